This is an optimization exercise on Yosys and OpenROAD, whose aim is small area and a short achievable clock period, not a production implementation. RTL that was checked went through simulation tests only; none was proved equivalent to the original. Order is by start time. A run may have started before the one above it ended, and the first run may already hold edits. Not every run is shown, and edits may drop behaviour that the tests do not exercise. Function not checked in runs 6, 20, 21, 23 and 24: the RTL went through the layout flow alone. The clock cells of runs 15 to 26 come from the design's own scripts or RTL, not from TritonCTS. The clock port is modelled as an ideal driver, which makes a skipped or thinned clock tree look cheaper than it is; a real chip needs a root buffer or a tree. Power and IR drop assume default switching activity.

### flow/constraint.sdc
create_clock -name core_clock -period 9.0 [get_ports {i_clk}]
set_input_delay 1.8000 -clock core_clock [delete_from_list [all_inputs] [get_ports {i_clk}]]
set_output_delay 1.8000 -clock core_clock [all_outputs]
set_load 0.01 [all_outputs]
### flow/config.mk
export PLATFORM = sky130hd
export DESIGN_NAME = TEN_GIG_MAC_RX_PATH
export DESIGN_NICKNAME = TEN_GIG_MAC_RX_PATH
export VERILOG_FILES = /design/flow/design.v
export SDC_FILE = /design/flow/constraint.sdc
export NUM_CORES = 4
export LEC_CHECK = 0
export CAP_MARGIN = 20
export CORE_MARGIN = 2
export CORE_UTILIZATION = 40
export SLEW_MARGIN = 20
### flow/run.sh
#!/bin/bash
# synth_recipe.tcl (not shown) runs the flow's synth.tcl, then flattens the netlist and writes it again
# the make line also repeats each setting of config.mk as NAME=value (left out here)
make -C /OpenROAD-flow-scripts/flow DESIGN_CONFIG=/design/flow/config.mk WORK_HOME=/design/flow/orfs CLKGATE_MAP_FILE= SYNTH_SCRIPT=/design/flow/synth_recipe.tcl finish
### flow/design.v
module CRC32_64bKEEP(
  input             i_clk       ,
  input             i_rst       ,
  input             i_en        ,
  input  [7 :0]     i_data      ,
  input  [7 :0]     i_data_1    ,
  input  [7 :0]     i_data_2    ,
  input  [7 :0]     i_data_3    ,
  input  [7 :0]     i_data_4    ,
  input  [7 :0]     i_data_5    ,
  input  [7 :0]     i_data_6    ,
  input  [7 :0]     i_data_7    ,
  output [31:0]     o_crc_8     , 
  output [31:0]     o_crc_1     , 
  output [31:0]     o_crc_2     , 
  output [31:0]     o_crc_3     , 
  output [31:0]     o_crc_4     , 
  output [31:0]     o_crc_5     , 
  output [31:0]     o_crc_6     , 
  output [31:0]     o_crc_7       
);
    reg  [31:0] crc;
    wire [7 :0] d[0:7];
    wire [31:0] c[0:7];
    wire [31:0] newcrc[0:7];
    reg  [31:0] ro_crc[0:7];
    assign o_crc_8 = ro_crc[7];
    assign o_crc_1 = ro_crc[0];
    assign o_crc_2 = ro_crc[1];
    assign o_crc_3 = ro_crc[2];
    assign o_crc_4 = ro_crc[3];
    assign o_crc_5 = ro_crc[4];
    assign o_crc_6 = ro_crc[5];
    assign o_crc_7 = ro_crc[6];
    assign d[0] = {i_data[0],i_data[1],i_data[2],i_data[3],i_data[4],i_data[5],i_data[6],i_data[7]}; 
    assign d[1] = {i_data_1[0],i_data_1[1],i_data_1[2],i_data_1[3],i_data_1[4],i_data_1[5],i_data_1[6],i_data_1[7]};
    assign d[2] = {i_data_2[0],i_data_2[1],i_data_2[2],i_data_2[3],i_data_2[4],i_data_2[5],i_data_2[6],i_data_2[7]};
    assign d[3] = {i_data_3[0],i_data_3[1],i_data_3[2],i_data_3[3],i_data_3[4],i_data_3[5],i_data_3[6],i_data_3[7]};
    assign d[4] = {i_data_4[0],i_data_4[1],i_data_4[2],i_data_4[3],i_data_4[4],i_data_4[5],i_data_4[6],i_data_4[7]};
    assign d[5] = {i_data_5[0],i_data_5[1],i_data_5[2],i_data_5[3],i_data_5[4],i_data_5[5],i_data_5[6],i_data_5[7]};
    assign d[6] = {i_data_6[0],i_data_6[1],i_data_6[2],i_data_6[3],i_data_6[4],i_data_6[5],i_data_6[6],i_data_6[7]};
    assign d[7] = {i_data_7[0],i_data_7[1],i_data_7[2],i_data_7[3],i_data_7[4],i_data_7[5],i_data_7[6],i_data_7[7]};
    assign c[0]  = crc;
genvar i ;
generate for(i = 0 ; i < 8 ; i = i + 1)
begin
    assign newcrc[i][0]  = i_en ? d[i][6] ^ d[i][0] ^ c[i][24] ^ c[i][30] : 'd0;
    assign newcrc[i][1]  = i_en ? d[i][7] ^ d[i][6] ^ d[i][1] ^ d[i][0] ^ c[i][24] ^ c[i][25] ^ c[i][30] ^ c[i][31]: 'd0;
    assign newcrc[i][2]  = i_en ? d[i][7] ^ d[i][6] ^ d[i][2] ^ d[i][1] ^ d[i][0] ^ c[i][24] ^ c[i][25] ^ c[i][26] ^ c[i][30] ^ c[i][31]: 'd0;
    assign newcrc[i][3]  = i_en ? d[i][7] ^ d[i][3] ^ d[i][2] ^ d[i][1] ^ c[i][25] ^ c[i][26] ^ c[i][27] ^ c[i][31]: 'd0;
    assign newcrc[i][4]  = i_en ? d[i][6] ^ d[i][4] ^ d[i][3] ^ d[i][2] ^ d[i][0] ^ c[i][24] ^ c[i][26] ^ c[i][27] ^ c[i][28] ^ c[i][30]: 'd0;
    assign newcrc[i][5]  = i_en ? d[i][7] ^ d[i][6] ^ d[i][5] ^ d[i][4] ^ d[i][3] ^ d[i][1] ^ d[i][0] ^ c[i][24] ^ c[i][25] ^ c[i][27] ^ c[i][28] ^ c[i][29] ^ c[i][30] ^ c[i][31]: 'd0;
    assign newcrc[i][6]  = i_en ? d[i][7] ^ d[i][6] ^ d[i][5] ^ d[i][4] ^ d[i][2] ^ d[i][1] ^ c[i][25] ^ c[i][26] ^ c[i][28] ^ c[i][29] ^ c[i][30] ^ c[i][31]: 'd0;
    assign newcrc[i][7]  = i_en ? d[i][7] ^ d[i][5] ^ d[i][3] ^ d[i][2] ^ d[i][0] ^ c[i][24] ^ c[i][26] ^ c[i][27] ^ c[i][29] ^ c[i][31]: 'd0;
    assign newcrc[i][8]  = i_en ? d[i][4] ^ d[i][3] ^ d[i][1] ^ d[i][0] ^ c[i][0] ^ c[i][24] ^ c[i][25] ^ c[i][27] ^ c[i][28]: 'd0;
    assign newcrc[i][9]  = i_en ? d[i][5] ^ d[i][4] ^ d[i][2] ^ d[i][1] ^ c[i][1] ^ c[i][25] ^ c[i][26] ^ c[i][28] ^ c[i][29]: 'd0;
    assign newcrc[i][10] = i_en ? d[i][5] ^ d[i][3] ^ d[i][2] ^ d[i][0] ^ c[i][2] ^ c[i][24] ^ c[i][26] ^ c[i][27] ^ c[i][29]: 'd0;
    assign newcrc[i][11] = i_en ? d[i][4] ^ d[i][3] ^ d[i][1] ^ d[i][0] ^ c[i][3] ^ c[i][24] ^ c[i][25] ^ c[i][27] ^ c[i][28]: 'd0;
    assign newcrc[i][12] = i_en ? d[i][6] ^ d[i][5] ^ d[i][4] ^ d[i][2] ^ d[i][1] ^ d[i][0] ^ c[i][4] ^ c[i][24] ^ c[i][25] ^ c[i][26] ^ c[i][28] ^ c[i][29] ^ c[i][30]: 'd0;
    assign newcrc[i][13] = i_en ? d[i][7] ^ d[i][6] ^ d[i][5] ^ d[i][3] ^ d[i][2] ^ d[i][1] ^ c[i][5] ^ c[i][25] ^ c[i][26] ^ c[i][27] ^ c[i][29] ^ c[i][30] ^ c[i][31]: 'd0;
    assign newcrc[i][14] = i_en ? d[i][7] ^ d[i][6] ^ d[i][4] ^ d[i][3] ^ d[i][2] ^ c[i][6] ^ c[i][26] ^ c[i][27] ^ c[i][28] ^ c[i][30] ^ c[i][31]: 'd0;
    assign newcrc[i][15] = i_en ? d[i][7] ^ d[i][5] ^ d[i][4] ^ d[i][3] ^ c[i][7] ^ c[i][27] ^ c[i][28] ^ c[i][29] ^ c[i][31]: 'd0;
    assign newcrc[i][16] = i_en ? d[i][5] ^ d[i][4] ^ d[i][0] ^ c[i][8] ^ c[i][24] ^ c[i][28] ^ c[i][29]: 'd0;
    assign newcrc[i][17] = i_en ? d[i][6] ^ d[i][5] ^ d[i][1] ^ c[i][9] ^ c[i][25] ^ c[i][29] ^ c[i][30]: 'd0;
    assign newcrc[i][18] = i_en ? d[i][7] ^ d[i][6] ^ d[i][2] ^ c[i][10] ^ c[i][26] ^ c[i][30] ^ c[i][31]: 'd0;
    assign newcrc[i][19] = i_en ? d[i][7] ^ d[i][3] ^ c[i][11] ^ c[i][27] ^ c[i][31]: 'd0;
    assign newcrc[i][20] = i_en ? d[i][4] ^ c[i][12] ^ c[i][28]: 'd0;
    assign newcrc[i][21] = i_en ? d[i][5] ^ c[i][13] ^ c[i][29]: 'd0;
    assign newcrc[i][22] = i_en ? d[i][0] ^ c[i][14] ^ c[i][24]: 'd0;
    assign newcrc[i][23] = i_en ? d[i][6] ^ d[i][1] ^ d[i][0] ^ c[i][15] ^ c[i][24] ^ c[i][25] ^ c[i][30]: 'd0;
    assign newcrc[i][24] = i_en ? d[i][7] ^ d[i][2] ^ d[i][1] ^ c[i][16] ^ c[i][25] ^ c[i][26] ^ c[i][31]: 'd0;
    assign newcrc[i][25] = i_en ? d[i][3] ^ d[i][2] ^ c[i][17] ^ c[i][26] ^ c[i][27]: 'd0;
    assign newcrc[i][26] = i_en ? d[i][6] ^ d[i][4] ^ d[i][3] ^ d[i][0] ^ c[i][18] ^ c[i][24] ^ c[i][27] ^ c[i][28] ^ c[i][30]: 'd0;
    assign newcrc[i][27] = i_en ? d[i][7] ^ d[i][5] ^ d[i][4] ^ d[i][1] ^ c[i][19] ^ c[i][25] ^ c[i][28] ^ c[i][29] ^ c[i][31]: 'd0;
    assign newcrc[i][28] = i_en ? d[i][6] ^ d[i][5] ^ d[i][2] ^ c[i][20] ^ c[i][26] ^ c[i][29] ^ c[i][30]: 'd0;
    assign newcrc[i][29] = i_en ? d[i][7] ^ d[i][6] ^ d[i][3] ^ c[i][21] ^ c[i][27] ^ c[i][30] ^ c[i][31]: 'd0;
    assign newcrc[i][30] = i_en ? d[i][7] ^ d[i][4] ^ c[i][22] ^ c[i][28] ^ c[i][31]: 'd0;
    assign newcrc[i][31] = i_en ? d[i][5] ^ c[i][23] ^ c[i][29]: 'd0;
    if(i > 0) begin
        assign c[i] = newcrc[i - 1];
    end
always@(posedge i_clk,posedge i_rst)
begin
  if(i_rst)
    ro_crc[i] <= 'd0;
  else 
    ro_crc[i] <= ~{
                  newcrc[i][0],newcrc[i][1],newcrc[i][2],newcrc[i][3],newcrc[i][4],newcrc[i][5],newcrc[i][6],newcrc[i][7],
                  newcrc[i][8],newcrc[i][9],newcrc[i][10],newcrc[i][11],newcrc[i][12],newcrc[i][13],newcrc[i][14],newcrc[i][15],
                  newcrc[i][16],newcrc[i][17],newcrc[i][18],newcrc[i][19],newcrc[i][20],newcrc[i][21],newcrc[i][22],newcrc[i][23],
                  newcrc[i][24],newcrc[i][25],newcrc[i][26],newcrc[i][27],newcrc[i][28],newcrc[i][29],newcrc[i][30],newcrc[i][31]
                  };
end
end
endgenerate
always@(posedge i_clk,posedge i_rst)
begin
  if(i_rst)
    crc <= 32'hffffffff;
  else if(!i_en)
    crc <= 32'hffffffff;
  else if(i_en)
    crc <= newcrc[7];
  else 
    crc <= crc;
end
endmodule
`timescale 1ns / 1ps
module MAC_RX_header(
    input           i_clk               ,
    input           i_rst               ,
    input  [63:0]   i_xgmii_rxd         ,
    input  [7 :0]   i_xgmii_rxc         ,
    output [63:0]   o_xgmii_rxd         ,
    output [7 :0]   o_xgmii_rxc         
);
reg  [63:0]         ri_xgmii_rxd        ;
reg  [7 :0]         ri_xgmii_rxc        ;
reg  [7 :0]         ri_xgmii_rxc_1d     ;
reg  [63:0]         ri_xgmii_rxd_1d     ;
reg  [63:0]         ro_xgmii_rxd        ;
reg  [7 :0]         ro_xgmii_rxc        ;
wire                w_sof               ;
wire                w_sof_local         ;
wire                w_eof               ;
assign o_xgmii_rxd = ro_xgmii_rxd       ;
assign o_xgmii_rxc = ro_xgmii_rxc       ;
assign w_sof = (ri_xgmii_rxc[7] && ri_xgmii_rxd[63:56] == 8'hFB) || 
               (ri_xgmii_rxc[3] && ri_xgmii_rxd[31:24] == 8'hFB) ;
assign w_sof_local = (ri_xgmii_rxc[7] && ri_xgmii_rxd[63:56] == 8'hFB) ? 0 : 1;
always@(posedge i_clk,posedge i_rst)
begin
    if(i_rst) begin
        ri_xgmii_rxd <= 'd0;
        ri_xgmii_rxc <= 'd0;
        ri_xgmii_rxc_1d <= 'd0;
        ri_xgmii_rxd_1d <= 'd0;
    end else begin
        ri_xgmii_rxd <= i_xgmii_rxd;
        ri_xgmii_rxc <= i_xgmii_rxc;
        ri_xgmii_rxc_1d <= ri_xgmii_rxc;
        ri_xgmii_rxd_1d <= ri_xgmii_rxd;
    end  
end
always@(posedge i_clk,posedge i_rst)
begin
    if(i_rst)   
        ro_xgmii_rxd <= 'd0;
    else if(w_sof && w_sof_local == 0)
        ro_xgmii_rxd <= {ri_xgmii_rxd[63:56],8'h55,ri_xgmii_rxd[55:8]};
    else if(w_sof && w_sof_local == 1)
        ro_xgmii_rxd <= {ri_xgmii_rxd[63:32],ri_xgmii_rxd[31:24],8'h55,ri_xgmii_rxd[23:8]};
    else 
        ro_xgmii_rxd <= {ri_xgmii_rxd_1d[7 :0],ri_xgmii_rxd[63:8]};
end
always@(posedge i_clk,posedge i_rst)
begin
    if(i_rst)   
        ro_xgmii_rxc <= 'd0;
    else if(w_sof && w_sof_local == 0)
        ro_xgmii_rxc <= ri_xgmii_rxc;
    else if(w_sof && w_sof_local == 1)
        ro_xgmii_rxc <= ri_xgmii_rxc;
    else 
        ro_xgmii_rxc <= {ri_xgmii_rxc_1d[0],ri_xgmii_rxc[7:1]};
end
endmodule
`timescale 1ns / 1ps
module TEN_GIG_MAC_RX#(
    parameter       P_SRC_MAC  = 48'h00_00_00_00_00_00   ,
    parameter       P_DST_MAC  = 48'h00_00_00_00_00_00   
)(
    input           i_clk               ,
    input           i_rst               ,
    input  [63:0]   i_xgmii_rxd         ,
    input  [7 :0]   i_xgmii_rxc         ,
    input  [47:0]   i_dynamic_src_mac   ,
    input           i_dynamic_src_valid ,
    input  [47:0]   i_dynamic_dst_mac   ,
    input           i_dynamic_dst_valid ,
    output [63:0]   m_axis_rdata        ,
    output [79:0]   m_axis_ruser        , 
    output [7 :0]   m_axis_rkeep        ,
    output          m_axis_rlast        ,
    output          m_axis_rvalid       ,
    output          o_crc_error         ,
    output          o_crc_valid         
);
localparam      P_FRAME_IDLE    = 8'h07 ,
                P_FRAME_START   = 8'hFB ,
                P_FRAME_END     = 8'hFD ,
                P_FRAME_EEROR   = 8'hFE ;
reg  [47:0]     ri_dynamic_src_mac      ;
reg  [47:0]     ri_dynamic_dst_mac      ;
reg  [63:0]     ri_xgmii_rxd        ;
reg  [7 :0]     ri_xgmii_rxc        ;
reg  [63:0]     ri_xgmii_rxd_1d     ;
reg  [7 :0]     ri_xgmii_rxc_1d     ;
reg  [63:0]     ri_xgmii_rxd_2d     ;
reg  [7 :0]     ri_xgmii_rxc_2d     ;
reg  [63:0]     rm_axis_rdata       ;
reg  [63:0]     rm_axis_rdata_1d    ;
reg  [79:0]     rm_axis_ruser       ;
reg  [7 :0]     rm_axis_rkeep       ;
reg  [7 :0]     rm_axis_rkeep_1d    ;
reg             rm_axis_rlast       ;
reg             rm_axis_rlast_1d    ;
reg             rm_axis_rvalid      ;
reg             rm_axis_rvalid_1d   ;
reg  [15:0]     r_data_len          ;
reg  [15:0]     r_recv_cnt          ;
reg             r_comma             ;
reg  [47:0]     r_dst_mac           ;
reg  [47:0]     r_src_mac           ;
reg  [15:0]     r_type              ;
reg             r_data_run          ; 
reg             r_data_run_1d       ;
reg             r_data_run_2d       ;
reg             r_data_run_3d       ;
reg             r_mac_check         ;
reg             r_sof               ;
reg             r_eof               ;
reg             r_eof_1d            ;
reg  [2 :0]     r_sof_location      ;
reg  [2 :0]     r_eof_location      ;
reg             r_crc_run           ; 
reg             r_crc_run_1d        ;
reg             r_crc_run_2d        ;
reg  [63:0]     r_crc_data          ;
reg  [7 :0]     r_crc_keep          ;
reg  [7 :0]     r_crc_keep_1d       ;
reg             r_crc_end           ;
reg             r_crc_en            ;
reg             r_crc_en_1d         ;
reg  [31:0]     r_crc_result        ;
reg             ro_crc_valid        ;
reg  [31:0]     r_crc_recv          ;
reg             ro_crc_error        ;
reg             r_crc_check         ;
reg             r_crc_out           ;
wire            w_sof               ;
wire            w_eof               ;
wire [2 :0]     w_sof_location      ;
wire [2 :0]     w_eof_location      ;
wire [31:0]     w_crc_8             ;
wire [31:0]     w_crc_1             ;
wire [31:0]     w_crc_2             ;
wire [31:0]     w_crc_3             ;
wire [31:0]     w_crc_4             ;
wire [31:0]     w_crc_5             ;
wire [31:0]     w_crc_6             ;
wire [31:0]     w_crc_7             ;
wire [31:0]     w_crc_recv          ;
CRC32_64bKEEP CRC32_64bKEEP_u0(
  .i_clk        (i_clk              ),
  .i_rst        (i_rst              ),
  .i_en         (r_crc_en           ),
  .i_data       (r_crc_data[63:56]  ),
  .i_data_1     (r_crc_data[55:48]  ),
  .i_data_2     (r_crc_data[47:40]  ),
  .i_data_3     (r_crc_data[39:32]  ),
  .i_data_4     (r_crc_data[31:24]  ),
  .i_data_5     (r_crc_data[23:16]  ),
  .i_data_6     (r_crc_data[15: 8]  ),
  .i_data_7     (r_crc_data[7 : 0]  ),
  .o_crc_8      (w_crc_8            ),
  .o_crc_1      (w_crc_1            ),
  .o_crc_2      (w_crc_2            ),
  .o_crc_3      (w_crc_3            ),
  .o_crc_4      (w_crc_4            ),
  .o_crc_5      (w_crc_5            ),
  .o_crc_6      (w_crc_6            ),
  .o_crc_7      (w_crc_7            ) 
);
assign m_axis_rdata  = rm_axis_rdata_1d ;
assign m_axis_ruser  = rm_axis_ruser    ;
assign m_axis_rkeep  = rm_axis_rkeep_1d ;
assign m_axis_rlast  = rm_axis_rlast_1d ;
assign m_axis_rvalid = rm_axis_rvalid_1d;
assign o_crc_valid   = ro_crc_valid     ;
assign o_crc_error   = ro_crc_error     ;
assign w_crc_recv = {r_crc_recv[7:0],r_crc_recv[15:8],r_crc_recv[23:16],r_crc_recv[31:24]};
assign w_sof =  ((ri_xgmii_rxd[63:56] == P_FRAME_START) && (ri_xgmii_rxc[7] == 1)) || 
                ((ri_xgmii_rxd[31:24] == P_FRAME_START) && (ri_xgmii_rxc[3] == 1));
assign w_sof_location = ((ri_xgmii_rxd[63:56] == P_FRAME_START) && (ri_xgmii_rxc[7] == 1)) ? 7 : 
                        ((ri_xgmii_rxd[31:24] == P_FRAME_START) && (ri_xgmii_rxc[3] == 1)) ? 3 :0;
assign w_eof =  ((ri_xgmii_rxd[63:56] == P_FRAME_END) && (ri_xgmii_rxc[7] == 1)) || 
                ((ri_xgmii_rxd[55:48] == P_FRAME_END) && (ri_xgmii_rxc[6] == 1)) ||
                ((ri_xgmii_rxd[47:40] == P_FRAME_END) && (ri_xgmii_rxc[5] == 1)) ||
                ((ri_xgmii_rxd[39:32] == P_FRAME_END) && (ri_xgmii_rxc[4] == 1)) ||
                ((ri_xgmii_rxd[31:24] == P_FRAME_END) && (ri_xgmii_rxc[3] == 1)) ||
                ((ri_xgmii_rxd[23:16] == P_FRAME_END) && (ri_xgmii_rxc[2] == 1)) ||
                ((ri_xgmii_rxd[15: 8] == P_FRAME_END) && (ri_xgmii_rxc[1] == 1)) ||
                ((ri_xgmii_rxd[7 : 0] == P_FRAME_END) && (ri_xgmii_rxc[0] == 1));
assign w_eof_location = ((ri_xgmii_rxd[63:56] == P_FRAME_END) && (ri_xgmii_rxc[7] == 1)) ? 7 : 
                        ((ri_xgmii_rxd[55:48] == P_FRAME_END) && (ri_xgmii_rxc[6] == 1)) ? 6 :
                        ((ri_xgmii_rxd[47:40] == P_FRAME_END) && (ri_xgmii_rxc[5] == 1)) ? 5 :
                        ((ri_xgmii_rxd[39:32] == P_FRAME_END) && (ri_xgmii_rxc[4] == 1)) ? 4 :
                        ((ri_xgmii_rxd[31:24] == P_FRAME_END) && (ri_xgmii_rxc[3] == 1)) ? 3 :
                        ((ri_xgmii_rxd[23:16] == P_FRAME_END) && (ri_xgmii_rxc[2] == 1)) ? 2 :
                        ((ri_xgmii_rxd[15: 8] == P_FRAME_END) && (ri_xgmii_rxc[1] == 1)) ? 1 :
                        ((ri_xgmii_rxd[7 : 0] == P_FRAME_END) && (ri_xgmii_rxc[0] == 1)) ? 0 : 0;
always @(posedge i_clk or posedge i_rst)begin
    if(i_rst)
        ri_dynamic_src_mac <= P_SRC_MAC;
    else if(i_dynamic_src_valid)
        ri_dynamic_src_mac <= i_dynamic_src_mac;
    else
        ri_dynamic_src_mac <= ri_dynamic_src_mac;
end
always @(posedge i_clk or posedge i_rst)begin
    if(i_rst)
        ri_dynamic_dst_mac <= P_DST_MAC;
    else if(i_dynamic_dst_valid)
        ri_dynamic_dst_mac <= i_dynamic_dst_mac;
    else
        ri_dynamic_dst_mac <= ri_dynamic_dst_mac;
end
always @(posedge i_clk or posedge i_rst)begin
    if(i_rst)begin
        ri_xgmii_rxd    <= 'd0;
        ri_xgmii_rxc    <= 'd0;
        ri_xgmii_rxd_1d <= 'd0;
        ri_xgmii_rxc_1d <= 'd0;
        ri_xgmii_rxd_2d <= 'd0;
        ri_xgmii_rxc_2d <= 'd0;
        r_eof_1d <= 'd0;
    end
    else begin
        ri_xgmii_rxd    <= i_xgmii_rxd      ;
        ri_xgmii_rxc    <= i_xgmii_rxc      ;
        ri_xgmii_rxd_1d <= ri_xgmii_rxd     ;
        ri_xgmii_rxc_1d <= ri_xgmii_rxc     ;
        ri_xgmii_rxd_2d <= ri_xgmii_rxd_1d;
        ri_xgmii_rxc_2d <= ri_xgmii_rxc_1d;
        r_eof_1d <= r_eof;
    end
end
always @(posedge i_clk or posedge i_rst)begin
    if(i_rst)begin
        r_sof           <= 'd0;
        r_sof_location  <= 'd0;
    end
    else if(w_sof)begin
        r_sof           <= w_sof            ;
        r_sof_location  <= w_sof_location   ;
    end
    else begin
        r_sof           <= 'd0            ;
        r_sof_location  <= r_sof_location   ;
    end
end
always @(posedge i_clk or posedge i_rst)begin
    if(i_rst)begin
        r_eof           <= 'd0;
        r_eof_location  <= 'd0;
    end
    else if(w_eof)begin
        r_eof           <= w_eof            ;
        r_eof_location  <= w_eof_location   ;
    end
    else begin
        r_eof           <= 'd0            ;
        r_eof_location  <= r_eof_location   ;    
    end
end 
always @(posedge i_clk or posedge i_rst)begin
    if(i_rst)
        r_comma <= 'd0;
    else if(r_eof)
        r_comma <= 'd0;
    else if((r_sof_location == 7) && (ri_xgmii_rxd_1d[55:0] == 56'h55_5555_5555_5555) && (ri_xgmii_rxd[63:56] == 8'hd5))
        r_comma <= 'd1;
    else if((r_sof_location == 3) && (ri_xgmii_rxd_1d[23:0] == 24'h55_5555) && (ri_xgmii_rxd[63:24] == 40'h55_5555_55d5))
        r_comma <= 'd1;
    else
        r_comma <= r_comma;
end
always @(posedge i_clk or posedge i_rst)begin
    if(i_rst)
        r_recv_cnt <= 'd0;
    else if(r_eof)
        r_recv_cnt <= 'd0;
    else if(r_sof | r_recv_cnt)
        r_recv_cnt <= r_recv_cnt + 'd1;
    else
        r_recv_cnt <= r_recv_cnt;
end
always @(posedge i_clk or posedge i_rst)begin
    if(i_rst)
        r_dst_mac <= 'd0;
    else if(r_sof_location == 7 && r_recv_cnt == 1)
        r_dst_mac <= ri_xgmii_rxd_1d[55:8];
    else if(r_sof_location == 3 && r_recv_cnt == 1)
        r_dst_mac <= {ri_xgmii_rxd_1d[23:0],ri_xgmii_rxd[63:40]};
    else
        r_dst_mac <= r_dst_mac;
end
always @(posedge i_clk or posedge i_rst)begin
    if(i_rst)
        r_src_mac <= 'd0;
    else if(r_sof_location == 7 && r_recv_cnt == 1)
        r_src_mac <= {ri_xgmii_rxd_1d[7:0],ri_xgmii_rxd[63:24]};
    else if(r_sof_location == 3 && r_recv_cnt == 2)
        r_src_mac <= {ri_xgmii_rxd_1d[39:0],ri_xgmii_rxd[63:56]};
    else
        r_src_mac <= r_src_mac;
end
always @(posedge i_clk or posedge i_rst)begin
    if(i_rst)
        r_type <= 'd0;
    else if(r_sof_location == 7 && r_recv_cnt == 2)
        r_type <= ri_xgmii_rxd_1d[23:8];
    else if(r_sof_location == 3 && r_recv_cnt == 3)
        r_type <= ri_xgmii_rxd_1d[55:40];
    else
        r_type <= r_type;
end
always @(posedge i_clk or posedge i_rst)begin
    if(i_rst)
        r_mac_check <= 'd0;
    else if(r_dst_mac == 48'hff_ff_ff_ff_ff_ff && r_recv_cnt == 2)
        r_mac_check <= 'd1;
    else if(r_dst_mac == ri_dynamic_src_mac && r_recv_cnt == 2)
        r_mac_check <= 'd1;
    else if(r_dst_mac != ri_dynamic_src_mac && r_recv_cnt == 2)
        r_mac_check <= 'd0;
    else
        r_mac_check <= r_mac_check;
end
always @(posedge i_clk or posedge i_rst)begin
    if(i_rst)
        r_crc_run <= 'd0;
    else if(r_sof_location == 7 && w_eof && w_eof_location >= 2)
        r_crc_run <= 'd0;
    else if(r_sof_location == 7 && r_eof && r_eof_location < 2)
        r_crc_run <= 'd0;
    else if(r_sof_location == 3 && w_eof && w_eof_location >= 6)
        r_crc_run <= 'd0;
    else if(r_sof_location == 3 && r_eof && r_eof_location < 6)
        r_crc_run <= 'd0;
    else if(r_sof && (r_sof_location == 7 || r_sof_location == 3))
        r_crc_run <= 'd1;
    else
        r_crc_run <= r_crc_run;
end
always @(posedge i_clk or posedge i_rst)begin
    if(i_rst)begin
        r_crc_run_1d <= 'd0;
        r_crc_run_2d <= 'd0;
    end
    else begin
        r_crc_run_1d <= r_crc_run   ;
        r_crc_run_2d <= r_crc_run_1d;
    end
end
always @(posedge i_clk or posedge i_rst)begin
    if(i_rst)
        r_crc_data <= 'd0;
    else if(r_sof_location == 7 && r_crc_run)
        r_crc_data <= {ri_xgmii_rxd_1d[55:0],ri_xgmii_rxd[63:56]};
    else if(r_sof_location == 3 && r_crc_run_1d)
        r_crc_data <= {ri_xgmii_rxd_2d[23:0],ri_xgmii_rxd_1d[63:24]};
    else
        r_crc_data <= 'd0;
end
always @(posedge i_clk or posedge i_rst)begin
    if(i_rst)
        r_crc_keep <= 8'b1111_1111;
    else if(r_sof_location == 7 && w_eof && w_eof_location >= 2)
        case (w_eof_location)
            7       : r_crc_keep <= 8'b1110_0000;
            6       : r_crc_keep <= 8'b1111_0000;
            5       : r_crc_keep <= 8'b1111_1000;
            4       : r_crc_keep <= 8'b1111_1100;
            3       : r_crc_keep <= 8'b1111_1110;
            2       : r_crc_keep <= 8'b1111_1111;
            default : r_crc_keep <= 8'b1111_1111;
        endcase
    else if(r_sof_location == 7 && r_eof && r_eof_location < 2)
        case (r_eof_location)
            1       : r_crc_keep <= 8'b1000_0000;
            0       : r_crc_keep <= 8'b1100_0000;
            default : r_crc_keep <= 8'b1111_1111;
    endcase
    else if(r_sof_location == 3 && w_eof && w_eof_location >= 6)
        case (w_eof_location)
            7       : r_crc_keep <= 8'b1111_1110; 
            6       : r_crc_keep <= 8'b1111_1111; 
            default : r_crc_keep <= 8'b1111_1111;
        endcase
    else if(r_sof_location == 3 && r_eof && r_eof_location < 6)
        case (r_eof_location)
            5       : r_crc_keep <= 8'b1000_0000;
            4       : r_crc_keep <= 8'b1100_0000;
            3       : r_crc_keep <= 8'b1110_0000;
            2       : r_crc_keep <= 8'b1111_0000;
            1       : r_crc_keep <= 8'b1111_1000;
            0       : r_crc_keep <= 8'b1111_1100;
            default : r_crc_keep <= 8'b1111_1111;
        endcase
    else
        r_crc_keep <= 8'b1111_1111;
end
always @(posedge i_clk or posedge i_rst)begin
    if(i_rst)
        r_crc_end <= 'd0;
    else if(r_sof_location == 7 && w_eof && w_eof_location >= 2)
        r_crc_end <= 'd1;
    else if(r_sof_location == 7 && r_eof && r_eof_location < 2)
        r_crc_end <= 'd1;
    else if(r_sof_location == 3 && w_eof && w_eof_location >= 6)
        r_crc_end <= 'd1;
    else if(r_sof_location == 3 && r_eof && r_eof_location < 6)
        r_crc_end <= 'd1;
    else
        r_crc_end <= 'd0;
end
always @(posedge i_clk or posedge i_rst)begin
    if(i_rst)
        r_crc_recv <= 'd0;
    else if(ro_crc_valid)
        r_crc_recv <= 'd0;
    else if(r_eof)
        case (r_eof_location)
            7       : r_crc_recv <= ri_xgmii_rxd_2d[31:0];
            6       : r_crc_recv <= {ri_xgmii_rxd_2d[23:0],ri_xgmii_rxd_1d[63:56]};
            5       : r_crc_recv <= {ri_xgmii_rxd_2d[15:0],ri_xgmii_rxd_1d[63:48]};
            4       : r_crc_recv <= {ri_xgmii_rxd_2d[7 :0],ri_xgmii_rxd_1d[63:40]};
            3       : r_crc_recv <= {ri_xgmii_rxd_1d[63:32]};
            2       : r_crc_recv <= {ri_xgmii_rxd_1d[55:24]};
            1       : r_crc_recv <= {ri_xgmii_rxd_1d[47:16]};
            0       : r_crc_recv <= {ri_xgmii_rxd_1d[39: 8]};
            default : r_crc_recv <= r_crc_recv;
        endcase
    else
        r_crc_recv <= r_crc_recv;
end
always @(posedge i_clk or posedge i_rst)begin
    if(i_rst)
        r_crc_en <= 'd0;
    else if(r_crc_end)
        r_crc_en <= 'd0;
    else if(r_sof_location == 7 && r_crc_run && !r_crc_run_1d)
        r_crc_en <= 'd1;
    else if(r_sof_location == 3 && r_crc_run_1d && !r_crc_run_2d)
        r_crc_en <= 'd1;
    else
        r_crc_en <= r_crc_en;
end
always @(posedge i_clk or posedge i_rst)begin
    if(i_rst)
        r_crc_en_1d <= 'd0;
    else
        r_crc_en_1d <= r_crc_en;
end
always @(posedge i_clk or posedge i_rst)begin
    if(i_rst)
        r_crc_keep_1d <= 'd0;
    else
        r_crc_keep_1d <= r_crc_keep;
end
always @(posedge i_clk or posedge i_rst)begin
    if(i_rst)
        r_crc_result <= 'd0;
    else if(!r_crc_en && r_crc_en_1d)
        case (r_crc_keep_1d)
            8'b1000_0000    : r_crc_result <= w_crc_1;
            8'b1100_0000    : r_crc_result <= w_crc_2;
            8'b1110_0000    : r_crc_result <= w_crc_3;
            8'b1111_0000    : r_crc_result <= w_crc_4;
            8'b1111_1000    : r_crc_result <= w_crc_5; 
            8'b1111_1100    : r_crc_result <= w_crc_6; 
            8'b1111_1110    : r_crc_result <= w_crc_7; 
            8'b1111_1111    : r_crc_result <= w_crc_8; 
            default         : r_crc_result <= 'd0; 
        endcase
    else
        r_crc_result <= 'd0;
end
always @(posedge i_clk or posedge i_rst)begin
    if(i_rst)
        r_crc_check <= 'd0;
    else if(!r_crc_en && r_crc_en_1d)
        r_crc_check <= 'd1;
    else
        r_crc_check <= 'd0;
end
always @(posedge i_clk or posedge i_rst)begin
    if(i_rst)
        ro_crc_error <= 'd0;
    else if(r_crc_check)
        ro_crc_error <= (r_crc_result == w_crc_recv) ? 'd0 : 'd1;
    else
        ro_crc_error <= 'd0;
end
always@(posedge i_clk,posedge i_rst)
begin
    if(i_rst)
        r_crc_out <= 'd0;
    else if(r_crc_check)
        r_crc_out <= 'd0;
    else if(rm_axis_rvalid)       
        r_crc_out <= 'd1;
    else    
        r_crc_out <= r_crc_out;
end
always @(posedge i_clk or posedge i_rst)begin
    if(i_rst)
        ro_crc_valid <= 'd0;
    else if(r_crc_check && r_crc_out)
        ro_crc_valid <= 'd1;
    else
        ro_crc_valid <= 'd0;
end
always @(posedge i_clk or posedge i_rst)begin
    if(i_rst)
        r_data_run <= 'd0;
    else if(r_eof_1d)
        r_data_run <= 'd0;
    else if(r_sof_location == 7 && r_recv_cnt == 1)
        r_data_run <= 'd1;
    else if(r_sof_location == 3 && r_recv_cnt == 2)
        r_data_run <= 'd1;
    else
        r_data_run <= r_data_run;
end
always @(posedge i_clk or posedge i_rst)begin
    if(i_rst)begin
        r_data_run_1d <= 'd0;
        r_data_run_2d <= 'd0;
        r_data_run_3d <= 'd0;
    end
    else begin
        r_data_run_1d <= r_data_run;
        r_data_run_2d <= r_data_run_1d;
        r_data_run_3d <= r_data_run_2d;
    end
end
always @(posedge i_clk or posedge i_rst)begin
    if(i_rst)
        rm_axis_rkeep <= 8'b1111_1111;
    else if(r_sof_location == 7 && w_eof && w_eof_location >= 4)
        case (w_eof_location)
            7       : rm_axis_rkeep <= 8'b1111_1000; 
            6       : rm_axis_rkeep <= 8'b1111_1100; 
            5       : rm_axis_rkeep <= 8'b1111_1110; 
            4       : rm_axis_rkeep <= 8'b1111_1111; 
            default : rm_axis_rkeep <= 8'b1111_1111;
        endcase
    else if(r_sof_location == 7 && r_eof && r_eof_location < 4)
        case (r_eof_location)
            3       : rm_axis_rkeep <= 8'b1000_0000;
            2       : rm_axis_rkeep <= 8'b1100_0000;
            1       : rm_axis_rkeep <= 8'b1110_0000;
            0       : rm_axis_rkeep <= 8'b1111_0000;
            default : rm_axis_rkeep <= 8'b1111_1111;
    endcase
    else if(r_sof_location == 3 && r_eof)
        case (r_eof_location)
            7       : rm_axis_rkeep <= 8'b1000_0000;
            6       : rm_axis_rkeep <= 8'b1100_0000;
            5       : rm_axis_rkeep <= 8'b1110_0000;
            4       : rm_axis_rkeep <= 8'b1111_0000;
            3       : rm_axis_rkeep <= 8'b1111_1000;
            2       : rm_axis_rkeep <= 8'b1111_1100;
            1       : rm_axis_rkeep <= 8'b1111_1110;
            0       : rm_axis_rkeep <= 8'b1111_1111;
            default : rm_axis_rkeep <= 8'b1111_1111;
        endcase
    else
        rm_axis_rkeep <= 8'b1111_1111;
end
always @(posedge i_clk or posedge i_rst)begin
    if(i_rst)
        rm_axis_rdata <= 'd0;
    else if(r_sof_location == 7 && r_data_run_1d)
        rm_axis_rdata <= {ri_xgmii_rxd_2d[7:0],ri_xgmii_rxd_1d[63:8]};
    else if(r_sof_location == 3 && r_data_run_1d)
        rm_axis_rdata <= {ri_xgmii_rxd_2d[39:0],ri_xgmii_rxd_1d[63:40]};
    else
        rm_axis_rdata <= 'd0;
end
always @(posedge i_clk or posedge i_rst)begin
    if(i_rst)
        rm_axis_rlast <= 'd0;
    else if(r_sof_location == 7 && w_eof && w_eof_location >= 4 && rm_axis_rvalid)
        rm_axis_rlast <= 'd1;
    else if(r_sof_location == 7 && r_eof && r_eof_location < 4 && rm_axis_rvalid)
        rm_axis_rlast <= 'd1;
    else if(r_sof_location == 3 && r_eof && rm_axis_rvalid)
        rm_axis_rlast <= 'd1;
    else
        rm_axis_rlast <= 'd0;
end
always @(posedge i_clk or posedge i_rst)begin
    if(i_rst)
        rm_axis_rlast_1d <= 'd0;
    else
        rm_axis_rlast_1d <= rm_axis_rlast; 
end
always @(posedge i_clk or posedge i_rst)begin
    if(i_rst)
        rm_axis_rvalid <= 'd0;
    else if(rm_axis_rlast)
        rm_axis_rvalid <= 'd0; 
    else if(r_data_run_1d && !r_data_run_2d && r_mac_check && r_comma)
        rm_axis_rvalid <= 'd1; 
    else
        rm_axis_rvalid <= rm_axis_rvalid;
end
always @(posedge i_clk or posedge i_rst)begin
    if(i_rst)
        rm_axis_rvalid_1d <= 'd0;
    else
        rm_axis_rvalid_1d <= rm_axis_rvalid; 
end
always @(posedge i_clk or posedge i_rst)begin
    if(i_rst)
        rm_axis_rdata_1d <= 'd0;
    else
        rm_axis_rdata_1d <= rm_axis_rdata;
end
always @(posedge i_clk or posedge i_rst)begin
    if(i_rst)
        rm_axis_rkeep_1d <= 'd0;
    else
        rm_axis_rkeep_1d <= rm_axis_rkeep;
end
always @(posedge i_clk or posedge i_rst)begin
    if(i_rst)
        rm_axis_ruser <= 'd0;
    else
        rm_axis_ruser <= {r_data_len + 16'd1,r_src_mac,r_type};
end
always @(posedge i_clk or posedge i_rst)begin
    if(i_rst)
        r_data_len <= 'd0;
    else if(rm_axis_rlast_1d)
        r_data_len <= 'd0;
    else if((r_data_run_2d && !r_data_run_3d) || r_data_len)
        r_data_len <= r_data_len + 1;
    else
        r_data_len <= r_data_len;
end
endmodule
`timescale 1ns / 1ps
module TEN_GIG_MAC_RX_PATH #(
    parameter       P_SRC_MAC  = 48'h01_02_03_04_05_06
)(
    input           i_clk               ,
    input           i_rst               ,
    input  [63:0]   i_xgmii_rxd         ,
    input  [7 :0]   i_xgmii_rxc         ,
    input  [47:0]   i_dynamic_src_mac   ,
    input           i_dynamic_src_valid ,
    output [63:0]   m_axis_rdata        ,
    output [79:0]   m_axis_ruser        ,
    output [7 :0]   m_axis_rkeep        ,
    output          m_axis_rlast        ,
    output          m_axis_rvalid       ,
    output          o_crc_error         ,
    output          o_crc_valid
);
wire [63:0]     w_xgmii_rxd         ;
wire [7 :0]     w_xgmii_rxc         ;
wire [63:0]     w_xgmii_rxd_7h55    ;
wire [7 :0]     w_xgmii_rxc_7h55    ;
assign w_xgmii_rxd   = {i_xgmii_rxd[7 :0],i_xgmii_rxd[15:8],i_xgmii_rxd[23:16],i_xgmii_rxd[31:24],
                        i_xgmii_rxd[39:32],i_xgmii_rxd[47:40],i_xgmii_rxd[55:48],i_xgmii_rxd[63:56]};
assign w_xgmii_rxc   = {i_xgmii_rxc[0],i_xgmii_rxc[1],i_xgmii_rxc[2],i_xgmii_rxc[3],
                        i_xgmii_rxc[4],i_xgmii_rxc[5],i_xgmii_rxc[6],i_xgmii_rxc[7]};
MAC_RX_header MAC_RX_header_u0(
    .i_clk                  (i_clk                  ),
    .i_rst                  (i_rst                  ),
    .i_xgmii_rxd            (w_xgmii_rxd            ),
    .i_xgmii_rxc            (w_xgmii_rxc            ),
    .o_xgmii_rxd            (w_xgmii_rxd_7h55       ),
    .o_xgmii_rxc            (w_xgmii_rxc_7h55       )
);
TEN_GIG_MAC_RX#(
    .P_SRC_MAC              (P_SRC_MAC          ),
    .P_DST_MAC              (48'h00_00_00_00_00_00)
) TEN_GIG_MAC_RX_u0(
    .i_clk                  (i_clk              ),
    .i_rst                  (i_rst              ),
    .i_dynamic_src_mac      (i_dynamic_src_mac  ),
    .i_dynamic_src_valid    (i_dynamic_src_valid),
    .i_dynamic_dst_mac      (48'd0              ),
    .i_dynamic_dst_valid    (1'b0               ),
    .i_xgmii_rxd            (w_xgmii_rxd_7h55   ),
    .i_xgmii_rxc            (w_xgmii_rxc_7h55   ),
    .m_axis_rdata           (m_axis_rdata       ),
    .m_axis_ruser           (m_axis_ruser       ),
    .m_axis_rkeep           (m_axis_rkeep       ),
    .m_axis_rlast           (m_axis_rlast       ),
    .m_axis_rvalid          (m_axis_rvalid      ),
    .o_crc_error            (o_crc_error        ),
    .o_crc_valid            (o_crc_valid        )
);
endmodule
==> results of run 1 <==
worst max-delay path by stage:
stage / end / cells past startpoint
global route: TEN_GIG_MAC_RX_u0.CRC32_64bKEEP_u0.ro_crc[7][18] / 23
finish: TEN_GIG_MAC_RX_u0.CRC32_64bKEEP_u0.ro_crc[7][18] / 23
detailed placement: TEN_GIG_MAC_RX_u0.CRC32_64bKEEP_u0.ro_crc[7][18] / 23
CTS: TEN_GIG_MAC_RX_u0.CRC32_64bKEEP_u0.ro_crc[7][18] / 23
floorplan: MAC_RX_header_u0.ri_xgmii_rxc[0] / 1
global placement: TEN_GIG_MAC_RX_u0.CRC32_64bKEEP_u0.ro_crc[7][18] / 23
logic make-up after synthesis:
logic type,share of synthesized area
AND/OR/NAND/NOR,0.0859
XOR/XNOR,0.208
other,0.0000683
AO/OA/AOI/OAI,0.0759
buffers and inverters,0.0212
adder cells (fa/ha/maj),0.00228
flip-flops,0.549
multiplexers,0.0584
cells in the mapped netlist, types with 9 or more instances:
cell type | count | area, um2
xnor2_1 | 464 | 4060
a222oi_1 | 64 | 641
xnor3_1 | 114 | 2570
or2_2 | 25 | 156
mux2_2 | 88 | 991
o21ai_0 | 105 | 526
nor4_1 | 44 | 275
nand4_1 | 47 | 294
inv_1 | 34 | 128
mux2i_1 | 216 | 2160
and3_1 | 17 | 106
a31oi_1 | 9 | 56.3
or3_1 | 9 | 56.3
nor2b_1 | 19 | 119
nor4bb_1 | 9 | 90.1
xnor2_2 | 31 | 504
xnor3_2 | 11 | 262
xor3_1 | 38 | 903
nand2_1 | 431 | 1620
xnor2_4 | 15 | 413
nand3_1 | 34 | 170
dfstp_2 | 55 | 1450
ha_1 | 10 | 125
nand2b_1 | 58 | 363
and2_1 | 21 | 131
nor2_1 | 234 | 878
clkbuf_1 | 213 | 800
a22o_1 | 128 | 1120
buf_1 | 44 | 165
dfrtp_1 | 1147 | 28700
nor3_1 | 27 | 135
xor2_2 | 13 | 211
a22oi_1 | 33 | 248
a21oi_1 | 188 | 941
a221oi_1 | 26 | 228
xor2_1 | 244 | 2140
flip-flops by register name, indices dropped and copies added, names as in the netlist, 16 cells and up:
signal,flops
TEN_GIG_MAC_RX_u0.rm_axis_ruser,80
TEN_GIG_MAC_RX_u0.r_src_mac,48
TEN_GIG_MAC_RX_u0.ri_xgmii_rxd_1d,64
TEN_GIG_MAC_RX_u0.r_data_len,16
TEN_GIG_MAC_RX_u0.r_crc_result,32
MAC_RX_header_u0.ro_xgmii_rxd,64
TEN_GIG_MAC_RX_u0.rm_axis_rdata_1d,64
TEN_GIG_MAC_RX_u0.ri_xgmii_rxd_2d,40
TEN_GIG_MAC_RX_u0.r_dst_mac,48
TEN_GIG_MAC_RX_u0.r_crc_recv,32
TEN_GIG_MAC_RX_u0.rm_axis_rdata,64
TEN_GIG_MAC_RX_u0.r_recv_cnt,16
TEN_GIG_MAC_RX_u0.CRC32_64bKEEP_u0.ro_crc,256
TEN_GIG_MAC_RX_u0.CRC32_64bKEEP_u0.crc,32
TEN_GIG_MAC_RX_u0.ri_xgmii_rxd,64
TEN_GIG_MAC_RX_u0.ri_dynamic_src_mac,48
MAC_RX_header_u0.ri_xgmii_rxd,64
TEN_GIG_MAC_RX_u0.r_crc_data,64
TEN_GIG_MAC_RX_u0.r_type,16
critical path: cells and delay by family (launching register included):
kind,cells,cell delay [ps]
muxes,2,690
and+or+nand+nor,4,970
xor gates and xnor gates,17,6630
DFF,1,460
metal layers:
metal	track usage	up-vias	wire [um]	part of all wire
met5	0	-	27	0.00014
met4	0.110	4	8110	0.042
met3	0.0590	331	16200	0.083
met2	0.407	1822	85500	0.44
met1	0.395	18400	84600	0.43
li1	-	15500	-	-
cell type report:
class,count,area [um2],share of cell area
Antenna cell,9,22.5,0.000348
Inverter,37,143,0.00221
Clock buffer,184,3780,0.0585
Tap cell,1781,2230,0.0345
Timing Repair Buffer,394,3770,0.0583
Sequential cell,1202,30200,0.466
Clock inverter,55,838,0.0130
Multi-Input combinational cell,2875,23700,0.367
through the flow:
step	hold WS (ps)	utilization	cells	power, mW
after floorplan	331	-	4382	10.1
after global placement	332	0.442	6288	11.9
after detailed placement	335	0.442	6288	11.9
after CTS	336	0.476	6527	17.7
after global routing	351	0.476	6528	18.3
final	336	0.476	6537	17.7
power breakdown:
group          leakage, nW  total (mW)  internal [mW]  switching (mW)
sequential            14.3        6.00           5.69           0.311
combinational         11.9        5.91           2.67            3.24
clock                 2.25        5.79           3.41            2.38
==> flow_metrics.env, run 1 <==
export IMPL_period_share=0.984
export IMPL_tightestPinTransition_ps=1260
export IMPL_antenna_left=0
export IMPL_final_common_cell="dfrtp_1"
export IMPL_ys_flop_type="dfrtp_1"
export IMPL_start_kind="register"
export IMPL_hold_violations=0
export IMPL_syn_nets=4515
export IMPL_setup_tns_ps=0
export IMPL_drc_errors=0
export IMPL_period_needed_ps=8860
export IMPL_cts_htree_levels=4
export IMPL_synthArstFlopShare=1.00
export IMPL_vias=36100
export IMPL_ios=279
export IMPL_hold_start="MAC_RX_header_u0.ri_xgmii_rxd[4]"
export IMPL_peakVddDrop_v=0.000189
export IMPL_start_util=0.405
export IMPL_core_area_um2=136000
export IMPL_cp_max_fo=9
export IMPL_setup_viol=0
export IMPL_netlist_instances=4382
export IMPL_fp_dieH_um=375
export IMPL_critPathMaxStageDelay_ps=540
export IMPL_cts_buffers=134
export IMPL_grt_max_degree=166
export IMPL_slew_violations=0
export IMPL_crit_chain="xnor2_4 > xnor3_2 > xnor3_1 > xnor2_1 > mux2_4 > xnor2_2 > xnor2_1 > nand2_1 > xnor2_1 > xor3_1 > xnor2_1 > xnor3_1 > nand2b_4 > xor3_2 > xnor2_4 > mux2i_1 > xnor2_1 > xnor2_1 > nand2b_4 > xor3_2 > xor2_2 > xnor3_1 > or2_1"
export IMPL_fp_dieArea_um2=140000
export IMPL_status="timing/DRC/antenna clean"
export IMPL_synth_seq_cells=1202
export IMPL_grt_overflow=0
export IMPL_fin_worst_skew_ps=42.9
export IMPL_final_cell_mix="dfrtp_1, xnor2_1, nand2_1"
export IMPL_rsz0062_at_grt="false"
export IMPL_placed_cell_area_um2=60000
export IMPL_synth_cell_types=85
export IMPL_clock_sinks=1202
export IMPL_grt_pass1_wl_mm=273
export IMPL_n_fill_cell=12200
export IMPL_grt_use_total=0.275
export IMPL_gp_congestion=0.941
export IMPL_max_freq_mhz=113
export IMPL_pre_cts_ws_ps=310
export IMPL_drt_iter0_markers=4248
export IMPL_yosys_warnings=4
export IMPL_hold_buffers=0
export IMPL_grt_antenna_before_repair=13
export IMPL_worstPathArrival_ps=9530
export IMPL_cts_resized=0
export IMPL_maxCapViolCount=0
export IMPL_drive_above_1_share=0.134
export IMPL_max_slew_margin_rel=0.151
export IMPL_crit_start="TEN_GIG_MAC_RX_u0.r_crc_data[57]"
export IMPL_clock_latency_ps=800
export IMPL_cts_tree="done"
export IMPL_r2r_start="TEN_GIG_MAC_RX_u0.r_crc_data[57]"
export IMPL_power_per_cell_area_nw_per_um2=274
export IMPL_hold_depth=0
export IMPL_worst_r2r_path_depth=23
export IMPL_clkSlewWorstSetupHoldPaths_ps=60
export IMPL_syn_mean_instance_area_um2=12.5
export IMPL_synth_area_um2=54900
export IMPL_area_delta_synth_final_pct=17.7
export IMPL_holdCritPathClass="reg -> reg"
export IMPL_final_nets=4777
export IMPL_crit_top_cell="xnor2_1"
export IMPL_wl_per_cell_um=29.7
export IMPL_drtPass1Iterations=11
export IMPL_crit_type="reg -> reg"
export IMPL_r2r_slack_ps=140
export IMPL_port_buffers=278
export IMPL_reg2reg_to="TEN_GIG_MAC_RX_u0.CRC32_64bKEEP_u0.ro_crc[7][18]"
export IMPL_crit_path_top_delay_cell="xnor3_2"
export IMPL_via_per_inst=5.52
export IMPL_ys_seq_area_frac=0.549
export IMPL_die_x_um=375
export IMPL_p_leak_nw=28.5
export IMPL_cts_buffer_depth=3
export IMPL_postCtsSetupRepairBufs=0
export IMPL_endpoint_kind="register"
export IMPL_synth_edff_count=0
export IMPL_worstPathRequired_ps=9680
export IMPL_num_rows=135
export IMPL_cts_root_buffer="clkbuf_16"
export IMPL_first_global_vias=35800
export IMPL_routed_wl_mm=194
export IMPL_design_area_um2=64700
export IMPL_setup_slack_ps=141
export IMPL_holdPathEnd="MAC_RX_header_u0.ri_xgmii_rxd_1d[4]"
export IMPL_place_hpwl_mm=143
==> inputs of run 2 (changes only) <==
==> flow/design.v (replaced) <==
module CRC32_64bKEEP(
    input  [31:0] c,
    input  [63:0] d,
    output [31:0] n
);
assign n[0] = c[1] ^ c[3] ^ c[4] ^ c[6] ^ c[9] ^ c[10] ^ c[11] ^ c[14] ^ c[16] ^ c[17] ^ c[19] ^ c[20] ^ c[27] ^ c[30] ^ d[1] ^ d[3] ^ d[4] ^ d[6] ^ d[9] ^ d[10] ^ d[11] ^ d[14] ^ d[16] ^ d[17] ^ d[19] ^ d[20] ^ d[27] ^ d[30] ^ d[32] ^ d[33] ^ d[34] ^ d[35] ^ d[36] ^ d[38] ^ d[39] ^ d[40] ^ d[48] ^ d[52] ^ d[54] ^ d[55] ^ d[58];
assign n[1] = c[0] ^ c[2] ^ c[4] ^ c[5] ^ c[7] ^ c[10] ^ c[11] ^ c[12] ^ c[15] ^ c[17] ^ c[18] ^ c[20] ^ c[21] ^ c[28] ^ c[31] ^ d[0] ^ d[2] ^ d[4] ^ d[5] ^ d[7] ^ d[10] ^ d[11] ^ d[12] ^ d[15] ^ d[17] ^ d[18] ^ d[20] ^ d[21] ^ d[28] ^ d[31] ^ d[33] ^ d[34] ^ d[35] ^ d[36] ^ d[37] ^ d[39] ^ d[40] ^ d[41] ^ d[49] ^ d[53] ^ d[55] ^ d[56] ^ d[59];
assign n[2] = c[0] ^ c[1] ^ c[3] ^ c[5] ^ c[6] ^ c[8] ^ c[11] ^ c[12] ^ c[13] ^ c[16] ^ c[18] ^ c[19] ^ c[21] ^ c[22] ^ c[29] ^ d[0] ^ d[1] ^ d[3] ^ d[5] ^ d[6] ^ d[8] ^ d[11] ^ d[12] ^ d[13] ^ d[16] ^ d[18] ^ d[19] ^ d[21] ^ d[22] ^ d[29] ^ d[32] ^ d[34] ^ d[35] ^ d[36] ^ d[37] ^ d[38] ^ d[40] ^ d[41] ^ d[42] ^ d[50] ^ d[54] ^ d[56] ^ d[57] ^ d[60];
assign n[3] = c[0] ^ c[1] ^ c[2] ^ c[4] ^ c[6] ^ c[7] ^ c[9] ^ c[12] ^ c[13] ^ c[14] ^ c[17] ^ c[19] ^ c[20] ^ c[22] ^ c[23] ^ c[30] ^ d[0] ^ d[1] ^ d[2] ^ d[4] ^ d[6] ^ d[7] ^ d[9] ^ d[12] ^ d[13] ^ d[14] ^ d[17] ^ d[19] ^ d[20] ^ d[22] ^ d[23] ^ d[30] ^ d[33] ^ d[35] ^ d[36] ^ d[37] ^ d[38] ^ d[39] ^ d[41] ^ d[42] ^ d[43] ^ d[51] ^ d[55] ^ d[57] ^ d[58] ^ d[61];
assign n[4] = c[0] ^ c[1] ^ c[2] ^ c[3] ^ c[5] ^ c[7] ^ c[8] ^ c[10] ^ c[13] ^ c[14] ^ c[15] ^ c[18] ^ c[20] ^ c[21] ^ c[23] ^ c[24] ^ c[31] ^ d[0] ^ d[1] ^ d[2] ^ d[3] ^ d[5] ^ d[7] ^ d[8] ^ d[10] ^ d[13] ^ d[14] ^ d[15] ^ d[18] ^ d[20] ^ d[21] ^ d[23] ^ d[24] ^ d[31] ^ d[34] ^ d[36] ^ d[37] ^ d[38] ^ d[39] ^ d[40] ^ d[42] ^ d[43] ^ d[44] ^ d[52] ^ d[56] ^ d[58] ^ d[59] ^ d[62];
assign n[5] = c[1] ^ c[2] ^ c[3] ^ c[4] ^ c[6] ^ c[8] ^ c[9] ^ c[11] ^ c[14] ^ c[15] ^ c[16] ^ c[19] ^ c[21] ^ c[22] ^ c[24] ^ c[25] ^ d[1] ^ d[2] ^ d[3] ^ d[4] ^ d[6] ^ d[8] ^ d[9] ^ d[11] ^ d[14] ^ d[15] ^ d[16] ^ d[19] ^ d[21] ^ d[22] ^ d[24] ^ d[25] ^ d[32] ^ d[35] ^ d[37] ^ d[38] ^ d[39] ^ d[40] ^ d[41] ^ d[43] ^ d[44] ^ d[45] ^ d[53] ^ d[57] ^ d[59] ^ d[60] ^ d[63];
assign n[6] = c[1] ^ c[2] ^ c[5] ^ c[6] ^ c[7] ^ c[11] ^ c[12] ^ c[14] ^ c[15] ^ c[19] ^ c[22] ^ c[23] ^ c[25] ^ c[26] ^ c[27] ^ c[30] ^ d[1] ^ d[2] ^ d[5] ^ d[6] ^ d[7] ^ d[11] ^ d[12] ^ d[14] ^ d[15] ^ d[19] ^ d[22] ^ d[23] ^ d[25] ^ d[26] ^ d[27] ^ d[30] ^ d[32] ^ d[34] ^ d[35] ^ d[41] ^ d[42] ^ d[44] ^ d[45] ^ d[46] ^ d[48] ^ d[52] ^ d[55] ^ d[60] ^ d[61];
assign n[7] = c[0] ^ c[2] ^ c[3] ^ c[6] ^ c[7] ^ c[8] ^ c[12] ^ c[13] ^ c[15] ^ c[16] ^ c[20] ^ c[23] ^ c[24] ^ c[26] ^ c[27] ^ c[28] ^ c[31] ^ d[0] ^ d[2] ^ d[3] ^ d[6] ^ d[7] ^ d[8] ^ d[12] ^ d[13] ^ d[15] ^ d[16] ^ d[20] ^ d[23] ^ d[24] ^ d[26] ^ d[27] ^ d[28] ^ d[31] ^ d[33] ^ d[35] ^ d[36] ^ d[42] ^ d[43] ^ d[45] ^ d[46] ^ d[47] ^ d[49] ^ d[53] ^ d[56] ^ d[61] ^ d[62];
assign n[8] = c[1] ^ c[3] ^ c[4] ^ c[7] ^ c[8] ^ c[9] ^ c[13] ^ c[14] ^ c[16] ^ c[17] ^ c[21] ^ c[24] ^ c[25] ^ c[27] ^ c[28] ^ c[29] ^ d[1] ^ d[3] ^ d[4] ^ d[7] ^ d[8] ^ d[9] ^ d[13] ^ d[14] ^ d[16] ^ d[17] ^ d[21] ^ d[24] ^ d[25] ^ d[27] ^ d[28] ^ d[29] ^ d[32] ^ d[34] ^ d[36] ^ d[37] ^ d[43] ^ d[44] ^ d[46] ^ d[47] ^ d[48] ^ d[50] ^ d[54] ^ d[57] ^ d[62] ^ d[63];
assign n[9] = c[1] ^ c[2] ^ c[3] ^ c[5] ^ c[6] ^ c[8] ^ c[11] ^ c[15] ^ c[16] ^ c[18] ^ c[19] ^ c[20] ^ c[22] ^ c[25] ^ c[26] ^ c[27] ^ c[28] ^ c[29] ^ d[1] ^ d[2] ^ d[3] ^ d[5] ^ d[6] ^ d[8] ^ d[11] ^ d[15] ^ d[16] ^ d[18] ^ d[19] ^ d[20] ^ d[22] ^ d[25] ^ d[26] ^ d[27] ^ d[28] ^ d[29] ^ d[32] ^ d[34] ^ d[36] ^ d[37] ^ d[39] ^ d[40] ^ d[44] ^ d[45] ^ d[47] ^ d[49] ^ d[51] ^ d[52] ^ d[54] ^ d[63];
assign n[10] = c[1] ^ c[2] ^ c[7] ^ c[10] ^ c[11] ^ c[12] ^ c[14] ^ c[21] ^ c[23] ^ c[26] ^ c[28] ^ c[29] ^ d[1] ^ d[2] ^ d[7] ^ d[10] ^ d[11] ^ d[12] ^ d[14] ^ d[21] ^ d[23] ^ d[26] ^ d[28] ^ d[29] ^ d[32] ^ d[34] ^ d[36] ^ d[37] ^ d[39] ^ d[41] ^ d[45] ^ d[46] ^ d[50] ^ d[53] ^ d[54] ^ d[58];
assign n[11] = c[2] ^ c[3] ^ c[8] ^ c[11] ^ c[12] ^ c[13] ^ c[15] ^ c[22] ^ c[24] ^ c[27] ^ c[29] ^ c[30] ^ d[2] ^ d[3] ^ d[8] ^ d[11] ^ d[12] ^ d[13] ^ d[15] ^ d[22] ^ d[24] ^ d[27] ^ d[29] ^ d[30] ^ d[33] ^ d[35] ^ d[37] ^ d[38] ^ d[40] ^ d[42] ^ d[46] ^ d[47] ^ d[51] ^ d[54] ^ d[55] ^ d[59];
assign n[12] = c[3] ^ c[4] ^ c[9] ^ c[12] ^ c[13] ^ c[14] ^ c[16] ^ c[23] ^ c[25] ^ c[28] ^ c[30] ^ c[31] ^ d[3] ^ d[4] ^ d[9] ^ d[12] ^ d[13] ^ d[14] ^ d[16] ^ d[23] ^ d[25] ^ d[28] ^ d[30] ^ d[31] ^ d[34] ^ d[36] ^ d[38] ^ d[39] ^ d[41] ^ d[43] ^ d[47] ^ d[48] ^ d[52] ^ d[55] ^ d[56] ^ d[60];
assign n[13] = c[4] ^ c[5] ^ c[10] ^ c[13] ^ c[14] ^ c[15] ^ c[17] ^ c[24] ^ c[26] ^ c[29] ^ c[31] ^ d[4] ^ d[5] ^ d[10] ^ d[13] ^ d[14] ^ d[15] ^ d[17] ^ d[24] ^ d[26] ^ d[29] ^ d[31] ^ d[32] ^ d[35] ^ d[37] ^ d[39] ^ d[40] ^ d[42] ^ d[44] ^ d[48] ^ d[49] ^ d[53] ^ d[56] ^ d[57] ^ d[61];
assign n[14] = c[5] ^ c[6] ^ c[11] ^ c[14] ^ c[15] ^ c[16] ^ c[18] ^ c[25] ^ c[27] ^ c[30] ^ d[5] ^ d[6] ^ d[11] ^ d[14] ^ d[15] ^ d[16] ^ d[18] ^ d[25] ^ d[27] ^ d[30] ^ d[32] ^ d[33] ^ d[36] ^ d[38] ^ d[40] ^ d[41] ^ d[43] ^ d[45] ^ d[49] ^ d[50] ^ d[54] ^ d[57] ^ d[58] ^ d[62];
assign n[15] = c[6] ^ c[7] ^ c[12] ^ c[15] ^ c[16] ^ c[17] ^ c[19] ^ c[26] ^ c[28] ^ c[31] ^ d[6] ^ d[7] ^ d[12] ^ d[15] ^ d[16] ^ d[17] ^ d[19] ^ d[26] ^ d[28] ^ d[31] ^ d[33] ^ d[34] ^ d[37] ^ d[39] ^ d[41] ^ d[42] ^ d[44] ^ d[46] ^ d[50] ^ d[51] ^ d[55] ^ d[58] ^ d[59] ^ d[63];
assign n[16] = c[1] ^ c[3] ^ c[4] ^ c[6] ^ c[7] ^ c[8] ^ c[9] ^ c[10] ^ c[11] ^ c[13] ^ c[14] ^ c[18] ^ c[19] ^ c[29] ^ c[30] ^ d[1] ^ d[3] ^ d[4] ^ d[6] ^ d[7] ^ d[8] ^ d[9] ^ d[10] ^ d[11] ^ d[13] ^ d[14] ^ d[18] ^ d[19] ^ d[29] ^ d[30] ^ d[33] ^ d[36] ^ d[39] ^ d[42] ^ d[43] ^ d[45] ^ d[47] ^ d[48] ^ d[51] ^ d[54] ^ d[55] ^ d[56] ^ d[58] ^ d[59] ^ d[60];
assign n[17] = c[0] ^ c[2] ^ c[4] ^ c[5] ^ c[7] ^ c[8] ^ c[9] ^ c[10] ^ c[11] ^ c[12] ^ c[14] ^ c[15] ^ c[19] ^ c[20] ^ c[30] ^ c[31] ^ d[0] ^ d[2] ^ d[4] ^ d[5] ^ d[7] ^ d[8] ^ d[9] ^ d[10] ^ d[11] ^ d[12] ^ d[14] ^ d[15] ^ d[19] ^ d[20] ^ d[30] ^ d[31] ^ d[34] ^ d[37] ^ d[40] ^ d[43] ^ d[44] ^ d[46] ^ d[48] ^ d[49] ^ d[52] ^ d[55] ^ d[56] ^ d[57] ^ d[59] ^ d[60] ^ d[61];
assign n[18] = c[1] ^ c[3] ^ c[5] ^ c[6] ^ c[8] ^ c[9] ^ c[10] ^ c[11] ^ c[12] ^ c[13] ^ c[15] ^ c[16] ^ c[20] ^ c[21] ^ c[31] ^ d[1] ^ d[3] ^ d[5] ^ d[6] ^ d[8] ^ d[9] ^ d[10] ^ d[11] ^ d[12] ^ d[13] ^ d[15] ^ d[16] ^ d[20] ^ d[21] ^ d[31] ^ d[32] ^ d[35] ^ d[38] ^ d[41] ^ d[44] ^ d[45] ^ d[47] ^ d[49] ^ d[50] ^ d[53] ^ d[56] ^ d[57] ^ d[58] ^ d[60] ^ d[61] ^ d[62];
assign n[19] = c[0] ^ c[2] ^ c[4] ^ c[6] ^ c[7] ^ c[9] ^ c[10] ^ c[11] ^ c[12] ^ c[13] ^ c[14] ^ c[16] ^ c[17] ^ c[21] ^ c[22] ^ d[0] ^ d[2] ^ d[4] ^ d[6] ^ d[7] ^ d[9] ^ d[10] ^ d[11] ^ d[12] ^ d[13] ^ d[14] ^ d[16] ^ d[17] ^ d[21] ^ d[22] ^ d[32] ^ d[33] ^ d[36] ^ d[39] ^ d[42] ^ d[45] ^ d[46] ^ d[48] ^ d[50] ^ d[51] ^ d[54] ^ d[57] ^ d[58] ^ d[59] ^ d[61] ^ d[62] ^ d[63];
assign n[20] = c[4] ^ c[5] ^ c[6] ^ c[7] ^ c[8] ^ c[9] ^ c[12] ^ c[13] ^ c[15] ^ c[16] ^ c[18] ^ c[19] ^ c[20] ^ c[22] ^ c[23] ^ c[27] ^ c[30] ^ d[4] ^ d[5] ^ d[6] ^ d[7] ^ d[8] ^ d[9] ^ d[12] ^ d[13] ^ d[15] ^ d[16] ^ d[18] ^ d[19] ^ d[20] ^ d[22] ^ d[23] ^ d[27] ^ d[30] ^ d[32] ^ d[35] ^ d[36] ^ d[37] ^ d[38] ^ d[39] ^ d[43] ^ d[46] ^ d[47] ^ d[48] ^ d[49] ^ d[51] ^ d[54] ^ d[59] ^ d[60] ^ d[62] ^ d[63];
assign n[21] = c[0] ^ c[1] ^ c[3] ^ c[4] ^ c[5] ^ c[7] ^ c[8] ^ c[11] ^ c[13] ^ c[21] ^ c[23] ^ c[24] ^ c[27] ^ c[28] ^ c[30] ^ c[31] ^ d[0] ^ d[1] ^ d[3] ^ d[4] ^ d[5] ^ d[7] ^ d[8] ^ d[11] ^ d[13] ^ d[21] ^ d[23] ^ d[24] ^ d[27] ^ d[28] ^ d[30] ^ d[31] ^ d[32] ^ d[34] ^ d[35] ^ d[37] ^ d[44] ^ d[47] ^ d[49] ^ d[50] ^ d[54] ^ d[58] ^ d[60] ^ d[61] ^ d[63];
assign n[22] = c[2] ^ c[3] ^ c[5] ^ c[8] ^ c[10] ^ c[11] ^ c[12] ^ c[16] ^ c[17] ^ c[19] ^ c[20] ^ c[22] ^ c[24] ^ c[25] ^ c[27] ^ c[28] ^ c[29] ^ c[30] ^ c[31] ^ d[2] ^ d[3] ^ d[5] ^ d[8] ^ d[10] ^ d[11] ^ d[12] ^ d[16] ^ d[17] ^ d[19] ^ d[20] ^ d[22] ^ d[24] ^ d[25] ^ d[27] ^ d[28] ^ d[29] ^ d[30] ^ d[31] ^ d[34] ^ d[39] ^ d[40] ^ d[45] ^ d[50] ^ d[51] ^ d[52] ^ d[54] ^ d[58] ^ d[59] ^ d[61] ^ d[62];
assign n[23] = c[0] ^ c[3] ^ c[4] ^ c[6] ^ c[9] ^ c[11] ^ c[12] ^ c[13] ^ c[17] ^ c[18] ^ c[20] ^ c[21] ^ c[23] ^ c[25] ^ c[26] ^ c[28] ^ c[29] ^ c[30] ^ c[31] ^ d[0] ^ d[3] ^ d[4] ^ d[6] ^ d[9] ^ d[11] ^ d[12] ^ d[13] ^ d[17] ^ d[18] ^ d[20] ^ d[21] ^ d[23] ^ d[25] ^ d[26] ^ d[28] ^ d[29] ^ d[30] ^ d[31] ^ d[32] ^ d[35] ^ d[40] ^ d[41] ^ d[46] ^ d[51] ^ d[52] ^ d[53] ^ d[55] ^ d[59] ^ d[60] ^ d[62] ^ d[63];
assign n[24] = c[3] ^ c[5] ^ c[6] ^ c[7] ^ c[9] ^ c[11] ^ c[12] ^ c[13] ^ c[16] ^ c[17] ^ c[18] ^ c[20] ^ c[21] ^ c[22] ^ c[24] ^ c[26] ^ c[29] ^ c[31] ^ d[3] ^ d[5] ^ d[6] ^ d[7] ^ d[9] ^ d[11] ^ d[12] ^ d[13] ^ d[16] ^ d[17] ^ d[18] ^ d[20] ^ d[21] ^ d[22] ^ d[24] ^ d[26] ^ d[29] ^ d[31] ^ d[34] ^ d[35] ^ d[38] ^ d[39] ^ d[40] ^ d[41] ^ d[42] ^ d[47] ^ d[48] ^ d[53] ^ d[55] ^ d[56] ^ d[58] ^ d[60] ^ d[61] ^ d[63];
assign n[25] = c[1] ^ c[3] ^ c[7] ^ c[8] ^ c[9] ^ c[11] ^ c[12] ^ c[13] ^ c[16] ^ c[18] ^ c[20] ^ c[21] ^ c[22] ^ c[23] ^ c[25] ^ d[1] ^ d[3] ^ d[7] ^ d[8] ^ d[9] ^ d[11] ^ d[12] ^ d[13] ^ d[16] ^ d[18] ^ d[20] ^ d[21] ^ d[22] ^ d[23] ^ d[25] ^ d[33] ^ d[34] ^ d[38] ^ d[41] ^ d[42] ^ d[43] ^ d[49] ^ d[52] ^ d[55] ^ d[56] ^ d[57] ^ d[58] ^ d[59] ^ d[61] ^ d[62];
assign n[26] = c[0] ^ c[2] ^ c[4] ^ c[8] ^ c[9] ^ c[10] ^ c[12] ^ c[13] ^ c[14] ^ c[17] ^ c[19] ^ c[21] ^ c[22] ^ c[23] ^ c[24] ^ c[26] ^ d[0] ^ d[2] ^ d[4] ^ d[8] ^ d[9] ^ d[10] ^ d[12] ^ d[13] ^ d[14] ^ d[17] ^ d[19] ^ d[21] ^ d[22] ^ d[23] ^ d[24] ^ d[26] ^ d[34] ^ d[35] ^ d[39] ^ d[42] ^ d[43] ^ d[44] ^ d[50] ^ d[53] ^ d[56] ^ d[57] ^ d[58] ^ d[59] ^ d[60] ^ d[62] ^ d[63];
assign n[27] = c[0] ^ c[4] ^ c[5] ^ c[6] ^ c[13] ^ c[15] ^ c[16] ^ c[17] ^ c[18] ^ c[19] ^ c[22] ^ c[23] ^ c[24] ^ c[25] ^ c[30] ^ d[0] ^ d[4] ^ d[5] ^ d[6] ^ d[13] ^ d[15] ^ d[16] ^ d[17] ^ d[18] ^ d[19] ^ d[22] ^ d[23] ^ d[24] ^ d[25] ^ d[30] ^ d[32] ^ d[33] ^ d[34] ^ d[38] ^ d[39] ^ d[43] ^ d[44] ^ d[45] ^ d[48] ^ d[51] ^ d[52] ^ d[55] ^ d[57] ^ d[59] ^ d[60] ^ d[61] ^ d[63];
assign n[28] = c[3] ^ c[4] ^ c[5] ^ c[7] ^ c[9] ^ c[10] ^ c[11] ^ c[18] ^ c[23] ^ c[24] ^ c[25] ^ c[26] ^ c[27] ^ c[30] ^ c[31] ^ d[3] ^ d[4] ^ d[5] ^ d[7] ^ d[9] ^ d[10] ^ d[11] ^ d[18] ^ d[23] ^ d[24] ^ d[25] ^ d[26] ^ d[27] ^ d[30] ^ d[31] ^ d[32] ^ d[36] ^ d[38] ^ d[44] ^ d[45] ^ d[46] ^ d[48] ^ d[49] ^ d[53] ^ d[54] ^ d[55] ^ d[56] ^ d[60] ^ d[61] ^ d[62];
assign n[29] = c[4] ^ c[5] ^ c[6] ^ c[8] ^ c[10] ^ c[11] ^ c[12] ^ c[19] ^ c[24] ^ c[25] ^ c[26] ^ c[27] ^ c[28] ^ c[31] ^ d[4] ^ d[5] ^ d[6] ^ d[8] ^ d[10] ^ d[11] ^ d[12] ^ d[19] ^ d[24] ^ d[25] ^ d[26] ^ d[27] ^ d[28] ^ d[31] ^ d[32] ^ d[33] ^ d[37] ^ d[39] ^ d[45] ^ d[46] ^ d[47] ^ d[49] ^ d[50] ^ d[54] ^ d[55] ^ d[56] ^ d[57] ^ d[61] ^ d[62] ^ d[63];
assign n[30] = c[0] ^ c[1] ^ c[3] ^ c[4] ^ c[5] ^ c[7] ^ c[10] ^ c[12] ^ c[13] ^ c[14] ^ c[16] ^ c[17] ^ c[19] ^ c[25] ^ c[26] ^ c[28] ^ c[29] ^ c[30] ^ d[0] ^ d[1] ^ d[3] ^ d[4] ^ d[5] ^ d[7] ^ d[10] ^ d[12] ^ d[13] ^ d[14] ^ d[16] ^ d[17] ^ d[19] ^ d[25] ^ d[26] ^ d[28] ^ d[29] ^ d[30] ^ d[35] ^ d[36] ^ d[39] ^ d[46] ^ d[47] ^ d[50] ^ d[51] ^ d[52] ^ d[54] ^ d[56] ^ d[57] ^ d[62] ^ d[63];
assign n[31] = c[0] ^ c[2] ^ c[3] ^ c[5] ^ c[8] ^ c[9] ^ c[10] ^ c[13] ^ c[15] ^ c[16] ^ c[18] ^ c[19] ^ c[26] ^ c[29] ^ c[31] ^ d[0] ^ d[2] ^ d[3] ^ d[5] ^ d[8] ^ d[9] ^ d[10] ^ d[13] ^ d[15] ^ d[16] ^ d[18] ^ d[19] ^ d[26] ^ d[29] ^ d[31] ^ d[32] ^ d[33] ^ d[34] ^ d[35] ^ d[37] ^ d[38] ^ d[39] ^ d[47] ^ d[51] ^ d[53] ^ d[54] ^ d[57] ^ d[63];
endmodule
`timescale 1ns / 1ps
module TEN_GIG_MAC_RX_PATH #(
    parameter       P_SRC_MAC  = 48'h01_02_03_04_05_06
)(
    input           i_clk               ,
    input           i_rst               ,
    input  [63:0]   i_xgmii_rxd         ,
    input  [7 :0]   i_xgmii_rxc         ,
    input  [47:0]   i_dynamic_src_mac   ,
    input           i_dynamic_src_valid ,
    output [63:0]   m_axis_rdata        ,
    output [79:0]   m_axis_ruser        ,
    output [7 :0]   m_axis_rkeep        ,
    output          m_axis_rlast        ,
    output          m_axis_rvalid       ,
    output          o_crc_error         ,
    output          o_crc_valid
);
reg  [63:0] d1;              
reg  [7 :0] c1;
reg  [31:0] r2;              
always @(posedge i_clk) begin
    d1 <= i_xgmii_rxd;
    c1 <= i_xgmii_rxc;
    r2 <= d1[63:32];
end
wire        fb0 = c1[0] && d1[7 :0 ] == 8'hFB;      
wire        fb4 = c1[4] && d1[39:32] == 8'hFB;      
wire [7:0]  fd;                                     
genvar gi;
generate for (gi = 0; gi < 8; gi = gi + 1) begin : g_fd
    assign fd[gi] = c1[gi] && d1[8*gi+7 -: 8] == 8'hFD;
end endgenerate
reg         loc3;            
reg         sof4d;
reg  [3:0]  fdr;             
always @(posedge i_clk or posedge i_rst) begin
    if (i_rst) begin
        loc3  <= 1'b0;
        sof4d <= 1'b0;
        fdr   <= 4'd0;
    end else begin
        if (fb0)
            loc3 <= 1'b0;
        else if (fb4)
            loc3 <= 1'b1;
        sof4d <= fb4 && !fb0;
        fdr   <= fd[7:4];
    end
end
wire [63:0] acur  = loc3 ? {d1[31:0], r2} : d1;
wire [7 :0] fda   = loc3 ? {fd[3:0], fdr} : fd;
wire        sofa  = fb0 || sof4d;
wire        eofa  = |fda;
wire [2 :0] phia  = {fda[4] | fda[5] | fda[6] | fda[7],
                     fda[2] | fda[3] | fda[6] | fda[7],
                     fda[1] | fda[3] | fda[5] | fda[7]};
reg  [63:0] a2, a3, a4, a5, a6;
reg  [15:0] a7;              
always @(posedge i_clk) begin
    a2 <= acur;
    a3 <= a2;
    a4 <= a3;
    a5 <= a4;
    a6 <= a5;
    a7 <= a6[63:48];
end
assign m_axis_rdata = {a7[7:0], a7[15:8], a6[7:0], a6[15:8], a6[23:16],
                       a6[31:24], a6[39:32], a6[47:40]};
reg         s2, s3, s4;      
reg         e2, e3, e4, e5;  
reg  [2:0]  phi;
reg         busy, cnt1, cnt2, vs, vs2, p6, p7, p8, p9;
reg         rv_int, rlast_int, rlast_out, rvalid_out, rl2;
reg  [7:0]  rkeep_out;
reg         k1, k2, chk, crc_out, crc_valid;
reg  [15:0] ulen;
reg  [47:0] local_mac;
wire        r_eof  = (e4 && phi != 3'd7) || (e5 && phi == 3'd7);
wire        kc     = (e3 && phi <= 3'd2) || (e4 && phi >= 3'd3);
wire        clr    = (e3 && phi <= 3'd4) || (e4 && phi >= 3'd5);
wire [47:0] dst    = {a4[7:0], a4[15:8], a4[23:16], a4[31:24], a4[39:32], a4[47:40]};
wire [47:0] mac_c  = (i_dynamic_src_valid && !loc3) ? i_dynamic_src_mac : local_mac;
wire        mac_ok = (&dst) || (dst == mac_c);
reg  [7:0]  kv;
always @(*) begin
    case (phi)
        3'd0: kv = 8'b1111_1100;
        3'd1: kv = 8'b1111_1110;
        3'd2: kv = 8'b1111_1111;
        3'd3: kv = 8'b1000_0000;
        3'd4: kv = 8'b1100_0000;
        3'd5: kv = 8'b1110_0000;
        3'd6: kv = 8'b1111_0000;
        default: kv = 8'b1111_1000;
    endcase
end
always @(posedge i_clk or posedge i_rst) begin
    if (i_rst) begin
        s2 <= 1'b0; s3 <= 1'b0; s4 <= 1'b0;
        e2 <= 1'b0; e3 <= 1'b0; e4 <= 1'b0; e5 <= 1'b0;
        phi <= 3'd0;
        busy <= 1'b0; cnt1 <= 1'b0; cnt2 <= 1'b0; vs <= 1'b0; vs2 <= 1'b0;
        p6 <= 1'b0; p7 <= 1'b0; p8 <= 1'b0; p9 <= 1'b0;
        rv_int <= 1'b0; rlast_int <= 1'b0; rlast_out <= 1'b0;
        rvalid_out <= 1'b0; rl2 <= 1'b0;
        k1 <= 1'b0; k2 <= 1'b0; chk <= 1'b0;
        crc_out <= 1'b0; crc_valid <= 1'b0;
        ulen <= 16'd1;
        local_mac <= P_SRC_MAC;
    end else begin
        s2 <= sofa; s3 <= s2; s4 <= s3;
        e2 <= eofa; e3 <= e2; e4 <= e3; e5 <= e4;
        if (eofa)
            phi <= phia;
        busy <= !r_eof && (s3 || busy);
        cnt1 <= !r_eof && s3 && !busy;
        cnt2 <= !r_eof && cnt1;
        vs   <= cnt2 && mac_ok;
        vs2  <= vs;
        p6 <= cnt2; p7 <= p6; p8 <= p7; p9 <= p8;
        if (rlast_int)
            rv_int <= 1'b0;
        else if (vs2)
            rv_int <= 1'b1;
        rlast_int  <= rv_int && kc;
        rlast_out  <= rlast_int;
        rvalid_out <= rv_int;
        rl2        <= rlast_out;
        k1 <= clr; k2 <= k1; chk <= k2;
        if (chk)
            crc_out <= 1'b0;
        else if (rv_int)
            crc_out <= 1'b1;
        crc_valid <= chk && crc_out;
        if (rl2)
            ulen <= 16'd1;
        else if (p9 || ulen != 16'd1)
            ulen <= ulen + 16'd1;
        if (i_dynamic_src_valid)
            local_mac <= i_dynamic_src_mac;
    end
end
reg  [63:0] st;
always @(posedge i_clk) begin
    rkeep_out <= rlast_int ? kv : 8'hFF;
    if (p8)
        st <= m_axis_rdata;
end
reg  [31:0] crc;
reg         crc_err;
wire [31:0] crc_nxt;
reg  [31:0] kres;
always @(*) begin
    case (phi)
        3'd0: kres = 32'hc37bc775;
        3'd1: kres = 32'h7749d4fa;
        3'd2: kres = 32'h4ee46c06;
        3'd3: kres = 32'he0ef52e5;
        3'd4: kres = 32'h3abbfb0d;
        3'd5: kres = 32'h0eaac366;
        3'd6: kres = 32'h714b540f;
        default: kres = 32'hfad18643;
    endcase
end
CRC32_64bKEEP u_crc (.c(crc), .d(a4), .n(crc_nxt));
always @(posedge i_clk) begin
    crc <= s4 ? 32'hFFFF_FFFF : crc_nxt;
    if (e5)
        crc_err <= crc != kres;
end
assign m_axis_rvalid = rvalid_out;
assign m_axis_rlast  = rlast_out;
assign m_axis_rkeep  = rkeep_out;
assign m_axis_ruser  = {ulen, st};
assign o_crc_valid   = crc_valid;
assign o_crc_error   = crc_err;
endmodule
==> run 2 against run 1 <==
Sequential share of layout area shrank 1.2 points. Via count down 58%. Synthesized area decreased by 54%. Final area fell by 52%. Highest routed layer unchanged. Final cell count is 52% lower. Non-clock buffer count is 88 lower. Clock-buffer cell count fell by 92.
==> flow_metrics.env, run 2 <==
export IMPL_port_buffers=277
export IMPL_synth_cell_types=69
export IMPL_yosys_warnings=1
export IMPL_synthAdderAreaFrac=0.00246
export IMPL_setup_tns_ps=0
export IMPL_synth_xor_xnor_area_share=0.266
export IMPL_vias=15000
export IMPL_period_needed_ps=4250
export IMPL_synth_largest_area_cell="dfxtp_1"
export IMPL_synth_edff_count=65
export IMPL_ys_top_cells_by_area="dfxtp_1, xnor2_1, dfrtp_1"
export IMPL_crit_top_cell="buf_4"
export IMPL_num_rows=92
export IMPL_post_synth_top_area_fraction=0.377
export IMPL_cts_tree="done"
export IMPL_ys_seq_area_frac=0.552
export IMPL_hold_violations=0
export IMPL_slew_violations=0
export IMPL_final_nets=2355
export IMPL_cts_buffer_depth=3
export IMPL_synth_area_um2=25400
export IMPL_grt_use_total=0.234
export IMPL_path_buf_inv=3
export IMPL_drtPass1Iterations=5
export IMPL_crit_path_top_delay_cell="buf_4"
export IMPL_worstPathRequired_ps=9530
export IMPL_final_cell_mix="xnor2_1, dfxtp_1, clkdlybuf4s50_1"
export IMPL_critPathMaxStageDelay_ps=510
export IMPL_postCtsSetupRepairBufs=0
export IMPL_fp_dieArea_um2=65600
export IMPL_synth_top_family_by_area="XOR/XNOR gates"
export IMPL_synth_compound_area_frac=0.0238
export IMPL_start_util=0.404
export IMPL_cts_buffers=67
export IMPL_drc_errors=0
export IMPL_syn_nets=2147
export IMPL_synth_mux_area_frac=0.0734
export IMPL_yosysMostFrequentCell="xnor2_1"
export IMPL_grt_pass1_wl_mm=111
export IMPL_maxCapViolCount=0
export IMPL_via_per_inst=4.80
export IMPL_antenna_left=0
export IMPL_cts_htree_levels=3
export IMPL_area_delta_synth_final_pct=21.6
export IMPL_worstPathArrival_ps=4780
export IMPL_grt_max_degree=67
export IMPL_rsz0062_at_grt="false"
export IMPL_clock_sinks=643
export IMPL_endpoint_kind="register"
export IMPL_die_x_um=256
export IMPL_num_antenna_cells=0
export IMPL_cp_max_fo=49
export IMPL_gp_congestion=0.955
export IMPL_crit_family="simple AND/OR/NAND/NOR gates"
export IMPL_drive_above_1_share=0.127
export IMPL_period_share=0.472
export IMPL_grt_overflow=0
export IMPL_syn_mean_instance_area_um2=12.6
export IMPL_cts_resized=0
export IMPL_core_area_um2=63000
export IMPL_ys_flop_type="dfxtp_1"
export IMPL_start_kind="input port"
export IMPL_synthArstFlopShare=0.154
export IMPL_netlist_instances=2019
export IMPL_clkSlewWorstSetupHoldPaths_ps=60
export IMPL_crit_type="in -> reg"
export IMPL_hold_buffers=0
export IMPL_clock_latency_ps=610
export IMPL_fp_dieH_um=256
export IMPL_setup_viol=0
export IMPL_status="timing/DRC/antenna clean"
export IMPL_routed_wl_mm=77.3
export IMPL_fin_worst_skew_ps=36.4
export IMPL_place_hpwl_mm=58.3
export IMPL_wl_per_cell_um=24.7
export IMPL_synth_seq_cells=643
export IMPL_cts_root_buffer="clkbuf_16"
export IMPL_n_fill_cell=5561
export IMPL_first_global_vias=15700
export IMPL_grt_antenna_before_repair=3
export IMPL_holdCritPathClass="reg -> reg"
export IMPL_tightestPinTransition_ps=1020
export IMPL_crit_chain="buf_2 > buf_4 > nand2b_2 > buf_4 > mux2i_1 > xor2_1 > nand4_1 > nor4_1 > nand3_1 > a21boi_0"
export IMPL_max_freq_mhz=235
export IMPL_synth_simple_area_share=0.0451
export IMPL_drt_iter0_markers=1031
export IMPL_final_common_cell="xnor2_1"
export IMPL_max_slew_margin_rel=0.318
export IMPL_ios=279
export IMPL_synth_commonest_cells="xnor2_1, dfxtp_1, xor2_1, mux2_2, dfrtp_1"
==> run 2: stage by stage <==
step | worst slack (ps) | hold WS [ps] | cell area, um2 | util | std cells
after floorplan | 4630 | 310 | 25400 | - | 2019
after global placement | 4270 | 310 | 28600 | 0.454 | 3003
after CTS | 4780 | 315 | 30900 | 0.491 | 3126
after detailed placement | 4170 | 312 | 28600 | 0.454 | 3004
final | 4750 | 317 | 30900 | 0.491 | 3126
after global routing | 4580 | 320 | 30900 | 0.491 | 3126
==> run 2: routing by layer <==
layer  share of wire  global-route usage  wire (um)  up-vias
met5         0.00017                   0         13        -
met4           0.034              0.0854       2630        2
met3           0.054              0.0433       4170      127
met2            0.47               0.384      36200      494
met1            0.44               0.308      34300     7419
li1                -                   -          -     6977
==> run 2: worst paths after layout <==
path | cells after the start | endpoint | startpoint | slack [ps]
max | 10 | vs | i_dynamic_src_valid | 4750
max in group asynchronous | 3 | loc3 | i_rst | 6180
min reg2reg | 0 | a4[27] | a3[27] | 320
min | 0 | a4[27] | a3[27] | 320
min in group asynchronous | 2 | ulen[5] | i_rst | 1550
max reg2reg | 9 | crc_err | phi[2] | 5430
==> run 2: worst reg2reg max path: cells and delay by family, from the launching register on <==
family	cells	cell delay [ps]
AO/OA/AOI/OAI	3	1010
XOR/XNOR	1	160
adder cells (fa/ha/maj)	1	420
buffers and inverters	2	700
flip-flops	1	330
AND/OR/NAND/NOR	2	680
==> run 2: cell families (layout without fill, tap and decap cells) <==
kind of cell / Yosys count / count (layout)
XOR/XNOR: 712 / 712
flip-flops: 643 / 643
AND/OR/NAND/NOR: 206 / 206
buffers and inverters: 183 / 444
multiplexers: 172 / 172
AO/OA/AOI/OAI: 97 / 97
adder cells (fa/ha/maj): 5 / 5
other: 1 / 1
==> run 2: layout make-up <==
| type | count | area (um2) | area share |
|---|---|---|---|
| sequential | 643 | 14000 | 0.454 |
| multi-input combinational | 1193 | 10400 | 0.338 |
| timing repair buffer | 306 | 3010 | 0.0972 |
| clock buffer | 92 | 1920 | 0.0622 |
| tap | 846 | 1060 | 0.0342 |
| clock inverter | 30 | 383 | 0.0124 |
| inverter | 16 | 62.6 | 0.00202 |
Power of run 2 is not shown: the default activity estimate is doubtful for this run.
==> inputs of run 3 (changes only) <==
==> flow/design.v (replaced) <==
module CRC32_64bKEEP(
    input  [31:0] c,
    input  [63:0] d,
    output [31:0] n
);
wire [31:0] x = c ^ d[31:0];
wire t64 = x[3] ^ x[13];
wire t65 = x[4] ^ d[39];
wire t66 = x[11] ^ d[32];
wire t67 = x[6] ^ x[16];
wire t68 = x[7] ^ x[12];
wire t69 = d[36] ^ d[54];
wire t70 = x[5] ^ x[15];
wire t71 = x[8] ^ d[37];
wire t72 = x[9] ^ d[38];
wire t73 = x[19] ^ d[34];
wire t74 = x[30] ^ d[55];
wire t75 = x[10] ^ d[56];
wire t76 = d[47] ^ t64;
wire t77 = d[35] ^ d[53];
wire t78 = x[1] ^ x[14];
wire t79 = x[31] ^ d[61];
wire t80 = d[45] ^ t66;
wire t81 = d[50] ^ d[57];
wire t82 = d[42] ^ d[58];
wire t83 = d[43] ^ d[59];
wire t84 = d[44] ^ d[60];
wire t85 = d[46] ^ d[62];
wire t86 = d[51] ^ d[63];
wire t87 = x[20] ^ d[40];
wire t88 = x[0] ^ x[2];
wire t89 = x[21] ^ d[41];
wire t90 = x[25] ^ d[52];
wire t91 = x[17] ^ t65;
wire t92 = x[24] ^ x[27];
wire t93 = x[26] ^ x[28];
wire t94 = d[48] ^ t74;
wire t95 = x[18] ^ t70;
wire t96 = x[22] ^ t67;
wire t97 = d[49] ^ t79;
wire t98 = x[29] ^ t69;
wire t99 = d[33] ^ t68;
wire t100 = x[23] ^ d[34];
wire t101 = t77 ^ t89;
wire t102 = x[13] ^ t91;
wire t103 = t75 ^ t97;
wire t104 = x[12] ^ t81;
wire t105 = x[18] ^ d[60];
wire t106 = x[24] ^ t83;
wire t107 = x[23] ^ t84;
wire t108 = x[8] ^ d[62];
wire t109 = t85 ^ t86;
wire t110 = d[35] ^ t78;
wire t111 = t73 ^ t87;
wire t112 = d[36] ^ t88;
wire t113 = d[35] ^ t71;
wire t114 = x[20] ^ t72;
wire t115 = x[19] ^ t65;
wire t116 = t85 ^ t92;
wire t117 = x[16] ^ t90;
wire t118 = d[49] ^ t95;
wire t119 = t82 ^ t99;
wire t120 = x[2] ^ t80;
wire t121 = d[38] ^ d[40];
wire t122 = d[41] ^ d[43];
wire t123 = d[57] ^ d[61];
wire t124 = d[39] ^ d[44];
wire t125 = d[32] ^ d[48];
wire t126 = d[50] ^ d[58];
wire t127 = d[33] ^ d[54];
wire t128 = x[27] ^ t69;
wire t129 = x[11] ^ d[55];
wire t130 = x[31] ^ d[59];
wire t131 = x[0] ^ x[5];
wire t132 = x[22] ^ d[51];
wire t133 = x[7] ^ x[21];
wire t134 = x[25] ^ d[63];
wire t135 = x[4] ^ x[9];
wire t136 = x[10] ^ d[39];
wire t137 = x[12] ^ x[29];
wire t138 = x[26] ^ x[29];
wire t139 = x[3] ^ t72;
wire t140 = d[58] ^ t67;
wire t141 = t71 ^ t78;
wire t142 = t75 ^ t82;
wire t143 = x[26] ^ t107;
wire t144 = d[46] ^ t68;
wire t145 = t93 ^ t98;
wire t146 = t73 ^ t86;
wire t147 = x[14] ^ t88;
wire t148 = d[33] ^ t94;
wire t149 = t87 ^ t101;
wire t150 = d[56] ^ t76;
wire t151 = t70 ^ t103;
wire t152 = d[40] ^ d[57];
wire t153 = x[28] ^ d[34];
wire t154 = x[1] ^ d[56];
wire t155 = d[42] ^ t121;
wire t156 = x[6] ^ x[23];
wire t157 = x[8] ^ d[45];
wire t158 = d[42] ^ t77;
wire t159 = d[44] ^ t125;
wire t160 = x[2] ^ x[11];
wire t161 = x[15] ^ d[46];
wire t162 = x[14] ^ t122;
wire t163 = x[30] ^ t81;
wire t164 = x[11] ^ t83;
wire t165 = x[1] ^ t84;
wire t166 = x[9] ^ x[21];
wire t167 = x[28] ^ x[30];
wire t168 = d[54] ^ t126;
wire t169 = x[5] ^ x[17];
wire t170 = d[37] ^ t130;
wire t171 = t64 ^ t66;
wire t172 = t73 ^ t104;
wire t173 = t89 ^ t154;
wire t174 = t98 ^ t105;
wire t175 = t74 ^ t132;
wire t176 = x[31] ^ t100;
wire t177 = d[38] ^ t106;
wire t178 = x[27] ^ t90;
wire t179 = t67 ^ t93;
wire t180 = x[17] ^ t135;
wire t181 = d[47] ^ t71;
wire t182 = d[59] ^ t92;
wire t183 = t137 ^ t160;
wire t184 = x[24] ^ t138;
wire t185 = d[57] ^ t71;
wire t186 = t68 ^ t109;
wire t187 = t167 ^ t168;
wire t188 = t79 ^ t169;
wire t189 = x[0] ^ t90;
wire t190 = x[22] ^ t108;
wire t191 = d[52] ^ t111;
wire t192 = t91 ^ t110;
wire t193 = t128 ^ t140;
wire t194 = t99 ^ t112;
wire t195 = t96 ^ t113;
wire t196 = t114 ^ t123;
wire t197 = t95 ^ t177;
wire t198 = t133 ^ t141;
wire t199 = t115 ^ t134;
wire t200 = t94 ^ t143;
wire t201 = d[43] ^ t116;
wire t202 = x[16] ^ t76;
wire t203 = x[3] ^ t111;
wire t204 = t76 ^ t113;
wire t205 = t182 ^ t183;
wire t206 = x[25] ^ t80;
wire t207 = t80 ^ t104;
wire t208 = d[48] ^ t96;
wire t209 = t147 ^ t166;
wire t210 = d[32] ^ t146;
wire t211 = x[5] ^ t116;
wire t212 = t129 ^ t149;
wire t213 = d[37] ^ t102;
wire t214 = t119 ^ t196;
wire t215 = t96 ^ t120;
wire t216 = t120 ^ t144;
wire t217 = t72 ^ t150;
wire t218 = t102 ^ t209;
wire t219 = t103 ^ t211;
assign n[0] = ((t191 ^ t192) ^ (t193 ^ (((x[10] ^ t66) ^ t139) ^ t148)));
assign n[1] = (t212 ^ ((t118 ^ t194) ^ (t91 ^ ((t153 ^ t75) ^ t170))));
assign n[2] = (((t172 ^ t173) ^ t195) ^ (t174 ^ ((t131 ^ t155) ^ t171)));
assign n[3] = (t214 ^ (((((t122 ^ x[19]) ^ t156) ^ t110) ^ (t112 ^ t175)) ^ t213));
assign n[4] = ((t176 ^ (t112 ^ t142)) ^ (t198 ^ ((t87 ^ (((d[52] ^ d[62]) ^ t124) ^ t64)) ^ t197)));
assign n[5] = (t215 ^ (((t106 ^ (x[15] ^ (t152 ^ t84))) ^ t199) ^ (t141 ^ (t101 ^ t139))));
assign n[6] = (t216 ^ (t200 ^ ((((d[61] ^ (d[41] ^ d[42])) ^ (x[22] ^ x[6])) ^ (t70 ^ t73)) ^ (t110 ^ t178))));
assign n[7] = ((t150 ^ t194) ^ (t201 ^ (((t157 ^ t158) ^ (x[23] ^ (x[15] ^ x[20]))) ^ (t179 ^ t97))));
assign n[8] = ((t198 ^ t201) ^ (t202 ^ (((t81 ^ t134) ^ t180) ^ (t98 ^ (t153 ^ t159)))));
assign n[9] = (t215 ^ ((((x[1] ^ (t124 ^ t86)) ^ t145) ^ (t178 ^ t181)) ^ (t118 ^ t203)));
assign n[10] = ((((t136 ^ t78) ^ t145) ^ (t89 ^ (((d[37] ^ d[53]) ^ t126) ^ t100))) ^ t216);
assign n[11] = ((t175 ^ (t161 ^ (t127 ^ t155))) ^ (t204 ^ t205));
assign n[12] = (t217 ^ ((t117 ^ t176) ^ (t94 ^ ((t162 ^ t65) ^ (x[28] ^ ((d[36] ^ d[60]) ^ x[12]))))));
assign n[13] = (t213 ^ ((t184 ^ (t159 ^ ((t152 ^ x[14]) ^ t158))) ^ t151));
assign n[14] = (((t163 ^ (((d[33] ^ d[62]) ^ t121) ^ t162)) ^ t118) ^ (t193 ^ t206));
assign n[15] = (((t161 ^ ((d[55] ^ (d[41] ^ d[50])) ^ (t124 ^ x[17]))) ^ t119) ^ (t179 ^ (t146 ^ t170)));
assign n[16] = ((t76 ^ ((t157 ^ t164) ^ t115)) ^ (t148 ^ ((t142 ^ t174) ^ (t78 ^ ((d[51] ^ x[6]) ^ (x[7] ^ x[9]))))));
assign n[17] = (t151 ^ (((t144 ^ t147) ^ (t164 ^ (t84 ^ t135))) ^ ((t185 ^ t94) ^ t191)));
assign n[18] = (t151 ^ (((t114 ^ t140) ^ t207) ^ (t76 ^ ((t108 ^ t165) ^ t101))));
assign n[19] = (t218 ^ ((t119 ^ t208) ^ (t80 ^ (t109 ^ (((d[59] ^ d[61]) ^ t69) ^ (t81 ^ x[10]))))));
assign n[20] = ((t186 ^ ((((d[47] ^ d[60]) ^ t125) ^ (t83 ^ x[13])) ^ ((x[23] ^ x[30]) ^ t128))) ^ (t195 ^ ((t114 ^ t115) ^ t118)));
assign n[21] = ((((t131 ^ t133) ^ (t165 ^ t66)) ^ (t187 ^ t97)) ^ ((t92 ^ ((d[63] ^ x[4]) ^ t100)) ^ t204));
assign n[22] = ((t188 ^ ((d[45] ^ t108) ^ (t132 ^ t136))) ^ (t205 ^ ((t117 ^ t187) ^ t203)));
assign n[23] = ((t189 ^ ((t130 ^ t137) ^ (t156 ^ t74))) ^ (t149 ^ ((t171 ^ t180) ^ (t93 ^ (t105 ^ t109)))));
assign n[24] = ((t208 ^ (((t105 ^ t68) ^ (t82 ^ (d[63] ^ (d[34] ^ d[39])))) ^ (t184 ^ t188))) ^ (t212 ^ t217));
assign n[25] = (t214 ^ ((t64 ^ (t100 ^ t129)) ^ (((x[18] ^ (d[49] ^ t83)) ^ t117) ^ (t173 ^ t190))));
assign n[26] = (t218 ^ ((t143 ^ t172) ^ (t190 ^ (((d[63] ^ t77) ^ t106) ^ t142))));
assign n[27] = ((t96 ^ (((d[45] ^ t123) ^ t107) ^ t189)) ^ ((t102 ^ t148) ^ (t197 ^ t210)));
assign n[28] = (t219 ^ ((t139 ^ ((x[18] ^ x[4]) ^ (x[7] ^ (d[53] ^ t69)))) ^ (t200 ^ t206)));
assign n[29] = (t219 ^ ((t181 ^ (t93 ^ (x[6] ^ (d[55] ^ t127)))) ^ (t199 ^ t207)));
assign n[30] = ((((t163 ^ t75) ^ (x[19] ^ t131)) ^ (t117 ^ t145)) ^ ((t186 ^ t76) ^ t192));
assign n[31] = ((t95 ^ ((t136 ^ t138) ^ (t72 ^ t88))) ^ (t210 ^ (((x[31] ^ (t127 ^ t77)) ^ t185) ^ t202)));
endmodule
`timescale 1ns / 1ps
module TEN_GIG_MAC_RX_PATH #(
    parameter       P_SRC_MAC  = 48'h01_02_03_04_05_06
)(
    input           i_clk               ,
    input           i_rst               ,
    input  [63:0]   i_xgmii_rxd         ,
    input  [7 :0]   i_xgmii_rxc         ,
    input  [47:0]   i_dynamic_src_mac   ,
    input           i_dynamic_src_valid ,
    output [63:0]   m_axis_rdata        ,
    output [79:0]   m_axis_ruser        ,
    output [7 :0]   m_axis_rkeep        ,
    output          m_axis_rlast        ,
    output          m_axis_rvalid       ,
    output          o_crc_error         ,
    output          o_crc_valid
);
reg  [63:0] d1;              
reg  [7 :0] c1;
reg  [31:0] r2;              
always @(posedge i_clk) begin
    d1 <= i_xgmii_rxd;
    c1 <= i_xgmii_rxc;
    r2 <= d1[63:32];
end
wire        fb0 = c1[0] && d1[7 :0 ] == 8'hFB;      
wire        fb4 = c1[4] && d1[39:32] == 8'hFB;      
wire [7:0]  fd;                                     
genvar gi;
generate for (gi = 0; gi < 8; gi = gi + 1) begin : g_fd
    assign fd[gi] = c1[gi] && d1[8*gi+7 -: 8] == 8'hFD;
end endgenerate
reg         loc3;            
reg         sof4d;
reg  [3:0]  fdr;             
always @(posedge i_clk or posedge i_rst) begin
    if (i_rst) begin
        loc3  <= 1'b0;
        sof4d <= 1'b0;
        fdr   <= 4'd0;
    end else begin
        if (fb0)
            loc3 <= 1'b0;
        else if (fb4)
            loc3 <= 1'b1;
        sof4d <= fb4 && !fb0;
        fdr   <= fd[7:4];
    end
end
wire [63:0] acur  = loc3 ? {d1[31:0], r2} : d1;
wire [7 :0] fda   = loc3 ? {fd[3:0], fdr} : fd;
wire        sofa  = fb0 || sof4d;
wire        eofa  = |fda;
wire [2 :0] phia  = {fda[4] | fda[5] | fda[6] | fda[7],
                     fda[2] | fda[3] | fda[6] | fda[7],
                     fda[1] | fda[3] | fda[5] | fda[7]};
reg  [63:0] a2, a3, a4, a5, a6;
reg  [15:0] a7;              
always @(posedge i_clk) begin
    a2 <= acur;
    a3 <= a2;
    a4 <= a3;
    a5 <= a4;
    a6 <= a5;
    a7 <= a6[63:48];
end
assign m_axis_rdata = {a7[7:0], a7[15:8], a6[7:0], a6[15:8], a6[23:16],
                       a6[31:24], a6[39:32], a6[47:40]};
reg         s2, s3, s4;      
reg         e2, e3, e4, e5, e6;  
reg  [2:0]  phi;
reg         busy, cnt1, cnt2, mok, p6, p7, p8, p9;
reg         rv_int, rlast_int, rlast_out, rvalid_out, rl2;
reg  [7:0]  rkeep_out;
reg         k1, k2, chk, crc_out, crc_valid;
reg  [15:0] ulen;
reg  [47:0] local_mac;
wire        r_eof  = (e4 && phi != 3'd7) || (e5 && phi == 3'd7);
wire        kc     = (e3 && phi <= 3'd2) || (e4 && phi >= 3'd3);
wire        clr    = (e3 && phi <= 3'd4) || (e4 && phi >= 3'd5);
wire [47:0] da4    = {a4[7:0], a4[15:8], a4[23:16], a4[31:24], a4[39:32], a4[47:40]};
wire [47:0] da5    = {a5[7:0], a5[15:8], a5[23:16], a5[31:24], a5[39:32], a5[47:40]};
wire [47:0] dst    = loc3 ? da4 : da5;
wire        mac_ok = (&dst) || (dst == local_mac);
wire        mac_at = loc3 ? cnt2 : p6;
reg  [7:0]  kv;
always @(*) begin
    case (phi)
        3'd0: kv = 8'b1111_1100;
        3'd1: kv = 8'b1111_1110;
        3'd2: kv = 8'b1111_1111;
        3'd3: kv = 8'b1000_0000;
        3'd4: kv = 8'b1100_0000;
        3'd5: kv = 8'b1110_0000;
        3'd6: kv = 8'b1111_0000;
        default: kv = 8'b1111_1000;
    endcase
end
always @(posedge i_clk or posedge i_rst) begin
    if (i_rst) begin
        s2 <= 1'b0; s3 <= 1'b0; s4 <= 1'b0;
        e2 <= 1'b0; e3 <= 1'b0; e4 <= 1'b0; e5 <= 1'b0; e6 <= 1'b0;
        phi <= 3'd0;
        busy <= 1'b0; cnt1 <= 1'b0; cnt2 <= 1'b0; mok <= 1'b0;
        p6 <= 1'b0; p7 <= 1'b0; p8 <= 1'b0; p9 <= 1'b0;
        rv_int <= 1'b0; rlast_int <= 1'b0; rlast_out <= 1'b0;
        rvalid_out <= 1'b0; rl2 <= 1'b0;
        k1 <= 1'b0; k2 <= 1'b0; chk <= 1'b0;
        crc_out <= 1'b0; crc_valid <= 1'b0;
        ulen <= 16'd1;
        local_mac <= P_SRC_MAC;
    end else begin
        s2 <= sofa; s3 <= s2; s4 <= s3;
        e2 <= eofa; e3 <= e2; e4 <= e3; e5 <= e4; e6 <= e5;
        if (eofa)
            phi <= phia;
        busy <= !r_eof && (s3 || busy);
        cnt1 <= !r_eof && s3 && !busy;
        cnt2 <= !r_eof && cnt1;
        if (mac_at)
            mok <= mac_ok;
        p6 <= cnt2; p7 <= p6; p8 <= p7; p9 <= p8;
        if (rlast_int)
            rv_int <= 1'b0;
        else if (p7 && mok)
            rv_int <= 1'b1;
        rlast_int  <= rv_int && kc;
        rlast_out  <= rlast_int;
        rvalid_out <= rv_int;
        rl2        <= rlast_out;
        k1 <= clr; k2 <= k1; chk <= k2;
        if (chk)
            crc_out <= 1'b0;
        else if (rv_int)
            crc_out <= 1'b1;
        crc_valid <= chk && crc_out;
        if (rl2)
            ulen <= 16'd1;
        else if (p9 || ulen != 16'd1)
            ulen <= ulen + 16'd1;
        if (i_dynamic_src_valid)
            local_mac <= i_dynamic_src_mac;
    end
end
reg  [63:0] st;
always @(posedge i_clk) begin
    rkeep_out <= rlast_int ? kv : 8'hFF;
    if (p8)
        st <= m_axis_rdata;
end
reg  [31:0] crc;
reg         crc_err;
wire [31:0] crc_nxt;
reg  [31:0] kres;
always @(*) begin
    case (phi)
        3'd0: kres = 32'hc37bc775;
        3'd1: kres = 32'h7749d4fa;
        3'd2: kres = 32'h4ee46c06;
        3'd3: kres = 32'he0ef52e5;
        3'd4: kres = 32'h3abbfb0d;
        3'd5: kres = 32'h0eaac366;
        3'd6: kres = 32'h714b540f;
        default: kres = 32'hfad18643;
    endcase
end
CRC32_64bKEEP u_crc (.c(crc), .d(a4), .n(crc_nxt));
wire [31:0] crc_x = crc ^ kres;
reg  [3:0]  crc_m;
always @(posedge i_clk) begin
    crc <= s4 ? 32'hFFFF_FFFF : crc_nxt;
    crc_m <= {~|crc_x[31:24], ~|crc_x[23:16], ~|crc_x[15:8], ~|crc_x[7:0]};
    if (e6)
        crc_err <= !(&crc_m);
end
assign m_axis_rvalid = rvalid_out;
assign m_axis_rlast  = rlast_out;
assign m_axis_rkeep  = rkeep_out;
assign m_axis_ruser  = {ulen, st};
assign o_crc_valid   = crc_valid;
assign o_crc_error   = crc_err;
endmodule
--- a/flow/config.mk
+++ b/flow/config.mk
@@ -7,5 +7,6 @@
 export LEC_CHECK = 0
 export CAP_MARGIN = 20
 export CORE_MARGIN = 2
-export CORE_UTILIZATION = 40
+export CORE_UTILIZATION = 60
+export SETUP_SLACK_MARGIN = 5
 export SLEW_MARGIN = 20
==> run 3 against run 2 <==
Still clean on timing, DRC and antenna. Worst hold slack improved by 3.3 ps. Global-route usage is 7.8 points higher. Sequential share of layout area increased by 3.3 points. Worst setup slack improved by 670 ps. Clock-buffer cell count down 6. Via count shrank 5.9%. Synthesized cell count is 14% lower. Wire length is 17% lower. Clock skew decreased by 13 ps. Fmax up 19%. Final cell count fell by 18%.
==> flow_metrics.env, run 3 <==
export IMPL_maxCapViolCount=0
export IMPL_final_common_cell="dfxtp_1"
export IMPL_ios=279
export IMPL_final_cell_mix="dfxtp_1, clkdlybuf4s50_1, xnor2_1"
export IMPL_cp_max_fo=6
export IMPL_tightestPinTransition_ps=1040
export IMPL_clock_latency_ps=620
export IMPL_max_slew_margin_rel=0.306
export IMPL_die_x_um=204
export IMPL_crit_path_top_delay_cell="dfstp_2"
export IMPL_synth_commonest_cells="dfxtp_1, xnor2_1, xor2_1, mux2_2, dfrtp_1"
export IMPL_drt_iter0_markers=1259
export IMPL_cts_resized=0
export IMPL_grt_use_total=0.312
export IMPL_path_buf_inv=1
export IMPL_drc_errors=0
export IMPL_clock_sinks=647
export IMPL_synth_cell_types=66
export IMPL_fp_dieH_um=204
export IMPL_clkSlewWorstSetupHoldPaths_ps=70
export IMPL_hold_buffers=0
export IMPL_start_util=0.606
export IMPL_antenna_left=0
export IMPL_num_antenna_cells=0
export IMPL_period_needed_ps=3580
export IMPL_fin_worst_skew_ps=23.5
export IMPL_placed_cell_area_um2=26900
export IMPL_synth_largest_area_cell="dfxtp_1"
export IMPL_fp_dieArea_um2=41600
export IMPL_crit_family="flip-flops"
export IMPL_slew_violations=0
export IMPL_endpoint_kind="output port"
export IMPL_drtPass1Iterations=7
export IMPL_period_share=0.397
export IMPL_rsz0062_at_grt="false"
export IMPL_port_buffers=277
export IMPL_crit_start="ulen[0]"
export IMPL_synth_seq_cells=647
export IMPL_hold_start="a2[32]"
export IMPL_area_delta_synth_final_pct=20.6
export IMPL_place_hpwl_mm=47.5
export IMPL_vias=14100
export IMPL_grt_overflow=0
export IMPL_postCtsSetupRepairBufs=0
export IMPL_syn_mean_instance_area_um2=13.8
export IMPL_yosysMostFrequentCell="dfxtp_1"
export IMPL_grt_antenna_before_repair=0
export IMPL_synth_area_um2=24000
export IMPL_syn_nets=1863
export IMPL_synthArstFlopShare=0.153
export IMPL_worstPathArrival_ps=1780
export IMPL_worstPathRequired_ps=7200
export IMPL_wl_per_cell_um=25.2
export IMPL_r2r_start="loc3"
export IMPL_crit_chain="clkdlybuf4s50_1"
export IMPL_post_synth_top_area_fraction=0.403
export IMPL_ys_seq_area_frac=0.588
export IMPL_design_area_um2=29000
export IMPL_synth_edff_count=65
export IMPL_crit_type="reg -> out"
export IMPL_ys_top_cells_by_area="dfxtp_1, dfrtp_1, edfxtp_1"
export IMPL_gp_congestion=0.997
export IMPL_grt_max_degree=77
export IMPL_status="timing/DRC/antenna clean"
export IMPL_routed_wl_mm=64.3
export IMPL_whs_ps=320
export IMPL_netlist_instances=1735
export IMPL_cts_buffer_depth=3
export IMPL_final_cells=2553
export IMPL_setup_tns_ps=0
export IMPL_via_per_inst=5.54
export IMPL_setup_viol=0
export IMPL_core_area_um2=39600
export IMPL_holdCritPathClass="reg -> reg"
export IMPL_ys_flop_type="dfxtp_1"
export IMPL_cts_htree_levels=2
export IMPL_cts_buffers=60
export IMPL_yosys_warnings=1
export IMPL_max_freq_mhz=280
export IMPL_drive_above_1_share=0.134
export IMPL_cts_root_buffer="clkbuf_16"
export IMPL_first_global_vias=14000
export IMPL_cts_tree="done"
export IMPL_dp_cells=2439
export IMPL_hold_violations=0
export IMPL_num_rows=73
export IMPL_start_kind="register"
export IMPL_final_nets=2105
export IMPL_critPathMaxStageDelay_ps=590
export IMPL_grt_pass1_wl_mm=93.1
[run 3: routing by layer]
metal  GRT usage  part of all wire  vias to the layer above
met5           0                 0                        -
met2       0.496              0.46                      670
met3      0.0552             0.076                      106
li1            -                 -                     6338
met4       0.101             0.029                        0
met1       0.438              0.43                     7022
[run 3: metrics by stage]
step	setup slack, ps	utilization
2_1_floorplan	6030	-
3_3_place_gp	5240	0.679
3_5_place_dp	5200	0.679
4_1_cts	5400	0.730
5_1_grt	5380	0.731
6_report	5420	0.731
[run 3: cell type report]
class / count / area [um2]
multi-input combinational: 967 / 9240
clock inverter: 27 / 275
clock buffer: 86 / 1740
timing repair buffer: 289 / 2870
sequential: 647 / 14100
inverter: 12 / 48.8
fill: 2606 / 10700
tap: 525 / 657
[run 3: cell families (layout without fill, tap and decap cells)]
logic type | Yosys count | after routing | synth area share
flip-flops | 647 | 647 | 0.588
XOR/XNOR | 442 | 442 | 0.223
AND/OR/NAND/NOR | 257 | 257 | 0.0567
multiplexers | 178 | 178 | 0.0801
buffers and inverters | 121 | 414 | 0.0271
AO/OA/AOI/OAI | 84 | 84 | 0.0222
adder cells (fa/ha/maj) | 5 | 5 | 0.00261
other | 1 | 1 | 0.000156
[run 3: path summary, 6_finish.rpt]
| path | slack, ps | cells after the start | to |
|---|---|---|---|
| setup / recovery | 5420 | 1 | m_axis_ruser[64] |
| hold / removal | 320 | 0 | a3[32] |
| setup reg to reg | 5620 | 7 | mok |
| hold reg to reg | 320 | 0 | a3[32] |
| max in group asynchronous | 6180 | 4 | p8 |
| min in group asynchronous | 1470 | 2 | ulen[1] |
Power of run 3 is not shown: the default activity estimate is doubtful for this run.
==> inputs of run 4 (changes only) <==
--- a/flow/config.mk
+++ b/flow/config.mk
@@ -7,6 +7,5 @@
 export LEC_CHECK = 0
 export CAP_MARGIN = 20
 export CORE_MARGIN = 2
-export CORE_UTILIZATION = 60
-export SETUP_SLACK_MARGIN = 5
+export CORE_UTILIZATION = 40
 export SLEW_MARGIN = 20
==> run 4 against run 3 <==
Worst hold slack worse by 4.5 ps. Die area grew 49%. Final cell count increased by 10%. Wire length increased by 4.0%. Synthesized cell count unchanged. Final area grew 2.1%. Worst setup slack got worse by 1.1 ps. Clock-buffer cell count grew 1. Core utilization shrank 23 points. Critical endpoint is now m_axis_ruser[45]. Highest routed layer is now met5.
==> flow_metrics.env, run 4 <==
export IMPL_post_synth_top_area_fraction=0.403
export IMPL_cts_resized=0
export IMPL_drive_above_1_share=0.140
export IMPL_num_rows=89
export IMPL_fin_worst_skew_ps=36.7
export IMPL_via_per_inst=4.89
export IMPL_final_nets=2111
export IMPL_grt_overflow=0
export IMPL_synth_seq_cells=647
export IMPL_cts_root_buffer="clkbuf_16"
export IMPL_crit_end="m_axis_ruser[45]"
export IMPL_max_slew_margin_rel=0.315
export IMPL_r2r_start="loc3"
export IMPL_reg2reg_to="phi[0]"
export IMPL_hold_start="a2[16]"
export IMPL_yosys_warnings=1
export IMPL_n_fill_cell=5018
export IMPL_status="timing/DRC/antenna clean"
export IMPL_setup_viol=0
export IMPL_fp_dieH_um=249
export IMPL_antenna_left=0
export IMPL_period_share=0.398
export IMPL_grt_antenna_before_repair=2
export IMPL_synth_largest_area_cell="dfxtp_1"
export IMPL_path_buf_inv=1
export IMPL_design_area_um2=29600
export IMPL_crit_family="buffers and inverters"
export IMPL_syn_mean_instance_area_um2=13.8
export IMPL_fp_dieArea_um2=62000
export IMPL_ys_top_cells_by_area="dfxtp_1, dfrtp_1, edfxtp_1"
export IMPL_crit_chain="clkdlybuf4s50_1"
export IMPL_cts_buffers=69
export IMPL_ios=279
export IMPL_crit_type="reg -> out"
export IMPL_worst_r2r_path_depth=5
export IMPL_clock_sinks=647
export IMPL_netlist_instances=1735
export IMPL_cts_buffer_depth=3
export IMPL_drt_iter0_markers=944
export IMPL_slew_violations=0
export IMPL_cts_tree="done"
export IMPL_drtPass1Iterations=5
export IMPL_period_needed_ps=3580
export IMPL_cp_depth=1
export IMPL_start_util=0.406
export IMPL_synthArstFlopShare=0.153
export IMPL_setup_tns_ps=0
export IMPL_clkSlewWorstSetupHoldPaths_ps=70
export IMPL_worstPathArrival_ps=1780
export IMPL_endpoint_kind="output port"
export IMPL_tightestPinTransition_ps=1030
export IMPL_place_hpwl_mm=50.7
export IMPL_synth_cell_types=66
export IMPL_hold_buffers=0
export IMPL_drc_errors=0
export IMPL_wl_per_cell_um=23.8
export IMPL_cts_htree_levels=3
export IMPL_vias=13800
export IMPL_critPathMaxStageDelay_ps=620
export IMPL_first_global_vias=14000
export IMPL_synth_edff_count=65
export IMPL_crit_start="st[45]"
export IMPL_final_cell_mix="dfxtp_1, clkdlybuf4s50_1, xnor2_1"
export IMPL_final_common_cell="dfxtp_1"
export IMPL_gp_congestion=0.959
export IMPL_maxCapViolCount=0
export IMPL_rsz0062_at_grt="false"
export IMPL_start_kind="register"
export IMPL_placed_cell_area_um2=27200
export IMPL_routed_wl_mm=66.8
export IMPL_postCtsSetupRepairBufs=0
export IMPL_die_x_um=249
export IMPL_core_area_um2=59100
export IMPL_grt_use_total=0.214
export IMPL_worstPathRequired_ps=7200
export IMPL_syn_nets=1863
export IMPL_synth_commonest_cells="dfxtp_1, xnor2_1, xor2_1, mux2_2, dfrtp_1"
export IMPL_port_buffers=277
export IMPL_area_delta_synth_final_pct=23.2
export IMPL_max_freq_mhz=279
export IMPL_crit_path_top_delay_cell="clkdlybuf4s50_1"
export IMPL_r2r_slack_ps=5740
export IMPL_ys_seq_area_frac=0.588
export IMPL_holdCritPathClass="reg -> reg"
export IMPL_grt_max_degree=75
export IMPL_grt_pass1_wl_mm=96.5
export IMPL_synth_area_um2=24000
export IMPL_hold_violations=0
export IMPL_ys_flop_type="dfxtp_1"
export IMPL_cp_max_fo=1
export IMPL_clock_latency_ps=640
export IMPL_yosysMostFrequentCell="dfxtp_1"
## run 4: cell counts after synthesis
Identical to the previous run, type by type.
## run 4: final cells by class
cell class	instances	area, um2	area share
diodes	2	5.00	0.000169
clock buffers	87	1900	0.0641
clock inverters	37	458	0.0155
inverters	12	47.5	0.00161
multi-input cells	967	9240	0.313
flip-flops and latches	647	14100	0.477
well taps	773	967	0.0327
repair buffers	286	2840	0.0960
## run 4: worst min-delay path by stage
stage | endpoint | slack, ps | depth (start not counted)
floorplan | a3[0] | 310 | 0
finish | a3[16] | 320 | 0
global route | a4[16] | 320 | 0
global placement | a4[59] | 310 | 0
detailed placement | a3[1] | 310 | 0
CTS | a4[46] | 310 | 0
## run 4: through the flow
step                      utilization  setup WS (ps)  instances  hold WS (ps)
after floorplan                     -           4630       1735           310
after global placement          0.460           5450       2685           310
after detailed placement        0.460           5440       2685           312
after CTS                       0.500           5380       2809           308
after global routing            0.500           5370       2810           317
final                           0.500           5420       2811           316
## run 4: worst register-to-register path: cells and delay by family, from the launching register on
family	cells	cell delay, ps
AOI/OAI and AO/OA	1	660
and+or+nand+nor	2	450
muxes	1	210
DFF	1	1030
buffers and inverters	1	820
## run 4: kinds of logic after synthesis
| kind of cell | Yosys count | synth area share |
|---|---|---|
| compound gates | 84 | 0.0222 |
| xor+xnor | 442 | 0.223 |
| fa+ha+maj | 5 | 0.00261 |
| buf+inv | 121 | 0.0271 |
| flops | 647 | 0.588 |
| mux | 178 | 0.0801 |
| other cells | 1 | 0.000156 |
| simple gates | 257 | 0.0567 |
## run 4: layer usage
layer | global-route usage | wire (um) | vias up
met1 | 0.291 | 29800 | 6806
met5 | 0 | 13 | -
met4 | 0.0823 | 2150 | 2
met2 | 0.343 | 31100 | 477
li1 | - | - | 6368
met3 | 0.0356 | 3720 | 103
Power of run 4 is not shown: the default activity estimate is doubtful for this run.
==> inputs of run 5 (changes only) <==
==> flow/flow/run.sh (new file) <==
#!/bin/bash
# Own layout flow: the standard ORFS flow (standard.sh), with
#  - port buffers chosen here (buf_1 on inputs, buf_2 on outputs) instead of
#    the resizer's default cell, one buffer per port as the standard flow does;
#  - timing repair asked to leave more setup slack than the default, so the
#    layout reaches a shorter clock period (the SDC and clock are the standard flow's).
set -euo pipefail
W=$(pwd)
export DONT_BUFFER_PORTS=1
export PRE_GLOBAL_PLACE_TCL=$W/flow/ports.tcl
export SETUP_SLACK_MARGIN=${RUN_SETUP_MARGIN:-6.0}
export CTS_BUF_LIST="sky130_fd_sc_hd__clkbuf_4 sky130_fd_sc_hd__clkbuf_8"
bash standard.sh > $W/standard_flow.log 2>&1
==> flow/flow/ports.tcl (new file) <==
# one buffer on every input and output port (the clock port is left to CTS)
buffer_ports -inputs -buffer_cell sky130_fd_sc_hd__buf_1
buffer_ports -outputs -buffer_cell sky130_fd_sc_hd__buf_2
==> flow/standard.sh (new file) <==
#!/bin/bash
# synth_recipe.tcl (not shown) runs the flow's synth.tcl, then flattens the netlist and writes it again
# the make line also repeats each setting of config.mk as NAME=value (left out here)
make -C /OpenROAD-flow-scripts/flow DESIGN_CONFIG=/design/flow/config.mk WORK_HOME=/design/flow/orfs CLKGATE_MAP_FILE= SYNTH_SCRIPT=/design/flow/synth_recipe.tcl "${@:-finish}"
removed: flow/run.sh
==> run 5 against run 4 <==
Still clean. Core utilization shrank 4.4 points. Via count fell by 5.2%. Final cell count decreased by 7.4%. Highest routed layer unchanged.
==> flow_metrics.env, run 5 <==
export IMPL_use_met2=0.337
export IMPL_synth_seq_cells=647
export IMPL_cts_buffer_depth=3
export IMPL_slew_violations=0
export IMPL_place_hpwl_mm=50.5
export IMPL_grt_overflow=0
export IMPL_max_freq_mhz=319
export IMPL_grt_antenna_before_repair=4
export IMPL_worstPathArrival_ps=1340
export IMPL_vias=13000
export IMPL_synthAdderAreaFrac=0.00261
export IMPL_cts_tree="done"
export IMPL_core_area_um2=59100
export IMPL_ys_top_cells_by_area="dfxtp_1, dfrtp_1, edfxtp_1"
export IMPL_synth_top_family_by_area="XOR/XNOR gates"
export IMPL_tightestPinTransition_ps=1010
export IMPL_synth_commonest_cells="dfxtp_1, xnor2_1, xor2_1, mux2_2, dfrtp_1"
export IMPL_start_kind="register"
export IMPL_synth_xor_xnor_area_share=0.223
export IMPL_cts_buffers=104
export IMPL_busiest_layer="met2"
export IMPL_cts_htree_levels=3
export IMPL_ys_flop_type="dfxtp_1"
export IMPL_clkSlewWorstSetupHoldPaths_ps=60
export IMPL_num_rows=89
export IMPL_first_global_vias=13500
export IMPL_final_common_cell="dfxtp_1"
export IMPL_clock_sinks=647
export IMPL_gr_usage_met1=0.288
export IMPL_final_cell_mix="dfxtp_1, xnor2_1, clkbuf_8"
export IMPL_status="timing/DRC/antenna clean"
export IMPL_grt_max_degree=75
export IMPL_port_buffers=276
export IMPL_synthArstFlopShare=0.153
export IMPL_yosys_warnings=1
export IMPL_crit_type="reg -> out"
export IMPL_drtPass1Iterations=5
export IMPL_fp_dieArea_um2=62000
export IMPL_setup_tns_ps=0
export IMPL_routed_wl_mm=67.3
export IMPL_hold_violations=0
export IMPL_maxCapViolCount=0
export IMPL_yosysMostFrequentCell="dfxtp_1"
export IMPL_synth_mux_area_frac=0.0801
export IMPL_synth_cell_types=66
export IMPL_synth_edff_count=65
export IMPL_drt_iter0_markers=919
export IMPL_netlist_instances=1735
export IMPL_die_x_um=249
export IMPL_endpoint_kind="output port"
export IMPL_synth_area_um2=24000
export IMPL_cts_root_buffer="clkbuf_8"
export IMPL_grt_use_total=0.216
export IMPL_start_util=0.406
export IMPL_drc_errors=0
export IMPL_wl_per_cell_um=25.8
export IMPL_syn_mean_instance_area_um2=13.8
export IMPL_period_share=0.349
export IMPL_post_synth_top_area_fraction=0.403
export IMPL_worstPathRequired_ps=7200
export IMPL_hold_buffers=0
export IMPL_fin_worst_skew_ps=60.1
export IMPL_grt_pass1_wl_mm=96.6
export IMPL_rsz0062_at_grt="true"
export IMPL_synth_compound_area_frac=0.0222
export IMPL_synth_largest_area_cell="dfxtp_1"
export IMPL_antenna_left=0
export IMPL_cp_max_fo=6
export IMPL_holdCritPathClass="reg -> reg"
export IMPL_ios=279
export IMPL_syn_nets=1863
export IMPL_ys_seq_area_frac=0.588
export IMPL_via_per_inst=5.01
export IMPL_drive_above_1_share=0.214
export IMPL_max_slew_margin_rel=0.325
export IMPL_setup_viol=0
export IMPL_clock_latency_ps=730
export IMPL_fp_dieH_um=249
export IMPL_synth_simple_area_share=0.0567
export IMPL_period_needed_ps=3140
export IMPL_area_delta_synth_final_pct=12.3
export IMPL_gp_congestion=1.02
export IMPL_final_nets=1873
export IMPL_grt_met3_usage=0.0521
run 5: cell families (layout without fill, tap and decap cells):
group | after synthesis | count (layout)
xor gates and xnor gates | 442 | 442
DFF | 647 | 647
adders and majority gates | 5 | 5
and+or+nand+nor | 257 | 257
muxes | 178 | 178
AOI/OAI and AO/OA | 84 | 84
other | 1 | 4
buffers and inverters | 121 | 214
run 5: cell type report:
| cell class | count | area, um2 |
|---|---|---|
| Antenna cell | 3 | 7.51 |
| Clock inverter | 29 | 373 |
| Timing Repair Buffer | 13 | 134 |
| Tap cell | 773 | 967 |
| Clock buffer | 160 | 2020 |
| Fill cell | 5265 | 32200 |
| Multi-Input combinational cell | 967 | 9270 |
| Sequential cell | 647 | 14100 |
| Inverter | 12 | 48.8 |
run 5: timing repair:
action	in CTS	in global routing
gates resized for setup	22	5
setup buffers	1	0
cloned	0	0
endpoints found under the hold margin	0	0
setup endpoints to repair	38	23
run 5: metrics by stage:
step | hold WS [ps] | setup WS [ps] | utilization | cell area, um2 | std cells
5_1_grt | 313 | 5810 | 0.456 | 27000 | 2602
6_report | 282 | 5860 | 0.456 | 27000 | 2604
3_5_place_dp | 312 | 5680 | 0.414 | 24500 | 2410
4_1_cts | 298 | 5790 | 0.455 | 26900 | 2600
2_1_floorplan | 310 | 6030 | - | 24000 | 1735
3_3_place_gp | 310 | 5740 | 0.414 | 24500 | 2410
run 5: worst register-to-register path: stages (launching register included):
cell	delay, ps
dfxtp_1	700
xor2_1	490
xor2_2	420
xnor3_1	540
xnor3_1	410
xnor2_1	190
nand2b_1	70
run 5: metal layers:
metal	share of wire	vias up	wire, um
li1	-	5903	-
met1	0.44	6494	29700
met2	0.45	514	30400
met3	0.069	128	4660
met4	0.036	4	2420
met5	0.00077	-	52
run 5: final timing paths:
| path | from | slack (ps) | end | cells after the start |
|---|---|---|---|---|
| hold / removal | a2[2] | 280 | a3[2] | 0 |
| max in group asynchronous | i_rst | 6840 | loc3 | 2 |
| setup / recovery | ulen[0] | 5860 | m_axis_ruser[64] | 0 |
| min in group asynchronous | i_rst | 1020 | ulen[8] | 1 |
| setup reg to reg | a4[10] | 6070 | crc[31] | 6 |
| hold reg to reg | a2[2] | 280 | a3[2] | 0 |
Power of run 5 is not shown: the default activity estimate is doubtful for this run.
==> inputs of run 6 (changes only) <==
==> flow/design.v (replaced) <==
module CRC32_64bKEEP(
    input  [31:0] c,
    input  [63:0] d,
    output [31:0] n
);
wire [31:0] x;
CRC_XOR2 u0 (.a(c[0]), .b(d[0]), .y(x[0]));
CRC_XOR2 u1 (.a(c[1]), .b(d[1]), .y(x[1]));
CRC_XOR2 u2 (.a(c[2]), .b(d[2]), .y(x[2]));
CRC_XOR2 u3 (.a(c[3]), .b(d[3]), .y(x[3]));
CRC_XOR2 u4 (.a(c[4]), .b(d[4]), .y(x[4]));
CRC_XOR2 u5 (.a(c[5]), .b(d[5]), .y(x[5]));
CRC_XOR2 u6 (.a(c[6]), .b(d[6]), .y(x[6]));
CRC_XOR2 u7 (.a(c[7]), .b(d[7]), .y(x[7]));
CRC_XOR2 u8 (.a(c[8]), .b(d[8]), .y(x[8]));
CRC_XOR2 u9 (.a(c[9]), .b(d[9]), .y(x[9]));
CRC_XOR2 u10 (.a(c[10]), .b(d[10]), .y(x[10]));
CRC_XOR2 u11 (.a(c[11]), .b(d[11]), .y(x[11]));
CRC_XOR2 u12 (.a(c[12]), .b(d[12]), .y(x[12]));
CRC_XOR2 u13 (.a(c[13]), .b(d[13]), .y(x[13]));
CRC_XOR2 u14 (.a(c[14]), .b(d[14]), .y(x[14]));
CRC_XOR2 u15 (.a(c[15]), .b(d[15]), .y(x[15]));
CRC_XOR2 u16 (.a(c[16]), .b(d[16]), .y(x[16]));
CRC_XOR2 u17 (.a(c[17]), .b(d[17]), .y(x[17]));
CRC_XOR2 u18 (.a(c[18]), .b(d[18]), .y(x[18]));
CRC_XOR2 u19 (.a(c[19]), .b(d[19]), .y(x[19]));
CRC_XOR2 u20 (.a(c[20]), .b(d[20]), .y(x[20]));
CRC_XOR2 u21 (.a(c[21]), .b(d[21]), .y(x[21]));
CRC_XOR2 u22 (.a(c[22]), .b(d[22]), .y(x[22]));
CRC_XOR2 u23 (.a(c[23]), .b(d[23]), .y(x[23]));
CRC_XOR2 u24 (.a(c[24]), .b(d[24]), .y(x[24]));
CRC_XOR2 u25 (.a(c[25]), .b(d[25]), .y(x[25]));
CRC_XOR2 u26 (.a(c[26]), .b(d[26]), .y(x[26]));
CRC_XOR2 u27 (.a(c[27]), .b(d[27]), .y(x[27]));
CRC_XOR2 u28 (.a(c[28]), .b(d[28]), .y(x[28]));
CRC_XOR2 u29 (.a(c[29]), .b(d[29]), .y(x[29]));
CRC_XOR2 u30 (.a(c[30]), .b(d[30]), .y(x[30]));
CRC_XOR2 u31 (.a(c[31]), .b(d[31]), .y(x[31]));
wire t64;
CRC_XOR2 u32 (.a(x[3]), .b(x[13]), .y(t64));
wire t65;
CRC_XOR2 u33 (.a(x[4]), .b(d[39]), .y(t65));
wire t66;
CRC_XOR2 u34 (.a(x[11]), .b(d[32]), .y(t66));
wire t67;
CRC_XOR2 u35 (.a(x[6]), .b(x[16]), .y(t67));
wire t68;
CRC_XOR2 u36 (.a(x[7]), .b(x[12]), .y(t68));
wire t69;
CRC_XOR2 u37 (.a(d[36]), .b(d[54]), .y(t69));
wire t70;
CRC_XOR2 u38 (.a(x[5]), .b(x[15]), .y(t70));
wire t71;
CRC_XOR2 u39 (.a(x[8]), .b(d[37]), .y(t71));
wire t72;
CRC_XOR2 u40 (.a(x[9]), .b(d[38]), .y(t72));
wire t73;
CRC_XOR2 u41 (.a(x[19]), .b(d[34]), .y(t73));
wire t74;
CRC_XOR2 u42 (.a(x[30]), .b(d[55]), .y(t74));
wire t75;
CRC_XOR2 u43 (.a(x[10]), .b(d[56]), .y(t75));
wire t76;
CRC_XOR2 u44 (.a(d[47]), .b(t64), .y(t76));
wire t77;
CRC_XOR2 u45 (.a(d[35]), .b(d[53]), .y(t77));
wire t78;
CRC_XOR2 u46 (.a(x[1]), .b(x[14]), .y(t78));
wire t79;
CRC_XOR2 u47 (.a(x[31]), .b(d[61]), .y(t79));
wire t80;
CRC_XOR2 u48 (.a(d[45]), .b(t66), .y(t80));
wire t81;
CRC_XOR2 u49 (.a(d[50]), .b(d[57]), .y(t81));
wire t82;
CRC_XOR2 u50 (.a(d[42]), .b(d[58]), .y(t82));
wire t83;
CRC_XOR2 u51 (.a(d[43]), .b(d[59]), .y(t83));
wire t84;
CRC_XOR2 u52 (.a(d[44]), .b(d[60]), .y(t84));
wire t85;
CRC_XOR2 u53 (.a(d[46]), .b(d[62]), .y(t85));
wire t86;
CRC_XOR2 u54 (.a(d[51]), .b(d[63]), .y(t86));
wire t87;
CRC_XOR2 u55 (.a(x[20]), .b(d[40]), .y(t87));
wire t88;
CRC_XOR2 u56 (.a(x[0]), .b(x[2]), .y(t88));
wire t89;
CRC_XOR2 u57 (.a(x[21]), .b(d[41]), .y(t89));
wire t90;
CRC_XOR2 u58 (.a(x[25]), .b(d[52]), .y(t90));
wire t91;
CRC_XOR2 u59 (.a(x[17]), .b(t65), .y(t91));
wire t92;
CRC_XOR2 u60 (.a(x[24]), .b(x[27]), .y(t92));
wire t93;
CRC_XOR2 u61 (.a(x[26]), .b(x[28]), .y(t93));
wire t94;
CRC_XOR2 u62 (.a(d[48]), .b(t74), .y(t94));
wire t95;
CRC_XOR2 u63 (.a(x[18]), .b(t70), .y(t95));
wire t96;
CRC_XOR2 u64 (.a(x[22]), .b(t67), .y(t96));
wire t97;
CRC_XOR2 u65 (.a(d[49]), .b(t79), .y(t97));
wire t98;
CRC_XOR2 u66 (.a(x[29]), .b(t69), .y(t98));
wire t99;
CRC_XOR2 u67 (.a(d[33]), .b(t68), .y(t99));
wire t100;
CRC_XOR2 u68 (.a(x[23]), .b(d[34]), .y(t100));
wire t101;
CRC_XOR2 u69 (.a(t77), .b(t89), .y(t101));
wire t102;
CRC_XOR2 u70 (.a(x[13]), .b(t91), .y(t102));
wire t103;
CRC_XOR2 u71 (.a(t75), .b(t97), .y(t103));
wire t104;
CRC_XOR2 u72 (.a(x[12]), .b(t81), .y(t104));
wire t105;
CRC_XOR2 u73 (.a(x[18]), .b(d[60]), .y(t105));
wire t106;
CRC_XOR2 u74 (.a(x[24]), .b(t83), .y(t106));
wire t107;
CRC_XOR2 u75 (.a(x[23]), .b(t84), .y(t107));
wire t108;
CRC_XOR2 u76 (.a(x[8]), .b(d[62]), .y(t108));
wire t109;
CRC_XOR2 u77 (.a(t85), .b(t86), .y(t109));
wire t110;
CRC_XOR2 u78 (.a(d[35]), .b(t78), .y(t110));
wire t111;
CRC_XOR2 u79 (.a(t73), .b(t87), .y(t111));
wire t112;
CRC_XOR2 u80 (.a(d[36]), .b(t88), .y(t112));
wire t113;
CRC_XOR2 u81 (.a(d[35]), .b(t71), .y(t113));
wire t114;
CRC_XOR2 u82 (.a(x[20]), .b(t72), .y(t114));
wire t115;
CRC_XOR2 u83 (.a(x[19]), .b(t65), .y(t115));
wire t116;
CRC_XOR2 u84 (.a(t85), .b(t92), .y(t116));
wire t117;
CRC_XOR2 u85 (.a(x[16]), .b(t90), .y(t117));
wire t118;
CRC_XOR2 u86 (.a(d[49]), .b(t95), .y(t118));
wire t119;
CRC_XOR2 u87 (.a(t82), .b(t99), .y(t119));
wire t120;
CRC_XOR2 u88 (.a(x[2]), .b(t80), .y(t120));
wire t121;
CRC_XOR2 u89 (.a(d[38]), .b(d[40]), .y(t121));
wire t122;
CRC_XOR2 u90 (.a(d[41]), .b(d[43]), .y(t122));
wire t123;
CRC_XOR2 u91 (.a(d[57]), .b(d[61]), .y(t123));
wire t124;
CRC_XOR2 u92 (.a(d[39]), .b(d[44]), .y(t124));
wire t125;
CRC_XOR2 u93 (.a(d[32]), .b(d[48]), .y(t125));
wire t126;
CRC_XOR2 u94 (.a(d[50]), .b(d[58]), .y(t126));
wire t127;
CRC_XOR2 u95 (.a(d[33]), .b(d[54]), .y(t127));
wire t128;
CRC_XOR2 u96 (.a(x[27]), .b(t69), .y(t128));
wire t129;
CRC_XOR2 u97 (.a(x[11]), .b(d[55]), .y(t129));
wire t130;
CRC_XOR2 u98 (.a(x[31]), .b(d[59]), .y(t130));
wire t131;
CRC_XOR2 u99 (.a(x[0]), .b(x[5]), .y(t131));
wire t132;
CRC_XOR2 u100 (.a(x[22]), .b(d[51]), .y(t132));
wire t133;
CRC_XOR2 u101 (.a(x[7]), .b(x[21]), .y(t133));
wire t134;
CRC_XOR2 u102 (.a(x[25]), .b(d[63]), .y(t134));
wire t135;
CRC_XOR2 u103 (.a(x[4]), .b(x[9]), .y(t135));
wire t136;
CRC_XOR2 u104 (.a(x[10]), .b(d[39]), .y(t136));
wire t137;
CRC_XOR2 u105 (.a(x[12]), .b(x[29]), .y(t137));
wire t138;
CRC_XOR2 u106 (.a(x[26]), .b(x[29]), .y(t138));
wire t139;
CRC_XOR2 u107 (.a(x[3]), .b(t72), .y(t139));
wire t140;
CRC_XOR2 u108 (.a(d[58]), .b(t67), .y(t140));
wire t141;
CRC_XOR2 u109 (.a(t71), .b(t78), .y(t141));
wire t142;
CRC_XOR2 u110 (.a(t75), .b(t82), .y(t142));
wire t143;
CRC_XOR2 u111 (.a(x[26]), .b(t107), .y(t143));
wire t144;
CRC_XOR2 u112 (.a(d[46]), .b(t68), .y(t144));
wire t145;
CRC_XOR2 u113 (.a(t93), .b(t98), .y(t145));
wire t146;
CRC_XOR2 u114 (.a(t73), .b(t86), .y(t146));
wire t147;
CRC_XOR2 u115 (.a(x[14]), .b(t88), .y(t147));
wire t148;
CRC_XOR2 u116 (.a(d[33]), .b(t94), .y(t148));
wire t149;
CRC_XOR2 u117 (.a(t87), .b(t101), .y(t149));
wire t150;
CRC_XOR2 u118 (.a(d[56]), .b(t76), .y(t150));
wire t151;
CRC_XOR2 u119 (.a(t70), .b(t103), .y(t151));
wire t152;
CRC_XOR2 u120 (.a(d[40]), .b(d[57]), .y(t152));
wire t153;
CRC_XOR2 u121 (.a(x[28]), .b(d[34]), .y(t153));
wire t154;
CRC_XOR2 u122 (.a(x[1]), .b(d[56]), .y(t154));
wire t155;
CRC_XOR2 u123 (.a(d[42]), .b(t121), .y(t155));
wire t156;
CRC_XOR2 u124 (.a(x[6]), .b(x[23]), .y(t156));
wire t157;
CRC_XOR2 u125 (.a(x[8]), .b(d[45]), .y(t157));
wire t158;
CRC_XOR2 u126 (.a(d[42]), .b(t77), .y(t158));
wire t159;
CRC_XOR2 u127 (.a(d[44]), .b(t125), .y(t159));
wire t160;
CRC_XOR2 u128 (.a(x[2]), .b(x[11]), .y(t160));
wire t161;
CRC_XOR2 u129 (.a(x[15]), .b(d[46]), .y(t161));
wire t162;
CRC_XOR2 u130 (.a(x[14]), .b(t122), .y(t162));
wire t163;
CRC_XOR2 u131 (.a(x[30]), .b(t81), .y(t163));
wire t164;
CRC_XOR2 u132 (.a(x[11]), .b(t83), .y(t164));
wire t165;
CRC_XOR2 u133 (.a(x[1]), .b(t84), .y(t165));
wire t166;
CRC_XOR2 u134 (.a(x[9]), .b(x[21]), .y(t166));
wire t167;
CRC_XOR2 u135 (.a(x[28]), .b(x[30]), .y(t167));
wire t168;
CRC_XOR2 u136 (.a(d[54]), .b(t126), .y(t168));
wire t169;
CRC_XOR2 u137 (.a(x[5]), .b(x[17]), .y(t169));
wire t170;
CRC_XOR2 u138 (.a(d[37]), .b(t130), .y(t170));
wire t171;
CRC_XOR2 u139 (.a(t64), .b(t66), .y(t171));
wire t172;
CRC_XOR2 u140 (.a(t73), .b(t104), .y(t172));
wire t173;
CRC_XOR2 u141 (.a(t89), .b(t154), .y(t173));
wire t174;
CRC_XOR2 u142 (.a(t98), .b(t105), .y(t174));
wire t175;
CRC_XOR2 u143 (.a(t74), .b(t132), .y(t175));
wire t176;
CRC_XOR2 u144 (.a(x[31]), .b(t100), .y(t176));
wire t177;
CRC_XOR2 u145 (.a(d[38]), .b(t106), .y(t177));
wire t178;
CRC_XOR2 u146 (.a(x[27]), .b(t90), .y(t178));
wire t179;
CRC_XOR2 u147 (.a(t67), .b(t93), .y(t179));
wire t180;
CRC_XOR2 u148 (.a(x[17]), .b(t135), .y(t180));
wire t181;
CRC_XOR2 u149 (.a(d[47]), .b(t71), .y(t181));
wire t182;
CRC_XOR2 u150 (.a(d[59]), .b(t92), .y(t182));
wire t183;
CRC_XOR2 u151 (.a(t137), .b(t160), .y(t183));
wire t184;
CRC_XOR2 u152 (.a(x[24]), .b(t138), .y(t184));
wire t185;
CRC_XOR2 u153 (.a(d[57]), .b(t71), .y(t185));
wire t186;
CRC_XOR2 u154 (.a(t68), .b(t109), .y(t186));
wire t187;
CRC_XOR2 u155 (.a(t167), .b(t168), .y(t187));
wire t188;
CRC_XOR2 u156 (.a(t79), .b(t169), .y(t188));
wire t189;
CRC_XOR2 u157 (.a(x[0]), .b(t90), .y(t189));
wire t190;
CRC_XOR2 u158 (.a(x[22]), .b(t108), .y(t190));
wire t191;
CRC_XOR2 u159 (.a(d[52]), .b(t111), .y(t191));
wire t192;
CRC_XOR2 u160 (.a(t91), .b(t110), .y(t192));
wire t193;
CRC_XOR2 u161 (.a(t128), .b(t140), .y(t193));
wire t194;
CRC_XOR2 u162 (.a(t99), .b(t112), .y(t194));
wire t195;
CRC_XOR2 u163 (.a(t96), .b(t113), .y(t195));
wire t196;
CRC_XOR2 u164 (.a(t114), .b(t123), .y(t196));
wire t197;
CRC_XOR2 u165 (.a(t95), .b(t177), .y(t197));
wire t198;
CRC_XOR2 u166 (.a(t133), .b(t141), .y(t198));
wire t199;
CRC_XOR2 u167 (.a(t115), .b(t134), .y(t199));
wire t200;
CRC_XOR2 u168 (.a(t94), .b(t143), .y(t200));
wire t201;
CRC_XOR2 u169 (.a(d[43]), .b(t116), .y(t201));
wire t202;
CRC_XOR2 u170 (.a(x[16]), .b(t76), .y(t202));
wire t203;
CRC_XOR2 u171 (.a(x[3]), .b(t111), .y(t203));
wire t204;
CRC_XOR2 u172 (.a(t76), .b(t113), .y(t204));
wire t205;
CRC_XOR2 u173 (.a(t182), .b(t183), .y(t205));
wire t206;
CRC_XOR2 u174 (.a(x[25]), .b(t80), .y(t206));
wire t207;
CRC_XOR2 u175 (.a(t80), .b(t104), .y(t207));
wire t208;
CRC_XOR2 u176 (.a(d[48]), .b(t96), .y(t208));
wire t209;
CRC_XOR2 u177 (.a(t147), .b(t166), .y(t209));
wire t210;
CRC_XOR2 u178 (.a(d[32]), .b(t146), .y(t210));
wire t211;
CRC_XOR2 u179 (.a(x[5]), .b(t116), .y(t211));
wire t212;
CRC_XOR2 u180 (.a(t129), .b(t149), .y(t212));
wire t213;
CRC_XOR2 u181 (.a(d[37]), .b(t102), .y(t213));
wire t214;
CRC_XOR2 u182 (.a(t119), .b(t196), .y(t214));
wire t215;
CRC_XOR2 u183 (.a(t96), .b(t120), .y(t215));
wire t216;
CRC_XOR2 u184 (.a(t120), .b(t144), .y(t216));
wire t217;
CRC_XOR2 u185 (.a(t72), .b(t150), .y(t217));
wire t218;
CRC_XOR2 u186 (.a(t102), .b(t209), .y(t218));
wire t219;
CRC_XOR2 u187 (.a(t103), .b(t211), .y(t219));
wire w0;
CRC_XOR2 u188 (.a(t191), .b(t192), .y(w0));
wire w1;
CRC_XOR2 u189 (.a(x[10]), .b(t66), .y(w1));
wire w2;
CRC_XOR2 u190 (.a(w1), .b(t139), .y(w2));
wire w3;
CRC_XOR2 u191 (.a(w2), .b(t148), .y(w3));
wire w4;
CRC_XOR2 u192 (.a(t193), .b(w3), .y(w4));
wire w5;
CRC_XOR2 u193 (.a(w0), .b(w4), .y(w5));
assign n[0] = w5;
wire w6;
CRC_XOR2 u194 (.a(t118), .b(t194), .y(w6));
wire w7;
CRC_XOR2 u195 (.a(t153), .b(t75), .y(w7));
wire w8;
CRC_XOR2 u196 (.a(w7), .b(t170), .y(w8));
wire w9;
CRC_XOR2 u197 (.a(t91), .b(w8), .y(w9));
wire w10;
CRC_XOR2 u198 (.a(w6), .b(w9), .y(w10));
wire w11;
CRC_XOR2 u199 (.a(t212), .b(w10), .y(w11));
assign n[1] = w11;
wire w12;
CRC_XOR2 u200 (.a(t172), .b(t173), .y(w12));
wire w13;
CRC_XOR2 u201 (.a(w12), .b(t195), .y(w13));
wire w14;
CRC_XOR2 u202 (.a(t131), .b(t155), .y(w14));
wire w15;
CRC_XOR2 u203 (.a(w14), .b(t171), .y(w15));
wire w16;
CRC_XOR2 u204 (.a(t174), .b(w15), .y(w16));
wire w17;
CRC_XOR2 u205 (.a(w13), .b(w16), .y(w17));
assign n[2] = w17;
wire w18;
CRC_XOR2 u206 (.a(t122), .b(x[19]), .y(w18));
wire w19;
CRC_XOR2 u207 (.a(w18), .b(t156), .y(w19));
wire w20;
CRC_XOR2 u208 (.a(w19), .b(t110), .y(w20));
wire w21;
CRC_XOR2 u209 (.a(t112), .b(t175), .y(w21));
wire w22;
CRC_XOR2 u210 (.a(w20), .b(w21), .y(w22));
wire w23;
CRC_XOR2 u211 (.a(w22), .b(t213), .y(w23));
wire w24;
CRC_XOR2 u212 (.a(t214), .b(w23), .y(w24));
assign n[3] = w24;
wire w25;
CRC_XOR2 u213 (.a(t112), .b(t142), .y(w25));
wire w26;
CRC_XOR2 u214 (.a(t176), .b(w25), .y(w26));
wire w27;
CRC_XOR2 u215 (.a(d[52]), .b(d[62]), .y(w27));
wire w28;
CRC_XOR2 u216 (.a(w27), .b(t124), .y(w28));
wire w29;
CRC_XOR2 u217 (.a(w28), .b(t64), .y(w29));
wire w30;
CRC_XOR2 u218 (.a(t87), .b(w29), .y(w30));
wire w31;
CRC_XOR2 u219 (.a(w30), .b(t197), .y(w31));
wire w32;
CRC_XOR2 u220 (.a(t198), .b(w31), .y(w32));
wire w33;
CRC_XOR2 u221 (.a(w26), .b(w32), .y(w33));
assign n[4] = w33;
wire w34;
CRC_XOR2 u222 (.a(t152), .b(t84), .y(w34));
wire w35;
CRC_XOR2 u223 (.a(x[15]), .b(w34), .y(w35));
wire w36;
CRC_XOR2 u224 (.a(t106), .b(w35), .y(w36));
wire w37;
CRC_XOR2 u225 (.a(w36), .b(t199), .y(w37));
wire w38;
CRC_XOR2 u226 (.a(t101), .b(t139), .y(w38));
wire w39;
CRC_XOR2 u227 (.a(t141), .b(w38), .y(w39));
wire w40;
CRC_XOR2 u228 (.a(w37), .b(w39), .y(w40));
wire w41;
CRC_XOR2 u229 (.a(t215), .b(w40), .y(w41));
assign n[5] = w41;
wire w42;
CRC_XOR2 u230 (.a(d[41]), .b(d[42]), .y(w42));
wire w43;
CRC_XOR2 u231 (.a(d[61]), .b(w42), .y(w43));
wire w44;
CRC_XOR2 u232 (.a(x[22]), .b(x[6]), .y(w44));
wire w45;
CRC_XOR2 u233 (.a(w43), .b(w44), .y(w45));
wire w46;
CRC_XOR2 u234 (.a(t70), .b(t73), .y(w46));
wire w47;
CRC_XOR2 u235 (.a(w45), .b(w46), .y(w47));
wire w48;
CRC_XOR2 u236 (.a(t110), .b(t178), .y(w48));
wire w49;
CRC_XOR2 u237 (.a(w47), .b(w48), .y(w49));
wire w50;
CRC_XOR2 u238 (.a(t200), .b(w49), .y(w50));
wire w51;
CRC_XOR2 u239 (.a(t216), .b(w50), .y(w51));
assign n[6] = w51;
wire w52;
CRC_XOR2 u240 (.a(t150), .b(t194), .y(w52));
wire w53;
CRC_XOR2 u241 (.a(t157), .b(t158), .y(w53));
wire w54;
CRC_XOR2 u242 (.a(x[15]), .b(x[20]), .y(w54));
wire w55;
CRC_XOR2 u243 (.a(x[23]), .b(w54), .y(w55));
wire w56;
CRC_XOR2 u244 (.a(w53), .b(w55), .y(w56));
wire w57;
CRC_XOR2 u245 (.a(t179), .b(t97), .y(w57));
wire w58;
CRC_XOR2 u246 (.a(w56), .b(w57), .y(w58));
wire w59;
CRC_XOR2 u247 (.a(t201), .b(w58), .y(w59));
wire w60;
CRC_XOR2 u248 (.a(w52), .b(w59), .y(w60));
assign n[7] = w60;
wire w61;
CRC_XOR2 u249 (.a(t198), .b(t201), .y(w61));
wire w62;
CRC_XOR2 u250 (.a(t81), .b(t134), .y(w62));
wire w63;
CRC_XOR2 u251 (.a(w62), .b(t180), .y(w63));
wire w64;
CRC_XOR2 u252 (.a(t153), .b(t159), .y(w64));
wire w65;
CRC_XOR2 u253 (.a(t98), .b(w64), .y(w65));
wire w66;
CRC_XOR2 u254 (.a(w63), .b(w65), .y(w66));
wire w67;
CRC_XOR2 u255 (.a(t202), .b(w66), .y(w67));
wire w68;
CRC_XOR2 u256 (.a(w61), .b(w67), .y(w68));
assign n[8] = w68;
wire w69;
CRC_XOR2 u257 (.a(t124), .b(t86), .y(w69));
wire w70;
CRC_XOR2 u258 (.a(x[1]), .b(w69), .y(w70));
wire w71;
CRC_XOR2 u259 (.a(w70), .b(t145), .y(w71));
wire w72;
CRC_XOR2 u260 (.a(t178), .b(t181), .y(w72));
wire w73;
CRC_XOR2 u261 (.a(w71), .b(w72), .y(w73));
wire w74;
CRC_XOR2 u262 (.a(t118), .b(t203), .y(w74));
wire w75;
CRC_XOR2 u263 (.a(w73), .b(w74), .y(w75));
wire w76;
CRC_XOR2 u264 (.a(t215), .b(w75), .y(w76));
assign n[9] = w76;
wire w77;
CRC_XOR2 u265 (.a(t136), .b(t78), .y(w77));
wire w78;
CRC_XOR2 u266 (.a(w77), .b(t145), .y(w78));
wire w79;
CRC_XOR2 u267 (.a(d[37]), .b(d[53]), .y(w79));
wire w80;
CRC_XOR2 u268 (.a(w79), .b(t126), .y(w80));
wire w81;
CRC_XOR2 u269 (.a(w80), .b(t100), .y(w81));
wire w82;
CRC_XOR2 u270 (.a(t89), .b(w81), .y(w82));
wire w83;
CRC_XOR2 u271 (.a(w78), .b(w82), .y(w83));
wire w84;
CRC_XOR2 u272 (.a(w83), .b(t216), .y(w84));
assign n[10] = w84;
wire w85;
CRC_XOR2 u273 (.a(t127), .b(t155), .y(w85));
wire w86;
CRC_XOR2 u274 (.a(t161), .b(w85), .y(w86));
wire w87;
CRC_XOR2 u275 (.a(t175), .b(w86), .y(w87));
wire w88;
CRC_XOR2 u276 (.a(t204), .b(t205), .y(w88));
wire w89;
CRC_XOR2 u277 (.a(w87), .b(w88), .y(w89));
assign n[11] = w89;
wire w90;
CRC_XOR2 u278 (.a(t117), .b(t176), .y(w90));
wire w91;
CRC_XOR2 u279 (.a(t162), .b(t65), .y(w91));
wire w92;
CRC_XOR2 u280 (.a(d[36]), .b(d[60]), .y(w92));
wire w93;
CRC_XOR2 u281 (.a(w92), .b(x[12]), .y(w93));
wire w94;
CRC_XOR2 u282 (.a(x[28]), .b(w93), .y(w94));
wire w95;
CRC_XOR2 u283 (.a(w91), .b(w94), .y(w95));
wire w96;
CRC_XOR2 u284 (.a(t94), .b(w95), .y(w96));
wire w97;
CRC_XOR2 u285 (.a(w90), .b(w96), .y(w97));
wire w98;
CRC_XOR2 u286 (.a(t217), .b(w97), .y(w98));
assign n[12] = w98;
wire w99;
CRC_XOR2 u287 (.a(t152), .b(x[14]), .y(w99));
wire w100;
CRC_XOR2 u288 (.a(w99), .b(t158), .y(w100));
wire w101;
CRC_XOR2 u289 (.a(t159), .b(w100), .y(w101));
wire w102;
CRC_XOR2 u290 (.a(t184), .b(w101), .y(w102));
wire w103;
CRC_XOR2 u291 (.a(w102), .b(t151), .y(w103));
wire w104;
CRC_XOR2 u292 (.a(t213), .b(w103), .y(w104));
assign n[13] = w104;
wire w105;
CRC_XOR2 u293 (.a(d[33]), .b(d[62]), .y(w105));
wire w106;
CRC_XOR2 u294 (.a(w105), .b(t121), .y(w106));
wire w107;
CRC_XOR2 u295 (.a(w106), .b(t162), .y(w107));
wire w108;
CRC_XOR2 u296 (.a(t163), .b(w107), .y(w108));
wire w109;
CRC_XOR2 u297 (.a(w108), .b(t118), .y(w109));
wire w110;
CRC_XOR2 u298 (.a(t193), .b(t206), .y(w110));
wire w111;
CRC_XOR2 u299 (.a(w109), .b(w110), .y(w111));
assign n[14] = w111;
wire w112;
CRC_XOR2 u300 (.a(d[41]), .b(d[50]), .y(w112));
wire w113;
CRC_XOR2 u301 (.a(d[55]), .b(w112), .y(w113));
wire w114;
CRC_XOR2 u302 (.a(t124), .b(x[17]), .y(w114));
wire w115;
CRC_XOR2 u303 (.a(w113), .b(w114), .y(w115));
wire w116;
CRC_XOR2 u304 (.a(t161), .b(w115), .y(w116));
wire w117;
CRC_XOR2 u305 (.a(w116), .b(t119), .y(w117));
wire w118;
CRC_XOR2 u306 (.a(t146), .b(t170), .y(w118));
wire w119;
CRC_XOR2 u307 (.a(t179), .b(w118), .y(w119));
wire w120;
CRC_XOR2 u308 (.a(w117), .b(w119), .y(w120));
assign n[15] = w120;
wire w121;
CRC_XOR2 u309 (.a(t157), .b(t164), .y(w121));
wire w122;
CRC_XOR2 u310 (.a(w121), .b(t115), .y(w122));
wire w123;
CRC_XOR2 u311 (.a(t76), .b(w122), .y(w123));
wire w124;
CRC_XOR2 u312 (.a(t142), .b(t174), .y(w124));
wire w125;
CRC_XOR2 u313 (.a(d[51]), .b(x[6]), .y(w125));
wire w126;
CRC_XOR2 u314 (.a(x[7]), .b(x[9]), .y(w126));
wire w127;
CRC_XOR2 u315 (.a(w125), .b(w126), .y(w127));
wire w128;
CRC_XOR2 u316 (.a(t78), .b(w127), .y(w128));
wire w129;
CRC_XOR2 u317 (.a(w124), .b(w128), .y(w129));
wire w130;
CRC_XOR2 u318 (.a(t148), .b(w129), .y(w130));
wire w131;
CRC_XOR2 u319 (.a(w123), .b(w130), .y(w131));
assign n[16] = w131;
wire w132;
CRC_XOR2 u320 (.a(t144), .b(t147), .y(w132));
wire w133;
CRC_XOR2 u321 (.a(t84), .b(t135), .y(w133));
wire w134;
CRC_XOR2 u322 (.a(t164), .b(w133), .y(w134));
wire w135;
CRC_XOR2 u323 (.a(w132), .b(w134), .y(w135));
wire w136;
CRC_XOR2 u324 (.a(t185), .b(t94), .y(w136));
wire w137;
CRC_XOR2 u325 (.a(w136), .b(t191), .y(w137));
wire w138;
CRC_XOR2 u326 (.a(w135), .b(w137), .y(w138));
wire w139;
CRC_XOR2 u327 (.a(t151), .b(w138), .y(w139));
assign n[17] = w139;
wire w140;
CRC_XOR2 u328 (.a(t114), .b(t140), .y(w140));
wire w141;
CRC_XOR2 u329 (.a(w140), .b(t207), .y(w141));
wire w142;
CRC_XOR2 u330 (.a(t108), .b(t165), .y(w142));
wire w143;
CRC_XOR2 u331 (.a(w142), .b(t101), .y(w143));
wire w144;
CRC_XOR2 u332 (.a(t76), .b(w143), .y(w144));
wire w145;
CRC_XOR2 u333 (.a(w141), .b(w144), .y(w145));
wire w146;
CRC_XOR2 u334 (.a(t151), .b(w145), .y(w146));
assign n[18] = w146;
wire w147;
CRC_XOR2 u335 (.a(t119), .b(t208), .y(w147));
wire w148;
CRC_XOR2 u336 (.a(d[59]), .b(d[61]), .y(w148));
wire w149;
CRC_XOR2 u337 (.a(w148), .b(t69), .y(w149));
wire w150;
CRC_XOR2 u338 (.a(t81), .b(x[10]), .y(w150));
wire w151;
CRC_XOR2 u339 (.a(w149), .b(w150), .y(w151));
wire w152;
CRC_XOR2 u340 (.a(t109), .b(w151), .y(w152));
wire w153;
CRC_XOR2 u341 (.a(t80), .b(w152), .y(w153));
wire w154;
CRC_XOR2 u342 (.a(w147), .b(w153), .y(w154));
wire w155;
CRC_XOR2 u343 (.a(t218), .b(w154), .y(w155));
assign n[19] = w155;
wire w156;
CRC_XOR2 u344 (.a(d[47]), .b(d[60]), .y(w156));
wire w157;
CRC_XOR2 u345 (.a(w156), .b(t125), .y(w157));
wire w158;
CRC_XOR2 u346 (.a(t83), .b(x[13]), .y(w158));
wire w159;
CRC_XOR2 u347 (.a(w157), .b(w158), .y(w159));
wire w160;
CRC_XOR2 u348 (.a(x[23]), .b(x[30]), .y(w160));
wire w161;
CRC_XOR2 u349 (.a(w160), .b(t128), .y(w161));
wire w162;
CRC_XOR2 u350 (.a(w159), .b(w161), .y(w162));
wire w163;
CRC_XOR2 u351 (.a(t186), .b(w162), .y(w163));
wire w164;
CRC_XOR2 u352 (.a(t114), .b(t115), .y(w164));
wire w165;
CRC_XOR2 u353 (.a(w164), .b(t118), .y(w165));
wire w166;
CRC_XOR2 u354 (.a(t195), .b(w165), .y(w166));
wire w167;
CRC_XOR2 u355 (.a(w163), .b(w166), .y(w167));
assign n[20] = w167;
wire w168;
CRC_XOR2 u356 (.a(t131), .b(t133), .y(w168));
wire w169;
CRC_XOR2 u357 (.a(t165), .b(t66), .y(w169));
wire w170;
CRC_XOR2 u358 (.a(w168), .b(w169), .y(w170));
wire w171;
CRC_XOR2 u359 (.a(t187), .b(t97), .y(w171));
wire w172;
CRC_XOR2 u360 (.a(w170), .b(w171), .y(w172));
wire w173;
CRC_XOR2 u361 (.a(d[63]), .b(x[4]), .y(w173));
wire w174;
CRC_XOR2 u362 (.a(w173), .b(t100), .y(w174));
wire w175;
CRC_XOR2 u363 (.a(t92), .b(w174), .y(w175));
wire w176;
CRC_XOR2 u364 (.a(w175), .b(t204), .y(w176));
wire w177;
CRC_XOR2 u365 (.a(w172), .b(w176), .y(w177));
assign n[21] = w177;
wire w178;
CRC_XOR2 u366 (.a(d[45]), .b(t108), .y(w178));
wire w179;
CRC_XOR2 u367 (.a(t132), .b(t136), .y(w179));
wire w180;
CRC_XOR2 u368 (.a(w178), .b(w179), .y(w180));
wire w181;
CRC_XOR2 u369 (.a(t188), .b(w180), .y(w181));
wire w182;
CRC_XOR2 u370 (.a(t117), .b(t187), .y(w182));
wire w183;
CRC_XOR2 u371 (.a(w182), .b(t203), .y(w183));
wire w184;
CRC_XOR2 u372 (.a(t205), .b(w183), .y(w184));
wire w185;
CRC_XOR2 u373 (.a(w181), .b(w184), .y(w185));
assign n[22] = w185;
wire w186;
CRC_XOR2 u374 (.a(t130), .b(t137), .y(w186));
wire w187;
CRC_XOR2 u375 (.a(t156), .b(t74), .y(w187));
wire w188;
CRC_XOR2 u376 (.a(w186), .b(w187), .y(w188));
wire w189;
CRC_XOR2 u377 (.a(t189), .b(w188), .y(w189));
wire w190;
CRC_XOR2 u378 (.a(t171), .b(t180), .y(w190));
wire w191;
CRC_XOR2 u379 (.a(t105), .b(t109), .y(w191));
wire w192;
CRC_XOR2 u380 (.a(t93), .b(w191), .y(w192));
wire w193;
CRC_XOR2 u381 (.a(w190), .b(w192), .y(w193));
wire w194;
CRC_XOR2 u382 (.a(t149), .b(w193), .y(w194));
wire w195;
CRC_XOR2 u383 (.a(w189), .b(w194), .y(w195));
assign n[23] = w195;
wire w196;
CRC_XOR2 u384 (.a(t105), .b(t68), .y(w196));
wire w197;
CRC_XOR2 u385 (.a(d[34]), .b(d[39]), .y(w197));
wire w198;
CRC_XOR2 u386 (.a(d[63]), .b(w197), .y(w198));
wire w199;
CRC_XOR2 u387 (.a(t82), .b(w198), .y(w199));
wire w200;
CRC_XOR2 u388 (.a(w196), .b(w199), .y(w200));
wire w201;
CRC_XOR2 u389 (.a(t184), .b(t188), .y(w201));
wire w202;
CRC_XOR2 u390 (.a(w200), .b(w201), .y(w202));
wire w203;
CRC_XOR2 u391 (.a(t208), .b(w202), .y(w203));
wire w204;
CRC_XOR2 u392 (.a(t212), .b(t217), .y(w204));
wire w205;
CRC_XOR2 u393 (.a(w203), .b(w204), .y(w205));
assign n[24] = w205;
wire w206;
CRC_XOR2 u394 (.a(t100), .b(t129), .y(w206));
wire w207;
CRC_XOR2 u395 (.a(t64), .b(w206), .y(w207));
wire w208;
CRC_XOR2 u396 (.a(d[49]), .b(t83), .y(w208));
wire w209;
CRC_XOR2 u397 (.a(x[18]), .b(w208), .y(w209));
wire w210;
CRC_XOR2 u398 (.a(w209), .b(t117), .y(w210));
wire w211;
CRC_XOR2 u399 (.a(t173), .b(t190), .y(w211));
wire w212;
CRC_XOR2 u400 (.a(w210), .b(w211), .y(w212));
wire w213;
CRC_XOR2 u401 (.a(w207), .b(w212), .y(w213));
wire w214;
CRC_XOR2 u402 (.a(t214), .b(w213), .y(w214));
assign n[25] = w214;
wire w215;
CRC_XOR2 u403 (.a(t143), .b(t172), .y(w215));
wire w216;
CRC_XOR2 u404 (.a(d[63]), .b(t77), .y(w216));
wire w217;
CRC_XOR2 u405 (.a(w216), .b(t106), .y(w217));
wire w218;
CRC_XOR2 u406 (.a(w217), .b(t142), .y(w218));
wire w219;
CRC_XOR2 u407 (.a(t190), .b(w218), .y(w219));
wire w220;
CRC_XOR2 u408 (.a(w215), .b(w219), .y(w220));
wire w221;
CRC_XOR2 u409 (.a(t218), .b(w220), .y(w221));
assign n[26] = w221;
wire w222;
CRC_XOR2 u410 (.a(d[45]), .b(t123), .y(w222));
wire w223;
CRC_XOR2 u411 (.a(w222), .b(t107), .y(w223));
wire w224;
CRC_XOR2 u412 (.a(w223), .b(t189), .y(w224));
wire w225;
CRC_XOR2 u413 (.a(t96), .b(w224), .y(w225));
wire w226;
CRC_XOR2 u414 (.a(t102), .b(t148), .y(w226));
wire w227;
CRC_XOR2 u415 (.a(t197), .b(t210), .y(w227));
wire w228;
CRC_XOR2 u416 (.a(w226), .b(w227), .y(w228));
wire w229;
CRC_XOR2 u417 (.a(w225), .b(w228), .y(w229));
assign n[27] = w229;
wire w230;
CRC_XOR2 u418 (.a(x[18]), .b(x[4]), .y(w230));
wire w231;
CRC_XOR2 u419 (.a(d[53]), .b(t69), .y(w231));
wire w232;
CRC_XOR2 u420 (.a(x[7]), .b(w231), .y(w232));
wire w233;
CRC_XOR2 u421 (.a(w230), .b(w232), .y(w233));
wire w234;
CRC_XOR2 u422 (.a(t139), .b(w233), .y(w234));
wire w235;
CRC_XOR2 u423 (.a(t200), .b(t206), .y(w235));
wire w236;
CRC_XOR2 u424 (.a(w234), .b(w235), .y(w236));
wire w237;
CRC_XOR2 u425 (.a(t219), .b(w236), .y(w237));
assign n[28] = w237;
wire w238;
CRC_XOR2 u426 (.a(d[55]), .b(t127), .y(w238));
wire w239;
CRC_XOR2 u427 (.a(x[6]), .b(w238), .y(w239));
wire w240;
CRC_XOR2 u428 (.a(t93), .b(w239), .y(w240));
wire w241;
CRC_XOR2 u429 (.a(t181), .b(w240), .y(w241));
wire w242;
CRC_XOR2 u430 (.a(t199), .b(t207), .y(w242));
wire w243;
CRC_XOR2 u431 (.a(w241), .b(w242), .y(w243));
wire w244;
CRC_XOR2 u432 (.a(t219), .b(w243), .y(w244));
assign n[29] = w244;
wire w245;
CRC_XOR2 u433 (.a(t163), .b(t75), .y(w245));
wire w246;
CRC_XOR2 u434 (.a(x[19]), .b(t131), .y(w246));
wire w247;
CRC_XOR2 u435 (.a(w245), .b(w246), .y(w247));
wire w248;
CRC_XOR2 u436 (.a(t117), .b(t145), .y(w248));
wire w249;
CRC_XOR2 u437 (.a(w247), .b(w248), .y(w249));
wire w250;
CRC_XOR2 u438 (.a(t186), .b(t76), .y(w250));
wire w251;
CRC_XOR2 u439 (.a(w250), .b(t192), .y(w251));
wire w252;
CRC_XOR2 u440 (.a(w249), .b(w251), .y(w252));
assign n[30] = w252;
wire w253;
CRC_XOR2 u441 (.a(t136), .b(t138), .y(w253));
wire w254;
CRC_XOR2 u442 (.a(t72), .b(t88), .y(w254));
wire w255;
CRC_XOR2 u443 (.a(w253), .b(w254), .y(w255));
wire w256;
CRC_XOR2 u444 (.a(t95), .b(w255), .y(w256));
wire w257;
CRC_XOR2 u445 (.a(t127), .b(t77), .y(w257));
wire w258;
CRC_XOR2 u446 (.a(x[31]), .b(w257), .y(w258));
wire w259;
CRC_XOR2 u447 (.a(w258), .b(t185), .y(w259));
wire w260;
CRC_XOR2 u448 (.a(w259), .b(t202), .y(w260));
wire w261;
CRC_XOR2 u449 (.a(t210), .b(w260), .y(w261));
wire w262;
CRC_XOR2 u450 (.a(w256), .b(w261), .y(w262));
assign n[31] = w262;
endmodule
module CRC_XOR2(input a, input b, output y);
assign y = a ^ b;
endmodule
`timescale 1ns / 1ps
module TEN_GIG_MAC_RX_PATH #(
    parameter       P_SRC_MAC  = 48'h01_02_03_04_05_06
)(
    input           i_clk               ,
    input           i_rst               ,
    input  [63:0]   i_xgmii_rxd         ,
    input  [7 :0]   i_xgmii_rxc         ,
    input  [47:0]   i_dynamic_src_mac   ,
    input           i_dynamic_src_valid ,
    output [63:0]   m_axis_rdata        ,
    output [79:0]   m_axis_ruser        ,
    output [7 :0]   m_axis_rkeep        ,
    output          m_axis_rlast        ,
    output          m_axis_rvalid       ,
    output          o_crc_error         ,
    output          o_crc_valid
);
reg  [63:0] d1;              
reg  [7 :0] c1;
reg  [31:0] r2;              
always @(posedge i_clk) begin
    d1 <= i_xgmii_rxd;
    c1 <= i_xgmii_rxc;
    r2 <= d1[63:32];
end
wire        fb0 = c1[0] && d1[7 :0 ] == 8'hFB;      
wire        fb4 = c1[4] && d1[39:32] == 8'hFB;      
wire [7:0]  fd;                                     
genvar gi;
generate for (gi = 0; gi < 8; gi = gi + 1) begin : g_fd
    assign fd[gi] = c1[gi] && d1[8*gi+7 -: 8] == 8'hFD;
end endgenerate
reg         loc3;            
reg         sof4d;
reg  [3:0]  fdr;             
always @(posedge i_clk or posedge i_rst) begin
    if (i_rst) begin
        loc3  <= 1'b0;
        sof4d <= 1'b0;
        fdr   <= 4'd0;
    end else begin
        if (fb0)
            loc3 <= 1'b0;
        else if (fb4)
            loc3 <= 1'b1;
        sof4d <= fb4 && !fb0;
        fdr   <= fd[7:4];
    end
end
wire [63:0] acur  = loc3 ? {d1[31:0], r2} : d1;
wire [7 :0] fda   = loc3 ? {fd[3:0], fdr} : fd;
wire        sofa  = fb0 || sof4d;
wire        eofa  = |fda;
wire [2 :0] phia  = {fda[4] | fda[5] | fda[6] | fda[7],
                     fda[2] | fda[3] | fda[6] | fda[7],
                     fda[1] | fda[3] | fda[5] | fda[7]};
reg  [63:0] a2, a3, a4, a5, a6;
reg  [15:0] a7;              
always @(posedge i_clk) begin
    a2 <= acur;
    a3 <= a2;
    a4 <= a3;
    a5 <= a4;
    a6 <= a5;
    a7 <= a6[63:48];
end
assign m_axis_rdata = {a7[7:0], a7[15:8], a6[7:0], a6[15:8], a6[23:16],
                       a6[31:24], a6[39:32], a6[47:40]};
reg         s2, s3, s4;      
reg         e2, e3, e4, e5, e6;  
reg  [2:0]  phi;
reg         busy, cnt1, cnt2, mok, p6, p7, p8, p9;
reg         rv_int, rlast_int, rlast_out, rvalid_out, rl2;
reg  [7:0]  rkeep_out;
reg         k1, k2, chk, crc_out, crc_valid;
reg  [15:0] ulen;
reg  [47:0] local_mac;
wire        r_eof  = (e4 && phi != 3'd7) || (e5 && phi == 3'd7);
wire        kc     = (e3 && phi <= 3'd2) || (e4 && phi >= 3'd3);
wire        clr    = (e3 && phi <= 3'd4) || (e4 && phi >= 3'd5);
wire [47:0] da4    = {a4[7:0], a4[15:8], a4[23:16], a4[31:24], a4[39:32], a4[47:40]};
wire [47:0] da5    = {a5[7:0], a5[15:8], a5[23:16], a5[31:24], a5[39:32], a5[47:40]};
wire [47:0] dst    = loc3 ? da4 : da5;
wire        mac_ok = (&dst) || (dst == local_mac);
wire        mac_at = loc3 ? cnt2 : p6;
reg  [7:0]  kv;
always @(*) begin
    case (phi)
        3'd0: kv = 8'b1111_1100;
        3'd1: kv = 8'b1111_1110;
        3'd2: kv = 8'b1111_1111;
        3'd3: kv = 8'b1000_0000;
        3'd4: kv = 8'b1100_0000;
        3'd5: kv = 8'b1110_0000;
        3'd6: kv = 8'b1111_0000;
        default: kv = 8'b1111_1000;
    endcase
end
always @(posedge i_clk or posedge i_rst) begin
    if (i_rst) begin
        s2 <= 1'b0; s3 <= 1'b0; s4 <= 1'b0;
        e2 <= 1'b0; e3 <= 1'b0; e4 <= 1'b0; e5 <= 1'b0; e6 <= 1'b0;
        phi <= 3'd0;
        busy <= 1'b0; cnt1 <= 1'b0; cnt2 <= 1'b0; mok <= 1'b0;
        p6 <= 1'b0; p7 <= 1'b0; p8 <= 1'b0; p9 <= 1'b0;
        rv_int <= 1'b0; rlast_int <= 1'b0; rlast_out <= 1'b0;
        rvalid_out <= 1'b0; rl2 <= 1'b0;
        k1 <= 1'b0; k2 <= 1'b0; chk <= 1'b0;
        crc_out <= 1'b0; crc_valid <= 1'b0;
        ulen <= 16'd0;
        local_mac <= P_SRC_MAC;
    end else begin
        s2 <= sofa; s3 <= s2; s4 <= s3;
        e2 <= eofa; e3 <= e2; e4 <= e3; e5 <= e4; e6 <= e5;
        if (eofa)
            phi <= phia;
        busy <= !r_eof && (s3 || busy);
        cnt1 <= !r_eof && s3 && !busy;
        cnt2 <= !r_eof && cnt1;
        if (mac_at)
            mok <= mac_ok;
        p6 <= cnt2; p7 <= p6; p8 <= p7; p9 <= p8;
        if (rlast_int)
            rv_int <= 1'b0;
        else if (p7 && mok)
            rv_int <= 1'b1;
        rlast_int  <= rv_int && kc;
        rlast_out  <= rlast_int;
        rvalid_out <= rv_int;
        rl2        <= rlast_out;
        k1 <= clr; k2 <= k1; chk <= k2;
        if (chk)
            crc_out <= 1'b0;
        else if (rv_int)
            crc_out <= 1'b1;
        crc_valid <= chk && crc_out;
        if (rl2)
            ulen <= 16'd1;
        else if (p9 || ulen != 16'd1)
            ulen <= ulen + 16'd1;
        if (i_dynamic_src_valid)
            local_mac <= i_dynamic_src_mac;
    end
end
reg  [63:0] st;
always @(posedge i_clk) begin
    rkeep_out <= rlast_int ? kv : 8'hFF;
    if (p8)
        st <= m_axis_rdata;
end
reg  [31:0] crc;
reg         crc_err;
wire [31:0] crc_nxt;
reg  [31:0] kres;
always @(*) begin
    case (phi)
        3'd0: kres = 32'hc37bc775;
        3'd1: kres = 32'h7749d4fa;
        3'd2: kres = 32'h4ee46c06;
        3'd3: kres = 32'he0ef52e5;
        3'd4: kres = 32'h3abbfb0d;
        3'd5: kres = 32'h0eaac366;
        3'd6: kres = 32'h714b540f;
        default: kres = 32'hfad18643;
    endcase
end
CRC32_64bKEEP u_crc (.c(crc), .d(a4), .n(crc_nxt));
wire [31:0] crc_x = crc ^ kres;
reg  [3:0]  crc_m;
always @(posedge i_clk) begin
    crc <= s4 ? 32'hFFFF_FFFF : crc_nxt;
    crc_m <= {~|crc_x[31:24], ~|crc_x[23:16], ~|crc_x[15:8], ~|crc_x[7:0]};
    if (e6)
        crc_err <= !(&crc_m);
end
assign m_axis_rvalid = rvalid_out;
assign m_axis_rlast  = rlast_out;
assign m_axis_rkeep  = rkeep_out;
assign m_axis_ruser  = {ulen, st};
assign o_crc_valid   = crc_valid;
assign o_crc_error   = crc_err;
endmodule
==> flow/flow/run.sh (replaced) <==
#!/bin/bash
set -euo pipefail
W=$(pwd)
MARGIN=6.2
CLUSTER=12
DIAM=60
export BUFFER_PORTS_ARGS="-buffer_cell sky130_fd_sc_hd__buf_2"
export CTS_ARGS="-sink_clustering_enable -repair_clock_nets -dont_use_dummy_load -buf_list {sky130_fd_sc_hd__clkbuf_4 sky130_fd_sc_hd__clkbuf_8} -sink_clustering_size $CLUSTER -sink_clustering_max_diameter $DIAM"
if [[ $MARGIN != 0 ]]; then export SETUP_SLACK_MARGIN=$MARGIN; fi
bash standard.sh > $W/standard_flow.log 2>&1
--- a/flow/config.mk
+++ b/flow/config.mk
@@ -9,3 +9,5 @@
 export CORE_MARGIN = 2
 export CORE_UTILIZATION = 40
 export SLEW_MARGIN = 20
+export SYNTH_HIERARCHICAL = 1
+export SYNTH_MINIMUM_KEEP_SIZE = 0
removed: flow/flow/ports.tcl
==> run 6 against run 5 <==
Synthesized area shrank 3.0%. Sequential share of layout area shrank 2.5 points. Synthesized cell count grew 4.5%. Final area rose by 6.0%. Still clean on timing, DRC and antenna. Largest cell class unchanged. Critical endpoint is now m_axis_ruser[68]. Register-to-register slack got worse by 20 ps. Critical path type unchanged. Worst hold slack gained 35 ps.
==> flow_metrics.env, run 6 <==
export IMPL_period_needed_ps=3000
export IMPL_holdPathEnd="a4[18]"
export IMPL_via_per_inst=4.78
export IMPL_die_x_um=245
export IMPL_area_delta_synth_final_pct=22.8
export IMPL_fp_dieH_um=245
export IMPL_num_rows=88
export IMPL_fin_worst_skew_ps=58.6
export IMPL_syn_nets=1941
export IMPL_worstPathArrival_ps=1200
export IMPL_hold_violations=0
export IMPL_routed_wl_mm=67.3
export IMPL_antenna_left=0
export IMPL_r2r_slack_ps=6050
export IMPL_setup_tns_ps=0
export IMPL_endpoint_kind="output port"
export IMPL_worstPathRequired_ps=7200
export IMPL_ys_seq_area_frac=0.606
export IMPL_drtPass1Iterations=12
export IMPL_setup_viol=0
export IMPL_syn_mean_instance_area_um2=12.8
export IMPL_crit_family="flip-flops"
export IMPL_grt_met3_usage=0.0442
export IMPL_reg2reg_to="mok"
export IMPL_place_hpwl_mm=51.3
export IMPL_synth_area_um2=23300
export IMPL_crit_type="reg -> out"
export IMPL_synth_edff_count=65
export IMPL_use_met2=0.362
export IMPL_yosys_warnings=7
export IMPL_core_area_um2=57600
export IMPL_synth_largest_area_cell="dfxtp_1"
export IMPL_hold_depth=0
export IMPL_r2r_start="loc3"
export IMPL_clock_latency_ps=670
export IMPL_ios=279
export IMPL_start_util=0.404
export IMPL_tightestPinTransition_ps=1000
export IMPL_cts_buffers=69
export IMPL_gp_congestion=1.02
export IMPL_grt_pass1_wl_mm=96.5
export IMPL_cts_htree_levels=3
export IMPL_path_buf_inv=1
export IMPL_cts_root_buffer="clkbuf_8"
export IMPL_grt_use_total=0.225
export IMPL_synth_commonest_cells="dfxtp_1, xor2_1, mux2_2, dfrtp_1, buf_4"
export IMPL_wl_per_cell_um=23.4
export IMPL_drive_above_1_share=0.388
export IMPL_synth_seq_cells=647
export IMPL_gr_usage_met1=0.299
export IMPL_worst_r2r_path_depth=7
export IMPL_slew_violations=0
export IMPL_post_synth_top_area_fraction=0.415
export IMPL_vias=13800
export IMPL_fp_dieArea_um2=60100
export IMPL_start_kind="register"
export IMPL_clock_sinks=647
export IMPL_clkSlewWorstSetupHoldPaths_ps=80
export IMPL_synth_cell_types=63
export IMPL_cts_buffer_depth=3
export IMPL_crit_path_top_delay_cell="dfrtp_1"
export IMPL_drc_errors=0
export IMPL_grt_antenna_before_repair=4
export IMPL_holdCritPathClass="reg -> reg"
export IMPL_first_global_vias=14200
export IMPL_whs_ps=317
export IMPL_grt_overflow=0
export IMPL_ys_top_cells_by_area="dfxtp_1, xor2_1, dfrtp_1"
export IMPL_final_common_cell="xor2_1"
export IMPL_max_freq_mhz=333
export IMPL_max_slew_margin_rel=0.331
export IMPL_drt_iter0_markers=1168
export IMPL_hold_start="a3[18]"
export IMPL_maxCapViolCount=0
export IMPL_crit_chain="buf_2"
export IMPL_port_buffers=277
export IMPL_final_cell_mix="xor2_1, dfxtp_1, buf_2"
export IMPL_rsz0062_at_grt="true"
export IMPL_cts_tree="done"
export IMPL_period_share=0.333
export IMPL_grt_max_degree=71
export IMPL_hold_buffers=0
export IMPL_n_fill_cell=5070
export IMPL_cp_max_fo=2
export IMPL_synthArstFlopShare=0.153
export IMPL_netlist_instances=1813
export IMPL_ys_flop_type="dfxtp_1"
export IMPL_busiest_layer="met2"
export IMPL_critPathMaxStageDelay_ps=410
export IMPL_final_nets=2243
export IMPL_status="timing/DRC/antenna clean"
==> run 6: changes by cell type in the layout (fill, tap and decap cells not counted), moves of 62 or more <==
cell	before	now
buf_2	0	201
buf_6	1	76
clkbuf_8	131	69
dfxtp_1	476	359
dfxtp_2	6	120
xnor2_1	194	44
xnor3_1	72	0
xor2_1	127	370
xor2_4	1	63
==> run 6: logic make-up (layout without fill, tap and decap cells) <==
group                    count (synthesis)  count (layout)  share of synthesized area
multiplexers                           156             156                     0.0730
adder cells (fa/ha/maj)                  6               6                    0.00312
flip-flops                             647             647                      0.606
other                                    1               2                   0.000161
AO/OA/AOI/OAI                           94              94                     0.0252
AND/OR/NAND/NOR                        252             252                     0.0578
XOR/XNOR                               527             527                      0.198
buffers and inverters                  130             430                     0.0363
==> run 6: final cells by class <==
class                      count  area, um2  share of cell area
sequential                   647      14300               0.500
inverter                      10       41.3             0.00144
clock buffer                  69        950              0.0332
multi-input combinational   1036       9890               0.346
timing repair buffer         351       2470              0.0864
antenna                        1       2.50           0.0000875
tap                          765        957              0.0335
==> run 6: worst max path at each step <==
stage	start	endpoint	slack, ps	depth (start not counted)
2_1_floorplan	i_rst	busy	6030	1
3_3_place_gp	a4[43]	crc[4]	5300	8
3_5_place_dp	loc3	mok	5280	7
4_1_cts	ulen[4]	m_axis_ruser[68]	5930	1
5_1_grt	st[39]	m_axis_ruser[39]	5930	1
6_report	ulen[4]	m_axis_ruser[68]	6000	1
==> run 6: per-stage QoR <==
step	util	setup WS (ps)	cell area, um2	cells
floorplan	-	6030	23300	1813
global placement	0.433	5300	24900	2750
detailed placement	0.433	5280	24900	2750
CTS	0.482	5930	27800	2850
global route	0.497	5930	28600	2879
finish	0.497	6000	28600	2879
==> run 6: what timing repair did <==
| item | 4_1_cts | 5_1_grt |
|---|---|---|
| endpoints found under the setup margin | 188 | 188 |
| buffers inserted | 31 | 28 |
| pin swaps | 13 | 20 |
| resized for setup | 293 | 93 |
==> run 6: Yosys stat by module (local to each module, per instance) <==
| module | flops+latches | copies in the design | cells |
|---|---|---|---|
| TEN_GIG_MAC_RX_PATH | 647 | 1 | 1330 |
| CRC32_64bKEEP | 0 | 1 | 32 |
| CRC_XOR2 | 0 | 451 | 1 |
==> run 6: per-layer routing <==
layer  wire, um  part of all wire
met5          0                 0
met4       2280             0.034
met3       3650             0.054
met2      31800              0.47
met1      29600              0.44
Power of run 6 is not shown: the default activity estimate is doubtful for this run.
==> inputs of run 7 (changes only) <==
==> flow/design.v (replaced) <==
module CRC32_64bKEEP(
    input  [31:0] c,
    input  [63:0] d,
    output [31:0] n
);
wire [31:0] x = c ^ d[31:0];
wire t64 = x[3] ^ x[13];
wire t65 = x[4] ^ d[39];
wire t66 = x[11] ^ d[32];
wire t67 = x[6] ^ x[16];
wire t68 = x[7] ^ x[12];
wire t69 = d[36] ^ d[54];
wire t70 = x[5] ^ x[15];
wire t71 = x[8] ^ d[37];
wire t72 = x[9] ^ d[38];
wire t73 = x[19] ^ d[34];
wire t74 = x[30] ^ d[55];
wire t75 = x[10] ^ d[56];
wire t76 = d[47] ^ t64;
wire t77 = d[35] ^ d[53];
wire t78 = x[1] ^ x[14];
wire t79 = x[31] ^ d[61];
wire t80 = d[45] ^ t66;
wire t81 = d[50] ^ d[57];
wire t82 = d[42] ^ d[58];
wire t83 = d[43] ^ d[59];
wire t84 = d[44] ^ d[60];
wire t85 = d[46] ^ d[62];
wire t86 = d[51] ^ d[63];
wire t87 = x[20] ^ d[40];
wire t88 = x[0] ^ x[2];
wire t89 = x[21] ^ d[41];
wire t90 = x[25] ^ d[52];
wire t91 = x[17] ^ t65;
wire t92 = x[24] ^ x[27];
wire t93 = x[26] ^ x[28];
wire t94 = d[48] ^ t74;
wire t95 = x[18] ^ t70;
wire t96 = x[22] ^ t67;
wire t97 = d[49] ^ t79;
wire t98 = x[29] ^ t69;
wire t99 = d[33] ^ t68;
wire t100 = x[23] ^ d[34];
wire t101 = t77 ^ t89;
wire t102 = x[13] ^ t91;
wire t103 = t75 ^ t97;
wire t104 = x[12] ^ t81;
wire t105 = x[18] ^ d[60];
wire t106 = x[24] ^ t83;
wire t107 = x[23] ^ t84;
wire t108 = x[8] ^ d[62];
wire t109 = t85 ^ t86;
wire t110 = d[35] ^ t78;
wire t111 = t73 ^ t87;
wire t112 = d[36] ^ t88;
wire t113 = d[35] ^ t71;
wire t114 = x[20] ^ t72;
wire t115 = x[19] ^ t65;
wire t116 = t85 ^ t92;
wire t117 = x[16] ^ t90;
wire t118 = d[49] ^ t95;
wire t119 = t82 ^ t99;
wire t120 = x[2] ^ t80;
wire t121 = d[38] ^ d[40];
wire t122 = d[41] ^ d[43];
wire t123 = d[57] ^ d[61];
wire t124 = d[39] ^ d[44];
wire t125 = d[32] ^ d[48];
wire t126 = d[50] ^ d[58];
wire t127 = d[33] ^ d[54];
wire t128 = x[27] ^ t69;
wire t129 = x[11] ^ d[55];
wire t130 = x[31] ^ d[59];
wire t131 = x[0] ^ x[5];
wire t132 = x[22] ^ d[51];
wire t133 = x[7] ^ x[21];
wire t134 = x[25] ^ d[63];
wire t135 = x[4] ^ x[9];
wire t136 = x[10] ^ d[39];
wire t137 = x[12] ^ x[29];
wire t138 = x[26] ^ x[29];
wire t139 = x[3] ^ t72;
wire t140 = d[58] ^ t67;
wire t141 = t71 ^ t78;
wire t142 = t75 ^ t82;
wire t143 = x[26] ^ t107;
wire t144 = d[46] ^ t68;
wire t145 = t93 ^ t98;
wire t146 = t73 ^ t86;
wire t147 = x[14] ^ t88;
wire t148 = d[33] ^ t94;
wire t149 = t87 ^ t101;
wire t150 = d[56] ^ t76;
wire t151 = t70 ^ t103;
wire t152 = d[40] ^ d[57];
wire t153 = x[28] ^ d[34];
wire t154 = x[1] ^ d[56];
wire t155 = d[42] ^ t121;
wire t156 = x[6] ^ x[23];
wire t157 = x[8] ^ d[45];
wire t158 = d[42] ^ t77;
wire t159 = d[44] ^ t125;
wire t160 = x[2] ^ x[11];
wire t161 = x[15] ^ d[46];
wire t162 = x[14] ^ t122;
wire t163 = x[30] ^ t81;
wire t164 = x[11] ^ t83;
wire t165 = x[1] ^ t84;
wire t166 = x[9] ^ x[21];
wire t167 = x[28] ^ x[30];
wire t168 = d[54] ^ t126;
wire t169 = x[5] ^ x[17];
wire t170 = d[37] ^ t130;
wire t171 = t64 ^ t66;
wire t172 = t73 ^ t104;
wire t173 = t89 ^ t154;
wire t174 = t98 ^ t105;
wire t175 = t74 ^ t132;
wire t176 = x[31] ^ t100;
wire t177 = d[38] ^ t106;
wire t178 = x[27] ^ t90;
wire t179 = t67 ^ t93;
wire t180 = x[17] ^ t135;
wire t181 = d[47] ^ t71;
wire t182 = d[59] ^ t92;
wire t183 = t137 ^ t160;
wire t184 = x[24] ^ t138;
wire t185 = d[57] ^ t71;
wire t186 = t68 ^ t109;
wire t187 = t167 ^ t168;
wire t188 = t79 ^ t169;
wire t189 = x[0] ^ t90;
wire t190 = x[22] ^ t108;
wire t191 = d[52] ^ t111;
wire t192 = t91 ^ t110;
wire t193 = t128 ^ t140;
wire t194 = t99 ^ t112;
wire t195 = t96 ^ t113;
wire t196 = t114 ^ t123;
wire t197 = t95 ^ t177;
wire t198 = t133 ^ t141;
wire t199 = t115 ^ t134;
wire t200 = t94 ^ t143;
wire t201 = d[43] ^ t116;
wire t202 = x[16] ^ t76;
wire t203 = x[3] ^ t111;
wire t204 = t76 ^ t113;
wire t205 = t182 ^ t183;
wire t206 = x[25] ^ t80;
wire t207 = t80 ^ t104;
wire t208 = d[48] ^ t96;
wire t209 = t147 ^ t166;
wire t210 = d[32] ^ t146;
wire t211 = x[5] ^ t116;
wire t212 = t129 ^ t149;
wire t213 = d[37] ^ t102;
wire t214 = t119 ^ t196;
wire t215 = t96 ^ t120;
wire t216 = t120 ^ t144;
wire t217 = t72 ^ t150;
wire t218 = t102 ^ t209;
wire t219 = t103 ^ t211;
assign n[0] = ((t191 ^ t192) ^ (t193 ^ (((x[10] ^ t66) ^ t139) ^ t148)));
assign n[1] = (t212 ^ ((t118 ^ t194) ^ (t91 ^ ((t153 ^ t75) ^ t170))));
assign n[2] = (((t172 ^ t173) ^ t195) ^ (t174 ^ ((t131 ^ t155) ^ t171)));
assign n[3] = (t214 ^ (((((t122 ^ x[19]) ^ t156) ^ t110) ^ (t112 ^ t175)) ^ t213));
assign n[4] = ((t176 ^ (t112 ^ t142)) ^ (t198 ^ ((t87 ^ (((d[52] ^ d[62]) ^ t124) ^ t64)) ^ t197)));
assign n[5] = (t215 ^ (((t106 ^ (x[15] ^ (t152 ^ t84))) ^ t199) ^ (t141 ^ (t101 ^ t139))));
assign n[6] = (t216 ^ (t200 ^ ((((d[61] ^ (d[41] ^ d[42])) ^ (x[22] ^ x[6])) ^ (t70 ^ t73)) ^ (t110 ^ t178))));
assign n[7] = ((t150 ^ t194) ^ (t201 ^ (((t157 ^ t158) ^ (x[23] ^ (x[15] ^ x[20]))) ^ (t179 ^ t97))));
assign n[8] = ((t198 ^ t201) ^ (t202 ^ (((t81 ^ t134) ^ t180) ^ (t98 ^ (t153 ^ t159)))));
assign n[9] = (t215 ^ ((((x[1] ^ (t124 ^ t86)) ^ t145) ^ (t178 ^ t181)) ^ (t118 ^ t203)));
assign n[10] = ((((t136 ^ t78) ^ t145) ^ (t89 ^ (((d[37] ^ d[53]) ^ t126) ^ t100))) ^ t216);
assign n[11] = ((t175 ^ (t161 ^ (t127 ^ t155))) ^ (t204 ^ t205));
assign n[12] = (t217 ^ ((t117 ^ t176) ^ (t94 ^ ((t162 ^ t65) ^ (x[28] ^ ((d[36] ^ d[60]) ^ x[12]))))));
assign n[13] = (t213 ^ ((t184 ^ (t159 ^ ((t152 ^ x[14]) ^ t158))) ^ t151));
assign n[14] = (((t163 ^ (((d[33] ^ d[62]) ^ t121) ^ t162)) ^ t118) ^ (t193 ^ t206));
assign n[15] = (((t161 ^ ((d[55] ^ (d[41] ^ d[50])) ^ (t124 ^ x[17]))) ^ t119) ^ (t179 ^ (t146 ^ t170)));
assign n[16] = ((t76 ^ ((t157 ^ t164) ^ t115)) ^ (t148 ^ ((t142 ^ t174) ^ (t78 ^ ((d[51] ^ x[6]) ^ (x[7] ^ x[9]))))));
assign n[17] = (t151 ^ (((t144 ^ t147) ^ (t164 ^ (t84 ^ t135))) ^ ((t185 ^ t94) ^ t191)));
assign n[18] = (t151 ^ (((t114 ^ t140) ^ t207) ^ (t76 ^ ((t108 ^ t165) ^ t101))));
assign n[19] = (t218 ^ ((t119 ^ t208) ^ (t80 ^ (t109 ^ (((d[59] ^ d[61]) ^ t69) ^ (t81 ^ x[10]))))));
assign n[20] = ((t186 ^ ((((d[47] ^ d[60]) ^ t125) ^ (t83 ^ x[13])) ^ ((x[23] ^ x[30]) ^ t128))) ^ (t195 ^ ((t114 ^ t115) ^ t118)));
assign n[21] = ((((t131 ^ t133) ^ (t165 ^ t66)) ^ (t187 ^ t97)) ^ ((t92 ^ ((d[63] ^ x[4]) ^ t100)) ^ t204));
assign n[22] = ((t188 ^ ((d[45] ^ t108) ^ (t132 ^ t136))) ^ (t205 ^ ((t117 ^ t187) ^ t203)));
assign n[23] = ((t189 ^ ((t130 ^ t137) ^ (t156 ^ t74))) ^ (t149 ^ ((t171 ^ t180) ^ (t93 ^ (t105 ^ t109)))));
assign n[24] = ((t208 ^ (((t105 ^ t68) ^ (t82 ^ (d[63] ^ (d[34] ^ d[39])))) ^ (t184 ^ t188))) ^ (t212 ^ t217));
assign n[25] = (t214 ^ ((t64 ^ (t100 ^ t129)) ^ (((x[18] ^ (d[49] ^ t83)) ^ t117) ^ (t173 ^ t190))));
assign n[26] = (t218 ^ ((t143 ^ t172) ^ (t190 ^ (((d[63] ^ t77) ^ t106) ^ t142))));
assign n[27] = ((t96 ^ (((d[45] ^ t123) ^ t107) ^ t189)) ^ ((t102 ^ t148) ^ (t197 ^ t210)));
assign n[28] = (t219 ^ ((t139 ^ ((x[18] ^ x[4]) ^ (x[7] ^ (d[53] ^ t69)))) ^ (t200 ^ t206)));
assign n[29] = (t219 ^ ((t181 ^ (t93 ^ (x[6] ^ (d[55] ^ t127)))) ^ (t199 ^ t207)));
assign n[30] = ((((t163 ^ t75) ^ (x[19] ^ t131)) ^ (t117 ^ t145)) ^ ((t186 ^ t76) ^ t192));
assign n[31] = ((t95 ^ ((t136 ^ t138) ^ (t72 ^ t88))) ^ (t210 ^ (((x[31] ^ (t127 ^ t77)) ^ t185) ^ t202)));
endmodule
`timescale 1ns / 1ps
module TEN_GIG_MAC_RX_PATH #(
    parameter       P_SRC_MAC  = 48'h01_02_03_04_05_06
)(
    input           i_clk               ,
    input           i_rst               ,
    input  [63:0]   i_xgmii_rxd         ,
    input  [7 :0]   i_xgmii_rxc         ,
    input  [47:0]   i_dynamic_src_mac   ,
    input           i_dynamic_src_valid ,
    output [63:0]   m_axis_rdata        ,
    output [79:0]   m_axis_ruser        ,
    output [7 :0]   m_axis_rkeep        ,
    output          m_axis_rlast        ,
    output          m_axis_rvalid       ,
    output          o_crc_error         ,
    output          o_crc_valid
);
reg  [63:0] d1;              
reg  [7 :0] c1;
reg  [31:0] r2;              
always @(posedge i_clk) begin
    d1 <= i_xgmii_rxd;
    c1 <= i_xgmii_rxc;
    r2 <= d1[63:32];
end
wire        fb0 = c1[0] && d1[7 :0 ] == 8'hFB;      
wire        fb4 = c1[4] && d1[39:32] == 8'hFB;      
wire [7:0]  fd;                                     
genvar gi;
generate for (gi = 0; gi < 8; gi = gi + 1) begin : g_fd
    assign fd[gi] = c1[gi] && d1[8*gi+7 -: 8] == 8'hFD;
end endgenerate
reg         loc3;            
reg         sof4d;
reg  [3:0]  fdr;             
always @(posedge i_clk or posedge i_rst) begin
    if (i_rst) begin
        loc3  <= 1'b0;
        sof4d <= 1'b0;
        fdr   <= 4'd0;
    end else begin
        if (fb0)
            loc3 <= 1'b0;
        else if (fb4)
            loc3 <= 1'b1;
        sof4d <= fb4 && !fb0;
        fdr   <= fd[7:4];
    end
end
wire [63:0] acur  = loc3 ? {d1[31:0], r2} : d1;
wire [7 :0] fda   = loc3 ? {fd[3:0], fdr} : fd;
wire        sofa  = fb0 || sof4d;
wire        eofa  = |fda;
wire [2 :0] phia  = {fda[4] | fda[5] | fda[6] | fda[7],
                     fda[2] | fda[3] | fda[6] | fda[7],
                     fda[1] | fda[3] | fda[5] | fda[7]};
reg  [63:0] a2, a3, a4, a5, a6;
reg  [15:0] a7;              
always @(posedge i_clk) begin
    a2 <= acur;
    a3 <= a2;
    a4 <= a3;
    a5 <= a4;
    a6 <= a5;
    a7 <= a6[63:48];
end
assign m_axis_rdata = {a7[7:0], a7[15:8], a6[7:0], a6[15:8], a6[23:16],
                       a6[31:24], a6[39:32], a6[47:40]};
reg         s2, s3, s4;      
reg         e2, e3, e4, e5, e6;  
reg  [2:0]  phi;
reg         busy, cnt1, cnt2, mok, p6, p7, p8, p9;
reg         rv_int, rlast_int, rlast_out, rvalid_out, rl2;
reg  [7:0]  rkeep_out;
reg         k1, k2, chk, crc_out, crc_valid;
reg  [15:0] ulen;
reg  [47:0] local_mac;
wire        r_eof  = (e4 && phi != 3'd7) || (e5 && phi == 3'd7);
wire        kc     = (e3 && phi <= 3'd2) || (e4 && phi >= 3'd3);
wire        clr    = (e3 && phi <= 3'd4) || (e4 && phi >= 3'd5);
wire [47:0] da4    = {a4[7:0], a4[15:8], a4[23:16], a4[31:24], a4[39:32], a4[47:40]};
wire [47:0] da5    = {a5[7:0], a5[15:8], a5[23:16], a5[31:24], a5[39:32], a5[47:40]};
wire [47:0] dst    = loc3 ? da4 : da5;
wire        mac_ok = (&dst) || (dst == local_mac);
wire        mac_at = loc3 ? cnt2 : p6;
reg  [7:0]  kv;
always @(*) begin
    case (phi)
        3'd0: kv = 8'b1111_1100;
        3'd1: kv = 8'b1111_1110;
        3'd2: kv = 8'b1111_1111;
        3'd3: kv = 8'b1000_0000;
        3'd4: kv = 8'b1100_0000;
        3'd5: kv = 8'b1110_0000;
        3'd6: kv = 8'b1111_0000;
        default: kv = 8'b1111_1000;
    endcase
end
always @(posedge i_clk or posedge i_rst) begin
    if (i_rst) begin
        s2 <= 1'b0; s3 <= 1'b0; s4 <= 1'b0;
        e2 <= 1'b0; e3 <= 1'b0; e4 <= 1'b0; e5 <= 1'b0; e6 <= 1'b0;
        phi <= 3'd0;
        busy <= 1'b0; cnt1 <= 1'b0; cnt2 <= 1'b0; mok <= 1'b0;
        p6 <= 1'b0; p7 <= 1'b0; p8 <= 1'b0; p9 <= 1'b0;
        rv_int <= 1'b0; rlast_int <= 1'b0; rlast_out <= 1'b0;
        rvalid_out <= 1'b0; rl2 <= 1'b0;
        k1 <= 1'b0; k2 <= 1'b0; chk <= 1'b0;
        crc_out <= 1'b0; crc_valid <= 1'b0;
        ulen <= 16'd0;
        local_mac <= P_SRC_MAC;
    end else begin
        s2 <= sofa; s3 <= s2; s4 <= s3;
        e2 <= eofa; e3 <= e2; e4 <= e3; e5 <= e4; e6 <= e5;
        if (eofa)
            phi <= phia;
        busy <= !r_eof && (s3 || busy);
        cnt1 <= !r_eof && s3 && !busy;
        cnt2 <= !r_eof && cnt1;
        if (mac_at)
            mok <= mac_ok;
        p6 <= cnt2; p7 <= p6; p8 <= p7; p9 <= p8;
        if (rlast_int)
            rv_int <= 1'b0;
        else if (p7 && mok)
            rv_int <= 1'b1;
        rlast_int  <= rv_int && kc;
        rlast_out  <= rlast_int;
        rvalid_out <= rv_int;
        rl2        <= rlast_out;
        k1 <= clr; k2 <= k1; chk <= k2;
        if (chk)
            crc_out <= 1'b0;
        else if (rv_int)
            crc_out <= 1'b1;
        crc_valid <= chk && crc_out;
        if (rl2)
            ulen <= 16'd1;
        else if (p9 || ulen != 16'd1)
            ulen <= ulen + 16'd1;
        if (i_dynamic_src_valid)
            local_mac <= i_dynamic_src_mac;
    end
end
reg  [63:0] st;
always @(posedge i_clk) begin
    rkeep_out <= rlast_int ? kv : 8'hFF;
    if (p8)
        st <= m_axis_rdata;
end
reg  [31:0] crc;
reg         crc_err;
wire [31:0] crc_nxt;
reg  [31:0] kres;
always @(*) begin
    case (phi)
        3'd0: kres = 32'hc37bc775;
        3'd1: kres = 32'h7749d4fa;
        3'd2: kres = 32'h4ee46c06;
        3'd3: kres = 32'he0ef52e5;
        3'd4: kres = 32'h3abbfb0d;
        3'd5: kres = 32'h0eaac366;
        3'd6: kres = 32'h714b540f;
        default: kres = 32'hfad18643;
    endcase
end
CRC32_64bKEEP u_crc (.c(crc), .d(a4), .n(crc_nxt));
wire [31:0] crc_x = crc ^ kres;
reg  [3:0]  crc_m;
always @(posedge i_clk) begin
    crc <= s4 ? 32'hFFFF_FFFF : crc_nxt;
    crc_m <= {~|crc_x[31:24], ~|crc_x[23:16], ~|crc_x[15:8], ~|crc_x[7:0]};
    if (e6)
        crc_err <= !(&crc_m);
end
assign m_axis_rvalid = rvalid_out;
assign m_axis_rlast  = rlast_out;
assign m_axis_rkeep  = rkeep_out;
assign m_axis_ruser  = {ulen, st};
assign o_crc_valid   = crc_valid;
assign o_crc_error   = crc_err;
endmodule
--- a/flow/config.mk
+++ b/flow/config.mk
@@ -9,5 +9,3 @@
 export CORE_MARGIN = 2
 export CORE_UTILIZATION = 40
 export SLEW_MARGIN = 20
-export SYNTH_HIERARCHICAL = 1
-export SYNTH_MINIMUM_KEEP_SIZE = 0
==> run 7 against run 6 <==
Fmax shrank 1.2%. Critical path depth is the same. Core utilization decreased by 2.5 points. Non-clock buffer count is 37 lower. Worst setup slack lost 37 ps. Largest cell class unchanged.
==> flow_metrics.env, run 7 <==
export IMPL_synth_commonest_cells="dfxtp_1, xnor2_1, xor2_1, mux2_2, dfrtp_1"
export IMPL_setup_viol=0
export IMPL_hold_buffers=0
export IMPL_use_met2=0.338
export IMPL_post_synth_top_area_fraction=0.403
export IMPL_gp_congestion=0.939
export IMPL_crit_family="flip-flops"
export IMPL_vias=13700
export IMPL_final_common_cell="dfxtp_1"
export IMPL_crit_path_top_delay_cell="dfrtp_1"
export IMPL_start_kind="register"
export IMPL_setup_slack_ps=5960
export IMPL_grt_met3_usage=0.0350
export IMPL_ys_seq_area_frac=0.588
export IMPL_clock_sinks=647
export IMPL_cts_root_buffer="clkbuf_8"
export IMPL_fp_dieArea_um2=62000
export IMPL_design_area_um2=27900
export IMPL_fp_dieH_um=249
export IMPL_syn_nets=1863
export IMPL_synthArstFlopShare=0.153
export IMPL_placed_cell_area_um2=25900
export IMPL_worstPathRequired_ps=7200
export IMPL_port_buffers=277
export IMPL_area_delta_synth_final_pct=16.1
export IMPL_rsz0062_at_grt="true"
export IMPL_synth_largest_area_cell="dfxtp_1"
export IMPL_final_cell_mix="dfxtp_1, buf_2, xnor2_1"
export IMPL_ys_flop_type="dfxtp_1"
export IMPL_yosys_warnings=1
export IMPL_via_per_inst=4.93
export IMPL_period_share=0.337
export IMPL_drt_iter0_markers=974
export IMPL_fin_worst_skew_ps=95.7
export IMPL_synth_area_um2=24000
export IMPL_drive_above_1_share=0.324
export IMPL_slew_violations=0
export IMPL_worstPathArrival_ps=1240
export IMPL_drtPass1Iterations=5
export IMPL_syn_mean_instance_area_um2=13.8
export IMPL_grt_max_degree=75
export IMPL_synth_edff_count=65
export IMPL_core_area_um2=59100
export IMPL_pre_cts_ws_ps=5800
export IMPL_die_x_um=249
export IMPL_clock_latency_ps=670
export IMPL_critPathMaxStageDelay_ps=420
export IMPL_netlist_instances=1735
export IMPL_maxCapViolCount=0
export IMPL_cts_buffers=69
export IMPL_cts_buffer_depth=3
export IMPL_start_util=0.406
export IMPL_endpoint_kind="output port"
export IMPL_max_freq_mhz=329
export IMPL_final_nets=2139
export IMPL_cp_max_fo=5
export IMPL_holdCritPathClass="reg -> reg"
export IMPL_synth_seq_cells=647
export IMPL_grt_antenna_before_repair=3
export IMPL_period_needed_ps=3040
export IMPL_cts_tree="done"
export IMPL_path_buf_inv=1
export IMPL_yosysMostFrequentCell="dfxtp_1"
export IMPL_n_fill_cell=5220
export IMPL_busiest_layer="met2"
export IMPL_num_rows=89
export IMPL_seq_area_um2=14200
export IMPL_grt_use_total=0.212
export IMPL_utilization=0.471
export IMPL_setup_tns_ps=0
export IMPL_multi_input_area_um2=9520
export IMPL_drc_errors=0
export IMPL_status="timing/DRC/antenna clean"
export IMPL_crit_type="reg -> out"
export IMPL_grt_pass1_wl_mm=95.6
export IMPL_grt_overflow=0
export IMPL_clkSlewWorstSetupHoldPaths_ps=70
export IMPL_ios=279
export IMPL_synth_cell_types=66
export IMPL_first_global_vias=14000
export IMPL_gr_usage_met1=0.285
export IMPL_routed_wl_mm=66.3
export IMPL_place_hpwl_mm=50.5
export IMPL_antenna_left=0
export IMPL_cts_htree_levels=3
export IMPL_tightestPinTransition_ps=1130
export IMPL_hold_violations=0
export IMPL_wl_per_cell_um=23.8
export IMPL_crit_chain="buf_2"
export IMPL_ys_top_cells_by_area="dfxtp_1, dfrtp_1, edfxtp_1"
export IMPL_max_slew_margin_rel=0.246
[run 7: metal layers]
| layer | vias up | wire (um) |
|---|---|---|
| li1 | 6342 | - |
| met1 | 6799 | 29000 |
| met2 | 487 | 30700 |
| met3 | 107 | 4090 |
| met4 | 0 | 2400 |
| met5 | - | 0 |
[run 7: layout make-up]
class,count,share of cell area
sequential,647,0.510
multi-input combinational,967,0.341
timing repair buffer,314,0.0775
tap,773,0.0347
clock buffer,69,0.0341
inverter,12,0.00180
antenna,2,0.000180
[run 7: worst paths after layout]
check / start / to / slack, ps / depth (start not counted)
max: ulen[8] / m_axis_ruser[72] / 5960 / 1
max reg2reg: crc[31] / crc[17] / 6200 / 6
min: a2[40] / a3[40] / 300 / 0
min in group asynchronous: i_rst / local_mac[38] / 1250 / 2
min reg2reg: a2[40] / a3[40] / 300 / 0
max in group asynchronous: i_rst / ulen[0] / 6560 / 3
[run 7: through the flow]
stage	hold slack, ps	cells
global route	301	2783
floorplan	310	1735
CTS	299	2775
global placement	310	2686
detailed placement	312	2687
finish	301	2784
[run 7: what timing repair did]
action | in CTS | in global routing
setup endpoints to repair | 175 | 175
pin swaps | 1 | 0
gates resized for setup | 165 | 28
setup buffers | 19 | 7
[run 7: cell families after synthesis]
group	share of synthesized area
adders and majority gates	0.00261
AOI/OAI and AO/OA	0.0222
DFF	0.588
other	0.000156
and+or+nand+nor	0.0567
buffers and inverters	0.0271
xor gates and xnor gates	0.223
muxes	0.0801
Power of run 7 is not shown: the default activity estimate is doubtful for this run.
==> inputs of run 8 (changes only) <==
==> flow/flow/run.sh (replaced) <==
#!/bin/bash
set -euo pipefail
W=$(pwd)
MARGIN=6.0
CLUSTER=16
DIAM=60
export BUFFER_PORTS_ARGS="-buffer_cell sky130_fd_sc_hd__buf_2"
export CTS_ARGS="-sink_clustering_enable -repair_clock_nets -dont_use_dummy_load -buf_list {sky130_fd_sc_hd__clkbuf_8 sky130_fd_sc_hd__clkbuf_16} -root_buf sky130_fd_sc_hd__clkbuf_16 -sink_clustering_size $CLUSTER -sink_clustering_max_diameter $DIAM"
if [[ $MARGIN != 0 ]]; then export SETUP_SLACK_MARGIN=$MARGIN; fi
bash standard.sh > $W/standard_flow.log 2>&1
==> run 8 against run 7 <==
Critical path depth did not move. Largest cell class unchanged. Clock-buffer cell count fell by 17. Global-route usage rose by 0.32 points. Still clean. Wire length rose by 2.0%. Synthesized area did not move. Worst hold slack improved by 8.1 ps. Non-clock buffer count fell by 9. Final cell count fell by 0.97%. Register-to-register slack got worse by 150 ps. Clock skew fell by 12 ps. Core utilization fell by 0.79 points. Sequential share of layout area rose by 0.52 points.
==> flow_metrics.env, run 8 <==
export IMPL_max_freq_mhz=338
export IMPL_crit_chain="buf_2"
export IMPL_period_needed_ps=2960
export IMPL_syn_mean_instance_area_um2=13.8
export IMPL_setup_tns_ps=0
export IMPL_yosysMostFrequentCell="dfxtp_1"
export IMPL_synth_cell_types=66
export IMPL_period_share=0.329
export IMPL_yosys_warnings=1
export IMPL_hold_violations=0
export IMPL_place_hpwl_mm=51.9
export IMPL_synth_seq_cells=647
export IMPL_ios=279
export IMPL_grt_use_total=0.215
export IMPL_start_kind="register"
export IMPL_crit_path_top_delay_cell="dfrtp_2"
export IMPL_netlist_instances=1735
export IMPL_num_rows=89
export IMPL_drc_errors=0
export IMPL_drt_iter0_markers=1067
export IMPL_path_buf_inv=1
export IMPL_start_util=0.406
export IMPL_vias=13800
export IMPL_cts_tree="done"
export IMPL_die_x_um=249
export IMPL_setup_viol=0
export IMPL_crit_family="flip-flops"
export IMPL_area_delta_synth_final_pct=14.2
export IMPL_first_global_vias=13900
export IMPL_ys_seq_area_frac=0.588
export IMPL_synth_edff_count=65
export IMPL_ys_top_cells_by_area="dfxtp_1, dfrtp_1, edfxtp_1"
export IMPL_post_synth_top_area_fraction=0.403
export IMPL_clock_latency_ps=620
export IMPL_slew_violations=0
export IMPL_cp_max_fo=2
export IMPL_syn_nets=1863
export IMPL_utilization=0.463
export IMPL_final_common_cell="dfxtp_1"
export IMPL_cts_buffer_depth=3
export IMPL_via_per_inst=5.01
export IMPL_cts_buffers=52
export IMPL_r2r_slack_ps=6050
export IMPL_maxCapViolCount=0
export IMPL_critPathMaxStageDelay_ps=410
export IMPL_endpoint_kind="output port"
export IMPL_max_slew_margin_rel=0.281
export IMPL_rsz0062_at_grt="true"
export IMPL_tightestPinTransition_ps=1080
export IMPL_worstPathRequired_ps=7200
export IMPL_gp_congestion=1.01
export IMPL_use_met2=0.341
export IMPL_setup_slack_ps=6040
export IMPL_busiest_layer="met2"
export IMPL_synth_area_um2=24000
export IMPL_grt_max_degree=84
export IMPL_ys_flop_type="dfxtp_1"
export IMPL_hold_buffers=0
export IMPL_grt_antenna_before_repair=3
export IMPL_cts_root_buffer="clkbuf_16"
export IMPL_synth_commonest_cells="dfxtp_1, xnor2_1, xor2_1, mux2_2, dfrtp_1"
export IMPL_clock_sinks=647
export IMPL_fp_dieH_um=249
export IMPL_grt_overflow=0
export IMPL_pre_cts_ws_ps=5470
export IMPL_drtPass1Iterations=5
export IMPL_synth_largest_area_cell="dfxtp_1"
export IMPL_antenna_left=0
export IMPL_wl_per_cell_um=24.5
export IMPL_final_cell_mix="dfxtp_1, buf_2, xnor2_1"
export IMPL_fin_worst_skew_ps=83.4
export IMPL_core_area_um2=59100
export IMPL_fp_dieArea_um2=62000
export IMPL_holdCritPathClass="reg -> reg"
export IMPL_grt_met3_usage=0.0413
export IMPL_gr_usage_met1=0.290
export IMPL_routed_wl_mm=67.6
export IMPL_final_nets=2113
export IMPL_cts_htree_levels=2
export IMPL_clkSlewWorstSetupHoldPaths_ps=70
export IMPL_crit_type="reg -> out"
export IMPL_port_buffers=277
export IMPL_drive_above_1_share=0.269
export IMPL_synthArstFlopShare=0.153
export IMPL_status="timing/DRC/antenna clean"
export IMPL_worstPathArrival_ps=1160
export IMPL_grt_pass1_wl_mm=96.6
## run 8: kinds of logic (layout without fill, tap and decap cells)
| group | Yosys count | in the layout | synth area share |
|---|---|---|---|
| buffers and inverters | 121 | 369 | 0.0271 |
| multiplexers | 178 | 178 | 0.0801 |
| other | 1 | 2 | 0.000156 |
| flip-flops | 647 | 647 | 0.588 |
| adder cells (fa/ha/maj) | 5 | 5 | 0.00261 |
| AND/OR/NAND/NOR | 257 | 257 | 0.0567 |
| AO/OA/AOI/OAI | 84 | 84 | 0.0222 |
| XOR/XNOR | 442 | 442 | 0.223 |
## run 8: final timing paths
kind,startpoint,endpoint,cells past startpoint
max in group asynchronous,i_rst,loc3,4
worst max-delay path,ulen[6],m_axis_ruser[70],1
worst max register to register,a4[9],crc[5],6
worst min register to register,a2[2],a3[2],0
min in group asynchronous,i_rst,ulen[10],3
worst min-delay path,a2[2],a3[2],0
## run 8: layout make-up
| type | count | area [um2] |
|---|---|---|
| Fill cell | 5308 | 31700 |
| Timing Repair Buffer | 305 | 1630 |
| Antenna cell | 1 | 2.50 |
| Inverter | 12 | 52.6 |
| Sequential cell | 647 | 14100 |
| Multi-Input combinational cell | 967 | 9330 |
| Tap cell | 773 | 967 |
| Clock buffer | 52 | 1300 |
## run 8: per-stage QoR
step	hold WS, ps	area [um2]	instances
floorplan	310	24000	1735
global placement	310	25800	2687
detailed placement	312	25800	2687
CTS	316	27300	2756
global route	310	27400	2756
finish	309	27400	2757
## run 8: routing by layer
layer  part of all wire  up-vias
met2               0.46      530
li1                   -     6309
met3              0.069      119
met5            0.00038        -
met1               0.43     6862
met4              0.035        4
## run 8: repair_timing
action / 4_1_cts / 5_1_grt
gates cloned: 0 / 0
buffers inserted: 17 / 0
pin swaps: 0 / 0
setup endpoints to repair: 24 / 16
gates resized for setup: 9 / 14
Power of run 8 is not shown: the default activity estimate is doubtful for this run.
==> inputs of run 9 (changes only) <==
--- a/flow/config.mk
+++ b/flow/config.mk
@@ -7,5 +7,5 @@
 export LEC_CHECK = 0
 export CAP_MARGIN = 20
 export CORE_MARGIN = 2
-export CORE_UTILIZATION = 40
+export CORE_UTILIZATION = 60
 export SLEW_MARGIN = 20
==> run 9 against run 8 <==
Still clean on timing, DRC and antenna. Worst hold slack lost 2.7 ps. Die area shrank 33%. Core utilization grew 22 points. Clock skew grew 5.1 ps. Highest routed layer is now met4.
==> flow_metrics.env, run 9 <==
export IMPL_die_x_um=204
export IMPL_hold_violations=0
export IMPL_final_cell_mix="dfxtp_1, buf_2, xnor2_1"
export IMPL_core_area_um2=39600
export IMPL_synth_xor_xnor_area_share=0.223
export IMPL_antenna_left=0
export IMPL_wl_per_cell_um=25.0
export IMPL_crit_family="XOR/XNOR gates"
export IMPL_cp_max_fo=5
export IMPL_status="timing/DRC/antenna clean"
export IMPL_yosys_warnings=1
export IMPL_start_kind="register"
export IMPL_num_rows=73
export IMPL_crit_chain="xnor2_1 > xnor2_2 > xnor3_1 > xnor3_1 > xnor2_1 > nand2b_1"
export IMPL_synth_seq_cells=647
export IMPL_drt_iter0_markers=1285
export IMPL_port_buffers=277
export IMPL_slew_violations=0
export IMPL_first_global_vias=13500
export IMPL_post_synth_top_area_fraction=0.403
export IMPL_holdCritPathClass="reg -> reg"
export IMPL_drc_errors=0
export IMPL_synth_top_family_by_area="XOR/XNOR gates"
export IMPL_start_util=0.606
export IMPL_max_freq_mhz=337
export IMPL_yosysMostFrequentCell="dfxtp_1"
export IMPL_worstPathRequired_ps=9430
export IMPL_final_nets=2116
export IMPL_clkSlewWorstSetupHoldPaths_ps=70
export IMPL_crit_path_top_delay_cell="xnor2_1"
export IMPL_area_delta_synth_final_pct=12.7
export IMPL_grt_pass1_wl_mm=90.1
export IMPL_synth_cell_types=66
export IMPL_synth_compound_area_frac=0.0222
export IMPL_period_needed_ps=2970
export IMPL_final_common_cell="dfxtp_1"
export IMPL_drive_above_1_share=0.271
export IMPL_synth_edff_count=65
export IMPL_path_buf_inv=0
export IMPL_synth_simple_area_share=0.0567
export IMPL_place_hpwl_mm=47.9
export IMPL_vias=13800
export IMPL_routed_wl_mm=62.8
export IMPL_setup_viol=0
export IMPL_grt_antenna_before_repair=1
export IMPL_synth_mux_area_frac=0.0801
export IMPL_fp_dieArea_um2=41600
export IMPL_max_slew_margin_rel=0.338
export IMPL_netlist_instances=1735
export IMPL_ys_flop_type="dfxtp_1"
export IMPL_setup_tns_ps=0
export IMPL_cts_buffers=51
export IMPL_synth_commonest_cells="dfxtp_1, xnor2_1, xor2_1, mux2_2, dfrtp_1"
export IMPL_ys_seq_area_frac=0.588
export IMPL_cts_buffer_depth=3
export IMPL_synthArstFlopShare=0.153
export IMPL_grt_use_total=0.304
export IMPL_syn_mean_instance_area_um2=13.8
export IMPL_critPathMaxStageDelay_ps=810
export IMPL_drtPass1Iterations=5
export IMPL_grt_overflow=0
export IMPL_endpoint_kind="register"
export IMPL_clock_sinks=647
export IMPL_via_per_inst=5.49
export IMPL_cts_root_buffer="clkbuf_16"
export IMPL_fin_worst_skew_ps=88.5
export IMPL_period_share=0.329
export IMPL_maxCapViolCount=0
export IMPL_synth_area_um2=24000
export IMPL_syn_nets=1863
export IMPL_cts_htree_levels=2
export IMPL_tightestPinTransition_ps=994
export IMPL_worstPathArrival_ps=3400
export IMPL_crit_type="reg -> reg"
export IMPL_grt_max_degree=75
export IMPL_clock_latency_ps=610
export IMPL_n_fill_cell=2858
export IMPL_fp_dieH_um=204
export IMPL_ys_top_cells_by_area="dfxtp_1, dfrtp_1, edfxtp_1"
export IMPL_ios=279
export IMPL_synth_largest_area_cell="dfxtp_1"
export IMPL_gp_congestion=1.03
export IMPL_cts_tree="done"
export IMPL_synthAdderAreaFrac=0.00261
export IMPL_rsz0062_at_grt="true"
## run 9: repair_timing
item | CTS | global route
hold buffers | 0 | 0
endpoints found under the setup margin | 18 | 10
resized for setup | 10 | 6
setup buffers | 10 | 9
## run 9: path summary, 6_finish.rpt
kind                                  to  slack [ps]   start  depth (start not counted)
max                              crc[16]        6030  a4[11]                          6
min                                a4[2]         310   a3[2]                          0
max reg2reg                      crc[16]        6030  a4[11]                          6
min reg2reg                        a4[2]         310   a3[2]                          0
max in group asynchronous             p8        6500   i_rst                          4
min in group asynchronous  local_mac[16]        1450   i_rst                          3
## run 9: stage by stage
| stage | area, um2 | setup slack [ps] | utilization | std cells | hold WS [ps] |
|---|---|---|---|---|---|
| floorplan | 24000 | 6030 | - | 1735 | 310 |
| finish | 27000 | 6030 | 0.682 | 2513 | 307 |
| global route | 27000 | 5990 | 0.682 | 2511 | 318 |
| global placement | 25600 | 5800 | 0.645 | 2441 | 311 |
| detailed placement | 25600 | 5720 | 0.645 | 2441 | 312 |
| CTS | 26900 | 6000 | 0.680 | 2502 | 303 |
## run 9: layer usage
layer	GRT usage	wire length, um	vias up
li1	-	-	6320
met1	0.432	27200	6747
met2	0.462	28100	628
met3	0.0781	5780	97
met4	0.0914	1820	0
met5	0	0	-
## run 9: cell families after synthesis
group           Yosys count
xor+xnor                442
mux                     178
buf+inv                 121
fa+ha+maj                 5
compound gates           84
other cells               1
flops                   647
simple gates            257
## run 9: layout make-up
class	instances	area, um2	share of cell area
sequential	647	14100	0.522
multi-input combinational	967	9300	0.344
timing repair buffer	309	1630	0.0604
antenna	2	5.00	0.000185
inverter	12	52.6	0.00194
clock buffer	51	1280	0.0472
tap	525	657	0.0243
Power of run 9 is not shown: the default activity estimate is doubtful for this run.
==> inputs of run 10 (changes only) <==
==> flow/flow/run.sh (replaced) <==
#!/bin/bash
set -euo pipefail
W=$(pwd)
MARGIN=6.3
CLUSTER=30
DIAM=80
export BUFFER_PORTS_ARGS="-buffer_cell sky130_fd_sc_hd__buf_2"
export CTS_ARGS="-sink_clustering_enable -repair_clock_nets -dont_use_dummy_load -buf_list {sky130_fd_sc_hd__clkbuf_8 sky130_fd_sc_hd__clkbuf_16} -root_buf sky130_fd_sc_hd__clkbuf_16 -sink_clustering_size $CLUSTER -sink_clustering_max_diameter $DIAM"
if [[ $MARGIN != 0 ]]; then export SETUP_SLACK_MARGIN=$MARGIN; fi
bash standard.sh > $W/standard_flow.log 2>&1
==> run 10 against run 9 <==
Critical endpoint is now m_axis_ruser[26]. Largest cell class unchanged. Still clean on timing, DRC and antenna. Synthesized cell count stayed put. Worst setup slack worse by 17 ps. Die area stayed put. Global-route usage is 0.33 points lower. Sequential cell count stayed put. Sequential share of layout area is 0.89 points lower. Highest routed layer unchanged. Via count is 0.24% higher. Final cell count is 0.12% higher. Core utilization is 1.9 points higher. Register-to-register slack better by 260 ps. Worst hold slack worse by 54 ps.
==> flow_metrics.env, run 10 <==
export IMPL_status="timing/DRC/antenna clean"
export IMPL_ys_top_cells_by_area="dfxtp_1, dfrtp_1, edfxtp_1"
export IMPL_synth_cell_types=66
export IMPL_ios=279
export IMPL_utilization=0.701
export IMPL_worst_r2r_path_depth=8
export IMPL_yosysMostFrequentCell="dfxtp_1"
export IMPL_grt_max_degree=75
export IMPL_grt_pass1_wl_mm=89.7
export IMPL_synth_area_um2=24000
export IMPL_holdCritPathClass="reg -> reg"
export IMPL_start_util=0.606
export IMPL_cts_tree="done"
export IMPL_clkSlewWorstSetupHoldPaths_ps=100
export IMPL_slew_violations=0
export IMPL_design_area_um2=27800
export IMPL_clock_sinks=647
export IMPL_cts_root_buffer="clkbuf_16"
export IMPL_synth_edff_count=65
export IMPL_syn_mean_instance_area_um2=13.8
export IMPL_cts_buffer_depth=3
export IMPL_place_hpwl_mm=47.3
export IMPL_crit_path_top_delay_cell="edfxtp_1"
export IMPL_fp_dieH_um=204
export IMPL_post_synth_top_area_fraction=0.403
export IMPL_cp_max_fo=1
export IMPL_first_global_vias=13600
export IMPL_vias=13800
export IMPL_syn_nets=1863
export IMPL_num_rows=73
export IMPL_num_antenna_cells=0
export IMPL_setup_tns_ps=0
export IMPL_wl_met1_mm=27.6
export IMPL_drtPass1Iterations=5
export IMPL_clock_latency_ps=640
export IMPL_grt_overflow=0
export IMPL_rsz0062_at_grt="true"
export IMPL_placed_cell_area_um2=25500
export IMPL_synth_largest_area_cell="dfxtp_1"
export IMPL_wl_per_cell_um=24.9
export IMPL_met2_length_mm=28.5
export IMPL_path_buf_inv=1
export IMPL_cts_buffers=30
export IMPL_whs_ps=252
export IMPL_via_per_inst=5.49
export IMPL_period_needed_ps=2980
export IMPL_drt_iter0_markers=1160
export IMPL_wl_met3_mm=4.77
export IMPL_synth_seq_cells=647
export IMPL_antenna_left=0
export IMPL_ys_seq_area_frac=0.588
export IMPL_final_common_cell="dfxtp_1"
export IMPL_endpoint_kind="output port"
export IMPL_tightestPinTransition_ps=1010
export IMPL_drive_above_1_share=0.339
export IMPL_period_share=0.331
export IMPL_top_layer="met4"
export IMPL_final_cell_mix="dfxtp_1, buf_2, xnor2_1"
export IMPL_gp_congestion=1.00
export IMPL_drc_errors=0
export IMPL_start_kind="register"
export IMPL_synth_commonest_cells="dfxtp_1, xnor2_1, xor2_1, mux2_2, dfrtp_1"
export IMPL_crit_family="flip-flops"
export IMPL_worstPathArrival_ps=1180
export IMPL_setup_viol=0
export IMPL_grt_use_total=0.301
export IMPL_ys_flop_type="dfxtp_1"
export IMPL_final_nets=2121
export IMPL_yosys_warnings=1
export IMPL_crit_type="reg -> out"
export IMPL_netlist_instances=1735
export IMPL_fp_dieArea_um2=41600
export IMPL_worstPathRequired_ps=7200
export IMPL_port_buffers=277
export IMPL_cts_htree_levels=1
export IMPL_cp_depth=1
export IMPL_fin_worst_skew_ps=104
export IMPL_critPathMaxStageDelay_ps=390
export IMPL_synthArstFlopShare=0.153
export IMPL_hold_violations=0
export IMPL_area_delta_synth_final_pct=15.8
export IMPL_max_slew_margin_rel=0.324
export IMPL_routed_wl_mm=62.7
export IMPL_grt_antenna_before_repair=1
export IMPL_maxCapViolCount=0
export IMPL_hold_depth=0
export IMPL_crit_chain="buf_2"
export IMPL_core_area_um2=39600
export IMPL_die_x_um=204
export IMPL_max_freq_mhz=335
export IMPL_n_fill_cell=2854
[run 10: through the flow]
step / cells / setup slack (ps)
6_report: 2516 / 6020
4_1_cts: 2490 / 5990
3_3_place_gp: 2432 / 5700
5_1_grt: 2516 / 5970
3_5_place_dp: 2432 / 5560
2_1_floorplan: 1735 / 6030
[run 10: layout make-up]
cell class	instances	area, um2	area share
sequential	647	14300	0.514
timing repair buffer	335	2320	0.0837
inverter	12	50.0	0.00180
tap	525	657	0.0236
clock buffer	30	751	0.0270
multi-input combinational	967	9740	0.350
[run 10: final timing paths]
kind | startpoint | to | slack [ps]
worst max-delay path | st[26] | m_axis_ruser[26] | 6020
worst max register to register | phi[2] | crc_m[2] | 6290
worst min-delay path | a3[42] | a4[42] | 250
worst min register to register | a3[42] | a4[42] | 250
min in group asynchronous | i_rst | s3 | 1340
max in group asynchronous | i_rst | ulen[11] | 6570
[run 10: logic make-up (layout without fill, tap and decap cells)]
kind of cell | after synthesis | in the layout | share of synthesized area
muxes | 178 | 178 | 0.0801
other | 1 | 1 | 0.000156
DFF | 647 | 647 | 0.588
xor gates and xnor gates | 442 | 442 | 0.223
and+or+nand+nor | 257 | 257 | 0.0567
adders and majority gates | 5 | 5 | 0.00261
buffers and inverters | 121 | 377 | 0.0271
AOI/OAI and AO/OA | 84 | 84 | 0.0222
[run 10: worst reg2reg max path, cell delays in order (launching register included)]
cell and delay (ps):
dfrtp_2 790, clkinv_2 440, ha_1 420, nor3b_1 180
a21oi_1 140, o21ai_0 90, o31a_1 130, a221oi_1 280
nor4_1 90
[run 10: per-layer routing]
metal  GRT usage  vias up
met2       0.470      581
met3      0.0556      105
li1            -     6306
met1       0.435     6833
met5     0.00238        -
met4      0.0802        0
[run 10: repair_timing]
item | in CTS | in global routing
hold buffers | 0 | 0
hold endpoints to repair | 0 | 0
setup endpoints to repair | 228 | 182
resized for setup | 205 | 45
pin swaps | 3 | 7
setup buffers | 28 | 26
gates cloned | 0 | 0
Power of run 10 is not shown: the default activity estimate is doubtful for this run.
==> inputs of run 11 (changes only) <==
--- a/flow/flow/run.sh
+++ b/flow/flow/run.sh
@@ -1,7 +1,7 @@
 #!/bin/bash
 set -euo pipefail
 W=$(pwd)
-MARGIN=6.3
+MARGIN=6.6
 CLUSTER=30
 DIAM=80
 export BUFFER_PORTS_ARGS="-buffer_cell sky130_fd_sc_hd__buf_2"
==> run 11 against run 10 <==
Final cell count is 2.1% higher. Critical path depth stayed put. Critical endpoint is now m_axis_ruser[55]. Still clean on timing, DRC and antenna. Sequential cell count did not move. Critical path type unchanged.
==> flow_metrics.env, run 11 <==
export IMPL_status="timing/DRC/antenna clean"
export IMPL_wl_per_cell_um=25.2
export IMPL_drive_above_1_share=0.405
export IMPL_die_x_um=204
export IMPL_fp_dieArea_um2=41600
export IMPL_path_buf_inv=1
export IMPL_slew_violations=0
export IMPL_routed_wl_mm=64.7
export IMPL_synth_largest_area_cell="dfxtp_1"
export IMPL_crit_path_top_delay_cell="edfxtp_1"
export IMPL_cts_buffer_depth=3
export IMPL_final_common_cell="dfxtp_1"
export IMPL_place_hpwl_mm=47.2
export IMPL_syn_mean_instance_area_um2=13.8
export IMPL_post_synth_top_area_fraction=0.403
export IMPL_tightestPinTransition_ps=981
export IMPL_reg2reg_to="crc[24]"
export IMPL_area_delta_synth_final_pct=21.2
export IMPL_yosysMostFrequentCell="dfxtp_1"
export IMPL_r2r_slack_ps=6570
export IMPL_hold_depth=0
export IMPL_grt_max_degree=75
export IMPL_vias=14200
export IMPL_ys_seq_area_frac=0.588
export IMPL_maxCapViolCount=0
export IMPL_start_util=0.606
export IMPL_grt_pass1_wl_mm=91.8
export IMPL_clkSlewWorstSetupHoldPaths_ps=110
export IMPL_period_needed_ps=2970
export IMPL_grt_overflow=0
export IMPL_worst_r2r_path_depth=7
export IMPL_utilization=0.734
export IMPL_hold_violations=0
export IMPL_crit_family="flip-flops"
export IMPL_hold_start="a6[63]"
export IMPL_synth_seq_cells=647
export IMPL_clock_sinks=647
export IMPL_r2r_start="a4[11]"
export IMPL_synthArstFlopShare=0.153
export IMPL_synth_edff_count=65
export IMPL_via_per_inst=5.54
export IMPL_setup_tns_ps=0
export IMPL_setup_viol=0
export IMPL_synth_mux_area_frac=0.0801
export IMPL_holdPathEnd="a7[15]"
export IMPL_max_freq_mhz=337
export IMPL_ys_flop_type="dfxtp_1"
export IMPL_synth_commonest_cells="dfxtp_1, xnor2_1, xor2_1, mux2_2, dfrtp_1"
export IMPL_synth_compound_area_frac=0.0222
export IMPL_cp_max_fo=1
export IMPL_gp_congestion=1.02
export IMPL_critPathMaxStageDelay_ps=400
export IMPL_synth_xor_xnor_area_share=0.223
export IMPL_crit_chain="buf_2"
export IMPL_cts_root_buffer="clkbuf_16"
export IMPL_endpoint_kind="output port"
export IMPL_num_antenna_cells=0
export IMPL_clock_latency_ps=630
export IMPL_first_global_vias=13700
export IMPL_grt_use_total=0.307
export IMPL_n_fill_cell=2638
export IMPL_grt_antenna_before_repair=2
export IMPL_cts_htree_levels=1
export IMPL_crit_type="reg -> out"
export IMPL_hold_buffers=0
export IMPL_cp_depth=1
export IMPL_drtPass1Iterations=6
export IMPL_core_area_um2=39600
export IMPL_fin_worst_skew_ps=78.7
export IMPL_worstPathArrival_ps=1170
export IMPL_synthAdderAreaFrac=0.00261
export IMPL_cts_tree="done"
export IMPL_netlist_instances=1735
export IMPL_yosys_warnings=1
export IMPL_synth_simple_area_share=0.0567
export IMPL_antenna_left=0
export IMPL_ys_top_cells_by_area="dfxtp_1, dfrtp_1, edfxtp_1"
export IMPL_synth_cell_types=66
export IMPL_final_nets=2174
export IMPL_synth_top_family_by_area="XOR/XNOR gates"
export IMPL_final_cell_mix="dfxtp_1, buf_2, xnor2_1"
export IMPL_fp_dieH_um=204
export IMPL_holdCritPathClass="reg -> reg"
export IMPL_ios=279
export IMPL_cts_buffers=29
export IMPL_period_share=0.330
export IMPL_synth_area_um2=24000
export IMPL_num_rows=73
export IMPL_drt_iter0_markers=1270
export IMPL_start_kind="register"
export IMPL_syn_nets=1863
export IMPL_max_slew_margin_rel=0.346
export IMPL_worstPathRequired_ps=7200
export IMPL_drc_errors=0
export IMPL_rsz0062_at_grt="true"
export IMPL_port_buffers=277
## run 11: worst max-delay path by stage
stage	startpoint	to
final	st[55]	m_axis_ruser[55]
after global routing	st[6]	m_axis_ruser[6]
after CTS	st[6]	m_axis_ruser[6]
after detailed placement	i_rst	p9
after global placement	i_rst	ulen[14]
after floorplan	i_rst	busy
## run 11: routing by layer
metal | up-vias | wire length, um | track usage
met3 | 148 | 5430 | 0.0482
li1 | 6424 | - | -
met4 | 0 | 2830 | 0.107
met5 | - | 0 | 0
met1 | 6987 | 27200 | 0.437
met2 | 686 | 29300 | 0.483
## run 11: through the flow
| stage | area (um2) | cells | setup WS (ps) | hold WS, ps |
|---|---|---|---|---|
| 6_report | 29100 | 2569 | 6030 | 268 |
| 5_1_grt | 29100 | 2569 | 5970 | 279 |
| 4_1_cts | 28300 | 2528 | 6000 | 279 |
| 3_5_place_dp | 25600 | 2437 | 5770 | 312 |
| 3_3_place_gp | 25600 | 2437 | 5810 | 310 |
| 2_1_floorplan | 24200 | 1735 | 6030 | 310 |
## run 11: repair_timing
action / CTS / global route
setup endpoints to repair: 310 / 188
resized for setup: 316 / 95
pin swaps: 36 / 36
buffers inserted: 62 / 41
## run 11: layout make-up
class / count / area (um2) / area share
clock buffer: 29 / 726 / 0.0249
tap: 525 / 657 / 0.0226
multi-input combinational: 967 / 10500 / 0.359
inverter: 12 / 56.3 / 0.00194
sequential: 647 / 14400 / 0.495
timing repair buffer: 389 / 2810 / 0.0964
## run 11: logic make-up after synthesis
| family | Yosys count |
|---|---|
| buf+inv | 121 |
| simple gates | 257 |
| other cells | 1 |
| xor+xnor | 442 |
| mux | 178 |
| flops | 647 |
| compound gates | 84 |
| fa+ha+maj | 5 |
Power of run 11 is not shown: the default activity estimate is doubtful for this run.
==> inputs of run 12 (changes only) <==
--- a/flow/flow/run.sh
+++ b/flow/flow/run.sh
@@ -1,7 +1,7 @@
 #!/bin/bash
 set -euo pipefail
 W=$(pwd)
-MARGIN=6.6
+MARGIN=6.0
 CLUSTER=30
 DIAM=80
 export BUFFER_PORTS_ARGS="-buffer_cell sky130_fd_sc_hd__buf_2"
--- a/flow/config.mk
+++ b/flow/config.mk
@@ -7,5 +7,5 @@
 export LEC_CHECK = 0
 export CAP_MARGIN = 20
 export CORE_MARGIN = 2
-export CORE_UTILIZATION = 60
+export CORE_UTILIZATION = 70
 export SLEW_MARGIN = 20
==> run 12 against run 11 <==
Critical endpoint is now m_axis_ruser[26]. Sequential cell count unchanged. Critical path depth is the same. Largest cell class unchanged. Highest routed layer unchanged. Final cell count down 6.9%. Via count down 0.37%. First-iteration DRC count is 24% higher. Core utilization up 4.5 points. Register-to-register slack worse by 550 ps. Clock skew rose by 15 ps. Synthesized area did not move.
==> flow_metrics.env, run 12 <==
export IMPL_status="timing/DRC/antenna clean"
export IMPL_drc_errors=0
export IMPL_synthArstFlopShare=0.153
export IMPL_crit_chain="buf_2"
export IMPL_cp_max_fo=1
export IMPL_fp_dieH_um=189
export IMPL_post_synth_top_area_fraction=0.403
export IMPL_grt_max_degree=66
export IMPL_grt_antenna_before_repair=0
export IMPL_cts_tree="done"
export IMPL_clock_latency_ps=610
export IMPL_wl_per_cell_um=26.0
export IMPL_final_cell_mix="dfxtp_1, buf_2, xnor2_1"
export IMPL_hold_start="a5[52]"
export IMPL_synth_cell_types=66
export IMPL_final_nets=2072
export IMPL_rsz0062_at_grt="true"
export IMPL_area_delta_synth_final_pct=9.12
export IMPL_holdCritPathClass="reg -> reg"
export IMPL_crit_start="st[26]"
export IMPL_syn_mean_instance_area_um2=13.8
export IMPL_cts_htree_levels=1
export IMPL_port_buffers=277
export IMPL_yosysMostFrequentCell="dfxtp_1"
export IMPL_critPathMaxStageDelay_ps=450
export IMPL_holdPathEnd="a6[52]"
export IMPL_ios=279
export IMPL_synth_largest_area_cell="dfxtp_1"
export IMPL_synth_edff_count=65
export IMPL_max_slew_margin_rel=0.185
export IMPL_path_buf_inv=1
export IMPL_fp_dieArea_um2=35800
export IMPL_num_rows=67
export IMPL_ys_top_cells_by_area="dfxtp_1, dfrtp_1, edfxtp_1"
export IMPL_start_kind="register"
export IMPL_grt_overflow=0
export IMPL_worst_r2r_path_depth=6
export IMPL_via_per_inst=5.94
export IMPL_cts_root_buffer="clkbuf_16"
export IMPL_reg2reg_to="crc[19]"
export IMPL_first_global_vias=13900
export IMPL_whs_ps=314
export IMPL_start_util=0.714
export IMPL_synth_seq_cells=647
export IMPL_core_area_um2=33600
export IMPL_cts_buffers=26
export IMPL_vias=14200
export IMPL_tightestPinTransition_ps=1210
export IMPL_cts_buffer_depth=3
export IMPL_syn_nets=1863
export IMPL_worstPathRequired_ps=7200
export IMPL_drtPass1Iterations=6
export IMPL_crit_family="flip-flops"
export IMPL_ys_flop_type="dfxtp_1"
export IMPL_slew_violations=0
export IMPL_period_share=0.336
export IMPL_die_x_um=189
export IMPL_max_freq_mhz=330
export IMPL_crit_type="reg -> out"
export IMPL_place_hpwl_mm=46.4
export IMPL_setup_tns_ps=0
export IMPL_hold_violations=0
export IMPL_setup_viol=0
export IMPL_synth_area_um2=24000
export IMPL_clock_sinks=647
export IMPL_r2r_slack_ps=6020
export IMPL_ys_seq_area_frac=0.588
export IMPL_final_common_cell="dfxtp_1"
export IMPL_drt_iter0_markers=1581
export IMPL_worstPathArrival_ps=1230
export IMPL_grt_pass1_wl_mm=90.2
export IMPL_period_needed_ps=3030
export IMPL_maxCapViolCount=0
export IMPL_clkSlewWorstSetupHoldPaths_ps=110
export IMPL_fin_worst_skew_ps=93.2
export IMPL_drive_above_1_share=0.255
export IMPL_netlist_instances=1735
export IMPL_grt_use_total=0.346
export IMPL_gp_congestion=0.990
export IMPL_hold_buffers=0
export IMPL_crit_path_top_delay_cell="edfxtp_1"
export IMPL_synth_commonest_cells="dfxtp_1, xnor2_1, xor2_1, mux2_2, dfrtp_1"
export IMPL_routed_wl_mm=62.2
export IMPL_yosys_warnings=1
export IMPL_r2r_start="a4[12]"
export IMPL_antenna_left=0
export IMPL_hold_depth=0
export IMPL_endpoint_kind="output port"
[run 12: worst max path at each step]
stage	end	slack, ps	cells past startpoint
4_1_cts	m_axis_ruser[26]	5960	1
3_5_place_dp	mok	5670	7
2_1_floorplan	busy	6030	1
3_3_place_gp	loc3	5820	4
5_1_grt	m_axis_ruser[26]	5950	1
6_report	m_axis_ruser[26]	5970	1
[run 12: repair_timing]
item                                    4_1_cts  5_1_grt
buffers inserted                              1        3
endpoints found under the setup margin        8       17
resized for setup                             7       12
[run 12: cell type report]
cell class                 instances  area, um2
antenna                            1       2.50
clock buffer                      26        651
fill                            1996       7420
inverter                          12       48.8
multi-input combinational        967       9290
sequential                       647      14100
tap                              448        561
timing repair buffer             290       1510
[run 12: layer usage]
layer	vias up	routed length, um	global-route usage
met3	134	6490	0.0584
met5	-	0	0
met1	6995	24800	0.493
met2	843	28600	0.548
met4	0	2300	0.110
li1	6220	-	-
[run 12: cells by family (layout without fill, tap and decap cells)]
| group | Yosys count | count (layout) | share of synthesized area |
|---|---|---|---|
| buf+inv | 121 | 328 | 0.0271 |
| other cells | 1 | 2 | 0.000156 |
| mux | 178 | 178 | 0.0801 |
| fa+ha+maj | 5 | 5 | 0.00261 |
| simple gates | 257 | 257 | 0.0567 |
| flops | 647 | 647 | 0.588 |
| compound gates | 84 | 84 | 0.0222 |
| xor+xnor | 442 | 442 | 0.223 |
[run 12: through the flow]
step | utilization | cell area, um2 | setup slack, ps | cells
after detailed placement | 0.756 | 25400 | 5670 | 2360
after CTS | 0.777 | 26100 | 5960 | 2387
after global routing | 0.779 | 26200 | 5950 | 2390
after floorplan | - | 24000 | 6030 | 1735
after global placement | 0.756 | 25400 | 5820 | 2360
final | 0.779 | 26200 | 5970 | 2391
Power of run 12 is not shown: the default activity estimate is doubtful for this run.
==> inputs of run 13 (changes only) <==
--- a/flow/config.mk
+++ b/flow/config.mk
@@ -7,5 +7,5 @@
 export LEC_CHECK = 0
 export CAP_MARGIN = 20
 export CORE_MARGIN = 2
-export CORE_UTILIZATION = 70
+export CORE_UTILIZATION = 60
 export SLEW_MARGIN = 20
==> run 13 against run 12 <==
Largest cell class unchanged. Final cell count rose by 4.1%. Core utilization fell by 11 points. Worst hold slack got worse by 20 ps. Sequential share of layout area fell by 0.60 points. Still clean. Sequential cell count did not move. Highest routed layer unchanged. Clock skew fell by 8.9 ps. Global-route usage fell by 4.7 points. Worst setup slack improved by 43 ps. Final area rose by 1.2%. Via count fell by 3.7%. Critical path type unchanged.
==> flow_metrics.env, run 13 <==
export IMPL_worst_r2r_path_depth=6
export IMPL_cts_htree_levels=1
export IMPL_die_x_um=204
export IMPL_rsz0062_at_grt="true"
export IMPL_hold_violations=0
export IMPL_n_fill_cell=2901
export IMPL_setup_viol=0
export IMPL_grt_max_degree=75
export IMPL_grt_use_total=0.299
export IMPL_ys_top_cells_by_area="dfxtp_1, dfrtp_1, edfxtp_1"
export IMPL_syn_nets=1863
export IMPL_max_slew_margin_rel=0.339
export IMPL_ys_seq_area_frac=0.588
export IMPL_whs_ps=294
export IMPL_final_common_cell="dfxtp_1"
export IMPL_placed_cell_area_um2=25600
export IMPL_routed_wl_mm=62.0
export IMPL_worstPathArrival_ps=1180
export IMPL_drc_errors=0
export IMPL_worstPathRequired_ps=7200
export IMPL_ys_flop_type="dfxtp_1"
export IMPL_fin_worst_skew_ps=84.3
export IMPL_clkSlewWorstSetupHoldPaths_ps=100
export IMPL_endpoint_kind="output port"
export IMPL_crit_path_top_delay_cell="edfxtp_1"
export IMPL_gp_congestion=1.03
export IMPL_grt_pass1_wl_mm=88.7
export IMPL_maxCapViolCount=0
export IMPL_design_area_um2=26500
export IMPL_grt_antenna_before_repair=2
export IMPL_cp_depth=1
export IMPL_tightestPinTransition_ps=992
export IMPL_final_nets=2094
export IMPL_vias=13700
export IMPL_critPathMaxStageDelay_ps=410
export IMPL_drive_above_1_share=0.264
export IMPL_synth_area_um2=24000
export IMPL_crit_type="reg -> out"
export IMPL_crit_chain="buf_2"
export IMPL_start_kind="register"
export IMPL_area_delta_synth_final_pct=10.4
export IMPL_status="timing/DRC/antenna clean"
export IMPL_first_global_vias=13200
export IMPL_hold_depth=0
export IMPL_synth_commonest_cells="dfxtp_1, xnor2_1, xor2_1, mux2_2, dfrtp_1"
export IMPL_final_cell_mix="dfxtp_1, buf_2, xnor2_1"
export IMPL_slew_violations=0
export IMPL_clock_latency_ps=620
export IMPL_yosysMostFrequentCell="dfxtp_1"
export IMPL_cts_buffers=29
export IMPL_path_buf_inv=1
export IMPL_drt_iter0_markers=1144
export IMPL_synthArstFlopShare=0.153
export IMPL_cts_tree="done"
export IMPL_period_needed_ps=2980
export IMPL_drtPass1Iterations=6
export IMPL_fp_dieH_um=204
export IMPL_holdCritPathClass="reg -> reg"
export IMPL_num_rows=73
export IMPL_synth_largest_area_cell="dfxtp_1"
export IMPL_grt_overflow=0
export IMPL_yosys_warnings=1
export IMPL_setup_tns_ps=0
export IMPL_start_util=0.606
export IMPL_fp_dieArea_um2=41600
export IMPL_clock_sinks=647
export IMPL_core_area_um2=39600
export IMPL_via_per_inst=5.49
export IMPL_synth_seq_cells=647
export IMPL_netlist_instances=1735
export IMPL_place_hpwl_mm=47.9
export IMPL_synth_cell_types=66
export IMPL_cts_root_buffer="clkbuf_16"
export IMPL_port_buffers=277
export IMPL_cts_buffer_depth=3
export IMPL_synth_edff_count=65
export IMPL_period_share=0.332
export IMPL_syn_mean_instance_area_um2=13.8
export IMPL_cp_max_fo=1
export IMPL_antenna_left=0
export IMPL_wl_per_cell_um=24.9
export IMPL_post_synth_top_area_fraction=0.403
export IMPL_max_freq_mhz=335
export IMPL_crit_family="flip-flops"
export IMPL_ios=279
==> run 13: timing repair <==
| action | 4_1_cts | 5_1_grt |
|---|---|---|
| hold endpoints to repair | 0 | 0 |
| hold buffers | 0 | 0 |
| buffers inserted | 12 | 7 |
| endpoints found under the setup margin | 22 | 30 |
| resized for setup | 11 | 11 |
==> run 13: cell families (layout without fill, tap and decap cells) <==
group,Yosys count,after routing,synth area share
fa+ha+maj,5,5,0.00261
simple gates,257,257,0.0567
xor+xnor,442,442,0.223
compound gates,84,84,0.0222
mux,178,178,0.0801
other cells,1,2,0.000156
buf+inv,121,350,0.0271
flops,647,647,0.588
==> run 13: worst paths after layout <==
kind                             start               end  slack, ps
worst max-delay path            st[49]  m_axis_ruser[49]       6020
worst min-delay path            a5[61]            a6[61]        290
worst max register to register   a4[8]           crc[16]       6070
worst min register to register  a5[61]            a6[61]        290
max in group asynchronous        i_rst                s4       6490
min in group asynchronous        i_rst           ulen[2]       1430
==> run 13: per-stage QoR <==
stage	cells	util	worst slack, ps
4_1_cts	2482	0.666	5970
2_1_floorplan	1735	-	6030
3_3_place_gp	2441	0.645	5800
5_1_grt	2489	0.669	5950
6_report	2490	0.669	6020
3_5_place_dp	2441	0.645	5720
==> run 13: routing by layer <==
layer | global-route usage | vias up | routed length [um]
li1 | - | 6274 | -
met1 | 0.430 | 6668 | 26800
met2 | 0.453 | 624 | 27400
met3 | 0.0689 | 104 | 5750
met4 | 0.0880 | 0 | 2030
met5 | 0 | - | 0
==> run 13: final cells by class <==
class | instances | area (um2) | share of cell area
multi-input cells | 967 | 9300 | 0.351
inverters | 12 | 52.6 | 0.00198
diodes | 1 | 2.50 | 0.0000944
clock buffers | 29 | 726 | 0.0274
repair buffers | 309 | 1630 | 0.0616
flip-flops and latches | 647 | 14100 | 0.533
well taps | 525 | 657 | 0.0248
Power of run 13 is not shown: the default activity estimate is doubtful for this run.
==> inputs of run 14 (changes only) <==
==> flow/flow/run.sh (replaced) <==
#!/bin/bash
set -euo pipefail
W=$(pwd)
MARGIN=6.0
CLUSTER=30
DIAM=80
export DONT_BUFFER_PORTS=1
export PRE_GLOBAL_PLACE_TCL=$W/flow/ports.tcl
export CTS_ARGS="-sink_clustering_enable -repair_clock_nets -dont_use_dummy_load -buf_list {sky130_fd_sc_hd__clkbuf_8 sky130_fd_sc_hd__clkbuf_16} -root_buf sky130_fd_sc_hd__clkbuf_16 -sink_clustering_size $CLUSTER -sink_clustering_max_diameter $DIAM"
if [[ $MARGIN != 0 ]]; then export SETUP_SLACK_MARGIN=$MARGIN; fi
bash standard.sh > $W/standard_flow.log 2>&1
==> flow/flow/ports.tcl (new file) <==
# Sourced before global placement (PRE_GLOBAL_PLACE_TCL). The standard step
# removes the synthesis buffers and then buffers every port; here the port
# buffering (DONT_BUFFER_PORTS=1 skips the standard one) follows
# remove_buffers directly, with buf_1 on inputs and buf_2 on outputs.
rename remove_buffers my_std_remove_buffers
proc remove_buffers {args} {
  my_std_remove_buffers {*}$args
  buffer_ports -inputs -buffer_cell sky130_fd_sc_hd__buf_1
  buffer_ports -outputs -buffer_cell sky130_fd_sc_hd__buf_2
}
==> run 14 against run 13 <==
Wire length is 1.3% higher. First-iteration DRC count is 5.0% higher. Final area down 0.55%. Worst hold slack improved by 30 ps. Global-route usage up 0.10 points. Non-clock buffer count decreased by 3. Sequential share of layout area grew 0.29 points. Critical path type unchanged. Critical endpoint is now m_axis_ruser[62]. Largest cell class unchanged.
==> flow_metrics.env, run 14 <==
export IMPL_status="timing/DRC/antenna clean"
export IMPL_start_kind="register"
export IMPL_port_buffers=277
export IMPL_synth_commonest_cells="dfxtp_1, xnor2_1, xor2_1, mux2_2, dfrtp_1"
export IMPL_cts_tree="done"
export IMPL_synthArstFlopShare=0.153
export IMPL_worst_r2r_path_depth=6
export IMPL_reg2reg_to="crc[7]"
export IMPL_first_global_vias=13300
export IMPL_die_x_um=204
export IMPL_vias=13800
export IMPL_synth_edff_count=65
export IMPL_ys_seq_area_frac=0.588
export IMPL_cts_buffers=29
export IMPL_crit_type="reg -> out"
export IMPL_synth_area_um2=24000
export IMPL_synth_cell_types=66
export IMPL_setup_tns_ps=0
export IMPL_hold_buffers=0
export IMPL_maxCapViolCount=0
export IMPL_drive_above_1_share=0.203
export IMPL_fp_dieArea_um2=41600
export IMPL_period_needed_ps=2970
export IMPL_drc_errors=0
export IMPL_setup_viol=0
export IMPL_grt_pass1_wl_mm=89.5
export IMPL_clkSlewWorstSetupHoldPaths_ps=110
export IMPL_path_buf_inv=1
export IMPL_grt_use_total=0.300
export IMPL_hold_violations=0
export IMPL_grt_antenna_before_repair=0
export IMPL_yosys_warnings=1
export IMPL_worstPathArrival_ps=1170
export IMPL_crit_path_top_delay_cell="edfxtp_1"
export IMPL_antenna_left=0
export IMPL_max_freq_mhz=337
export IMPL_final_nets=2091
export IMPL_num_antenna_cells=0
export IMPL_crit_chain="buf_2"
export IMPL_period_share=0.330
export IMPL_setup_slack_ps=6030
export IMPL_grt_overflow=0
export IMPL_holdCritPathClass="reg -> reg"
export IMPL_netlist_instances=1735
export IMPL_post_synth_top_area_fraction=0.403
export IMPL_yosysMostFrequentCell="dfxtp_1"
export IMPL_tightestPinTransition_ps=1010
export IMPL_critPathMaxStageDelay_ps=390
export IMPL_crit_family="flip-flops"
export IMPL_holdPathEnd="a4[24]"
export IMPL_cp_max_fo=1
export IMPL_ys_flop_type="dfxtp_1"
export IMPL_final_common_cell="dfxtp_1"
export IMPL_cts_root_buffer="clkbuf_16"
export IMPL_r2r_slack_ps=6040
export IMPL_clock_latency_ps=630
export IMPL_r2r_start="crc[13]"
export IMPL_area_delta_synth_final_pct=9.83
export IMPL_ys_top_cells_by_area="dfxtp_1, dfrtp_1, edfxtp_1"
export IMPL_core_area_um2=39600
export IMPL_place_hpwl_mm=48.3
export IMPL_final_cell_mix="dfxtp_1, xnor2_1, buf_2"
export IMPL_design_area_um2=26400
export IMPL_max_slew_margin_rel=0.324
export IMPL_syn_nets=1863
export IMPL_routed_wl_mm=62.8
export IMPL_placed_cell_area_um2=25400
export IMPL_fin_worst_skew_ps=92.3
export IMPL_endpoint_kind="output port"
export IMPL_syn_mean_instance_area_um2=13.8
export IMPL_clock_sinks=647
export IMPL_synth_largest_area_cell="dfxtp_1"
export IMPL_whs_ps=324
export IMPL_hold_depth=0
export IMPL_synth_seq_cells=647
export IMPL_grt_max_degree=76
export IMPL_pre_cts_ws_ps=5650
export IMPL_drtPass1Iterations=5
export IMPL_worstPathRequired_ps=7200
export IMPL_hold_start="a3[24]"
export IMPL_n_fill_cell=2954
export IMPL_drt_iter0_markers=1201
export IMPL_cts_buffer_depth=3
export IMPL_start_util=0.606
export IMPL_gp_congestion=1.07
export IMPL_via_per_inst=5.55
export IMPL_fp_dieH_um=204
export IMPL_num_rows=73
export IMPL_wl_per_cell_um=25.3
export IMPL_slew_violations=0
export IMPL_cts_htree_levels=1
export IMPL_rsz0062_at_grt="true"
export IMPL_ios=279
run 14: metrics by stage:
step / util / instances
2_1_floorplan: - / 1735
3_3_place_gp: 0.641 / 2442
3_5_place_dp: 0.641 / 2442
4_1_cts: 0.662 / 2483
5_1_grt: 0.665 / 2486
6_report: 0.665 / 2486
run 14: area by class of cell:
class                   count  area (um2)  share of cell area
multi-input cells         967        9320               0.354
flip-flops and latches    647       14100               0.536
clock buffers              29         726              0.0275
repair buffers            306        1470              0.0557
inverters                  12        50.0             0.00190
well taps                 525         657              0.0249
run 14: cells by family (layout without fill, tap and decap cells):
| group | count (synthesis) | after routing | synth area share |
|---|---|---|---|
| adder cells (fa/ha/maj) | 5 | 5 | 0.00261 |
| AO/OA/AOI/OAI | 84 | 84 | 0.0222 |
| XOR/XNOR | 442 | 442 | 0.223 |
| multiplexers | 178 | 178 | 0.0801 |
| other | 1 | 1 | 0.000156 |
| AND/OR/NAND/NOR | 257 | 257 | 0.0567 |
| buffers and inverters | 121 | 347 | 0.0271 |
| flip-flops | 647 | 647 | 0.588 |
run 14: metal layers:
metal  wire (um)  GRT usage  vias to the layer above  share of wire
met5           0          0                        -              0
met4        1690     0.0761                        0          0.027
met3        4730     0.0364                       88          0.075
met2       28400      0.468                      599           0.45
met1       28000      0.447                     6850           0.45
li1            -          -                     6250              -
run 14: worst max-delay path by stage:
stage                             to  slack [ps]   start  cells past startpoint
floorplan                       busy        6030   i_rst                      1
global placement       local_mac[16]        5690   i_rst                      3
detailed placement      local_mac[4]        5650   i_rst                      3
CTS                 m_axis_ruser[62]        6000  st[62]                      1
global route        m_axis_ruser[42]        5980  st[42]                      1
finish              m_axis_ruser[62]        6030  st[62]                      1
run 14: timing repair:
action / CTS / global route
resized for setup: 14 / 13
pin swaps: 0 / 0
buffers inserted: 12 / 3
setup endpoints to repair: 22 / 23
endpoints found under the hold margin: 0 / 0
Power of run 14 is not shown: the default activity estimate is doubtful for this run.
==> inputs of run 15 (changes only) <==
--- a/flow/design.v
+++ b/flow/design.v
@@ -338,11 +338,13 @@
             local_mac <= i_dynamic_src_mac;
     end
 end
+wire [63:0] nxt_rdata = {a6[55:48], a6[63:56], a5[7:0], a5[15:8], a5[23:16],
+                         a5[31:24], a5[39:32], a5[47:40]};
 reg  [63:0] st;
 always @(posedge i_clk) begin
     rkeep_out <= rlast_int ? kv : 8'hFF;
-    if (p8)
-        st <= m_axis_rdata;
+    if (p7)
+        st <= nxt_rdata;
 end
 reg  [31:0] crc;
 reg         crc_err;
==> flow/flow/run.sh (replaced) <==
#!/bin/bash
set -euo pipefail
W=$(pwd)
MARGIN=6.25
CLUSTER=30
DIAM=80
export DONT_BUFFER_PORTS=1
export PRE_GLOBAL_PLACE_TCL=$W/flow/ports.tcl
export CTS_ARGS="-sink_clustering_enable -repair_clock_nets -dont_use_dummy_load -buf_list {sky130_fd_sc_hd__clkbuf_8 sky130_fd_sc_hd__clkbuf_16} -root_buf sky130_fd_sc_hd__clkbuf_16 -sink_clustering_size $CLUSTER -sink_clustering_max_diameter $DIAM"
NLEAF=26
if [[ $NLEAF != 0 ]]; then export PRE_CTS_TCL=$W/flow/cts.tcl; fi
if [[ $MARGIN != 0 ]]; then export SETUP_SLACK_MARGIN=$MARGIN; fi
bash standard.sh > $W/standard_flow.log 2>&1
==> flow/flow/cts.tcl (new file) <==
# Sourced at the start of the CTS step (PRE_CTS_TCL): builds the clock tree
# here instead of TritonCTS, whose H-tree always puts three buffers between the
# clock port and the registers.  This tree has two levels: one root buffer
# driving one leaf buffer per cluster of registers (k-means on the placed
# register locations, at most a fixed number per cluster), every register one root and one leaf buffer from the
# port, so clock arrival is balanced.  The rest of the CTS step (placement
# legalisation, timing repair) runs as usual.
proc my_two_level_cts {nleaf leafcell rootcell} {
  set block [ord::get_db_block]
  set db [ord::get_db]
  set clknet [$block findNet i_clk]
  set sinks {}
  foreach it [$clknet getITerms] {
    set inst [$it getInst]
    set loc [$inst getLocation]
    lappend sinks [list $it [lindex $loc 0] [lindex $loc 1]]
  }
  set n [llength $sinks]
  set sorted [lsort -real -index 1 $sinks]
  set cents {}
  for {set k 0} {$k < $nleaf} {incr k} {
    set s [lindex $sorted [expr {int(($k + 0.5) * $n / $nleaf)}]]
    lappend cents [list [lindex $s 1] [lindex $s 2]]
  }
  # k-means with at most cap registers per cluster: registers are assigned
  # in order of their distance to the nearest centre, each to the nearest
  # centre that still has room
  set cap [expr {int(ceil(1.12 * $n / $nleaf))}]
  for {set iter 0} {$iter < 30} {incr iter} {
    set order {}
    set i 0
    foreach s $sinks {
      set ds {}
      for {set k 0} {$k < $nleaf} {incr k} {
        set c [lindex $cents $k]
        lappend ds [list $k [expr {abs([lindex $s 1] - [lindex $c 0]) + abs([lindex $s 2] - [lindex $c 1])}]]
      }
      set ds [lsort -real -index 1 $ds]
      lappend order [list $i [lindex $ds 0 1] $ds]
      incr i
    }
    set sumx [lrepeat $nleaf 0.0]; set sumy [lrepeat $nleaf 0.0]; set cnt [lrepeat $nleaf 0]
    set assign [lrepeat $n 0]
    foreach o [lsort -real -index 1 $order] {
      set i [lindex $o 0]
      foreach kd [lindex $o 2] {
        set k [lindex $kd 0]
        if {[lindex $cnt $k] < $cap} { break }
      }
      set s [lindex $sinks $i]
      lset assign $i $k
      lset sumx $k [expr {[lindex $sumx $k] + [lindex $s 1]}]
      lset sumy $k [expr {[lindex $sumy $k] + [lindex $s 2]}]
      lset cnt $k [expr {[lindex $cnt $k] + 1}]
    }
    for {set k 0} {$k < $nleaf} {incr k} {
      if {[lindex $cnt $k] > 0} {
        lset cents $k [list [expr {[lindex $sumx $k] / [lindex $cnt $k]}] [expr {[lindex $sumy $k] / [lindex $cnt $k]}]]
      }
    }
  }
  puts "two-level clock tree: $n registers, cluster sizes [lsort -integer $cnt]"
  set rootm [$db findMaster $rootcell]
  set leafm [$db findMaster $leafcell]
  set root [odb::dbInst_create $block $rootm clktree_root]
  set rootnet [odb::dbNet_create $block clktree_root_net]
  $rootnet setSigType CLOCK
  [$root findITerm A] connect $clknet
  [$root findITerm X] connect $rootnet
  set rx 0.0; set ry 0.0; set used 0
  for {set k 0} {$k < $nleaf} {incr k} {
    if {[lindex $cnt $k] == 0} { continue }
    set leaf [odb::dbInst_create $block $leafm clktree_leaf_$k]
    set lnet [odb::dbNet_create $block clktree_leaf_net_$k]
    $lnet setSigType CLOCK
    [$leaf findITerm A] connect $rootnet
    [$leaf findITerm X] connect $lnet
    set c [lindex $cents $k]
    $leaf setLocation [expr {int([lindex $c 0])}] [expr {int([lindex $c 1])}]
    $leaf setPlacementStatus PLACED
    set rx [expr {$rx + [lindex $c 0]}]; set ry [expr {$ry + [lindex $c 1]}]
    incr used
    set leaves($k) $lnet
  }
  $root setLocation [expr {int($rx / $used)}] [expr {int($ry / $used)}]
  $root setPlacementStatus PLACED
  set i 0
  foreach s $sinks {
    set it [lindex $s 0]
    $it disconnect
    $it connect $leaves([lindex $assign $i])
    incr i
  }
}

my_two_level_cts 26 sky130_fd_sc_hd__clkbuf_16 sky130_fd_sc_hd__clkbuf_16

# the tree is built: the step's clock_tree_synthesis call only sets the
# clock propagated, as TritonCTS leaves it
rename clock_tree_synthesis my_unused_clock_tree_synthesis
proc clock_tree_synthesis {args} {
  puts "clock tree built by flow/cts.tcl; TritonCTS not run"
  set_propagated_clock [all_clocks]
}
==> run 15 against run 14 <==
Fmax fell by 1.9%. Worst setup slack got worse by 57 ps. First-iteration DRC count shrank 11%. Wire length is 0.80% lower. Synthesized cell count did not move. Global-route usage decreased by 0.35 points. Sequential share of layout area down 0.85 points. Critical path depth unchanged. Still clean on timing, DRC and antenna.
==> flow_metrics.env, run 15 <==
export IMPL_yosys_warnings=1
export IMPL_busiest_layer="met2"
export IMPL_tightestPinTransition_ps=1020
export IMPL_use_met2=0.467
export IMPL_crit_family="flip-flops"
export IMPL_synth_commonest_cells="dfxtp_1, xnor2_1, xor2_1, mux2_2, dfrtp_1"
export IMPL_placed_cell_area_um2=25400
export IMPL_hold_violations=0
export IMPL_ys_flop_type="dfxtp_1"
export IMPL_synthArstFlopShare=0.153
export IMPL_antenna_left=0
export IMPL_vias=13600
export IMPL_via_per_inst=5.45
export IMPL_rsz0062_at_grt="true"
export IMPL_critPathMaxStageDelay_ps=440
export IMPL_design_area_um2=26900
export IMPL_start_util=0.606
export IMPL_drtPass1Iterations=8
export IMPL_grt_antenna_before_repair=0
export IMPL_fp_dieArea_um2=41600
export IMPL_yosysMostFrequentCell="dfxtp_1"
export IMPL_wl_per_cell_um=24.9
export IMPL_reg2reg_to="crc[7]"
export IMPL_gp_congestion=0.998
export IMPL_drive_above_1_share=0.232
export IMPL_cp_max_fo=5
export IMPL_syn_mean_instance_area_um2=13.8
export IMPL_drc_errors=0
export IMPL_ys_seq_area_frac=0.588
export IMPL_num_rows=73
export IMPL_final_nets=2102
export IMPL_grt_pass1_wl_mm=89.6
export IMPL_endpoint_kind="output port"
export IMPL_worst_r2r_path_depth=6
export IMPL_fp_dieH_um=204
export IMPL_ys_top_cells_by_area="dfxtp_1, dfrtp_1, edfxtp_1"
export IMPL_setup_tns_ps=0
export IMPL_path_buf_inv=1
export IMPL_post_synth_top_area_fraction=0.403
export IMPL_synth_cell_types=66
export IMPL_r2r_start="a4[13]"
export IMPL_place_hpwl_mm=47.8
export IMPL_worstPathRequired_ps=7200
export IMPL_period_needed_ps=3020
export IMPL_crit_type="reg -> out"
export IMPL_setup_viol=0
export IMPL_syn_nets=1863
export IMPL_crit_chain="buf_2"
export IMPL_max_freq_mhz=331
export IMPL_area_delta_synth_final_pct=11.9
export IMPL_clkSlewWorstSetupHoldPaths_ps=100
export IMPL_first_global_vias=13400
export IMPL_synth_edff_count=65
export IMPL_core_area_um2=39600
export IMPL_grt_met3_usage=0.0391
export IMPL_hold_start="a3[0]"
export IMPL_die_x_um=204
export IMPL_final_common_cell="dfxtp_1"
export IMPL_synth_area_um2=24000
export IMPL_grt_use_total=0.296
export IMPL_holdPathEnd="a4[0]"
export IMPL_utilization=0.678
export IMPL_worstPathArrival_ps=1220
export IMPL_crit_path_top_delay_cell="dfrtp_1"
export IMPL_routed_wl_mm=62.3
export IMPL_ios=279
export IMPL_port_buffers=277
export IMPL_fin_worst_skew_ps=34.1
export IMPL_max_slew_margin_rel=0.319
export IMPL_r2r_slack_ps=6240
export IMPL_gr_usage_met1=0.437
export IMPL_n_fill_cell=2900
export IMPL_synth_seq_cells=647
export IMPL_drt_iter0_markers=1064
export IMPL_netlist_instances=1735
export IMPL_slew_violations=0
export IMPL_grt_overflow=0
export IMPL_clock_latency_ps=620
export IMPL_grt_max_degree=76
export IMPL_synth_largest_area_cell="dfxtp_1"
export IMPL_status="timing/DRC/antenna clean"
export IMPL_hold_depth=0
export IMPL_maxCapViolCount=0
export IMPL_holdCritPathClass="reg -> reg"
export IMPL_hold_buffers=0
export IMPL_start_kind="register"
export IMPL_period_share=0.336
export IMPL_final_cell_mix="dfxtp_1, xnor2_1, buf_1"
[run 15: logic make-up (layout without fill, tap and decap cells)]
kind of cell	Yosys count	count (layout)	synth area share
flops	647	647	0.588
xor+xnor	442	442	0.223
simple gates	257	257	0.0567
mux	178	178	0.0801
buf+inv	121	358	0.0271
compound gates	84	84	0.0222
fa+ha+maj	5	5	0.00261
other cells	1	3	0.000156
[run 15: layout make-up]
type | count | area [um2] | share of cell area
multi-input combinational | 967 | 9470 | 0.353
inverter | 12 | 50.0 | 0.00186
timing repair buffer | 319 | 1820 | 0.0678
antenna | 2 | 5.00 | 0.000186
buffer | 27 | 676 | 0.0252
tap | 525 | 657 | 0.0245
sequential | 647 | 14200 | 0.528
[run 15: worst max path at each step]
stage / from / to / depth (start not counted)
finish: ulen[8] / m_axis_ruser[72] / 1
global route: ulen[8] / m_axis_ruser[72] / 1
CTS: ulen[9] / m_axis_ruser[73] / 1
detailed placement: i_rst / ulen[15] / 3
global placement: i_rst / ulen[14] / 3
floorplan: i_rst / busy / 1
[run 15: layer usage]
metal  vias up  part of all wire
li1       6270                 -
met1      6651              0.43
met2       602              0.45
met3       101             0.083
met4         0             0.031
met5         -                 0
[run 15: repair_timing]
action / CTS / global route
endpoints found under the setup margin: 174 / 228
pin swaps: 1 / 3
setup buffers: 15 / 10
resized for setup: 70 / 49
gates cloned: 0 / 0
[run 15: per-stage QoR]
| step | instances | hold slack [ps] | worst slack, ps |
|---|---|---|---|
| finish | 2499 | 314 | 5980 |
| global route | 2497 | 321 | 5920 |
| CTS | 2487 | 322 | 5910 |
| detailed placement | 2445 | 312 | 5660 |
| global placement | 2445 | 310 | 5700 |
| floorplan | 1735 | 310 | 6030 |
Power of run 15 is not shown: the default activity estimate is doubtful for this run.
==> inputs of run 16 (changes only) <==
==> flow/flow/run.sh (replaced) <==
#!/bin/bash
set -euo pipefail
W=$(pwd)
MARGIN=6.15
CLUSTER=30
DIAM=80
export DONT_BUFFER_PORTS=1
export PRE_GLOBAL_PLACE_TCL=$W/flow/ports.tcl
export CTS_ARGS="-sink_clustering_enable -repair_clock_nets -dont_use_dummy_load -buf_list {sky130_fd_sc_hd__clkbuf_8 sky130_fd_sc_hd__clkbuf_16} -root_buf sky130_fd_sc_hd__clkbuf_16 -sink_clustering_size $CLUSTER -sink_clustering_max_diameter $DIAM"
NLEAF=24
if [[ $NLEAF != 0 ]]; then export PRE_CTS_TCL=$W/flow/cts.tcl; fi
if [[ $MARGIN != 0 ]]; then export SETUP_SLACK_MARGIN=$MARGIN; fi
bash standard.sh > $W/standard_flow.log 2>&1
--- a/flow/flow/cts.tcl
+++ b/flow/flow/cts.tcl
@@ -93,7 +93,7 @@
   }
 }
 
-my_two_level_cts 26 sky130_fd_sc_hd__clkbuf_16 sky130_fd_sc_hd__clkbuf_16
+my_two_level_cts 24 sky130_fd_sc_hd__clkbuf_16 sky130_fd_sc_hd__clkbuf_16
 
 # the tree is built: the step's clock_tree_synthesis call only sets the
 # clock propagated, as TritonCTS leaves it
==> run 16 against run 15 <==
Register-to-register slack got worse by 80 ps. Highest routed layer unchanged. Critical path depth unchanged. Final area fell by 0.66%. Fmax shrank 0.37%. Core utilization is 0.45 points lower. Final cell count down 0.44%. Sequential share of layout area is 0.32 points higher.
==> flow_metrics.env, run 16 <==
export IMPL_hold_start="a2[51]"
export IMPL_vias=13700
export IMPL_port_buffers=277
export IMPL_syn_nets=1863
export IMPL_drc_errors=0
export IMPL_drive_above_1_share=0.224
export IMPL_setup_slack_ps=5970
export IMPL_syn_mean_instance_area_um2=13.8
export IMPL_endpoint_kind="output port"
export IMPL_path_buf_inv=1
export IMPL_crit_start="st[8]"
export IMPL_grt_overflow=0
export IMPL_place_hpwl_mm=47.3
export IMPL_crit_path_top_delay_cell="edfxtp_1"
export IMPL_routed_wl_mm=62.4
export IMPL_fp_dieH_um=204
export IMPL_yosys_warnings=1
export IMPL_setup_tns_ps=0
export IMPL_pre_cts_ws_ps=5780
export IMPL_crit_chain="buf_2"
export IMPL_grt_use_total=0.297
export IMPL_setup_viol=0
export IMPL_period_needed_ps=3030
export IMPL_rsz0062_at_grt="true"
export IMPL_hold_violations=0
export IMPL_status="timing/DRC/antenna clean"
export IMPL_hold_buffers=0
export IMPL_synth_cell_types=66
export IMPL_crit_family="flip-flops"
export IMPL_synthArstFlopShare=0.153
export IMPL_grt_max_degree=76
export IMPL_final_common_cell="dfxtp_1"
export IMPL_max_slew_margin_rel=0.279
export IMPL_fin_worst_skew_ps=48.9
export IMPL_slew_violations=0
export IMPL_netlist_instances=1735
export IMPL_ios=279
export IMPL_core_area_um2=39600
export IMPL_fp_dieArea_um2=41600
export IMPL_crit_type="reg -> out"
export IMPL_maxCapViolCount=0
export IMPL_start_util=0.606
export IMPL_synth_largest_area_cell="dfxtp_1"
export IMPL_num_antenna_cells=0
export IMPL_synth_edff_count=65
export IMPL_max_freq_mhz=330
export IMPL_grt_pass1_wl_mm=89.9
export IMPL_post_synth_top_area_fraction=0.403
export IMPL_holdCritPathClass="reg -> reg"
export IMPL_cp_max_fo=1
export IMPL_final_nets=2093
export IMPL_area_delta_synth_final_pct=11.2
export IMPL_via_per_inst=5.51
export IMPL_ys_flop_type="dfxtp_1"
export IMPL_tightestPinTransition_ps=1080
export IMPL_first_global_vias=13300
export IMPL_period_share=0.337
export IMPL_ys_seq_area_frac=0.588
export IMPL_yosysMostFrequentCell="dfxtp_1"
export IMPL_drt_iter0_markers=1262
export IMPL_synth_commonest_cells="dfxtp_1, xnor2_1, xor2_1, mux2_2, dfrtp_1"
export IMPL_synth_seq_cells=647
export IMPL_die_x_um=204
export IMPL_grt_antenna_before_repair=1
export IMPL_synth_area_um2=24000
export IMPL_start_kind="register"
export IMPL_worstPathArrival_ps=1230
export IMPL_worstPathRequired_ps=7200
export IMPL_antenna_left=0
export IMPL_num_rows=73
export IMPL_drtPass1Iterations=6
export IMPL_critPathMaxStageDelay_ps=440
export IMPL_r2r_start="a4[0]"
export IMPL_wl_per_cell_um=25.1
export IMPL_final_cell_mix="dfxtp_1, xnor2_1, xor2_1"
export IMPL_clock_latency_ps=630
export IMPL_ys_top_cells_by_area="dfxtp_1, dfrtp_1, edfxtp_1"
export IMPL_clkSlewWorstSetupHoldPaths_ps=120
export IMPL_gp_congestion=0.985
run 16: metrics by stage:
step	instances	utilization	hold slack (ps)	cell area (um2)
global route	2488	0.673	315	26700
global placement	2443	0.641	310	25400
detailed placement	2443	0.641	312	25400
CTS	2485	0.667	309	26500
finish	2488	0.673	308	26700
floorplan	1735	-	310	24000
run 16: path summary, 6_finish.rpt:
path                                    to  slack, ps  cells past startpoint
setup / recovery           m_axis_ruser[8]       5970                      1
hold / removal                      a3[51]        310                      0
min in group asynchronous          ulen[5]       1390                      3
setup reg to reg                    crc[3]       6160                      6
hold reg to reg                     a3[51]        310                      0
max in group asynchronous             loc3       6480                      4
run 16: what timing repair did:
item | CTS | global route
setup buffers | 17 | 3
cloned | 0 | 0
resized for setup | 58 | 47
endpoints found under the setup margin | 168 | 169
run 16: metal layers:
| metal | GRT usage | share of wire | vias up |
|---|---|---|---|
| met2 | 0.470 | 0.45 | 615 |
| met5 | 0 | 0 | - |
| li1 | - | - | 6261 |
| met1 | 0.438 | 0.44 | 6728 |
| met4 | 0.0787 | 0.031 | 0 |
| met3 | 0.0354 | 0.080 | 102 |
run 16: cell families after synthesis:
group / share of synthesized area
other cells: 0.000156
flops: 0.588
xor+xnor: 0.223
mux: 0.0801
buf+inv: 0.0271
compound gates: 0.0222
fa+ha+maj: 0.00261
simple gates: 0.0567
run 16: area by class of cell:
cell class / instances / area, um2
plain buffers: 25 / 626
fillers: 2943 / 13000
inverters: 12 / 52.6
multi-input cells: 967 / 9420
flip-flops and latches: 647 / 14200
well taps: 525 / 657
repair buffers: 312 / 1750
Power of run 16 is not shown: the default activity estimate is doubtful for this run.
==> inputs of run 17 (changes only) <==
==> flow/flow/run.sh (replaced) <==
#!/bin/bash
set -euo pipefail
W=$(pwd)
MARGIN=6.35
CLUSTER=30
DIAM=80
export DONT_BUFFER_PORTS=1
export PRE_GLOBAL_PLACE_TCL=$W/flow/ports.tcl
export CTS_ARGS="-sink_clustering_enable -repair_clock_nets -dont_use_dummy_load -buf_list {sky130_fd_sc_hd__clkbuf_8 sky130_fd_sc_hd__clkbuf_16} -root_buf sky130_fd_sc_hd__clkbuf_16 -sink_clustering_size $CLUSTER -sink_clustering_max_diameter $DIAM"
NLEAF=26
if [[ $NLEAF != 0 ]]; then export PRE_CTS_TCL=$W/flow/cts.tcl; fi
if [[ $MARGIN != 0 ]]; then export SETUP_SLACK_MARGIN=$MARGIN; fi
bash standard.sh > $W/standard_flow.log 2>&1
--- a/flow/flow/cts.tcl
+++ b/flow/flow/cts.tcl
@@ -1,11 +1,4 @@
-# Sourced at the start of the CTS step (PRE_CTS_TCL): builds the clock tree
-# here instead of TritonCTS, whose H-tree always puts three buffers between the
-# clock port and the registers.  This tree has two levels: one root buffer
-# driving one leaf buffer per cluster of registers (k-means on the placed
-# register locations, at most a fixed number per cluster), every register one root and one leaf buffer from the
-# port, so clock arrival is balanced.  The rest of the CTS step (placement
-# legalisation, timing repair) runs as usual.
-proc my_two_level_cts {nleaf leafcell rootcell} {
+proc my_two_level_cts {nroot nleaf leafcell rootcell} {
   set block [ord::get_db_block]
   set db [ord::get_db]
   set clknet [$block findNet i_clk]
@@ -59,31 +52,75 @@
       }
     }
   }
-  puts "two-level clock tree: $n registers, cluster sizes [lsort -integer $cnt]"
+  puts "clock tree: $n registers, $nleaf leaf clusters, sizes [lsort -integer $cnt]"
+  # group the leaf clusters into nroot groups (k-means on their centres)
+  set lc {}
+  for {set k 0} {$k < $nleaf} {incr k} {
+    if {[lindex $cnt $k] > 0} { lappend lc [list $k {*}[lindex $cents $k]] }
+  }
+  set nl [llength $lc]
+  set sortedl [lsort -real -index 1 $lc]
+  set rc {}
+  for {set r 0} {$r < $nroot} {incr r} {
+    set s [lindex $sortedl [expr {int(($r + 0.5) * $nl / $nroot)}]]
+    lappend rc [list [lindex $s 1] [lindex $s 2]]
+  }
+  set rcap [expr {int(ceil(1.0 * $nl / $nroot))}]
+  for {set iter 0} {$iter < 30} {incr iter} {
+    set order {}
+    foreach l $lc {
+      set ds {}
+      for {set r 0} {$r < $nroot} {incr r} {
+        set c [lindex $rc $r]
+        lappend ds [list $r [expr {abs([lindex $l 1] - [lindex $c 0]) + abs([lindex $l 2] - [lindex $c 1])}]]
+      }
+      set ds [lsort -real -index 1 $ds]
+      lappend order [list $l [lindex $ds 0 1] $ds]
+    }
+    set rsx [lrepeat $nroot 0.0]; set rsy [lrepeat $nroot 0.0]; set rcnt [lrepeat $nroot 0]
+    array unset rof
+    foreach o [lsort -real -index 1 $order] {
+      set l [lindex $o 0]
+      foreach kd [lindex $o 2] {
+        set r [lindex $kd 0]
+        if {[lindex $rcnt $r] < $rcap} { break }
+      }
+      set rof([lindex $l 0]) $r
+      lset rsx $r [expr {[lindex $rsx $r] + [lindex $l 1]}]
+      lset rsy $r [expr {[lindex $rsy $r] + [lindex $l 2]}]
+      lset rcnt $r [expr {[lindex $rcnt $r] + 1}]
+    }
+    for {set r 0} {$r < $nroot} {incr r} {
+      if {[lindex $rcnt $r] > 0} {
+        lset rc $r [list [expr {[lindex $rsx $r] / [lindex $rcnt $r]}] [expr {[lindex $rsy $r] / [lindex $rcnt $r]}]]
+      }
+    }
+  }
+  puts "clock tree: $nroot root buffers driving [lsort -integer $rcnt] leaf buffers"
   set rootm [$db findMaster $rootcell]
   set leafm [$db findMaster $leafcell]
-  set root [odb::dbInst_create $block $rootm clktree_root]
-  set rootnet [odb::dbNet_create $block clktree_root_net]
-  $rootnet setSigType CLOCK
-  [$root findITerm A] connect $clknet
-  [$root findITerm X] connect $rootnet
-  set rx 0.0; set ry 0.0; set used 0
-  for {set k 0} {$k < $nleaf} {incr k} {
-    if {[lindex $cnt $k] == 0} { continue }
+  for {set r 0} {$r < $nroot} {incr r} {
+    if {[lindex $rcnt $r] == 0} { continue }
+    set root [odb::dbInst_create $block $rootm clktree_root_$r]
+    set rnet($r) [odb::dbNet_create $block clktree_root_net_$r]
+    $rnet($r) setSigType CLOCK
+    [$root findITerm A] connect $clknet
+    [$root findITerm X] connect $rnet($r)
+    set c [lindex $rc $r]
+    $root setLocation [expr {int([lindex $c 0])}] [expr {int([lindex $c 1])}]
+    $root setPlacementStatus PLACED
+  }
+  foreach l $lc {
+    set k [lindex $l 0]
     set leaf [odb::dbInst_create $block $leafm clktree_leaf_$k]
     set lnet [odb::dbNet_create $block clktree_leaf_net_$k]
     $lnet setSigType CLOCK
-    [$leaf findITerm A] connect $rootnet
+    [$leaf findITerm A] connect $rnet($rof($k))
     [$leaf findITerm X] connect $lnet
-    set c [lindex $cents $k]
-    $leaf setLocation [expr {int([lindex $c 0])}] [expr {int([lindex $c 1])}]
+    $leaf setLocation [expr {int([lindex $l 1])}] [expr {int([lindex $l 2])}]
     $leaf setPlacementStatus PLACED
-    set rx [expr {$rx + [lindex $c 0]}]; set ry [expr {$ry + [lindex $c 1]}]
-    incr used
     set leaves($k) $lnet
   }
-  $root setLocation [expr {int($rx / $used)}] [expr {int($ry / $used)}]
-  $root setPlacementStatus PLACED
   set i 0
   foreach s $sinks {
     set it [lindex $s 0]
@@ -93,7 +130,7 @@
   }
 }
 
-my_two_level_cts 24 sky130_fd_sc_hd__clkbuf_16 sky130_fd_sc_hd__clkbuf_16
+my_two_level_cts 4 26 sky130_fd_sc_hd__clkbuf_16 sky130_fd_sc_hd__clkbuf_16
 
 # the tree is built: the step's clock_tree_synthesis call only sets the
 # clock propagated, as TritonCTS leaves it
==> run 17 against run 16 <==
Register-to-register slack improved by 150 ps. Synthesized cell count did not move. First-iteration DRC count fell by 1.2%. Final cell count is 0.76% higher. Clock skew up 4.7 ps. Sequential cell count did not move. Worst hold slack worse by 12 ps. Die area unchanged. Largest cell class unchanged.
==> flow_metrics.env, run 17 <==
export IMPL_die_x_um=204
export IMPL_synth_area_um2=24000
export IMPL_worstPathArrival_ps=940
export IMPL_yosys_warnings=1
export IMPL_ys_top_cells_by_area="dfxtp_1, dfrtp_1, edfxtp_1"
export IMPL_tightestPinTransition_ps=1040
export IMPL_final_common_cell="dfxtp_1"
export IMPL_post_synth_top_area_fraction=0.403
export IMPL_crit_family="flip-flops"
export IMPL_drtPass1Iterations=5
export IMPL_grt_max_degree=76
export IMPL_ys_flop_type="dfxtp_1"
export IMPL_first_global_vias=13200
export IMPL_drt_iter0_markers=1247
export IMPL_crit_type="reg -> out"
export IMPL_synth_largest_area_cell="dfxtp_1"
export IMPL_period_share=0.304
export IMPL_synth_xor_xnor_area_share=0.223
export IMPL_critPathMaxStageDelay_ps=440
export IMPL_synth_commonest_cells="dfxtp_1, xnor2_1, xor2_1, mux2_2, dfrtp_1"
export IMPL_slew_violations=0
export IMPL_clock_latency_ps=380
export IMPL_port_buffers=277
export IMPL_core_area_um2=39600
export IMPL_netlist_instances=1735
export IMPL_cp_max_fo=2
export IMPL_placed_cell_area_um2=25400
export IMPL_maxCapViolCount=0
export IMPL_num_antenna_cells=0
export IMPL_start_kind="register"
export IMPL_final_cell_mix="dfxtp_1, xnor2_1, buf_2"
export IMPL_syn_nets=1863
export IMPL_seq_area_um2=14200
export IMPL_syn_mean_instance_area_um2=13.8
export IMPL_gp_congestion=1.03
export IMPL_fp_dieH_um=204
export IMPL_place_hpwl_mm=47.7
export IMPL_fp_dieArea_um2=41600
export IMPL_wl_per_cell_um=24.9
export IMPL_synth_top_family_by_area="XOR/XNOR gates"
export IMPL_area_delta_synth_final_pct=12.2
export IMPL_drive_above_1_share=0.239
export IMPL_max_freq_mhz=365
export IMPL_synthArstFlopShare=0.153
export IMPL_num_rows=73
export IMPL_via_per_inst=5.47
export IMPL_grt_pass1_wl_mm=88.9
export IMPL_routed_wl_mm=62.3
export IMPL_worstPathRequired_ps=7200
export IMPL_ys_seq_area_frac=0.588
export IMPL_hold_violations=0
export IMPL_crit_chain="buf_6"
export IMPL_holdCritPathClass="reg -> reg"
export IMPL_synth_cell_types=66
export IMPL_max_slew_margin_rel=0.309
export IMPL_fin_worst_skew_ps=53.6
export IMPL_multi_input_area_um2=9560
export IMPL_drc_errors=0
export IMPL_period_needed_ps=2740
export IMPL_synthAdderAreaFrac=0.00261
export IMPL_final_nets=2112
export IMPL_rsz0062_at_grt="true"
export IMPL_endpoint_kind="output port"
export IMPL_n_fill_cell=2954
export IMPL_setup_tns_ps=0
export IMPL_utilization=0.680
export IMPL_ios=279
export IMPL_crit_path_top_delay_cell="dfrtp_2"
export IMPL_grt_antenna_before_repair=4
export IMPL_status="timing/DRC/antenna clean"
export IMPL_hold_buffers=0
export IMPL_clkSlewWorstSetupHoldPaths_ps=100
export IMPL_synth_edff_count=65
export IMPL_setup_viol=0
export IMPL_synth_seq_cells=647
export IMPL_antenna_left=0
export IMPL_whs_ps=296
export IMPL_synth_mux_area_frac=0.0801
export IMPL_vias=13700
export IMPL_path_buf_inv=1
export IMPL_synth_simple_area_share=0.0567
export IMPL_design_area_um2=26900
export IMPL_grt_use_total=0.295
export IMPL_synth_compound_area_frac=0.0222
export IMPL_yosysMostFrequentCell="dfxtp_1"
export IMPL_grt_overflow=0
export IMPL_start_util=0.606
-- run 17: cell count changes in the layout (fill, tap and decap cells not counted), moves of 4 or more --
cell,delta
buf_2,+21
buf_6,-20
buf_4,+12
clkbuf_16,+5
xnor2_1,-5
dfxtp_1,-4
xnor3_1,-4
xnor3_2,+4
xor2_1,-4
-- run 17: stage by stage --
step / cells / worst slack [ps]
4_1_cts: 2496 / 6260
3_3_place_gp: 2445 / 5780
6_report: 2507 / 6260
3_5_place_dp: 2445 / 5790
2_1_floorplan: 1735 / 6030
5_1_grt: 2507 / 6240
-- run 17: final cells by class --
class / count / share of cell area
inverters: 12 / 0.00209
flip-flops and latches: 647 / 0.526
repair buffers: 326 / 0.0645
well taps: 525 / 0.0244
plain buffers: 30 / 0.0279
multi-input cells: 967 / 0.355
-- run 17: path summary, 6_finish.rpt --
check	slack (ps)	from	end	cells past startpoint
min in group asynchronous	1550	i_rst	p8	3
max in group asynchronous	6620	i_rst	local_mac[25]	4
setup reg to reg	6310	crc[30]	crc[23]	5
hold reg to reg	300	a5[51]	a6[51]	0
setup / recovery	6260	ulen[11]	m_axis_ruser[75]	1
hold / removal	300	a5[51]	a6[51]	0
-- run 17: routing by layer --
layer,routed length (um),global-route usage,vias to the layer above
li1,-,-,6298
met1,26600,0.426,6690
met2,28600,0.470,620
met3,5230,0.0470,112
met4,1900,0.0758,2
met5,18,0,-
-- run 17: cell families (layout without fill, tap and decap cells) --
logic type               after synthesis  after routing
multiplexers                         178            178
adder cells (fa/ha/maj)                5              5
AO/OA/AOI/OAI                         84             84
other                                  1              1
flip-flops                           647            647
AND/OR/NAND/NOR                      257            257
buffers and inverters                121            368
XOR/XNOR                             442            442
-- run 17: timing repair --
| item | in CTS | in global routing |
|---|---|---|
| setup buffers | 21 | 11 |
| cloned | 0 | 0 |
| pin swaps | 3 | 4 |
| endpoints found under the setup margin | 163 | 170 |
| hold endpoints to repair | 0 | 0 |
| gates resized for setup | 47 | 65 |
Power of run 17 is not shown: the default activity estimate is doubtful for this run.
==> inputs of run 18 (changes only) <==
--- a/flow/flow/run.sh
+++ b/flow/flow/run.sh
@@ -1,7 +1,7 @@
 #!/bin/bash
 set -euo pipefail
 W=$(pwd)
-MARGIN=6.35
+MARGIN=6.5
 CLUSTER=30
 DIAM=80
 export DONT_BUFFER_PORTS=1
==> run 18 against run 17 <==
Final area up 3.7%. Synthesized area unchanged. Critical path depth unchanged. Sequential share of layout area down 1.5 points. Global-route usage up 0.77 points. Final cell count up 1.4%. Clock skew down 13 ps. Register-to-register slack better by 170 ps. First-iteration DRC count up 2.1%. Worst setup slack worse by 43 ps. Critical path type unchanged.
==> flow_metrics.env, run 18 <==
export IMPL_placed_cell_area_um2=25400
export IMPL_r2r_slack_ps=6480
export IMPL_endpoint_kind="output port"
export IMPL_fin_worst_skew_ps=40.8
export IMPL_netlist_instances=1735
export IMPL_seq_area_um2=14300
export IMPL_syn_mean_instance_area_um2=13.8
export IMPL_core_area_um2=39600
export IMPL_area_delta_synth_final_pct=16.4
export IMPL_design_area_um2=27900
export IMPL_setup_slack_ps=6220
export IMPL_drc_errors=0
export IMPL_post_synth_top_area_fraction=0.403
export IMPL_grt_pass1_wl_mm=91.2
export IMPL_synth_edff_count=65
export IMPL_period_share=0.309
export IMPL_ys_seq_area_frac=0.588
export IMPL_synth_commonest_cells="dfxtp_1, xnor2_1, xor2_1, mux2_2, dfrtp_1"
export IMPL_ys_flop_type="dfxtp_1"
export IMPL_max_freq_mhz=359
export IMPL_routed_wl_mm=64.3
export IMPL_multi_input_area_um2=10100
export IMPL_gp_congestion=0.998
export IMPL_syn_nets=1863
export IMPL_drtPass1Iterations=5
export IMPL_tightestPinTransition_ps=1050
export IMPL_pre_cts_ws_ps=5660
export IMPL_cp_max_fo=5
export IMPL_start_kind="register"
export IMPL_final_cell_mix="dfxtp_1, xnor2_1, buf_2"
export IMPL_worstPathArrival_ps=980
export IMPL_period_needed_ps=2780
export IMPL_final_cells=2541
export IMPL_port_buffers=277
export IMPL_worstPathRequired_ps=7200
export IMPL_die_x_um=204
export IMPL_holdPathEnd="a6[51]"
export IMPL_final_nets=2146
export IMPL_fp_dieArea_um2=41600
export IMPL_synth_largest_area_cell="dfxtp_1"
export IMPL_drive_above_1_share=0.291
export IMPL_fp_dieH_um=204
export IMPL_hold_start="a5[51]"
export IMPL_grt_max_degree=82
export IMPL_critPathMaxStageDelay_ps=440
export IMPL_start_util=0.606
export IMPL_r2r_start="crc[24]"
export IMPL_drt_iter0_markers=1273
export IMPL_grt_antenna_before_repair=0
export IMPL_crit_chain="buf_2"
export IMPL_maxCapViolCount=0
export IMPL_clock_latency_ps=380
export IMPL_synth_seq_cells=647
export IMPL_crit_path_top_delay_cell="dfrtp_1"
export IMPL_yosysMostFrequentCell="dfxtp_1"
export IMPL_grt_overflow=0
export IMPL_synthArstFlopShare=0.153
export IMPL_vias=14100
export IMPL_crit_start="ulen[9]"
export IMPL_status="timing/DRC/antenna clean"
export IMPL_wl_per_cell_um=25.3
export IMPL_hold_buffers=0
export IMPL_antenna_left=0
export IMPL_synth_area_um2=24000
export IMPL_num_antenna_cells=0
export IMPL_worst_r2r_path_depth=6
export IMPL_path_buf_inv=1
export IMPL_synth_cell_types=66
export IMPL_ys_top_cells_by_area="dfxtp_1, dfrtp_1, edfxtp_1"
export IMPL_via_per_inst=5.53
export IMPL_holdCritPathClass="reg -> reg"
export IMPL_reg2reg_to="crc[27]"
export IMPL_setup_tns_ps=0
export IMPL_yosys_warnings=1
export IMPL_clkSlewWorstSetupHoldPaths_ps=110
export IMPL_grt_use_total=0.303
export IMPL_crit_family="flip-flops"
export IMPL_hold_violations=0
export IMPL_rsz0062_at_grt="true"
export IMPL_n_fill_cell=2803
export IMPL_slew_violations=0
export IMPL_place_hpwl_mm=47.5
export IMPL_hold_depth=0
export IMPL_setup_viol=0
export IMPL_num_rows=73
export IMPL_ios=279
export IMPL_first_global_vias=13600
export IMPL_dp_cells=2441
export IMPL_max_slew_margin_rel=0.296
export IMPL_crit_type="reg -> out"
export IMPL_final_common_cell="dfxtp_1"
[run 18: cell types whose count changed in the layout (fill, tap and decap cells not counted), moves of 4 or more]
cell	change
dfxtp_1	-40
buf_4	+30
xnor2_1	-22
dfxtp_2	+21
dfxtp_4	+19
buf_6	+15
xnor2_4	+15
buf_2	-14
xor2_4	+9
xor2_1	-8
xnor2_2	+7
xnor3_1	-4
xnor3_2	+4
[run 18: worst max-delay path by stage]
stage	endpoint	slack [ps]	cells after the start
detailed placement	loc3	5660	3
global route	m_axis_ruser[73]	6180	1
finish	m_axis_ruser[73]	6220	1
CTS	m_axis_ruser[73]	6210	1
global placement	loc3	5680	3
floorplan	busy	6030	1
[run 18: final cells by class]
class / instances / share of cell area
Inverter: 12 / 0.00206
Timing Repair Buffer: 360 / 0.0758
Buffer: 30 / 0.0269
Multi-Input combinational cell: 967 / 0.360
Tap cell: 525 / 0.0235
Sequential cell: 647 / 0.511
[run 18: metrics by stage]
step,util,hold WS (ps)
after floorplan,-,310
after global placement,0.641,310
after detailed placement,0.641,312
after CTS,0.687,301
after global routing,0.705,300
final,0.705,301
[run 18: timing repair]
| action | in CTS | in global routing |
|---|---|---|
| setup endpoints to repair | 326 | 187 |
| hold endpoints to repair | 0 | 0 |
| cloned | 0 | 0 |
| buffers inserted | 34 | 36 |
| pin swaps | 17 | 21 |
| gates resized for setup | 165 | 87 |
[run 18: metal layers]
| metal | wire length [um] | GRT usage | vias up | share of wire |
|---|---|---|---|---|
| met5 | 0 | 0 | - | 0 |
| met4 | 2270 | 0.0942 | 0 | 0.035 |
| met3 | 5370 | 0.0359 | 116 | 0.083 |
| met2 | 29200 | 0.472 | 657 | 0.45 |
| met1 | 27500 | 0.448 | 6907 | 0.43 |
| li1 | - | - | 6379 | - |
[run 18: cells by family after synthesis]
logic type,count (synthesis),share of synthesized area
flip-flops,647,0.588
XOR/XNOR,442,0.223
AND/OR/NAND/NOR,257,0.0567
multiplexers,178,0.0801
buffers and inverters,121,0.0271
AO/OA/AOI/OAI,84,0.0222
adder cells (fa/ha/maj),5,0.00261
other,1,0.000156
Power of run 18 is not shown: the default activity estimate is doubtful for this run.
==> inputs of run 19 (changes only) <==
==> flow/flow/run.sh (replaced) <==
#!/bin/bash
set -euo pipefail
W=$(pwd)
MARGIN=6.25
CLUSTER=30
DIAM=80
export DONT_BUFFER_PORTS=1
export PRE_GLOBAL_PLACE_TCL=$W/flow/ports.tcl
export CTS_ARGS="-sink_clustering_enable -repair_clock_nets -dont_use_dummy_load -buf_list {sky130_fd_sc_hd__clkbuf_8 sky130_fd_sc_hd__clkbuf_16} -root_buf sky130_fd_sc_hd__clkbuf_16 -sink_clustering_size $CLUSTER -sink_clustering_max_diameter $DIAM"
NLEAF=32
if [[ $NLEAF != 0 ]]; then export PRE_CTS_TCL=$W/flow/cts.tcl; fi
if [[ $MARGIN != 0 ]]; then export SETUP_SLACK_MARGIN=$MARGIN; fi
bash standard.sh > $W/standard_flow.log 2>&1
--- a/flow/flow/cts.tcl
+++ b/flow/flow/cts.tcl
@@ -130,7 +130,7 @@
   }
 }
 
-my_two_level_cts 4 26 sky130_fd_sc_hd__clkbuf_16 sky130_fd_sc_hd__clkbuf_16
+my_two_level_cts 4 32 sky130_fd_sc_hd__clkbuf_16 sky130_fd_sc_hd__clkbuf_16
 
 # the tree is built: the step's clock_tree_synthesis call only sets the
 # clock propagated, as TritonCTS leaves it
==> run 19 against run 18 <==
Still clean. Fmax barely moved. Synthesized area is the same. Sequential share of layout area increased by 1.6 points. Final area is 4.0% lower. Worst hold slack improved by 2.7 ps. Synthesized cell count is the same. Register-to-register slack got worse by 260 ps. Final cell count down 1.6%. Wire length fell by 3.0%. First-iteration DRC count shrank 5.7%. Global-route usage is 0.60 points lower. Highest routed layer unchanged.
==> flow_metrics.env, run 19 <==
export IMPL_fp_dieH_um=204
export IMPL_synth_largest_area_cell="dfxtp_1"
export IMPL_grt_antenna_before_repair=1
export IMPL_first_global_vias=13500
export IMPL_post_synth_top_area_fraction=0.403
export IMPL_ios=279
export IMPL_maxCapViolCount=0
export IMPL_core_area_um2=39600
export IMPL_max_freq_mhz=359
export IMPL_setup_viol=0
export IMPL_worstPathArrival_ps=3110
export IMPL_drtPass1Iterations=5
export IMPL_ys_top_cells_by_area="dfxtp_1, dfrtp_1, edfxtp_1"
export IMPL_grt_use_total=0.297
export IMPL_worstPathRequired_ps=9330
export IMPL_wl_per_cell_um=24.9
export IMPL_syn_nets=1863
export IMPL_hold_start="a3[30]"
export IMPL_drive_above_1_share=0.213
export IMPL_grt_pass1_wl_mm=90.0
export IMPL_synthArstFlopShare=0.153
export IMPL_area_delta_synth_final_pct=11.7
export IMPL_place_hpwl_mm=47.8
export IMPL_port_buffers=277
export IMPL_crit_start="crc[13]"
export IMPL_hold_violations=0
export IMPL_routed_wl_mm=62.3
export IMPL_yosys_warnings=1
export IMPL_max_slew_margin_rel=0.319
export IMPL_synth_edff_count=65
export IMPL_crit_chain="xor2_4 > xor3_2 > xor2_1 > xnor2_1 > xnor3_1 > nand2b_1"
export IMPL_clkSlewWorstSetupHoldPaths_ps=90
export IMPL_num_antenna_cells=0
export IMPL_cp_max_fo=5
export IMPL_period_needed_ps=2780
export IMPL_hold_buffers=0
export IMPL_seq_area_um2=14100
export IMPL_period_share=0.309
export IMPL_start_util=0.606
export IMPL_clock_latency_ps=410
export IMPL_crit_path_top_delay_cell="dfxtp_1"
export IMPL_num_rows=73
export IMPL_grt_overflow=0
export IMPL_synth_seq_cells=647
export IMPL_crit_family="XOR/XNOR gates"
export IMPL_final_nets=2106
export IMPL_yosysMostFrequentCell="dfxtp_1"
export IMPL_final_cell_mix="dfxtp_1, xnor2_1, buf_2"
export IMPL_r2r_start="crc[13]"
export IMPL_synth_commonest_cells="dfxtp_1, xnor2_1, xor2_1, mux2_2, dfrtp_1"
export IMPL_dp_cells=2445
export IMPL_synth_area_um2=24000
export IMPL_ys_seq_area_frac=0.588
export IMPL_tightestPinTransition_ps=1020
export IMPL_vias=13700
export IMPL_r2r_slack_ps=6220
export IMPL_via_per_inst=5.46
export IMPL_gp_congestion=0.998
export IMPL_fin_worst_skew_ps=71.8
export IMPL_rsz0062_at_grt="true"
export IMPL_drt_iter0_markers=1201
export IMPL_n_fill_cell=2911
export IMPL_path_buf_inv=0
export IMPL_endpoint_kind="register"
export IMPL_start_kind="register"
export IMPL_fp_dieArea_um2=41600
export IMPL_syn_mean_instance_area_um2=13.8
export IMPL_multi_input_area_um2=9470
export IMPL_status="timing/DRC/antenna clean"
export IMPL_synth_cell_types=66
export IMPL_slew_violations=0
export IMPL_ys_flop_type="dfxtp_1"
export IMPL_antenna_left=0
export IMPL_final_common_cell="dfxtp_1"
export IMPL_final_cells=2501
export IMPL_crit_type="reg -> reg"
export IMPL_utilization=0.676
export IMPL_holdCritPathClass="reg -> reg"
export IMPL_grt_max_degree=76
export IMPL_setup_tns_ps=0
export IMPL_critPathMaxStageDelay_ps=590
export IMPL_netlist_instances=1735
export IMPL_drc_errors=0
export IMPL_die_x_um=204
[run 19: metrics by stage]
stage                     area, um2  setup slack (ps)  hold slack, ps
after floorplan               24000              6030             310
after global placement        25400              5700             310
after detailed placement      25400              5660             312
after CTS                     26600              6210             309
after global routing          26800              6220             312
final                         26800              6220             304
[run 19: worst paths after layout]
check / to / cells after the start
worst min-delay path: a4[30] / 0
worst min register to register: a4[30] / 0
worst max register to register: crc[7] / 6
worst max-delay path: crc[7] / 6
min in group asynchronous: local_mac[23] / 2
max in group asynchronous: ulen[2] / 4
[run 19: cells by family (layout without fill, tap and decap cells)]
logic type,count (synthesis),after routing,share of synthesized area
and+or+nand+nor,257,257,0.0567
AOI/OAI and AO/OA,84,84,0.0222
adders and majority gates,5,5,0.00261
other,1,1,0.000156
DFF,647,647,0.588
muxes,178,178,0.0801
buffers and inverters,121,362,0.0271
xor gates and xnor gates,442,442,0.223
[run 19: what timing repair did]
action                                  4_1_cts  5_1_grt
endpoints found under the setup margin       87       31
setup buffers                                14        5
hold endpoints to repair                      0        0
gates resized for setup                      22       24
[run 19: final cells by class]
type                       instances  share of cell area
sequential                       647               0.527
multi-input combinational        967               0.353
timing repair buffer             314              0.0596
buffer                            36              0.0336
tap                              525              0.0245
inverter                          12             0.00187
[run 19: layer usage]
layer | track usage | vias to the layer above | wire length, um
li1 | - | 6295 | -
met1 | 0.436 | 6670 | 27100
met2 | 0.465 | 587 | 28000
met3 | 0.0429 | 109 | 5170
met4 | 0.0802 | 0 | 2070
met5 | 0 | - | 0
[run 19: worst reg2reg max path: cells and delay by family, from the launching register on]
kind	cells	cell delay, ps
xor gates and xnor gates	5	2020
DFF	1	590
and+or+nand+nor	1	100
Power of run 19 is not shown: the default activity estimate is doubtful for this run.
==> inputs of run 20 (changes only) <==
--- a/flow/design.v
+++ b/flow/design.v
@@ -263,7 +263,7 @@
 assign m_axis_rdata = {a7[7:0], a7[15:8], a6[7:0], a6[15:8], a6[23:16],
                        a6[31:24], a6[39:32], a6[47:40]};
 reg         s2, s3, s4;      
-reg         e2, e3, e4, e5, e6;  
+reg         e2, e3, e4, e5;  
 reg  [2:0]  phi;
 reg         busy, cnt1, cnt2, mok, p6, p7, p8, p9;
 reg         rv_int, rlast_int, rlast_out, rvalid_out, rl2;
@@ -295,7 +295,7 @@
 always @(posedge i_clk or posedge i_rst) begin
     if (i_rst) begin
         s2 <= 1'b0; s3 <= 1'b0; s4 <= 1'b0;
-        e2 <= 1'b0; e3 <= 1'b0; e4 <= 1'b0; e5 <= 1'b0; e6 <= 1'b0;
+        e2 <= 1'b0; e3 <= 1'b0; e4 <= 1'b0; e5 <= 1'b0;
         phi <= 3'd0;
         busy <= 1'b0; cnt1 <= 1'b0; cnt2 <= 1'b0; mok <= 1'b0;
         p6 <= 1'b0; p7 <= 1'b0; p8 <= 1'b0; p9 <= 1'b0;
@@ -307,7 +307,7 @@
         local_mac <= P_SRC_MAC;
     end else begin
         s2 <= sofa; s3 <= s2; s4 <= s3;
-        e2 <= eofa; e3 <= e2; e4 <= e3; e5 <= e4; e6 <= e5;
+        e2 <= eofa; e3 <= e2; e4 <= e3; e5 <= e4;
         if (eofa)
             phi <= phia;
         busy <= !r_eof && (s3 || busy);
@@ -362,18 +362,15 @@
         default: kres = 32'hfad18643;
     endcase
 end
-CRC32_64bKEEP u_crc (.c(crc), .d(a4), .n(crc_nxt));
-wire [31:0] crc_x = crc ^ kres;
-reg  [3:0]  crc_m;
+CRC32_64bKEEP u_crc (.c(crc), .d(a3), .n(crc_nxt));
 always @(posedge i_clk) begin
-    crc <= s4 ? 32'hFFFF_FFFF : crc_nxt;
-    crc_m <= {~|crc_x[31:24], ~|crc_x[23:16], ~|crc_x[15:8], ~|crc_x[7:0]};
-    if (e6)
-        crc_err <= !(&crc_m);
+    crc <= s3 ? 32'hFFFF_FFFF : crc_nxt;
+    if (e4)
+        crc_err <= crc != kres;
 end
 assign m_axis_rvalid = rvalid_out;
 assign m_axis_rlast  = rlast_out;
-assign m_axis_rkeep  = rkeep_out;
+assign m_axis_rkeep  = {1'b1, rkeep_out[6:0]};    
 assign m_axis_ruser  = {ulen, st};
 assign o_crc_valid   = crc_valid;
 assign o_crc_error   = crc_err;
==> flow/flow/run.sh (replaced) <==
#!/bin/bash
set -euo pipefail
W=$(pwd)
MARGIN=6.35
CLUSTER=30
DIAM=80
export DONT_BUFFER_PORTS=1
export PRE_GLOBAL_PLACE_TCL=$W/flow/ports.tcl
export CTS_ARGS="-sink_clustering_enable -repair_clock_nets -dont_use_dummy_load -buf_list {sky130_fd_sc_hd__clkbuf_8 sky130_fd_sc_hd__clkbuf_16} -root_buf sky130_fd_sc_hd__clkbuf_16 -sink_clustering_size $CLUSTER -sink_clustering_max_diameter $DIAM"
NLEAF=26
if [[ $NLEAF != 0 ]]; then export PRE_CTS_TCL=$W/flow/cts.tcl; fi
if [[ $MARGIN != 0 ]]; then export SETUP_SLACK_MARGIN=$MARGIN; fi
bash standard.sh > $W/standard_flow.log 2>&1
--- a/flow/flow/cts.tcl
+++ b/flow/flow/cts.tcl
@@ -130,7 +130,7 @@
   }
 }
 
-my_two_level_cts 4 32 sky130_fd_sc_hd__clkbuf_16 sky130_fd_sc_hd__clkbuf_16
+my_two_level_cts 4 26 sky130_fd_sc_hd__clkbuf_16 sky130_fd_sc_hd__clkbuf_16
 
 # the tree is built: the step's clock_tree_synthesis call only sets the
 # clock propagated, as TritonCTS leaves it
==> run 20 against run 19 <==
Die area increased by 0.36%. Via count increased by 0.40%. Clock skew increased by 6.3 ps. Global-route usage decreased by 0.98 points. Critical path depth decreased by 5. Worst hold slack got worse by 2.5 ps. Synthesized cell count decreased by 0.35%. Fmax increased by 2.4%. Sequential share of layout area decreased by 1.5 points. Core utilization increased by 1.5 points. Final area increased by 2.3%. Critical endpoint is now m_axis_ruser[7]. Largest cell class unchanged.
==> flow_metrics.env, run 20 <==
export IMPL_syn_nets=1857
export IMPL_yosys_warnings=1
export IMPL_die_x_um=204
export IMPL_syn_mean_instance_area_um2=13.9
export IMPL_fin_worst_skew_ps=78.1
export IMPL_path_buf_inv=1
export IMPL_period_needed_ps=2720
export IMPL_ios=279
export IMPL_synth_area_um2=24100
export IMPL_grt_max_degree=70
export IMPL_n_fill_cell=2825
export IMPL_grt_pass1_wl_mm=87.3
export IMPL_num_antenna_cells=0
export IMPL_port_buffers=277
export IMPL_hold_violations=0
export IMPL_clock_latency_ps=380
export IMPL_max_freq_mhz=368
export IMPL_grt_use_total=0.287
export IMPL_synth_edff_count=65
export IMPL_vias=13700
export IMPL_gp_congestion=1.04
export IMPL_wl_per_cell_um=24.2
export IMPL_seq_area_um2=14100
export IMPL_drt_iter0_markers=1080
export IMPL_synth_seq_cells=641
export IMPL_multi_input_area_um2=9970
export IMPL_rsz0062_at_grt="true"
export IMPL_slew_violations=0
export IMPL_netlist_instances=1729
export IMPL_worstPathArrival_ps=920
export IMPL_crit_chain="buf_2"
export IMPL_place_hpwl_mm=46.0
export IMPL_post_synth_top_area_fraction=0.398
export IMPL_placed_cell_area_um2=25500
export IMPL_endpoint_kind="output port"
export IMPL_final_nets=2127
export IMPL_cp_max_fo=1
export IMPL_setup_viol=0
export IMPL_critPathMaxStageDelay_ps=390
export IMPL_first_global_vias=13400
export IMPL_start_util=0.608
export IMPL_synth_cell_types=68
export IMPL_grt_antenna_before_repair=2
export IMPL_fp_dieH_um=204
export IMPL_via_per_inst=5.44
export IMPL_holdCritPathClass="reg -> reg"
export IMPL_start_kind="register"
export IMPL_final_cell_mix="dfxtp_1, xnor2_1, buf_2"
export IMPL_routed_wl_mm=61.0
export IMPL_synth_largest_area_cell="dfxtp_1"
export IMPL_drive_above_1_share=0.248
export IMPL_crit_type="reg -> out"
export IMPL_ys_flop_type="dfxtp_1"
export IMPL_design_area_um2=27400
export IMPL_status="timing/DRC/antenna clean"
export IMPL_tightestPinTransition_ps=958
export IMPL_synth_commonest_cells="dfxtp_1, xnor2_1, mux2_2, dfrtp_1, xnor3_1"
export IMPL_area_delta_synth_final_pct=13.8
export IMPL_crit_family="flip-flops"
export IMPL_maxCapViolCount=0
export IMPL_antenna_left=0
export IMPL_drc_errors=0
export IMPL_core_area_um2=39600
export IMPL_final_common_cell="dfxtp_1"
export IMPL_fp_dieArea_um2=41800
export IMPL_yosysMostFrequentCell="dfxtp_1"
export IMPL_ys_seq_area_frac=0.580
export IMPL_final_cells=2522
export IMPL_synthArstFlopShare=0.151
export IMPL_ys_top_cells_by_area="dfxtp_1, xnor2_1, dfrtp_1"
export IMPL_setup_tns_ps=0
export IMPL_drtPass1Iterations=7
export IMPL_num_rows=73
export IMPL_hold_buffers=0
export IMPL_crit_path_top_delay_cell="edfxtp_1"
export IMPL_clkSlewWorstSetupHoldPaths_ps=100
export IMPL_dp_cells=2441
export IMPL_max_slew_margin_rel=0.362
export IMPL_grt_overflow=0
export IMPL_period_share=0.302
export IMPL_worstPathRequired_ps=7200
[run 20: metrics by stage]
step	hold slack, ps	utilization	worst slack [ps]
floorplan	310	-	6060
global placement	310	0.643	5550
detailed placement	312	0.643	5450
CTS	304	0.678	6180
global route	311	0.692	6220
finish	301	0.692	6280
[run 20: area by class of cell]
type                    count  share of cell area
flip-flops and latches    641               0.512
repair buffers            336              0.0702
inverters                  13             0.00233
well taps                 525              0.0240
multi-input cells         977               0.364
plain buffers              30              0.0274
[run 20: per-layer routing]
layer  wire length [um]  GRT usage
met1              25900      0.400
met3               5010     0.0574
met5                  0          0
met2              27400      0.451
met4               2680      0.101
[run 20: worst paths after layout]
kind / start / depth (start not counted) / to / slack (ps)
max: st[7] / 1 / m_axis_ruser[7] / 6280
max in group asynchronous: i_rst / 4 / ulen[5] / 6540
min reg2reg: a4[49] / 0 / a5[49] / 300
min: a4[49] / 0 / a5[49] / 300
min in group asynchronous: i_rst / 3 / local_mac[27] / 1530
max reg2reg: loc3 / 6 / mok / 6330
[run 20: cell families after synthesis]
kind of cell / count (synthesis) / synth area share
other: 1 / 0.000156
flip-flops: 641 / 0.580
adder cells (fa/ha/maj): 6 / 0.00301
AO/OA/AOI/OAI: 105 / 0.0277
AND/OR/NAND/NOR: 247 / 0.0565
XOR/XNOR: 448 / 0.230
buffers and inverters: 111 / 0.0254
multiplexers: 170 / 0.0766
[run 20: worst reg2reg max path: stages (launching register included)]
cell and delay (ps):
dfrtp_4 690, buf_12 400, mux2i_1 210, nor4_1 630, o2111ai_1 240, o31ai_1 280, o22a_1 170
[run 20: what timing repair did]
item	in CTS	in global routing
gates resized for setup	77	67
pin swaps	7	9
gates cloned	1	2
buffers inserted	31	17
setup endpoints to repair	154	168
Power of run 20 is not shown: the default activity estimate is doubtful for this run.
==> inputs of run 21 (changes only) <==
--- a/flow/config.mk
+++ b/flow/config.mk
@@ -7,5 +7,5 @@
 export LEC_CHECK = 0
 export CAP_MARGIN = 20
 export CORE_MARGIN = 2
-export CORE_UTILIZATION = 60
+export CORE_UTILIZATION = 70
 export SLEW_MARGIN = 20
==> run 21 against run 20 <==
Still clean. Sequential cell count unchanged. Clock skew decreased by 19 ps. Synthesized cell count unchanged. Final area decreased by 0.73%. Critical path type is now reg -> reg.
==> flow_metrics.env, run 21 <==
export IMPL_gp_congestion=1.04
export IMPL_syn_mean_instance_area_um2=13.9
export IMPL_syn_nets=1857
export IMPL_synthArstFlopShare=0.151
export IMPL_post_synth_top_area_fraction=0.398
export IMPL_drt_iter0_markers=1558
export IMPL_netlist_instances=1729
export IMPL_period_share=0.305
export IMPL_clock_latency_ps=370
export IMPL_final_nets=2123
export IMPL_gr_usage_met1=0.486
export IMPL_n_fill_cell=1821
export IMPL_start_kind="register"
export IMPL_wl_per_cell_um=27.4
export IMPL_port_buffers=277
export IMPL_routed_wl_mm=66.8
export IMPL_grt_pass1_wl_mm=94.4
export IMPL_max_freq_mhz=364
export IMPL_synth_largest_area_cell="dfxtp_1"
export IMPL_synth_seq_cells=641
export IMPL_rsz0062_at_grt="true"
export IMPL_grt_max_degree=67
export IMPL_slew_violations=0
export IMPL_ys_top_cells_by_area="dfxtp_1, xnor2_1, dfrtp_1"
export IMPL_endpoint_kind="register"
export IMPL_final_cell_mix="dfxtp_1, xnor2_1, buf_2"
export IMPL_fp_dieArea_um2=35900
export IMPL_synth_edff_count=65
export IMPL_holdCritPathClass="reg -> reg"
export IMPL_drc_errors=0
export IMPL_drtPass1Iterations=7
export IMPL_status="timing/DRC/antenna clean"
export IMPL_fp_dieH_um=190
export IMPL_yosys_warnings=1
export IMPL_grt_met3_usage=0.0606
export IMPL_synth_commonest_cells="dfxtp_1, xnor2_1, mux2_2, dfrtp_1, xnor3_1"
export IMPL_hold_buffers=0
export IMPL_grt_antenna_before_repair=4
export IMPL_area_delta_synth_final_pct=13.0
export IMPL_worstPathRequired_ps=9230
export IMPL_synth_cell_types=68
export IMPL_place_hpwl_mm=46.8
export IMPL_tightestPinTransition_ps=1030
export IMPL_maxCapViolCount=0
export IMPL_die_x_um=190
export IMPL_r2r_slack_ps=6250
export IMPL_period_needed_ps=2750
export IMPL_hold_violations=0
export IMPL_first_global_vias=14600
export IMPL_core_area_um2=33700
export IMPL_max_slew_margin_rel=0.305
export IMPL_setup_viol=0
export IMPL_num_rows=67
export IMPL_synth_area_um2=24100
export IMPL_fin_worst_skew_ps=59.0
export IMPL_antenna_left=0
export IMPL_drive_above_1_share=0.244
export IMPL_start_util=0.715
export IMPL_clkSlewWorstSetupHoldPaths_ps=90
export IMPL_via_per_inst=6.00
export IMPL_cp_max_fo=6
export IMPL_grt_overflow=0
export IMPL_busiest_layer="met2"
export IMPL_setup_tns_ps=0
export IMPL_grt_use_total=0.361
export IMPL_worstPathArrival_ps=2970
export IMPL_ys_seq_area_frac=0.580
export IMPL_use_met2=0.598
export IMPL_final_common_cell="dfxtp_1"
export IMPL_yosysMostFrequentCell="dfxtp_1"
export IMPL_crit_type="reg -> reg"
export IMPL_ios=279
export IMPL_vias=14700
export IMPL_ys_flop_type="dfxtp_1"
-- run 21: cell counts after synthesis --
Identical to the previous run, type by type.
-- run 21: cell families (layout without fill, tap and decap cells) --
group | after synthesis | count (layout) | share of synthesized area
flops | 641 | 641 | 0.580
xor+xnor | 448 | 448 | 0.230
simple gates | 247 | 247 | 0.0565
mux | 170 | 170 | 0.0766
buf+inv | 111 | 375 | 0.0254
compound gates | 105 | 105 | 0.0277
fa+ha+maj | 6 | 6 | 0.00301
other cells | 1 | 2 | 0.000156
-- run 21: metal layers --
| layer | wire length, um | vias up |
|---|---|---|
| li1 | - | 6363 |
| met1 | 25300 | 7214 |
| met2 | 31800 | 894 |
| met3 | 6600 | 186 |
| met4 | 3160 | 0 |
| met5 | 0 | - |
-- run 21: critical path, cell delays in order, from the launching register on --
cell,delay [ps]
dfxtp_2,520
xnor3_1,630
xor2_2,420
xnor3_1,550
xnor2_1,400
nand2b_1,110
-- run 21: path summary, 6_finish.rpt --
path                            cells after the start        to   start
worst min-delay path                                0    a5[54]  a4[54]
worst max register to register                      5   crc[25]  crc[9]
worst max-delay path                                5   crc[25]  crc[9]
min in group asynchronous                           2  ulen[10]   i_rst
worst min register to register                      0    a5[54]  a4[54]
max in group asynchronous                           3      loc3   i_rst
-- run 21: per-stage QoR --
step	utilization	hold WS [ps]	cells	worst slack [ps]	cell area, um2
5_1_grt	0.808	311	2441	6230	27200
2_1_floorplan	-	310	1729	6060	24100
6_report	0.808	303	2442	6250	27200
4_1_cts	0.795	302	2429	6210	26800
3_5_place_dp	0.754	312	2364	5610	25400
3_3_place_gp	0.754	311	2364	5690	25400
-- run 21: cell type report --
class / instances / area (um2) / area share
Inverter: 13 / 67.6 / 0.00248
Antenna cell: 1 / 2.50 / 0.0000919
Tap cell: 448 / 561 / 0.0206
Timing Repair inverter: 1 / 5.00 / 0.000184
Timing Repair Buffer: 331 / 1900 / 0.0699
Buffer: 30 / 751 / 0.0276
Multi-Input combinational cell: 977 / 9880 / 0.363
Sequential cell: 641 / 14000 / 0.516
-- run 21: timing repair --
action / in CTS / in global routing
buffers inserted: 34 / 10
gates resized for setup: 63 / 71
cloned: 1 / 2
setup endpoints to repair: 175 / 118
pin swaps: 4 / 4
Power of run 21 is not shown: the default activity estimate is doubtful for this run.
==> inputs of run 22 (changes only) <==
--- a/flow/design.v
+++ b/flow/design.v
@@ -263,7 +263,7 @@
 assign m_axis_rdata = {a7[7:0], a7[15:8], a6[7:0], a6[15:8], a6[23:16],
                        a6[31:24], a6[39:32], a6[47:40]};
 reg         s2, s3, s4;      
-reg         e2, e3, e4, e5;  
+reg         e2, e3, e4, e5, e6;  
 reg  [2:0]  phi;
 reg         busy, cnt1, cnt2, mok, p6, p7, p8, p9;
 reg         rv_int, rlast_int, rlast_out, rvalid_out, rl2;
@@ -295,7 +295,7 @@
 always @(posedge i_clk or posedge i_rst) begin
     if (i_rst) begin
         s2 <= 1'b0; s3 <= 1'b0; s4 <= 1'b0;
-        e2 <= 1'b0; e3 <= 1'b0; e4 <= 1'b0; e5 <= 1'b0;
+        e2 <= 1'b0; e3 <= 1'b0; e4 <= 1'b0; e5 <= 1'b0; e6 <= 1'b0;
         phi <= 3'd0;
         busy <= 1'b0; cnt1 <= 1'b0; cnt2 <= 1'b0; mok <= 1'b0;
         p6 <= 1'b0; p7 <= 1'b0; p8 <= 1'b0; p9 <= 1'b0;
@@ -307,7 +307,7 @@
         local_mac <= P_SRC_MAC;
     end else begin
         s2 <= sofa; s3 <= s2; s4 <= s3;
-        e2 <= eofa; e3 <= e2; e4 <= e3; e5 <= e4;
+        e2 <= eofa; e3 <= e2; e4 <= e3; e5 <= e4; e6 <= e5;
         if (eofa)
             phi <= phia;
         busy <= !r_eof && (s3 || busy);
@@ -362,15 +362,18 @@
         default: kres = 32'hfad18643;
     endcase
 end
-CRC32_64bKEEP u_crc (.c(crc), .d(a3), .n(crc_nxt));
+CRC32_64bKEEP u_crc (.c(crc), .d(a4), .n(crc_nxt));
+wire [31:0] crc_x = crc ^ kres;
+reg  [3:0]  crc_m;
 always @(posedge i_clk) begin
-    crc <= s3 ? 32'hFFFF_FFFF : crc_nxt;
-    if (e4)
-        crc_err <= crc != kres;
+    crc <= s4 ? 32'hFFFF_FFFF : crc_nxt;
+    crc_m <= {~|crc_x[31:24], ~|crc_x[23:16], ~|crc_x[15:8], ~|crc_x[7:0]};
+    if (e6)
+        crc_err <= !(&crc_m);
 end
 assign m_axis_rvalid = rvalid_out;
 assign m_axis_rlast  = rlast_out;
-assign m_axis_rkeep  = {1'b1, rkeep_out[6:0]};    
+assign m_axis_rkeep  = rkeep_out;
 assign m_axis_ruser  = {ulen, st};
 assign o_crc_valid   = crc_valid;
 assign o_crc_error   = crc_err;
==> flow/flow/run.sh (replaced) <==
#!/bin/bash
set -euo pipefail
W=$(pwd)
MARGIN=6.35
CLUSTER=30
DIAM=80
export DONT_BUFFER_PORTS=1
export PRE_GLOBAL_PLACE_TCL=$W/flow/ports.tcl
export CTS_ARGS="-sink_clustering_enable -repair_clock_nets -dont_use_dummy_load -buf_list {sky130_fd_sc_hd__clkbuf_8 sky130_fd_sc_hd__clkbuf_16} -root_buf sky130_fd_sc_hd__clkbuf_16 -sink_clustering_size $CLUSTER -sink_clustering_max_diameter $DIAM"
NLEAF=34
if [[ $NLEAF != 0 ]]; then export PRE_CTS_TCL=$W/flow/cts.tcl; fi
if [[ $MARGIN != 0 ]]; then export SETUP_SLACK_MARGIN=$MARGIN; fi
bash standard.sh > $W/standard_flow.log 2>&1
--- a/flow/flow/cts.tcl
+++ b/flow/flow/cts.tcl
@@ -130,7 +130,7 @@
   }
 }
 
-my_two_level_cts 4 26 sky130_fd_sc_hd__clkbuf_16 sky130_fd_sc_hd__clkbuf_16
+my_two_level_cts 4 34 sky130_fd_sc_hd__clkbuf_16 sky130_fd_sc_hd__clkbuf_16
 
 # the tree is built: the step's clock_tree_synthesis call only sets the
 # clock propagated, as TritonCTS leaves it
--- a/flow/config.mk
+++ b/flow/config.mk
@@ -7,5 +7,5 @@
 export LEC_CHECK = 0
 export CAP_MARGIN = 20
 export CORE_MARGIN = 2
-export CORE_UTILIZATION = 70
+export CORE_UTILIZATION = 60
 export SLEW_MARGIN = 20
==> run 22 against run 21 <==
Final cell count rose by 3.0%. Clock skew fell by 7.6 ps. Via count fell by 5.3%. Fmax fell by 0.27%. Final area fell by 0.10%. Global-route usage fell by 6.5 points. Synthesized cell count rose by 0.35%. Core utilization fell by 12 points.
==> flow_metrics.env, run 22 <==
export IMPL_gp_congestion=1.03
export IMPL_fin_worst_skew_ps=51.4
export IMPL_slew_violations=0
export IMPL_setup_tns_ps=0
export IMPL_synthArstFlopShare=0.153
export IMPL_grt_antenna_before_repair=4
export IMPL_r2r_slack_ps=6330
export IMPL_period_needed_ps=2760
export IMPL_core_area_um2=39600
export IMPL_grt_pass1_wl_mm=89.5
export IMPL_num_antenna_cells=0
export IMPL_wl_per_cell_um=25.0
export IMPL_whs_ps=306
export IMPL_setup_viol=0
export IMPL_maxCapViolCount=0
export IMPL_ys_flop_type="dfxtp_1"
export IMPL_drive_above_1_share=0.241
export IMPL_post_synth_top_area_fraction=0.403
export IMPL_ys_seq_area_frac=0.588
export IMPL_hold_buffers=0
export IMPL_max_freq_mhz=363
export IMPL_worst_r2r_path_depth=6
export IMPL_yosysMostFrequentCell="dfxtp_1"
export IMPL_worstPathRequired_ps=7200
export IMPL_critPathMaxStageDelay_ps=410
export IMPL_path_buf_inv=1
export IMPL_crit_family="flip-flops"
export IMPL_final_nets=2120
export IMPL_fp_dieArea_um2=41600
export IMPL_antenna_left=0
export IMPL_status="timing/DRC/antenna clean"
export IMPL_utilization=0.686
export IMPL_clkSlewWorstSetupHoldPaths_ps=80
export IMPL_synth_seq_cells=647
export IMPL_n_fill_cell=2920
export IMPL_drc_errors=0
export IMPL_pre_cts_ws_ps=5790
export IMPL_first_global_vias=13400
export IMPL_max_slew_margin_rel=0.310
export IMPL_place_hpwl_mm=47.7
export IMPL_routed_wl_mm=62.9
export IMPL_multi_input_area_um2=9590
export IMPL_drt_iter0_markers=1302
export IMPL_reg2reg_to="crc[7]"
export IMPL_via_per_inst=5.52
export IMPL_start_util=0.606
export IMPL_grt_use_total=0.296
export IMPL_synth_area_um2=24000
export IMPL_synth_cell_types=66
export IMPL_die_x_um=204
export IMPL_start_kind="register"
export IMPL_fp_dieH_um=204
export IMPL_crit_path_top_delay_cell="dfrtp_1"
export IMPL_cp_max_fo=2
export IMPL_yosys_warnings=1
export IMPL_endpoint_kind="output port"
export IMPL_grt_max_degree=76
export IMPL_syn_mean_instance_area_um2=13.8
export IMPL_hold_violations=0
export IMPL_port_buffers=277
export IMPL_setup_slack_ps=6240
export IMPL_period_share=0.306
export IMPL_crit_start="ulen[13]"
export IMPL_area_delta_synth_final_pct=13.3
export IMPL_final_cell_mix="dfxtp_1, xnor2_1, buf_2"
export IMPL_ys_top_cells_by_area="dfxtp_1, dfrtp_1, edfxtp_1"
export IMPL_synth_edff_count=65
export IMPL_rsz0062_at_grt="true"
export IMPL_worstPathArrival_ps=960
export IMPL_holdCritPathClass="reg -> reg"
export IMPL_crit_end="m_axis_ruser[77]"
export IMPL_drtPass1Iterations=7
export IMPL_ios=279
export IMPL_cp_depth=1
export IMPL_final_common_cell="dfxtp_1"
export IMPL_synth_commonest_cells="dfxtp_1, xnor2_1, xor2_1, mux2_2, dfrtp_1"
export IMPL_crit_chain="buf_2"
export IMPL_num_rows=73
export IMPL_tightestPinTransition_ps=1030
export IMPL_vias=13900
export IMPL_clock_latency_ps=390
export IMPL_grt_overflow=0
export IMPL_r2r_start="a4[13]"
export IMPL_syn_nets=1863
export IMPL_seq_area_um2=14200
export IMPL_netlist_instances=1735
export IMPL_synth_largest_area_cell="dfxtp_1"
export IMPL_crit_type="reg -> out"
## run 22: layout make-up
type | count | area share
plain buffers | 38 | 0.0350
repair buffers | 326 | 0.0652
well taps | 525 | 0.0242
multi-input cells | 967 | 0.353
inverters | 12 | 0.00207
flip-flops and latches | 647 | 0.521
## run 22: worst min path at each step
stage | startpoint | to | slack [ps] | cells after the start
3_5_place_dp | a2[12] | a3[12] | 310 | 0
4_1_cts | a2[28] | a3[28] | 310 | 0
2_1_floorplan | a2[0] | a3[0] | 310 | 0
6_report | a2[28] | a3[28] | 310 | 0
5_1_grt | a5[51] | a6[51] | 320 | 0
3_3_place_gp | a3[59] | a4[59] | 310 | 0
## run 22: through the flow
stage / cell area (um2) / instances
2_1_floorplan: 24000 / 1735
3_3_place_gp: 25400 / 2445
3_5_place_dp: 25400 / 2445
4_1_cts: 26800 / 2502
5_1_grt: 27200 / 2515
6_report: 27200 / 2515
## run 22: layer usage
metal / share of wire / up-vias / GRT usage
met3: 0.084 / 105 / 0.0410
met2: 0.46 / 636 / 0.471
met5: 0 / - / 0
li1: - / 6312 / -
met1: 0.43 / 6821 / 0.428
met4: 0.032 / 0 / 0.0815
## run 22: logic make-up after synthesis
| logic type | Yosys count | synth area share |
|---|---|---|
| AO/OA/AOI/OAI | 84 | 0.0222 |
| XOR/XNOR | 442 | 0.223 |
| other | 1 | 0.000156 |
| AND/OR/NAND/NOR | 257 | 0.0567 |
| flip-flops | 647 | 0.588 |
| multiplexers | 178 | 0.0801 |
| adder cells (fa/ha/maj) | 5 | 0.00261 |
| buffers and inverters | 121 | 0.0271 |
## run 22: timing repair
item                       4_1_cts  5_1_grt
setup endpoints to repair      167      177
setup buffers                   19       13
gates resized for setup         59       50
pin swaps                        2        5
Power of run 22 is not shown: the default activity estimate is doubtful for this run.
==> inputs of run 23 (changes only) <==
--- a/flow/design.v
+++ b/flow/design.v
@@ -3,163 +3,351 @@
     input  [63:0] d,
     output [31:0] n
 );
-wire [31:0] x = c ^ d[31:0];
-wire t64 = x[3] ^ x[13];
-wire t65 = x[4] ^ d[39];
-wire t66 = x[11] ^ d[32];
-wire t67 = x[6] ^ x[16];
-wire t68 = x[7] ^ x[12];
-wire t69 = d[36] ^ d[54];
-wire t70 = x[5] ^ x[15];
-wire t71 = x[8] ^ d[37];
-wire t72 = x[9] ^ d[38];
-wire t73 = x[19] ^ d[34];
-wire t74 = x[30] ^ d[55];
-wire t75 = x[10] ^ d[56];
-wire t76 = d[47] ^ t64;
-wire t77 = d[35] ^ d[53];
-wire t78 = x[1] ^ x[14];
-wire t79 = x[31] ^ d[61];
-wire t80 = d[45] ^ t66;
-wire t81 = d[50] ^ d[57];
-wire t82 = d[42] ^ d[58];
-wire t83 = d[43] ^ d[59];
-wire t84 = d[44] ^ d[60];
-wire t85 = d[46] ^ d[62];
-wire t86 = d[51] ^ d[63];
-wire t87 = x[20] ^ d[40];
-wire t88 = x[0] ^ x[2];
-wire t89 = x[21] ^ d[41];
-wire t90 = x[25] ^ d[52];
-wire t91 = x[17] ^ t65;
-wire t92 = x[24] ^ x[27];
-wire t93 = x[26] ^ x[28];
-wire t94 = d[48] ^ t74;
-wire t95 = x[18] ^ t70;
-wire t96 = x[22] ^ t67;
-wire t97 = d[49] ^ t79;
-wire t98 = x[29] ^ t69;
-wire t99 = d[33] ^ t68;
-wire t100 = x[23] ^ d[34];
-wire t101 = t77 ^ t89;
-wire t102 = x[13] ^ t91;
-wire t103 = t75 ^ t97;
-wire t104 = x[12] ^ t81;
-wire t105 = x[18] ^ d[60];
-wire t106 = x[24] ^ t83;
-wire t107 = x[23] ^ t84;
-wire t108 = x[8] ^ d[62];
-wire t109 = t85 ^ t86;
-wire t110 = d[35] ^ t78;
-wire t111 = t73 ^ t87;
-wire t112 = d[36] ^ t88;
-wire t113 = d[35] ^ t71;
-wire t114 = x[20] ^ t72;
-wire t115 = x[19] ^ t65;
-wire t116 = t85 ^ t92;
-wire t117 = x[16] ^ t90;
-wire t118 = d[49] ^ t95;
-wire t119 = t82 ^ t99;
-wire t120 = x[2] ^ t80;
-wire t121 = d[38] ^ d[40];
-wire t122 = d[41] ^ d[43];
-wire t123 = d[57] ^ d[61];
-wire t124 = d[39] ^ d[44];
-wire t125 = d[32] ^ d[48];
-wire t126 = d[50] ^ d[58];
-wire t127 = d[33] ^ d[54];
-wire t128 = x[27] ^ t69;
-wire t129 = x[11] ^ d[55];
-wire t130 = x[31] ^ d[59];
-wire t131 = x[0] ^ x[5];
-wire t132 = x[22] ^ d[51];
-wire t133 = x[7] ^ x[21];
-wire t134 = x[25] ^ d[63];
-wire t135 = x[4] ^ x[9];
-wire t136 = x[10] ^ d[39];
-wire t137 = x[12] ^ x[29];
-wire t138 = x[26] ^ x[29];
-wire t139 = x[3] ^ t72;
-wire t140 = d[58] ^ t67;
-wire t141 = t71 ^ t78;
-wire t142 = t75 ^ t82;
-wire t143 = x[26] ^ t107;
-wire t144 = d[46] ^ t68;
-wire t145 = t93 ^ t98;
-wire t146 = t73 ^ t86;
-wire t147 = x[14] ^ t88;
-wire t148 = d[33] ^ t94;
-wire t149 = t87 ^ t101;
-wire t150 = d[56] ^ t76;
-wire t151 = t70 ^ t103;
-wire t152 = d[40] ^ d[57];
-wire t153 = x[28] ^ d[34];
-wire t154 = x[1] ^ d[56];
-wire t155 = d[42] ^ t121;
-wire t156 = x[6] ^ x[23];
-wire t157 = x[8] ^ d[45];
-wire t158 = d[42] ^ t77;
-wire t159 = d[44] ^ t125;
-wire t160 = x[2] ^ x[11];
-wire t161 = x[15] ^ d[46];
-wire t162 = x[14] ^ t122;
-wire t163 = x[30] ^ t81;
-wire t164 = x[11] ^ t83;
-wire t165 = x[1] ^ t84;
-wire t166 = x[9] ^ x[21];
-wire t167 = x[28] ^ x[30];
-wire t168 = d[54] ^ t126;
-wire t169 = x[5] ^ x[17];
-wire t170 = d[37] ^ t130;
-wire t171 = t64 ^ t66;
-wire t172 = t73 ^ t104;
-wire t173 = t89 ^ t154;
-wire t174 = t98 ^ t105;
-wire t175 = t74 ^ t132;
-wire t176 = x[31] ^ t100;
-wire t177 = d[38] ^ t106;
-wire t178 = x[27] ^ t90;
-wire t179 = t67 ^ t93;
-wire t180 = x[17] ^ t135;
-wire t181 = d[47] ^ t71;
-wire t182 = d[59] ^ t92;
-wire t183 = t137 ^ t160;
-wire t184 = x[24] ^ t138;
-wire t185 = d[57] ^ t71;
-wire t186 = t68 ^ t109;
-wire t187 = t167 ^ t168;
-wire t188 = t79 ^ t169;
-wire t189 = x[0] ^ t90;
-wire t190 = x[22] ^ t108;
-wire t191 = d[52] ^ t111;
-wire t192 = t91 ^ t110;
-wire t193 = t128 ^ t140;
-wire t194 = t99 ^ t112;
-wire t195 = t96 ^ t113;
-wire t196 = t114 ^ t123;
-wire t197 = t95 ^ t177;
-wire t198 = t133 ^ t141;
-wire t199 = t115 ^ t134;
-wire t200 = t94 ^ t143;
-wire t201 = d[43] ^ t116;
-wire t202 = x[16] ^ t76;
-wire t203 = x[3] ^ t111;
-wire t204 = t76 ^ t113;
-wire t205 = t182 ^ t183;
-wire t206 = x[25] ^ t80;
-wire t207 = t80 ^ t104;
-wire t208 = d[48] ^ t96;
-wire t209 = t147 ^ t166;
-wire t210 = d[32] ^ t146;
-wire t211 = x[5] ^ t116;
-wire t212 = t129 ^ t149;
-wire t213 = d[37] ^ t102;
-wire t214 = t119 ^ t196;
-wire t215 = t96 ^ t120;
-wire t216 = t120 ^ t144;
-wire t217 = t72 ^ t150;
-wire t218 = t102 ^ t209;
-wire t219 = t103 ^ t211;
+wire [31:0] x;
+CRC_XOR2 ux0 (.a(c[0]), .b(d[0]), .y(x[0]));
+CRC_XOR2 ux1 (.a(c[1]), .b(d[1]), .y(x[1]));
+CRC_XOR2 ux2 (.a(c[2]), .b(d[2]), .y(x[2]));
+CRC_XOR2 ux3 (.a(c[3]), .b(d[3]), .y(x[3]));
+CRC_XOR2 ux4 (.a(c[4]), .b(d[4]), .y(x[4]));
+CRC_XOR2 ux5 (.a(c[5]), .b(d[5]), .y(x[5]));
+CRC_XOR2 ux6 (.a(c[6]), .b(d[6]), .y(x[6]));
+CRC_XOR2 ux7 (.a(c[7]), .b(d[7]), .y(x[7]));
+CRC_XOR2 ux8 (.a(c[8]), .b(d[8]), .y(x[8]));
+CRC_XOR2 ux9 (.a(c[9]), .b(d[9]), .y(x[9]));
+CRC_XOR2 ux10 (.a(c[10]), .b(d[10]), .y(x[10]));
+CRC_XOR2 ux11 (.a(c[11]), .b(d[11]), .y(x[11]));
+CRC_XOR2 ux12 (.a(c[12]), .b(d[12]), .y(x[12]));
+CRC_XOR2 ux13 (.a(c[13]), .b(d[13]), .y(x[13]));
+CRC_XOR2 ux14 (.a(c[14]), .b(d[14]), .y(x[14]));
+CRC_XOR2 ux15 (.a(c[15]), .b(d[15]), .y(x[15]));
+CRC_XOR2 ux16 (.a(c[16]), .b(d[16]), .y(x[16]));
+CRC_XOR2 ux17 (.a(c[17]), .b(d[17]), .y(x[17]));
+CRC_XOR2 ux18 (.a(c[18]), .b(d[18]), .y(x[18]));
+CRC_XOR2 ux19 (.a(c[19]), .b(d[19]), .y(x[19]));
+CRC_XOR2 ux20 (.a(c[20]), .b(d[20]), .y(x[20]));
+CRC_XOR2 ux21 (.a(c[21]), .b(d[21]), .y(x[21]));
+CRC_XOR2 ux22 (.a(c[22]), .b(d[22]), .y(x[22]));
+CRC_XOR2 ux23 (.a(c[23]), .b(d[23]), .y(x[23]));
+CRC_XOR2 ux24 (.a(c[24]), .b(d[24]), .y(x[24]));
+CRC_XOR2 ux25 (.a(c[25]), .b(d[25]), .y(x[25]));
+CRC_XOR2 ux26 (.a(c[26]), .b(d[26]), .y(x[26]));
+CRC_XOR2 ux27 (.a(c[27]), .b(d[27]), .y(x[27]));
+CRC_XOR2 ux28 (.a(c[28]), .b(d[28]), .y(x[28]));
+CRC_XOR2 ux29 (.a(c[29]), .b(d[29]), .y(x[29]));
+CRC_XOR2 ux30 (.a(c[30]), .b(d[30]), .y(x[30]));
+CRC_XOR2 ux31 (.a(c[31]), .b(d[31]), .y(x[31]));
+wire t64;
+CRC_XOR2 us0 (.a(x[3]), .b(x[13]), .y(t64));
+wire t65;
+CRC_XOR2 us1 (.a(x[4]), .b(d[39]), .y(t65));
+wire t66;
+CRC_XOR2 us2 (.a(x[11]), .b(d[32]), .y(t66));
+wire t67;
+CRC_XOR2 us3 (.a(x[6]), .b(x[16]), .y(t67));
+wire t68;
+CRC_XOR2 us4 (.a(x[7]), .b(x[12]), .y(t68));
+wire t69;
+CRC_XOR2 us5 (.a(d[36]), .b(d[54]), .y(t69));
+wire t70;
+CRC_XOR2 us6 (.a(x[5]), .b(x[15]), .y(t70));
+wire t71;
+CRC_XOR2 us7 (.a(x[8]), .b(d[37]), .y(t71));
+wire t72;
+CRC_XOR2 us8 (.a(x[9]), .b(d[38]), .y(t72));
+wire t73;
+CRC_XOR2 us9 (.a(x[19]), .b(d[34]), .y(t73));
+wire t74;
+CRC_XOR2 us10 (.a(x[30]), .b(d[55]), .y(t74));
+wire t75;
+CRC_XOR2 us11 (.a(x[10]), .b(d[56]), .y(t75));
+wire t76;
+CRC_XOR2 us12 (.a(d[47]), .b(t64), .y(t76));
+wire t77;
+CRC_XOR2 us13 (.a(d[35]), .b(d[53]), .y(t77));
+wire t78;
+CRC_XOR2 us14 (.a(x[1]), .b(x[14]), .y(t78));
+wire t79;
+CRC_XOR2 us15 (.a(x[31]), .b(d[61]), .y(t79));
+wire t80;
+CRC_XOR2 us16 (.a(d[45]), .b(t66), .y(t80));
+wire t81;
+CRC_XOR2 us17 (.a(d[50]), .b(d[57]), .y(t81));
+wire t82;
+CRC_XOR2 us18 (.a(d[42]), .b(d[58]), .y(t82));
+wire t83;
+CRC_XOR2 us19 (.a(d[43]), .b(d[59]), .y(t83));
+wire t84;
+CRC_XOR2 us20 (.a(d[44]), .b(d[60]), .y(t84));
+wire t85;
+CRC_XOR2 us21 (.a(d[46]), .b(d[62]), .y(t85));
+wire t86;
+CRC_XOR2 us22 (.a(d[51]), .b(d[63]), .y(t86));
+wire t87;
+CRC_XOR2 us23 (.a(x[20]), .b(d[40]), .y(t87));
+wire t88;
+CRC_XOR2 us24 (.a(x[0]), .b(x[2]), .y(t88));
+wire t89;
+CRC_XOR2 us25 (.a(x[21]), .b(d[41]), .y(t89));
+wire t90;
+CRC_XOR2 us26 (.a(x[25]), .b(d[52]), .y(t90));
+wire t91;
+CRC_XOR2 us27 (.a(x[17]), .b(t65), .y(t91));
+wire t92;
+CRC_XOR2 us28 (.a(x[24]), .b(x[27]), .y(t92));
+wire t93;
+CRC_XOR2 us29 (.a(x[26]), .b(x[28]), .y(t93));
+wire t94;
+CRC_XOR2 us30 (.a(d[48]), .b(t74), .y(t94));
+wire t95;
+CRC_XOR2 us31 (.a(x[18]), .b(t70), .y(t95));
+wire t96;
+CRC_XOR2 us32 (.a(x[22]), .b(t67), .y(t96));
+wire t97;
+CRC_XOR2 us33 (.a(d[49]), .b(t79), .y(t97));
+wire t98;
+CRC_XOR2 us34 (.a(x[29]), .b(t69), .y(t98));
+wire t99;
+CRC_XOR2 us35 (.a(d[33]), .b(t68), .y(t99));
+wire t100;
+CRC_XOR2 us36 (.a(x[23]), .b(d[34]), .y(t100));
+wire t101;
+CRC_XOR2 us37 (.a(t77), .b(t89), .y(t101));
+wire t102;
+CRC_XOR2 us38 (.a(x[13]), .b(t91), .y(t102));
+wire t103;
+CRC_XOR2 us39 (.a(t75), .b(t97), .y(t103));
+wire t104;
+CRC_XOR2 us40 (.a(x[12]), .b(t81), .y(t104));
+wire t105;
+CRC_XOR2 us41 (.a(x[18]), .b(d[60]), .y(t105));
+wire t106;
+CRC_XOR2 us42 (.a(x[24]), .b(t83), .y(t106));
+wire t107;
+CRC_XOR2 us43 (.a(x[23]), .b(t84), .y(t107));
+wire t108;
+CRC_XOR2 us44 (.a(x[8]), .b(d[62]), .y(t108));
+wire t109;
+CRC_XOR2 us45 (.a(t85), .b(t86), .y(t109));
+wire t110;
+CRC_XOR2 us46 (.a(d[35]), .b(t78), .y(t110));
+wire t111;
+CRC_XOR2 us47 (.a(t73), .b(t87), .y(t111));
+wire t112;
+CRC_XOR2 us48 (.a(d[36]), .b(t88), .y(t112));
+wire t113;
+CRC_XOR2 us49 (.a(d[35]), .b(t71), .y(t113));
+wire t114;
+CRC_XOR2 us50 (.a(x[20]), .b(t72), .y(t114));
+wire t115;
+CRC_XOR2 us51 (.a(x[19]), .b(t65), .y(t115));
+wire t116;
+CRC_XOR2 us52 (.a(t85), .b(t92), .y(t116));
+wire t117;
+CRC_XOR2 us53 (.a(x[16]), .b(t90), .y(t117));
+wire t118;
+CRC_XOR2 us54 (.a(d[49]), .b(t95), .y(t118));
+wire t119;
+CRC_XOR2 us55 (.a(t82), .b(t99), .y(t119));
+wire t120;
+CRC_XOR2 us56 (.a(x[2]), .b(t80), .y(t120));
+wire t121;
+CRC_XOR2 us57 (.a(d[38]), .b(d[40]), .y(t121));
+wire t122;
+CRC_XOR2 us58 (.a(d[41]), .b(d[43]), .y(t122));
+wire t123;
+CRC_XOR2 us59 (.a(d[57]), .b(d[61]), .y(t123));
+wire t124;
+CRC_XOR2 us60 (.a(d[39]), .b(d[44]), .y(t124));
+wire t125;
+CRC_XOR2 us61 (.a(d[32]), .b(d[48]), .y(t125));
+wire t126;
+CRC_XOR2 us62 (.a(d[50]), .b(d[58]), .y(t126));
+wire t127;
+CRC_XOR2 us63 (.a(d[33]), .b(d[54]), .y(t127));
+wire t128;
+CRC_XOR2 us64 (.a(x[27]), .b(t69), .y(t128));
+wire t129;
+CRC_XOR2 us65 (.a(x[11]), .b(d[55]), .y(t129));
+wire t130;
+CRC_XOR2 us66 (.a(x[31]), .b(d[59]), .y(t130));
+wire t131;
+CRC_XOR2 us67 (.a(x[0]), .b(x[5]), .y(t131));
+wire t132;
+CRC_XOR2 us68 (.a(x[22]), .b(d[51]), .y(t132));
+wire t133;
+CRC_XOR2 us69 (.a(x[7]), .b(x[21]), .y(t133));
+wire t134;
+CRC_XOR2 us70 (.a(x[25]), .b(d[63]), .y(t134));
+wire t135;
+CRC_XOR2 us71 (.a(x[4]), .b(x[9]), .y(t135));
+wire t136;
+CRC_XOR2 us72 (.a(x[10]), .b(d[39]), .y(t136));
+wire t137;
+CRC_XOR2 us73 (.a(x[12]), .b(x[29]), .y(t137));
+wire t138;
+CRC_XOR2 us74 (.a(x[26]), .b(x[29]), .y(t138));
+wire t139;
+CRC_XOR2 us75 (.a(x[3]), .b(t72), .y(t139));
+wire t140;
+CRC_XOR2 us76 (.a(d[58]), .b(t67), .y(t140));
+wire t141;
+CRC_XOR2 us77 (.a(t71), .b(t78), .y(t141));
+wire t142;
+CRC_XOR2 us78 (.a(t75), .b(t82), .y(t142));
+wire t143;
+CRC_XOR2 us79 (.a(x[26]), .b(t107), .y(t143));
+wire t144;
+CRC_XOR2 us80 (.a(d[46]), .b(t68), .y(t144));
+wire t145;
+CRC_XOR2 us81 (.a(t93), .b(t98), .y(t145));
+wire t146;
+CRC_XOR2 us82 (.a(t73), .b(t86), .y(t146));
+wire t147;
+CRC_XOR2 us83 (.a(x[14]), .b(t88), .y(t147));
+wire t148;
+CRC_XOR2 us84 (.a(d[33]), .b(t94), .y(t148));
+wire t149;
+CRC_XOR2 us85 (.a(t87), .b(t101), .y(t149));
+wire t150;
+CRC_XOR2 us86 (.a(d[56]), .b(t76), .y(t150));
+wire t151;
+CRC_XOR2 us87 (.a(t70), .b(t103), .y(t151));
+wire t152;
+CRC_XOR2 us88 (.a(d[40]), .b(d[57]), .y(t152));
+wire t153;
+CRC_XOR2 us89 (.a(x[28]), .b(d[34]), .y(t153));
+wire t154;
+CRC_XOR2 us90 (.a(x[1]), .b(d[56]), .y(t154));
+wire t155;
+CRC_XOR2 us91 (.a(d[42]), .b(t121), .y(t155));
+wire t156;
+CRC_XOR2 us92 (.a(x[6]), .b(x[23]), .y(t156));
+wire t157;
+CRC_XOR2 us93 (.a(x[8]), .b(d[45]), .y(t157));
+wire t158;
+CRC_XOR2 us94 (.a(d[42]), .b(t77), .y(t158));
+wire t159;
+CRC_XOR2 us95 (.a(d[44]), .b(t125), .y(t159));
+wire t160;
+CRC_XOR2 us96 (.a(x[2]), .b(x[11]), .y(t160));
+wire t161;
+CRC_XOR2 us97 (.a(x[15]), .b(d[46]), .y(t161));
+wire t162;
+CRC_XOR2 us98 (.a(x[14]), .b(t122), .y(t162));
+wire t163;
+CRC_XOR2 us99 (.a(x[30]), .b(t81), .y(t163));
+wire t164;
+CRC_XOR2 us100 (.a(x[11]), .b(t83), .y(t164));
+wire t165;
+CRC_XOR2 us101 (.a(x[1]), .b(t84), .y(t165));
+wire t166;
+CRC_XOR2 us102 (.a(x[9]), .b(x[21]), .y(t166));
+wire t167;
+CRC_XOR2 us103 (.a(x[28]), .b(x[30]), .y(t167));
+wire t168;
+CRC_XOR2 us104 (.a(d[54]), .b(t126), .y(t168));
+wire t169;
+CRC_XOR2 us105 (.a(x[5]), .b(x[17]), .y(t169));
+wire t170;
+CRC_XOR2 us106 (.a(d[37]), .b(t130), .y(t170));
+wire t171;
+CRC_XOR2 us107 (.a(t64), .b(t66), .y(t171));
+wire t172;
+CRC_XOR2 us108 (.a(t73), .b(t104), .y(t172));
+wire t173;
+CRC_XOR2 us109 (.a(t89), .b(t154), .y(t173));
+wire t174;
+CRC_XOR2 us110 (.a(t98), .b(t105), .y(t174));
+wire t175;
+CRC_XOR2 us111 (.a(t74), .b(t132), .y(t175));
+wire t176;
+CRC_XOR2 us112 (.a(x[31]), .b(t100), .y(t176));
+wire t177;
+CRC_XOR2 us113 (.a(d[38]), .b(t106), .y(t177));
+wire t178;
+CRC_XOR2 us114 (.a(x[27]), .b(t90), .y(t178));
+wire t179;
+CRC_XOR2 us115 (.a(t67), .b(t93), .y(t179));
+wire t180;
+CRC_XOR2 us116 (.a(x[17]), .b(t135), .y(t180));
+wire t181;
+CRC_XOR2 us117 (.a(d[47]), .b(t71), .y(t181));
+wire t182;
+CRC_XOR2 us118 (.a(d[59]), .b(t92), .y(t182));
+wire t183;
+CRC_XOR2 us119 (.a(t137), .b(t160), .y(t183));
+wire t184;
+CRC_XOR2 us120 (.a(x[24]), .b(t138), .y(t184));
+wire t185;
+CRC_XOR2 us121 (.a(d[57]), .b(t71), .y(t185));
+wire t186;
+CRC_XOR2 us122 (.a(t68), .b(t109), .y(t186));
+wire t187;
+CRC_XOR2 us123 (.a(t167), .b(t168), .y(t187));
+wire t188;
+CRC_XOR2 us124 (.a(t79), .b(t169), .y(t188));
+wire t189;
+CRC_XOR2 us125 (.a(x[0]), .b(t90), .y(t189));
+wire t190;
+CRC_XOR2 us126 (.a(x[22]), .b(t108), .y(t190));
+wire t191;
+CRC_XOR2 us127 (.a(d[52]), .b(t111), .y(t191));
+wire t192;
+CRC_XOR2 us128 (.a(t91), .b(t110), .y(t192));
+wire t193;
+CRC_XOR2 us129 (.a(t128), .b(t140), .y(t193));
+wire t194;
+CRC_XOR2 us130 (.a(t99), .b(t112), .y(t194));
+wire t195;
+CRC_XOR2 us131 (.a(t96), .b(t113), .y(t195));
+wire t196;
+CRC_XOR2 us132 (.a(t114), .b(t123), .y(t196));
+wire t197;
+CRC_XOR2 us133 (.a(t95), .b(t177), .y(t197));
+wire t198;
+CRC_XOR2 us134 (.a(t133), .b(t141), .y(t198));
+wire t199;
+CRC_XOR2 us135 (.a(t115), .b(t134), .y(t199));
+wire t200;
+CRC_XOR2 us136 (.a(t94), .b(t143), .y(t200));
+wire t201;
+CRC_XOR2 us137 (.a(d[43]), .b(t116), .y(t201));
+wire t202;
+CRC_XOR2 us138 (.a(x[16]), .b(t76), .y(t202));
+wire t203;
+CRC_XOR2 us139 (.a(x[3]), .b(t111), .y(t203));
+wire t204;
+CRC_XOR2 us140 (.a(t76), .b(t113), .y(t204));
+wire t205;
+CRC_XOR2 us141 (.a(t182), .b(t183), .y(t205));
+wire t206;
+CRC_XOR2 us142 (.a(x[25]), .b(t80), .y(t206));
+wire t207;
+CRC_XOR2 us143 (.a(t80), .b(t104), .y(t207));
+wire t208;
+CRC_XOR2 us144 (.a(d[48]), .b(t96), .y(t208));
+wire t209;
+CRC_XOR2 us145 (.a(t147), .b(t166), .y(t209));
+wire t210;
+CRC_XOR2 us146 (.a(d[32]), .b(t146), .y(t210));
+wire t211;
+CRC_XOR2 us147 (.a(x[5]), .b(t116), .y(t211));
+wire t212;
+CRC_XOR2 us148 (.a(t129), .b(t149), .y(t212));
+wire t213;
+CRC_XOR2 us149 (.a(d[37]), .b(t102), .y(t213));
+wire t214;
+CRC_XOR2 us150 (.a(t119), .b(t196), .y(t214));
+wire t215;
+CRC_XOR2 us151 (.a(t96), .b(t120), .y(t215));
+wire t216;
+CRC_XOR2 us152 (.a(t120), .b(t144), .y(t216));
+wire t217;
+CRC_XOR2 us153 (.a(t72), .b(t150), .y(t217));
+wire t218;
+CRC_XOR2 us154 (.a(t102), .b(t209), .y(t218));
+wire t219;
+CRC_XOR2 us155 (.a(t103), .b(t211), .y(t219));
 assign n[0] = ((t191 ^ t192) ^ (t193 ^ (((x[10] ^ t66) ^ t139) ^ t148)));
 assign n[1] = (t212 ^ ((t118 ^ t194) ^ (t91 ^ ((t153 ^ t75) ^ t170))));
 assign n[2] = (((t172 ^ t173) ^ t195) ^ (t174 ^ ((t131 ^ t155) ^ t171)));
@@ -193,6 +381,9 @@
 assign n[30] = ((((t163 ^ t75) ^ (x[19] ^ t131)) ^ (t117 ^ t145)) ^ ((t186 ^ t76) ^ t192));
 assign n[31] = ((t95 ^ ((t136 ^ t138) ^ (t72 ^ t88))) ^ (t210 ^ (((x[31] ^ (t127 ^ t77)) ^ t185) ^ t202)));
 endmodule
+module CRC_XOR2(input a, input b, output y);
+assign y = a ^ b;
+endmodule
 `timescale 1ns / 1ps
 module TEN_GIG_MAC_RX_PATH #(
     parameter       P_SRC_MAC  = 48'h01_02_03_04_05_06
==> flow/flow/run.sh (replaced) <==
#!/bin/bash
set -euo pipefail
W=$(pwd)
MARGIN=6.35
CLUSTER=30
DIAM=80
export DONT_BUFFER_PORTS=1
export PRE_GLOBAL_PLACE_TCL=$W/flow/ports.tcl
export CTS_ARGS="-sink_clustering_enable -repair_clock_nets -dont_use_dummy_load -buf_list {sky130_fd_sc_hd__clkbuf_8 sky130_fd_sc_hd__clkbuf_16} -root_buf sky130_fd_sc_hd__clkbuf_16 -sink_clustering_size $CLUSTER -sink_clustering_max_diameter $DIAM"
NLEAF=26
if [[ $NLEAF != 0 ]]; then export PRE_CTS_TCL=$W/flow/cts.tcl; fi
if [[ $MARGIN != 0 ]]; then export SETUP_SLACK_MARGIN=$MARGIN; fi
bash standard.sh > $W/standard_flow.log 2>&1
--- a/flow/flow/cts.tcl
+++ b/flow/flow/cts.tcl
@@ -130,7 +130,7 @@
   }
 }
 
-my_two_level_cts 4 34 sky130_fd_sc_hd__clkbuf_16 sky130_fd_sc_hd__clkbuf_16
+my_two_level_cts 4 26 sky130_fd_sc_hd__clkbuf_16 sky130_fd_sc_hd__clkbuf_16
 
 # the tree is built: the step's clock_tree_synthesis call only sets the
 # clock propagated, as TritonCTS leaves it
--- a/flow/config.mk
+++ b/flow/config.mk
@@ -9,3 +9,5 @@
 export CORE_MARGIN = 2
 export CORE_UTILIZATION = 60
 export SLEW_MARGIN = 20
+export SYNTH_HIERARCHICAL = 1
+export SYNTH_MINIMUM_KEEP_SIZE = 0
==> run 23 against run 22 <==
Still clean. Critical path depth grew 9. Worst hold slack improved by 4.5 ps. Fmax down 3.1%. Register-to-register slack lost 170 ps. Clock skew decreased by 17 ps. Final cell count up 4.7%. Die area fell by 3.0%.
==> flow_metrics.env, run 23 <==
export IMPL_status="timing/DRC/antenna clean"
export IMPL_fp_dieArea_um2=40400
export IMPL_syn_mean_instance_area_um2=13.2
export IMPL_area_delta_synth_final_pct=24.5
export IMPL_maxCapViolCount=0
export IMPL_tightestPinTransition_ps=1050
export IMPL_drt_iter0_markers=1372
export IMPL_synth_seq_cells=647
export IMPL_max_slew_margin_rel=0.298
export IMPL_period_share=0.316
export IMPL_drc_errors=0
export IMPL_num_rows=72
export IMPL_final_nets=2244
export IMPL_setup_viol=0
export IMPL_fp_dieH_um=201
export IMPL_synthArstFlopShare=0.153
export IMPL_synth_largest_area_cell="dfxtp_1"
export IMPL_worst_r2r_path_depth=10
export IMPL_synthAdderAreaFrac=0.00269
export IMPL_vias=14500
export IMPL_yosysMostFrequentCell="dfxtp_1"
export IMPL_cp_max_fo=3
export IMPL_routed_wl_mm=66.1
export IMPL_start_kind="register"
export IMPL_grt_overflow=0
export IMPL_slew_violations=0
export IMPL_die_x_um=201
export IMPL_grt_antenna_before_repair=1
export IMPL_crit_type="reg -> reg"
export IMPL_fin_worst_skew_ps=34.6
export IMPL_core_area_um2=38500
export IMPL_rsz0062_at_grt="true"
export IMPL_ys_flop_type="dfxtp_1"
export IMPL_synth_mux_area_frac=0.0781
export IMPL_post_synth_top_area_fraction=0.415
export IMPL_crit_start="crc[11]"
export IMPL_wl_per_cell_um=25.1
export IMPL_ys_top_cells_by_area="dfxtp_1, xor2_1, dfrtp_1"
export IMPL_final_cell_mix="dfxtp_1, xnor2_1, buf_2"
export IMPL_n_fill_cell=2448
export IMPL_first_global_vias=14200
export IMPL_netlist_instances=1757
export IMPL_synth_area_um2=23300
export IMPL_holdCritPathClass="reg -> reg"
export IMPL_max_freq_mhz=352
export IMPL_worstPathRequired_ps=9240
export IMPL_ios=279
export IMPL_endpoint_kind="register"
export IMPL_hold_depth=0
export IMPL_gp_congestion=0.959
export IMPL_synth_commonest_cells="dfxtp_1, xor2_1, xnor2_1, mux2_2, dfrtp_1"
export IMPL_synth_top_family_by_area="XOR/XNOR gates"
export IMPL_worstPathArrival_ps=3090
export IMPL_via_per_inst=5.53
export IMPL_period_needed_ps=2840
export IMPL_drive_above_1_share=0.350
export IMPL_syn_nets=1885
export IMPL_clkSlewWorstSetupHoldPaths_ps=100
export IMPL_num_antenna_cells=0
export IMPL_hold_violations=0
export IMPL_yosys_warnings=7
export IMPL_grt_pass1_wl_mm=94.7
export IMPL_grt_use_total=0.319
export IMPL_drtPass1Iterations=5
export IMPL_place_hpwl_mm=48.3
export IMPL_r2r_start="crc[11]"
export IMPL_ys_seq_area_frac=0.606
export IMPL_port_buffers=277
export IMPL_synth_xor_xnor_area_share=0.203
export IMPL_setup_tns_ps=0
export IMPL_synth_simple_area_share=0.0588
export IMPL_synth_compound_area_frac=0.0238
export IMPL_antenna_left=0
export IMPL_grt_max_degree=81
export IMPL_clock_latency_ps=370
export IMPL_hold_start="a3[37]"
export IMPL_synth_cell_types=67
export IMPL_start_util=0.605
export IMPL_final_common_cell="dfxtp_1"
export IMPL_synth_edff_count=65
-- run 23: cell type report --
type | count | area [um2] | area share
Inverter | 11 | 45.0 | 0.00155
Timing Repair Buffer | 415 | 2620 | 0.0905
Buffer | 30 | 751 | 0.0259
Multi-Input combinational cell | 1011 | 10600 | 0.367
Tap cell | 518 | 648 | 0.0224
Sequential cell | 647 | 14300 | 0.493
-- run 23: cells by family after synthesis --
group / Yosys count
flip-flops: 647
AND/OR/NAND/NOR: 248
buffers and inverters: 99
other: 1
adder cells (fa/ha/maj): 5
multiplexers: 167
XOR/XNOR: 502
AO/OA/AOI/OAI: 88
-- run 23: worst max-delay path, stage by stage, from the launching register on --
cell     delay [ps]
dfxtp_4         410
xor2_4          310
xor2_4          260
xor2_4          290
xor2_4          240
buf_12          140
xor2_4          230
xor2_1          200
xnor2_1         130
xnor2_1         210
or2_4           270
-- run 23: per-module statistics from Yosys, one instance, submodules excluded --
module	copies in the design	cells inside
TEN_GIG_MAC_RX_PATH	1	1330
CRC_XOR2	188	1
CRC32_64bKEEP	1	239
-- run 23: per-layer routing --
layer,vias up,part of all wire,global-route usage
met4,0,0.039,0.100
li1,6430,-,-
met2,765,0.46,0.508
met1,7201,0.41,0.450
met3,148,0.089,0.0558
met5,-,0,0
-- run 23: worst paths after layout --
kind	to	slack, ps
min reg2reg	a4[37]	310
max	crc[5]	6160
max in group asynchronous	loc3	6540
max reg2reg	crc[5]	6160
min in group asynchronous	ulen[2]	1430
min	a4[37]	310
-- run 23: what timing repair did --
action | 4_1_cts | 5_1_grt
pin swaps | 49 | 40
gates resized for setup | 242 | 97
setup endpoints to repair | 210 | 136
hold buffers | 0 | 0
gates cloned | 0 | 1
buffers inserted | 83 | 42
-- run 23: through the flow --
step | hold slack (ps) | worst slack (ps) | utilization | cell area [um2] | cells
finish | 310 | 6160 | 0.754 | 29000 | 2632
global route | 322 | 6170 | 0.754 | 29000 | 2632
detailed placement | 312 | 5430 | 0.650 | 25000 | 2476
floorplan | 309 | 6030 | - | 23600 | 1757
global placement | 311 | 5320 | 0.650 | 25000 | 2476
CTS | 313 | 6200 | 0.728 | 28000 | 2589
Power of run 23 is not shown: the default activity estimate is doubtful for this run.
==> inputs of run 24 (changes only) <==
--- a/flow/design.v
+++ b/flow/design.v
@@ -454,7 +454,7 @@
 assign m_axis_rdata = {a7[7:0], a7[15:8], a6[7:0], a6[15:8], a6[23:16],
                        a6[31:24], a6[39:32], a6[47:40]};
 reg         s2, s3, s4;      
-reg         e2, e3, e4, e5, e6;  
+reg         e2, e3, e4, e5;  
 reg  [2:0]  phi;
 reg         busy, cnt1, cnt2, mok, p6, p7, p8, p9;
 reg         rv_int, rlast_int, rlast_out, rvalid_out, rl2;
@@ -486,7 +486,7 @@
 always @(posedge i_clk or posedge i_rst) begin
     if (i_rst) begin
         s2 <= 1'b0; s3 <= 1'b0; s4 <= 1'b0;
-        e2 <= 1'b0; e3 <= 1'b0; e4 <= 1'b0; e5 <= 1'b0; e6 <= 1'b0;
+        e2 <= 1'b0; e3 <= 1'b0; e4 <= 1'b0; e5 <= 1'b0;
         phi <= 3'd0;
         busy <= 1'b0; cnt1 <= 1'b0; cnt2 <= 1'b0; mok <= 1'b0;
         p6 <= 1'b0; p7 <= 1'b0; p8 <= 1'b0; p9 <= 1'b0;
@@ -498,7 +498,7 @@
         local_mac <= P_SRC_MAC;
     end else begin
         s2 <= sofa; s3 <= s2; s4 <= s3;
-        e2 <= eofa; e3 <= e2; e4 <= e3; e5 <= e4; e6 <= e5;
+        e2 <= eofa; e3 <= e2; e4 <= e3; e5 <= e4;
         if (eofa)
             phi <= phia;
         busy <= !r_eof && (s3 || busy);
@@ -553,18 +553,15 @@
         default: kres = 32'hfad18643;
     endcase
 end
-CRC32_64bKEEP u_crc (.c(crc), .d(a4), .n(crc_nxt));
-wire [31:0] crc_x = crc ^ kres;
-reg  [3:0]  crc_m;
+CRC32_64bKEEP u_crc (.c(crc), .d(a3), .n(crc_nxt));
 always @(posedge i_clk) begin
-    crc <= s4 ? 32'hFFFF_FFFF : crc_nxt;
-    crc_m <= {~|crc_x[31:24], ~|crc_x[23:16], ~|crc_x[15:8], ~|crc_x[7:0]};
-    if (e6)
-        crc_err <= !(&crc_m);
+    crc <= s3 ? 32'hFFFF_FFFF : crc_nxt;
+    if (e4)
+        crc_err <= crc != kres;
 end
 assign m_axis_rvalid = rvalid_out;
 assign m_axis_rlast  = rlast_out;
-assign m_axis_rkeep  = rkeep_out;
+assign m_axis_rkeep  = {1'b1, rkeep_out[6:0]};    
 assign m_axis_ruser  = {ulen, st};
 assign o_crc_valid   = crc_valid;
 assign o_crc_error   = crc_err;
==> run 24 against run 23 <==
Still clean. Sequential share of layout area shrank 0.74 points. Register-to-register slack gained 130 ps. Fmax grew 3.1%. Die area shrank 0.10%. Final cell count grew 1.5%. Final area grew 0.59%. Global-route usage shrank 0.48 points. Worst hold slack gained 12 ps. First-iteration DRC count shrank 0.95%. Clock skew grew 11 ps. Critical endpoint is now m_axis_ruser[69].
==> flow_metrics.env, run 24 <==
export IMPL_worstPathArrival_ps=960
export IMPL_drive_above_1_share=0.352
export IMPL_ios=279
export IMPL_endpoint_kind="output port"
export IMPL_slew_violations=0
export IMPL_die_x_um=201
export IMPL_ys_seq_area_frac=0.601
export IMPL_routed_wl_mm=66.4
export IMPL_r2r_start="crc[31]"
export IMPL_place_hpwl_mm=48.3
export IMPL_fin_worst_skew_ps=46.1
export IMPL_setup_viol=0
export IMPL_hold_violations=0
export IMPL_wl_per_cell_um=24.9
export IMPL_synth_commonest_cells="dfxtp_1, xor2_1, xnor2_1, mux2_2, dfrtp_1"
export IMPL_period_needed_ps=2760
export IMPL_fp_dieH_um=201
export IMPL_ys_top_cells_by_area="dfxtp_1, dfrtp_1, xor2_1"
export IMPL_synth_seq_cells=641
export IMPL_period_share=0.306
export IMPL_maxCapViolCount=0
export IMPL_wl_met3_mm=5.84
export IMPL_hold_buffers=0
export IMPL_hold_depth=0
export IMPL_num_rows=72
export IMPL_syn_mean_instance_area_um2=13.1
export IMPL_start_kind="register"
export IMPL_worst_r2r_path_depth=10
export IMPL_clock_latency_ps=380
export IMPL_cp_max_fo=2
export IMPL_drc_errors=0
export IMPL_path_buf_inv=1
export IMPL_crit_path_top_delay_cell="dfrtp_2"
export IMPL_setup_tns_ps=0
export IMPL_via_per_inst=5.50
export IMPL_clkSlewWorstSetupHoldPaths_ps=110
export IMPL_vias=14700
export IMPL_netlist_instances=1776
export IMPL_fp_dieArea_um2=40300
export IMPL_max_freq_mhz=363
export IMPL_grt_antenna_before_repair=3
export IMPL_critPathMaxStageDelay_ps=450
export IMPL_grt_pass1_wl_mm=93.1
export IMPL_worstPathRequired_ps=7200
export IMPL_drtPass1Iterations=5
export IMPL_hold_start="a4[56]"
export IMPL_grt_overflow=0
export IMPL_synth_cell_types=69
export IMPL_final_cell_mix="dfxtp_1, xnor2_1, buf_2"
export IMPL_start_util=0.604
export IMPL_first_global_vias=14300
export IMPL_top_layer="met4"
export IMPL_tightestPinTransition_ps=1050
export IMPL_synth_edff_count=65
export IMPL_synthArstFlopShare=0.151
export IMPL_final_nets=2284
export IMPL_yosysMostFrequentCell="dfxtp_1"
export IMPL_final_common_cell="dfxtp_1"
export IMPL_utilization=0.758
export IMPL_status="timing/DRC/antenna clean"
export IMPL_yosys_warnings=7
export IMPL_core_area_um2=38500
export IMPL_drt_iter0_markers=1359
export IMPL_area_delta_synth_final_pct=25.4
export IMPL_crit_chain="buf_6"
export IMPL_grt_use_total=0.314
export IMPL_syn_nets=1904
export IMPL_ys_flop_type="dfxtp_1"
export IMPL_r2r_slack_ps=6290
export IMPL_crit_family="flip-flops"
export IMPL_crit_type="reg -> out"
export IMPL_grt_max_degree=68
export IMPL_antenna_left=0
export IMPL_synth_area_um2=23300
export IMPL_met2_length_mm=29.9
export IMPL_post_synth_top_area_fraction=0.412
export IMPL_holdCritPathClass="reg -> reg"
export IMPL_port_buffers=277
export IMPL_holdPathEnd="a5[56]"
export IMPL_wl_met1_mm=27.4
export IMPL_synth_largest_area_cell="dfxtp_1"
export IMPL_reg2reg_to="crc[17]"
export IMPL_gp_congestion=1.05
export IMPL_max_slew_margin_rel=0.297
export IMPL_num_antenna_cells=0
export IMPL_rsz0062_at_grt="true"
==> run 24: changes by cell type in the layout (fill, tap and decap cells not counted), sizes merged, moves of 4 or more <==
cell / change
inv: +5
buf: +21
nor2b: +4
nor4: +6
nand2b: +4
xor2: -13
o22ai: +5
dfxtp: -4
nand3b: +4
nand3: +8
==> run 24: what timing repair did <==
action / in CTS / in global routing
pin swaps: 45 / 53
setup buffers: 83 / 66
gates resized for setup: 222 / 127
cloned: 1 / 1
setup endpoints to repair: 189 / 196
==> run 24: layout make-up <==
type                            count  area, um2
Sequential cell                   641      14200
Multi-Input combinational cell   1029      10700
Fill cell                        2453       9310
Timing Repair Buffer              436       2780
Buffer                             30        751
Tap cell                          518        648
Inverter                           17       77.6
Timing Repair inverter              1       5.00
==> run 24: metrics by stage <==
stage          setup WS [ps]  cells  hold WS, ps  cell area, um2
2_1_floorplan           6060   1776          310           23600
3_3_place_gp            5190   2491          310           24900
3_5_place_dp            5320   2491          312           24900
4_1_cts                 6240   2605          328           27900
5_1_grt                 6220   2672          332           29200
6_report                6240   2672          322           29200
==> run 24: worst max-delay path by stage <==
stage / startpoint / endpoint / slack, ps / cells past startpoint
after floorplan: i_rst / busy / 6060 / 1
after detailed placement: a3[19] / crc[31] / 5320 / 8
after global routing: ulen[4] / m_axis_ruser[68] / 6220 / 1
after global placement: a3[19] / crc[31] / 5190 / 8
final: ulen[5] / m_axis_ruser[69] / 6240 / 1
after CTS: ulen[5] / m_axis_ruser[69] / 6240 / 1
==> run 24: modules after synthesis (local to each module, per instance) <==
module,flops+latches,cells
CRC32_64bKEEP,0,239
TEN_GIG_MAC_RX_PATH,641,1349
CRC_XOR2,0,1
==> run 24: cell families (layout without fill, tap and decap cells) <==
kind of cell    Yosys count  count (layout)  synth area share
other cells               1               1          0.000161
fa+ha+maj                 6               6           0.00312
buf+inv                 106             484            0.0283
compound gates          107             107            0.0304
flops                   641             641             0.601
simple gates            263             263            0.0623
xor+xnor                489             489             0.198
mux                     163             163            0.0761
==> run 24: per-layer routing <==
metal	up-vias	GRT usage
met5	-	0
met4	0	0.120
met2	743	0.484
met3	174	0.0606
li1	6573	-
met1	7200	0.445
Power of run 24 is not shown: the default activity estimate is doubtful for this run.
==> inputs of run 25 (changes only) <==
==> flow/design.v: back to that of run 15 <==
--- a/flow/config.mk
+++ b/flow/config.mk
@@ -9,5 +9,4 @@
 export CORE_MARGIN = 2
 export CORE_UTILIZATION = 60
 export SLEW_MARGIN = 20
-export SYNTH_HIERARCHICAL = 1
-export SYNTH_MINIMUM_KEEP_SIZE = 0
+export TNS_END_PERCENT = 10
==> run 25 against run 24 <==
Highest routed layer unchanged. Sequential share of layout area grew 4.3 points. Still clean. Fmax fell by 1.1%. Final cell count decreased by 6.6%.
==> flow_metrics.env, run 25 <==
export IMPL_drt_iter0_markers=1203
export IMPL_maxCapViolCount=0
export IMPL_fp_dieArea_um2=41600
export IMPL_netlist_instances=1735
export IMPL_vias=13800
export IMPL_worstPathArrival_ps=3050
export IMPL_place_hpwl_mm=47.4
export IMPL_rsz0062_at_grt="true"
export IMPL_period_needed_ps=2790
export IMPL_num_rows=73
export IMPL_hold_violations=0
export IMPL_antenna_left=0
export IMPL_start_kind="register"
export IMPL_synth_area_um2=24000
export IMPL_final_cell_mix="dfxtp_1, xnor2_1, buf_2"
export IMPL_slew_violations=0
export IMPL_synthAdderAreaFrac=0.00261
export IMPL_synth_largest_area_cell="dfxtp_1"
export IMPL_endpoint_kind="register"
export IMPL_ys_top_cells_by_area="dfxtp_1, dfrtp_1, edfxtp_1"
export IMPL_synth_xor_xnor_area_share=0.223
export IMPL_grt_use_total=0.294
export IMPL_hold_buffers=0
export IMPL_clock_latency_ps=370
export IMPL_max_freq_mhz=359
export IMPL_setup_viol=0
export IMPL_cp_max_fo=4
export IMPL_clkSlewWorstSetupHoldPaths_ps=100
export IMPL_r2r_start="crc[5]"
export IMPL_status="timing/DRC/antenna clean"
export IMPL_start_util=0.606
export IMPL_first_global_vias=13300
export IMPL_hold_start="a2[15]"
export IMPL_whs_ps=328
export IMPL_syn_mean_instance_area_um2=13.8
export IMPL_gp_congestion=0.974
export IMPL_die_x_um=204
export IMPL_r2r_slack_ps=6210
export IMPL_synth_mux_area_frac=0.0801
export IMPL_seq_area_um2=14200
export IMPL_routed_wl_mm=62.3
export IMPL_grt_pass1_wl_mm=88.2
export IMPL_fin_worst_skew_ps=44.1
export IMPL_holdPathEnd="a3[15]"
export IMPL_setup_tns_ps=0
export IMPL_tightestPinTransition_ps=1040
export IMPL_synth_commonest_cells="dfxtp_1, xnor2_1, xor2_1, mux2_2, dfrtp_1"
export IMPL_core_area_um2=39600
export IMPL_crit_type="reg -> reg"
export IMPL_grt_max_degree=75
export IMPL_synth_seq_cells=647
export IMPL_synthArstFlopShare=0.153
export IMPL_ios=279
export IMPL_fp_dieH_um=204
export IMPL_n_fill_cell=2954
export IMPL_worstPathRequired_ps=9270
export IMPL_drive_above_1_share=0.225
export IMPL_grt_antenna_before_repair=2
export IMPL_area_delta_synth_final_pct=11.6
export IMPL_yosysMostFrequentCell="dfxtp_1"
export IMPL_synth_compound_area_frac=0.0222
export IMPL_post_synth_top_area_fraction=0.403
export IMPL_port_buffers=277
export IMPL_holdCritPathClass="reg -> reg"
export IMPL_reg2reg_to="crc[17]"
export IMPL_via_per_inst=5.51
export IMPL_synth_cell_types=66
export IMPL_worst_r2r_path_depth=7
export IMPL_synth_top_family_by_area="XOR/XNOR gates"
export IMPL_max_slew_margin_rel=0.310
export IMPL_ys_flop_type="dfxtp_1"
export IMPL_ys_seq_area_frac=0.588
export IMPL_syn_nets=1863
export IMPL_synth_edff_count=65
export IMPL_period_share=0.310
export IMPL_hold_depth=0
export IMPL_wl_per_cell_um=25.0
export IMPL_drtPass1Iterations=5
export IMPL_grt_overflow=0
export IMPL_final_nets=2099
export IMPL_multi_input_area_um2=9600
export IMPL_drc_errors=0
export IMPL_synth_simple_area_share=0.0567
export IMPL_yosys_warnings=1
export IMPL_final_common_cell="dfxtp_1"
run 25: kinds of logic after synthesis:
| logic type | Yosys count |
|---|---|
| AND/OR/NAND/NOR | 257 |
| other | 1 |
| buffers and inverters | 121 |
| adder cells (fa/ha/maj) | 5 |
| AO/OA/AOI/OAI | 84 |
| multiplexers | 178 |
| flip-flops | 647 |
| XOR/XNOR | 442 |
run 25: metrics by stage:
stage | area (um2) | setup WS, ps | cells | util
final | 26800 | 6210 | 2495 | 0.676
after global routing | 26800 | 6200 | 2494 | 0.676
after CTS | 26400 | 6160 | 2478 | 0.666
after detailed placement | 25400 | 5570 | 2442 | 0.641
after global placement | 25400 | 5620 | 2442 | 0.641
after floorplan | 24000 | 6030 | 1735 | -
run 25: how the worst max path moves through the flow:
stage                        from          endpoint
after CTS                 ulen[0]  m_axis_ruser[64]
after global routing      ulen[5]  m_axis_ruser[69]
after floorplan             i_rst              busy
final                      crc[5]           crc[17]
after detailed placement    i_rst              loc3
after global placement      i_rst              loc3
run 25: final cells by class:
cell class	instances	area share
timing repair inverter	1	0.000280
inverter	12	0.00196
multi-input combinational	967	0.358
antenna	1	0.0000934
timing repair buffer	312	0.0584
sequential	647	0.528
tap	525	0.0245
buffer	30	0.0280
run 25: critical path, cell delays in order, from the launching register on:
cell	delay, ps
dfxtp_1	570
xor2_4	120
buf_4	190
xnor2_1	340
xnor3_1	620
xor2_1	250
xnor2_1	370
mux2i_1	220
run 25: timing repair:
item                                    CTS  global route
endpoints found under the setup margin  180           130
gates resized for setup                  31            51
buffers inserted                          5            16
pin swaps                                 2             0
gates cloned                              1             0
run 25: per-layer routing:
| layer | global-route usage | share of wire | up-vias |
|---|---|---|---|
| li1 | - | - | 6286 |
| met1 | 0.425 | 0.44 | 6745 |
| met2 | 0.449 | 0.44 | 623 |
| met3 | 0.0630 | 0.084 | 100 |
| met4 | 0.0888 | 0.033 | 0 |
| met5 | 0 | 0 | - |
Power of run 25 is not shown: the default activity estimate is doubtful for this run.
==> inputs of run 26 (changes only) <==
--- a/flow/config.mk
+++ b/flow/config.mk
@@ -9,4 +9,4 @@
 export CORE_MARGIN = 2
 export CORE_UTILIZATION = 60
 export SLEW_MARGIN = 20
-export TNS_END_PERCENT = 10
+export TNS_END_PERCENT = 30
==> run 26 against run 25 <==
Still clean on timing, DRC and antenna. Global-route usage is essentially flat. Fmax grew 0.21%. Sequential cell count is the same. Clock skew grew 0.58 ps. Wire length shrank 0.10%. Synthesized area is the same. Critical path depth shrank 6. Die area is the same. Register-to-register slack gained 110 ps. Core utilization grew 0.56 points. Via count grew 0.32%. Final area grew 0.83%. Critical endpoint is now m_axis_ruser[71].
==> flow_metrics.env, run 26 <==
export IMPL_setup_tns_ps=0
export IMPL_first_global_vias=13200
export IMPL_fp_dieH_um=204
export IMPL_ys_flop_type="dfxtp_1"
export IMPL_routed_wl_mm=62.2
export IMPL_critPathMaxStageDelay_ps=470
export IMPL_status="timing/DRC/antenna clean"
export IMPL_tightestPinTransition_ps=1030
export IMPL_ios=279
export IMPL_synthArstFlopShare=0.153
export IMPL_period_needed_ps=2780
export IMPL_final_common_cell="dfxtp_1"
export IMPL_hold_violations=0
export IMPL_grt_overflow=0
export IMPL_period_share=0.309
export IMPL_max_slew_margin_rel=0.316
export IMPL_max_freq_mhz=360
export IMPL_yosys_warnings=1
export IMPL_wl_per_cell_um=24.8
export IMPL_clkSlewWorstSetupHoldPaths_ps=100
export IMPL_setup_slack_ps=6220
export IMPL_rsz0062_at_grt="true"
export IMPL_synth_area_um2=24000
export IMPL_worstPathRequired_ps=7200
export IMPL_worstPathArrival_ps=980
export IMPL_cp_max_fo=5
export IMPL_start_util=0.606
export IMPL_final_nets=2113
export IMPL_hold_buffers=0
export IMPL_grt_antenna_before_repair=3
export IMPL_synth_seq_cells=647
export IMPL_die_x_um=204
export IMPL_num_rows=73
export IMPL_grt_max_degree=75
export IMPL_synth_largest_area_cell="dfxtp_1"
export IMPL_worst_r2r_path_depth=6
export IMPL_ys_top_cells_by_area="dfxtp_1, dfrtp_1, edfxtp_1"
export IMPL_place_hpwl_mm=47.4
export IMPL_yosysMostFrequentCell="dfxtp_1"
export IMPL_synth_edff_count=65
export IMPL_antenna_left=0
export IMPL_design_area_um2=27000
export IMPL_gp_congestion=0.974
export IMPL_fp_dieArea_um2=41600
export IMPL_placed_cell_area_um2=25400
export IMPL_pre_cts_ws_ps=5570
export IMPL_syn_nets=1863
export IMPL_crit_chain="buf_6"
export IMPL_path_buf_inv=1
export IMPL_drtPass1Iterations=5
export IMPL_holdCritPathClass="reg -> reg"
export IMPL_crit_family="flip-flops"
export IMPL_syn_mean_instance_area_um2=13.8
export IMPL_maxCapViolCount=0
export IMPL_crit_type="reg -> out"
export IMPL_fin_worst_skew_ps=44.7
export IMPL_final_cell_mix="dfxtp_1, xnor2_1, buf_2"
export IMPL_post_synth_top_area_fraction=0.403
export IMPL_start_kind="register"
export IMPL_grt_pass1_wl_mm=88.2
export IMPL_drive_above_1_share=0.241
export IMPL_ys_seq_area_frac=0.588
export IMPL_port_buffers=277
export IMPL_core_area_um2=39600
export IMPL_synth_cell_types=66
export IMPL_slew_violations=0
export IMPL_drc_errors=0
export IMPL_cp_depth=1
export IMPL_area_delta_synth_final_pct=12.5
export IMPL_synth_commonest_cells="dfxtp_1, xnor2_1, xor2_1, mux2_2, dfrtp_1"
export IMPL_n_fill_cell=2940
export IMPL_grt_use_total=0.294
export IMPL_endpoint_kind="output port"
export IMPL_via_per_inst=5.50
export IMPL_hold_depth=0
export IMPL_netlist_instances=1735
export IMPL_drt_iter0_markers=1196
export IMPL_crit_path_top_delay_cell="dfrtp_2"
export IMPL_clock_latency_ps=370
export IMPL_vias=13800
export IMPL_setup_viol=0
==> run 26: logic make-up (layout without fill, tap and decap cells) <==
family	after synthesis	after routing	share of synthesized area
flip-flops	647	647	0.588
XOR/XNOR	442	442	0.223
AND/OR/NAND/NOR	257	257	0.0567
multiplexers	178	178	0.0801
buffers and inverters	121	369	0.0271
AO/OA/AOI/OAI	84	84	0.0222
adder cells (fa/ha/maj)	5	5	0.00261
other	1	3	0.000156
==> run 26: repair_timing <==
item,4_1_cts,5_1_grt
resized for setup,37,72
setup endpoints to repair,180,128
gates cloned,1,0
pin swaps,2,4
setup buffers,5,30
==> run 26: routing by layer <==
layer / part of all wire / vias up / global-route usage
li1: - / 6305 / -
met5: 0 / - / 0
met2: 0.44 / 611 / 0.448
met3: 0.084 / 116 / 0.0601
met4: 0.035 / 0 / 0.0927
met1: 0.44 / 6766 / 0.426
==> run 26: worst register-to-register path: stages (launching register included) <==
cell and delay, ps:
dfxtp_1 530, xnor3_2 620, xor2_4 270, xor2_1 460, xnor2_1 160, xnor2_1 220
mux2i_1 290
==> run 26: area by class of cell <==
type	instances	area, um2	area share
Antenna cell	2	5.00	0.000185
Inverter	12	56.3	0.00208
Tap cell	525	657	0.0243
Buffer	30	751	0.0278
Timing Repair Buffer	326	1690	0.0627
Sequential cell	647	14200	0.525
Timing Repair inverter	1	7.51	0.000278
Multi-Input combinational cell	967	9670	0.358
==> run 26: through the flow <==
step,hold WS [ps],utilization,cells
2_1_floorplan,310,-,1735
3_3_place_gp,310,0.641,2442
3_5_place_dp,312,0.641,2442
4_1_cts,330,0.667,2478
5_1_grt,331,0.681,2508
6_report,328,0.681,2510
==> run 26: final timing paths <==
path | to | from | slack (ps)
max in group asynchronous | loc3 | i_rst | 6490
min in group asynchronous | local_mac[17] | i_rst | 1580
setup / recovery | m_axis_ruser[71] | ulen[7] | 6220
hold / removal | a4[53] | a3[53] | 330
hold reg to reg | a4[53] | a3[53] | 330
setup reg to reg | crc[9] | a4[11] | 6320
Power of run 26 is not shown: the default activity estimate is doubtful for this run.

-- port drivers added, routing unchanged --
In the flow no input, the clock included, has a driving cell. The finished layouts below were timed again as built, in two steps.
Step 1 sets driving cells, clkbuf_16 on the clock port and buf_2 on the other inputs (assumed; they add their load-dependent delay and slew).
Step 2 also shifts input and output timing later by t, the mid clock arrival at the registers, as if the neighbouring blocks saw the same clock.
Slacks: ideal ports / drivers / drivers and shift; pairs: ideal ports / drivers.
run	t, ns	setup slack, ns	slew at the worst register clock pin (ns)	cell pins on the clock port's net
run 1	0.853	0.141 / 0.141 / 0.141	0.07 / 0.07	1
run 2	0.663	4.753 / 4.790 / 4.127	0.06 / 0.06	1
run 3	0.671	5.423 / 5.365 / 5.531	0.08 / 0.08	1
run 4	0.676	5.422 / 5.363 / 5.521	0.07 / 0.07	1
run 5	0.753	5.860 / 5.805 / 5.870	0.07 / 0.07	1
run 6	0.692	6.000 / 5.946 / 5.983	0.09 / 0.09	1
run 7	0.679	5.964 / 5.910 / 5.776	0.09 / 0.09	1
run 8	0.633	6.041 / 5.983 / 5.817	0.07 / 0.07	1
run 9	0.618	6.035 / 5.987 / 5.912	0.07 / 0.07	1
run 10	0.640	6.018 / 5.963 / 5.954	0.12 / 0.12	1
run 11	0.645	6.029 / 5.972 / 6.097	0.11 / 0.11	1
run 12	0.613	5.972 / 5.919 / 5.884	0.12 / 0.12	1
run 13	0.634	6.015 / 5.960 / 5.885	0.11 / 0.11	1
run 14	0.639	6.034 / 5.977 / 5.693	0.11 / 0.11	1
run 15	0.663	5.977 / 5.921 / 5.953	0.10 / 0.10	1
run 16	0.655	5.965 / 5.911 / 5.853	0.12 / 0.12	1
run 17	0.468	6.260 / 6.143 / 6.041	0.11 / 0.11	4
run 18	0.460	6.216 / 6.111 / 6.182	0.11 / 0.11	4
run 19	0.486	6.216 / 6.124 / 6.044	0.09 / 0.09	4
run 20	0.473	6.281 / 6.153 / 6.072	0.10 / 0.10	4
run 21	0.468	6.252 / 6.139 / 6.035	0.11 / 0.11	4
run 22	0.477	6.244 / 6.133 / 6.032	0.09 / 0.09	4
run 23	0.462	6.157 / 6.127 / 6.040	0.10 / 0.10	4
run 24	0.474	6.244 / 6.132 / 6.038	0.11 / 0.11	4
run 25	0.477	6.214 / 6.098 / 6.060	0.10 / 0.10	4
run 26	0.474	6.220 / 6.097 / 6.059	0.10 / 0.10	4
After both steps every run listed still meets setup and hold. For run 2, which loses most, drivers alone change the setup slack by +0.037 ns; drivers and shift together by -0.626 ns. The worst setup slack also covers recovery checks on asynchronous resets.
